Context: an optimization exercise on an open-source flow, tuned for small area and a short achievable clock period. The choices shown serve that exercise and are no tape-out recipe.
Where RTL was checked, it was by simulation tests only, not by an equivalence proof against the original.
Runs are listed by start time; runs that overlapped did not see each other's results, and the first one shown may already differ from the original design.
The series may have gaps, and a smaller design here may also do less where the tests do not look.
The RTL of runs 13 and 15 to 18 was laid out without a check of its function.

### flow/run.sh
#!/bin/bash
# synth_recipe.tcl (not shown) runs the flow's synth.tcl, then flattens the netlist and writes it again
# the make line also repeats each setting of config.mk as NAME=value (left out here)
make -C /OpenROAD-flow-scripts/flow DESIGN_CONFIG=/design/flow/config.mk WORK_HOME=/design/flow/orfs CLKGATE_MAP_FILE= SYNTH_SCRIPT=/design/flow/synth_recipe.tcl finish
### flow/config.mk
export PLATFORM = sky130hd
export DESIGN_NAME = tmr_lif_neuron
export DESIGN_NICKNAME = tmr_lif_neuron
export VERILOG_FILES = /design/flow/design.v
export SDC_FILE = /design/flow/constraint.sdc
export NUM_CORES = 4
export LEC_CHECK = 0
export CAP_MARGIN = 20
export CORE_MARGIN = 2
export CORE_UTILIZATION = 40
export SLEW_MARGIN = 20
### flow/constraint.sdc
create_clock -name core_clock -period 13.0 [get_ports {clk}]
set_input_delay 2.6000 -clock core_clock [delete_from_list [all_inputs] [get_ports {clk}]]
set_output_delay 2.6000 -clock core_clock [all_outputs]
set_load 0.01 [all_outputs]
### flow/design.v
`timescale 1ns / 1ps
module fixed_point_q8_8 (
    input signed [15:0] a,  
    input signed [15:0] b,  
    input wire [1:0] op,    
    output reg signed [15:0] result
);
    wire signed [31:0] mul_temp;  
    reg signed [15:0] temp_result;
    always @(*) begin
        case (op)
            2'b00: temp_result = a + b;   
            2'b01: temp_result = a - b;   
            2'b10: temp_result = (a * b) >>> 8;  
            default: temp_result = 16'b0;
        endcase
        if (temp_result > 16'sh7FFF) 
            result = 16'sh7FFF;   
        else if (temp_result < 16'sh8000) 
            result = 16'sh8000;   
        else
            result = temp_result;
    end
endmodule
`timescale 1ns / 1ps
module lif_neuron_q8_8 (
    input signed [15:0] V_in,    
    input signed [15:0] I_in,    
    input signed [15:0] dt_tau,  
    input wire clk, rst,         
    output reg signed [15:0] V_out,  
    output reg spike               
);
    wire signed [15:0] delta_V, V_updated;
    localparam signed [15:0] threshold = 16'sh3200;  
    fixed_point_q8_8 adder (.a(I_in), .b(-V_in), .op(2'b01), .result(delta_V));  
    fixed_point_q8_8 multiplier (.a(delta_V), .b(dt_tau), .op(2'b10), .result(V_updated));  
    always @(posedge clk or posedge rst) begin
        if (rst) begin
            V_out <= 16'h0000;  
            spike <= 1'b0;
        end
        else begin
            V_out <= V_in + V_updated;  
            if (V_out >= threshold) begin
                spike <= 1;
                V_out <= 16'h0000;  
            end else
                spike <= 0;
        end
    end
endmodule
`timescale 1ns / 1ps
module tmr_lif_neuron (
    input signed [15:0] V_in1, V_in2, V_in3,   
    input signed [15:0] I_in1, I_in2, I_in3,   
    input signed [15:0] dt_tau,                
    input wire clk, rst,                       
    output reg signed [15:0] V_out,            
    output reg spike                           
);
    wire signed [15:0] V1, V2, V3;
    wire spike1, spike2, spike3;
    lif_neuron_q8_8 neuron1 (.V_in(V_in1), .I_in(I_in1), .dt_tau(dt_tau), .clk(clk), .rst(rst), .V_out(V1), .spike(spike1));
    lif_neuron_q8_8 neuron2 (.V_in(V_in2), .I_in(I_in2), .dt_tau(dt_tau), .clk(clk), .rst(rst), .V_out(V2), .spike(spike2));
    lif_neuron_q8_8 neuron3 (.V_in(V_in3), .I_in(I_in3), .dt_tau(dt_tau), .clk(clk), .rst(rst), .V_out(V3), .spike(spike3));
    always @(*) begin
        if ((V1 >= V2 && V1 <= V3) || (V1 <= V2 && V1 >= V3))
            V_out = V1;
        else if ((V2 >= V1 && V2 <= V3) || (V2 <= V1 && V2 >= V3))
            V_out = V2;
        else
            V_out = V3;
    end
    always @(*) begin
        spike = (spike1 & spike2) | (spike2 & spike3) | (spike1 & spike3);
    end
endmodule
==> results of run 1 <==
-- metrics by stage --
stage | utilization (%) | cells | instance area (µm²) | hold WS, ns
after floorplan | - | 2212 | 18700 | 0.556
after CTS | 45.4 | 2936 | 21000 | 0.609
final | 45.7 | 2939 | 21200 | 0.608
after global routing | 45.7 | 2938 | 21200 | 0.662
after detailed placement | 45.0 | 2929 | 20900 | 0.596
after global placement | 45.0 | 2928 | 20900 | 0.695
-- worst max-delay path, delay by kind of cell --
kind	cells	cell delay, ns
AOI/OAI and AO/OA	10	2.02
buffers and inverters	8	0.98
adders and majority gates	9	3.84
and+or+nand+nor	6	0.81
xor gates and xnor gates	12	2.45
-- area by class of cell --
| class | instances | area share [%] |
|---|---|---|
| multi-input cells | 1651 | 73.8 |
| repair buffers | 176 | 7.89 |
| inverters | 445 | 7.89 |
| flip-flops and latches | 51 | 6.03 |
| well taps | 607 | 3.59 |
| clock buffers | 5 | 0.591 |
| clock inverters | 2 | 0.177 |
| diodes | 2 | 0.0236 |
-- state kept, by name (all words and copies together) (netlist names) --
register / count
neuron3.spike: 1
neuron3.V_out: 16
neuron1.spike: 1
neuron2.spike: 1
neuron1.V_out: 16
neuron2.V_out: 16
-- cell families (layout without fill, tap and decap cells) --
group / after synthesis / after routing / share of synthesized area, %
DFF: 51 / 51 / 6.82
muxes: 1 / 1 / 0.0535
AOI/OAI and AO/OA: 251 / 251 / 8.33
and+or+nand+nor: 646 / 646 / 17.6
adders and majority gates: 563 / 563 / 47.3
xor gates and xnor gates: 190 / 190 / 9.64
other: 0 / 2 / 0
buffers and inverters: 510 / 628 / 10.3
-- cells in the mapped netlist, types with 3 or more instances --
master                     number  area, µm²
sky130_fd_sc_hd__a31oi_1        5       31.3
sky130_fd_sc_hd__nand3_1       16       80.1
sky130_fd_sc_hd__xnor3_1        8        180
sky130_fd_sc_hd__fa_1         240       4800
sky130_fd_sc_hd__nand2b_1      31        194
sky130_fd_sc_hd__or2_2          3       18.8
sky130_fd_sc_hd__xnor2_1      144       1260
sky130_fd_sc_hd__and2_1       190       1190
sky130_fd_sc_hd__xor2_1        35        307
sky130_fd_sc_hd__o21bai_1       7       52.6
sky130_fd_sc_hd__o311ai_0       3       26.3
sky130_fd_sc_hd__clkbuf_1      63        236
sky130_fd_sc_hd__dfrtp_1       51       1280
sky130_fd_sc_hd__nand2_1      195        732
sky130_fd_sc_hd__o21ai_0       48        240
sky130_fd_sc_hd__and3_1         7       43.8
sky130_fd_sc_hd__nor2_1        94        353
sky130_fd_sc_hd__inv_1        445       1670
sky130_fd_sc_hd__ha_1         322       4030
sky130_fd_sc_hd__nor3_1        17       85.1
sky130_fd_sc_hd__or3_1          8       50.1
sky130_fd_sc_hd__o31ai_1        3       22.5
sky130_fd_sc_hd__nor2b_1       67        419
sky130_fd_sc_hd__a211oi_1       7       52.6
sky130_fd_sc_hd__nand4_1       10       62.6
sky130_fd_sc_hd__o21a_1         9       67.6
sky130_fd_sc_hd__a21o_1        49        368
sky130_fd_sc_hd__o21ai_1        6       30.0
sky130_fd_sc_hd__a21oi_1       90        450
sky130_fd_sc_hd__a41oi_1        3       26.3
-- path summary, 6_finish.rpt --
check,to,cells after the start,slack [ns]
worst max-delay path,neuron3.V_out[15]$_DFF_PP0_,45,0.51
worst min-delay path,neuron3.V_out[1]$_DFF_PP0_,2,0.61
worst max register to register,neuron3.V_out[8]$_DFF_PP0_,4,11.41
worst min register to register,neuron3.V_out[1]$_DFF_PP0_,2,0.61
max in group asynchronous,neuron1.V_out[11]$_DFF_PP0_,2,9.71
min in group asynchronous,neuron3.spike$_DFF_PP0_,2,2.77
-- layer usage --
metal  up-vias  track usage (%)  part of all wire (%)  wire length [µm]
met4         0             4.94                   2.2              1110
met5         -                0                     0                 0
li1       7093                -                     -                 -
met1      7303             29.9                    44             22800
met2       400             37.2                    48             24800
met3        43             1.70                   5.5              2840
-- repair_timing --
| item | 4_1_cts | 5_1_grt |
|---|---|---|
| hold endpoints to repair | 0 | 0 |
| gates resized for setup | 0 | 24 |
| setup buffers | 0 | 1 |
| endpoints found under the setup margin | 0 | 8 |
==> flow_metrics.py, run 1 <==
metrics = {
    "status": {
        "result_of_the_run": "complete, no violations",
    },
    "routing": {
        "drtPass1Iterations": 5,
        "route.detailed.vias_per_inst": 5.05,
        "detail-route-antenna-nets": 0,
        "drt_drc_violations_left": 0,
        "route.detailed.wl_per_inst_um": 17.5,
        "via_count": 14800,
        "dr.first_iter.drc_count": 723,
        "totalWireLength_um": 51500,
    },
    "cells_and_area": {
        "drive_gt1_share_pct": 3.69,
        "fin_nets": 3006,
        "layout.cells.most_common": "sky130_fd_sc_hd__inv_1",
        "mostFrequentLayoutCells": "444 x sky130_fd_sc_hd__inv_1, 322 x sky130_fd_sc_hd__ha_1, 240 x sky130_fd_sc_hd__fa_1",
        "layout-area-overhead-vs-synth_pct": 13.2,
        "area_occupied_by_multi_input_gates_um2": 15600,
        "num-fill-cells": 4554,
        "sequential_cell_area_um2": 1280,
    },
    "hold_path": {
        "min_from": "neuron3.V_out[15]$_DFF_PP0_",
        "min_path_type": "reg2reg",
    },
    "place": {
        "dpl_worst_slack_ns": -0.245,
        "gpl.final_weighted_congestion": 0.936,
        "port_buffers": 130,
        "hpwl_um": 43400,
    },
    "clocking": {
        "tritoncts_num_sinks": 51,
        "tritoncts.num_buffers": 5,
        "cts_hold_buffers": 0,
        "cts.htree.levels": 2,
        "clock_path_buffers": 2,
        "path_clk_slew_ns": 0.06,
        "clock_insertion_delay_worst_skew_ns": 0.29,
        "tritoncts": "built",
        "root_buffer": "sky130_fd_sc_hd__clkbuf_16",
    },
    "die": {
        "die_w_um": 220,
        "placeableCoreArea_um2": 46400,
        "floorplan.die.height_um": 220,
        "dieArea_um2": 48500,
        "io_pins": 131,
        "rows": 79,
        "initial_utilization_pct": 40.4,
    },
    "synthesis": {
        "ys_warn_count": 3,
        "yosys_most_used_dff": "sky130_fd_sc_hd__dfrtp_1",
        "netlist-cell-type-count": 56,
        "synth_async_sr_flop_share_pct": 100,
        "count_of_state_elements_after_synthesis": 51,
        "post_synthesis_instance_area_um2": 18700,
        "number_of_enable_type_register_cells_in_the_synthesized_netlist": 0,
        "synthCells": 2212,
        "ys_seq_area_share_pct": 6.82,
        "synth_nets": 2888,
        "avgSynthCellArea_um2": 8.46,
    },
    "timing": {
        "rsz0062_at_grt": "true",
        "report.final.slew_viol_count": 0,
        "fmax_ghz": 0.0800,
        "hold_viol_final": 0,
        "final.setup_skew_ns": 0.00414,
        "setup_violations": 0,
        "tightestPinTransition_ns": 1.20,
        "fin_crit_sh_pct": 96.1,
        "postLayoutSetupSlackWorst_ns": 0.508,
        "totalNegativeSetupSlack_ns": 0,
        "relSlewSlack_pct": 19.7,
        "shortest_clock_period_the_worst_path_allows_after_layout_ns": 12.49,
    },
    "grt": {
        "antenna_found_initial": 1,
        "pin_count_of_the_biggest_net_entering_global_routing": 52,
        "grt_pass1_vias": 15300,
        "groute.usage.overall_pct": 21.7,
        "grt_first_pass_wirelength_um": 82300,
        "globalRoute.totalOverflow": 0,
    },
    "flow_run": {
        "drv.max_cap_violation_count": 0,
    },
    "critical_path": {
        "worst_setup_path_start_kind": "primary input",
        "cp_data_required_time_ns": 13.22,
        "crit_start": "V_in3[0]",
        "slowest_delay_ns": 0.54,
        "critPathMaxFanout": 5,
        "critical_path.slowest_cell": "sky130_fd_sc_hd__fa_1",
        "regToRegStartpoint": "neuron3.V_out[11]$_DFF_PP0_",
        "endpoint_kind": "register",
        "critPathKind": "in2reg",
        "critPathArrivalTime_ns": 12.71,
    },
}
Power of run 1 is not shown: default switching activity piles up to over one toggle a cycle in this logic, so the estimate is an artifact.
==> run 2, diff against run 1 <==
==> flow/design.v (replaced) <==
`timescale 1ns / 1ps
module fixed_point_q8_8 (
    input wire [15:0] V_in,
    input wire [15:0] I_in,
    input wire [15:0] dt_tau,
    input wire [7:0] one,
    input wire [7:0] two,
    input wire [7:0] neg,
    output wire [7:0] X
);
    wire [15:0] s = I_in + V_in;
    wire pp1 = (one[0] & s[0]) ^ neg[0];
    wire pp2 = ((one[0] & s[1]) | (two[0] & s[0])) ^ neg[0];
    wire pp3 = ((one[0] & s[2]) | (two[0] & s[1])) ^ neg[0];
    wire pp4 = ((one[0] & s[3]) | (two[0] & s[2])) ^ neg[0];
    wire pp5 = ((one[0] & s[4]) | (two[0] & s[3])) ^ neg[0];
    wire pp6 = ((one[0] & s[5]) | (two[0] & s[4])) ^ neg[0];
    wire pp7 = ((one[0] & s[6]) | (two[0] & s[5])) ^ neg[0];
    wire pp8 = ((one[0] & s[7]) | (two[0] & s[6])) ^ neg[0];
    wire pp9 = ((one[0] & s[8]) | (two[0] & s[7])) ^ neg[0];
    wire pp10 = ((one[0] & s[9]) | (two[0] & s[8])) ^ neg[0];
    wire pp11 = ((one[0] & s[10]) | (two[0] & s[9])) ^ neg[0];
    wire pp12 = ((one[0] & s[11]) | (two[0] & s[10])) ^ neg[0];
    wire pp13 = ((one[0] & s[12]) | (two[0] & s[11])) ^ neg[0];
    wire pp14 = ((one[0] & s[13]) | (two[0] & s[12])) ^ neg[0];
    wire pp15 = ((one[0] & s[14]) | (two[0] & s[13])) ^ neg[0];
    wire pp16 = ((one[0] & s[15]) | (two[0] & s[14])) ^ neg[0];
    wire pp17 = (one[1] & s[0]) ^ neg[1];
    wire pp18 = ((one[1] & s[1]) | (two[1] & s[0])) ^ neg[1];
    wire pp19 = ((one[1] & s[2]) | (two[1] & s[1])) ^ neg[1];
    wire pp20 = ((one[1] & s[3]) | (two[1] & s[2])) ^ neg[1];
    wire pp21 = ((one[1] & s[4]) | (two[1] & s[3])) ^ neg[1];
    wire pp22 = ((one[1] & s[5]) | (two[1] & s[4])) ^ neg[1];
    wire pp23 = ((one[1] & s[6]) | (two[1] & s[5])) ^ neg[1];
    wire pp24 = ((one[1] & s[7]) | (two[1] & s[6])) ^ neg[1];
    wire pp25 = ((one[1] & s[8]) | (two[1] & s[7])) ^ neg[1];
    wire pp26 = ((one[1] & s[9]) | (two[1] & s[8])) ^ neg[1];
    wire pp27 = ((one[1] & s[10]) | (two[1] & s[9])) ^ neg[1];
    wire pp28 = ((one[1] & s[11]) | (two[1] & s[10])) ^ neg[1];
    wire pp29 = ((one[1] & s[12]) | (two[1] & s[11])) ^ neg[1];
    wire pp30 = ((one[1] & s[13]) | (two[1] & s[12])) ^ neg[1];
    wire pp31 = (one[2] & s[0]) ^ neg[2];
    wire pp32 = ((one[2] & s[1]) | (two[2] & s[0])) ^ neg[2];
    wire pp33 = ((one[2] & s[2]) | (two[2] & s[1])) ^ neg[2];
    wire pp34 = ((one[2] & s[3]) | (two[2] & s[2])) ^ neg[2];
    wire pp35 = ((one[2] & s[4]) | (two[2] & s[3])) ^ neg[2];
    wire pp36 = ((one[2] & s[5]) | (two[2] & s[4])) ^ neg[2];
    wire pp37 = ((one[2] & s[6]) | (two[2] & s[5])) ^ neg[2];
    wire pp38 = ((one[2] & s[7]) | (two[2] & s[6])) ^ neg[2];
    wire pp39 = ((one[2] & s[8]) | (two[2] & s[7])) ^ neg[2];
    wire pp40 = ((one[2] & s[9]) | (two[2] & s[8])) ^ neg[2];
    wire pp41 = ((one[2] & s[10]) | (two[2] & s[9])) ^ neg[2];
    wire pp42 = ((one[2] & s[11]) | (two[2] & s[10])) ^ neg[2];
    wire pp43 = (one[3] & s[0]) ^ neg[3];
    wire pp44 = ((one[3] & s[1]) | (two[3] & s[0])) ^ neg[3];
    wire pp45 = ((one[3] & s[2]) | (two[3] & s[1])) ^ neg[3];
    wire pp46 = ((one[3] & s[3]) | (two[3] & s[2])) ^ neg[3];
    wire pp47 = ((one[3] & s[4]) | (two[3] & s[3])) ^ neg[3];
    wire pp48 = ((one[3] & s[5]) | (two[3] & s[4])) ^ neg[3];
    wire pp49 = ((one[3] & s[6]) | (two[3] & s[5])) ^ neg[3];
    wire pp50 = ((one[3] & s[7]) | (two[3] & s[6])) ^ neg[3];
    wire pp51 = ((one[3] & s[8]) | (two[3] & s[7])) ^ neg[3];
    wire pp52 = ((one[3] & s[9]) | (two[3] & s[8])) ^ neg[3];
    wire pp53 = (one[4] & s[0]) ^ neg[4];
    wire pp54 = ((one[4] & s[1]) | (two[4] & s[0])) ^ neg[4];
    wire pp55 = ((one[4] & s[2]) | (two[4] & s[1])) ^ neg[4];
    wire pp56 = ((one[4] & s[3]) | (two[4] & s[2])) ^ neg[4];
    wire pp57 = ((one[4] & s[4]) | (two[4] & s[3])) ^ neg[4];
    wire pp58 = ((one[4] & s[5]) | (two[4] & s[4])) ^ neg[4];
    wire pp59 = ((one[4] & s[6]) | (two[4] & s[5])) ^ neg[4];
    wire pp60 = ((one[4] & s[7]) | (two[4] & s[6])) ^ neg[4];
    wire pp61 = (one[5] & s[0]) ^ neg[5];
    wire pp62 = ((one[5] & s[1]) | (two[5] & s[0])) ^ neg[5];
    wire pp63 = ((one[5] & s[2]) | (two[5] & s[1])) ^ neg[5];
    wire pp64 = ((one[5] & s[3]) | (two[5] & s[2])) ^ neg[5];
    wire pp65 = ((one[5] & s[4]) | (two[5] & s[3])) ^ neg[5];
    wire pp66 = ((one[5] & s[5]) | (two[5] & s[4])) ^ neg[5];
    wire pp67 = (one[6] & s[0]) ^ neg[6];
    wire pp68 = ((one[6] & s[1]) | (two[6] & s[0])) ^ neg[6];
    wire pp69 = ((one[6] & s[2]) | (two[6] & s[1])) ^ neg[6];
    wire pp70 = ((one[6] & s[3]) | (two[6] & s[2])) ^ neg[6];
    wire pp71 = (one[7] & s[0]) ^ neg[7];
    wire pp72 = ((one[7] & s[1]) | (two[7] & s[0])) ^ neg[7];
    wire fs73 = neg[1] ^ pp17 ^ pp3;
    wire fc74 = (neg[1] & pp17) | (neg[1] & pp3) | (pp17 & pp3);
    wire fs75 = pp18 ^ pp4 ^ fc74;
    wire fc76 = (pp18 & pp4) | (pp18 & fc74) | (pp4 & fc74);
    wire fs77 = neg[2] ^ pp19 ^ pp31;
    wire fc78 = (neg[2] & pp19) | (neg[2] & pp31) | (pp19 & pp31);
    wire fs79 = pp5 ^ fs77 ^ fc76;
    wire fc80 = (pp5 & fs77) | (pp5 & fc76) | (fs77 & fc76);
    wire fs81 = pp20 ^ pp32 ^ pp6;
    wire fc82 = (pp20 & pp32) | (pp20 & pp6) | (pp32 & pp6);
    wire fs83 = fc78 ^ fs81 ^ fc80;
    wire fc84 = (fc78 & fs81) | (fc78 & fc80) | (fs81 & fc80);
    wire fs85 = neg[3] ^ pp21 ^ pp33;
    wire fc86 = (neg[3] & pp21) | (neg[3] & pp33) | (pp21 & pp33);
    wire fs87 = pp43 ^ pp7 ^ fc82;
    wire fc88 = (pp43 & pp7) | (pp43 & fc82) | (pp7 & fc82);
    wire fs89 = fs85 ^ fs87 ^ fc84;
    wire fc90 = (fs85 & fs87) | (fs85 & fc84) | (fs87 & fc84);
    wire fs91 = pp22 ^ pp34 ^ pp44;
    wire fc92 = (pp22 & pp34) | (pp22 & pp44) | (pp34 & pp44);
    wire fs93 = pp8 ^ fc86 ^ fs91;
    wire fc94 = (pp8 & fc86) | (pp8 & fs91) | (fc86 & fs91);
    wire fs95 = fc88 ^ fs93 ^ fc90;
    wire fc96 = (fc88 & fs93) | (fc88 & fc90) | (fs93 & fc90);
    wire fs97 = neg[4] ^ pp23 ^ pp35;
    wire fc98 = (neg[4] & pp23) | (neg[4] & pp35) | (pp23 & pp35);
    wire fs99 = pp45 ^ pp53 ^ pp9;
    wire fc100 = (pp45 & pp53) | (pp45 & pp9) | (pp53 & pp9);
    wire fs101 = fc92 ^ fs97 ^ fs99;
    wire fc102 = (fc92 & fs97) | (fc92 & fs99) | (fs97 & fs99);
    wire fs103 = fc94 ^ fs101 ^ fc96;
    wire fc104 = (fc94 & fs101) | (fc94 & fc96) | (fs101 & fc96);
    wire fs105 = pp10 ^ pp24 ^ pp36;
    wire fc106 = (pp10 & pp24) | (pp10 & pp36) | (pp24 & pp36);
    wire fs107 = pp46 ^ pp54 ^ fc100;
    wire fc108 = (pp46 & pp54) | (pp46 & fc100) | (pp54 & fc100);
    wire fs109 = fc98 ^ fs105 ^ fc102;
    wire fc110 = (fc98 & fs105) | (fc98 & fc102) | (fs105 & fc102);
    wire fs111 = fs107 ^ fs109 ^ fc104;
    wire fc112 = (fs107 & fs109) | (fs107 & fc104) | (fs109 & fc104);
    wire fs113 = neg[5] ^ pp11 ^ pp25;
    wire fc114 = (neg[5] & pp11) | (neg[5] & pp25) | (pp11 & pp25);
    wire fs115 = pp37 ^ pp47 ^ pp55;
    wire fc116 = (pp37 & pp47) | (pp37 & pp55) | (pp47 & pp55);
    wire fs117 = pp61 ^ fc106 ^ fs113;
    wire fc118 = (pp61 & fc106) | (pp61 & fs113) | (fc106 & fs113);
    wire fs119 = fs115 ^ fc108 ^ fs117;
    wire fc120 = (fs115 & fc108) | (fs115 & fs117) | (fc108 & fs117);
    wire fs121 = fc110 ^ fs119 ^ fc112;
    wire fc122 = (fc110 & fs119) | (fc110 & fc112) | (fs119 & fc112);
    wire fs123 = pp12 ^ pp26 ^ pp38;
    wire fc124 = (pp12 & pp26) | (pp12 & pp38) | (pp26 & pp38);
    wire fs125 = pp48 ^ pp56 ^ pp62;
    wire fc126 = (pp48 & pp56) | (pp48 & pp62) | (pp56 & pp62);
    wire fs127 = fc114 ^ fc116 ^ fs123;
    wire fc128 = (fc114 & fc116) | (fc114 & fs123) | (fc116 & fs123);
    wire fs129 = fs125 ^ fc118 ^ fs127;
    wire fc130 = (fs125 & fc118) | (fs125 & fs127) | (fc118 & fs127);
    wire fs131 = fc120 ^ fs129 ^ fc122;
    wire fc132 = (fc120 & fs129) | (fc120 & fc122) | (fs129 & fc122);
    wire fs133 = neg[6] ^ pp13 ^ pp27;
    wire fc134 = (neg[6] & pp13) | (neg[6] & pp27) | (pp13 & pp27);
    wire fs135 = pp39 ^ pp49 ^ pp57;
    wire fc136 = (pp39 & pp49) | (pp39 & pp57) | (pp49 & pp57);
    wire fs137 = pp63 ^ pp67 ^ fc124;
    wire fc138 = (pp63 & pp67) | (pp63 & fc124) | (pp67 & fc124);
    wire fs139 = fc126 ^ fs133 ^ fs135;
    wire fc140 = (fc126 & fs133) | (fc126 & fs135) | (fs133 & fs135);
    wire fs141 = fc128 ^ fs137 ^ fs139;
    wire fc142 = (fc128 & fs137) | (fc128 & fs139) | (fs137 & fs139);
    wire fs143 = fc130 ^ fs141 ^ fc132;
    wire fc144 = (fc130 & fs141) | (fc130 & fc132) | (fs141 & fc132);
    wire fs145 = pp14 ^ pp28 ^ pp40;
    wire fc146 = (pp14 & pp28) | (pp14 & pp40) | (pp28 & pp40);
    wire fs147 = pp50 ^ pp58 ^ pp64;
    wire fc148 = (pp50 & pp58) | (pp50 & pp64) | (pp58 & pp64);
    wire fs149 = pp68 ^ fc134 ^ fc136;
    wire fc150 = (pp68 & fc134) | (pp68 & fc136) | (fc134 & fc136);
    wire fs151 = fs145 ^ fs147 ^ fc138;
    wire fc152 = (fs145 & fs147) | (fs145 & fc138) | (fs147 & fc138);
    wire fs153 = fc140 ^ fs149 ^ fs151;
    wire fc154 = (fc140 & fs149) | (fc140 & fs151) | (fs149 & fs151);
    wire fs155 = fc142 ^ fs153 ^ fc144;
    wire fc156 = (fc142 & fs153) | (fc142 & fc144) | (fs153 & fc144);
    wire fs157 = neg[7] ^ pp15 ^ pp29;
    wire fc158 = (neg[7] & pp15) | (neg[7] & pp29) | (pp15 & pp29);
    wire fs159 = pp41 ^ pp51 ^ pp59;
    wire fc160 = (pp41 & pp51) | (pp41 & pp59) | (pp51 & pp59);
    wire fs161 = pp65 ^ pp69 ^ pp71;
    wire fc162 = (pp65 & pp69) | (pp65 & pp71) | (pp69 & pp71);
    wire fs163 = fc146 ^ fc148 ^ fs157;
    wire fc164 = (fc146 & fc148) | (fc146 & fs157) | (fc148 & fs157);
    wire fs165 = fs159 ^ fs161 ^ fc150;
    wire fc166 = (fs159 & fs161) | (fs159 & fc150) | (fs161 & fc150);
    wire fs167 = fs163 ^ fc152 ^ fs165;
    wire fc168 = (fs163 & fc152) | (fs163 & fs165) | (fc152 & fs165);
    wire fs169 = fc154 ^ fs167 ^ fc156;
    wire fc170 = (fc154 & fs167) | (fc154 & fc156) | (fs167 & fc156);
    wire fs171 = pp16 ^ pp30 ^ pp42;
    wire fs173 = pp52 ^ pp60 ^ pp66;
    wire fs175 = pp70 ^ pp72 ^ fc158;
    wire fs177 = fc160 ^ fc162 ^ fs171;
    wire fs179 = fs173 ^ fc164 ^ fs175;
    wire fs181 = fs177 ^ fc166 ^ fs179;
    wire fs183 = fc168 ^ fs181 ^ fc170;
    wire [15:0] ra = {fs183, fs169, fs155, fs143, fs131, fs121, fs111, fs103, fs95, fs89, fs83, fs79, fs75, fs73, pp2, neg[0]};
    wire [15:0] rb = {1'b0, 1'b0, 1'b0, 1'b0, 1'b0, 1'b0, 1'b0, 1'b0, 1'b0, 1'b0, 1'b0, 1'b0, 1'b0, 1'b0, 1'b0, pp1};
    wire [15:0] p = ra + rb;
    assign X = p[15:8];
endmodule
`timescale 1ns / 1ps
module lif_neuron_q8_8 (
    input  wire signed [15:0] a, b, c,
    output wire signed [15:0] m
);
    wire ab = a < b;
    wire bc = b < c;
    wire ac = a < c;
    assign m = (ab == ac) ? ((ab == bc) ? b : c) : a;
endmodule
`timescale 1ns / 1ps
module tmr_lif_neuron (
    input signed [15:0] V_in1, V_in2, V_in3,
    input signed [15:0] I_in1, I_in2, I_in3,
    input signed [15:0] dt_tau,
    input wire clk, rst,
    output wire signed [15:0] V_out,
    output wire spike
);
    wire [16:0] dx = {dt_tau, 1'b0};
    wire [7:0] one, two, neg;
    genvar g;
    generate for (g = 0; g < 8; g = g + 1) begin : enc
        assign one[g] = dx[2*g+1] ^ dx[2*g];
        assign two[g] = (dx[2*g+2] & ~dx[2*g+1] & ~dx[2*g]) | (~dx[2*g+2] & dx[2*g+1] & dx[2*g]);
        assign neg[g] = dx[2*g+2];
    end endgenerate
    reg [2:0] c;
    wire [7:0] x1_d;
    fixed_point_q8_8 l1 (.V_in(V_in1), .I_in(I_in1), .dt_tau(dt_tau), .one(one), .two(two), .neg(neg), .X(x1_d));
    reg [7:0] x1;
    reg [15:0] v1;
    wire [15:0] u1 = v1 + {{8{x1[7]}}, x1};
    wire signed [15:0] r1 = c[0] ? 16'h0000 : u1;
    wire [7:0] x2_d;
    fixed_point_q8_8 l2 (.V_in(V_in2), .I_in(I_in2), .dt_tau(dt_tau), .one(one), .two(two), .neg(neg), .X(x2_d));
    reg [7:0] x2;
    reg [15:0] v2;
    wire [15:0] u2 = v2 + {{8{x2[7]}}, x2};
    wire signed [15:0] r2 = c[1] ? 16'h0000 : u2;
    wire [7:0] x3_d;
    fixed_point_q8_8 l3 (.V_in(V_in3), .I_in(I_in3), .dt_tau(dt_tau), .one(one), .two(two), .neg(neg), .X(x3_d));
    reg [7:0] x3;
    reg [15:0] v3;
    wire [15:0] u3 = v3 + {{8{x3[7]}}, x3};
    wire signed [15:0] r3 = c[2] ? 16'h0000 : u3;
    lif_neuron_q8_8 vote (.a(r1), .b(r2), .c(r3), .m(V_out));
    assign spike = (c[0] & c[1]) | (c[1] & c[2]) | (c[0] & c[2]);
    always @(posedge clk or posedge rst) begin
        if (rst) begin
            c <= 3'b000;
            x1 <= 8'h00;
            v1 <= 16'h0000;
            x2 <= 8'h00;
            v2 <= 16'h0000;
            x3 <= 8'h00;
            v3 <= 16'h0000;
        end else begin
            c <= {r3 >= 16'sh3200, r2 >= 16'sh3200, r1 >= 16'sh3200};
            x1 <= x1_d;
            v1 <= V_in1;
            x2 <= x2_d;
            v2 <= V_in2;
            x3 <= x3_d;
            v3 <= V_in3;
        end
    end
endmodule
--- a/flow/config.mk
+++ b/flow/config.mk
@@ -5,6 +5,7 @@
 export SDC_FILE = /design/flow/constraint.sdc
 export NUM_CORES = 4
 export LEC_CHECK = 0
+export ABC_AREA = 1
 export CAP_MARGIN = 20
 export CORE_MARGIN = 2
 export CORE_UTILIZATION = 40
==> run 2 against run 1 <==
Still clean on timing, DRC and antenna. Synthesized cell count increased by 14%. Area after synthesis decreased by 7.8%. Core utilization decreased by 0.42 points. Clock skew increased by 0.0035 ns. Via count increased by 16%. First-iteration DRC count increased by 92%. Worst setup slack improved by 1.9 ns. Sequential share of layout area increased by 3.7 points. Critical path type unchanged. Largest cell class unchanged.
==> flow_metrics.py, run 2 <==
metrics = {
    "grt": {
        "globalRoute.totalOverflow": 0,
        "globalRouteMet3Util_pct": 2.80,
        "grt_first_pass_wirelength_um": 92900,
        "grt-busiest-layer": "met2",
        "antenna_found_initial": 2,
        "globalRouteMet1Util_pct": 36.9,
        "pin_count_of_the_biggest_net_entering_global_routing": 57,
        "groute.layer.met2.usage_pct": 45.4,
        "grt_pass1_vias": 16500,
        "groute.usage.overall_pct": 26.9,
    },
    "clocking": {
        "clock_path_buffers": 2,
        "cts_resized": 0,
        "tritoncts.num_buffers": 9,
        "path_clk_slew_ns": 0.07,
        "cts.htree.levels": 3,
        "tritoncts_num_sinks": 75,
        "tritoncts": "built",
        "post_cts_setup_inserts": 0,
        "clock_insertion_delay_worst_skew_ns": 0.37,
        "cts_hold_buffers": 0,
        "root_buffer": "sky130_fd_sc_hd__clkbuf_16",
    },
    "hold_path": {
        "hold_end": "c[0]$_DFF_PP0_",
        "worst_hold_path_cells": 4,
        "min_from": "v1[14]$_DFF_PP0_",
        "min_path_type": "reg2reg",
    },
    "critical_path": {
        "cpLargestDelayFamily": "adder cells",
        "cp_data_required_time_ns": 13.25,
        "slowest_delay_ns": 0.73,
        "worst_setup_path_start_kind": "primary input",
        "critPathKind": "in2reg",
        "regToRegSetupSlack_ns": 10.19,
        "crit_path_frequent_cell": "sky130_fd_sc_hd__nand2_1",
        "critical_path.reg2reg.endpoint": "c[2]$_DFF_PP0_",
        "critical_path.slowest_cell": "sky130_fd_sc_hd__clkdlybuf4s50_1",
        "cp.buffers_inverters": 10,
        "critPathArrivalTime_ns": 10.84,
        "regToRegStartpoint": "x3[7]$_DFF_PP0_",
        "critPathMaxFanout": 31,
        "endpoint_kind": "register",
        "ff2ff_path_depth": 8,
    },
    "synthesis": {
        "avgSynthCellArea_um2": 6.86,
        "yosysTopAreaCell": "sky130_fd_sc_hd__fa_1",
        "yosys.area.top_type_share_pct": 17.1,
        "synth_most_common_cell": "sky130_fd_sc_hd__nand2_1",
        "number_of_enable_type_register_cells_in_the_synthesized_netlist": 0,
        "synth_async_sr_flop_share_pct": 100,
        "netlist-cell-type-count": 57,
        "ys_seq_area_share_pct": 10.9,
        "synth_top_cells_by_count": "610 x sky130_fd_sc_hd__nand2_1, 395 x sky130_fd_sc_hd__inv_1, 202 x sky130_fd_sc_hd__xor2_1, 197 x sky130_fd_sc_hd__nand3_1, 158 x sky130_fd_sc_hd__o22ai_1",
        "post_synthesis_instance_area_um2": 17200,
        "yosys-top-cells-area": "sky130_fd_sc_hd__fa_1 17%, sky130_fd_sc_hd__nand2_1 13%, sky130_fd_sc_hd__dfrtp_1 11%, sky130_fd_sc_hd__xor2_1 10%, sky130_fd_sc_hd__ha_1 9.9%",
        "synthCells": 2512,
        "yosys_most_used_dff": "sky130_fd_sc_hd__dfrtp_1",
        "count_of_state_elements_after_synthesis": 75,
        "ys_warn_count": 1,
        "synth_nets": 2910,
    },
    "routing": {
        "drt_drc_violations_left": 0,
        "dr.first_iter.drc_count": 1387,
        "via_count": 17200,
        "route.detailed.wl_per_inst_um": 18.8,
        "route.detailed.vias_per_inst": 5.45,
        "detail-route-antenna-nets": 0,
        "totalWireLength_um": 59400,
        "drtPass1Iterations": 5,
    },
    "cells_and_area": {
        "fin_nets": 2997,
        "sequential_cell_area_um2": 1880,
        "area_occupied_by_multi_input_gates_um2": 13400,
        "num-fill-cells": 4447,
        "layout.cells.most_common": "sky130_fd_sc_hd__nand2_1",
        "final_cell_count_no_fill": 3151,
        "postLayoutCoreUtil_pct": 45.3,
        "layout-area-overhead-vs-synth_pct": 12.4,
        "largestRegisters": "v1 (16), v2 (16), v3 (16)",
        "mostFrequentLayoutCells": "610 x sky130_fd_sc_hd__nand2_1, 394 x sky130_fd_sc_hd__inv_1, 202 x sky130_fd_sc_hd__xor2_1",
        "drive_gt1_share_pct": 3.99,
    },
    "die": {
        "dieArea_um2": 44800,
        "initial_utilization_pct": 40.3,
        "floorplan.die.height_um": 212,
        "io_pins": 131,
        "rows": 76,
        "placeableCoreArea_um2": 42800,
        "die_w_um": 212,
    },
    "place": {
        "port_buffers": 130,
        "dp.cells": 3134,
        "gpl.final_weighted_congestion": 0.976,
        "hpwl_um": 49000,
    },
    "timing": {
        "timing.hold.ws_ns": 0.772,
        "shortest_clock_period_the_worst_path_allows_after_layout_ns": 10.59,
        "setup_violations": 0,
        "fmax_ghz": 0.0944,
        "tightestPinTransition_ns": 1.00,
        "fin_crit_sh_pct": 81.5,
        "totalNegativeSetupSlack_ns": 0,
        "final.setup_skew_ns": 0.00768,
        "relSlewSlack_pct": 32.3,
        "report.final.slew_viol_count": 0,
        "hold_viol_final": 0,
        "rsz0062_at_grt": "false",
    },
    "flow_run": {
        "drv.max_cap_violation_count": 0,
    },
    "status": {
        "result_of_the_run": "complete, no violations",
    },
}
## run 2: cell count changes after synthesis, sizes merged, moves of 157 or more
| cell | delta |
|---|---|
| nand2 | +428 |
| ha | -185 |
| nand3 | +184 |
| and2 | -182 |
| xor2 | +167 |
| o22ai | +157 |
## run 2: kinds of logic after synthesis
family | count (synthesis) | synth area share (%)
AO/OA/AOI/OAI | 385 | 13.2
AND/OR/NAND/NOR | 1053 | 26.5
flip-flops | 75 | 10.9
XOR/XNOR | 216 | 11.1
buffers and inverters | 499 | 11.3
adder cells (fa/ha/maj) | 284 | 27.0
## run 2: worst max-delay path by stage
stage                    from              end  slack (ns)  cells past startpoint
global placement    dt_tau[3]  x1[7]$_DFF_PP0_        2.14                     37
floorplan            V_in1[0]  x1[7]$_DFF_PP0_        3.41                     40
finish              dt_tau[3]  x1[7]$_DFF_PP0_        2.41                     37
global route        dt_tau[3]  x1[7]$_DFF_PP0_        1.97                     35
detailed placement  dt_tau[3]  x1[7]$_DFF_PP0_        2.06                     37
CTS                 dt_tau[3]  x1[7]$_DFF_PP0_        2.45                     37
## run 2: stage by stage
step,cell area [µm²],worst slack (ns)
6_report,19400,2.41
3_3_place_gp,19000,2.14
4_1_cts,19400,2.45
5_1_grt,19400,1.97
2_1_floorplan,17200,3.41
3_5_place_dp,19000,2.06
## run 2: tightest hold or removal path, delay by kind of cell, from the launching register on
| kind | cells | cell delay [ns] |
|---|---|---|
| AOI/OAI and AO/OA | 1 | 0.07 |
| adders and majority gates | 1 | 0.18 |
| DFF | 1 | 0.33 |
| and+or+nand+nor | 2 | 0.15 |
## run 2: layer usage
metal  part of all wire [%]  routed length (µm)
met5                      0                   0
met4                    2.0                1170
met3                    6.7                3980
met2                     48               28300
met1                     44               25900
## run 2: layout make-up
cell class / count / share of cell area, %
multi-input combinational: 1938 / 69.3
sequential: 75 / 9.69
inverter: 426 / 8.31
timing repair buffer: 149 / 7.45
tap: 546 / 3.53
clock buffer: 10 / 1.23
clock inverter: 6 / 0.484
antenna: 1 / 0.0129
Power of run 2 is not shown: the default activity estimate is doubtful for this run.
==> run 3, diff against run 2 <==
==> flow/design.v (replaced) <==
`timescale 1ns / 1ps
module fa (input wire a, b, c, output wire s, co);
    assign s = a ^ b ^ c;
    assign co = (a & b) | (a & c) | (b & c);
endmodule
module ha (input wire a, b, output wire s, co);
    assign s = a ^ b;
    assign co = a & b;
endmodule
module mj (input wire a, b, c, output wire y);
    assign y = (a & b) | (a & c) | (b & c);
endmodule
module c8net (
    input wire [7:0] g,
    input wire [7:0] p,
    output wire [7:0] c
);
    wire g_1 = g[1] | (p[1] & g[0]);
    wire p_1 = p[1] & p[0];
    wire g_2 = g[3] | (p[3] & g[2]);
    wire p_2 = p[3] & p[2];
    wire g_3 = g[5] | (p[5] & g[4]);
    wire p_3 = p[5] & p[4];
    wire g_4 = g[7] | (p[7] & g[6]);
    wire p_4 = p[7] & p[6];
    wire g_5 = g_2 | (p_2 & g_1);
    wire p_5 = p_2 & p_1;
    wire g_6 = g_4 | (p_4 & g_3);
    wire p_6 = p_4 & p_3;
    wire g_7 = g_6 | (p_6 & g_5);
    wire p_7 = p_6 & p_5;
    wire g_8 = g_3 | (p_3 & g_5);
    wire p_8 = p_3 & p_5;
    wire g_9 = g[2] | (p[2] & g_1);
    wire p_9 = p[2] & p_1;
    wire g_10 = g[4] | (p[4] & g_5);
    wire p_10 = p[4] & p_5;
    wire g_11 = g[6] | (p[6] & g_8);
    wire p_11 = p[6] & p_8;
    assign c = {g_7, g_11, g_8, g_10, g_5, g_9, g_1, g[0]};
endmodule
module add_s_c (
    input wire [15:0] g,
    input wire [15:0] p,
    output wire [15:0] c
);
    wire g_1 = g[1] | (p[1] & g[0]);
    wire p_1 = p[1] & p[0];
    wire g_2 = g[3] | (p[3] & g[2]);
    wire p_2 = p[3] & p[2];
    wire g_3 = g[5] | (p[5] & g[4]);
    wire p_3 = p[5] & p[4];
    wire g_4 = g[7] | (p[7] & g[6]);
    wire p_4 = p[7] & p[6];
    wire g_5 = g[9] | (p[9] & g[8]);
    wire p_5 = p[9] & p[8];
    wire g_6 = g[11] | (p[11] & g[10]);
    wire p_6 = p[11] & p[10];
    wire g_7 = g[13] | (p[13] & g[12]);
    wire p_7 = p[13] & p[12];
    wire g_8 = g[15] | (p[15] & g[14]);
    wire p_8 = p[15] & p[14];
    wire g_9 = g_2 | (p_2 & g_1);
    wire p_9 = p_2 & p_1;
    wire g_10 = g_4 | (p_4 & g_3);
    wire p_10 = p_4 & p_3;
    wire g_11 = g_6 | (p_6 & g_5);
    wire p_11 = p_6 & p_5;
    wire g_12 = g_8 | (p_8 & g_7);
    wire p_12 = p_8 & p_7;
    wire g_13 = g_10 | (p_10 & g_9);
    wire p_13 = p_10 & p_9;
    wire g_14 = g_12 | (p_12 & g_11);
    wire p_14 = p_12 & p_11;
    wire g_15 = g_14 | (p_14 & g_13);
    wire p_15 = p_14 & p_13;
    wire g_16 = g_11 | (p_11 & g_13);
    wire p_16 = p_11 & p_13;
    wire g_17 = g_3 | (p_3 & g_9);
    wire p_17 = p_3 & p_9;
    wire g_18 = g_5 | (p_5 & g_13);
    wire p_18 = p_5 & p_13;
    wire g_19 = g_7 | (p_7 & g_16);
    wire p_19 = p_7 & p_16;
    wire g_20 = g[2] | (p[2] & g_1);
    wire p_20 = p[2] & p_1;
    wire g_21 = g[4] | (p[4] & g_9);
    wire p_21 = p[4] & p_9;
    wire g_22 = g[6] | (p[6] & g_17);
    wire p_22 = p[6] & p_17;
    wire g_23 = g[8] | (p[8] & g_13);
    wire p_23 = p[8] & p_13;
    wire g_24 = g[10] | (p[10] & g_18);
    wire p_24 = p[10] & p_18;
    wire g_25 = g[12] | (p[12] & g_16);
    wire p_25 = p[12] & p_16;
    wire g_26 = g[14] | (p[14] & g_19);
    wire p_26 = p[14] & p_19;
    assign c = {g_15, g_26, g_19, g_25, g_16, g_24, g_18, g_23, g_13, g_22, g_17, g_21, g_9, g_20, g_1, g[0]};
endmodule
module add_s (
    input wire [15:0] a,
    input wire [15:0] b,
    output wire [15:0] s
);
    wire [15:0] p0 = a ^ b;
    wire [15:0] g0 = a & b;
    wire [15:0] cc;
    add_s_c cn (.g(g0), .p(p0), .c(cc));
    assign s = p0 ^ {cc[14:0], 1'b0};
endmodule
module add_p_c (
    input wire [7:0] g,
    input wire [7:0] p,
    output wire [7:0] c
);
    wire g_1 = g[1] | (p[1] & g[0]);
    wire p_1 = p[1] & p[0];
    wire g_2 = g[3] | (p[3] & g[2]);
    wire p_2 = p[3] & p[2];
    wire g_3 = g[5] | (p[5] & g[4]);
    wire p_3 = p[5] & p[4];
    wire g_4 = g[7] | (p[7] & g[6]);
    wire p_4 = p[7] & p[6];
    wire g_5 = g_2 | (p_2 & g_1);
    wire p_5 = p_2 & p_1;
    wire g_6 = g_4 | (p_4 & g_3);
    wire p_6 = p_4 & p_3;
    wire g_7 = g_6 | (p_6 & g_5);
    wire p_7 = p_6 & p_5;
    wire g_8 = g_3 | (p_3 & g_5);
    wire p_8 = p_3 & p_5;
    wire g_9 = g[2] | (p[2] & g_1);
    wire p_9 = p[2] & p_1;
    wire g_10 = g[4] | (p[4] & g_5);
    wire p_10 = p[4] & p_5;
    wire g_11 = g[6] | (p[6] & g_8);
    wire p_11 = p[6] & p_8;
    assign c = {g_7, g_11, g_8, g_10, g_5, g_9, g_1, g[0]};
endmodule
module add_p (
    input wire [7:0] a,
    input wire [7:0] b,
    output wire [7:0] s
);
    wire [7:0] p0 = a ^ b;
    wire [7:0] g0 = a & b;
    wire [7:0] cc;
    add_p_c cn (.g(g0), .p(p0), .c(cc));
    assign s = p0 ^ {cc[6:0], 1'b0};
endmodule
module add_u_c (
    input wire [15:0] g,
    input wire [15:0] p,
    output wire [15:0] c
);
    wire g_1 = g[1] | (p[1] & g[0]);
    wire p_1 = p[1] & p[0];
    wire g_2 = g[3] | (p[3] & g[2]);
    wire p_2 = p[3] & p[2];
    wire g_3 = g[5] | (p[5] & g[4]);
    wire p_3 = p[5] & p[4];
    wire g_4 = g[7] | (p[7] & g[6]);
    wire p_4 = p[7] & p[6];
    wire g_5 = g[9] | (p[9] & g[8]);
    wire p_5 = p[9] & p[8];
    wire g_6 = g[11] | (p[11] & g[10]);
    wire p_6 = p[11] & p[10];
    wire g_7 = g[13] | (p[13] & g[12]);
    wire p_7 = p[13] & p[12];
    wire g_8 = g[15] | (p[15] & g[14]);
    wire p_8 = p[15] & p[14];
    wire g_9 = g_2 | (p_2 & g_1);
    wire p_9 = p_2 & p_1;
    wire g_10 = g_4 | (p_4 & g_3);
    wire p_10 = p_4 & p_3;
    wire g_11 = g_6 | (p_6 & g_5);
    wire p_11 = p_6 & p_5;
    wire g_12 = g_8 | (p_8 & g_7);
    wire p_12 = p_8 & p_7;
    wire g_13 = g_10 | (p_10 & g_9);
    wire p_13 = p_10 & p_9;
    wire g_14 = g_12 | (p_12 & g_11);
    wire p_14 = p_12 & p_11;
    wire g_15 = g_14 | (p_14 & g_13);
    wire p_15 = p_14 & p_13;
    wire g_16 = g_11 | (p_11 & g_13);
    wire p_16 = p_11 & p_13;
    wire g_17 = g_3 | (p_3 & g_9);
    wire p_17 = p_3 & p_9;
    wire g_18 = g_5 | (p_5 & g_13);
    wire p_18 = p_5 & p_13;
    wire g_19 = g_7 | (p_7 & g_16);
    wire p_19 = p_7 & p_16;
    wire g_20 = g[2] | (p[2] & g_1);
    wire p_20 = p[2] & p_1;
    wire g_21 = g[4] | (p[4] & g_9);
    wire p_21 = p[4] & p_9;
    wire g_22 = g[6] | (p[6] & g_17);
    wire p_22 = p[6] & p_17;
    wire g_23 = g[8] | (p[8] & g_13);
    wire p_23 = p[8] & p_13;
    wire g_24 = g[10] | (p[10] & g_18);
    wire p_24 = p[10] & p_18;
    wire g_25 = g[12] | (p[12] & g_16);
    wire p_25 = p[12] & p_16;
    wire g_26 = g[14] | (p[14] & g_19);
    wire p_26 = p[14] & p_19;
    assign c = {g_15, g_26, g_19, g_25, g_16, g_24, g_18, g_23, g_13, g_22, g_17, g_21, g_9, g_20, g_1, g[0]};
endmodule
module add_u (
    input wire [15:0] a,
    input wire [15:0] b,
    output wire [15:0] s
);
    wire [15:0] p0 = a ^ b;
    wire [15:0] g0 = a & b;
    wire [15:0] cc;
    add_u_c cn (.g(g0), .p(p0), .c(cc));
    assign s = p0 ^ {cc[14:0], 1'b0};
endmodule
`timescale 1ns / 1ps
module lt16 (input wire [15:0] a, input wire [15:0] b, output wire y);
    wire [15:0] ua = {~a[15], a[14:0]}, ub = {~b[15], b[14:0]};
    wire [15:0] l [0:4];
    wire [15:0] e [0:4];
    assign l[0] = ~ua & ub;
    assign e[0] = ~(ua ^ ub);
    genvar k, i;
    generate for (k = 0; k < 4; k = k + 1) begin : lv
        for (i = 0; i < 16; i = i + 1) begin : bt
            if (i >= (1 << k)) begin : m
                assign l[k+1][i] = l[k][i] | (e[k][i] & l[k][i-(1<<k)]);
                assign e[k+1][i] = e[k][i] & e[k][i-(1<<k)];
            end else begin : p
                assign l[k+1][i] = l[k][i];
                assign e[k+1][i] = e[k][i];
            end
        end
    end endgenerate
    assign y = l[4][15];
endmodule
module lif_neuron_q8_8 (
    input  wire [15:0] a, b, c,
    output wire [15:0] m
);
    wire ab, bc, ac;
    lt16 c0 (.a(a), .b(b), .y(ab));
    lt16 c1 (.a(b), .b(c), .y(bc));
    lt16 c2 (.a(a), .b(c), .y(ac));
    assign m = (ab == ac) ? ((ab == bc) ? b : c) : a;
endmodule
`timescale 1ns / 1ps
module fixed_point_q8_8 (
    input wire [15:0] V_in,
    input wire [15:0] I_in,
    input wire [7:0] one,
    input wire [7:0] two,
    input wire [7:0] neg,
    output wire [7:0] X
);
    wire [15:0] s;
    add_s as (.a(I_in), .b(V_in), .s(s));
    wire pp1 = (one[0] & s[0]) ^ neg[0];
    wire pp2 = ((one[0] & s[1]) | (two[0] & s[0])) ^ neg[0];
    wire pp3 = ((one[0] & s[2]) | (two[0] & s[1])) ^ neg[0];
    wire pp4 = ((one[0] & s[3]) | (two[0] & s[2])) ^ neg[0];
    wire pp5 = ((one[0] & s[4]) | (two[0] & s[3])) ^ neg[0];
    wire pp6 = ((one[0] & s[5]) | (two[0] & s[4])) ^ neg[0];
    wire pp7 = ((one[0] & s[6]) | (two[0] & s[5])) ^ neg[0];
    wire pp8 = ((one[0] & s[7]) | (two[0] & s[6])) ^ neg[0];
    wire pp9 = ((one[0] & s[8]) | (two[0] & s[7])) ^ neg[0];
    wire pp10 = ((one[0] & s[9]) | (two[0] & s[8])) ^ neg[0];
    wire pp11 = ((one[0] & s[10]) | (two[0] & s[9])) ^ neg[0];
    wire pp12 = ((one[0] & s[11]) | (two[0] & s[10])) ^ neg[0];
    wire pp13 = ((one[0] & s[12]) | (two[0] & s[11])) ^ neg[0];
    wire pp14 = ((one[0] & s[13]) | (two[0] & s[12])) ^ neg[0];
    wire pp15 = ((one[0] & s[14]) | (two[0] & s[13])) ^ neg[0];
    wire pp16 = ((one[0] & s[15]) | (two[0] & s[14])) ^ neg[0];
    wire pp17 = (one[1] & s[0]) ^ neg[1];
    wire pp18 = ((one[1] & s[1]) | (two[1] & s[0])) ^ neg[1];
    wire pp19 = ((one[1] & s[2]) | (two[1] & s[1])) ^ neg[1];
    wire pp20 = ((one[1] & s[3]) | (two[1] & s[2])) ^ neg[1];
    wire pp21 = ((one[1] & s[4]) | (two[1] & s[3])) ^ neg[1];
    wire pp22 = ((one[1] & s[5]) | (two[1] & s[4])) ^ neg[1];
    wire pp23 = ((one[1] & s[6]) | (two[1] & s[5])) ^ neg[1];
    wire pp24 = ((one[1] & s[7]) | (two[1] & s[6])) ^ neg[1];
    wire pp25 = ((one[1] & s[8]) | (two[1] & s[7])) ^ neg[1];
    wire pp26 = ((one[1] & s[9]) | (two[1] & s[8])) ^ neg[1];
    wire pp27 = ((one[1] & s[10]) | (two[1] & s[9])) ^ neg[1];
    wire pp28 = ((one[1] & s[11]) | (two[1] & s[10])) ^ neg[1];
    wire pp29 = ((one[1] & s[12]) | (two[1] & s[11])) ^ neg[1];
    wire pp30 = ((one[1] & s[13]) | (two[1] & s[12])) ^ neg[1];
    wire pp31 = (one[2] & s[0]) ^ neg[2];
    wire pp32 = ((one[2] & s[1]) | (two[2] & s[0])) ^ neg[2];
    wire pp33 = ((one[2] & s[2]) | (two[2] & s[1])) ^ neg[2];
    wire pp34 = ((one[2] & s[3]) | (two[2] & s[2])) ^ neg[2];
    wire pp35 = ((one[2] & s[4]) | (two[2] & s[3])) ^ neg[2];
    wire pp36 = ((one[2] & s[5]) | (two[2] & s[4])) ^ neg[2];
    wire pp37 = ((one[2] & s[6]) | (two[2] & s[5])) ^ neg[2];
    wire pp38 = ((one[2] & s[7]) | (two[2] & s[6])) ^ neg[2];
    wire pp39 = ((one[2] & s[8]) | (two[2] & s[7])) ^ neg[2];
    wire pp40 = ((one[2] & s[9]) | (two[2] & s[8])) ^ neg[2];
    wire pp41 = ((one[2] & s[10]) | (two[2] & s[9])) ^ neg[2];
    wire pp42 = ((one[2] & s[11]) | (two[2] & s[10])) ^ neg[2];
    wire pp43 = (one[3] & s[0]) ^ neg[3];
    wire pp44 = ((one[3] & s[1]) | (two[3] & s[0])) ^ neg[3];
    wire pp45 = ((one[3] & s[2]) | (two[3] & s[1])) ^ neg[3];
    wire pp46 = ((one[3] & s[3]) | (two[3] & s[2])) ^ neg[3];
    wire pp47 = ((one[3] & s[4]) | (two[3] & s[3])) ^ neg[3];
    wire pp48 = ((one[3] & s[5]) | (two[3] & s[4])) ^ neg[3];
    wire pp49 = ((one[3] & s[6]) | (two[3] & s[5])) ^ neg[3];
    wire pp50 = ((one[3] & s[7]) | (two[3] & s[6])) ^ neg[3];
    wire pp51 = ((one[3] & s[8]) | (two[3] & s[7])) ^ neg[3];
    wire pp52 = ((one[3] & s[9]) | (two[3] & s[8])) ^ neg[3];
    wire pp53 = (one[4] & s[0]) ^ neg[4];
    wire pp54 = ((one[4] & s[1]) | (two[4] & s[0])) ^ neg[4];
    wire pp55 = ((one[4] & s[2]) | (two[4] & s[1])) ^ neg[4];
    wire pp56 = ((one[4] & s[3]) | (two[4] & s[2])) ^ neg[4];
    wire pp57 = ((one[4] & s[4]) | (two[4] & s[3])) ^ neg[4];
    wire pp58 = ((one[4] & s[5]) | (two[4] & s[4])) ^ neg[4];
    wire pp59 = ((one[4] & s[6]) | (two[4] & s[5])) ^ neg[4];
    wire pp60 = ((one[4] & s[7]) | (two[4] & s[6])) ^ neg[4];
    wire pp61 = (one[5] & s[0]) ^ neg[5];
    wire pp62 = ((one[5] & s[1]) | (two[5] & s[0])) ^ neg[5];
    wire pp63 = ((one[5] & s[2]) | (two[5] & s[1])) ^ neg[5];
    wire pp64 = ((one[5] & s[3]) | (two[5] & s[2])) ^ neg[5];
    wire pp65 = ((one[5] & s[4]) | (two[5] & s[3])) ^ neg[5];
    wire pp66 = ((one[5] & s[5]) | (two[5] & s[4])) ^ neg[5];
    wire pp67 = (one[6] & s[0]) ^ neg[6];
    wire pp68 = ((one[6] & s[1]) | (two[6] & s[0])) ^ neg[6];
    wire pp69 = ((one[6] & s[2]) | (two[6] & s[1])) ^ neg[6];
    wire pp70 = ((one[6] & s[3]) | (two[6] & s[2])) ^ neg[6];
    wire pp71 = (one[7] & s[0]) ^ neg[7];
    wire pp72 = ((one[7] & s[1]) | (two[7] & s[0])) ^ neg[7];
    wire [7:0] la = {hc90, fs87, hc80, fs77, hc74, pp3, pp2, neg[0]};
    wire [7:0] lb = {hs95, hs89, hs83, hs79, hs75, hs73, 1'b0, pp1};
    wire [7:0] lc;
    wire c8 = lc[7];
    c8net cn8 (.g(la & lb), .p(la ^ lb), .c(lc));
    wire hs73, hc74;
    ha uhs73 (.a(neg[1]), .b(pp17), .s(hs73), .co(hc74));
    wire hs75, hc76;
    ha uhs75 (.a(pp18), .b(pp4), .s(hs75), .co(hc76));
    wire fs77, fc78;
    fa ufs77 (.a(neg[2]), .b(pp19), .c(pp31), .s(fs77), .co(fc78));
    wire hs79, hc80;
    ha uhs79 (.a(pp5), .b(hc76), .s(hs79), .co(hc80));
    wire fs81, fc82;
    fa ufs81 (.a(pp20), .b(pp32), .c(pp6), .s(fs81), .co(fc82));
    wire hs83, hc84;
    ha uhs83 (.a(fc78), .b(fs81), .s(hs83), .co(hc84));
    wire fs85, fc86;
    fa ufs85 (.a(neg[3]), .b(pp21), .c(pp33), .s(fs85), .co(fc86));
    wire fs87, fc88;
    fa ufs87 (.a(pp43), .b(pp7), .c(fc82), .s(fs87), .co(fc88));
    wire hs89, hc90;
    ha uhs89 (.a(fs85), .b(hc84), .s(hs89), .co(hc90));
    wire fs91, fc92;
    fa ufs91 (.a(pp22), .b(pp34), .c(pp44), .s(fs91), .co(fc92));
    wire fs93, fc94;
    fa ufs93 (.a(pp8), .b(fc86), .c(fs91), .s(fs93), .co(fc94));
    wire hs95, hc96;
    ha uhs95 (.a(fc88), .b(fs93), .s(hs95), .co(hc96));
    wire fs97, fc98;
    fa ufs97 (.a(neg[4]), .b(pp23), .c(pp35), .s(fs97), .co(fc98));
    wire fs99, fc100;
    fa ufs99 (.a(pp45), .b(pp53), .c(pp9), .s(fs99), .co(fc100));
    wire fs101, fc102;
    fa ufs101 (.a(fc92), .b(fs97), .c(fs99), .s(fs101), .co(fc102));
    wire fs103, fc104;
    fa ufs103 (.a(fc94), .b(fs101), .c(hc96), .s(fs103), .co(fc104));
    wire fs105, fc106;
    fa ufs105 (.a(pp10), .b(pp24), .c(pp36), .s(fs105), .co(fc106));
    wire fs107, fc108;
    fa ufs107 (.a(pp46), .b(pp54), .c(fc100), .s(fs107), .co(fc108));
    wire fs109, fc110;
    fa ufs109 (.a(fc98), .b(fs105), .c(fc102), .s(fs109), .co(fc110));
    wire hs111, hc112;
    ha uhs111 (.a(fs107), .b(fs109), .s(hs111), .co(hc112));
    wire fs113, fc114;
    fa ufs113 (.a(neg[5]), .b(pp11), .c(pp25), .s(fs113), .co(fc114));
    wire fs115, fc116;
    fa ufs115 (.a(pp37), .b(pp47), .c(pp55), .s(fs115), .co(fc116));
    wire fs117, fc118;
    fa ufs117 (.a(pp61), .b(fc106), .c(fs113), .s(fs117), .co(fc118));
    wire fs119, fc120;
    fa ufs119 (.a(fs115), .b(fc108), .c(fs117), .s(fs119), .co(fc120));
    wire hs121, hc122;
    ha uhs121 (.a(fc110), .b(fs119), .s(hs121), .co(hc122));
    wire fs123, fc124;
    fa ufs123 (.a(pp12), .b(pp26), .c(pp38), .s(fs123), .co(fc124));
    wire fs125, fc126;
    fa ufs125 (.a(pp48), .b(pp56), .c(pp62), .s(fs125), .co(fc126));
    wire fs127, fc128;
    fa ufs127 (.a(fc114), .b(fc116), .c(fs123), .s(fs127), .co(fc128));
    wire fs129, fc130;
    fa ufs129 (.a(fs125), .b(fc118), .c(fs127), .s(fs129), .co(fc130));
    wire hs131, hc132;
    ha uhs131 (.a(fc120), .b(fs129), .s(hs131), .co(hc132));
    wire fs133, fc134;
    fa ufs133 (.a(neg[6]), .b(pp13), .c(pp27), .s(fs133), .co(fc134));
    wire fs135, fc136;
    fa ufs135 (.a(pp39), .b(pp49), .c(pp57), .s(fs135), .co(fc136));
    wire fs137, fc138;
    fa ufs137 (.a(pp63), .b(pp67), .c(fc124), .s(fs137), .co(fc138));
    wire fs139, fc140;
    fa ufs139 (.a(fc126), .b(fs133), .c(fs135), .s(fs139), .co(fc140));
    wire fs141, fc142;
    fa ufs141 (.a(fc128), .b(fs137), .c(fs139), .s(fs141), .co(fc142));
    wire hs143, hc144;
    ha uhs143 (.a(fc130), .b(fs141), .s(hs143), .co(hc144));
    wire fs145, fc146;
    fa ufs145 (.a(pp14), .b(pp28), .c(pp40), .s(fs145), .co(fc146));
    wire fs147, fc148;
    fa ufs147 (.a(pp50), .b(pp58), .c(pp64), .s(fs147), .co(fc148));
    wire fs149, fc150;
    fa ufs149 (.a(pp68), .b(fc134), .c(fc136), .s(fs149), .co(fc150));
    wire fs151, fc152;
    fa ufs151 (.a(fs145), .b(fs147), .c(fc138), .s(fs151), .co(fc152));
    wire fs153, fc154;
    fa ufs153 (.a(fc140), .b(fs149), .c(fs151), .s(fs153), .co(fc154));
    wire hs155, hc156;
    ha uhs155 (.a(fc142), .b(hc144), .s(hs155), .co(hc156));
    wire fs157, fc158;
    fa ufs157 (.a(neg[7]), .b(pp15), .c(pp29), .s(fs157), .co(fc158));
    wire fs159, fc160;
    fa ufs159 (.a(pp41), .b(pp51), .c(pp59), .s(fs159), .co(fc160));
    wire fs161, fc162;
    fa ufs161 (.a(pp65), .b(pp69), .c(pp71), .s(fs161), .co(fc162));
    wire fs163, fc164;
    fa ufs163 (.a(fc146), .b(fc148), .c(fs157), .s(fs163), .co(fc164));
    wire fs165, fc166;
    fa ufs165 (.a(fs159), .b(fs161), .c(fc150), .s(fs165), .co(fc166));
    wire fs167, fc168;
    fa ufs167 (.a(fs163), .b(fc152), .c(fs165), .s(fs167), .co(fc168));
    wire hs169, hc170;
    ha uhs169 (.a(fc154), .b(fs167), .s(hs169), .co(hc170));
    wire fs171 = pp16 ^ pp30 ^ pp42;
    wire fs173 = pp52 ^ pp60 ^ pp66;
    wire fs175 = pp70 ^ pp72 ^ fc158;
    wire fs177 = fc160 ^ fc162 ^ fs171;
    wire fs179 = fs173 ^ fc164 ^ fs175;
    wire fs181 = fs177 ^ fc166 ^ fs179;
    wire hs183 = fc168 ^ fs181;
    wire [7:0] ra = {hc170, hc156, fs153, hc132, hc122, hc112, fc104, fs103};
    wire [7:0] rb = {hs183, hs169, hs155, hs143, hs131, hs121, hs111, c8};
    wire [7:0] x;
    add_p ap (.a(ra), .b(rb), .s(x));
    assign X = x;
endmodule
module tmr_lif_neuron (
    input signed [15:0] V_in1, V_in2, V_in3,
    input signed [15:0] I_in1, I_in2, I_in3,
    input signed [15:0] dt_tau,
    input wire clk, rst,
    output wire signed [15:0] V_out,
    output wire spike
);
    wire [16:0] dx = {dt_tau, 1'b0};
    wire [7:0] one, two, neg;
    genvar g;
    generate for (g = 0; g < 8; g = g + 1) begin : enc
        assign one[g] = dx[2*g+1] ^ dx[2*g];
        assign two[g] = (dx[2*g+2] & ~dx[2*g+1] & ~dx[2*g]) | (~dx[2*g+2] & dx[2*g+1] & dx[2*g]);
        assign neg[g] = dx[2*g+2];
    end endgenerate
    reg [2:0] c;
    reg [7:0] x1;
    wire [7:0] x1_d;
    reg [15:0] v1;
    fixed_point_q8_8 l1 (.V_in(V_in1), .I_in(I_in1), .one(one), .two(two), .neg(neg), .X(x1_d));
    wire [15:0] u1;
    add_u au1 (.a(v1), .b({{8{x1[7]}}, x1}), .s(u1));
    wire signed [15:0] r1 = c[0] ? 16'h0000 : u1;
    reg [7:0] x2;
    wire [7:0] x2_d;
    reg [15:0] v2;
    fixed_point_q8_8 l2 (.V_in(V_in2), .I_in(I_in2), .one(one), .two(two), .neg(neg), .X(x2_d));
    wire [15:0] u2;
    add_u au2 (.a(v2), .b({{8{x2[7]}}, x2}), .s(u2));
    wire signed [15:0] r2 = c[1] ? 16'h0000 : u2;
    reg [7:0] x3;
    wire [7:0] x3_d;
    reg [15:0] v3;
    fixed_point_q8_8 l3 (.V_in(V_in3), .I_in(I_in3), .one(one), .two(two), .neg(neg), .X(x3_d));
    wire [15:0] u3;
    add_u au3 (.a(v3), .b({{8{x3[7]}}, x3}), .s(u3));
    wire signed [15:0] r3 = c[2] ? 16'h0000 : u3;
    lif_neuron_q8_8 vote (.a(r1), .b(r2), .c(r3), .m(V_out));
    assign spike = (c[0] & c[1]) | (c[1] & c[2]) | (c[0] & c[2]);
    always @(posedge clk or posedge rst) begin
        if (rst) begin
            c <= 3'b000;
            x1 <= 8'h0;
            v1 <= 16'h0;
            x2 <= 8'h0;
            v2 <= 16'h0;
            x3 <= 8'h0;
            v3 <= 16'h0;
        end else begin
            c <= {r3 >= 16'sh3200, r2 >= 16'sh3200, r1 >= 16'sh3200};
            x1 <= x1_d;
            v1 <= V_in1;
            x2 <= x2_d;
            v2 <= V_in2;
            x3 <= x3_d;
            v3 <= V_in3;
        end
    end
endmodule
--- a/flow/config.mk
+++ b/flow/config.mk
@@ -5,8 +5,10 @@
 export SDC_FILE = /design/flow/constraint.sdc
 export NUM_CORES = 4
 export LEC_CHECK = 0
-export ABC_AREA = 1
+export ABC_AREA = 0
+export ABC_CLOCK_PERIOD_IN_PS = 100000
 export CAP_MARGIN = 20
 export CORE_MARGIN = 2
 export CORE_UTILIZATION = 40
 export SLEW_MARGIN = 20
+export SYNTH_HIERARCHICAL = 1
==> run 3 against run 2 <==
Core utilization down 2.0 points. Worst setup slack better by 1.7 ns. Worst hold slack better by 0.035 ns. Global-route usage down 4.6 points. Flip-flop and latch count unchanged. Critical path type is now reg2out.
==> flow_metrics.py, run 3 <==
metrics = {
    "status": {
        "result_of_the_run": "complete, no violations",
    },
    "clocking": {
        "clock_insertion_delay_worst_skew_ns": 0.35,
        "tritoncts_num_sinks": 75,
        "post_cts_setup_inserts": 0,
        "tritoncts": "built",
        "clock_path_buffers": 2,
        "tritoncts.num_buffers": 9,
        "path_clk_slew_ns": 0.06,
        "root_buffer": "sky130_fd_sc_hd__clkbuf_16",
        "cts_hold_buffers": 0,
        "cts_resized": 0,
        "cts.htree.levels": 3,
    },
    "place": {
        "hpwl_um": 36600,
        "gpl.final_weighted_congestion": 0.926,
        "port_buffers": 130,
        "dpl_worst_slack_ns": 4.20,
    },
    "grt": {
        "groute.usage.overall_pct": 22.3,
        "grt_first_pass_wirelength_um": 77100,
        "globalRouteMet3Util_pct": 2.18,
        "globalRoute.totalOverflow": 0,
        "antenna_found_initial": 0,
        "grt_pass1_vias": 13500,
        "globalRouteMet1Util_pct": 29.0,
        "grt-busiest-layer": "met2",
        "pin_count_of_the_biggest_net_entering_global_routing": 76,
        "groute.layer.met2.usage_pct": 38.4,
    },
    "critical_path": {
        "critPathArrivalTime_ns": 6.28,
        "ff2ff_path_depth": 9,
        "critPathMaxFanout": 34,
        "endpoint_kind": "primary output",
        "critical_path.reg2reg.endpoint": "c[1]$_DFF_PP0_",
        "regToRegStartpoint": "v2[3]$_DFF_PP0_",
        "cp_data_required_time_ns": 10.40,
        "worst_setup_path_start_kind": "register",
        "setup.worst_path.end": "V_out[2]",
        "regToRegSetupSlack_ns": 10.01,
        "crit_start": "v2[3]$_DFF_PP0_",
        "critPathKind": "reg2out",
    },
    "die": {
        "die_w_um": 210,
        "placeableCoreArea_um2": 41900,
        "rows": 75,
        "floorplan.die.height_um": 210,
        "initial_utilization_pct": 40.5,
        "dieArea_um2": 44000,
        "io_pins": 131,
    },
    "cells_and_area": {
        "fin_nets": 2171,
        "total_inserted_antenna_cells": 0,
        "layout-area-overhead-vs-synth_pct": 6.86,
        "largestRegisters": "v1 (16), v2 (16), v3 (16)",
        "num-fill-cells": 4044,
        "mostFrequentLayoutCells": "222 x sky130_fd_sc_hd__ha_1, 219 x sky130_fd_sc_hd__xnor2_1, 183 x sky130_fd_sc_hd__a22oi_1",
        "drive_gt1_share_pct": 7.29,
        "layout.cells.most_common": "sky130_fd_sc_hd__ha_1",
    },
    "synthesis": {
        "synth_nets": 2222,
        "synthCells": 1775,
        "avgSynthCellArea_um2": 9.55,
        "post_synthesis_instance_area_um2": 16900,
        "ys_warn_count": 8,
    },
    "timing": {
        "fin_crit_sh_pct": 68.3,
        "rsz0062_at_grt": "false",
        "totalNegativeSetupSlack_ns": 0,
        "fmax_ghz": 0.113,
        "final.setup_skew_ns": 0.00687,
        "setup_violations": 0,
        "report.final.slew_viol_count": 0,
        "tightestPinTransition_ns": 1.11,
        "relSlewSlack_pct": 25.3,
        "hold_viol_final": 0,
        "postLayoutSetupSlackWorst_ns": 4.12,
        "shortest_clock_period_the_worst_path_allows_after_layout_ns": 8.88,
    },
    "routing": {
        "route.detailed.wl_per_inst_um": 21.5,
        "via_count": 13100,
        "drtPass1Iterations": 5,
        "dr.first_iter.drc_count": 938,
        "drt_drc_violations_left": 0,
        "detail-route-antenna-nets": 0,
        "route.detailed.vias_per_inst": 5.78,
        "totalWireLength_um": 48800,
    },
    "hold_path": {
        "min_path_type": "reg2reg",
    },
    "flow_run": {
        "drv.max_cap_violation_count": 0,
    },
}
## run 3: area by class of cell
type | instances | area [µm²] | share of cell area [%]
clock buffers | 9 | 225 | 1.24
clock inverters | 7 | 116 | 0.643
inverters | 55 | 208 | 1.15
multi-input cells | 1416 | 13500 | 74.3
flip-flops and latches | 75 | 1880 | 10.4
well taps | 539 | 674 | 3.72
repair buffers | 167 | 1550 | 8.55
## run 3: critical path: stages, from the launching register on
cell and delay [ns]:
sky130_fd_sc_hd__dfrtp_1 0.42, sky130_fd_sc_hd__ha_1 0.36, sky130_fd_sc_hd__a21o_1 0.20, sky130_fd_sc_hd__a22o_1 0.25
sky130_fd_sc_hd__a41o_1 0.31, sky130_fd_sc_hd__a21o_1 0.24, sky130_fd_sc_hd__a221o_1 0.33, sky130_fd_sc_hd__xor2_1 0.23
sky130_fd_sc_hd__nor2b_1 0.40, sky130_fd_sc_hd__inv_1 0.09, sky130_fd_sc_hd__ha_1 0.33, sky130_fd_sc_hd__nand4_1 0.18
sky130_fd_sc_hd__nor4_2 0.19, sky130_fd_sc_hd__a31oi_1 0.11, sky130_fd_sc_hd__o211ai_1 0.11, sky130_fd_sc_hd__buf_4 0.34
sky130_fd_sc_hd__or2_1 0.72, sky130_fd_sc_hd__o31ai_1 0.12, sky130_fd_sc_hd__nor3_1 0.39, sky130_fd_sc_hd__clkdlybuf4s50_1 0.62
## run 3: through the flow
step | cell area (µm²) | std cells | hold WS (ns) | util [%]
floorplan | 16900 | 1775 | 0.716 | -
global placement | 17800 | 2252 | 0.799 | 42.4
detailed placement | 17800 | 2252 | 0.800 | 42.4
CTS | 18100 | 2268 | 0.821 | 43.3
global route | 18100 | 2268 | 0.846 | 43.3
finish | 18100 | 2268 | 0.807 | 43.3
## run 3: worst min path at each step
stage | endpoint | startpoint | depth (start not counted)
3_5_place_dp | c[1]$_DFF_PP0_ | v2[15]$_DFF_PP0_ | 4
4_1_cts | c[1]$_DFF_PP0_ | v2[15]$_DFF_PP0_ | 4
3_3_place_gp | c[2]$_DFF_PP0_ | v3[15]$_DFF_PP0_ | 4
2_1_floorplan | c[0]$_DFF_PP0_ | v1[15]$_DFF_PP0_ | 4
6_report | c[2]$_DFF_PP0_ | v3[15]$_DFF_PP0_ | 4
5_1_grt | c[2]$_DFF_PP0_ | v3[15]$_DFF_PP0_ | 4
## run 3: routing by layer
metal  up-vias  wire length (µm)
met5         -                 0
met4         0              1510
met3        75              2660
met2       443             24100
met1      6496             20500
li1       6087                 -
Power of run 3 is left out: the tool's default activity adds up to more than one toggle a clock period on the data nets, which glitch-free logic cannot reach.
==> run 4, diff against run 3 <==
--- a/flow/config.mk
+++ b/flow/config.mk
@@ -6,9 +6,9 @@
 export NUM_CORES = 4
 export LEC_CHECK = 0
 export ABC_AREA = 0
-export ABC_CLOCK_PERIOD_IN_PS = 100000
 export CAP_MARGIN = 20
 export CORE_MARGIN = 2
 export CORE_UTILIZATION = 40
+export SETUP_SLACK_MARGIN = 5
 export SLEW_MARGIN = 20
 export SYNTH_HIERARCHICAL = 1
==> run 4 against run 3 <==
Flip-flop and latch count did not move. Non-clock buffer count rose by 44. Die area did not move. Critical endpoint is now x1[7]$_DFF_PP0_. Core utilization rose by 2.8 points. Final cell count rose by 1.9%. Cell area rose by 6.4%. Still clean on timing, DRC and antenna. Clock skew fell by 0.00072 ns.
==> flow_metrics.py, run 4 <==
metrics = {
    "status": {
        "result_of_the_run": "complete, no violations",
    },
    "timing": {
        "report.final.slew_viol_count": 0,
        "final.setup_skew_ns": 0.00616,
        "fin_crit_sh_pct": 60.5,
        "relSlewSlack_pct": 21.9,
        "totalNegativeSetupSlack_ns": 0,
        "fmax_ghz": 0.127,
        "setup_violations": 0,
        "rsz0062_at_grt": "true",
        "tightestPinTransition_ns": 1.16,
        "hold_viol_final": 0,
        "shortest_clock_period_the_worst_path_allows_after_layout_ns": 7.87,
    },
    "die": {
        "floorplan.die.height_um": 210,
        "dieArea_um2": 44000,
        "io_pins": 131,
        "die_w_um": 210,
        "rows": 75,
        "placeableCoreArea_um2": 41900,
        "initial_utilization_pct": 40.5,
    },
    "routing": {
        "route.detailed.wl_per_inst_um": 21.9,
        "dr.first_iter.drc_count": 1083,
        "drt_drc_violations_left": 0,
        "via_count": 13500,
        "totalWireLength_um": 50500,
        "detail-route-antenna-nets": 0,
        "route.detailed.vias_per_inst": 5.84,
        "drtPass1Iterations": 7,
    },
    "synthesis": {
        "post_synthesis_instance_area_um2": 16900,
        "ys_warn_count": 8,
        "synth_nets": 2222,
        "avgSynthCellArea_um2": 9.55,
        "synthCells": 1775,
    },
    "clocking": {
        "root_buffer": "sky130_fd_sc_hd__clkbuf_16",
        "tritoncts_num_sinks": 75,
        "tritoncts.num_buffers": 9,
        "clock_insertion_delay_worst_skew_ns": 0.35,
        "path_clk_slew_ns": 0.06,
        "cts_hold_buffers": 0,
        "cts.htree.levels": 3,
        "tritoncts": "built",
        "clock_path_buffers": 2,
    },
    "cells_and_area": {
        "fin_nets": 2215,
        "total_inserted_antenna_cells": 0,
        "drive_gt1_share_pct": 14.9,
        "layout.cells.most_common": "sky130_fd_sc_hd__xnor2_1",
        "mostFrequentLayoutCells": "215 x sky130_fd_sc_hd__xnor2_1, 204 x sky130_fd_sc_hd__ha_1, 175 x sky130_fd_sc_hd__a22oi_1",
        "largestRegisters": "v1 (16), v2 (16), v3 (16)",
        "layout-area-overhead-vs-synth_pct": 13.7,
    },
    "place": {
        "port_buffers": 130,
        "hpwl_um": 36600,
        "gpl.final_weighted_congestion": 0.926,
    },
    "critical_path": {
        "worst_setup_path_start_kind": "primary input",
        "cp_data_required_time_ns": 13.23,
        "critPathKind": "in2reg",
        "critPathMaxFanout": 4,
        "critPathArrivalTime_ns": 8.10,
        "endpoint_kind": "register",
    },
    "grt": {
        "groute.usage.overall_pct": 22.9,
        "pin_count_of_the_biggest_net_entering_global_routing": 76,
        "grt_pass1_vias": 13900,
        "antenna_found_initial": 0,
        "globalRoute.totalOverflow": 0,
        "grt_first_pass_wirelength_um": 79000,
    },
    "flow_run": {
        "drv.max_cap_violation_count": 0,
    },
    "hold_path": {
        "min_path_type": "reg2reg",
    },
}
run 4: per-stage QoR:
stage / std cells / instance area (µm²) / utilization [%] / hold slack (ns) / setup slack, ns
after global routing: 2312 / 19300 / 46.0 / 0.873 / 4.93
after CTS: 2296 / 18700 / 44.7 / 0.824 / 4.98
after floorplan: 1775 / 16900 / - / 0.716 / 5.10
after detailed placement: 2252 / 17800 / 42.4 / 0.800 / 4.20
final: 2312 / 19300 / 46.0 / 0.819 / 5.13
after global placement: 2252 / 17800 / 42.4 / 0.799 / 4.31
run 4: worst paths after layout:
| kind | startpoint | endpoint | slack (ns) | depth (start not counted) |
|---|---|---|---|---|
| max | I_in1[3] | x1[7]$_DFF_PP0_ | 5.13 | 19 |
| min | v1[15]$_DFF_PP0_ | c[0]$_DFF_PP0_ | 0.82 | 4 |
| max reg2reg | v1[1]$_DFF_PP0_ | c[0]$_DFF_PP0_ | 10.00 | 9 |
| min reg2reg | v1[15]$_DFF_PP0_ | c[0]$_DFF_PP0_ | 0.82 | 4 |
| max in group asynchronous | rst | v3[15]$_DFF_PP0_ | 9.70 | 3 |
| min in group asynchronous | rst | v1[9]$_DFF_PP0_ | 2.76 | 3 |
run 4: routing by layer:
layer | vias up | GRT usage, % | wire, µm
met2 | 497 | 39.5 | 24700
li1 | 6175 | - | -
met4 | 0 | 8.68 | 1710
met1 | 6739 | 29.3 | 21100
met3 | 98 | 2.84 | 2950
met5 | - | 0 | 0
run 4: critical path, cell delays in order:
cell and delay [ns]:
sky130_fd_sc_hd__clkdlybuf4s50_1 0.54, sky130_fd_sc_hd__ha_4 0.24, sky130_fd_sc_hd__a21o_1 0.18, sky130_fd_sc_hd__a22o_1 0.24
sky130_fd_sc_hd__a41o_1 0.26, sky130_fd_sc_hd__a21o_1 0.18, sky130_fd_sc_hd__a221o_1 0.37, sky130_fd_sc_hd__xor2_2 0.29
sky130_fd_sc_hd__a22oi_2 0.16, sky130_fd_sc_hd__xnor2_2 0.19, sky130_fd_sc_hd__fa_2 0.40, sky130_fd_sc_hd__fa_1 0.41
sky130_fd_sc_hd__fa_1 0.51, sky130_fd_sc_hd__fa_2 0.43, sky130_fd_sc_hd__ha_1 0.33, sky130_fd_sc_hd__ha_1 0.34
sky130_fd_sc_hd__a21oi_1 0.17, sky130_fd_sc_hd__o21ai_2 0.11, sky130_fd_sc_hd__xor2_1 0.15
run 4: timing repair:
| item | CTS | global route |
|---|---|---|
| setup buffers | 23 | 16 |
| gates resized for setup | 61 | 80 |
| endpoints found under the setup margin | 29 | 27 |
| cloned | 5 | 0 |
| pin swaps | 19 | 44 |
run 4: cell type report:
type / count / area (µm²)
Sequential cell: 75 / 1880
Clock inverter: 7 / 116
Fill cell: 3934 / 22600
Tap cell: 539 / 674
Clock buffer: 9 / 225
Inverter: 55 / 208
Timing Repair Buffer: 211 / 1990
Multi-Input combinational cell: 1416 / 14200
Power of run 4 is left out for the same reason.
==> run 5, diff against run 4 <==
--- a/flow/design.v
+++ b/flow/design.v
@@ -10,6 +10,9 @@
 module mj (input wire a, b, c, output wire y);
     assign y = (a & b) | (a & c) | (b & c);
 endmodule
+module bsel (input wire one, two, neg, a, b, output wire y);
+    assign y = ((one & a) | (two & b)) ^ neg;
+endmodule
 module c8net (
     input wire [7:0] g,
     input wire [7:0] p,
@@ -242,13 +245,24 @@
 endmodule
 module lif_neuron_q8_8 (
     input  wire [15:0] a, b, c,
+    input  wire ca, cb, cc,
     output wire [15:0] m
 );
-    wire ab, bc, ac;
-    lt16 c0 (.a(a), .b(b), .y(ab));
-    lt16 c1 (.a(b), .b(c), .y(bc));
-    lt16 c2 (.a(a), .b(c), .y(ac));
-    assign m = (ab == ac) ? ((ab == bc) ? b : c) : a;
+    wire [15:0] ra = ca ? 16'h0000 : a;
+    wire [15:0] rb = cb ? 16'h0000 : b;
+    wire [15:0] rc = cc ? 16'h0000 : c;
+    wire uab, ubc, uac;
+    lt16 c0 (.a(a), .b(b), .y(uab));
+    lt16 c1 (.a(b), .b(c), .y(ubc));
+    lt16 c2 (.a(a), .b(c), .y(uac));
+    wire pa = ~a[15] & (|a), pb = ~b[15] & (|b), pc = ~c[15] & (|c);
+    wire ab = (ca & cb) ? 1'b0 : ca ? pb : cb ? a[15] : uab;
+    wire bc = (cb & cc) ? 1'b0 : cb ? pc : cc ? b[15] : ubc;
+    wire ac = (ca & cc) ? 1'b0 : ca ? pc : cc ? a[15] : uac;
+    wire sa = ab ^ ac;
+    wire sb = ~sa & ~(ab ^ bc);
+    wire sc = ~sa & (ab ^ bc);
+    assign m = ({16{sa}} & ra) | ({16{sb}} & rb) | ({16{sc}} & rc);
 endmodule
 `timescale 1ns / 1ps
 module fixed_point_q8_8 (
@@ -487,25 +501,24 @@
     wire [15:0] u3;
     add_u au3 (.a(v3), .b({{8{x3[7]}}, x3}), .s(u3));
     wire signed [15:0] r3 = c[2] ? 16'h0000 : u3;
-    lif_neuron_q8_8 vote (.a(r1), .b(r2), .c(r3), .m(V_out));
-    assign spike = (c[0] & c[1]) | (c[1] & c[2]) | (c[0] & c[2]);
+    lif_neuron_q8_8 vote (.a(u1), .b(u2), .c(u3), .ca(c[0]), .cb(c[1]), .cc(c[2]), .m(V_out));
+    reg rs;
+    assign spike = ~rs & ((c[0] & c[1]) | (c[1] & c[2]) | (c[0] & c[2]));
     always @(posedge clk or posedge rst) begin
         if (rst) begin
-            c <= 3'b000;
-            x1 <= 8'h0;
-            v1 <= 16'h0;
-            x2 <= 8'h0;
-            v2 <= 16'h0;
-            x3 <= 8'h0;
-            v3 <= 16'h0;
+            c <= 3'b111;
+            rs <= 1'b1;
         end else begin
             c <= {r3 >= 16'sh3200, r2 >= 16'sh3200, r1 >= 16'sh3200};
-            x1 <= x1_d;
-            v1 <= V_in1;
-            x2 <= x2_d;
-            v2 <= V_in2;
-            x3 <= x3_d;
-            v3 <= V_in3;
+            rs <= 1'b0;
         end
     end
+    always @(posedge clk) begin
+        x1 <= x1_d;
+        v1 <= V_in1;
+        x2 <= x2_d;
+        v2 <= V_in2;
+        x3 <= x3_d;
+        v3 <= V_in3;
+    end
 endmodule
==> run 5 against run 4 <==
Maximum frequency down 1.2%. Flip-flop and latch count up 1. Still clean. Clock skew down 0.0017 ns. Highest routed layer unchanged.
==> flow_metrics.py, run 5 <==
metrics = {
    "status": {
        "result_of_the_run": "complete, no violations",
    },
    "grt": {
        "grt_first_pass_wirelength_um": 71300,
        "antenna_found_initial": 0,
        "pin_count_of_the_biggest_net_entering_global_routing": 51,
        "grt_pass1_vias": 12700,
        "globalRoute.totalOverflow": 0,
        "groute.usage.overall_pct": 21.9,
    },
    "synthesis": {
        "synth_nets": 2181,
        "ys_warn_count": 8,
        "avgSynthCellArea_um2": 9.32,
        "post_synthesis_instance_area_um2": 16200,
        "synthCells": 1734,
    },
    "clocking": {
        "tritoncts": "built",
        "cts.htree.levels": 3,
        "clock_insertion_delay_worst_skew_ns": 0.35,
        "clock_path_buffers": 2,
        "tritoncts_num_sinks": 76,
        "tritoncts.num_buffers": 9,
        "cts_hold_buffers": 0,
        "root_buffer": "sky130_fd_sc_hd__clkbuf_16",
        "path_clk_slew_ns": 0.07,
    },
    "cells_and_area": {
        "drive_gt1_share_pct": 11.8,
        "mostFrequentLayoutCells": "219 x sky130_fd_sc_hd__xnor2_1, 218 x sky130_fd_sc_hd__ha_1, 184 x sky130_fd_sc_hd__a22oi_1",
        "layout.cells.most_common": "sky130_fd_sc_hd__xnor2_1",
        "final_cell_area_um2": 18100,
        "largestRegisters": "v1 (16), v2 (16), v3 (16)",
        "total_inserted_antenna_cells": 0,
        "layout-area-overhead-vs-synth_pct": 11.9,
        "fin_nets": 2182,
    },
    "die": {
        "placeableCoreArea_um2": 39800,
        "dieArea_um2": 42000,
        "initial_utilization_pct": 40.6,
        "io_pins": 131,
        "floorplan.die.height_um": 205,
        "rows": 73,
        "die_w_um": 205,
    },
    "place": {
        "hpwl_um": 34800,
        "gpl.final_weighted_congestion": 0.887,
        "placed_cell_area_um2": 17000,
        "port_buffers": 130,
    },
    "timing": {
        "totalNegativeSetupSlack_ns": 0,
        "hold_viol_final": 0,
        "shortest_clock_period_the_worst_path_allows_after_layout_ns": 7.96,
        "tightestPinTransition_ns": 1.01,
        "report.final.slew_viol_count": 0,
        "fin_crit_sh_pct": 61.3,
        "setup_violations": 0,
        "relSlewSlack_pct": 32.6,
        "rsz0062_at_grt": "true",
        "final.setup_skew_ns": 0.00447,
        "fmax_ghz": 0.126,
    },
    "routing": {
        "route.detailed.wl_per_inst_um": 20.4,
        "drtPass1Iterations": 6,
        "totalWireLength_um": 46200,
        "via_count": 12900,
        "drt_drc_violations_left": 0,
        "route.detailed.vias_per_inst": 5.68,
        "detail-route-antenna-nets": 0,
        "dr.first_iter.drc_count": 1060,
    },
    "critical_path": {
        "slowest_delay_ns": 0.48,
        "critPathMaxFanout": 9,
        "cp.buffers_inverters": 1,
        "endpoint_kind": "register",
        "crit_path_frequent_cell": "sky130_fd_sc_hd__fa_1",
        "cpLargestDelayFamily": "adder cells",
        "critPathKind": "in2reg",
        "cp_data_required_time_ns": 13.24,
        "path_cells": "clkdlybuf4s50_1 -> ha_1 -> a21o_1 -> a31o_4 -> a21o_1 -> a31o_1 -> xor2_4 -> a22oi_1 -> xnor2_1 -> fa_1 -> fa_1 -> fa_1 -> fa_1 -> xor2_1 -> xnor2_1 -> xnor2_1 -> xnor3_1 -> ha_1 -> xor2_1",
        "critical_path.slowest_cell": "sky130_fd_sc_hd__fa_1",
        "worst_setup_path_start_kind": "primary input",
        "critPathArrivalTime_ns": 8.21,
    },
    "hold_path": {
        "min_path_type": "reg2reg",
    },
    "flow_run": {
        "drv.max_cap_violation_count": 0,
    },
}
==> run 5: cell type report <==
cell class | instances | area (µm²)
Inverter | 69 | 259
Sequential cell | 76 | 1550
Clock inverter | 5 | 52.6
Timing Repair Buffer | 203 | 1830
Fill cell | 3848 | 21800
Multi-Input combinational cell | 1376 | 13500
Tap cell | 525 | 657
Clock buffer | 11 | 233
==> run 5: stage by stage <==
stage / std cells / util (%) / hold slack, ns / worst slack, ns
after global routing: 2265 / 45.4 / 0.794 / 4.78
after floorplan: 1734 / - / 0.566 / 5.50
final: 2265 / 45.4 / 0.746 / 5.04
after CTS: 2232 / 44.1 / 0.743 / 5.00
after global placement: 2208 / 42.7 / 0.714 / 4.53
after detailed placement: 2208 / 42.7 / 0.715 / 4.38
==> run 5: final timing paths <==
| path | start | endpoint | slack, ns | cells after the start |
|---|---|---|---|---|
| max | V_in2[1] | x2[7]$_DFF_P_ | 5.04 | 19 |
| min | c[0]$_DFF_PP1_ | c[0]$_DFF_PP1_ | 0.75 | 1 |
| max reg2reg | v2[3]$_DFF_P_ | c[1]$_DFF_PP1_ | 10.13 | 10 |
| min reg2reg | c[0]$_DFF_PP1_ | c[0]$_DFF_PP1_ | 0.75 | 1 |
| max in group asynchronous | rst | c[2]$_DFF_PP1_ | 10.32 | 2 |
| min in group asynchronous | rst | c[0]$_DFF_PP1_ | 2.65 | 2 |
==> run 5: layer usage <==
layer	global-route usage (%)	share of wire, %
met4	8.17	3.3
met1	29.9	44
met5	0	0
met3	2.94	7.6
met2	35.1	45
==> run 5: repair_timing <==
action,4_1_cts,5_1_grt
endpoints found under the setup margin,19,27
resized for setup,44,35
setup buffers,8,33
pin swaps,9,13
==> run 5: worst register-to-register path: cells and delay by family, from the launching register on <==
family / cells / cell delay, ns
AOI/OAI and AO/OA: 5 / 1.35
adders and majority gates: 1 / 0.35
DFF: 1 / 0.34
and+or+nand+nor: 2 / 0.31
xor gates and xnor gates: 1 / 0.25
buffers and inverters: 1 / 0.16
Power of run 5 is left out for the same reason.
==> run 6, diff against run 5 <==
==> flow/config.mk (replaced) <==
export PLATFORM = sky130hd
export DESIGN_NAME = tmr_lif_neuron
export DESIGN_NICKNAME = tmr_lif_neuron
export VERILOG_FILES = /design/flow/design.v
export SDC_FILE = /design/flow/constraint.sdc
export NUM_CORES = 4
export LEC_CHECK = 0
export ABC_AREA = 1
export CAP_MARGIN = 20
export CORE_MARGIN = 2
export CORE_UTILIZATION = 40
export SETUP_SLACK_MARGIN = 5.0
export SLEW_MARGIN = 20
export SYNTH_HIERARCHICAL = 0
==> run 6 against run 5 <==
Cell area up 6.3%. Synthesized cell count up 15%. Non-clock buffer count up 11. Count of clock-buffer cells in the layout up 1. Worst hold slack better by 0.0027 ns. Largest cell class unchanged.
==> flow_metrics.py, run 6 <==
metrics = {
    "status": {
        "result_of_the_run": "complete, no violations",
    },
    "die": {
        "floorplan.die.height_um": 201,
        "rows": 72,
        "dieArea_um2": 40500,
        "die_w_um": 201,
        "placeableCoreArea_um2": 38600,
        "io_pins": 131,
        "initial_utilization_pct": 40.4,
    },
    "synthesis": {
        "number_of_enable_type_register_cells_in_the_synthesized_netlist": 0,
        "synth_top_cells_by_count": "336 x sky130_fd_sc_hd__inv_1, 285 x sky130_fd_sc_hd__nand2_1, 214 x sky130_fd_sc_hd__xor2_1, 192 x sky130_fd_sc_hd__ha_1, 176 x sky130_fd_sc_hd__o22ai_1",
        "avgSynthCellArea_um2": 7.82,
        "post_synthesis_instance_area_um2": 15600,
        "yosys.area.top_type_share_pct": 21.6,
        "ys_seq_area_share_pct": 9.93,
        "yosys-top-cells-area": "sky130_fd_sc_hd__fa_1 22%, sky130_fd_sc_hd__ha_1 15%, sky130_fd_sc_hd__xor2_1 12%, sky130_fd_sc_hd__dfxtp_1 9.3%, sky130_fd_sc_hd__inv_1 8.1%",
        "synth_most_common_cell": "sky130_fd_sc_hd__inv_1",
        "synth_async_sr_flop_share_pct": 5.26,
        "synthCells": 1991,
        "synth_nets": 2465,
        "yosysTopAreaCell": "sky130_fd_sc_hd__fa_1",
        "ys_warn_count": 2,
        "count_of_state_elements_after_synthesis": 76,
        "yosys_most_used_dff": "sky130_fd_sc_hd__dfxtp_1",
        "netlist-cell-type-count": 51,
    },
    "timing": {
        "shortest_clock_period_the_worst_path_allows_after_layout_ns": 8.74,
        "fin_crit_sh_pct": 67.2,
        "fmax_ghz": 0.114,
        "hold_viol_final": 0,
        "final.setup_skew_ns": 0.0140,
        "timing.hold.ws_ns": 0.749,
        "setup_violations": 0,
        "totalNegativeSetupSlack_ns": 0,
        "tightestPinTransition_ns": 0.907,
        "rsz0062_at_grt": "true",
        "relSlewSlack_pct": 39.4,
        "report.final.slew_viol_count": 0,
        "postLayoutSetupSlackWorst_ns": 4.26,
    },
    "grt": {
        "grt_pass1_vias": 14500,
        "globalRouteMet3Util_pct": 2.72,
        "groute.usage.overall_pct": 24.6,
        "groute.layer.met2.usage_pct": 43.0,
        "pin_count_of_the_biggest_net_entering_global_routing": 43,
        "antenna_found_initial": 0,
        "globalRouteMet1Util_pct": 31.8,
        "grt_first_pass_wirelength_um": 78200,
        "globalRoute.totalOverflow": 0,
        "grt-busiest-layer": "met2",
    },
    "routing": {
        "route.detailed.vias_per_inst": 5.35,
        "totalWireLength_um": 49800,
        "drt_drc_violations_left": 0,
        "route.detailed.wl_per_inst_um": 18.8,
        "via_count": 14200,
        "drtPass1Iterations": 6,
        "dr.first_iter.drc_count": 901,
        "detail-route-antenna-nets": 0,
    },
    "place": {
        "hpwl_um": 37500,
        "port_buffers": 130,
        "gpl.final_weighted_congestion": 0.878,
        "dpl_worst_slack_ns": 3.16,
        "dp.cells": 2568,
    },
    "clocking": {
        "clock_insertion_delay_worst_skew_ns": 0.37,
        "cts_hold_buffers": 0,
        "cts.htree.levels": 3,
        "path_clk_slew_ns": 0.07,
        "clock_path_buffers": 2,
        "tritoncts_num_sinks": 76,
        "tritoncts": "built",
        "root_buffer": "sky130_fd_sc_hd__clkbuf_16",
        "tritoncts.num_buffers": 9,
    },
    "cells_and_area": {
        "drive_gt1_share_pct": 16.2,
        "mostFrequentLayoutCells": "308 x sky130_fd_sc_hd__inv_1, 257 x sky130_fd_sc_hd__nand2_1, 203 x sky130_fd_sc_hd__xor2_1",
        "total_inserted_antenna_cells": 0,
        "layout.cells.most_common": "sky130_fd_sc_hd__inv_1",
        "area_occupied_by_multi_input_gates_um2": 13400,
        "layout-area-overhead-vs-synth_pct": 23.5,
        "fin_nets": 2601,
        "sequential_cell_area_um2": 1550,
        "final_cell_count_no_fill": 2650,
        "num-fill-cells": 3727,
        "largestRegisters": "v1 (16), v2 (16), v3 (16)",
    },
    "critical_path": {
        "regToRegSetupSlack_ns": 9.93,
        "critical_path.reg2reg.endpoint": "c[2]$_DFF_PP1_",
        "critPathArrivalTime_ns": 9.00,
        "slowest_delay_ns": 0.53,
        "crit_start": "V_in2[0]",
        "regToRegStartpoint": "v3[0]$_DFF_P_",
        "endpoint_kind": "register",
        "ff2ff_path_depth": 13,
        "cp_data_required_time_ns": 13.26,
        "crit_path_frequent_cell": "sky130_fd_sc_hd__nand2_2",
        "worst_setup_path_start_kind": "primary input",
        "critPathKind": "in2reg",
        "critPathMaxFanout": 3,
        "critical_path.slowest_cell": "sky130_fd_sc_hd__fa_1",
    },
    "hold_path": {
        "min_path_type": "reg2reg",
        "min_from": "v3[14]$_DFF_P_",
        "worst_hold_path_cells": 3,
        "hold_end": "c[2]$_DFF_PP1_",
    },
    "flow_run": {
        "drv.max_cap_violation_count": 0,
    },
}
-- run 6: critical path: cells and delay by family --
family          cells  cell delay, ns
compound gates      5            0.55
xor+xnor            3            0.50
fa+ha+maj           9            3.18
buf+inv             8            0.57
simple gates       20            1.60
-- run 6: layer usage --
metal,part of all wire (%),up-vias,wire [µm]
met1,43,6940,21300
met4,2.5,0,1230
li1,-,6704,-
met2,49,478,24500
met3,5.5,63,2760
met5,0,-,0
-- run 6: logic make-up after synthesis --
| family | share of synthesized area [%] |
|---|---|
| simple gates | 15.3 |
| buf+inv | 11.0 |
| fa+ha+maj | 37.0 |
| compound gates | 12.5 |
| xor+xnor | 14.2 |
| flops | 9.93 |
| other cells | 0.0241 |
-- run 6: timing repair --
item	CTS	global route
setup buffers	43	21
setup endpoints to repair	33	26
gates resized for setup	227	77
pin swaps	106	77
cloned	1	1
-- run 6: cell type report --
type	instances	area share [%]
well taps	518	3.37
clock inverters	4	0.365
repair buffers	214	10.1
multi-input cells	1483	69.9
flip-flops and latches	76	8.05
inverters	343	6.84
clock buffers	12	1.39
-- run 6: metrics by stage --
stage,area [µm²],util (%)
3_3_place_gp,17500,45.3
5_1_grt,19200,49.8
3_5_place_dp,17500,45.3
6_report,19200,49.8
4_1_cts,18600,48.4
2_1_floorplan,15800,-
-- run 6: worst max-delay path by stage --
stage	to	cells after the start	slack, ns
final	x2[7]$_DFF_P_	45	4.26
after floorplan	x2[7]$_DFF_P_	43	4.39
after global placement	x2[7]$_DFF_P_	38	3.33
after detailed placement	x2[7]$_DFF_P_	38	3.16
after CTS	x2[7]$_DFF_P_	41	4.32
after global routing	x2[7]$_DFF_P_	43	3.93
Power of run 6 is left out for the same reason.
==> run 7, diff against run 6 <==
==> flow/flow/run.sh (new file) <==
#!/bin/bash
set -euo pipefail
MARGIN=${MARGIN:-7}
bash standard.sh SETUP_SLACK_MARGIN=$MARGIN finish > make_finish.log 2>&1
==> flow/standard.sh (new file) <==
#!/bin/bash
# synth_recipe.tcl (not shown) runs the flow's synth.tcl, then flattens the netlist and writes it again
# the make line also repeats each setting of config.mk as NAME=value (left out here)
make -C /OpenROAD-flow-scripts/flow DESIGN_CONFIG=/design/flow/config.mk WORK_HOME=/design/flow/orfs CLKGATE_MAP_FILE= SYNTH_SCRIPT=/design/flow/synth_recipe.tcl "${@:-finish}"
==> flow/config.mk (replaced) <==
export PLATFORM = sky130hd
export DESIGN_NAME = tmr_lif_neuron
export DESIGN_NICKNAME = tmr_lif_neuron
export VERILOG_FILES = /design/flow/design.v
export SDC_FILE = /design/flow/constraint.sdc
export NUM_CORES = 4
export LEC_CHECK = 0
export ABC_AREA = 0
export CAP_MARGIN = 20
export CORE_MARGIN = 2
export CORE_UTILIZATION = 40
export SETUP_SLACK_MARGIN = 5
export SLEW_MARGIN = 20
export SYNTH_HIERARCHICAL = 1
removed: flow/run.sh
==> run 7 against run 6 <==
Maximum frequency grew 16%. Worst hold slack improved by 0.046 ns. Sequential share of layout area decreased by 0.93 points. Area after synthesis increased by 3.8%. Flip-flop and latch count stayed put. Non-clock buffer count is 141 higher. Critical path type is now reg2out. Largest cell class unchanged.
==> flow_metrics.py, run 7 <==
metrics = {
    "die": {
        "rows": 73,
        "die_w_um": 205,
        "io_pins": 131,
        "dieArea_um2": 42000,
        "placeableCoreArea_um2": 39800,
        "floorplan.die.height_um": 205,
        "initial_utilization_pct": 40.6,
    },
    "timing": {
        "timing.hold.ws_ns": 0.795,
        "rsz0062_at_grt": "true",
        "fin_crit_sh_pct": 57.9,
        "relSlewSlack_pct": 31.4,
        "fmax_ghz": 0.133,
        "shortest_clock_period_the_worst_path_allows_after_layout_ns": 7.53,
        "setup_violations": 0,
        "report.final.slew_viol_count": 0,
        "tightestPinTransition_ns": 1.03,
        "final.setup_skew_ns": 0.00807,
        "hold_viol_final": 0,
        "totalNegativeSetupSlack_ns": 0,
    },
    "cells_and_area": {
        "layout.cells.most_common": "sky130_fd_sc_hd__xnor2_1",
        "num-fill-cells": 3377,
        "layout-area-overhead-vs-synth_pct": 36.4,
        "final_cell_area_um2": 22000,
        "largestRegisters": "v1 (16), v2 (16), v3 (16)",
        "final_cell_count_no_fill": 2418,
        "fin_nets": 2334,
        "mostFrequentLayoutCells": "189 x sky130_fd_sc_hd__xnor2_1, 169 x sky130_fd_sc_hd__buf_4, 135 x sky130_fd_sc_hd__a22oi_1",
        "drive_gt1_share_pct": 39.4,
    },
    "grt": {
        "pin_count_of_the_biggest_net_entering_global_routing": 51,
        "antenna_found_initial": 1,
        "groute.usage.overall_pct": 24.3,
        "globalRoute.totalOverflow": 0,
        "grt_pass1_vias": 14100,
        "grt_first_pass_wirelength_um": 79500,
    },
    "critical_path": {
        "endpoint_kind": "primary output",
        "worst_setup_path_start_kind": "register",
        "critPathMaxFanout": 8,
        "regToRegSetupSlack_ns": 10.23,
        "cp_data_required_time_ns": 10.40,
        "critPathKind": "reg2out",
        "critPathArrivalTime_ns": 4.93,
    },
    "place": {
        "dp.cells": 2213,
        "port_buffers": 130,
        "placed_cell_area_um2": 17600,
        "gpl.final_weighted_congestion": 0.879,
        "hpwl_um": 35700,
    },
    "routing": {
        "detail-route-antenna-nets": 0,
        "drt_drc_violations_left": 0,
        "route.detailed.vias_per_inst": 5.72,
        "drtPass1Iterations": 5,
        "via_count": 13800,
        "route.detailed.wl_per_inst_um": 21.9,
        "dr.first_iter.drc_count": 968,
        "totalWireLength_um": 52900,
    },
    "clocking": {
        "cts.htree.levels": 3,
        "tritoncts": "built",
        "tritoncts.num_buffers": 9,
        "clock_insertion_delay_worst_skew_ns": 0.36,
        "cts_hold_buffers": 0,
        "path_clk_slew_ns": 0.07,
        "root_buffer": "sky130_fd_sc_hd__clkbuf_16",
        "tritoncts_num_sinks": 76,
        "clock_path_buffers": 2,
    },
    "synthesis": {
        "synthCells": 1734,
        "ys_warn_count": 8,
        "post_synthesis_instance_area_um2": 16200,
        "synth_nets": 2181,
        "avgSynthCellArea_um2": 9.32,
    },
    "hold_path": {
        "min_path_type": "reg2reg",
    },
    "status": {
        "result_of_the_run": "complete, no violations",
    },
    "flow_run": {
        "drv.max_cap_violation_count": 0,
    },
}
-- run 7: what timing repair did --
item	4_1_cts	5_1_grt
pin swaps	202	231
gates cloned	2	1
buffers inserted	131	54
setup endpoints to repair	40	40
resized for setup	473	218
-- run 7: final cells by class --
type                            count  area (µm²)  area share, %
Antenna cell                        1        2.50         0.0114
Tap cell                          525         657           2.98
Inverter                           69         259           1.18
Timing Repair Buffer              355        3140           14.2
Sequential cell                    76        1570           7.13
Clock buffer                       11         253           1.15
Multi-Input combinational cell   1376       16100           73.1
Clock inverter                      5        58.8          0.267
-- run 7: path summary, 6_finish.rpt --
path | from | endpoint | cells after the start
setup / recovery | v3[2]$_DFF_P_ | V_out[7] | 21
hold / removal | c[2]$_DFF_PP1_ | c[2]$_DFF_PP1_ | 1
setup reg to reg | v2[1]$_DFF_P_ | c[1]$_DFF_PP1_ | 10
hold reg to reg | c[2]$_DFF_PP1_ | c[2]$_DFF_PP1_ | 1
max in group asynchronous | rst | c[0]$_DFF_PP1_ | 2
min in group asynchronous | rst | c[1]$_DFF_PP1_ | 2
-- run 7: per-layer routing --
layer	track usage [%]	vias to the layer above	wire length, µm
li1	-	6324	-
met1	32.0	6913	22100
met2	41.2	515	26000
met3	2.96	91	3280
met4	8.35	0	1530
met5	0	-	0
-- run 7: critical path, cell delays in order, from the launching register on --
cell and delay, ns:
sky130_fd_sc_hd__dfxtp_2 0.34, sky130_fd_sc_hd__ha_4 0.25, sky130_fd_sc_hd__and3_4 0.16, sky130_fd_sc_hd__a22o_1 0.22
sky130_fd_sc_hd__a41o_1 0.30, sky130_fd_sc_hd__a31o_2 0.27, sky130_fd_sc_hd__a21o_1 0.20, sky130_fd_sc_hd__xor2_2 0.38
sky130_fd_sc_hd__ha_4 0.21, sky130_fd_sc_hd__nand4_4 0.10, sky130_fd_sc_hd__nor4_2 0.23, sky130_fd_sc_hd__a31oi_1 0.12
sky130_fd_sc_hd__o211ai_1 0.22, sky130_fd_sc_hd__buf_4 0.18, sky130_fd_sc_hd__mux2i_1 0.05, sky130_fd_sc_hd__nor2_1 0.19
sky130_fd_sc_hd__a31oi_4 0.07, sky130_fd_sc_hd__or3_4 0.42, sky130_fd_sc_hd__a21oi_4 0.16, sky130_fd_sc_hd__buf_6 0.16
sky130_fd_sc_hd__a221o_1 0.19, sky130_fd_sc_hd__buf_2 0.14
-- run 7: per-stage QoR --
step | worst slack, ns | util [%]
after floorplan | 5.92 | -
after global placement | 4.66 | 44.3
after detailed placement | 4.60 | 44.3
after CTS | 5.44 | 51.7
after global routing | 5.28 | 55.3
final | 5.47 | 55.3
Power of run 7 is left out for the same reason.
==> run 8, diff against run 7 <==
==> flow/run.sh (new file) <==
#!/bin/bash
# synth_recipe.tcl (not shown) runs the flow's synth.tcl, then flattens the netlist and writes it again
# the make line also repeats each setting of config.mk as NAME=value (left out here)
make -C /OpenROAD-flow-scripts/flow DESIGN_CONFIG=/design/flow/config.mk WORK_HOME=/design/flow/orfs CLKGATE_MAP_FILE= SYNTH_SCRIPT=/design/flow/synth_recipe.tcl finish
--- a/flow/config.mk
+++ b/flow/config.mk
@@ -8,7 +8,7 @@
 export ABC_AREA = 0
 export CAP_MARGIN = 20
 export CORE_MARGIN = 2
-export CORE_UTILIZATION = 40
+export CORE_UTILIZATION = 65
 export SETUP_SLACK_MARGIN = 5
 export SLEW_MARGIN = 20
 export SYNTH_HIERARCHICAL = 1
removed: flow/flow/run.sh
removed: flow/standard.sh
==> run 8 against run 7 <==
Still clean. Global-route usage rose by 9.6 points. Maximum frequency is 6.5% lower. Die area is 38% lower. Critical path type unchanged.
==> flow_metrics.py, run 8 <==
metrics = {
    "place": {
        "gpl.final_weighted_congestion": 0.892,
        "dpl_worst_slack_ns": 4.34,
        "placed_cell_area_um2": 16700,
        "hpwl_um": 32000,
        "port_buffers": 130,
    },
    "cells_and_area": {
        "drive_gt1_share_pct": 13.4,
        "layout.cells.most_common": "sky130_fd_sc_hd__xnor2_1",
        "mostFrequentLayoutCells": "219 x sky130_fd_sc_hd__xnor2_1, 215 x sky130_fd_sc_hd__ha_1, 181 x sky130_fd_sc_hd__a22oi_1",
        "total_inserted_antenna_cells": 0,
        "postLayoutCoreUtil_pct": 74.1,
        "fin_nets": 2190,
        "final_cell_area_um2": 18100,
        "layout-area-overhead-vs-synth_pct": 11.9,
        "largestRegisters": "v1 (16), v2 (16), v3 (16)",
    },
    "routing": {
        "drt_drc_violations_left": 0,
        "drtPass1Iterations": 7,
        "totalWireLength_um": 44700,
        "detail-route-antenna-nets": 0,
        "dr.first_iter.drc_count": 1391,
        "via_count": 13100,
        "route.detailed.wl_per_inst_um": 21.6,
        "route.detailed.vias_per_inst": 6.34,
    },
    "die": {
        "initial_utilization_pct": 66.2,
        "placeableCoreArea_um2": 24400,
        "dieArea_um2": 26100,
        "io_pins": 131,
        "rows": 57,
        "floorplan.die.height_um": 162,
        "die_w_um": 162,
    },
    "critical_path": {
        "critPathKind": "reg2out",
        "setup.worst_path.end": "V_out[6]",
        "ff2ff_path_depth": 9,
        "endpoint_kind": "primary output",
        "critical_path.reg2reg.endpoint": "c[1]$_DFF_PP1_",
        "critical_path.slowest_cell": "sky130_fd_sc_hd__clkdlybuf4s50_1",
        "critPathMaxFanout": 16,
        "cp_data_required_time_ns": 10.40,
        "critPathArrivalTime_ns": 5.45,
        "slowest_delay_ns": 0.55,
        "regToRegSetupSlack_ns": 10.12,
        "worst_setup_path_start_kind": "register",
        "regToRegStartpoint": "v2[3]$_DFF_P_",
        "path_cells": "ha_1 -> a21o_1 -> a22o_1 -> a41o_1 -> a21o_1 -> a221o_1 -> xor2_4 -> inv_1 -> ha_1 -> nand4_1 -> nor4_2 -> a31oi_1 -> o211ai_1 -> mux2i_1 -> nor2_1 -> a31oi_2 -> or3_4 -> a21oi_4 -> buf_12 -> a221o_1 -> clkdlybuf4s50_1",
        "crit_start": "v1[1]$_DFF_P_",
    },
    "clocking": {
        "tritoncts.num_buffers": 9,
        "tritoncts": "built",
        "cts.htree.levels": 3,
        "cts_hold_buffers": 0,
        "clock_insertion_delay_worst_skew_ns": 0.35,
        "path_clk_slew_ns": 0.07,
        "tritoncts_num_sinks": 76,
        "clock_path_buffers": 2,
        "root_buffer": "sky130_fd_sc_hd__clkbuf_16",
    },
    "grt": {
        "groute.usage.overall_pct": 34.0,
        "globalRoute.totalOverflow": 0,
        "grt_first_pass_wirelength_um": 69900,
        "pin_count_of_the_biggest_net_entering_global_routing": 51,
        "grt_pass1_vias": 13000,
        "antenna_found_initial": 0,
    },
    "status": {
        "result_of_the_run": "complete, no violations",
    },
    "timing": {
        "setup_violations": 0,
        "final.setup_skew_ns": 0.00853,
        "fmax_ghz": 0.124,
        "hold_viol_final": 0,
        "relSlewSlack_pct": 22.7,
        "rsz0062_at_grt": "true",
        "fin_crit_sh_pct": 61.9,
        "shortest_clock_period_the_worst_path_allows_after_layout_ns": 8.05,
        "report.final.slew_viol_count": 0,
        "totalNegativeSetupSlack_ns": 0,
        "tightestPinTransition_ns": 1.16,
        "postLayoutSetupSlackWorst_ns": 4.95,
    },
    "flow_run": {
        "drv.max_cap_violation_count": 0,
    },
    "hold_path": {
        "min_path_type": "reg2reg",
    },
    "synthesis": {
        "synth_nets": 2181,
        "synthCells": 1734,
        "avgSynthCellArea_um2": 9.32,
        "post_synthesis_instance_area_um2": 16200,
        "ys_warn_count": 8,
    },
}
## run 8: changes by cell type in the layout (fill, tap and decap cells not counted), sizes merged, moves of 6 or more
| cell | change |
|---|---|
| dlygate4sd2 | -21 |
| clkbuf | -13 |
| clkdlybuf4s50 | +72 |
| clkdlybuf4s15 | -6 |
| buf | -178 |
## run 8: per-layer routing
| layer | GRT usage, % | wire length (µm) | up-vias |
|---|---|---|---|
| li1 | - | - | 6031 |
| met1 | 46.6 | 19000 | 6390 |
| met2 | 55.9 | 20900 | 623 |
| met3 | 4.67 | 3680 | 100 |
| met4 | 10.5 | 1130 | 0 |
| met5 | 0 | 0 | - |
## run 8: layout make-up
class / instances / area [µm²]
tap: 324 / 405
inverter: 69 / 259
clock buffer: 10 / 239
clock inverter: 6 / 71.3
multi-input combinational: 1377 / 13600
timing repair buffer: 210 / 1940
fill: 1811 / 6310
sequential: 76 / 1550
## run 8: worst max-delay path, delay by kind of cell, from the launching register on
| kind | cells | cell delay, ns |
|---|---|---|
| AO/OA/AOI/OAI | 10 | 2.05 |
| AND/OR/NAND/NOR | 4 | 0.87 |
| buffers and inverters | 3 | 0.78 |
| adder cells (fa/ha/maj) | 2 | 0.64 |
| flip-flops | 1 | 0.32 |
| XOR/XNOR | 1 | 0.26 |
| multiplexers | 1 | 0.16 |
## run 8: how the worst min path moves through the flow
stage          slack (ns)            from  cells after the start        endpoint
6_report             0.77  c[2]$_DFF_PP1_                      1  c[2]$_DFF_PP1_
5_1_grt              0.79  c[2]$_DFF_PP1_                      1  c[2]$_DFF_PP1_
4_1_cts              0.75  c[0]$_DFF_PP1_                      1  c[0]$_DFF_PP1_
3_5_place_dp         0.73  c[0]$_DFF_PP1_                      1  c[0]$_DFF_PP1_
3_3_place_gp         0.73  c[0]$_DFF_PP1_                      1  c[0]$_DFF_PP1_
2_1_floorplan        0.57  c[0]$_DFF_PP1_                      1  c[0]$_DFF_PP1_
## run 8: stage by stage
step,hold WS (ns),std cells
after global routing,0.794,2072
after CTS,0.754,2033
final,0.767,2072
after detailed placement,0.728,2005
after global placement,0.729,2005
after floorplan,0.566,1734
## run 8: what timing repair did
item / 4_1_cts / 5_1_grt
pin swaps: 8 / 25
buffers inserted: 12 / 38
gates cloned: 0 / 1
gates resized for setup: 49 / 61
setup endpoints to repair: 24 / 26
Power of run 8 is left out for the same reason.
==> run 9, diff against run 8 <==
--- a/flow/design.v
+++ b/flow/design.v
@@ -63,43 +63,55 @@
     wire p_7 = p[13] & p[12];
     wire g_8 = g[15] | (p[15] & g[14]);
     wire p_8 = p[15] & p[14];
-    wire g_9 = g_2 | (p_2 & g_1);
-    wire p_9 = p_2 & p_1;
-    wire g_10 = g_4 | (p_4 & g_3);
-    wire p_10 = p_4 & p_3;
-    wire g_11 = g_6 | (p_6 & g_5);
-    wire p_11 = p_6 & p_5;
-    wire g_12 = g_8 | (p_8 & g_7);
-    wire p_12 = p_8 & p_7;
-    wire g_13 = g_10 | (p_10 & g_9);
-    wire p_13 = p_10 & p_9;
-    wire g_14 = g_12 | (p_12 & g_11);
-    wire p_14 = p_12 & p_11;
-    wire g_15 = g_14 | (p_14 & g_13);
-    wire p_15 = p_14 & p_13;
-    wire g_16 = g_11 | (p_11 & g_13);
-    wire p_16 = p_11 & p_13;
-    wire g_17 = g_3 | (p_3 & g_9);
-    wire p_17 = p_3 & p_9;
-    wire g_18 = g_5 | (p_5 & g_13);
-    wire p_18 = p_5 & p_13;
-    wire g_19 = g_7 | (p_7 & g_16);
-    wire p_19 = p_7 & p_16;
-    wire g_20 = g[2] | (p[2] & g_1);
-    wire p_20 = p[2] & p_1;
-    wire g_21 = g[4] | (p[4] & g_9);
-    wire p_21 = p[4] & p_9;
-    wire g_22 = g[6] | (p[6] & g_17);
-    wire p_22 = p[6] & p_17;
-    wire g_23 = g[8] | (p[8] & g_13);
-    wire p_23 = p[8] & p_13;
-    wire g_24 = g[10] | (p[10] & g_18);
-    wire p_24 = p[10] & p_18;
-    wire g_25 = g[12] | (p[12] & g_16);
-    wire p_25 = p[12] & p_16;
-    wire g_26 = g[14] | (p[14] & g_19);
-    wire p_26 = p[14] & p_19;
-    assign c = {g_15, g_26, g_19, g_25, g_16, g_24, g_18, g_23, g_13, g_22, g_17, g_21, g_9, g_20, g_1, g[0]};
+    wire g_9 = g[2] | (p[2] & g_1);
+    wire p_9 = p[2] & p_1;
+    wire g_10 = g_2 | (p_2 & g_1);
+    wire p_10 = p_2 & p_1;
+    wire g_11 = g[6] | (p[6] & g_3);
+    wire p_11 = p[6] & p_3;
+    wire g_12 = g_4 | (p_4 & g_3);
+    wire p_12 = p_4 & p_3;
+    wire g_13 = g[10] | (p[10] & g_5);
+    wire p_13 = p[10] & p_5;
+    wire g_14 = g_6 | (p_6 & g_5);
+    wire p_14 = p_6 & p_5;
+    wire g_15 = g[14] | (p[14] & g_7);
+    wire p_15 = p[14] & p_7;
+    wire g_16 = g_8 | (p_8 & g_7);
+    wire p_16 = p_8 & p_7;
+    wire g_17 = g[4] | (p[4] & g_10);
+    wire p_17 = p[4] & p_10;
+    wire g_18 = g_3 | (p_3 & g_10);
+    wire p_18 = p_3 & p_10;
+    wire g_19 = g_11 | (p_11 & g_10);
+    wire p_19 = p_11 & p_10;
+    wire g_20 = g_12 | (p_12 & g_10);
+    wire p_20 = p_12 & p_10;
+    wire g_21 = g[12] | (p[12] & g_14);
+    wire p_21 = p[12] & p_14;
+    wire g_22 = g_7 | (p_7 & g_14);
+    wire p_22 = p_7 & p_14;
+    wire g_23 = g_15 | (p_15 & g_14);
+    wire p_23 = p_15 & p_14;
+    wire g_24 = g_16 | (p_16 & g_14);
+    wire p_24 = p_16 & p_14;
+    wire g_25 = g[8] | (p[8] & g_20);
+    wire p_25 = p[8] & p_20;
+    wire g_26 = g_5 | (p_5 & g_20);
+    wire p_26 = p_5 & p_20;
+    wire g_27 = g_13 | (p_13 & g_20);
+    wire p_27 = p_13 & p_20;
+    wire g_28 = g_14 | (p_14 & g_20);
+    wire p_28 = p_14 & p_20;
+    wire g_29 = g_21 | (p_21 & g_20);
+    wire p_29 = p_21 & p_20;
+    wire g_30 = g_22 | (p_22 & g_20);
+    wire p_30 = p_22 & p_20;
+    wire g_31 = g_23 | (p_23 & g_20);
+    wire p_31 = p_23 & p_20;
+    wire g_32 = g_24 | (p_24 & g_20);
+    wire p_32 = p_24 & p_20;
+    assign c = {g_32, g_31, g_30, g_29, g_28, g_27, g_26, g_25, g_20, g_19, g_18, g_17, g_10, g_9, g_1, g[0]};
 endmodule
 module add_s (
     input wire [15:0] a,
@@ -450,12 +462,18 @@
     fa ufs167 (.a(fs163), .b(fc152), .c(fs165), .s(fs167), .co(fc168));
     wire hs169, hc170;
     ha uhs169 (.a(fc154), .b(fs167), .s(hs169), .co(hc170));
-    wire fs171 = pp16 ^ pp30 ^ pp42;
-    wire fs173 = pp52 ^ pp60 ^ pp66;
-    wire fs175 = pp70 ^ pp72 ^ fc158;
-    wire fs177 = fc160 ^ fc162 ^ fs171;
-    wire fs179 = fs173 ^ fc164 ^ fs175;
-    wire fs181 = fs177 ^ fc166 ^ fs179;
+    wire fs171;
+    fa ufs171 (.a(pp16), .b(pp30), .c(pp42), .s(fs171), .co());
+    wire fs173;
+    fa ufs173 (.a(pp52), .b(pp60), .c(pp66), .s(fs173), .co());
+    wire fs175;
+    fa ufs175 (.a(pp70), .b(pp72), .c(fc158), .s(fs175), .co());
+    wire fs177;
+    fa ufs177 (.a(fc160), .b(fc162), .c(fs171), .s(fs177), .co());
+    wire fs179;
+    fa ufs179 (.a(fs173), .b(fc164), .c(fs175), .s(fs179), .co());
+    wire fs181;
+    fa ufs181 (.a(fs177), .b(fc166), .c(fs179), .s(fs181), .co());
     wire hs183 = fc168 ^ fs181;
     wire [7:0] ra = {hc170, hc156, fs153, hc132, hc122, hc112, fc104, fs103};
     wire [7:0] rb = {hs183, hs169, hs155, hs143, hs131, hs121, hs111, c8};
--- a/flow/config.mk
+++ b/flow/config.mk
@@ -8,7 +8,7 @@
 export ABC_AREA = 0
 export CAP_MARGIN = 20
 export CORE_MARGIN = 2
-export CORE_UTILIZATION = 65
-export SETUP_SLACK_MARGIN = 5
+export CORE_UTILIZATION = 40
+export SETUP_SLACK_MARGIN = 5.0
 export SLEW_MARGIN = 20
 export SYNTH_HIERARCHICAL = 1
==> run 9 against run 8 <==
Die area is 62% higher. Via count is 4.4% lower. Critical path depth is 3 lower. Sequential share of layout area hardly changed. Wire length is 2.7% higher. Worst setup slack better by 0.095 ns. First-iteration DRC count is 24% lower. Critical endpoint is now V_out[15]. Highest routed layer unchanged.
==> flow_metrics.py, run 9 <==
metrics = {
    "status": {
        "result_of_the_run": "complete, no violations",
    },
    "critical_path": {
        "endpoint_kind": "primary output",
        "setup.worst_path.end": "V_out[15]",
        "worst_setup_path_start_kind": "register",
        "critPathMaxFanout": 16,
        "crit_start": "v2[1]$_DFF_P_",
        "critPathKind": "reg2out",
        "regToRegStartpoint": "v3[3]$_DFF_P_",
        "cp_data_required_time_ns": 10.40,
        "critPathArrivalTime_ns": 5.35,
        "regToRegSetupSlack_ns": 10.07,
        "ff2ff_path_depth": 11,
        "critical_path.reg2reg.endpoint": "c[2]$_DFF_PP1_",
    },
    "timing": {
        "rsz0062_at_grt": "true",
        "totalNegativeSetupSlack_ns": 0,
        "relSlewSlack_pct": 23.5,
        "report.final.slew_viol_count": 0,
        "hold_viol_final": 0,
        "tightestPinTransition_ns": 1.14,
        "fin_crit_sh_pct": 61.2,
        "fmax_ghz": 0.126,
        "final.setup_skew_ns": 0.0100,
        "setup_violations": 0,
        "shortest_clock_period_the_worst_path_allows_after_layout_ns": 7.95,
    },
    "die": {
        "die_w_um": 206,
        "dieArea_um2": 42400,
        "rows": 73,
        "placeableCoreArea_um2": 40000,
        "io_pins": 131,
        "initial_utilization_pct": 40.7,
        "floorplan.die.height_um": 206,
    },
    "clocking": {
        "cts.htree.levels": 3,
        "clock_path_buffers": 2,
        "path_clk_slew_ns": 0.07,
        "tritoncts_num_sinks": 76,
        "root_buffer": "sky130_fd_sc_hd__clkbuf_16",
        "tritoncts.num_buffers": 9,
        "cts_hold_buffers": 0,
        "tritoncts": "built",
        "clock_insertion_delay_worst_skew_ns": 0.37,
    },
    "routing": {
        "drt_drc_violations_left": 0,
        "totalWireLength_um": 45900,
        "route.detailed.vias_per_inst": 5.67,
        "detail-route-antenna-nets": 0,
        "route.detailed.wl_per_inst_um": 20.7,
        "drtPass1Iterations": 6,
        "dr.first_iter.drc_count": 1053,
        "via_count": 12600,
    },
    "cells_and_area": {
        "layout-area-overhead-vs-synth_pct": 10.5,
        "largestRegisters": "v1 (16), v2 (16), v3 (16)",
        "drive_gt1_share_pct": 13.6,
        "final_cell_area_um2": 18000,
        "total_inserted_antenna_cells": 0,
        "layout.cells.most_common": "sky130_fd_sc_hd__ha_1",
        "fin_nets": 2151,
        "mostFrequentLayoutCells": "216 x sky130_fd_sc_hd__ha_1, 211 x sky130_fd_sc_hd__xnor2_1, 158 x sky130_fd_sc_hd__a22oi_1",
    },
    "grt": {
        "antenna_found_initial": 0,
        "grt_pass1_vias": 12800,
        "groute.usage.overall_pct": 21.8,
        "grt_first_pass_wirelength_um": 71600,
        "pin_count_of_the_biggest_net_entering_global_routing": 51,
        "globalRoute.totalOverflow": 0,
    },
    "synthesis": {
        "ys_warn_count": 8,
        "synth_nets": 2166,
        "avgSynthCellArea_um2": 9.58,
        "post_synthesis_instance_area_um2": 16300,
        "synthCells": 1701,
    },
    "place": {
        "hpwl_um": 34200,
        "placed_cell_area_um2": 16900,
        "port_buffers": 130,
        "gpl.final_weighted_congestion": 0.869,
    },
    "flow_run": {
        "drv.max_cap_violation_count": 0,
    },
    "hold_path": {
        "min_path_type": "reg2reg",
    },
}
run 9: cell type report:
| type | count | area (µm²) |
|---|---|---|
| repair buffers | 190 | 1740 |
| multi-input cells | 1346 | 13500 |
| well taps | 525 | 657 |
| inverters | 63 | 236 |
| clock inverters | 6 | 65.1 |
| clock buffers | 10 | 229 |
| fillers | 3793 | 22000 |
| flip-flops and latches | 76 | 1550 |
run 9: worst min path at each step:
stage	endpoint	slack (ns)	depth (start not counted)	from
after CTS	c[0]$_DFF_PP1_	0.75	1	c[0]$_DFF_PP1_
final	c[0]$_DFF_PP1_	0.75	1	c[0]$_DFF_PP1_
after global routing	c[0]$_DFF_PP1_	0.78	1	c[0]$_DFF_PP1_
after floorplan	c[0]$_DFF_PP1_	0.57	1	c[0]$_DFF_PP1_
after detailed placement	c[0]$_DFF_PP1_	0.72	1	c[0]$_DFF_PP1_
after global placement	c[0]$_DFF_PP1_	0.72	1	c[0]$_DFF_PP1_
run 9: worst max-delay path, stage by stage, from the launching register on:
cell and delay (ns):
sky130_fd_sc_hd__dfxtp_1 0.35, sky130_fd_sc_hd__ha_1 0.33, sky130_fd_sc_hd__a21o_1 0.22, sky130_fd_sc_hd__a22o_1 0.22
sky130_fd_sc_hd__a41o_4 0.32, sky130_fd_sc_hd__a31o_2 0.26, sky130_fd_sc_hd__xor2_1 0.51, sky130_fd_sc_hd__inv_1 0.11
sky130_fd_sc_hd__ha_1 0.31, sky130_fd_sc_hd__nand4_2 0.11, sky130_fd_sc_hd__nor4_2 0.29, sky130_fd_sc_hd__a31oi_1 0.12
sky130_fd_sc_hd__o211ai_1 0.23, sky130_fd_sc_hd__mux2i_1 0.17, sky130_fd_sc_hd__or3_4 0.42, sky130_fd_sc_hd__a21oi_4 0.15
sky130_fd_sc_hd__buf_12 0.15, sky130_fd_sc_hd__a221o_2 0.16, sky130_fd_sc_hd__clkdlybuf4s50_1 0.52
run 9: stage by stage:
| stage | hold slack, ns | utilization (%) | setup slack, ns | instances |
|---|---|---|---|---|
| floorplan | 0.566 | - | 5.50 | 1701 |
| global placement | 0.721 | 42.3 | 4.52 | 2171 |
| detailed placement | 0.720 | 42.3 | 4.42 | 2171 |
| CTS | 0.753 | 44.0 | 5.00 | 2198 |
| global route | 0.784 | 45.0 | 4.81 | 2216 |
| finish | 0.749 | 45.0 | 5.05 | 2216 |
run 9: repair_timing:
action / in CTS / in global routing
pin swaps: 9 / 13
resized for setup: 50 / 39
setup buffers: 11 / 18
endpoints found under the setup margin: 26 / 28
run 9: metal layers:
layer | wire [µm] | global-route usage [%] | part of all wire (%)
met2 | 22500 | 37.7 | 49
met4 | 1020 | 6.66 | 2.2
met1 | 19900 | 28.4 | 43
met5 | 0 | 0 | 0
met3 | 2510 | 2.50 | 5.5
Power of run 9 is left out for the same reason.
==> run 10, diff against run 9 <==
==> flow/flow/run.sh (new file) <==
#!/bin/bash
set -euo pipefail
bash standard.sh "BUFFER_PORTS_ARGS=-buffer_cell sky130_fd_sc_hd__buf_1" SETUP_SLACK_MARGIN=6 finish > make_finish.log 2>&1
==> flow/standard.sh (new file) <==
#!/bin/bash
# synth_recipe.tcl (not shown) runs the flow's synth.tcl, then flattens the netlist and writes it again
# the make line also repeats each setting of config.mk as NAME=value (left out here)
make -C /OpenROAD-flow-scripts/flow DESIGN_CONFIG=/design/flow/config.mk WORK_HOME=/design/flow/orfs CLKGATE_MAP_FILE= SYNTH_SCRIPT=/design/flow/synth_recipe.tcl "${@:-finish}"
removed: flow/run.sh
==> run 10 against run 9 <==
Cell area increased by 8.4%. Largest cell class unchanged. Core utilization grew 3.8 points. Highest routed layer unchanged. Area after synthesis unchanged. Maximum frequency grew 5.8%. Non-clock buffer count increased by 77. Register-to-register slack improved by 0.11 ns. Flip-flop and latch count unchanged. First-iteration DRC count shrank 17%. Critical endpoint is now V_out[6]. Worst setup slack improved by 0.43 ns. Via count up 3.7%. Count of clock-buffer cells in the layout is 1 lower. Worst hold slack improved by 0.018 ns.
==> flow_metrics.py, run 10 <==
metrics = {
    "timing": {
        "postLayoutSetupSlackWorst_ns": 5.48,
        "relSlewSlack_pct": 21.7,
        "shortest_clock_period_the_worst_path_allows_after_layout_ns": 7.52,
        "rsz0062_at_grt": "true",
        "report.final.slew_viol_count": 0,
        "setup_violations": 0,
        "final.setup_skew_ns": 0.0102,
        "tightestPinTransition_ns": 1.17,
        "totalNegativeSetupSlack_ns": 0,
        "fmax_ghz": 0.133,
        "fin_crit_sh_pct": 57.8,
        "hold_viol_final": 0,
    },
    "hold_path": {
        "min_path_type": "reg2reg",
        "worst_hold_path_cells": 1,
        "min_from": "c[0]$_DFF_PP1_",
        "hold_end": "c[0]$_DFF_PP1_",
    },
    "cells_and_area": {
        "total_inserted_antenna_cells": 0,
        "largestRegisters": "v1 (16), v2 (16), v3 (16)",
        "layout-area-overhead-vs-synth_pct": 19.8,
        "postLayoutCoreUtil_pct": 48.8,
        "drive_gt1_share_pct": 28.2,
        "fin_nets": 2229,
        "num-fill-cells": 3605,
        "mostFrequentLayoutCells": "202 x sky130_fd_sc_hd__xnor2_1, 152 x sky130_fd_sc_hd__ha_1, 142 x sky130_fd_sc_hd__a22oi_1",
        "layout.cells.most_common": "sky130_fd_sc_hd__xnor2_1",
    },
    "critical_path": {
        "ff2ff_path_depth": 10,
        "worst_setup_path_start_kind": "register",
        "regToRegSetupSlack_ns": 10.18,
        "critical_path.reg2reg.endpoint": "c[2]$_DFF_PP1_",
        "endpoint_kind": "primary output",
        "critPathMaxFanout": 8,
        "critPathArrivalTime_ns": 4.92,
        "critPathKind": "reg2out",
        "cp_data_required_time_ns": 10.40,
        "regToRegStartpoint": "v3[3]$_DFF_P_",
    },
    "synthesis": {
        "synth_nets": 2166,
        "ys_warn_count": 8,
        "synthCells": 1701,
        "avgSynthCellArea_um2": 9.58,
        "post_synthesis_instance_area_um2": 16300,
    },
    "grt": {
        "groute.usage.overall_pct": 23.0,
        "globalRoute.totalOverflow": 0,
        "grt_first_pass_wirelength_um": 75300,
        "antenna_found_initial": 0,
        "pin_count_of_the_biggest_net_entering_global_routing": 52,
        "grt_pass1_vias": 13600,
    },
    "die": {
        "io_pins": 131,
        "die_w_um": 206,
        "floorplan.die.height_um": 206,
        "initial_utilization_pct": 40.7,
        "dieArea_um2": 42400,
        "placeableCoreArea_um2": 40000,
        "rows": 73,
    },
    "routing": {
        "totalWireLength_um": 48100,
        "route.detailed.vias_per_inst": 5.68,
        "detail-route-antenna-nets": 0,
        "drt_drc_violations_left": 0,
        "route.detailed.wl_per_inst_um": 21.0,
        "via_count": 13000,
        "drtPass1Iterations": 6,
        "dr.first_iter.drc_count": 870,
    },
    "place": {
        "port_buffers": 130,
        "dpl_worst_slack_ns": 4.89,
        "hpwl_um": 34100,
        "gpl.final_weighted_congestion": 0.875,
    },
    "clocking": {
        "clock_insertion_delay_worst_skew_ns": 0.36,
        "cts_hold_buffers": 0,
        "root_buffer": "sky130_fd_sc_hd__clkbuf_16",
        "clock_path_buffers": 2,
        "tritoncts_num_sinks": 76,
        "path_clk_slew_ns": 0.06,
        "tritoncts": "built",
        "tritoncts.num_buffers": 9,
        "cts.htree.levels": 3,
    },
    "status": {
        "result_of_the_run": "complete, no violations",
    },
    "flow_run": {
        "drv.max_cap_violation_count": 0,
    },
}
[run 10: through the flow]
step / area [µm²] / cells / hold WS [ns]
floorplan: 17000 / 1701 / 0.566
global placement: 16800 / 2170 / 0.721
detailed placement: 16900 / 2170 / 0.716
CTS: 19000 / 2269 / 0.752
global route: 19500 / 2293 / 0.767
finish: 19500 / 2293 / 0.767
[run 10: metal layers]
metal	track usage, %	part of all wire [%]	vias to the layer above
li1	-	-	5968
met1	29.7	43	6485
met4	7.78	3.0	0
met3	3.47	6.2	88
met5	0	0	-
met2	39.2	48	484
[run 10: worst max-delay path, cell delays in order, from the launching register on]
cell	delay [ns]
sky130_fd_sc_hd__dfxtp_2	0.33
sky130_fd_sc_hd__ha_4	0.25
sky130_fd_sc_hd__a21o_1	0.17
sky130_fd_sc_hd__a22o_1	0.24
sky130_fd_sc_hd__a41o_1	0.23
sky130_fd_sc_hd__a31o_2	0.27
sky130_fd_sc_hd__a21o_1	0.18
sky130_fd_sc_hd__xor2_2	0.26
sky130_fd_sc_hd__inv_1	0.14
sky130_fd_sc_hd__ha_4	0.31
sky130_fd_sc_hd__nand4_4	0.10
sky130_fd_sc_hd__nor4_2	0.21
sky130_fd_sc_hd__a31oi_1	0.12
sky130_fd_sc_hd__o211ai_1	0.27
sky130_fd_sc_hd__mux2i_1	0.14
sky130_fd_sc_hd__nor2_1	0.14
sky130_fd_sc_hd__a31oi_2	0.08
sky130_fd_sc_hd__or3_4	0.43
sky130_fd_sc_hd__a21oi_4	0.21
sky130_fd_sc_hd__buf_12	0.16
sky130_fd_sc_hd__a221o_1	0.19
sky130_fd_sc_hd__buf_2	0.15
[run 10: worst max path at each step]
| stage | cells past startpoint | from | end |
|---|---|---|---|
| 2_1_floorplan | 22 | I_in1[1] | x1[7]$_DFF_P_ |
| 3_3_place_gp | 19 | V_in1[1] | x1[6]$_DFF_P_ |
| 3_5_place_dp | 19 | V_in1[1] | x1[7]$_DFF_P_ |
| 4_1_cts | 21 | x1[1]$_DFF_P_ | V_out[0] |
| 5_1_grt | 21 | v1[3]$_DFF_P_ | V_out[6] |
| 6_report | 21 | x1[3]$_DFF_P_ | V_out[6] |
[run 10: what timing repair did]
item,4_1_cts,5_1_grt
resized for setup,206,61
pin swaps,116,57
setup endpoints to repair,36,32
setup buffers,81,23
gates cloned,3,1
[run 10: layout make-up]
class	count	area (µm²)	area share, %
tap	525	657	3.36
timing repair buffer	267	1910	9.78
inverter	63	236	1.21
clock buffer	9	225	1.15
multi-input combinational	1347	14800	76.0
sequential	76	1560	7.99
clock inverter	6	90.1	0.461
Power of run 10 is left out for the same reason.
==> run 11, diff against run 10 <==
==> flow/flow/run.sh (replaced) <==
#!/bin/bash
set -euo pipefail
bash standard.sh "BUFFER_PORTS_ARGS=-buffer_cell sky130_fd_sc_hd__buf_1" SETUP_SLACK_MARGIN=7 finish > make_finish.log 2>&1
==> run 11 against run 10 <==
Register-to-register slack gained 0.03 ns. Maximum frequency is 0.40% higher. Final cell count up 1.6%. Cell area increased by 3.4%. Worst setup slack improved by 0.030 ns. Via count rose by 2.0%. Highest routed layer is now met5. Still clean. Sequential share of layout area shrank 0.26 points. Count of clock-buffer cells in the layout grew 1. Flip-flop and latch count is the same. First-iteration DRC count up 28%.
==> flow_metrics.py, run 11 <==
metrics = {
    "status": {
        "result_of_the_run": "complete, no violations",
    },
    "timing": {
        "rsz0062_at_grt": "true",
        "setup_violations": 0,
        "shortest_clock_period_the_worst_path_allows_after_layout_ns": 7.49,
        "report.final.slew_viol_count": 0,
        "relSlewSlack_pct": 25.0,
        "final.setup_skew_ns": 0.00965,
        "totalNegativeSetupSlack_ns": 0,
        "timing.hold.ws_ns": 0.774,
        "hold_viol_final": 0,
        "fin_crit_sh_pct": 57.6,
        "fmax_ghz": 0.134,
        "tightestPinTransition_ns": 1.12,
    },
    "cells_and_area": {
        "layout-area-overhead-vs-synth_pct": 24.0,
        "final_cell_area_um2": 20200,
        "num-fill-cells": 3526,
        "layout.cells.most_common": "sky130_fd_sc_hd__xnor2_1",
        "fin_nets": 2263,
        "drive_gt1_share_pct": 31.2,
        "largestRegisters": "v1 (16), v2 (16), v3 (16)",
        "mostFrequentLayoutCells": "197 x sky130_fd_sc_hd__xnor2_1, 144 x sky130_fd_sc_hd__a22oi_1, 140 x sky130_fd_sc_hd__ha_1",
    },
    "synthesis": {
        "avgSynthCellArea_um2": 9.58,
        "synth_nets": 2166,
        "synthCells": 1701,
        "ys_warn_count": 8,
        "post_synthesis_instance_area_um2": 16300,
    },
    "clocking": {
        "tritoncts": "built",
        "cts.htree.levels": 3,
        "root_buffer": "sky130_fd_sc_hd__clkbuf_16",
        "tritoncts.num_buffers": 9,
        "cts_hold_buffers": 0,
        "clock_insertion_delay_worst_skew_ns": 0.36,
        "tritoncts_num_sinks": 76,
        "clock_path_buffers": 2,
        "path_clk_slew_ns": 0.07,
    },
    "routing": {
        "drt_drc_violations_left": 0,
        "totalWireLength_um": 49700,
        "via_count": 13300,
        "dr.first_iter.drc_count": 1111,
        "route.detailed.wl_per_inst_um": 21.4,
        "route.detailed.vias_per_inst": 5.70,
        "drtPass1Iterations": 5,
        "detail-route-antenna-nets": 0,
    },
    "die": {
        "die_w_um": 206,
        "floorplan.die.height_um": 206,
        "rows": 73,
        "io_pins": 131,
        "placeableCoreArea_um2": 40000,
        "dieArea_um2": 42400,
        "initial_utilization_pct": 40.7,
    },
    "critical_path": {
        "critPathKind": "reg2out",
        "slowest_delay_ns": 0.42,
        "critPathMaxFanout": 16,
        "cpLargestDelayFamily": "compound AO/OA/AOI/OAI gates",
        "path_cells": "ha_1 -> a211oi_2 -> o21bai_1 -> a41o_1 -> a21o_1 -> a221o_1 -> xor2_4 -> ha_4 -> buf_4 -> a211oi_2 -> o211ai_1 -> buf_4 -> mux2i_1 -> nor2_1 -> a31oi_2 -> or3_4 -> a21oi_4 -> buf_12 -> a221o_2 -> buf_2",
        "worst_setup_path_start_kind": "register",
        "endpoint_kind": "primary output",
        "critical_path.slowest_cell": "sky130_fd_sc_hd__a221o_2",
        "critPathArrivalTime_ns": 4.89,
        "cp_data_required_time_ns": 10.40,
        "cp.buffers_inverters": 4,
    },
    "grt": {
        "grt_first_pass_wirelength_um": 77900,
        "pin_count_of_the_biggest_net_entering_global_routing": 51,
        "groute.usage.overall_pct": 23.6,
        "globalRoute.totalOverflow": 0,
        "antenna_found_initial": 1,
        "grt_pass1_vias": 14000,
    },
    "place": {
        "placed_cell_area_um2": 17000,
        "port_buffers": 130,
        "hpwl_um": 34900,
        "gpl.final_weighted_congestion": 0.861,
    },
    "hold_path": {
        "min_path_type": "reg2reg",
    },
    "flow_run": {
        "drv.max_cap_violation_count": 0,
    },
}
-- run 11: path summary, 6_finish.rpt --
kind                       cells after the start  slack (ns)             end           start
hold / removal                                 1        0.77  c[0]$_DFF_PP1_  c[0]$_DFF_PP1_
setup / recovery                              20        5.51        V_out[2]   v3[5]$_DFF_P_
min in group asynchronous                      2        2.28    rs$_DFF_PP1_             rst
max in group asynchronous                      2       10.69  c[0]$_DFF_PP1_             rst
setup reg to reg                              10       10.21  c[2]$_DFF_PP1_   v3[5]$_DFF_P_
hold reg to reg                                1        0.77  c[0]$_DFF_PP1_  c[0]$_DFF_PP1_
-- run 11: area by class of cell --
class,count,area [µm²],share of cell area (%)
tap,525,657,3.25
clock buffer,10,229,1.13
inverter,63,236,1.17
sequential,76,1560,7.73
timing repair buffer,302,2230,11.0
clock inverter,6,136,0.675
antenna,1,2.50,0.0124
multi-input combinational,1346,15100,75.0
-- run 11: layer usage --
layer	up-vias	global-route usage [%]	wire, µm
met5	-	0	13
met4	2	7.68	1430
met3	98	3.74	3070
met2	490	40.6	24300
met1	6650	30.2	21000
li1	6041	-	-
-- run 11: metrics by stage --
step / cells / util (%) / setup WS (ns)
finish: 2329 / 50.5 / 5.51
global route: 2328 / 50.5 / 5.30
floorplan: 1701 / - / 5.76
detailed placement: 2169 / 42.5 / 4.77
CTS: 2285 / 48.7 / 5.63
global placement: 2169 / 42.5 / 4.84
-- run 11: repair_timing --
item	in CTS	in global routing
endpoints found under the hold margin	0	0
pin swaps	114	71
endpoints found under the setup margin	40	40
buffers inserted	100	42
cloned	0	1
resized for setup	222	68
Power of run 11 is left out for the same reason.
==> run 12, diff against run 11 <==
==> flow/flow/run.sh (replaced) <==
#!/bin/bash
set -euo pipefail
bash standard.sh "BUFFER_PORTS_ARGS=-buffer_cell sky130_fd_sc_hd__buf_1" finish > make_finish.log 2>&1
==> run 12 against run 11 <==
Maximum frequency shrank 4.6%. Sequential share of layout area is 1.5 points higher. Still clean on timing, DRC and antenna. Synthesized cell count unchanged. Clock skew down 0.0027 ns. Non-clock buffer count shrank 136.
==> flow_metrics.py, run 12 <==
metrics = {
    "status": {
        "result_of_the_run": "complete, no violations",
    },
    "clocking": {
        "tritoncts": "built",
        "cts.htree.levels": 3,
        "cts_hold_buffers": 0,
        "clock_path_buffers": 2,
        "tritoncts.num_buffers": 9,
        "clock_insertion_delay_worst_skew_ns": 0.39,
        "root_buffer": "sky130_fd_sc_hd__clkbuf_16",
        "tritoncts_num_sinks": 76,
        "path_clk_slew_ns": 0.07,
    },
    "timing": {
        "tightestPinTransition_ns": 1.19,
        "timing.hold.ws_ns": 0.744,
        "fin_crit_sh_pct": 60.4,
        "hold_viol_final": 0,
        "final.setup_skew_ns": 0.00695,
        "postLayoutSetupSlackWorst_ns": 5.15,
        "totalNegativeSetupSlack_ns": 0,
        "rsz0062_at_grt": "false",
        "setup_violations": 0,
        "relSlewSlack_pct": 20.5,
        "report.final.slew_viol_count": 0,
        "fmax_ghz": 0.127,
        "shortest_clock_period_the_worst_path_allows_after_layout_ns": 7.85,
    },
    "critical_path": {
        "slowest_delay_ns": 0.42,
        "regToRegStartpoint": "v2[3]$_DFF_P_",
        "cp_data_required_time_ns": 10.40,
        "regToRegSetupSlack_ns": 10.13,
        "stages_on_the_worst_setup_path": 20,
        "worst_setup_path_start_kind": "register",
        "critPathMaxFanout": 16,
        "critPathKind": "reg2out",
        "ff2ff_path_depth": 9,
        "setup.worst_path.end": "V_out[0]",
        "endpoint_kind": "primary output",
        "cpLargestDelayFamily": "compound AO/OA/AOI/OAI gates",
        "path_cells": "ha_1 -> a21o_1 -> a22o_1 -> a41o_1 -> a21o_1 -> a221o_1 -> xor2_4 -> ha_1 -> nand4_1 -> nor4_2 -> a31oi_1 -> o211ai_1 -> mux2i_1 -> nor2_1 -> a31oi_1 -> or3_4 -> a21oi_4 -> buf_12 -> a221o_2 -> buf_1",
        "critPathArrivalTime_ns": 5.25,
        "crit_start": "v2[3]$_DFF_P_",
        "cp.buffers_inverters": 2,
        "critical_path.slowest_cell": "sky130_fd_sc_hd__a221o_2",
        "critical_path.reg2reg.endpoint": "c[1]$_DFF_PP1_",
    },
    "die": {
        "placeableCoreArea_um2": 40000,
        "initial_utilization_pct": 40.7,
        "die_w_um": 206,
        "dieArea_um2": 42400,
        "rows": 73,
        "io_pins": 131,
        "floorplan.die.height_um": 206,
    },
    "synthesis": {
        "post_synthesis_instance_area_um2": 16300,
        "synth_nets": 2166,
        "synthCells": 1701,
        "avgSynthCellArea_um2": 9.58,
        "ys_warn_count": 8,
    },
    "place": {
        "hpwl_um": 33900,
        "gpl.final_weighted_congestion": 0.876,
        "dpl_worst_slack_ns": 4.78,
        "port_buffers": 130,
    },
    "cells_and_area": {
        "mostFrequentLayoutCells": "221 x sky130_fd_sc_hd__ha_1, 213 x sky130_fd_sc_hd__xnor2_1, 160 x sky130_fd_sc_hd__a22oi_1",
        "fin_nets": 2127,
        "layout-area-overhead-vs-synth_pct": 2.99,
        "total_inserted_antenna_cells": 0,
        "layout.cells.most_common": "sky130_fd_sc_hd__ha_1",
        "drive_gt1_share_pct": 10.6,
        "num-fill-cells": 3917,
        "largestRegisters": "v1 (16), v2 (16), v3 (16)",
    },
    "grt": {
        "groute.layer.met2.usage_pct": 35.6,
        "globalRouteMet3Util_pct": 3.04,
        "antenna_found_initial": 0,
        "grt_pass1_vias": 12500,
        "grt_first_pass_wirelength_um": 70000,
        "groute.usage.overall_pct": 21.4,
        "globalRouteMet1Util_pct": 28.3,
        "grt-busiest-layer": "met2",
        "globalRoute.totalOverflow": 0,
        "pin_count_of_the_biggest_net_entering_global_routing": 51,
    },
    "flow_run": {
        "drv.max_cap_violation_count": 0,
    },
    "routing": {
        "totalWireLength_um": 45100,
        "via_count": 12500,
        "drt_drc_violations_left": 0,
        "detail-route-antenna-nets": 0,
        "dr.first_iter.drc_count": 955,
        "route.detailed.wl_per_inst_um": 20.6,
        "drtPass1Iterations": 6,
        "route.detailed.vias_per_inst": 5.68,
    },
    "hold_path": {
        "min_path_type": "reg2reg",
        "worst_hold_path_cells": 1,
    },
}
[run 12: metrics by stage]
stage	area (µm²)	std cells	util, %
after global routing	16800	2192	41.9
final	16800	2192	41.9
after CTS	16500	2187	41.3
after floorplan	16300	1701	-
after detailed placement	16100	2169	40.3
after global placement	16100	2169	40.3
[run 12: layout make-up]
type,instances,area (µm²),area share [%]
Inverter,63,236,1.41
Clock inverter,7,90.1,0.537
Clock buffer,9,225,1.34
Sequential cell,76,1550,9.22
Multi-Input combinational cell,1346,13200,78.8
Tap cell,525,657,3.91
Timing Repair Buffer,166,796,4.74
[run 12: worst min-delay path by stage]
stage	to	from	slack (ns)
after floorplan	c[0]$_DFF_PP1_	c[0]$_DFF_PP1_	0.57
after detailed placement	c[0]$_DFF_PP1_	c[0]$_DFF_PP1_	0.72
final	c[0]$_DFF_PP1_	c[0]$_DFF_PP1_	0.74
after global routing	c[0]$_DFF_PP1_	c[0]$_DFF_PP1_	0.78
after CTS	c[0]$_DFF_PP1_	c[0]$_DFF_PP1_	0.73
after global placement	c[0]$_DFF_PP1_	c[0]$_DFF_PP1_	0.73
[run 12: routing by layer]
layer | wire, µm | vias up
met2 | 21500 | 388
met5 | 0 | -
met4 | 1130 | 0
met1 | 20000 | 6202
met3 | 2470 | 66
li1 | - | 5798
[run 12: what timing repair did]
action,4_1_cts,5_1_grt
resized for setup,5,28
endpoints found under the hold margin,0,0
gates cloned,0,0
pin swaps,2,6
setup endpoints to repair,16,22
setup buffers,2,5
Power of run 12 is left out for the same reason.
==> run 13, diff against run 12 <==
--- a/flow/design.v
+++ b/flow/design.v
@@ -47,71 +47,105 @@
     input wire [15:0] p,
     output wire [15:0] c
 );
-    wire g_1 = g[1] | (p[1] & g[0]);
-    wire p_1 = p[1] & p[0];
-    wire g_2 = g[3] | (p[3] & g[2]);
-    wire p_2 = p[3] & p[2];
-    wire g_3 = g[5] | (p[5] & g[4]);
-    wire p_3 = p[5] & p[4];
-    wire g_4 = g[7] | (p[7] & g[6]);
-    wire p_4 = p[7] & p[6];
-    wire g_5 = g[9] | (p[9] & g[8]);
-    wire p_5 = p[9] & p[8];
-    wire g_6 = g[11] | (p[11] & g[10]);
-    wire p_6 = p[11] & p[10];
-    wire g_7 = g[13] | (p[13] & g[12]);
-    wire p_7 = p[13] & p[12];
-    wire g_8 = g[15] | (p[15] & g[14]);
-    wire p_8 = p[15] & p[14];
-    wire g_9 = g[2] | (p[2] & g_1);
-    wire p_9 = p[2] & p_1;
-    wire g_10 = g_2 | (p_2 & g_1);
-    wire p_10 = p_2 & p_1;
-    wire g_11 = g[6] | (p[6] & g_3);
-    wire p_11 = p[6] & p_3;
-    wire g_12 = g_4 | (p_4 & g_3);
-    wire p_12 = p_4 & p_3;
-    wire g_13 = g[10] | (p[10] & g_5);
-    wire p_13 = p[10] & p_5;
-    wire g_14 = g_6 | (p_6 & g_5);
-    wire p_14 = p_6 & p_5;
-    wire g_15 = g[14] | (p[14] & g_7);
-    wire p_15 = p[14] & p_7;
-    wire g_16 = g_8 | (p_8 & g_7);
-    wire p_16 = p_8 & p_7;
-    wire g_17 = g[4] | (p[4] & g_10);
-    wire p_17 = p[4] & p_10;
-    wire g_18 = g_3 | (p_3 & g_10);
-    wire p_18 = p_3 & p_10;
-    wire g_19 = g_11 | (p_11 & g_10);
-    wire p_19 = p_11 & p_10;
-    wire g_20 = g_12 | (p_12 & g_10);
-    wire p_20 = p_12 & p_10;
-    wire g_21 = g[12] | (p[12] & g_14);
-    wire p_21 = p[12] & p_14;
-    wire g_22 = g_7 | (p_7 & g_14);
-    wire p_22 = p_7 & p_14;
-    wire g_23 = g_15 | (p_15 & g_14);
-    wire p_23 = p_15 & p_14;
-    wire g_24 = g_16 | (p_16 & g_14);
-    wire p_24 = p_16 & p_14;
-    wire g_25 = g[8] | (p[8] & g_20);
-    wire p_25 = p[8] & p_20;
-    wire g_26 = g_5 | (p_5 & g_20);
-    wire p_26 = p_5 & p_20;
-    wire g_27 = g_13 | (p_13 & g_20);
-    wire p_27 = p_13 & p_20;
-    wire g_28 = g_14 | (p_14 & g_20);
-    wire p_28 = p_14 & p_20;
-    wire g_29 = g_21 | (p_21 & g_20);
-    wire p_29 = p_21 & p_20;
-    wire g_30 = g_22 | (p_22 & g_20);
-    wire p_30 = p_22 & p_20;
-    wire g_31 = g_23 | (p_23 & g_20);
-    wire p_31 = p_23 & p_20;
-    wire g_32 = g_24 | (p_24 & g_20);
-    wire p_32 = p_24 & p_20;
-    assign c = {g_32, g_31, g_30, g_29, g_28, g_27, g_26, g_25, g_20, g_19, g_18, g_17, g_10, g_9, g_1, g[0]};
+    wire g_1 = g[15] | (p[15] & g[14]);
+    wire p_1 = p[15] & p[14];
+    wire g_2 = g[14] | (p[14] & g[13]);
+    wire p_2 = p[14] & p[13];
+    wire g_3 = g[13] | (p[13] & g[12]);
+    wire p_3 = p[13] & p[12];
+    wire g_4 = g[12] | (p[12] & g[11]);
+    wire p_4 = p[12] & p[11];
+    wire g_5 = g[11] | (p[11] & g[10]);
+    wire p_5 = p[11] & p[10];
+    wire g_6 = g[10] | (p[10] & g[9]);
+    wire p_6 = p[10] & p[9];
+    wire g_7 = g[9] | (p[9] & g[8]);
+    wire p_7 = p[9] & p[8];
+    wire g_8 = g[8] | (p[8] & g[7]);
+    wire p_8 = p[8] & p[7];
+    wire g_9 = g[7] | (p[7] & g[6]);
+    wire p_9 = p[7] & p[6];
+    wire g_10 = g[6] | (p[6] & g[5]);
+    wire p_10 = p[6] & p[5];
+    wire g_11 = g[5] | (p[5] & g[4]);
+    wire p_11 = p[5] & p[4];
+    wire g_12 = g[4] | (p[4] & g[3]);
+    wire p_12 = p[4] & p[3];
+    wire g_13 = g[3] | (p[3] & g[2]);
+    wire p_13 = p[3] & p[2];
+    wire g_14 = g[2] | (p[2] & g[1]);
+    wire p_14 = p[2] & p[1];
+    wire g_15 = g[1] | (p[1] & g[0]);
+    wire p_15 = p[1] & p[0];
+    wire g_16 = g_1 | (p_1 & g_3);
+    wire p_16 = p_1 & p_3;
+    wire g_17 = g_2 | (p_2 & g_4);
+    wire p_17 = p_2 & p_4;
+    wire g_18 = g_3 | (p_3 & g_5);
+    wire p_18 = p_3 & p_5;
+    wire g_19 = g_4 | (p_4 & g_6);
+    wire p_19 = p_4 & p_6;
+    wire g_20 = g_5 | (p_5 & g_7);
+    wire p_20 = p_5 & p_7;
+    wire g_21 = g_6 | (p_6 & g_8);
+    wire p_21 = p_6 & p_8;
+    wire g_22 = g_7 | (p_7 & g_9);
+    wire p_22 = p_7 & p_9;
+    wire g_23 = g_8 | (p_8 & g_10);
+    wire p_23 = p_8 & p_10;
+    wire g_24 = g_9 | (p_9 & g_11);
+    wire p_24 = p_9 & p_11;
+    wire g_25 = g_10 | (p_10 & g_12);
+    wire p_25 = p_10 & p_12;
+    wire g_26 = g_11 | (p_11 & g_13);
+    wire p_26 = p_11 & p_13;
+    wire g_27 = g_12 | (p_12 & g_14);
+    wire p_27 = p_12 & p_14;
+    wire g_28 = g_13 | (p_13 & g_15);
+    wire p_28 = p_13 & p_15;
+    wire g_29 = g_14 | (p_14 & g[0]);
+    wire p_29 = p_14 & p[0];
+    wire g_30 = g_16 | (p_16 & g_20);
+    wire p_30 = p_16 & p_20;
+    wire g_31 = g_17 | (p_17 & g_21);
+    wire p_31 = p_17 & p_21;
+    wire g_32 = g_18 | (p_18 & g_22);
+    wire p_32 = p_18 & p_22;
+    wire g_33 = g_19 | (p_19 & g_23);
+    wire p_33 = p_19 & p_23;
+    wire g_34 = g_20 | (p_20 & g_24);
+    wire p_34 = p_20 & p_24;
+    wire g_35 = g_21 | (p_21 & g_25);
+    wire p_35 = p_21 & p_25;
+    wire g_36 = g_22 | (p_22 & g_26);
+    wire p_36 = p_22 & p_26;
+    wire g_37 = g_23 | (p_23 & g_27);
+    wire p_37 = p_23 & p_27;
+    wire g_38 = g_24 | (p_24 & g_28);
+    wire p_38 = p_24 & p_28;
+    wire g_39 = g_25 | (p_25 & g_29);
+    wire p_39 = p_25 & p_29;
+    wire g_40 = g_26 | (p_26 & g_15);
+    wire p_40 = p_26 & p_15;
+    wire g_41 = g_27 | (p_27 & g[0]);
+    wire p_41 = p_27 & p[0];
+    wire g_42 = g_30 | (p_30 & g_38);
+    wire p_42 = p_30 & p_38;
+    wire g_43 = g_31 | (p_31 & g_39);
+    wire p_43 = p_31 & p_39;
+    wire g_44 = g_32 | (p_32 & g_40);
+    wire p_44 = p_32 & p_40;
+    wire g_45 = g_33 | (p_33 & g_41);
+    wire p_45 = p_33 & p_41;
+    wire g_46 = g_34 | (p_34 & g_28);
+    wire p_46 = p_34 & p_28;
+    wire g_47 = g_35 | (p_35 & g_29);
+    wire p_47 = p_35 & p_29;
+    wire g_48 = g_36 | (p_36 & g_15);
+    wire p_48 = p_36 & p_15;
+    wire g_49 = g_37 | (p_37 & g[0]);
+    wire p_49 = p_37 & p[0];
+    assign c = {g_42, g_43, g_44, g_45, g_46, g_47, g_48, g_49, g_38, g_39, g_40, g_41, g_28, g_29, g_15, g[0]};
 endmodule
 module add_s (
     input wire [15:0] a,
@@ -185,43 +219,55 @@
     wire p_7 = p[13] & p[12];
     wire g_8 = g[15] | (p[15] & g[14]);
     wire p_8 = p[15] & p[14];
-    wire g_9 = g_2 | (p_2 & g_1);
-    wire p_9 = p_2 & p_1;
-    wire g_10 = g_4 | (p_4 & g_3);
-    wire p_10 = p_4 & p_3;
-    wire g_11 = g_6 | (p_6 & g_5);
-    wire p_11 = p_6 & p_5;
-    wire g_12 = g_8 | (p_8 & g_7);
-    wire p_12 = p_8 & p_7;
-    wire g_13 = g_10 | (p_10 & g_9);
-    wire p_13 = p_10 & p_9;
-    wire g_14 = g_12 | (p_12 & g_11);
-    wire p_14 = p_12 & p_11;
-    wire g_15 = g_14 | (p_14 & g_13);
-    wire p_15 = p_14 & p_13;
-    wire g_16 = g_11 | (p_11 & g_13);
-    wire p_16 = p_11 & p_13;
-    wire g_17 = g_3 | (p_3 & g_9);
-    wire p_17 = p_3 & p_9;
-    wire g_18 = g_5 | (p_5 & g_13);
-    wire p_18 = p_5 & p_13;
-    wire g_19 = g_7 | (p_7 & g_16);
-    wire p_19 = p_7 & p_16;
-    wire g_20 = g[2] | (p[2] & g_1);
-    wire p_20 = p[2] & p_1;
-    wire g_21 = g[4] | (p[4] & g_9);
-    wire p_21 = p[4] & p_9;
-    wire g_22 = g[6] | (p[6] & g_17);
-    wire p_22 = p[6] & p_17;
-    wire g_23 = g[8] | (p[8] & g_13);
-    wire p_23 = p[8] & p_13;
-    wire g_24 = g[10] | (p[10] & g_18);
-    wire p_24 = p[10] & p_18;
-    wire g_25 = g[12] | (p[12] & g_16);
-    wire p_25 = p[12] & p_16;
-    wire g_26 = g[14] | (p[14] & g_19);
-    wire p_26 = p[14] & p_19;
-    assign c = {g_15, g_26, g_19, g_25, g_16, g_24, g_18, g_23, g_13, g_22, g_17, g_21, g_9, g_20, g_1, g[0]};
+    wire g_9 = g[2] | (p[2] & g_1);
+    wire p_9 = p[2] & p_1;
+    wire g_10 = g_2 | (p_2 & g_1);
+    wire p_10 = p_2 & p_1;
+    wire g_11 = g[6] | (p[6] & g_3);
+    wire p_11 = p[6] & p_3;
+    wire g_12 = g_4 | (p_4 & g_3);
+    wire p_12 = p_4 & p_3;
+    wire g_13 = g[10] | (p[10] & g_5);
+    wire p_13 = p[10] & p_5;
+    wire g_14 = g_6 | (p_6 & g_5);
+    wire p_14 = p_6 & p_5;
+    wire g_15 = g[14] | (p[14] & g_7);
+    wire p_15 = p[14] & p_7;
+    wire g_16 = g_8 | (p_8 & g_7);
+    wire p_16 = p_8 & p_7;
+    wire g_17 = g[4] | (p[4] & g_10);
+    wire p_17 = p[4] & p_10;
+    wire g_18 = g_3 | (p_3 & g_10);
+    wire p_18 = p_3 & p_10;
+    wire g_19 = g_11 | (p_11 & g_10);
+    wire p_19 = p_11 & p_10;
+    wire g_20 = g_12 | (p_12 & g_10);
+    wire p_20 = p_12 & p_10;
+    wire g_21 = g[12] | (p[12] & g_14);
+    wire p_21 = p[12] & p_14;
+    wire g_22 = g_7 | (p_7 & g_14);
+    wire p_22 = p_7 & p_14;
+    wire g_23 = g_15 | (p_15 & g_14);
+    wire p_23 = p_15 & p_14;
+    wire g_24 = g_16 | (p_16 & g_14);
+    wire p_24 = p_16 & p_14;
+    wire g_25 = g[8] | (p[8] & g_20);
+    wire p_25 = p[8] & p_20;
+    wire g_26 = g_5 | (p_5 & g_20);
+    wire p_26 = p_5 & p_20;
+    wire g_27 = g_13 | (p_13 & g_20);
+    wire p_27 = p_13 & p_20;
+    wire g_28 = g_14 | (p_14 & g_20);
+    wire p_28 = p_14 & p_20;
+    wire g_29 = g_21 | (p_21 & g_20);
+    wire p_29 = p_21 & p_20;
+    wire g_30 = g_22 | (p_22 & g_20);
+    wire p_30 = p_22 & p_20;
+    wire g_31 = g_23 | (p_23 & g_20);
+    wire p_31 = p_23 & p_20;
+    wire g_32 = g_24 | (p_24 & g_20);
+    wire p_32 = p_24 & p_20;
+    assign c = {g_32, g_31, g_30, g_29, g_28, g_27, g_26, g_25, g_20, g_19, g_18, g_17, g_10, g_9, g_1, g[0]};
 endmodule
 module add_u (
     input wire [15:0] a,
==> run 13 against run 12 <==
Flip-flop and latch count unchanged. Cell area increased by 1.4%. Synthesized cell count up 4.1%. Global-route usage up 0.15 points. Worst setup slack improved by 0.10 ns. Largest cell class unchanged.
==> flow_metrics.py, run 13 <==
metrics = {
    "status": {
        "result_of_the_run": "complete, no violations",
    },
    "clocking": {
        "tritoncts": "built",
        "path_clk_slew_ns": 0.06,
        "tritoncts_num_sinks": 76,
        "clock_insertion_delay_worst_skew_ns": 0.38,
        "cts.htree.levels": 3,
        "root_buffer": "sky130_fd_sc_hd__clkbuf_16",
        "tritoncts.num_buffers": 9,
        "clock_path_buffers": 2,
    },
    "cells_and_area": {
        "fin_nets": 2203,
        "layout.cells.most_common": "sky130_fd_sc_hd__ha_1",
        "largestRegisters": "v1 (16), v2 (16), v3 (16)",
        "drive_gt1_share_pct": 10.3,
        "layout-area-overhead-vs-synth_pct": 2.66,
        "mostFrequentLayoutCells": "222 x sky130_fd_sc_hd__ha_1, 213 x sky130_fd_sc_hd__xnor2_1, 160 x sky130_fd_sc_hd__a22oi_1",
        "total_inserted_antenna_cells": 0,
    },
    "place": {
        "port_buffers": 130,
        "gpl.final_weighted_congestion": 0.852,
        "hpwl_um": 35700,
    },
    "timing": {
        "tightestPinTransition_ns": 1.14,
        "shortest_clock_period_the_worst_path_allows_after_layout_ns": 7.75,
        "hold_viol_final": 0,
        "fin_crit_sh_pct": 59.6,
        "report.final.slew_viol_count": 0,
        "final.setup_skew_ns": 0.0122,
        "fmax_ghz": 0.129,
        "setup_violations": 0,
        "relSlewSlack_pct": 23.7,
        "totalNegativeSetupSlack_ns": 0,
        "rsz0062_at_grt": "false",
    },
    "grt": {
        "grt_pass1_vias": 13300,
        "grt_first_pass_wirelength_um": 73800,
        "globalRoute.totalOverflow": 0,
        "antenna_found_initial": 0,
        "pin_count_of_the_biggest_net_entering_global_routing": 51,
        "groute.usage.overall_pct": 21.6,
    },
    "hold_path": {
        "min_from": "c[0]$_DFF_PP1_",
        "min_path_type": "reg2reg",
        "hold_end": "c[0]$_DFF_PP1_",
        "worst_hold_path_cells": 1,
    },
    "routing": {
        "detail-route-antenna-nets": 0,
        "drtPass1Iterations": 5,
        "dr.first_iter.drc_count": 790,
        "route.detailed.wl_per_inst_um": 20.4,
        "totalWireLength_um": 46500,
        "wl_met3_um": 2230,
        "top_signal_layer_used": "met4",
        "met2WireLength_um": 22800,
        "via_count": 12900,
        "route.detailed.vias_per_inst": 5.67,
        "route.layer.met1.wl_um": 20100,
        "drt_drc_violations_left": 0,
    },
    "synthesis": {
        "synthCells": 1770,
        "post_synthesis_instance_area_um2": 16600,
        "ys_warn_count": 8,
        "synth_nets": 2235,
        "avgSynthCellArea_um2": 9.36,
    },
    "critical_path": {
        "cpLargestDelayFamily": "compound AO/OA/AOI/OAI gates",
        "cp.buffers_inverters": 4,
        "worst_setup_path_start_kind": "register",
        "critPathKind": "reg2out",
        "endpoint_kind": "primary output",
        "critical_path.slowest_cell": "sky130_fd_sc_hd__a221o_2",
        "critical_path.reg2reg.endpoint": "c[2]$_DFF_PP1_",
        "critPathArrivalTime_ns": 5.15,
        "ff2ff_path_depth": 9,
        "regToRegStartpoint": "v3[1]$_DFF_P_",
        "slowest_delay_ns": 0.37,
        "cp_data_required_time_ns": 10.40,
        "regToRegSetupSlack_ns": 10.29,
        "path_cells": "ha_1 -> a21o_1 -> a22o_1 -> a41o_4 -> a21oi_4 -> inv_2 -> a21o_1 -> xor2_1 -> inv_1 -> ha_1 -> nand4_2 -> nor4_2 -> a31oi_1 -> o211ai_1 -> mux2i_1 -> nor2_1 -> a31oi_1 -> a31oi_1 -> o22ai_4 -> buf_12 -> a221o_2 -> buf_1",
        "critPathMaxFanout": 16,
        "crit_path_frequent_cell": "sky130_fd_sc_hd__a31oi_1",
    },
    "die": {
        "io_pins": 131,
        "die_w_um": 208,
        "initial_utilization_pct": 40.6,
        "dieArea_um2": 43100,
        "floorplan.die.height_um": 208,
        "rows": 74,
        "placeableCoreArea_um2": 40800,
    },
    "flow_run": {
        "drv.max_cap_violation_count": 0,
    },
}
[run 13: metrics by stage]
step / utilization [%] / cells / hold slack (ns) / setup WS, ns / area, µm²
floorplan: - / 1770 / 0.566 / 5.71 / 16600
global placement: 40.2 / 2244 / 0.709 / 4.73 / 16400
detailed placement: 40.3 / 2245 / 0.711 / 4.61 / 16400
CTS: 41.2 / 2262 / 0.719 / 5.02 / 16800
global route: 41.7 / 2275 / 0.754 / 4.97 / 17000
finish: 41.7 / 2275 / 0.716 / 5.25 / 17000
[run 13: worst reg2reg max path: stages (launching register included)]
cell and delay, ns:
sky130_fd_sc_hd__dfxtp_1 0.35, sky130_fd_sc_hd__ha_1 0.34, sky130_fd_sc_hd__a21o_1 0.23, sky130_fd_sc_hd__a22o_1 0.24, sky130_fd_sc_hd__a41o_4 0.31, sky130_fd_sc_hd__nand2_1 0.11, sky130_fd_sc_hd__a21oi_1 0.08, sky130_fd_sc_hd__xor2_1 0.50
sky130_fd_sc_hd__nor4_1 0.11, sky130_fd_sc_hd__nor4_1 0.33
[run 13: timing repair]
| action | in CTS | in global routing |
|---|---|---|
| cloned | 0 | 0 |
| resized for setup | 7 | 15 |
| endpoints found under the setup margin | 16 | 26 |
| buffers inserted | 1 | 13 |
| hold endpoints to repair | 0 | 0 |
| pin swaps | 1 | 7 |
| hold buffers | 0 | 0 |
[run 13: cell type report]
cell class / count / area, µm²
inverters: 78 / 293
multi-input cells: 1400 / 13400
well taps: 532 / 666
clock buffers: 11 / 233
flip-flops and latches: 76 / 1550
clock inverters: 5 / 61.3
repair buffers: 173 / 845
fillers: 4003 / 23800
[run 13: how the worst max path moves through the flow]
stage,startpoint,endpoint,slack [ns],cells after the start
after CTS,I_in2[2],x2[7]$_DFF_P_,5.02,20
final,v1[1]$_DFF_P_,V_out[0],5.25,22
after global routing,v1[1]$_DFF_P_,V_out[5],4.97,22
after detailed placement,I_in2[2],x2[7]$_DFF_P_,4.61,20
after floorplan,I_in1[1],x1[7]$_DFF_P_,5.71,22
after global placement,I_in2[2],x2[7]$_DFF_P_,4.73,20
[run 13: per-layer routing]
metal | global-route usage, % | up-vias
met5 | 0 | -
met2 | 37.4 | 412
met4 | 7.54 | 0
met1 | 27.8 | 6385
met3 | 2.33 | 76
li1 | - | 6019
Power of run 13 is left out for the same reason.
==> run 14, diff against run 13 <==
==> flow/design.v: back to that of run 9 <==
--- a/flow/config.mk
+++ b/flow/config.mk
@@ -8,7 +8,7 @@
 export ABC_AREA = 0
 export CAP_MARGIN = 20
 export CORE_MARGIN = 2
-export CORE_UTILIZATION = 40
+export CORE_UTILIZATION = 50
 export SETUP_SLACK_MARGIN = 5.0
 export SLEW_MARGIN = 20
 export SYNTH_HIERARCHICAL = 1
==> run 14 against run 13 <==
Still clean. Final cell count fell by 7.3%. Worst setup slack got worse by 0.069 ns. Worst hold slack improved by 0.014 ns. Via count fell by 4.4%. Critical path depth fell by 2. Cell area fell by 2.4%. First-iteration DRC count rose by 7.2%. Area after synthesis fell by 1.7%. Critical path type is now in2reg.
==> flow_metrics.py, run 14 <==
metrics = {
    "die": {
        "dieArea_um2": 34000,
        "io_pins": 131,
        "placeableCoreArea_um2": 32300,
        "rows": 66,
        "floorplan.die.height_um": 185,
        "die_w_um": 185,
        "initial_utilization_pct": 50.5,
    },
    "clocking": {
        "root_buffer": "sky130_fd_sc_hd__clkbuf_16",
        "tritoncts.num_buffers": 9,
        "cts.htree.levels": 3,
        "clock_insertion_delay_worst_skew_ns": 0.35,
        "clock_path_buffers": 2,
        "cts_hold_buffers": 0,
        "tritoncts_num_sinks": 76,
        "tritoncts": "built",
        "path_clk_slew_ns": 0.05,
    },
    "critical_path": {
        "cp_data_required_time_ns": 13.23,
        "worst_setup_path_start_kind": "primary input",
        "critPathMaxFanout": 7,
        "critPathArrivalTime_ns": 8.05,
        "endpoint_kind": "register",
        "critPathKind": "in2reg",
    },
    "cells_and_area": {
        "drive_gt1_share_pct": 9.66,
        "total_inserted_antenna_cells": 0,
        "fin_nets": 2127,
        "largestRegisters": "v1 (16), v2 (16), v3 (16)",
        "layout.cells.most_common": "sky130_fd_sc_hd__ha_1",
        "layout-area-overhead-vs-synth_pct": 1.88,
        "mostFrequentLayoutCells": "222 x sky130_fd_sc_hd__ha_1, 213 x sky130_fd_sc_hd__xnor2_1, 160 x sky130_fd_sc_hd__a22oi_1",
        "num-fill-cells": 2970,
    },
    "synthesis": {
        "ys_warn_count": 8,
        "synth_nets": 2166,
        "synthCells": 1701,
        "avgSynthCellArea_um2": 9.58,
        "post_synthesis_instance_area_um2": 16300,
    },
    "timing": {
        "fmax_ghz": 0.128,
        "hold_viol_final": 0,
        "totalNegativeSetupSlack_ns": 0,
        "rsz0062_at_grt": "false",
        "final.setup_skew_ns": 0.00582,
        "shortest_clock_period_the_worst_path_allows_after_layout_ns": 7.82,
        "report.final.slew_viol_count": 0,
        "setup_violations": 0,
        "fin_crit_sh_pct": 60.2,
        "relSlewSlack_pct": 23.1,
        "tightestPinTransition_ns": 1.15,
    },
    "routing": {
        "drt_drc_violations_left": 0,
        "via_count": 12300,
        "totalWireLength_um": 43000,
        "detail-route-antenna-nets": 0,
        "drtPass1Iterations": 6,
        "route.detailed.vias_per_inst": 5.84,
        "dr.first_iter.drc_count": 847,
        "route.detailed.wl_per_inst_um": 20.4,
    },
    "hold_path": {
        "min_path_type": "reg2reg",
    },
    "status": {
        "result_of_the_run": "complete, no violations",
    },
    "place": {
        "hpwl_um": 32200,
        "port_buffers": 130,
        "gpl.final_weighted_congestion": 0.922,
    },
    "grt": {
        "pin_count_of_the_biggest_net_entering_global_routing": 53,
        "groute.usage.overall_pct": 25.6,
        "globalRoute.totalOverflow": 0,
        "grt_pass1_vias": 12200,
        "grt_first_pass_wirelength_um": 67500,
        "antenna_found_initial": 0,
    },
    "flow_run": {
        "drv.max_cap_violation_count": 0,
    },
}
[run 14: metrics by stage]
stage | hold slack (ns) | utilization [%] | std cells | instance area [µm²] | setup slack (ns)
3_5_place_dp | 0.719 | 49.7 | 2090 | 16100 | 4.74
5_1_grt | 0.763 | 51.4 | 2109 | 16600 | 4.99
4_1_cts | 0.727 | 50.8 | 2106 | 16400 | 5.03
3_3_place_gp | 0.722 | 49.7 | 2090 | 16100 | 4.78
2_1_floorplan | 0.566 | - | 1701 | 16300 | 5.50
6_report | 0.731 | 51.4 | 2109 | 16600 | 5.18
[run 14: final timing paths]
check | startpoint | cells after the start | slack [ns] | to
min in group asynchronous | rst | 2 | 2.30 | c[1]$_DFF_PP1_
worst min register to register | c[0]$_DFF_PP1_ | 1 | 0.73 | c[0]$_DFF_PP1_
worst max-delay path | I_in3[3] | 20 | 5.18 | x3[7]$_DFF_P_
worst max register to register | v3[3]$_DFF_P_ | 9 | 10.10 | c[2]$_DFF_PP1_
max in group asynchronous | rst | 2 | 10.68 | rs$_DFF_PP1_
worst min-delay path | c[0]$_DFF_PP1_ | 1 | 0.73 | c[0]$_DFF_PP1_
[run 14: layout make-up]
type,count,area (µm²),share of cell area [%]
sequential,76,1550,9.32
inverter,63,236,1.42
tap,442,553,3.33
multi-input combinational,1346,13200,79.3
clock buffer,12,236,1.42
clock inverter,4,73.8,0.445
timing repair buffer,166,792,4.77
[run 14: critical path, stage by stage]
cell                       delay, ns
sky130_fd_sc_hd__buf_1          0.08
sky130_fd_sc_hd__ha_1           0.35
sky130_fd_sc_hd__and3_1         0.18
sky130_fd_sc_hd__a22o_1         0.26
sky130_fd_sc_hd__a41o_4         0.31
sky130_fd_sc_hd__nand2_1        0.10
sky130_fd_sc_hd__nand2b_1       0.07
sky130_fd_sc_hd__xor2_1         0.80
sky130_fd_sc_hd__a22oi_1        0.21
sky130_fd_sc_hd__xnor2_1        0.27
sky130_fd_sc_hd__fa_1           0.47
sky130_fd_sc_hd__fa_1           0.54
sky130_fd_sc_hd__fa_1           0.43
sky130_fd_sc_hd__ha_1           0.20
sky130_fd_sc_hd__ha_1           0.27
sky130_fd_sc_hd__ha_1           0.34
sky130_fd_sc_hd__a21o_1         0.20
sky130_fd_sc_hd__a21oi_1        0.14
sky130_fd_sc_hd__o21ai_1        0.09
sky130_fd_sc_hd__xor2_1         0.14
[run 14: repair_timing]
item                       in CTS  in global routing
pin swaps                       0                  3
setup endpoints to repair      16                 24
buffers inserted                0                  3
gates resized for setup         3                 19
[run 14: per-layer routing]
layer	part of all wire (%)	vias to the layer above	global-route usage, %	routed length, µm
li1	-	5791	-	-
met1	45	6075	34.7	19300
met2	47	401	42.5	20200
met4	2.7	0	9.06	1170
met3	5.6	57	2.43	2400
met5	0	-	0	0
Power of run 14 is left out for the same reason.
==> run 15, diff against run 14 <==
--- a/flow/design.v
+++ b/flow/design.v
@@ -164,75 +164,44 @@
     add_p_c cn (.g(g0), .p(p0), .c(cc));
     assign s = p0 ^ {cc[6:0], 1'b0};
 endmodule
-module add_u_c (
-    input wire [15:0] g,
-    input wire [15:0] p,
-    output wire [15:0] c
-);
-    wire g_1 = g[1] | (p[1] & g[0]);
-    wire p_1 = p[1] & p[0];
-    wire g_2 = g[3] | (p[3] & g[2]);
-    wire p_2 = p[3] & p[2];
-    wire g_3 = g[5] | (p[5] & g[4]);
-    wire p_3 = p[5] & p[4];
-    wire g_4 = g[7] | (p[7] & g[6]);
-    wire p_4 = p[7] & p[6];
-    wire g_5 = g[9] | (p[9] & g[8]);
-    wire p_5 = p[9] & p[8];
-    wire g_6 = g[11] | (p[11] & g[10]);
-    wire p_6 = p[11] & p[10];
-    wire g_7 = g[13] | (p[13] & g[12]);
-    wire p_7 = p[13] & p[12];
-    wire g_8 = g[15] | (p[15] & g[14]);
-    wire p_8 = p[15] & p[14];
-    wire g_9 = g_2 | (p_2 & g_1);
-    wire p_9 = p_2 & p_1;
-    wire g_10 = g_4 | (p_4 & g_3);
-    wire p_10 = p_4 & p_3;
-    wire g_11 = g_6 | (p_6 & g_5);
-    wire p_11 = p_6 & p_5;
-    wire g_12 = g_8 | (p_8 & g_7);
-    wire p_12 = p_8 & p_7;
-    wire g_13 = g_10 | (p_10 & g_9);
-    wire p_13 = p_10 & p_9;
-    wire g_14 = g_12 | (p_12 & g_11);
-    wire p_14 = p_12 & p_11;
-    wire g_15 = g_14 | (p_14 & g_13);
-    wire p_15 = p_14 & p_13;
-    wire g_16 = g_11 | (p_11 & g_13);
-    wire p_16 = p_11 & p_13;
-    wire g_17 = g_3 | (p_3 & g_9);
-    wire p_17 = p_3 & p_9;
-    wire g_18 = g_5 | (p_5 & g_13);
-    wire p_18 = p_5 & p_13;
-    wire g_19 = g_7 | (p_7 & g_16);
-    wire p_19 = p_7 & p_16;
-    wire g_20 = g[2] | (p[2] & g_1);
-    wire p_20 = p[2] & p_1;
-    wire g_21 = g[4] | (p[4] & g_9);
-    wire p_21 = p[4] & p_9;
-    wire g_22 = g[6] | (p[6] & g_17);
-    wire p_22 = p[6] & p_17;
-    wire g_23 = g[8] | (p[8] & g_13);
-    wire p_23 = p[8] & p_13;
-    wire g_24 = g[10] | (p[10] & g_18);
-    wire p_24 = p[10] & p_18;
-    wire g_25 = g[12] | (p[12] & g_16);
-    wire p_25 = p[12] & p_16;
-    wire g_26 = g[14] | (p[14] & g_19);
-    wire p_26 = p[14] & p_19;
-    assign c = {g_15, g_26, g_19, g_25, g_16, g_24, g_18, g_23, g_13, g_22, g_17, g_21, g_9, g_20, g_1, g[0]};
-endmodule
 module add_u (
     input wire [15:0] a,
     input wire [15:0] b,
     output wire [15:0] s
 );
-    wire [15:0] p0 = a ^ b;
-    wire [15:0] g0 = a & b;
-    wire [15:0] cc;
-    add_u_c cn (.g(g0), .p(p0), .c(cc));
-    assign s = p0 ^ {cc[14:0], 1'b0};
+    wire [16:0] c;
+    assign c[0] = 1'b0;
+    ha h0 (.a(a[0]), .b(b[0]), .s(s[0]), .co(c[1]));
+    fa f1 (.a(a[1]), .b(b[1]), .c(c[1]), .s(s[1]), .co(c[2]));
+    fa f2 (.a(a[2]), .b(b[2]), .c(c[2]), .s(s[2]), .co(c[3]));
+    fa f3 (.a(a[3]), .b(b[3]), .c(c[3]), .s(s[3]), .co(c[4]));
+    fa f4 (.a(a[4]), .b(b[4]), .c(c[4]), .s(s[4]), .co(c[5]));
+    fa f5 (.a(a[5]), .b(b[5]), .c(c[5]), .s(s[5]), .co(c[6]));
+    fa f6 (.a(a[6]), .b(b[6]), .c(c[6]), .s(s[6]), .co(c[7]));
+    fa f7 (.a(a[7]), .b(b[7]), .c(c[7]), .s(s[7]), .co(c[8]));
+    wire [8:0] z8, o8;
+    wire [7:0] sz8, so8;
+    assign z8[0] = 1'b0;
+    assign o8[0] = 1'b1;
+    ha hz8 (.a(a[8]), .b(b[8]), .s(sz8[0]), .co(z8[1]));
+    assign so8[0] = ~(a[8] ^ b[8]);
+    assign o8[1] = a[8] | b[8];
+    fa fz9 (.a(a[9]), .b(b[9]), .c(z8[1]), .s(sz8[1]), .co(z8[2]));
+    fa fo9 (.a(a[9]), .b(b[9]), .c(o8[1]), .s(so8[1]), .co(o8[2]));
+    fa fz10 (.a(a[10]), .b(b[10]), .c(z8[2]), .s(sz8[2]), .co(z8[3]));
+    fa fo10 (.a(a[10]), .b(b[10]), .c(o8[2]), .s(so8[2]), .co(o8[3]));
+    fa fz11 (.a(a[11]), .b(b[11]), .c(z8[3]), .s(sz8[3]), .co(z8[4]));
+    fa fo11 (.a(a[11]), .b(b[11]), .c(o8[3]), .s(so8[3]), .co(o8[4]));
+    fa fz12 (.a(a[12]), .b(b[12]), .c(z8[4]), .s(sz8[4]), .co(z8[5]));
+    fa fo12 (.a(a[12]), .b(b[12]), .c(o8[4]), .s(so8[4]), .co(o8[5]));
+    fa fz13 (.a(a[13]), .b(b[13]), .c(z8[5]), .s(sz8[5]), .co(z8[6]));
+    fa fo13 (.a(a[13]), .b(b[13]), .c(o8[5]), .s(so8[5]), .co(o8[6]));
+    fa fz14 (.a(a[14]), .b(b[14]), .c(z8[6]), .s(sz8[6]), .co(z8[7]));
+    fa fo14 (.a(a[14]), .b(b[14]), .c(o8[6]), .s(so8[6]), .co(o8[7]));
+    fa fz15 (.a(a[15]), .b(b[15]), .c(z8[7]), .s(sz8[7]), .co(z8[8]));
+    fa fo15 (.a(a[15]), .b(b[15]), .c(o8[7]), .s(so8[7]), .co(o8[8]));
+    assign s[15:8] = c[8] ? so8 : sz8;
+    assign c[16] = c[8] ? o8[8] : z8[8];
 endmodule
 `timescale 1ns / 1ps
 module lt16 (input wire [15:0] a, input wire [15:0] b, output wire y);
==> run 15 against run 14 <==
Cell area is 5.4% higher. Wire length is 2.2% higher. Critical path depth is 4 higher. Critical endpoint is now V_out[3]. Core utilization is 3.9 points higher. Largest cell class unchanged. Final cell count is 3.3% lower. Critical path type is now reg2out.
==> flow_metrics.py, run 15 <==
metrics = {
    "grt": {
        "groute.usage.overall_pct": 26.4,
        "antenna_found_initial": 2,
        "pin_count_of_the_biggest_net_entering_global_routing": 51,
        "globalRoute.totalOverflow": 0,
        "grt_first_pass_wirelength_um": 68100,
        "grt_pass1_vias": 12000,
    },
    "critical_path": {
        "worst_setup_path_start_kind": "register",
        "critPathKind": "reg2out",
        "critPathArrivalTime_ns": 6.20,
        "endpoint_kind": "primary output",
        "ff2ff_path_depth": 13,
        "critPathMaxFanout": 8,
        "crit_start": "x3[0]$_DFF_P_",
        "cp_data_required_time_ns": 10.40,
        "regToRegSetupSlack_ns": 8.97,
        "regToRegStartpoint": "v2[0]$_DFF_P_",
        "critical_path.reg2reg.endpoint": "c[1]$_DFF_PP1_",
    },
    "clocking": {
        "cts.htree.levels": 3,
        "root_buffer": "sky130_fd_sc_hd__clkbuf_16",
        "tritoncts": "built",
        "tritoncts.num_buffers": 9,
        "cts_hold_buffers": 0,
        "clock_path_buffers": 2,
        "clock_insertion_delay_worst_skew_ns": 0.35,
        "path_clk_slew_ns": 0.06,
        "tritoncts_num_sinks": 76,
    },
    "cells_and_area": {
        "drive_gt1_share_pct": 20.1,
        "layout-area-overhead-vs-synth_pct": 8.86,
        "largestRegisters": "v1 (16), v2 (16), v3 (16)",
        "mostFrequentLayoutCells": "213 x sky130_fd_sc_hd__xnor2_1, 165 x sky130_fd_sc_hd__ha_1, 159 x sky130_fd_sc_hd__a22oi_1",
        "num-fill-cells": 2803,
        "fin_nets": 2118,
        "layout.cells.most_common": "sky130_fd_sc_hd__xnor2_1",
    },
    "synthesis": {
        "post_synthesis_instance_area_um2": 16100,
        "synth_nets": 2067,
        "synthCells": 1578,
        "ys_warn_count": 8,
        "avgSynthCellArea_um2": 10.2,
    },
    "routing": {
        "route.detailed.wl_per_inst_um": 21.5,
        "drt_drc_violations_left": 0,
        "dr.first_iter.drc_count": 780,
        "drtPass1Iterations": 5,
        "via_count": 12000,
        "route.detailed.vias_per_inst": 5.88,
        "totalWireLength_um": 43900,
        "detail-route-antenna-nets": 0,
    },
    "flow_run": {
        "drv.max_cap_violation_count": 0,
    },
    "timing": {
        "tightestPinTransition_ns": 1.17,
        "hold_viol_final": 0,
        "fmax_ghz": 0.114,
        "relSlewSlack_pct": 22.0,
        "timing.hold.ws_ns": 0.780,
        "fin_crit_sh_pct": 67.7,
        "rsz0062_at_grt": "true",
        "totalNegativeSetupSlack_ns": 0,
        "report.final.slew_viol_count": 0,
        "shortest_clock_period_the_worst_path_allows_after_layout_ns": 8.80,
        "final.setup_skew_ns": 0.00553,
        "setup_violations": 0,
    },
    "place": {
        "gpl.final_weighted_congestion": 0.904,
        "hpwl_um": 32000,
        "port_buffers": 130,
    },
    "die": {
        "dieArea_um2": 33600,
        "floorplan.die.height_um": 183,
        "initial_utilization_pct": 50.8,
        "rows": 65,
        "die_w_um": 183,
        "io_pins": 131,
        "placeableCoreArea_um2": 31600,
    },
    "hold_path": {
        "min_path_type": "reg2reg",
        "min_from": "c[2]$_DFF_PP1_",
        "worst_hold_path_cells": 1,
        "hold_end": "c[2]$_DFF_PP1_",
    },
    "status": {
        "result_of_the_run": "complete, no violations",
    },
}
==> run 15: area by class of cell <==
class | count | area (µm²) | area share [%]
Tap cell | 402 | 503 | 2.87
Clock buffer | 11 | 253 | 1.44
Multi-Input combinational cell | 1259 | 13600 | 77.7
Inverter | 72 | 270 | 1.54
Sequential cell | 76 | 1560 | 8.92
Clock inverter | 5 | 82.6 | 0.472
Antenna cell | 4 | 10.0 | 0.0572
Timing Repair Buffer | 211 | 1230 | 7.02
==> run 15: metal layers <==
metal  vias to the layer above  global-route usage, %  part of all wire, %
met3                        46                   4.07                  6.1
met2                       440                   43.7                   48
li1                       5523                      -                    -
met4                         0                   7.46                  2.0
met5                         -                      0                    0
met1                      5990                   35.9                   44
==> run 15: per-stage QoR <==
stage | cell area [µm²] | cells | utilization [%] | setup WS (ns)
6_report | 17500 | 2040 | 55.3 | 4.20
5_1_grt | 17500 | 2036 | 55.3 | 4.02
4_1_cts | 17200 | 2026 | 54.4 | 4.20
3_5_place_dp | 16300 | 1971 | 51.7 | 4.14
3_3_place_gp | 16300 | 1971 | 51.7 | 4.24
2_1_floorplan | 16300 | 1578 | - | 4.84
==> run 15: worst max-delay path, cell delays in order (launching register included) <==
cell and delay (ns):
sky130_fd_sc_hd__dfxtp_1 0.32, sky130_fd_sc_hd__ha_4 0.16, sky130_fd_sc_hd__fa_2 0.33, sky130_fd_sc_hd__fa_2 0.35, sky130_fd_sc_hd__fa_2 0.34, sky130_fd_sc_hd__fa_2 0.35, sky130_fd_sc_hd__fa_2 0.35, sky130_fd_sc_hd__fa_2 0.35
sky130_fd_sc_hd__fa_2 0.38, sky130_fd_sc_hd__buf_12 0.15, sky130_fd_sc_hd__mux2_4 0.35, sky130_fd_sc_hd__ha_4 0.29, sky130_fd_sc_hd__nand4_1 0.19, sky130_fd_sc_hd__nor4_4 0.18, sky130_fd_sc_hd__a31oi_1 0.11, sky130_fd_sc_hd__o211ai_1 0.20
sky130_fd_sc_hd__mux2i_1 0.13, sky130_fd_sc_hd__nor2_1 0.14, sky130_fd_sc_hd__a31oi_2 0.09, sky130_fd_sc_hd__a31oi_4 0.24, sky130_fd_sc_hd__o22ai_4 0.09, sky130_fd_sc_hd__buf_6 0.14, sky130_fd_sc_hd__buf_12 0.12, sky130_fd_sc_hd__a221o_2 0.36
sky130_fd_sc_hd__buf_6 0.12
==> run 15: worst max-delay path by stage <==
stage	endpoint	slack [ns]	depth (start not counted)
2_1_floorplan	V_out[10]	4.84	23
3_3_place_gp	V_out[8]	4.24	21
3_5_place_dp	V_out[8]	4.14	21
4_1_cts	V_out[2]	4.20	24
5_1_grt	V_out[15]	4.02	24
6_report	V_out[3]	4.20	24
==> run 15: what timing repair did <==
item,CTS,global route
pin swaps,9,9
setup endpoints to repair,16,28
gates cloned,1,0
buffers inserted,38,10
gates resized for setup,48,41
Power of run 15 is left out for the same reason.
==> run 16, diff against run 15 <==
--- a/flow/design.v
+++ b/flow/design.v
@@ -42,87 +42,62 @@
     wire p_11 = p[6] & p_8;
     assign c = {g_7, g_11, g_8, g_10, g_5, g_9, g_1, g[0]};
 endmodule
-module add_s_c (
-    input wire [15:0] g,
-    input wire [15:0] p,
-    output wire [15:0] c
-);
-    wire g_1 = g[1] | (p[1] & g[0]);
-    wire p_1 = p[1] & p[0];
-    wire g_2 = g[3] | (p[3] & g[2]);
-    wire p_2 = p[3] & p[2];
-    wire g_3 = g[5] | (p[5] & g[4]);
-    wire p_3 = p[5] & p[4];
-    wire g_4 = g[7] | (p[7] & g[6]);
-    wire p_4 = p[7] & p[6];
-    wire g_5 = g[9] | (p[9] & g[8]);
-    wire p_5 = p[9] & p[8];
-    wire g_6 = g[11] | (p[11] & g[10]);
-    wire p_6 = p[11] & p[10];
-    wire g_7 = g[13] | (p[13] & g[12]);
-    wire p_7 = p[13] & p[12];
-    wire g_8 = g[15] | (p[15] & g[14]);
-    wire p_8 = p[15] & p[14];
-    wire g_9 = g[2] | (p[2] & g_1);
-    wire p_9 = p[2] & p_1;
-    wire g_10 = g_2 | (p_2 & g_1);
-    wire p_10 = p_2 & p_1;
-    wire g_11 = g[6] | (p[6] & g_3);
-    wire p_11 = p[6] & p_3;
-    wire g_12 = g_4 | (p_4 & g_3);
-    wire p_12 = p_4 & p_3;
-    wire g_13 = g[10] | (p[10] & g_5);
-    wire p_13 = p[10] & p_5;
-    wire g_14 = g_6 | (p_6 & g_5);
-    wire p_14 = p_6 & p_5;
-    wire g_15 = g[14] | (p[14] & g_7);
-    wire p_15 = p[14] & p_7;
-    wire g_16 = g_8 | (p_8 & g_7);
-    wire p_16 = p_8 & p_7;
-    wire g_17 = g[4] | (p[4] & g_10);
-    wire p_17 = p[4] & p_10;
-    wire g_18 = g_3 | (p_3 & g_10);
-    wire p_18 = p_3 & p_10;
-    wire g_19 = g_11 | (p_11 & g_10);
-    wire p_19 = p_11 & p_10;
-    wire g_20 = g_12 | (p_12 & g_10);
-    wire p_20 = p_12 & p_10;
-    wire g_21 = g[12] | (p[12] & g_14);
-    wire p_21 = p[12] & p_14;
-    wire g_22 = g_7 | (p_7 & g_14);
-    wire p_22 = p_7 & p_14;
-    wire g_23 = g_15 | (p_15 & g_14);
-    wire p_23 = p_15 & p_14;
-    wire g_24 = g_16 | (p_16 & g_14);
-    wire p_24 = p_16 & p_14;
-    wire g_25 = g[8] | (p[8] & g_20);
-    wire p_25 = p[8] & p_20;
-    wire g_26 = g_5 | (p_5 & g_20);
-    wire p_26 = p_5 & p_20;
-    wire g_27 = g_13 | (p_13 & g_20);
-    wire p_27 = p_13 & p_20;
-    wire g_28 = g_14 | (p_14 & g_20);
-    wire p_28 = p_14 & p_20;
-    wire g_29 = g_21 | (p_21 & g_20);
-    wire p_29 = p_21 & p_20;
-    wire g_30 = g_22 | (p_22 & g_20);
-    wire p_30 = p_22 & p_20;
-    wire g_31 = g_23 | (p_23 & g_20);
-    wire p_31 = p_23 & p_20;
-    wire g_32 = g_24 | (p_24 & g_20);
-    wire p_32 = p_24 & p_20;
-    assign c = {g_32, g_31, g_30, g_29, g_28, g_27, g_26, g_25, g_20, g_19, g_18, g_17, g_10, g_9, g_1, g[0]};
-endmodule
 module add_s (
     input wire [15:0] a,
     input wire [15:0] b,
     output wire [15:0] s
 );
-    wire [15:0] p0 = a ^ b;
-    wire [15:0] g0 = a & b;
-    wire [15:0] cc;
-    add_s_c cn (.g(g0), .p(p0), .c(cc));
-    assign s = p0 ^ {cc[14:0], 1'b0};
+    wire [16:0] c;
+    assign c[0] = 1'b0;
+    ha h0 (.a(a[0]), .b(b[0]), .s(s[0]), .co(c[1]));
+    fa f1 (.a(a[1]), .b(b[1]), .c(c[1]), .s(s[1]), .co(c[2]));
+    fa f2 (.a(a[2]), .b(b[2]), .c(c[2]), .s(s[2]), .co(c[3]));
+    fa f3 (.a(a[3]), .b(b[3]), .c(c[3]), .s(s[3]), .co(c[4]));
+    wire [4:0] z4, o4;
+    wire [3:0] sz4, so4;
+    assign z4[0] = 1'b0;
+    assign o4[0] = 1'b1;
+    ha hz4 (.a(a[4]), .b(b[4]), .s(sz4[0]), .co(z4[1]));
+    assign so4[0] = ~(a[4] ^ b[4]);
+    assign o4[1] = a[4] | b[4];
+    fa fz5 (.a(a[5]), .b(b[5]), .c(z4[1]), .s(sz4[1]), .co(z4[2]));
+    fa fo5 (.a(a[5]), .b(b[5]), .c(o4[1]), .s(so4[1]), .co(o4[2]));
+    fa fz6 (.a(a[6]), .b(b[6]), .c(z4[2]), .s(sz4[2]), .co(z4[3]));
+    fa fo6 (.a(a[6]), .b(b[6]), .c(o4[2]), .s(so4[2]), .co(o4[3]));
+    fa fz7 (.a(a[7]), .b(b[7]), .c(z4[3]), .s(sz4[3]), .co(z4[4]));
+    fa fo7 (.a(a[7]), .b(b[7]), .c(o4[3]), .s(so4[3]), .co(o4[4]));
+    assign s[7:4] = c[4] ? so4 : sz4;
+    assign c[8] = c[4] ? o4[4] : z4[4];
+    wire [4:0] z8, o8;
+    wire [3:0] sz8, so8;
+    assign z8[0] = 1'b0;
+    assign o8[0] = 1'b1;
+    ha hz8 (.a(a[8]), .b(b[8]), .s(sz8[0]), .co(z8[1]));
+    assign so8[0] = ~(a[8] ^ b[8]);
+    assign o8[1] = a[8] | b[8];
+    fa fz9 (.a(a[9]), .b(b[9]), .c(z8[1]), .s(sz8[1]), .co(z8[2]));
+    fa fo9 (.a(a[9]), .b(b[9]), .c(o8[1]), .s(so8[1]), .co(o8[2]));
+    fa fz10 (.a(a[10]), .b(b[10]), .c(z8[2]), .s(sz8[2]), .co(z8[3]));
+    fa fo10 (.a(a[10]), .b(b[10]), .c(o8[2]), .s(so8[2]), .co(o8[3]));
+    fa fz11 (.a(a[11]), .b(b[11]), .c(z8[3]), .s(sz8[3]), .co(z8[4]));
+    fa fo11 (.a(a[11]), .b(b[11]), .c(o8[3]), .s(so8[3]), .co(o8[4]));
+    assign s[11:8] = c[8] ? so8 : sz8;
+    assign c[12] = c[8] ? o8[4] : z8[4];
+    wire [4:0] z12, o12;
+    wire [3:0] sz12, so12;
+    assign z12[0] = 1'b0;
+    assign o12[0] = 1'b1;
+    ha hz12 (.a(a[12]), .b(b[12]), .s(sz12[0]), .co(z12[1]));
+    assign so12[0] = ~(a[12] ^ b[12]);
+    assign o12[1] = a[12] | b[12];
+    fa fz13 (.a(a[13]), .b(b[13]), .c(z12[1]), .s(sz12[1]), .co(z12[2]));
+    fa fo13 (.a(a[13]), .b(b[13]), .c(o12[1]), .s(so12[1]), .co(o12[2]));
+    fa fz14 (.a(a[14]), .b(b[14]), .c(z12[2]), .s(sz12[2]), .co(z12[3]));
+    fa fo14 (.a(a[14]), .b(b[14]), .c(o12[2]), .s(so12[2]), .co(o12[3]));
+    fa fz15 (.a(a[15]), .b(b[15]), .c(z12[3]), .s(sz12[3]), .co(z12[4]));
+    fa fo15 (.a(a[15]), .b(b[15]), .c(o12[3]), .s(so12[3]), .co(o12[4]));
+    assign s[15:12] = c[12] ? so12 : sz12;
+    assign c[16] = c[12] ? o12[4] : z12[4];
 endmodule
 module add_p_c (
     input wire [7:0] g,
@@ -164,44 +139,75 @@
     add_p_c cn (.g(g0), .p(p0), .c(cc));
     assign s = p0 ^ {cc[6:0], 1'b0};
 endmodule
+module add_u_c (
+    input wire [15:0] g,
+    input wire [15:0] p,
+    output wire [15:0] c
+);
+    wire g_1 = g[1] | (p[1] & g[0]);
+    wire p_1 = p[1] & p[0];
+    wire g_2 = g[3] | (p[3] & g[2]);
+    wire p_2 = p[3] & p[2];
+    wire g_3 = g[5] | (p[5] & g[4]);
+    wire p_3 = p[5] & p[4];
+    wire g_4 = g[7] | (p[7] & g[6]);
+    wire p_4 = p[7] & p[6];
+    wire g_5 = g[9] | (p[9] & g[8]);
+    wire p_5 = p[9] & p[8];
+    wire g_6 = g[11] | (p[11] & g[10]);
+    wire p_6 = p[11] & p[10];
+    wire g_7 = g[13] | (p[13] & g[12]);
+    wire p_7 = p[13] & p[12];
+    wire g_8 = g[15] | (p[15] & g[14]);
+    wire p_8 = p[15] & p[14];
+    wire g_9 = g_2 | (p_2 & g_1);
+    wire p_9 = p_2 & p_1;
+    wire g_10 = g_4 | (p_4 & g_3);
+    wire p_10 = p_4 & p_3;
+    wire g_11 = g_6 | (p_6 & g_5);
+    wire p_11 = p_6 & p_5;
+    wire g_12 = g_8 | (p_8 & g_7);
+    wire p_12 = p_8 & p_7;
+    wire g_13 = g_10 | (p_10 & g_9);
+    wire p_13 = p_10 & p_9;
+    wire g_14 = g_12 | (p_12 & g_11);
+    wire p_14 = p_12 & p_11;
+    wire g_15 = g_14 | (p_14 & g_13);
+    wire p_15 = p_14 & p_13;
+    wire g_16 = g_11 | (p_11 & g_13);
+    wire p_16 = p_11 & p_13;
+    wire g_17 = g_3 | (p_3 & g_9);
+    wire p_17 = p_3 & p_9;
+    wire g_18 = g_5 | (p_5 & g_13);
+    wire p_18 = p_5 & p_13;
+    wire g_19 = g_7 | (p_7 & g_16);
+    wire p_19 = p_7 & p_16;
+    wire g_20 = g[2] | (p[2] & g_1);
+    wire p_20 = p[2] & p_1;
+    wire g_21 = g[4] | (p[4] & g_9);
+    wire p_21 = p[4] & p_9;
+    wire g_22 = g[6] | (p[6] & g_17);
+    wire p_22 = p[6] & p_17;
+    wire g_23 = g[8] | (p[8] & g_13);
+    wire p_23 = p[8] & p_13;
+    wire g_24 = g[10] | (p[10] & g_18);
+    wire p_24 = p[10] & p_18;
+    wire g_25 = g[12] | (p[12] & g_16);
+    wire p_25 = p[12] & p_16;
+    wire g_26 = g[14] | (p[14] & g_19);
+    wire p_26 = p[14] & p_19;
+    assign c = {g_15, g_26, g_19, g_25, g_16, g_24, g_18, g_23, g_13, g_22, g_17, g_21, g_9, g_20, g_1, g[0]};
+endmodule
 module add_u (
     input wire [15:0] a,
     input wire [15:0] b,
     output wire [15:0] s
 );
-    wire [16:0] c;
-    assign c[0] = 1'b0;
-    ha h0 (.a(a[0]), .b(b[0]), .s(s[0]), .co(c[1]));
-    fa f1 (.a(a[1]), .b(b[1]), .c(c[1]), .s(s[1]), .co(c[2]));
-    fa f2 (.a(a[2]), .b(b[2]), .c(c[2]), .s(s[2]), .co(c[3]));
-    fa f3 (.a(a[3]), .b(b[3]), .c(c[3]), .s(s[3]), .co(c[4]));
-    fa f4 (.a(a[4]), .b(b[4]), .c(c[4]), .s(s[4]), .co(c[5]));
-    fa f5 (.a(a[5]), .b(b[5]), .c(c[5]), .s(s[5]), .co(c[6]));
-    fa f6 (.a(a[6]), .b(b[6]), .c(c[6]), .s(s[6]), .co(c[7]));
-    fa f7 (.a(a[7]), .b(b[7]), .c(c[7]), .s(s[7]), .co(c[8]));
-    wire [8:0] z8, o8;
-    wire [7:0] sz8, so8;
-    assign z8[0] = 1'b0;
-    assign o8[0] = 1'b1;
-    ha hz8 (.a(a[8]), .b(b[8]), .s(sz8[0]), .co(z8[1]));
-    assign so8[0] = ~(a[8] ^ b[8]);
-    assign o8[1] = a[8] | b[8];
-    fa fz9 (.a(a[9]), .b(b[9]), .c(z8[1]), .s(sz8[1]), .co(z8[2]));
-    fa fo9 (.a(a[9]), .b(b[9]), .c(o8[1]), .s(so8[1]), .co(o8[2]));
-    fa fz10 (.a(a[10]), .b(b[10]), .c(z8[2]), .s(sz8[2]), .co(z8[3]));
-    fa fo10 (.a(a[10]), .b(b[10]), .c(o8[2]), .s(so8[2]), .co(o8[3]));
-    fa fz11 (.a(a[11]), .b(b[11]), .c(z8[3]), .s(sz8[3]), .co(z8[4]));
-    fa fo11 (.a(a[11]), .b(b[11]), .c(o8[3]), .s(so8[3]), .co(o8[4]));
-    fa fz12 (.a(a[12]), .b(b[12]), .c(z8[4]), .s(sz8[4]), .co(z8[5]));
-    fa fo12 (.a(a[12]), .b(b[12]), .c(o8[4]), .s(so8[4]), .co(o8[5]));
-    fa fz13 (.a(a[13]), .b(b[13]), .c(z8[5]), .s(sz8[5]), .co(z8[6]));
-    fa fo13 (.a(a[13]), .b(b[13]), .c(o8[5]), .s(so8[5]), .co(o8[6]));
-    fa fz14 (.a(a[14]), .b(b[14]), .c(z8[6]), .s(sz8[6]), .co(z8[7]));
-    fa fo14 (.a(a[14]), .b(b[14]), .c(o8[6]), .s(so8[6]), .co(o8[7]));
-    fa fz15 (.a(a[15]), .b(b[15]), .c(z8[7]), .s(sz8[7]), .co(z8[8]));
-    fa fo15 (.a(a[15]), .b(b[15]), .c(o8[7]), .s(so8[7]), .co(o8[8]));
-    assign s[15:8] = c[8] ? so8 : sz8;
-    assign c[16] = c[8] ? o8[8] : z8[8];
+    wire [15:0] p0 = a ^ b;
+    wire [15:0] g0 = a & b;
+    wire [15:0] cc;
+    add_u_c cn (.g(g0), .p(p0), .c(cc));
+    assign s = p0 ^ {cc[14:0], 1'b0};
 endmodule
 `timescale 1ns / 1ps
 module lt16 (input wire [15:0] a, input wire [15:0] b, output wire y);
==> run 16 against run 15 <==
Cell area grew 0.49%. Critical endpoint is now x3[7]$_DFF_P_. Global-route usage decreased by 0.69 points. Worst hold slack lost 0.021 ns. Maximum frequency up 12%. Register-to-register slack improved by 0.90 ns. Critical path depth fell by 5. Via count increased by 0.21%. Non-clock buffer count down 29. Flip-flop and latch count unchanged.
==> flow_metrics.py, run 16 <==
metrics = {
    "status": {
        "result_of_the_run": "complete, no violations",
    },
    "critical_path": {
        "worst_setup_path_start_kind": "primary input",
        "endpoint_kind": "register",
        "critPathArrivalTime_ns": 8.09,
        "critPathKind": "in2reg",
        "critical_path.slowest_cell": "sky130_fd_sc_hd__fa_2",
        "cp_data_required_time_ns": 13.22,
        "critPathMaxFanout": 5,
        "crit_path_frequent_cell": "sky130_fd_sc_hd__fa_2",
        "path_cells": "buf_1 -> ha_1 -> fa_2 -> fa_2 -> fa_2 -> mux2i_4 -> mux2i_4 -> mux2i_4 -> a22oi_2 -> xnor2_2 -> fa_2 -> fa_1 -> fa_1 -> ha_2 -> ha_4 -> and3_1 -> a22oi_2 -> o21ai_2 -> xor2_1",
        "slowest_delay_ns": 0.56,
    },
    "routing": {
        "dr.first_iter.drc_count": 798,
        "route.detailed.vias_per_inst": 5.77,
        "drtPass1Iterations": 5,
        "via_count": 12000,
        "detail-route-antenna-nets": 0,
        "route.detailed.wl_per_inst_um": 20.9,
        "totalWireLength_um": 43600,
        "drt_drc_violations_left": 0,
    },
    "hold_path": {
        "min_path_type": "reg2reg",
    },
    "cells_and_area": {
        "largestRegisters": "v1 (16), v2 (16), v3 (16)",
        "mostFrequentLayoutCells": "210 x sky130_fd_sc_hd__xnor2_1, 178 x sky130_fd_sc_hd__ha_1, 164 x sky130_fd_sc_hd__fa_1",
        "fin_nets": 2137,
        "final_cell_area_um2": 17600,
        "layout-area-overhead-vs-synth_pct": 6.68,
        "layout.cells.most_common": "sky130_fd_sc_hd__xnor2_1",
        "drive_gt1_share_pct": 15.9,
    },
    "clocking": {
        "clock_insertion_delay_worst_skew_ns": 0.34,
        "root_buffer": "sky130_fd_sc_hd__clkbuf_16",
        "tritoncts": "built",
        "path_clk_slew_ns": 0.06,
        "tritoncts_num_sinks": 76,
        "cts.htree.levels": 3,
        "tritoncts.num_buffers": 9,
        "clock_path_buffers": 2,
        "cts_hold_buffers": 0,
    },
    "timing": {
        "totalNegativeSetupSlack_ns": 0,
        "report.final.slew_viol_count": 0,
        "setup_violations": 0,
        "tightestPinTransition_ns": 1.06,
        "final.setup_skew_ns": 0.00745,
        "rsz0062_at_grt": "true",
        "hold_viol_final": 0,
        "fmax_ghz": 0.127,
        "relSlewSlack_pct": 28.9,
        "shortest_clock_period_the_worst_path_allows_after_layout_ns": 7.87,
        "fin_crit_sh_pct": 60.6,
    },
    "die": {
        "die_w_um": 186,
        "io_pins": 131,
        "initial_utilization_pct": 50.7,
        "placeableCoreArea_um2": 32500,
        "dieArea_um2": 34400,
        "rows": 66,
        "floorplan.die.height_um": 186,
    },
    "synthesis": {
        "synth_nets": 2115,
        "synthCells": 1614,
        "avgSynthCellArea_um2": 10.2,
        "ys_warn_count": 8,
        "post_synthesis_instance_area_um2": 16500,
    },
    "grt": {
        "groute.usage.overall_pct": 25.7,
        "grt_pass1_vias": 12200,
        "pin_count_of_the_biggest_net_entering_global_routing": 53,
        "antenna_found_initial": 1,
        "grt_first_pass_wirelength_um": 67900,
        "globalRoute.totalOverflow": 0,
    },
    "place": {
        "gpl.final_weighted_congestion": 0.912,
        "placed_cell_area_um2": 16700,
        "port_buffers": 130,
        "hpwl_um": 32800,
    },
    "flow_run": {
        "drv.max_cap_violation_count": 0,
    },
}
## run 16: per-stage QoR
stage | util (%) | std cells | hold WS [ns] | worst slack (ns)
6_report | 54.1 | 2085 | 0.759 | 5.13
5_1_grt | 54.0 | 2083 | 0.777 | 4.94
4_1_cts | 52.7 | 2060 | 0.739 | 5.00
3_5_place_dp | 51.4 | 2041 | 0.731 | 4.51
3_3_place_gp | 51.4 | 2041 | 0.736 | 4.60
2_1_floorplan | - | 1614 | 0.566 | 5.00
## run 16: worst max-delay path: cells and delay by family
kind                       cells  cell delay (ns)
muxes                          3             1.07
adders and majority gates      9             3.35
buffers and inverters          1             0.09
xor gates and xnor gates       2             0.32
AOI/OAI and AO/OA              3             0.48
and+or+nand+nor                1             0.18
## run 16: final timing paths
kind | startpoint | to | slack (ns) | cells past startpoint
min in group asynchronous | rst | c[0]$_DFF_PP1_ | 2.30 | 2
hold reg to reg | c[0]$_DFF_PP1_ | c[0]$_DFF_PP1_ | 0.76 | 1
max in group asynchronous | rst | c[1]$_DFF_PP1_ | 10.68 | 2
setup reg to reg | v3[3]$_DFF_P_ | c[2]$_DFF_PP1_ | 9.87 | 9
hold / removal | c[0]$_DFF_PP1_ | c[0]$_DFF_PP1_ | 0.76 | 1
setup / recovery | V_in3[0] | x3[7]$_DFF_P_ | 5.13 | 19
## run 16: final cells by class
| cell class | instances | area, µm² |
|---|---|---|
| clock buffer | 9 | 225 |
| antenna | 2 | 5.00 |
| multi-input combinational | 1277 | 13900 |
| clock inverter | 7 | 123 |
| sequential | 76 | 1550 |
| inverter | 90 | 338 |
| tap | 442 | 553 |
| timing repair buffer | 182 | 916 |
| fill | 2974 | 14900 |
## run 16: layer usage
layer | routed length, µm | share of wire (%) | up-vias | global-route usage [%]
met2 | 21100 | 49 | 403 | 43.4
li1 | - | - | 5602 | -
met3 | 2490 | 5.7 | 54 | 2.66
met4 | 836 | 1.9 | 0 | 6.52
met1 | 19100 | 44 | 5965 | 35.2
met5 | 0 | 0 | - | 0
## run 16: repair_timing
action / 4_1_cts / 5_1_grt
resized for setup: 8 / 46
buffers inserted: 3 / 23
pin swaps: 1 / 22
setup endpoints to repair: 24 / 25
gates cloned: 0 / 0
Power of run 16 is left out for the same reason.
==> run 17, diff against run 16 <==
--- a/flow/design.v
+++ b/flow/design.v
@@ -42,62 +42,87 @@
     wire p_11 = p[6] & p_8;
     assign c = {g_7, g_11, g_8, g_10, g_5, g_9, g_1, g[0]};
 endmodule
+module add_s_c (
+    input wire [15:0] g,
+    input wire [15:0] p,
+    output wire [15:0] c
+);
+    wire g_1 = g[1] | (p[1] & g[0]);
+    wire p_1 = p[1] & p[0];
+    wire g_2 = g[3] | (p[3] & g[2]);
+    wire p_2 = p[3] & p[2];
+    wire g_3 = g[5] | (p[5] & g[4]);
+    wire p_3 = p[5] & p[4];
+    wire g_4 = g[7] | (p[7] & g[6]);
+    wire p_4 = p[7] & p[6];
+    wire g_5 = g[9] | (p[9] & g[8]);
+    wire p_5 = p[9] & p[8];
+    wire g_6 = g[11] | (p[11] & g[10]);
+    wire p_6 = p[11] & p[10];
+    wire g_7 = g[13] | (p[13] & g[12]);
+    wire p_7 = p[13] & p[12];
+    wire g_8 = g[15] | (p[15] & g[14]);
+    wire p_8 = p[15] & p[14];
+    wire g_9 = g[2] | (p[2] & g_1);
+    wire p_9 = p[2] & p_1;
+    wire g_10 = g_2 | (p_2 & g_1);
+    wire p_10 = p_2 & p_1;
+    wire g_11 = g[6] | (p[6] & g_3);
+    wire p_11 = p[6] & p_3;
+    wire g_12 = g_4 | (p_4 & g_3);
+    wire p_12 = p_4 & p_3;
+    wire g_13 = g[10] | (p[10] & g_5);
+    wire p_13 = p[10] & p_5;
+    wire g_14 = g_6 | (p_6 & g_5);
+    wire p_14 = p_6 & p_5;
+    wire g_15 = g[14] | (p[14] & g_7);
+    wire p_15 = p[14] & p_7;
+    wire g_16 = g_8 | (p_8 & g_7);
+    wire p_16 = p_8 & p_7;
+    wire g_17 = g[4] | (p[4] & g_10);
+    wire p_17 = p[4] & p_10;
+    wire g_18 = g_3 | (p_3 & g_10);
+    wire p_18 = p_3 & p_10;
+    wire g_19 = g_11 | (p_11 & g_10);
+    wire p_19 = p_11 & p_10;
+    wire g_20 = g_12 | (p_12 & g_10);
+    wire p_20 = p_12 & p_10;
+    wire g_21 = g[12] | (p[12] & g_14);
+    wire p_21 = p[12] & p_14;
+    wire g_22 = g_7 | (p_7 & g_14);
+    wire p_22 = p_7 & p_14;
+    wire g_23 = g_15 | (p_15 & g_14);
+    wire p_23 = p_15 & p_14;
+    wire g_24 = g_16 | (p_16 & g_14);
+    wire p_24 = p_16 & p_14;
+    wire g_25 = g[8] | (p[8] & g_20);
+    wire p_25 = p[8] & p_20;
+    wire g_26 = g_5 | (p_5 & g_20);
+    wire p_26 = p_5 & p_20;
+    wire g_27 = g_13 | (p_13 & g_20);
+    wire p_27 = p_13 & p_20;
+    wire g_28 = g_14 | (p_14 & g_20);
+    wire p_28 = p_14 & p_20;
+    wire g_29 = g_21 | (p_21 & g_20);
+    wire p_29 = p_21 & p_20;
+    wire g_30 = g_22 | (p_22 & g_20);
+    wire p_30 = p_22 & p_20;
+    wire g_31 = g_23 | (p_23 & g_20);
+    wire p_31 = p_23 & p_20;
+    wire g_32 = g_24 | (p_24 & g_20);
+    wire p_32 = p_24 & p_20;
+    assign c = {g_32, g_31, g_30, g_29, g_28, g_27, g_26, g_25, g_20, g_19, g_18, g_17, g_10, g_9, g_1, g[0]};
+endmodule
 module add_s (
     input wire [15:0] a,
     input wire [15:0] b,
     output wire [15:0] s
 );
-    wire [16:0] c;
-    assign c[0] = 1'b0;
-    ha h0 (.a(a[0]), .b(b[0]), .s(s[0]), .co(c[1]));
-    fa f1 (.a(a[1]), .b(b[1]), .c(c[1]), .s(s[1]), .co(c[2]));
-    fa f2 (.a(a[2]), .b(b[2]), .c(c[2]), .s(s[2]), .co(c[3]));
-    fa f3 (.a(a[3]), .b(b[3]), .c(c[3]), .s(s[3]), .co(c[4]));
-    wire [4:0] z4, o4;
-    wire [3:0] sz4, so4;
-    assign z4[0] = 1'b0;
-    assign o4[0] = 1'b1;
-    ha hz4 (.a(a[4]), .b(b[4]), .s(sz4[0]), .co(z4[1]));
-    assign so4[0] = ~(a[4] ^ b[4]);
-    assign o4[1] = a[4] | b[4];
-    fa fz5 (.a(a[5]), .b(b[5]), .c(z4[1]), .s(sz4[1]), .co(z4[2]));
-    fa fo5 (.a(a[5]), .b(b[5]), .c(o4[1]), .s(so4[1]), .co(o4[2]));
-    fa fz6 (.a(a[6]), .b(b[6]), .c(z4[2]), .s(sz4[2]), .co(z4[3]));
-    fa fo6 (.a(a[6]), .b(b[6]), .c(o4[2]), .s(so4[2]), .co(o4[3]));
-    fa fz7 (.a(a[7]), .b(b[7]), .c(z4[3]), .s(sz4[3]), .co(z4[4]));
-    fa fo7 (.a(a[7]), .b(b[7]), .c(o4[3]), .s(so4[3]), .co(o4[4]));
-    assign s[7:4] = c[4] ? so4 : sz4;
-    assign c[8] = c[4] ? o4[4] : z4[4];
-    wire [4:0] z8, o8;
-    wire [3:0] sz8, so8;
-    assign z8[0] = 1'b0;
-    assign o8[0] = 1'b1;
-    ha hz8 (.a(a[8]), .b(b[8]), .s(sz8[0]), .co(z8[1]));
-    assign so8[0] = ~(a[8] ^ b[8]);
-    assign o8[1] = a[8] | b[8];
-    fa fz9 (.a(a[9]), .b(b[9]), .c(z8[1]), .s(sz8[1]), .co(z8[2]));
-    fa fo9 (.a(a[9]), .b(b[9]), .c(o8[1]), .s(so8[1]), .co(o8[2]));
-    fa fz10 (.a(a[10]), .b(b[10]), .c(z8[2]), .s(sz8[2]), .co(z8[3]));
-    fa fo10 (.a(a[10]), .b(b[10]), .c(o8[2]), .s(so8[2]), .co(o8[3]));
-    fa fz11 (.a(a[11]), .b(b[11]), .c(z8[3]), .s(sz8[3]), .co(z8[4]));
-    fa fo11 (.a(a[11]), .b(b[11]), .c(o8[3]), .s(so8[3]), .co(o8[4]));
-    assign s[11:8] = c[8] ? so8 : sz8;
-    assign c[12] = c[8] ? o8[4] : z8[4];
-    wire [4:0] z12, o12;
-    wire [3:0] sz12, so12;
-    assign z12[0] = 1'b0;
-    assign o12[0] = 1'b1;
-    ha hz12 (.a(a[12]), .b(b[12]), .s(sz12[0]), .co(z12[1]));
-    assign so12[0] = ~(a[12] ^ b[12]);
-    assign o12[1] = a[12] | b[12];
-    fa fz13 (.a(a[13]), .b(b[13]), .c(z12[1]), .s(sz12[1]), .co(z12[2]));
-    fa fo13 (.a(a[13]), .b(b[13]), .c(o12[1]), .s(so12[1]), .co(o12[2]));
-    fa fz14 (.a(a[14]), .b(b[14]), .c(z12[2]), .s(sz12[2]), .co(z12[3]));
-    fa fo14 (.a(a[14]), .b(b[14]), .c(o12[2]), .s(so12[2]), .co(o12[3]));
-    fa fz15 (.a(a[15]), .b(b[15]), .c(z12[3]), .s(sz12[3]), .co(z12[4]));
-    fa fo15 (.a(a[15]), .b(b[15]), .c(o12[3]), .s(so12[3]), .co(o12[4]));
-    assign s[15:12] = c[12] ? so12 : sz12;
-    assign c[16] = c[12] ? o12[4] : z12[4];
+    wire [15:0] p0 = a ^ b;
+    wire [15:0] g0 = a & b;
+    wire [15:0] cc;
+    add_s_c cn (.g(g0), .p(p0), .c(cc));
+    assign s = p0 ^ {cc[14:0], 1'b0};
 endmodule
 module add_p_c (
     input wire [7:0] g,
@@ -139,75 +164,43 @@
     add_p_c cn (.g(g0), .p(p0), .c(cc));
     assign s = p0 ^ {cc[6:0], 1'b0};
 endmodule
-module add_u_c (
-    input wire [15:0] g,
-    input wire [15:0] p,
-    output wire [15:0] c
-);
-    wire g_1 = g[1] | (p[1] & g[0]);
-    wire p_1 = p[1] & p[0];
-    wire g_2 = g[3] | (p[3] & g[2]);
-    wire p_2 = p[3] & p[2];
-    wire g_3 = g[5] | (p[5] & g[4]);
-    wire p_3 = p[5] & p[4];
-    wire g_4 = g[7] | (p[7] & g[6]);
-    wire p_4 = p[7] & p[6];
-    wire g_5 = g[9] | (p[9] & g[8]);
-    wire p_5 = p[9] & p[8];
-    wire g_6 = g[11] | (p[11] & g[10]);
-    wire p_6 = p[11] & p[10];
-    wire g_7 = g[13] | (p[13] & g[12]);
-    wire p_7 = p[13] & p[12];
-    wire g_8 = g[15] | (p[15] & g[14]);
-    wire p_8 = p[15] & p[14];
-    wire g_9 = g_2 | (p_2 & g_1);
-    wire p_9 = p_2 & p_1;
-    wire g_10 = g_4 | (p_4 & g_3);
-    wire p_10 = p_4 & p_3;
-    wire g_11 = g_6 | (p_6 & g_5);
-    wire p_11 = p_6 & p_5;
-    wire g_12 = g_8 | (p_8 & g_7);
-    wire p_12 = p_8 & p_7;
-    wire g_13 = g_10 | (p_10 & g_9);
-    wire p_13 = p_10 & p_9;
-    wire g_14 = g_12 | (p_12 & g_11);
-    wire p_14 = p_12 & p_11;
-    wire g_15 = g_14 | (p_14 & g_13);
-    wire p_15 = p_14 & p_13;
-    wire g_16 = g_11 | (p_11 & g_13);
-    wire p_16 = p_11 & p_13;
-    wire g_17 = g_3 | (p_3 & g_9);
-    wire p_17 = p_3 & p_9;
-    wire g_18 = g_5 | (p_5 & g_13);
-    wire p_18 = p_5 & p_13;
-    wire g_19 = g_7 | (p_7 & g_16);
-    wire p_19 = p_7 & p_16;
-    wire g_20 = g[2] | (p[2] & g_1);
-    wire p_20 = p[2] & p_1;
-    wire g_21 = g[4] | (p[4] & g_9);
-    wire p_21 = p[4] & p_9;
-    wire g_22 = g[6] | (p[6] & g_17);
-    wire p_22 = p[6] & p_17;
-    wire g_23 = g[8] | (p[8] & g_13);
-    wire p_23 = p[8] & p_13;
-    wire g_24 = g[10] | (p[10] & g_18);
-    wire p_24 = p[10] & p_18;
-    wire g_25 = g[12] | (p[12] & g_16);
-    wire p_25 = p[12] & p_16;
-    wire g_26 = g[14] | (p[14] & g_19);
-    wire p_26 = p[14] & p_19;
-    assign c = {g_15, g_26, g_19, g_25, g_16, g_24, g_18, g_23, g_13, g_22, g_17, g_21, g_9, g_20, g_1, g[0]};
+module uhi (input wire [7:0] x, input wire [15:0] v, output wire [15:0] u);
+    wire kk;
+    lt8 cmp (.a(x), .b({~v[7], v[6:0]}), .y(kk));
+    wire [7:0] hi = v[15:8];
+    wire [7:0] inc, dec;
+    incdec id (.a(hi), .inc(inc), .dec(dec));
+    wire up = v[7] & kk, dn = ~v[7] & ~kk;
+    assign u[7:0] = x;
+    assign u[15:8] = ({8{up}} & inc) | ({8{dn}} & dec) | ({8{~(up | dn)}} & hi);
 endmodule
-module add_u (
-    input wire [15:0] a,
-    input wire [15:0] b,
-    output wire [15:0] s
-);
-    wire [15:0] p0 = a ^ b;
-    wire [15:0] g0 = a & b;
-    wire [15:0] cc;
-    add_u_c cn (.g(g0), .p(p0), .c(cc));
-    assign s = p0 ^ {cc[14:0], 1'b0};
+module lt8 (input wire [7:0] a, input wire [7:0] b, output wire y);
+    wire [7:0] l [0:3];
+    wire [7:0] e [0:3];
+    assign l[0] = ~a & b;
+    assign e[0] = ~(a ^ b);
+    genvar k, i;
+    generate for (k = 0; k < 3; k = k + 1) begin : lv
+        for (i = 0; i < 8; i = i + 1) begin : bt
+            if (i >= (1 << k)) begin : m
+                assign l[k+1][i] = l[k][i] | (e[k][i] & l[k][i-(1<<k)]);
+                assign e[k+1][i] = e[k][i] & e[k][i-(1<<k)];
+            end else begin : p
+                assign l[k+1][i] = l[k][i];
+                assign e[k+1][i] = e[k][i];
+            end
+        end
+    end endgenerate
+    assign y = l[3][7];
+endmodule
+module incdec (input wire [7:0] a, output wire [7:0] inc, output wire [7:0] dec);
+    genvar i;
+    assign inc[0] = ~a[0];
+    assign dec[0] = ~a[0];
+    generate for (i = 1; i < 8; i = i + 1) begin : c
+        assign inc[i] = a[i] ^ (&a[i-1:0]);
+        assign dec[i] = a[i] ^ ~(|a[i-1:0]);
+    end endgenerate
 endmodule
 `timescale 1ns / 1ps
 module lt16 (input wire [15:0] a, input wire [15:0] b, output wire y);
@@ -364,94 +357,110 @@
     wire hs95, hc96;
     ha uhs95 (.a(fc88), .b(fs93), .s(hs95), .co(hc96));
     wire fs97, fc98;
-    fa ufs97 (.a(neg[4]), .b(pp23), .c(pp35), .s(fs97), .co(fc98));
+    fa ufs97 (.a(V_in[0]), .b(neg[4]), .c(pp23), .s(fs97), .co(fc98));
     wire fs99, fc100;
-    fa ufs99 (.a(pp45), .b(pp53), .c(pp9), .s(fs99), .co(fc100));
+    fa ufs99 (.a(pp35), .b(pp45), .c(pp53), .s(fs99), .co(fc100));
     wire fs101, fc102;
-    fa ufs101 (.a(fc92), .b(fs97), .c(fs99), .s(fs101), .co(fc102));
+    fa ufs101 (.a(pp9), .b(fc92), .c(fs97), .s(fs101), .co(fc102));
     wire fs103, fc104;
-    fa ufs103 (.a(fc94), .b(fs101), .c(hc96), .s(fs103), .co(fc104));
-    wire fs105, fc106;
-    fa ufs105 (.a(pp10), .b(pp24), .c(pp36), .s(fs105), .co(fc106));
+    fa ufs103 (.a(fs99), .b(fc94), .c(fs101), .s(fs103), .co(fc104));
+    wire hs105, hc106;
+    ha uhs105 (.a(hc96), .b(fs103), .s(hs105), .co(hc106));
     wire fs107, fc108;
-    fa ufs107 (.a(pp46), .b(pp54), .c(fc100), .s(fs107), .co(fc108));
+    fa ufs107 (.a(V_in[1]), .b(pp10), .c(pp24), .s(fs107), .co(fc108));
     wire fs109, fc110;
-    fa ufs109 (.a(fc98), .b(fs105), .c(fc102), .s(fs109), .co(fc110));
-    wire hs111, hc112;
-    ha uhs111 (.a(fs107), .b(fs109), .s(hs111), .co(hc112));
+    fa ufs109 (.a(pp36), .b(pp46), .c(pp54), .s(fs109), .co(fc110));
+    wire fs111, fc112;
+    fa ufs111 (.a(fc100), .b(fc98), .c(fs107), .s(fs111), .co(fc112));
     wire fs113, fc114;
-    fa ufs113 (.a(neg[5]), .b(pp11), .c(pp25), .s(fs113), .co(fc114));
-    wire fs115, fc116;
-    fa ufs115 (.a(pp37), .b(pp47), .c(pp55), .s(fs115), .co(fc116));
+    fa ufs113 (.a(fs109), .b(fc102), .c(fs111), .s(fs113), .co(fc114));
+    wire hs115, hc116;
+    ha uhs115 (.a(fc104), .b(fs113), .s(hs115), .co(hc116));
     wire fs117, fc118;
-    fa ufs117 (.a(pp61), .b(fc106), .c(fs113), .s(fs117), .co(fc118));
+    fa ufs117 (.a(V_in[2]), .b(neg[5]), .c(pp11), .s(fs117), .co(fc118));
     wire fs119, fc120;
-    fa ufs119 (.a(fs115), .b(fc108), .c(fs117), .s(fs119), .co(fc120));
-    wire hs121, hc122;
-    ha uhs121 (.a(fc110), .b(fs119), .s(hs121), .co(hc122));
+    fa ufs119 (.a(pp25), .b(pp37), .c(pp47), .s(fs119), .co(fc120));
+    wire fs121, fc122;
+    fa ufs121 (.a(pp55), .b(pp61), .c(fc108), .s(fs121), .co(fc122));
     wire fs123, fc124;
-    fa ufs123 (.a(pp12), .b(pp26), .c(pp38), .s(fs123), .co(fc124));
+    fa ufs123 (.a(fc110), .b(fs117), .c(fs119), .s(fs123), .co(fc124));
     wire fs125, fc126;
-    fa ufs125 (.a(pp48), .b(pp56), .c(pp62), .s(fs125), .co(fc126));
-    wire fs127, fc128;
-    fa ufs127 (.a(fc114), .b(fc116), .c(fs123), .s(fs127), .co(fc128));
+    fa ufs125 (.a(fc112), .b(fs121), .c(fs123), .s(fs125), .co(fc126));
+    wire hs127, hc128;
+    ha uhs127 (.a(fc114), .b(fs125), .s(hs127), .co(hc128));
     wire fs129, fc130;
-    fa ufs129 (.a(fs125), .b(fc118), .c(fs127), .s(fs129), .co(fc130));
-    wire hs131, hc132;
-    ha uhs131 (.a(fc120), .b(fs129), .s(hs131), .co(hc132));
+    fa ufs129 (.a(V_in[3]), .b(pp12), .c(pp26), .s(fs129), .co(fc130));
+    wire fs131, fc132;
+    fa ufs131 (.a(pp38), .b(pp48), .c(pp56), .s(fs131), .co(fc132));
     wire fs133, fc134;
-    fa ufs133 (.a(neg[6]), .b(pp13), .c(pp27), .s(fs133), .co(fc134));
+    fa ufs133 (.a(pp62), .b(fc118), .c(fc120), .s(fs133), .co(fc134));
     wire fs135, fc136;
-    fa ufs135 (.a(pp39), .b(pp49), .c(pp57), .s(fs135), .co(fc136));
+    fa ufs135 (.a(fs129), .b(fs131), .c(fc122), .s(fs135), .co(fc136));
     wire fs137, fc138;
-    fa ufs137 (.a(pp63), .b(pp67), .c(fc124), .s(fs137), .co(fc138));
-    wire fs139, fc140;
-    fa ufs139 (.a(fc126), .b(fs133), .c(fs135), .s(fs139), .co(fc140));
+    fa ufs137 (.a(fc124), .b(fs133), .c(fs135), .s(fs137), .co(fc138));
+    wire hs139, hc140;
+    ha uhs139 (.a(fc126), .b(hc128), .s(hs139), .co(hc140));
     wire fs141, fc142;
-    fa ufs141 (.a(fc128), .b(fs137), .c(fs139), .s(fs141), .co(fc142));
-    wire hs143, hc144;
-    ha uhs143 (.a(fc130), .b(fs141), .s(hs143), .co(hc144));
+    fa ufs141 (.a(V_in[4]), .b(neg[6]), .c(pp13), .s(fs141), .co(fc142));
+    wire fs143, fc144;
+    fa ufs143 (.a(pp27), .b(pp39), .c(pp49), .s(fs143), .co(fc144));
     wire fs145, fc146;
-    fa ufs145 (.a(pp14), .b(pp28), .c(pp40), .s(fs145), .co(fc146));
+    fa ufs145 (.a(pp57), .b(pp63), .c(pp67), .s(fs145), .co(fc146));
     wire fs147, fc148;
-    fa ufs147 (.a(pp50), .b(pp58), .c(pp64), .s(fs147), .co(fc148));
+    fa ufs147 (.a(fc130), .b(fc132), .c(fs141), .s(fs147), .co(fc148));
     wire fs149, fc150;
-    fa ufs149 (.a(pp68), .b(fc134), .c(fc136), .s(fs149), .co(fc150));
+    fa ufs149 (.a(fs143), .b(fs145), .c(fc134), .s(fs149), .co(fc150));
     wire fs151, fc152;
-    fa ufs151 (.a(fs145), .b(fs147), .c(fc138), .s(fs151), .co(fc152));
-    wire fs153, fc154;
-    fa ufs153 (.a(fc140), .b(fs149), .c(fs151), .s(fs153), .co(fc154));
-    wire hs155, hc156;
-    ha uhs155 (.a(fc142), .b(hc144), .s(hs155), .co(hc156));
+    fa ufs151 (.a(fs147), .b(fc136), .c(fs149), .s(fs151), .co(fc152));
+    wire hs153, hc154;
+    ha uhs153 (.a(fc138), .b(fs151), .s(hs153), .co(hc154));
+    wire fs155, fc156;
+    fa ufs155 (.a(V_in[5]), .b(pp14), .c(pp28), .s(fs155), .co(fc156));
     wire fs157, fc158;
-    fa ufs157 (.a(neg[7]), .b(pp15), .c(pp29), .s(fs157), .co(fc158));
+    fa ufs157 (.a(pp40), .b(pp50), .c(pp58), .s(fs157), .co(fc158));
     wire fs159, fc160;
-    fa ufs159 (.a(pp41), .b(pp51), .c(pp59), .s(fs159), .co(fc160));
+    fa ufs159 (.a(pp64), .b(pp68), .c(fc142), .s(fs159), .co(fc160));
     wire fs161, fc162;
-    fa ufs161 (.a(pp65), .b(pp69), .c(pp71), .s(fs161), .co(fc162));
+    fa ufs161 (.a(fc144), .b(fc146), .c(fs155), .s(fs161), .co(fc162));
     wire fs163, fc164;
-    fa ufs163 (.a(fc146), .b(fc148), .c(fs157), .s(fs163), .co(fc164));
+    fa ufs163 (.a(fs157), .b(fc148), .c(fs159), .s(fs163), .co(fc164));
     wire fs165, fc166;
-    fa ufs165 (.a(fs159), .b(fs161), .c(fc150), .s(fs165), .co(fc166));
-    wire fs167, fc168;
-    fa ufs167 (.a(fs163), .b(fc152), .c(fs165), .s(fs167), .co(fc168));
-    wire hs169, hc170;
-    ha uhs169 (.a(fc154), .b(fs167), .s(hs169), .co(hc170));
-    wire fs171;
-    fa ufs171 (.a(pp16), .b(pp30), .c(pp42), .s(fs171), .co());
-    wire fs173;
-    fa ufs173 (.a(pp52), .b(pp60), .c(pp66), .s(fs173), .co());
-    wire fs175;
-    fa ufs175 (.a(pp70), .b(pp72), .c(fc158), .s(fs175), .co());
-    wire fs177;
-    fa ufs177 (.a(fc160), .b(fc162), .c(fs171), .s(fs177), .co());
-    wire fs179;
-    fa ufs179 (.a(fs173), .b(fc164), .c(fs175), .s(fs179), .co());
-    wire fs181;
-    fa ufs181 (.a(fs177), .b(fc166), .c(fs179), .s(fs181), .co());
-    wire hs183 = fc168 ^ fs181;
-    wire [7:0] ra = {hc170, hc156, fs153, hc132, hc122, hc112, fc104, fs103};
-    wire [7:0] rb = {hs183, hs169, hs155, hs143, hs131, hs121, hs111, c8};
+    fa ufs165 (.a(fs161), .b(fc150), .c(fs163), .s(fs165), .co(fc166));
+    wire hs167, hc168;
+    ha uhs167 (.a(fc152), .b(fs165), .s(hs167), .co(hc168));
+    wire fs169, fc170;
+    fa ufs169 (.a(V_in[6]), .b(neg[7]), .c(pp15), .s(fs169), .co(fc170));
+    wire fs171, fc172;
+    fa ufs171 (.a(pp29), .b(pp41), .c(pp51), .s(fs171), .co(fc172));
+    wire fs173, fc174;
+    fa ufs173 (.a(pp59), .b(pp65), .c(pp69), .s(fs173), .co(fc174));
+    wire fs175, fc176;
+    fa ufs175 (.a(pp71), .b(fc156), .c(fc158), .s(fs175), .co(fc176));
+    wire fs177, fc178;
+    fa ufs177 (.a(fs169), .b(fs171), .c(fs173), .s(fs177), .co(fc178));
+    wire fs179, fc180;
+    fa ufs179 (.a(fc160), .b(fc162), .c(fs175), .s(fs179), .co(fc180));
+    wire fs181, fc182;
+    fa ufs181 (.a(fs177), .b(fc164), .c(fs179), .s(fs181), .co(fc182));
+    wire hs183, hc184;
+    ha uhs183 (.a(fc166), .b(fs181), .s(hs183), .co(hc184));
+    wire fs185;
+    fa ufs185 (.a(V_in[7]), .b(pp16), .c(pp30), .s(fs185), .co());
+    wire fs187;
+    fa ufs187 (.a(pp42), .b(pp52), .c(pp60), .s(fs187), .co());
+    wire fs189;
+    fa ufs189 (.a(pp66), .b(pp70), .c(pp72), .s(fs189), .co());
+    wire fs191;
+    fa ufs191 (.a(fc170), .b(fc172), .c(fc174), .s(fs191), .co());
+    wire fs193;
+    fa ufs193 (.a(fs185), .b(fs187), .c(fs189), .s(fs193), .co());
+    wire fs195;
+    fa ufs195 (.a(fc176), .b(fc178), .c(fs191), .s(fs195), .co());
+    wire fs197;
+    fa ufs197 (.a(fs193), .b(fc180), .c(fs195), .s(fs197), .co());
+    wire hs199 = fc182 ^ fs197;
+    wire [7:0] ra = {hc184, hc168, hc154, hc140, fs137, hc116, hc106, hs105};
+    wire [7:0] rb = {hs199, hs183, hs167, hs153, hs139, hs127, hs115, c8};
     wire [7:0] x;
     add_p ap (.a(ra), .b(rb), .s(x));
     assign X = x;
@@ -478,21 +487,21 @@
     reg [15:0] v1;
     fixed_point_q8_8 l1 (.V_in(V_in1), .I_in(I_in1), .one(one), .two(two), .neg(neg), .X(x1_d));
     wire [15:0] u1;
-    add_u au1 (.a(v1), .b({{8{x1[7]}}, x1}), .s(u1));
+    uhi uh1 (.x(x1), .v(v1), .u(u1));
     wire signed [15:0] r1 = c[0] ? 16'h0000 : u1;
     reg [7:0] x2;
     wire [7:0] x2_d;
     reg [15:0] v2;
     fixed_point_q8_8 l2 (.V_in(V_in2), .I_in(I_in2), .one(one), .two(two), .neg(neg), .X(x2_d));
     wire [15:0] u2;
-    add_u au2 (.a(v2), .b({{8{x2[7]}}, x2}), .s(u2));
+    uhi uh2 (.x(x2), .v(v2), .u(u2));
     wire signed [15:0] r2 = c[1] ? 16'h0000 : u2;
     reg [7:0] x3;
     wire [7:0] x3_d;
     reg [15:0] v3;
     fixed_point_q8_8 l3 (.V_in(V_in3), .I_in(I_in3), .one(one), .two(two), .neg(neg), .X(x3_d));
     wire [15:0] u3;
-    add_u au3 (.a(v3), .b({{8{x3[7]}}, x3}), .s(u3));
+    uhi uh3 (.x(x3), .v(v3), .u(u3));
     wire signed [15:0] r3 = c[2] ? 16'h0000 : u3;
     lif_neuron_q8_8 vote (.a(u1), .b(u2), .c(u3), .ca(c[0]), .cb(c[1]), .cc(c[2]), .m(V_out));
     reg rs;
==> flow/flow/run.sh (replaced) <==
#!/bin/bash
set -euo pipefail
bash standard.sh "BUFFER_PORTS_ARGS=-buffer_cell sky130_fd_sc_hd__buf_1" SETUP_SLACK_MARGIN=5 finish > make_finish.log 2>&1
==> run 17 against run 16 <==
Wire length rose by 4.8%. Non-clock buffer count rose by 23. Still clean on timing, DRC and antenna. Largest cell class unchanged. Count of clock-buffer cells in the layout rose by 1. Cell area fell by 0.40%. Synthesized cell count rose by 8.4%. First-iteration DRC count rose by 24%. Critical path depth rose by 1. Highest routed layer unchanged. Clock skew rose by 0.0037 ns. Via count rose by 6.9%.
==> flow_metrics.py, run 17 <==
metrics = {
    "die": {
        "rows": 66,
        "io_pins": 131,
        "floorplan.die.height_um": 187,
        "initial_utilization_pct": 51.0,
        "dieArea_um2": 34800,
        "placeableCoreArea_um2": 32700,
        "die_w_um": 187,
    },
    "critical_path": {
        "critical_path.slowest_cell": "sky130_fd_sc_hd__fa_1",
        "cp_data_required_time_ns": 13.23,
        "critPathArrivalTime_ns": 8.03,
        "slowest_delay_ns": 0.52,
        "crit_path_frequent_cell": "sky130_fd_sc_hd__fa_1",
        "worst_setup_path_start_kind": "primary input",
        "path_cells": "buf_1 -> ha_1 -> and3_1 -> a22o_1 -> a41o_4 -> nand2_1 -> nand2b_1 -> xor2_4 -> a22oi_2 -> xnor2_1 -> fa_1 -> fa_1 -> fa_1 -> fa_1 -> ha_1 -> ha_1 -> and3_1 -> a22oi_2 -> o21ai_1 -> xor2_1",
        "regToRegSetupSlack_ns": 10.09,
        "critPathKind": "in2reg",
        "endpoint_kind": "register",
        "critPathMaxFanout": 7,
    },
    "flow_run": {
        "drv.max_cap_violation_count": 0,
    },
    "clocking": {
        "clock_insertion_delay_worst_skew_ns": 0.35,
        "cts_hold_buffers": 0,
        "tritoncts.num_buffers": 9,
        "path_clk_slew_ns": 0.06,
        "cts.htree.levels": 3,
        "tritoncts_num_sinks": 76,
        "root_buffer": "sky130_fd_sc_hd__clkbuf_16",
        "tritoncts": "built",
        "clock_path_buffers": 2,
    },
    "cells_and_area": {
        "fin_nets": 2247,
        "sequential_cell_area_um2": 1560,
        "postLayoutCoreUtil_pct": 53.6,
        "largestRegisters": "v1 (16), v2 (16), v3 (16)",
        "num-fill-cells": 3037,
        "final_cell_area_um2": 17500,
        "layout.cells.most_common": "sky130_fd_sc_hd__xnor2_1",
        "layout-area-overhead-vs-synth_pct": 5.13,
        "mostFrequentLayoutCells": "225 x sky130_fd_sc_hd__xnor2_1, 216 x sky130_fd_sc_hd__ha_1, 160 x sky130_fd_sc_hd__a22oi_1",
        "area_occupied_by_multi_input_gates_um2": 13500,
        "drive_gt1_share_pct": 13.9,
    },
    "timing": {
        "hold_viol_final": 0,
        "postLayoutSetupSlackWorst_ns": 5.20,
        "relSlewSlack_pct": 30.5,
        "report.final.slew_viol_count": 0,
        "shortest_clock_period_the_worst_path_allows_after_layout_ns": 7.80,
        "fmax_ghz": 0.128,
        "fin_crit_sh_pct": 60.0,
        "setup_violations": 0,
        "rsz0062_at_grt": "true",
        "totalNegativeSetupSlack_ns": 0,
        "final.setup_skew_ns": 0.0111,
        "tightestPinTransition_ns": 1.04,
    },
    "routing": {
        "route.detailed.vias_per_inst": 5.83,
        "totalWireLength_um": 45700,
        "drt_drc_violations_left": 0,
        "dr.first_iter.drc_count": 989,
        "route.detailed.wl_per_inst_um": 20.7,
        "via_count": 12900,
        "drtPass1Iterations": 7,
        "detail-route-antenna-nets": 0,
    },
    "place": {
        "hpwl_um": 33800,
        "gpl.final_weighted_congestion": 0.906,
        "placed_cell_area_um2": 16500,
        "dpl_worst_slack_ns": 4.43,
        "port_buffers": 130,
    },
    "hold_path": {
        "min_path_type": "reg2reg",
    },
    "grt": {
        "pin_count_of_the_biggest_net_entering_global_routing": 46,
        "groute.usage.overall_pct": 26.3,
        "globalRoute.totalOverflow": 0,
        "grt_pass1_vias": 13200,
        "antenna_found_initial": 1,
        "grt_first_pass_wirelength_um": 72700,
    },
    "synthesis": {
        "ys_warn_count": 9,
        "post_synthesis_instance_area_um2": 16700,
        "synth_nets": 2235,
        "synthCells": 1749,
        "avgSynthCellArea_um2": 9.53,
    },
    "status": {
        "result_of_the_run": "complete, no violations",
    },
}
-- run 17: area by class of cell --
cell class	count	area share (%)
antenna	1	0.0143
clock buffer	10	1.36
clock inverter	4	0.293
inverter	141	3.02
multi-input combinational	1328	77.0
sequential	76	8.91
tap	442	3.16
timing repair buffer	205	6.21
-- run 17: repair_timing --
action / CTS / global route
endpoints found under the hold margin: 0 / 0
endpoints found under the setup margin: 25 / 26
pin swaps: 2 / 19
resized for setup: 10 / 57
setup buffers: 4 / 37
cloned: 0 / 1
-- run 17: worst max-delay path, delay by kind of cell --
family	cells	cell delay, ns
adders and majority gates	7	2.84
xor gates and xnor gates	3	0.70
buffers and inverters	1	0.13
AOI/OAI and AO/OA	5	1.08
and+or+nand+nor	4	0.66
-- run 17: worst paths after layout --
kind / from / to / cells after the start
max: I_in2[4] / x2[7]$_DFF_P_ / 20
min: c[0]$_DFF_PP1_ / c[0]$_DFF_PP1_ / 1
max reg2reg: x3[7]$_DFF_P_ / c[2]$_DFF_PP1_ / 12
min reg2reg: c[0]$_DFF_PP1_ / c[0]$_DFF_PP1_ / 1
max in group asynchronous: rst / c[1]$_DFF_PP1_ / 2
min in group asynchronous: rst / c[2]$_DFF_PP1_ / 2
-- run 17: metrics by stage --
step | hold slack [ns] | cells
after detailed placement | 0.718 | 2149
after global placement | 0.724 | 2149
after floorplan | 0.566 | 1749
after global routing | 0.790 | 2206
final | 0.737 | 2207
after CTS | 0.727 | 2167
-- run 17: layer usage --
metal,GRT usage [%],vias up,part of all wire (%),wire length (µm)
met5,0,-,0,0
met4,7.63,0,2.1,971
met3,5.13,67,7.5,3440
met2,43.7,461,47,21600
met1,34.8,6340,43,19700
li1,-,5991,-,-
Power of run 17 is not shown: the default activity estimate is doubtful for this run.
==> run 18, diff against run 17 <==
==> flow/flow/run.sh (replaced) <==
#!/bin/bash
set -euo pipefail
bash standard.sh "BUFFER_PORTS_ARGS=-buffer_cell sky130_fd_sc_hd__buf_1" SETUP_SLACK_MARGIN=6 finish > make_finish.log 2>&1
==> run 18 against run 17 <==
Clock skew down 0.0029 ns. Wire length up 11%. Via count up 6.8%. Global-route usage up 2.1 points. Core utilization up 9.7 points. Critical endpoint is now V_out[6]. Maximum frequency up 2.7%. Highest routed layer unchanged. Die area unchanged.
==> flow_metrics.py, run 18 <==
metrics = {
    "cells_and_area": {
        "mostFrequentLayoutCells": "210 x sky130_fd_sc_hd__xnor2_1, 182 x sky130_fd_sc_hd__buf_4, 145 x sky130_fd_sc_hd__ha_1",
        "layout.cells.most_common": "sky130_fd_sc_hd__xnor2_1",
        "largestRegisters": "v1 (16), v2 (16), v3 (16)",
        "fin_nets": 2380,
        "layout-area-overhead-vs-synth_pct": 24.1,
        "drive_gt1_share_pct": 34.2,
    },
    "synthesis": {
        "synth_nets": 2235,
        "post_synthesis_instance_area_um2": 16700,
        "ys_warn_count": 9,
        "avgSynthCellArea_um2": 9.53,
        "synthCells": 1749,
    },
    "place": {
        "gpl.final_weighted_congestion": 0.856,
        "port_buffers": 130,
        "hpwl_um": 34100,
    },
    "critical_path": {
        "worst_setup_path_start_kind": "register",
        "endpoint_kind": "primary output",
        "critPathMaxFanout": 8,
        "critPathKind": "reg2out",
        "cp_data_required_time_ns": 10.40,
        "critPathArrivalTime_ns": 5.00,
    },
    "grt": {
        "grt_first_pass_wirelength_um": 78300,
        "pin_count_of_the_biggest_net_entering_global_routing": 51,
        "antenna_found_initial": 1,
        "groute.usage.overall_pct": 28.4,
        "globalRoute.totalOverflow": 0,
        "grt_pass1_vias": 13800,
    },
    "timing": {
        "report.final.slew_viol_count": 0,
        "shortest_clock_period_the_worst_path_allows_after_layout_ns": 7.60,
        "tightestPinTransition_ns": 0.979,
        "totalNegativeSetupSlack_ns": 0,
        "rsz0062_at_grt": "true",
        "relSlewSlack_pct": 34.5,
        "hold_viol_final": 0,
        "setup_violations": 0,
        "fmax_ghz": 0.132,
        "final.setup_skew_ns": 0.00817,
        "fin_crit_sh_pct": 58.4,
    },
    "routing": {
        "via_count": 13700,
        "totalWireLength_um": 50500,
        "drtPass1Iterations": 8,
        "drt_drc_violations_left": 0,
        "route.detailed.wl_per_inst_um": 21.6,
        "detail-route-antenna-nets": 0,
        "dr.first_iter.drc_count": 1183,
        "route.detailed.vias_per_inst": 5.86,
    },
    "die": {
        "die_w_um": 187,
        "rows": 66,
        "initial_utilization_pct": 51.0,
        "io_pins": 131,
        "placeableCoreArea_um2": 32700,
        "floorplan.die.height_um": 187,
        "dieArea_um2": 34800,
    },
    "flow_run": {
        "drv.max_cap_violation_count": 0,
    },
    "status": {
        "result_of_the_run": "complete, no violations",
    },
    "clocking": {
        "tritoncts_num_sinks": 76,
        "tritoncts": "built",
        "clock_path_buffers": 2,
        "path_clk_slew_ns": 0.07,
        "root_buffer": "sky130_fd_sc_hd__clkbuf_16",
        "tritoncts.num_buffers": 9,
        "cts.htree.levels": 3,
        "clock_insertion_delay_worst_skew_ns": 0.35,
    },
    "hold_path": {
        "min_path_type": "reg2reg",
    },
}
[run 18: layout make-up]
type	instances	area, µm²
antenna	1	2.50
clock buffer	13	270
inverter	141	539
fill	2652	12000
clock inverter	3	43.8
timing repair buffer	338	2480
multi-input combinational	1328	15200
sequential	76	1610
tap	442	553
[run 18: final timing paths]
path	from	to	slack, ns	cells past startpoint
worst max-delay path	v1[7]$_DFF_P_	V_out[6]	5.40	24
worst min-delay path	c[0]$_DFF_PP1_	c[0]$_DFF_PP1_	0.79	1
worst max register to register	x2[7]$_DFF_P_	c[1]$_DFF_PP1_	10.11	12
worst min register to register	c[0]$_DFF_PP1_	c[0]$_DFF_PP1_	0.79	1
max in group asynchronous	rst	c[2]$_DFF_PP1_	10.64	2
min in group asynchronous	rst	c[0]$_DFF_PP1_	2.33	2
[run 18: worst max-delay path, cell delays in order, from the launching register on]
cell and delay, ns:
sky130_fd_sc_hd__dfxtp_4 0.36, sky130_fd_sc_hd__inv_4 0.04, sky130_fd_sc_hd__ha_4 0.24, sky130_fd_sc_hd__nand4_1 0.14, sky130_fd_sc_hd__nor2_1 0.07, sky130_fd_sc_hd__or3_4 0.42
sky130_fd_sc_hd__ha_4 0.20, sky130_fd_sc_hd__buf_6 0.12, sky130_fd_sc_hd__a222oi_1 0.35, sky130_fd_sc_hd__inv_1 0.21, sky130_fd_sc_hd__inv_2 0.11, sky130_fd_sc_hd__ha_4 0.14
sky130_fd_sc_hd__nand4_4 0.11, sky130_fd_sc_hd__nor4_2 0.28, sky130_fd_sc_hd__a31oi_1 0.12, sky130_fd_sc_hd__o211ai_1 0.19, sky130_fd_sc_hd__buf_4 0.19, sky130_fd_sc_hd__mux2i_1 0.06
sky130_fd_sc_hd__nor2_1 0.12, sky130_fd_sc_hd__a31oi_2 0.06, sky130_fd_sc_hd__or3_4 0.43, sky130_fd_sc_hd__a21oi_4 0.22, sky130_fd_sc_hd__buf_12 0.15, sky130_fd_sc_hd__a221o_1 0.18
sky130_fd_sc_hd__buf_2 0.14
[run 18: timing repair]
item,4_1_cts,5_1_grt
setup buffers,143,38
pin swaps,130,133
hold buffers,0,0
endpoints found under the hold margin,0,0
endpoints found under the setup margin,40,33
resized for setup,269,125
gates cloned,1,0
[run 18: through the flow]
stage,hold WS (ns),cells,setup WS (ns),area (µm²),utilization [%]
after detailed placement,0.739,2143,4.45,17000,52.1
after floorplan,0.566,1749,5.60,17200,-
after global routing,0.823,2342,5.19,20700,63.3
after global placement,0.737,2143,4.43,17000,52.1
final,0.787,2342,5.40,20700,63.3
after CTS,0.746,2303,5.57,19800,60.7
[run 18: metal layers]
layer	share of wire (%)	track usage (%)	vias up
met5	0	0	-
met4	2.1	7.42	0
met1	44	40.0	6813
met3	7.1	4.16	72
li1	-	-	6255
met2	46	45.7	587
Power of run 18 is not shown: the default activity estimate is doubtful for this run.
==> run 19, diff against run 18 <==
==> flow/design.v: back to that of run 9 <==
==> flow/flow/run.sh (replaced) <==
#!/bin/bash
set -euo pipefail
bash standard.sh "BUFFER_PORTS_ARGS=-buffer_cell sky130_fd_sc_hd__buf_1" finish > make_finish.log 2>&1
--- a/flow/config.mk
+++ b/flow/config.mk
@@ -8,7 +8,8 @@
 export ABC_AREA = 0
 export CAP_MARGIN = 20
 export CORE_MARGIN = 2
-export CORE_UTILIZATION = 50
+export CORE_UTILIZATION = 40
+export GPL_TIMING_DRIVEN = 1
 export SETUP_SLACK_MARGIN = 5.0
 export SLEW_MARGIN = 20
 export SYNTH_HIERARCHICAL = 1
==> run 19 against run 18 <==
Critical path depth fell by 4. Register-to-register slack improved by 0.02 ns. Critical endpoint is now V_out[0]. Area after synthesis fell by 2.2%. Cell area fell by 19%. Core utilization fell by 21 points. First-iteration DRC count fell by 19%. Critical path type unchanged. Die area rose by 22%. Global-route usage fell by 7.0 points. Worst hold slack got worse by 0.043 ns. Worst setup slack got worse by 0.26 ns. Still clean on timing, DRC and antenna. Wire length fell by 11%.
==> flow_metrics.py, run 19 <==
metrics = {
    "critical_path": {
        "worst_setup_path_start_kind": "register",
        "cp_data_required_time_ns": 10.40,
        "critical_path.slowest_cell": "sky130_fd_sc_hd__a221o_2",
        "slowest_delay_ns": 0.42,
        "path_cells": "ha_1 -> a21o_1 -> a22o_1 -> a41o_1 -> a21o_1 -> a221o_1 -> xor2_4 -> ha_1 -> nand4_1 -> nor4_2 -> a31oi_1 -> o211ai_1 -> mux2i_1 -> nor2_1 -> a31oi_1 -> or3_4 -> a21oi_4 -> buf_12 -> a221o_2 -> buf_1",
        "crit_start": "v2[3]$_DFF_P_",
        "critPathMaxFanout": 16,
        "critPathKind": "reg2out",
        "endpoint_kind": "primary output",
        "regToRegStartpoint": "v2[3]$_DFF_P_",
        "cp.buffers_inverters": 2,
        "critPathArrivalTime_ns": 5.25,
        "cpLargestDelayFamily": "compound AO/OA/AOI/OAI gates",
    },
    "grt": {
        "grt_first_pass_wirelength_um": 70000,
        "globalRoute.totalOverflow": 0,
        "grt_pass1_vias": 12500,
        "antenna_found_initial": 0,
        "pin_count_of_the_biggest_net_entering_global_routing": 51,
        "groute.usage.overall_pct": 21.4,
    },
    "synthesis": {
        "avgSynthCellArea_um2": 9.58,
        "synthCells": 1701,
        "synth_nets": 2166,
        "post_synthesis_instance_area_um2": 16300,
        "ys_warn_count": 8,
    },
    "die": {
        "rows": 73,
        "dieArea_um2": 42400,
        "io_pins": 131,
        "initial_utilization_pct": 40.7,
        "floorplan.die.height_um": 206,
        "die_w_um": 206,
        "placeableCoreArea_um2": 40000,
    },
    "timing": {
        "report.final.slew_viol_count": 0,
        "postLayoutSetupSlackWorst_ns": 5.15,
        "totalNegativeSetupSlack_ns": 0,
        "hold_viol_final": 0,
        "rsz0062_at_grt": "false",
        "tightestPinTransition_ns": 1.19,
        "fmax_ghz": 0.127,
        "relSlewSlack_pct": 20.5,
        "final.setup_skew_ns": 0.00695,
        "shortest_clock_period_the_worst_path_allows_after_layout_ns": 7.85,
        "setup_violations": 0,
        "fin_crit_sh_pct": 60.4,
    },
    "routing": {
        "totalWireLength_um": 45100,
        "dr.first_iter.drc_count": 955,
        "drtPass1Iterations": 6,
        "route.detailed.wl_per_inst_um": 20.6,
        "via_count": 12500,
        "detail-route-antenna-nets": 0,
        "route.detailed.vias_per_inst": 5.68,
        "drt_drc_violations_left": 0,
    },
    "clocking": {
        "path_clk_slew_ns": 0.07,
        "tritoncts": "built",
        "clock_path_buffers": 2,
        "tritoncts_num_sinks": 76,
        "clock_insertion_delay_worst_skew_ns": 0.39,
        "tritoncts.num_buffers": 9,
        "cts.htree.levels": 3,
        "cts_hold_buffers": 0,
        "root_buffer": "sky130_fd_sc_hd__clkbuf_16",
    },
    "place": {
        "dpl_worst_slack_ns": 4.78,
        "hpwl_um": 33900,
        "gpl.final_weighted_congestion": 0.876,
        "port_buffers": 130,
    },
    "cells_and_area": {
        "largestRegisters": "v1 (16), v2 (16), v3 (16)",
        "total_inserted_antenna_cells": 0,
        "drive_gt1_share_pct": 10.6,
        "mostFrequentLayoutCells": "221 x sky130_fd_sc_hd__ha_1, 213 x sky130_fd_sc_hd__xnor2_1, 160 x sky130_fd_sc_hd__a22oi_1",
        "layout-area-overhead-vs-synth_pct": 2.99,
        "fin_nets": 2127,
        "layout.cells.most_common": "sky130_fd_sc_hd__ha_1",
    },
    "hold_path": {
        "min_path_type": "reg2reg",
        "min_from": "c[0]$_DFF_PP1_",
    },
    "flow_run": {
        "drv.max_cap_violation_count": 0,
    },
    "status": {
        "result_of_the_run": "complete, no violations",
    },
}
-- run 19: changes by cell type in the layout (fill, tap and decap cells not counted), sizes merged, moves of 8 or more --
cell	previous run	this run
a21oi	55	46
xor2	88	121
a21o	48	78
clkbuf	26	18
fa	150	129
buf	324	157
xnor2	225	213
inv	141	69
a222oi	24	0
-- run 19: worst register-to-register path, cell delays in order, from the launching register on --
cell and delay [ns]:
sky130_fd_sc_hd__dfxtp_1 0.35, sky130_fd_sc_hd__ha_1 0.35, sky130_fd_sc_hd__a21o_1 0.19, sky130_fd_sc_hd__a22o_1 0.23, sky130_fd_sc_hd__a41o_1 0.33, sky130_fd_sc_hd__a21o_1 0.25
sky130_fd_sc_hd__a221o_1 0.40, sky130_fd_sc_hd__xor2_4 0.28, sky130_fd_sc_hd__nor4_1 0.10, sky130_fd_sc_hd__nor4_1 0.29
-- run 19: repair_timing --
action                                  in CTS  in global routing
cloned                                       0                  0
gates resized for setup                      5                 28
setup buffers                                2                  5
endpoints found under the setup margin      16                 22
pin swaps                                    2                  6
-- run 19: per-stage QoR --
step | hold slack (ns) | utilization, % | std cells | cell area (µm²)
global placement | 0.727 | 40.3 | 2169 | 16100
floorplan | 0.566 | - | 1701 | 16300
CTS | 0.733 | 41.3 | 2187 | 16500
detailed placement | 0.725 | 40.3 | 2169 | 16100
finish | 0.744 | 41.9 | 2192 | 16800
global route | 0.780 | 41.9 | 2192 | 16800
-- run 19: final cells by class --
cell class	instances	area, µm²
Clock buffer	9	225
Clock inverter	7	90.1
Fill cell	3917	23200
Inverter	63	236
Multi-Input combinational cell	1346	13200
Sequential cell	76	1550
Tap cell	525	657
Timing Repair Buffer	166	796
-- run 19: path summary, 6_finish.rpt --
path | slack [ns] | depth (start not counted) | endpoint
max | 5.15 | 20 | V_out[0]
min | 0.74 | 1 | c[0]$_DFF_PP1_
max reg2reg | 10.13 | 9 | c[1]$_DFF_PP1_
min reg2reg | 0.74 | 1 | c[0]$_DFF_PP1_
max in group asynchronous | 10.72 | 2 | c[0]$_DFF_PP1_
min in group asynchronous | 2.26 | 2 | c[2]$_DFF_PP1_
-- run 19: routing by layer --
metal	global-route usage (%)	share of wire [%]	vias up	wire length (µm)
met3	3.04	5.5	66	2470
met5	0	0	-	0
li1	-	-	5798	-
met2	35.6	48	388	21500
met4	7.73	2.5	0	1130
met1	28.3	44	6202	20000
Power of run 19 is left out: the tool's default activity adds up to more than one toggle a clock period on the data nets, which glitch-free logic cannot reach.
==> run 20, diff against run 19 <==
--- a/flow/config.mk
+++ b/flow/config.mk
@@ -9,7 +9,7 @@
 export CAP_MARGIN = 20
 export CORE_MARGIN = 2
 export CORE_UTILIZATION = 40
-export GPL_TIMING_DRIVEN = 1
+export PLACE_DENSITY = 0.8
 export SETUP_SLACK_MARGIN = 5.0
 export SLEW_MARGIN = 20
 export SYNTH_HIERARCHICAL = 1
==> run 20 against run 19 <==
Die area stayed put. Count of clock-buffer cells in the layout unchanged. Cell area down 0.60%. Worst hold slack lost 0.018 ns. Worst setup slack gained 0.065 ns. Sequential share of layout area about the same. Flip-flop and latch count is the same. Register-to-register slack lost 0.08 ns. First-iteration DRC count up 5.2%. Critical path type unchanged. Critical endpoint is now V_out[2]. Highest routed layer unchanged.
==> flow_metrics.py, run 20 <==
metrics = {
    "die": {
        "initial_utilization_pct": 40.7,
        "floorplan.die.height_um": 206,
        "rows": 73,
        "io_pins": 131,
        "die_w_um": 206,
        "dieArea_um2": 42400,
        "placeableCoreArea_um2": 40000,
    },
    "routing": {
        "detail-route-antenna-nets": 0,
        "totalWireLength_um": 43800,
        "route.detailed.vias_per_inst": 5.82,
        "route.detailed.wl_per_inst_um": 20.0,
        "dr.first_iter.drc_count": 1005,
        "drt_drc_violations_left": 0,
        "via_count": 12700,
        "drtPass1Iterations": 6,
    },
    "timing": {
        "relSlewSlack_pct": 20.4,
        "hold_viol_final": 0,
        "fin_crit_sh_pct": 59.9,
        "final.setup_skew_ns": 0.00772,
        "rsz0062_at_grt": "true",
        "shortest_clock_period_the_worst_path_allows_after_layout_ns": 7.79,
        "tightestPinTransition_ns": 1.19,
        "totalNegativeSetupSlack_ns": 0,
        "fmax_ghz": 0.128,
        "setup_violations": 0,
        "report.final.slew_viol_count": 0,
    },
    "grt": {
        "grt_first_pass_wirelength_um": 68700,
        "antenna_found_initial": 0,
        "globalRoute.totalOverflow": 0,
        "grt_pass1_vias": 13000,
        "groute.usage.overall_pct": 20.7,
        "pin_count_of_the_biggest_net_entering_global_routing": 51,
    },
    "place": {
        "placed_cell_area_um2": 16100,
        "port_buffers": 130,
        "hpwl_um": 33600,
        "gpl.final_weighted_congestion": 0.912,
    },
    "critical_path": {
        "endpoint_kind": "primary output",
        "critical_path.slowest_cell": "sky130_fd_sc_hd__ha_1",
        "cp_data_required_time_ns": 10.40,
        "slowest_delay_ns": 0.36,
        "critPathMaxFanout": 16,
        "worst_setup_path_start_kind": "register",
        "critPathKind": "reg2out",
        "regToRegStartpoint": "v3[3]$_DFF_P_",
        "cpLargestDelayFamily": "compound AO/OA/AOI/OAI gates",
        "critPathArrivalTime_ns": 5.19,
        "path_cells": "ha_1 -> a21o_1 -> a22o_1 -> a41o_1 -> a21o_1 -> a221o_1 -> xor2_2 -> ha_1 -> nand2_1 -> nor2_1 -> a211oi_1 -> o211ai_1 -> buf_4 -> nor3_1 -> nor3_1 -> a21oi_1 -> a211oi_1 -> buf_4 -> and2_1 -> a221o_2 -> buf_1",
        "cp.buffers_inverters": 3,
        "crit_start": "v3[3]$_DFF_P_",
    },
    "cells_and_area": {
        "final_cell_area_um2": 16700,
        "layout-area-overhead-vs-synth_pct": 2.37,
        "largestRegisters": "v1 (16), v2 (16), v3 (16)",
        "mostFrequentLayoutCells": "222 x sky130_fd_sc_hd__ha_1, 213 x sky130_fd_sc_hd__xnor2_1, 160 x sky130_fd_sc_hd__a22oi_1",
        "total_inserted_antenna_cells": 0,
        "layout.cells.most_common": "sky130_fd_sc_hd__ha_1",
        "num-fill-cells": 3780,
        "drive_gt1_share_pct": 9.60,
        "fin_nets": 2126,
        "postLayoutCoreUtil_pct": 41.7,
    },
    "clocking": {
        "root_buffer": "sky130_fd_sc_hd__clkbuf_16",
        "tritoncts": "built",
        "cts_hold_buffers": 0,
        "clock_path_buffers": 2,
        "path_clk_slew_ns": 0.07,
        "tritoncts.num_buffers": 9,
        "cts.htree.levels": 3,
        "clock_insertion_delay_worst_skew_ns": 0.36,
        "tritoncts_num_sinks": 76,
    },
    "hold_path": {
        "min_path_type": "reg2reg",
        "min_from": "c[0]$_DFF_PP1_",
    },
    "status": {
        "result_of_the_run": "complete, no violations",
    },
    "synthesis": {
        "synthCells": 1701,
        "post_synthesis_instance_area_um2": 16300,
        "avgSynthCellArea_um2": 9.58,
        "ys_warn_count": 8,
        "synth_nets": 2166,
    },
    "flow_run": {
        "drv.max_cap_violation_count": 0,
    },
}
==> run 20: repair_timing <==
| item | in CTS | in global routing |
|---|---|---|
| pin swaps | 1 | 3 |
| resized for setup | 5 | 13 |
| setup endpoints to repair | 16 | 22 |
| gates cloned | 0 | 0 |
| setup buffers | 1 | 4 |
==> run 20: through the flow <==
stage | instances | worst slack (ns) | hold WS [ns]
CTS | 2186 | 5.03 | 0.725
finish | 2191 | 5.21 | 0.727
floorplan | 1701 | 5.50 | 0.566
global route | 2191 | 4.98 | 0.751
detailed placement | 2169 | 4.79 | 0.716
global placement | 2169 | 4.91 | 0.711
==> run 20: layer usage <==
layer  GRT usage [%]  wire [µm]  vias up  part of all wire [%]
li1                -          -     5778                     -
met1            24.1      16700     6240                    38
met2            35.8      21400      603                    49
met3            3.71       3440      127                   7.9
met4            11.6       2300        0                   5.3
met5               0          0        -                     0
==> run 20: worst paths after layout <==
| check | end | slack [ns] | cells past startpoint |
|---|---|---|---|
| min in group asynchronous | c[2]$_DFF_PP1_ | 2.29 | 2 |
| worst max register to register | c[2]$_DFF_PP1_ | 10.05 | 9 |
| max in group asynchronous | c[0]$_DFF_PP1_ | 10.69 | 2 |
| worst min-delay path | c[0]$_DFF_PP1_ | 0.73 | 1 |
| worst min register to register | c[0]$_DFF_PP1_ | 0.73 | 1 |
| worst max-delay path | V_out[2] | 5.21 | 21 |
==> run 20: final cells by class <==
type	count	area (µm²)	area share, %
Tap cell	525	657	3.94
Clock inverter	7	98.8	0.593
Clock buffer	9	225	1.35
Multi-Input combinational cell	1346	13100	78.7
Timing Repair Buffer	165	787	4.72
Inverter	63	236	1.42
Sequential cell	76	1550	9.27
Power of run 20 is left out for the same reason.
==> run 21, diff against run 20 <==
==> flow/flow/run.sh (replaced) <==
#!/bin/bash
set -euo pipefail
bash standard.sh "BUFFER_PORTS_ARGS=-buffer_cell sky130_fd_sc_hd__buf_1" SETUP_SLACK_MARGIN=5.5 finish > make_finish.log 2>&1
==> run 21 against run 20 <==
First-iteration DRC count rose by 32%. Cell area rose by 6.7%. Highest routed layer unchanged. Via count rose by 3.4%. Critical path type unchanged. Clock skew rose by 0.0014 ns. Worst setup slack improved by 0.20 ns. Final cell count rose by 1.9%. Area after synthesis did not move. Still clean on timing, DRC and antenna. Largest cell class unchanged. Core utilization rose by 2.8 points. Global-route usage rose by 0.38 points. Count of clock-buffer cells in the layout did not move.
==> flow_metrics.py, run 21 <==
metrics = {
    "grt": {
        "antenna_found_initial": 0,
        "groute.usage.overall_pct": 21.1,
        "grt_pass1_vias": 13200,
        "globalRoute.totalOverflow": 0,
        "grt_first_pass_wirelength_um": 70100,
        "pin_count_of_the_biggest_net_entering_global_routing": 51,
    },
    "timing": {
        "timing.hold.ws_ns": 0.743,
        "rsz0062_at_grt": "true",
        "tightestPinTransition_ns": 1.10,
        "hold_viol_final": 0,
        "shortest_clock_period_the_worst_path_allows_after_layout_ns": 7.59,
        "fmax_ghz": 0.132,
        "relSlewSlack_pct": 26.7,
        "setup_violations": 0,
        "totalNegativeSetupSlack_ns": 0,
        "final.setup_skew_ns": 0.00911,
        "fin_crit_sh_pct": 58.4,
        "report.final.slew_viol_count": 0,
    },
    "die": {
        "die_w_um": 206,
        "floorplan.die.height_um": 206,
        "placeableCoreArea_um2": 40000,
        "io_pins": 131,
        "initial_utilization_pct": 40.7,
        "dieArea_um2": 42400,
        "rows": 73,
    },
    "clocking": {
        "cts_hold_buffers": 0,
        "tritoncts_num_sinks": 76,
        "tritoncts": "built",
        "cts.htree.levels": 3,
        "root_buffer": "sky130_fd_sc_hd__clkbuf_16",
        "clock_path_buffers": 2,
        "clock_insertion_delay_worst_skew_ns": 0.36,
        "tritoncts.num_buffers": 9,
        "path_clk_slew_ns": 0.07,
    },
    "routing": {
        "route.detailed.wl_per_inst_um": 20.9,
        "via_count": 13200,
        "dr.first_iter.drc_count": 1327,
        "drt_drc_violations_left": 0,
        "totalWireLength_um": 46700,
        "detail-route-antenna-nets": 0,
        "drtPass1Iterations": 7,
        "route.detailed.vias_per_inst": 5.90,
    },
    "cells_and_area": {
        "postLayoutCoreUtil_pct": 44.5,
        "mostFrequentLayoutCells": "213 x sky130_fd_sc_hd__xnor2_1, 197 x sky130_fd_sc_hd__ha_1, 158 x sky130_fd_sc_hd__a22oi_1",
        "layout-area-overhead-vs-synth_pct": 9.25,
        "drive_gt1_share_pct": 17.5,
        "total_inserted_antenna_cells": 0,
        "fin_nets": 2167,
        "largestRegisters": "v1 (16), v2 (16), v3 (16)",
        "layout.cells.most_common": "sky130_fd_sc_hd__xnor2_1",
    },
    "synthesis": {
        "ys_warn_count": 8,
        "avgSynthCellArea_um2": 9.58,
        "synth_nets": 2166,
        "post_synthesis_instance_area_um2": 16300,
        "synthCells": 1701,
    },
    "hold_path": {
        "hold_end": "c[0]$_DFF_PP1_",
        "min_path_type": "reg2reg",
        "worst_hold_path_cells": 1,
        "min_from": "c[0]$_DFF_PP1_",
    },
    "place": {
        "gpl.final_weighted_congestion": 0.912,
        "port_buffers": 130,
        "hpwl_um": 33600,
    },
    "critical_path": {
        "worst_setup_path_start_kind": "register",
        "critPathMaxFanout": 8,
        "critPathArrivalTime_ns": 4.99,
        "ff2ff_path_depth": 11,
        "endpoint_kind": "primary output",
        "critical_path.reg2reg.endpoint": "c[1]$_DFF_PP1_",
        "cp_data_required_time_ns": 10.40,
        "regToRegSetupSlack_ns": 10.12,
        "critPathKind": "reg2out",
        "regToRegStartpoint": "v2[1]$_DFF_P_",
    },
    "status": {
        "result_of_the_run": "complete, no violations",
    },
    "flow_run": {
        "drv.max_cap_violation_count": 0,
    },
}
-- run 21: through the flow --
stage | instance area, µm² | setup WS, ns | std cells
floorplan | 16300 | 5.50 | 1701
global placement | 16100 | 4.91 | 2169
global route | 17800 | 5.17 | 2232
detailed placement | 16100 | 4.79 | 2169
CTS | 17000 | 5.50 | 2200
finish | 17800 | 5.41 | 2232
-- run 21: how the worst max path moves through the flow --
stage | to | cells after the start | slack [ns] | start
floorplan | x1[7]$_DFF_P_ | 22 | 5.50 | I_in1[3]
global placement | x3[7]$_DFF_P_ | 20 | 4.91 | I_in3[1]
detailed placement | x3[7]$_DFF_P_ | 20 | 4.79 | I_in3[1]
CTS | V_out[6] | 20 | 5.50 | v2[1]$_DFF_P_
global route | V_out[6] | 21 | 5.17 | x1[3]$_DFF_P_
finish | V_out[6] | 20 | 5.41 | v3[3]$_DFF_P_
-- run 21: per-layer routing --
layer,part of all wire [%],global-route usage (%),up-vias
li1,-,-,5847
met1,36,24.5,6403
met2,49,36.8,744
met3,9.4,3.74,185
met4,5.8,11.3,0
met5,0,0,-
-- run 21: what timing repair did --
action	in CTS	in global routing
endpoints found under the setup margin	28	29
gates resized for setup	55	99
cloned	0	2
endpoints found under the hold margin	0	0
setup buffers	15	29
pin swaps	16	57
-- run 21: critical path: stages, from the launching register on --
cell and delay, ns:
sky130_fd_sc_hd__dfxtp_2 0.40, sky130_fd_sc_hd__ha_4 0.23, sky130_fd_sc_hd__a21o_1 0.18, sky130_fd_sc_hd__a22o_1 0.24
sky130_fd_sc_hd__a41o_1 0.22, sky130_fd_sc_hd__a21o_1 0.20, sky130_fd_sc_hd__a221o_1 0.39, sky130_fd_sc_hd__xor2_4 0.20
sky130_fd_sc_hd__ha_4 0.29, sky130_fd_sc_hd__nand4_1 0.13, sky130_fd_sc_hd__nor4_2 0.30, sky130_fd_sc_hd__a31oi_1 0.12
sky130_fd_sc_hd__o211ai_1 0.23, sky130_fd_sc_hd__mux2i_1 0.13, sky130_fd_sc_hd__nor2_1 0.15, sky130_fd_sc_hd__a31oi_2 0.07
sky130_fd_sc_hd__or3_4 0.37, sky130_fd_sc_hd__a21oi_4 0.24, sky130_fd_sc_hd__buf_12 0.16, sky130_fd_sc_hd__a221o_1 0.21
sky130_fd_sc_hd__buf_2 0.15
-- run 21: cell type report --
type / count / area [µm²]
inverter: 63 / 236
fill: 3598 / 22200
clock buffer: 9 / 225
clock inverter: 7 / 98.8
timing repair buffer: 205 / 1150
multi-input combinational: 1347 / 13900
tap: 525 / 657
sequential: 76 / 1560
Power of run 21 is left out for the same reason.
==> run 22, diff against run 21 <==
--- a/flow/design.v
+++ b/flow/design.v
@@ -127,9 +127,11 @@
 module add_p_c (
     input wire [7:0] g,
     input wire [7:0] p,
+    input wire ci,
     output wire [7:0] c
 );
-    wire g_1 = g[1] | (p[1] & g[0]);
+    wire gc0 = g[0] | (p[0] & ci);
+    wire g_1 = g[1] | (p[1] & gc0);
     wire p_1 = p[1] & p[0];
     wire g_2 = g[3] | (p[3] & g[2]);
     wire p_2 = p[3] & p[2];
@@ -151,18 +153,19 @@
     wire p_10 = p[4] & p_5;
     wire g_11 = g[6] | (p[6] & g_8);
     wire p_11 = p[6] & p_8;
-    assign c = {g_7, g_11, g_8, g_10, g_5, g_9, g_1, g[0]};
+    assign c = {g_7, g_11, g_8, g_10, g_5, g_9, g_1, gc0};
 endmodule
 module add_p (
     input wire [7:0] a,
     input wire [7:0] b,
+    input wire ci,
     output wire [7:0] s
 );
     wire [7:0] p0 = a ^ b;
     wire [7:0] g0 = a & b;
     wire [7:0] cc;
-    add_p_c cn (.g(g0), .p(p0), .c(cc));
-    assign s = p0 ^ {cc[6:0], 1'b0};
+    add_p_c cn (.g(g0), .p(p0), .ci(ci), .c(cc));
+    assign s = p0 ^ {cc[6:0], ci};
 endmodule
 module add_u_c (
     input wire [15:0] g,
@@ -359,126 +362,126 @@
     wire pp70 = ((one[6] & s[3]) | (two[6] & s[2])) ^ neg[6];
     wire pp71 = (one[7] & s[0]) ^ neg[7];
     wire pp72 = ((one[7] & s[1]) | (two[7] & s[0])) ^ neg[7];
-    wire [7:0] la = {hc90, fs87, hc80, fs77, hc74, pp3, pp2, neg[0]};
-    wire [7:0] lb = {hs95, hs89, hs83, hs79, hs75, hs73, 1'b0, pp1};
+    wire [7:0] la = {fc166, fc164, fc162, hc160, hc158, pp3, pp2, neg[0]};
+    wire [7:0] lb = {fs167, fs165, fs163, fs161, hs159, hs157, 1'b0, pp1};
     wire [7:0] lc;
     wire c8 = lc[7];
     c8net cn8 (.g(la & lb), .p(la ^ lb), .c(lc));
     wire hs73, hc74;
-    ha uhs73 (.a(neg[1]), .b(pp17), .s(hs73), .co(hc74));
+    ha uhs73 (.a(neg[5]), .b(pp11), .s(hs73), .co(hc74));
     wire hs75, hc76;
-    ha uhs75 (.a(pp18), .b(pp4), .s(hs75), .co(hc76));
+    ha uhs75 (.a(pp12), .b(pp26), .s(hs75), .co(hc76));
     wire fs77, fc78;
-    fa ufs77 (.a(neg[2]), .b(pp19), .c(pp31), .s(fs77), .co(fc78));
+    fa ufs77 (.a(neg[6]), .b(pp13), .c(pp27), .s(fs77), .co(fc78));
     wire hs79, hc80;
-    ha uhs79 (.a(pp5), .b(hc76), .s(hs79), .co(hc80));
+    ha uhs79 (.a(pp39), .b(pp49), .s(hs79), .co(hc80));
     wire fs81, fc82;
-    fa ufs81 (.a(pp20), .b(pp32), .c(pp6), .s(fs81), .co(fc82));
+    fa ufs81 (.a(pp14), .b(pp28), .c(pp40), .s(fs81), .co(fc82));
     wire hs83, hc84;
-    ha uhs83 (.a(fc78), .b(fs81), .s(hs83), .co(hc84));
+    ha uhs83 (.a(pp50), .b(pp58), .s(hs83), .co(hc84));
     wire fs85, fc86;
-    fa ufs85 (.a(neg[3]), .b(pp21), .c(pp33), .s(fs85), .co(fc86));
+    fa ufs85 (.a(neg[7]), .b(pp15), .c(pp29), .s(fs85), .co(fc86));
     wire fs87, fc88;
-    fa ufs87 (.a(pp43), .b(pp7), .c(fc82), .s(fs87), .co(fc88));
+    fa ufs87 (.a(pp41), .b(pp51), .c(pp59), .s(fs87), .co(fc88));
     wire hs89, hc90;
-    ha uhs89 (.a(fs85), .b(hc84), .s(hs89), .co(hc90));
-    wire fs91, fc92;
-    fa ufs91 (.a(pp22), .b(pp34), .c(pp44), .s(fs91), .co(fc92));
-    wire fs93, fc94;
-    fa ufs93 (.a(pp8), .b(fc86), .c(fs91), .s(fs93), .co(fc94));
-    wire hs95, hc96;
-    ha uhs95 (.a(fc88), .b(fs93), .s(hs95), .co(hc96));
-    wire fs97, fc98;
-    fa ufs97 (.a(neg[4]), .b(pp23), .c(pp35), .s(fs97), .co(fc98));
-    wire fs99, fc100;
-    fa ufs99 (.a(pp45), .b(pp53), .c(pp9), .s(fs99), .co(fc100));
+    ha uhs89 (.a(pp65), .b(pp69), .s(hs89), .co(hc90));
+    wire fs91;
+    fa ufs91 (.a(pp16), .b(pp30), .c(pp42), .s(fs91), .co());
+    wire fs93;
+    fa ufs93 (.a(pp52), .b(pp60), .c(pp66), .s(fs93), .co());
+    wire hs95 = pp70 ^ pp72;
+    wire hs97, hc98;
+    ha uhs97 (.a(neg[3]), .b(pp21), .s(hs97), .co(hc98));
+    wire hs99, hc100;
+    ha uhs99 (.a(pp22), .b(pp34), .s(hs99), .co(hc100));
     wire fs101, fc102;
-    fa ufs101 (.a(fc92), .b(fs97), .c(fs99), .s(fs101), .co(fc102));
-    wire fs103, fc104;
-    fa ufs103 (.a(fc94), .b(fs101), .c(hc96), .s(fs103), .co(fc104));
+    fa ufs101 (.a(neg[4]), .b(pp23), .c(pp35), .s(fs101), .co(fc102));
+    wire hs103, hc104;
+    ha uhs103 (.a(pp45), .b(pp53), .s(hs103), .co(hc104));
     wire fs105, fc106;
     fa ufs105 (.a(pp10), .b(pp24), .c(pp36), .s(fs105), .co(fc106));
-    wire fs107, fc108;
-    fa ufs107 (.a(pp46), .b(pp54), .c(fc100), .s(fs107), .co(fc108));
+    wire hs107, hc108;
+    ha uhs107 (.a(pp46), .b(pp54), .s(hs107), .co(hc108));
     wire fs109, fc110;
-    fa ufs109 (.a(fc98), .b(fs105), .c(fc102), .s(fs109), .co(fc110));
-    wire hs111, hc112;
-    ha uhs111 (.a(fs107), .b(fs109), .s(hs111), .co(hc112));
+    fa ufs109 (.a(pp25), .b(pp37), .c(pp47), .s(fs109), .co(fc110));
+    wire fs111, fc112;
+    fa ufs111 (.a(pp55), .b(pp61), .c(hs73), .s(fs111), .co(fc112));
     wire fs113, fc114;
-    fa ufs113 (.a(neg[5]), .b(pp11), .c(pp25), .s(fs113), .co(fc114));
+    fa ufs113 (.a(pp38), .b(pp48), .c(pp56), .s(fs113), .co(fc114));
     wire fs115, fc116;
-    fa ufs115 (.a(pp37), .b(pp47), .c(pp55), .s(fs115), .co(fc116));
+    fa ufs115 (.a(pp62), .b(hc74), .c(hs75), .s(fs115), .co(fc116));
     wire fs117, fc118;
-    fa ufs117 (.a(pp61), .b(fc106), .c(fs113), .s(fs117), .co(fc118));
+    fa ufs117 (.a(pp57), .b(pp63), .c(pp67), .s(fs117), .co(fc118));
     wire fs119, fc120;
-    fa ufs119 (.a(fs115), .b(fc108), .c(fs117), .s(fs119), .co(fc120));
-    wire hs121, hc122;
-    ha uhs121 (.a(fc110), .b(fs119), .s(hs121), .co(hc122));
+    fa ufs119 (.a(hc76), .b(hs79), .c(fs77), .s(fs119), .co(fc120));
+    wire fs121, fc122;
+    fa ufs121 (.a(pp64), .b(pp68), .c(hc80), .s(fs121), .co(fc122));
     wire fs123, fc124;
-    fa ufs123 (.a(pp12), .b(pp26), .c(pp38), .s(fs123), .co(fc124));
+    fa ufs123 (.a(hs83), .b(fc78), .c(fs81), .s(fs123), .co(fc124));
     wire fs125, fc126;
-    fa ufs125 (.a(pp48), .b(pp56), .c(pp62), .s(fs125), .co(fc126));
+    fa ufs125 (.a(pp71), .b(hc84), .c(hs89), .s(fs125), .co(fc126));
     wire fs127, fc128;
-    fa ufs127 (.a(fc114), .b(fc116), .c(fs123), .s(fs127), .co(fc128));
-    wire fs129, fc130;
-    fa ufs129 (.a(fs125), .b(fc118), .c(fs127), .s(fs129), .co(fc130));
-    wire hs131, hc132;
-    ha uhs131 (.a(fc120), .b(fs129), .s(hs131), .co(hc132));
-    wire fs133, fc134;
-    fa ufs133 (.a(neg[6]), .b(pp13), .c(pp27), .s(fs133), .co(fc134));
-    wire fs135, fc136;
-    fa ufs135 (.a(pp39), .b(pp49), .c(pp57), .s(fs135), .co(fc136));
+    fa ufs127 (.a(fc82), .b(fs85), .c(fs87), .s(fs127), .co(fc128));
+    wire fs129;
+    fa ufs129 (.a(hc90), .b(hs95), .c(fc86), .s(fs129), .co());
+    wire fs131;
+    fa ufs131 (.a(fc88), .b(fs91), .c(fs93), .s(fs131), .co());
+    wire hs133, hc134;
+    ha uhs133 (.a(neg[2]), .b(pp19), .s(hs133), .co(hc134));
+    wire hs135, hc136;
+    ha uhs135 (.a(pp20), .b(pp32), .s(hs135), .co(hc136));
     wire fs137, fc138;
-    fa ufs137 (.a(pp63), .b(pp67), .c(fc124), .s(fs137), .co(fc138));
+    fa ufs137 (.a(pp33), .b(pp43), .c(pp7), .s(fs137), .co(fc138));
     wire fs139, fc140;
-    fa ufs139 (.a(fc126), .b(fs133), .c(fs135), .s(fs139), .co(fc140));
+    fa ufs139 (.a(pp44), .b(pp8), .c(hc98), .s(fs139), .co(fc140));
     wire fs141, fc142;
-    fa ufs141 (.a(fc128), .b(fs137), .c(fs139), .s(fs141), .co(fc142));
-    wire hs143, hc144;
-    ha uhs143 (.a(fc130), .b(fs141), .s(hs143), .co(hc144));
+    fa ufs141 (.a(pp9), .b(hc100), .c(hs103), .s(fs141), .co(fc142));
+    wire fs143, fc144;
+    fa ufs143 (.a(hc104), .b(hs107), .c(fc102), .s(fs143), .co(fc144));
     wire fs145, fc146;
-    fa ufs145 (.a(pp14), .b(pp28), .c(pp40), .s(fs145), .co(fc146));
+    fa ufs145 (.a(hc108), .b(fc106), .c(fs109), .s(fs145), .co(fc146));
     wire fs147, fc148;
-    fa ufs147 (.a(pp50), .b(pp58), .c(pp64), .s(fs147), .co(fc148));
+    fa ufs147 (.a(fc110), .b(fs113), .c(fc112), .s(fs147), .co(fc148));
     wire fs149, fc150;
-    fa ufs149 (.a(pp68), .b(fc134), .c(fc136), .s(fs149), .co(fc150));
+    fa ufs149 (.a(fc114), .b(fs117), .c(fc116), .s(fs149), .co(fc150));
     wire fs151, fc152;
-    fa ufs151 (.a(fs145), .b(fs147), .c(fc138), .s(fs151), .co(fc152));
+    fa ufs151 (.a(fc118), .b(fs121), .c(fc120), .s(fs151), .co(fc152));
     wire fs153, fc154;
-    fa ufs153 (.a(fc140), .b(fs149), .c(fs151), .s(fs153), .co(fc154));
-    wire hs155, hc156;
-    ha uhs155 (.a(fc142), .b(hc144), .s(hs155), .co(hc156));
-    wire fs157, fc158;
-    fa ufs157 (.a(neg[7]), .b(pp15), .c(pp29), .s(fs157), .co(fc158));
-    wire fs159, fc160;
-    fa ufs159 (.a(pp41), .b(pp51), .c(pp59), .s(fs159), .co(fc160));
+    fa ufs153 (.a(fc122), .b(fs125), .c(fc124), .s(fs153), .co(fc154));
+    wire fs155;
+    fa ufs155 (.a(fc126), .b(fc128), .c(fs129), .s(fs155), .co());
+    wire hs157, hc158;
+    ha uhs157 (.a(neg[1]), .b(pp17), .s(hs157), .co(hc158));
+    wire hs159, hc160;
+    ha uhs159 (.a(pp18), .b(pp4), .s(hs159), .co(hc160));
     wire fs161, fc162;
-    fa ufs161 (.a(pp65), .b(pp69), .c(pp71), .s(fs161), .co(fc162));
+    fa ufs161 (.a(pp31), .b(pp5), .c(hs133), .s(fs161), .co(fc162));
     wire fs163, fc164;
-    fa ufs163 (.a(fc146), .b(fc148), .c(fs157), .s(fs163), .co(fc164));
+    fa ufs163 (.a(pp6), .b(hc134), .c(hs135), .s(fs163), .co(fc164));
     wire fs165, fc166;
-    fa ufs165 (.a(fs159), .b(fs161), .c(fc150), .s(fs165), .co(fc166));
+    fa ufs165 (.a(hc136), .b(hs97), .c(fs137), .s(fs165), .co(fc166));
     wire fs167, fc168;
-    fa ufs167 (.a(fs163), .b(fc152), .c(fs165), .s(fs167), .co(fc168));
-    wire hs169, hc170;
-    ha uhs169 (.a(fc154), .b(fs167), .s(hs169), .co(hc170));
-    wire fs171;
-    fa ufs171 (.a(pp16), .b(pp30), .c(pp42), .s(fs171), .co());
-    wire fs173;
-    fa ufs173 (.a(pp52), .b(pp60), .c(pp66), .s(fs173), .co());
-    wire fs175;
-    fa ufs175 (.a(pp70), .b(pp72), .c(fc158), .s(fs175), .co());
-    wire fs177;
-    fa ufs177 (.a(fc160), .b(fc162), .c(fs171), .s(fs177), .co());
-    wire fs179;
-    fa ufs179 (.a(fs173), .b(fc164), .c(fs175), .s(fs179), .co());
-    wire fs181;
-    fa ufs181 (.a(fs177), .b(fc166), .c(fs179), .s(fs181), .co());
-    wire hs183 = fc168 ^ fs181;
-    wire [7:0] ra = {hc170, hc156, fs153, hc132, hc122, hc112, fc104, fs103};
-    wire [7:0] rb = {hs183, hs169, hs155, hs143, hs131, hs121, hs111, c8};
+    fa ufs167 (.a(hs99), .b(fc138), .c(fs139), .s(fs167), .co(fc168));
+    wire fs169, fc170;
+    fa ufs169 (.a(fs101), .b(fc140), .c(fs141), .s(fs169), .co(fc170));
+    wire fs171, fc172;
+    fa ufs171 (.a(fs105), .b(fc142), .c(fs143), .s(fs171), .co(fc172));
+    wire fs173, fc174;
+    fa ufs173 (.a(fs111), .b(fc144), .c(fs145), .s(fs173), .co(fc174));
+    wire fs175, fc176;
+    fa ufs175 (.a(fs115), .b(fc146), .c(fs147), .s(fs175), .co(fc176));
+    wire fs177, fc178;
+    fa ufs177 (.a(fs119), .b(fc148), .c(fs149), .s(fs177), .co(fc178));
+    wire fs179, fc180;
+    fa ufs179 (.a(fs123), .b(fc150), .c(fs151), .s(fs179), .co(fc180));
+    wire fs181, fc182;
+    fa ufs181 (.a(fs127), .b(fc152), .c(fs153), .s(fs181), .co(fc182));
+    wire fs183;
+    fa ufs183 (.a(fs131), .b(fc154), .c(fs155), .s(fs183), .co());
+    wire [7:0] ra = {fc182, fc180, fc178, fc176, fc174, fc172, fc170, fc168};
+    wire [7:0] rb = {fs183, fs181, fs179, fs177, fs175, fs173, fs171, fs169};
     wire [7:0] x;
-    add_p ap (.a(ra), .b(rb), .s(x));
+    add_p ap (.a(ra), .b(rb), .ci(c8), .s(x));
     assign X = x;
 endmodule
 module tmr_lif_neuron (
==> flow/flow/run.sh (replaced) <==
#!/bin/bash
set -euo pipefail
bash standard.sh "BUFFER_PORTS_ARGS=-buffer_cell sky130_fd_sc_hd__buf_1" finish > make_finish.log 2>&1
==> run 22 against run 21 <==
Register-to-register slack is essentially flat. Cell area decreased by 6.8%. Still clean on timing, DRC and antenna. Worst hold slack worse by 0.019 ns. Via count decreased by 2.6%. Count of clock-buffer cells in the layout rose by 1. Sequential share of layout area increased by 0.54 points. Global-route usage rose by 0.46 points. Core utilization shrank 2.7 points. Die area shrank 1.1%. Worst setup slack worse by 0.25 ns. Clock skew is 0.0071 ns higher. Final cell count decreased by 2.2%.
==> flow_metrics.py, run 22 <==
metrics = {
    "status": {
        "result_of_the_run": "complete, no violations",
    },
    "clocking": {
        "tritoncts_num_sinks": 76,
        "tritoncts.num_buffers": 9,
        "tritoncts": "built",
        "clock_path_buffers": 2,
        "path_clk_slew_ns": 0.06,
        "cts_hold_buffers": 0,
        "root_buffer": "sky130_fd_sc_hd__clkbuf_16",
        "clock_insertion_delay_worst_skew_ns": 0.37,
        "cts.htree.levels": 3,
    },
    "critical_path": {
        "regToRegSetupSlack_ns": 10.11,
        "critPathKind": "in2reg",
        "cp_data_required_time_ns": 13.24,
        "critPathMaxFanout": 9,
        "worst_setup_path_start_kind": "primary input",
        "endpoint_kind": "register",
        "critPathArrivalTime_ns": 8.08,
    },
    "timing": {
        "report.final.slew_viol_count": 0,
        "fmax_ghz": 0.128,
        "shortest_clock_period_the_worst_path_allows_after_layout_ns": 7.84,
        "totalNegativeSetupSlack_ns": 0,
        "fin_crit_sh_pct": 60.3,
        "rsz0062_at_grt": "true",
        "tightestPinTransition_ns": 1.25,
        "postLayoutSetupSlackWorst_ns": 5.16,
        "relSlewSlack_pct": 16.2,
        "setup_violations": 0,
        "final.setup_skew_ns": 0.0162,
        "hold_viol_final": 0,
    },
    "routing": {
        "drt_drc_violations_left": 0,
        "totalWireLength_um": 44700,
        "route.layer.met1.wl_um": 16800,
        "detail-route-antenna-nets": 0,
        "dr.first_iter.drc_count": 1345,
        "route.detailed.vias_per_inst": 5.88,
        "met2WireLength_um": 22100,
        "drtPass1Iterations": 6,
        "top_signal_layer_used": "met4",
        "wl_met3_um": 3580,
        "via_count": 12800,
        "route.detailed.wl_per_inst_um": 20.5,
    },
    "flow_run": {
        "drv.max_cap_violation_count": 0,
    },
    "cells_and_area": {
        "largestRegisters": "v1 (16), v2 (16), v3 (16)",
        "final_cell_area_um2": 16600,
        "layout-area-overhead-vs-synth_pct": 2.99,
        "total_inserted_antenna_cells": 0,
        "mostFrequentLayoutCells": "225 x sky130_fd_sc_hd__ha_1, 210 x sky130_fd_sc_hd__xnor2_1, 187 x sky130_fd_sc_hd__a22oi_1",
        "fin_nets": 2119,
        "postLayoutCoreUtil_pct": 41.7,
        "layout.cells.most_common": "sky130_fd_sc_hd__ha_1",
        "drive_gt1_share_pct": 8.50,
    },
    "die": {
        "rows": 73,
        "die_w_um": 205,
        "dieArea_um2": 41900,
        "io_pins": 131,
        "floorplan.die.height_um": 205,
        "initial_utilization_pct": 40.5,
        "placeableCoreArea_um2": 39700,
    },
    "place": {
        "port_buffers": 130,
        "hpwl_um": 34300,
        "gpl.final_weighted_congestion": 0.922,
        "placed_cell_area_um2": 16100,
        "dpl_worst_slack_ns": 4.91,
    },
    "grt": {
        "grt_first_pass_wirelength_um": 70900,
        "antenna_found_initial": 1,
        "groute.usage.overall_pct": 21.5,
        "pin_count_of_the_biggest_net_entering_global_routing": 50,
        "grt_pass1_vias": 13500,
        "globalRoute.totalOverflow": 0,
    },
    "synthesis": {
        "post_synthesis_instance_area_um2": 16100,
        "synth_nets": 2157,
        "ys_warn_count": 8,
        "synthCells": 1692,
        "avgSynthCellArea_um2": 9.52,
    },
    "hold_path": {
        "min_path_type": "reg2reg",
    },
}
[run 22: layer usage]
layer,GRT usage (%),up-vias
met4,11.9,0
met3,3.90,166
met5,0,-
li1,-,5791
met2,37.4,603
met1,25.0,6281
[run 22: repair_timing]
action	in CTS	in global routing
setup buffers	1	2
pin swaps	1	2
hold endpoints to repair	0	0
endpoints found under the setup margin	16	16
gates resized for setup	9	5
[run 22: worst max-delay path: stages]
cell and delay [ns]:
sky130_fd_sc_hd__buf_1 0.12, sky130_fd_sc_hd__ha_1 0.37, sky130_fd_sc_hd__and3_1 0.19, sky130_fd_sc_hd__a22o_1 0.26, sky130_fd_sc_hd__or2_1 0.25, sky130_fd_sc_hd__a21o_1 0.21
sky130_fd_sc_hd__a21o_1 0.19, sky130_fd_sc_hd__xor2_1 0.70, sky130_fd_sc_hd__a22oi_1 0.23, sky130_fd_sc_hd__xnor2_1 0.21, sky130_fd_sc_hd__fa_1 0.54, sky130_fd_sc_hd__fa_1 0.54
sky130_fd_sc_hd__fa_1 0.42, sky130_fd_sc_hd__ha_1 0.33, sky130_fd_sc_hd__a21oi_1 0.20, sky130_fd_sc_hd__o31ai_2 0.12, sky130_fd_sc_hd__a31o_1 0.25, sky130_fd_sc_hd__a21o_2 0.22
sky130_fd_sc_hd__xor2_1 0.14
[run 22: final timing paths]
check,start,endpoint,cells past startpoint
worst min-delay path,c[0]$_DFF_PP1_,c[0]$_DFF_PP1_,1
worst max-delay path,V_in1[3],x1[7]$_DFF_P_,19
min in group asynchronous,rst,c[1]$_DFF_PP1_,2
max in group asynchronous,rst,c[0]$_DFF_PP1_,2
worst min register to register,c[0]$_DFF_PP1_,c[0]$_DFF_PP1_,1
worst max register to register,v3[3]$_DFF_P_,c[2]$_DFF_PP1_,9
[run 22: stage by stage]
step / cells / hold slack [ns]
floorplan: 1692 / 0.566
global placement: 2163 / 0.697
detailed placement: 2163 / 0.712
CTS: 2180 / 0.722
global route: 2184 / 0.751
finish: 2184 / 0.724
[run 22: final cells by class]
type                            instances  area [µm²]
Tap cell                              525         657
Clock inverter                          6        70.1
Clock buffer                           10         239
Inverter                               66         248
Fill cell                            3747       23100
Timing Repair Buffer                  164         805
Sequential cell                        76        1550
Multi-Input combinational cell       1337       13000
Power of run 22 is left out for the same reason.
==> run 23, diff against run 22 <==
--- a/flow/config.mk
+++ b/flow/config.mk
@@ -9,6 +9,8 @@
 export CAP_MARGIN = 20
 export CORE_MARGIN = 2
 export CORE_UTILIZATION = 40
+export CTS_BUF_LIST = sky130_fd_sc_hd__clkbuf_8
+export CTS_CLUSTER_SIZE = 40
 export PLACE_DENSITY = 0.8
 export SETUP_SLACK_MARGIN = 5.0
 export SLEW_MARGIN = 20
==> run 23 against run 22 <==
Clock skew rose by 0.0044 ns. Still clean. Maximum frequency rose by 0.90%. First-iteration DRC count fell by 5.7%. Worst setup slack improved by 0.070 ns. Via count barely moved. Cell area fell by 0.23%. Highest routed layer unchanged. Core utilization fell by 0.098 points.
==> flow_metrics.py, run 23 <==
metrics = {
    "timing": {
        "fmax_ghz": 0.129,
        "shortest_clock_period_the_worst_path_allows_after_layout_ns": 7.77,
        "relSlewSlack_pct": 19.7,
        "rsz0062_at_grt": "false",
        "timing.hold.ws_ns": 0.739,
        "final.setup_skew_ns": 0.0206,
        "report.final.slew_viol_count": 0,
        "fin_crit_sh_pct": 59.7,
        "totalNegativeSetupSlack_ns": 0,
        "setup_violations": 0,
        "tightestPinTransition_ns": 1.20,
        "postLayoutSetupSlackWorst_ns": 5.23,
        "hold_viol_final": 0,
    },
    "critical_path": {
        "slowest_delay_ns": 0.66,
        "critPathMaxFanout": 9,
        "cpLargestDelayFamily": "adder cells",
        "setup.worst_path.end": "x1[7]$_DFF_P_",
        "ff2ff_path_depth": 9,
        "crit_start": "V_in1[3]",
        "endpoint_kind": "register",
        "critical_path.slowest_cell": "sky130_fd_sc_hd__xor2_1",
        "critPathArrivalTime_ns": 8.04,
        "critPathKind": "in2reg",
        "path_cells": "buf_1 -> ha_1 -> and3_1 -> a22o_1 -> or2_1 -> a21o_1 -> a21o_1 -> xor2_1 -> a22oi_1 -> xnor2_1 -> fa_1 -> fa_1 -> fa_1 -> ha_1 -> a21oi_1 -> o31ai_2 -> a31o_1 -> a21o_2 -> xor2_1",
        "cp_data_required_time_ns": 13.27,
        "regToRegSetupSlack_ns": 10.12,
        "worst_setup_path_start_kind": "primary input",
        "stages_on_the_worst_setup_path": 19,
        "cp.buffers_inverters": 1,
        "regToRegStartpoint": "v3[3]$_DFF_P_",
        "crit_path_frequent_cell": "sky130_fd_sc_hd__fa_1",
        "critical_path.reg2reg.endpoint": "c[2]$_DFF_PP1_",
    },
    "routing": {
        "via_count": 12800,
        "totalWireLength_um": 44800,
        "route.detailed.wl_per_inst_um": 20.5,
        "drt_drc_violations_left": 0,
        "route.detailed.vias_per_inst": 5.87,
        "drtPass1Iterations": 7,
        "detail-route-antenna-nets": 0,
        "dr.first_iter.drc_count": 1268,
    },
    "grt": {
        "globalRoute.totalOverflow": 0,
        "grt_pass1_vias": 13600,
        "globalRouteMet1Util_pct": 24.9,
        "grt-busiest-layer": "met2",
        "groute.usage.overall_pct": 21.6,
        "globalRouteMet3Util_pct": 3.88,
        "grt_first_pass_wirelength_um": 71200,
        "pin_count_of_the_biggest_net_entering_global_routing": 50,
        "groute.layer.met2.usage_pct": 37.4,
        "antenna_found_initial": 1,
    },
    "cells_and_area": {
        "largestRegisters": "v1 (16), v2 (16), v3 (16)",
        "total_inserted_antenna_cells": 0,
        "layout.cells.most_common": "sky130_fd_sc_hd__ha_1",
        "fin_nets": 2121,
        "drive_gt1_share_pct": 8.73,
        "mostFrequentLayoutCells": "225 x sky130_fd_sc_hd__ha_1, 210 x sky130_fd_sc_hd__xnor2_1, 187 x sky130_fd_sc_hd__a22oi_1",
        "layout-area-overhead-vs-synth_pct": 2.75,
        "postLayoutCoreUtil_pct": 41.7,
    },
    "synthesis": {
        "avgSynthCellArea_um2": 9.52,
        "synth_nets": 2157,
        "synthCells": 1692,
        "post_synthesis_instance_area_um2": 16100,
        "ys_warn_count": 8,
    },
    "clocking": {
        "clock_insertion_delay_worst_skew_ns": 0.40,
        "root_buffer": "sky130_fd_sc_hd__clkbuf_8",
        "tritoncts": "built",
        "clock_path_buffers": 2,
        "tritoncts.num_buffers": 9,
        "cts.htree.levels": 3,
        "tritoncts_num_sinks": 76,
        "path_clk_slew_ns": 0.09,
        "cts_hold_buffers": 0,
    },
    "die": {
        "initial_utilization_pct": 40.5,
        "die_w_um": 205,
        "floorplan.die.height_um": 205,
        "io_pins": 131,
        "placeableCoreArea_um2": 39700,
        "rows": 73,
        "dieArea_um2": 41900,
    },
    "place": {
        "dpl_worst_slack_ns": 4.91,
        "gpl.final_weighted_congestion": 0.922,
        "hpwl_um": 34300,
        "port_buffers": 130,
    },
    "status": {
        "result_of_the_run": "complete, no violations",
    },
    "hold_path": {
        "worst_hold_path_cells": 1,
        "min_path_type": "reg2reg",
    },
    "flow_run": {
        "drv.max_cap_violation_count": 0,
    },
}
## run 23: area by class of cell
cell class / instances / area (µm²)
multi-input combinational: 1337 / 13100
inverter: 66 / 248
fill: 3754 / 23200
sequential: 76 / 1550
timing repair buffer: 166 / 820
clock buffer: 10 / 138
tap: 525 / 657
clock inverter: 6 / 70.1
## run 23: worst min path at each step
stage,from,to,slack [ns]
floorplan,c[0]$_DFF_PP1_,c[0]$_DFF_PP1_,0.57
global placement,c[0]$_DFF_PP1_,c[0]$_DFF_PP1_,0.70
detailed placement,c[0]$_DFF_PP1_,c[0]$_DFF_PP1_,0.71
CTS,c[0]$_DFF_PP1_,c[0]$_DFF_PP1_,0.73
global route,c[0]$_DFF_PP1_,c[0]$_DFF_PP1_,0.76
finish,c[0]$_DFF_PP1_,c[0]$_DFF_PP1_,0.74
## run 23: timing repair
| action | 4_1_cts | 5_1_grt |
|---|---|---|
| pin swaps | 1 | 4 |
| gates resized for setup | 9 | 10 |
| setup endpoints to repair | 16 | 16 |
| setup buffers | 1 | 4 |
## run 23: stage by stage
step / std cells / cell area, µm²
after floorplan: 1692 / 16100
after global placement: 2163 / 16100
after detailed placement: 2163 / 16100
after CTS: 2180 / 16400
after global routing: 2186 / 16500
final: 2186 / 16500
## run 23: metal layers
layer | routed length [µm] | share of wire, %
met5 | 0 | 0
met4 | 2420 | 5.4
met3 | 3740 | 8.4
met2 | 22000 | 49
met1 | 16700 | 37
Power of run 23 is left out for the same reason.
==> run 24, diff against run 23 <==
--- a/flow/config.mk
+++ b/flow/config.mk
@@ -8,9 +8,8 @@
 export ABC_AREA = 0
 export CAP_MARGIN = 20
 export CORE_MARGIN = 2
-export CORE_UTILIZATION = 40
+export CORE_UTILIZATION = 50
 export CTS_BUF_LIST = sky130_fd_sc_hd__clkbuf_8
-export CTS_CLUSTER_SIZE = 40
 export PLACE_DENSITY = 0.8
 export SETUP_SLACK_MARGIN = 5.0
 export SLEW_MARGIN = 20
==> run 24 against run 23 <==
Global-route usage up 4.0 points. First-iteration DRC count down 9.7%. Synthesized cell count unchanged. Flip-flop and latch count unchanged. Worst setup slack worse by 0.074 ns. Area after synthesis unchanged. Via count down 0.15%. Final cell count down 5.5%. Worst hold slack better by 0.018 ns. Core utilization up 10 points. Register-to-register slack better by 0.04 ns. Critical path type is now reg2out. Highest routed layer unchanged.
==> flow_metrics.py, run 24 <==
metrics = {
    "clocking": {
        "tritoncts.num_buffers": 9,
        "tritoncts": "built",
        "tritoncts_num_sinks": 76,
        "clock_insertion_delay_worst_skew_ns": 0.39,
        "clock_path_buffers": 2,
        "root_buffer": "sky130_fd_sc_hd__clkbuf_8",
        "cts.htree.levels": 3,
        "path_clk_slew_ns": 0.09,
    },
    "place": {
        "port_buffers": 130,
        "gpl.final_weighted_congestion": 0.950,
        "hpwl_um": 32400,
    },
    "critical_path": {
        "critPathArrivalTime_ns": 5.24,
        "cp.buffers_inverters": 2,
        "slowest_delay_ns": 0.41,
        "cp_data_required_time_ns": 10.40,
        "path_cells": "ha_1 -> a21o_1 -> a22o_1 -> a41o_1 -> a21o_1 -> a221o_1 -> xor2_2 -> ha_1 -> nand4_1 -> nor4_2 -> a31oi_1 -> o211ai_1 -> mux2i_1 -> nor2_1 -> a31oi_1 -> or3_4 -> a21oi_4 -> buf_12 -> a221o_2 -> clkbuf_2",
        "endpoint_kind": "primary output",
        "critPathMaxFanout": 16,
        "critPathKind": "reg2out",
        "cpLargestDelayFamily": "compound AO/OA/AOI/OAI gates",
        "critical_path.slowest_cell": "sky130_fd_sc_hd__a221o_2",
        "worst_setup_path_start_kind": "register",
    },
    "routing": {
        "detail-route-antenna-nets": 0,
        "dr.first_iter.drc_count": 1145,
        "route.detailed.vias_per_inst": 6.21,
        "drt_drc_violations_left": 0,
        "route.detailed.wl_per_inst_um": 20.9,
        "totalWireLength_um": 43100,
        "via_count": 12800,
        "drtPass1Iterations": 6,
    },
    "die": {
        "placeableCoreArea_um2": 31600,
        "io_pins": 131,
        "initial_utilization_pct": 50.9,
        "rows": 65,
        "floorplan.die.height_um": 183,
        "dieArea_um2": 33700,
        "die_w_um": 183,
    },
    "grt": {
        "grt_pass1_vias": 13200,
        "pin_count_of_the_biggest_net_entering_global_routing": 51,
        "globalRoute.totalOverflow": 0,
        "antenna_found_initial": 0,
        "groute.usage.overall_pct": 25.6,
        "grt_first_pass_wirelength_um": 68500,
    },
    "timing": {
        "report.final.slew_viol_count": 0,
        "relSlewSlack_pct": 25.0,
        "final.setup_skew_ns": 0.0179,
        "shortest_clock_period_the_worst_path_allows_after_layout_ns": 7.84,
        "tightestPinTransition_ns": 1.12,
        "totalNegativeSetupSlack_ns": 0,
        "fin_crit_sh_pct": 60.3,
        "setup_violations": 0,
        "hold_viol_final": 0,
        "rsz0062_at_grt": "false",
        "fmax_ghz": 0.128,
    },
    "cells_and_area": {
        "largestRegisters": "v1 (16), v2 (16), v3 (16)",
        "num-fill-cells": 2770,
        "fin_nets": 2123,
        "total_inserted_antenna_cells": 0,
        "mostFrequentLayoutCells": "223 x sky130_fd_sc_hd__ha_1, 210 x sky130_fd_sc_hd__xnor2_1, 187 x sky130_fd_sc_hd__a22oi_1",
        "layout-area-overhead-vs-synth_pct": 2.15,
        "layout.cells.most_common": "sky130_fd_sc_hd__ha_1",
        "drive_gt1_share_pct": 9.74,
    },
    "synthesis": {
        "post_synthesis_instance_area_um2": 16100,
        "synthCells": 1692,
        "synth_nets": 2157,
        "ys_warn_count": 8,
        "avgSynthCellArea_um2": 9.52,
    },
    "status": {
        "result_of_the_run": "complete, no violations",
    },
    "flow_run": {
        "drv.max_cap_violation_count": 0,
    },
    "hold_path": {
        "min_path_type": "reg2reg",
    },
}
[run 24: layout make-up]
class	count	area, µm²	share of cell area (%)
inverters	66	248	1.51
repair buffers	168	815	4.95
well taps	402	503	3.06
flip-flops and latches	76	1550	9.40
clock buffers	10	138	0.837
multi-input cells	1337	13100	79.7
clock inverters	6	93.8	0.570
[run 24: stage by stage]
stage          area (µm²)  cells  setup WS (ns)  util [%]  hold WS [ns]
2_1_floorplan       16100   1692           5.47         -         0.566
3_3_place_gp        15900   2040           5.02      50.3         0.710
3_5_place_dp        15900   2040           4.87      50.3         0.708
4_1_cts             16200   2057           5.02      51.2         0.722
5_1_grt             16500   2065           4.98      52.0         0.778
6_report            16500   2065           5.16      52.0         0.757
[run 24: path summary, 6_finish.rpt]
kind,slack (ns),startpoint,to,cells past startpoint
setup / recovery,5.16,v2[1]$_DFF_P_,V_out[2],20
min in group asynchronous,2.27,rst,c[1]$_DFF_PP1_,2
hold / removal,0.76,c[0]$_DFF_PP1_,c[0]$_DFF_PP1_,1
max in group asynchronous,10.71,rst,c[0]$_DFF_PP1_,2
hold reg to reg,0.76,c[0]$_DFF_PP1_,c[0]$_DFF_PP1_,1
setup reg to reg,10.16,v2[1]$_DFF_P_,c[1]$_DFF_PP1_,9
[run 24: worst register-to-register path, cell delays in order (launching register included)]
cell and delay [ns]:
sky130_fd_sc_hd__dfxtp_1 0.36, sky130_fd_sc_hd__ha_1 0.33, sky130_fd_sc_hd__a21o_1 0.22, sky130_fd_sc_hd__a22o_1 0.21, sky130_fd_sc_hd__a41o_1 0.30, sky130_fd_sc_hd__a21o_1 0.24, sky130_fd_sc_hd__a221o_1 0.36, sky130_fd_sc_hd__xor2_2 0.36
sky130_fd_sc_hd__nor4_1 0.11, sky130_fd_sc_hd__nor4_1 0.26
[run 24: timing repair]
item	4_1_cts	5_1_grt
resized for setup	4	28
setup endpoints to repair	16	17
cloned	0	1
pin swaps	1	9
buffers inserted	1	7
hold buffers	0	0
[run 24: routing by layer]
metal  routed length, µm  part of all wire [%]  vias up  track usage [%]
li1                    -                     -     5777                -
met1               16600                    38     6202             31.1
met2               21000                    49      688             44.5
met3                3670                   8.5      152             3.90
met4                1830                   4.2        0             12.2
met5                   0                     0        -                0
Power of run 24 is left out for the same reason.
==> run 25, diff against run 24 <==
--- a/flow/config.mk
+++ b/flow/config.mk
@@ -8,7 +8,7 @@
 export ABC_AREA = 0
 export CAP_MARGIN = 20
 export CORE_MARGIN = 2
-export CORE_UTILIZATION = 50
+export CORE_UTILIZATION = 40
 export CTS_BUF_LIST = sky130_fd_sc_hd__clkbuf_8
 export PLACE_DENSITY = 0.8
 export SETUP_SLACK_MARGIN = 5.0
==> run 25 against run 24 <==
Flip-flop and latch count unchanged. Non-clock buffer count decreased by 2. Worst hold slack got worse by 0.018 ns. Core utilization decreased by 10 points. Count of clock-buffer cells in the layout unchanged. First-iteration DRC count increased by 11%. Final cell count increased by 5.9%. Synthesized cell count unchanged. Area after synthesis unchanged. Via count increased by 0.15%.
==> flow_metrics.py, run 25 <==
metrics = {
    "status": {
        "result_of_the_run": "complete, no violations",
    },
    "cells_and_area": {
        "drive_gt1_share_pct": 8.73,
        "largestRegisters": "v1 (16), v2 (16), v3 (16)",
        "mostFrequentLayoutCells": "225 x sky130_fd_sc_hd__ha_1, 210 x sky130_fd_sc_hd__xnor2_1, 187 x sky130_fd_sc_hd__a22oi_1",
        "num-fill-cells": 3754,
        "fin_nets": 2121,
        "total_inserted_antenna_cells": 0,
        "final_cell_area_um2": 16500,
        "layout-area-overhead-vs-synth_pct": 2.75,
        "layout.cells.most_common": "sky130_fd_sc_hd__ha_1",
    },
    "die": {
        "initial_utilization_pct": 40.5,
        "io_pins": 131,
        "dieArea_um2": 41900,
        "die_w_um": 205,
        "placeableCoreArea_um2": 39700,
        "floorplan.die.height_um": 205,
        "rows": 73,
    },
    "timing": {
        "tightestPinTransition_ns": 1.20,
        "totalNegativeSetupSlack_ns": 0,
        "final.setup_skew_ns": 0.0206,
        "fin_crit_sh_pct": 59.7,
        "rsz0062_at_grt": "false",
        "report.final.slew_viol_count": 0,
        "fmax_ghz": 0.129,
        "setup_violations": 0,
        "hold_viol_final": 0,
        "relSlewSlack_pct": 19.7,
        "shortest_clock_period_the_worst_path_allows_after_layout_ns": 7.77,
    },
    "critical_path": {
        "ff2ff_path_depth": 9,
        "cp_data_required_time_ns": 13.27,
        "worst_setup_path_start_kind": "primary input",
        "endpoint_kind": "register",
        "critPathArrivalTime_ns": 8.04,
        "critPathMaxFanout": 9,
        "critPathKind": "in2reg",
    },
    "routing": {
        "drtPass1Iterations": 7,
        "detail-route-antenna-nets": 0,
        "route.detailed.vias_per_inst": 5.87,
        "dr.first_iter.drc_count": 1268,
        "route.detailed.wl_per_inst_um": 20.5,
        "drt_drc_violations_left": 0,
        "totalWireLength_um": 44800,
        "via_count": 12800,
    },
    "clocking": {
        "clock_path_buffers": 2,
        "clock_insertion_delay_worst_skew_ns": 0.40,
        "root_buffer": "sky130_fd_sc_hd__clkbuf_8",
        "cts.htree.levels": 3,
        "tritoncts": "built",
        "path_clk_slew_ns": 0.09,
        "tritoncts.num_buffers": 9,
        "tritoncts_num_sinks": 76,
        "cts_hold_buffers": 0,
    },
    "hold_path": {
        "min_path_type": "reg2reg",
        "worst_hold_path_cells": 1,
    },
    "flow_run": {
        "drv.max_cap_violation_count": 0,
    },
    "grt": {
        "grt_first_pass_wirelength_um": 71200,
        "grt_pass1_vias": 13600,
        "groute.usage.overall_pct": 21.6,
        "globalRoute.totalOverflow": 0,
        "pin_count_of_the_biggest_net_entering_global_routing": 50,
        "antenna_found_initial": 1,
    },
    "synthesis": {
        "avgSynthCellArea_um2": 9.52,
        "ys_warn_count": 8,
        "synthCells": 1692,
        "synth_nets": 2157,
        "post_synthesis_instance_area_um2": 16100,
    },
    "place": {
        "placed_cell_area_um2": 16100,
        "hpwl_um": 34300,
        "gpl.final_weighted_congestion": 0.922,
        "port_buffers": 130,
    },
}
==> run 25: final cells by class <==
class                   instances  area [µm²]  area share (%)
clock buffers                  10         138           0.832
clock inverters                 6        70.1           0.423
inverters                      66         248            1.50
multi-input cells            1337       13100            79.0
flip-flops and latches         76        1550            9.35
well taps                     525         657            3.97
repair buffers                166         820            4.95
==> run 25: metrics by stage <==
| step | cells | hold slack [ns] | util, % | setup WS [ns] |
|---|---|---|---|---|
| floorplan | 1692 | 0.566 | - | 5.47 |
| global placement | 2163 | 0.697 | 40.4 | 5.01 |
| detailed placement | 2163 | 0.712 | 40.5 | 4.91 |
| CTS | 2180 | 0.725 | 41.2 | 5.01 |
| global route | 2186 | 0.762 | 41.7 | 4.99 |
| finish | 2186 | 0.739 | 41.7 | 5.23 |
==> run 25: critical path: stages <==
cell                      delay, ns
sky130_fd_sc_hd__buf_1         0.12
sky130_fd_sc_hd__ha_1          0.36
sky130_fd_sc_hd__and3_1        0.19
sky130_fd_sc_hd__a22o_1        0.25
sky130_fd_sc_hd__or2_1         0.25
sky130_fd_sc_hd__a21o_1        0.21
sky130_fd_sc_hd__a21o_1        0.19
sky130_fd_sc_hd__xor2_1        0.66
sky130_fd_sc_hd__a22oi_1       0.23
sky130_fd_sc_hd__xnor2_1       0.21
sky130_fd_sc_hd__fa_1          0.54
sky130_fd_sc_hd__fa_1          0.54
sky130_fd_sc_hd__fa_1          0.42
sky130_fd_sc_hd__ha_1          0.33
sky130_fd_sc_hd__a21oi_1       0.20
sky130_fd_sc_hd__o31ai_2       0.12
sky130_fd_sc_hd__a31o_1        0.25
sky130_fd_sc_hd__a21o_2        0.22
sky130_fd_sc_hd__xor2_1        0.13
==> run 25: final timing paths <==
check	from	to	slack, ns
hold reg to reg	c[0]$_DFF_PP1_	c[0]$_DFF_PP1_	0.74
setup reg to reg	v3[3]$_DFF_P_	c[2]$_DFF_PP1_	10.12
hold / removal	c[0]$_DFF_PP1_	c[0]$_DFF_PP1_	0.74
setup / recovery	V_in1[3]	x1[7]$_DFF_P_	5.23
min in group asynchronous	rst	c[1]$_DFF_PP1_	2.26
max in group asynchronous	rst	c[0]$_DFF_PP1_	10.72
==> run 25: what timing repair did <==
action                     in CTS  in global routing
gates resized for setup         9                 10
pin swaps                       1                  4
setup endpoints to repair      16                 16
buffers inserted                1                  4
==> run 25: metal layers <==
layer	vias to the layer above	part of all wire, %	global-route usage (%)
met3	172	8.4	3.88
met2	596	49	37.4
li1	5791	-	-
met1	6279	37	24.9
met5	-	0	0
met4	0	5.4	12.4
Power of run 25 is left out for the same reason.
==> run 26, diff against run 25 <==
--- a/flow/config.mk
+++ b/flow/config.mk
@@ -5,7 +5,7 @@
 export SDC_FILE = /design/flow/constraint.sdc
 export NUM_CORES = 4
 export LEC_CHECK = 0
-export ABC_AREA = 0
+export ABC_AREA = 1
 export CAP_MARGIN = 20
 export CORE_MARGIN = 2
 export CORE_UTILIZATION = 40
@@ -13,4 +13,4 @@
 export PLACE_DENSITY = 0.8
 export SETUP_SLACK_MARGIN = 5.0
 export SLEW_MARGIN = 20
-export SYNTH_HIERARCHICAL = 1
+export SYNTH_HIERARCHICAL = 0
==> run 26 against run 25 <==
Still clean on timing, DRC and antenna. Clock skew fell by 0.011 ns. Final cell count is 28% higher. Global-route usage rose by 3.7 points. Flip-flop and latch count unchanged. Worst hold slack worse by 0.016 ns. Non-clock buffer count up 19. Maximum frequency fell by 11%. Cell area up 8.9%. Area after synthesis down 0.82%. Via count rose by 22%. Count of clock-buffer cells in the layout decreased by 1. Core utilization up 3.9 points. Critical path type unchanged.
==> flow_metrics.py, run 26 <==
metrics = {
    "status": {
        "result_of_the_run": "complete, no violations",
    },
    "synthesis": {
        "synth_top_cells_by_count": "373 x sky130_fd_sc_hd__inv_1, 360 x sky130_fd_sc_hd__nand2_1, 204 x sky130_fd_sc_hd__xor2_1, 195 x sky130_fd_sc_hd__ha_1, 167 x sky130_fd_sc_hd__nand3_1",
        "synth_nets": 2611,
        "synthCells": 2143,
        "yosysTopAreaCell": "sky130_fd_sc_hd__fa_1",
        "yosys.area.top_type_share_pct": 19.9,
        "yosys-top-cells-area": "sky130_fd_sc_hd__fa_1 20%, sky130_fd_sc_hd__ha_1 15%, sky130_fd_sc_hd__xor2_1 11%, sky130_fd_sc_hd__dfxtp_1 9.0%, sky130_fd_sc_hd__inv_1 8.8%",
        "number_of_enable_type_register_cells_in_the_synthesized_netlist": 0,
        "yosys_most_used_dff": "sky130_fd_sc_hd__dfxtp_1",
        "netlist-cell-type-count": 47,
        "ys_warn_count": 2,
        "avgSynthCellArea_um2": 7.45,
        "synth_async_sr_flop_share_pct": 5.26,
        "count_of_state_elements_after_synthesis": 76,
        "post_synthesis_instance_area_um2": 16000,
        "synth_most_common_cell": "sky130_fd_sc_hd__inv_1",
        "ys_seq_area_share_pct": 9.68,
    },
    "flow_run": {
        "drv.max_cap_violation_count": 0,
    },
    "timing": {
        "shortest_clock_period_the_worst_path_allows_after_layout_ns": 8.70,
        "setup_violations": 0,
        "fmax_ghz": 0.115,
        "tightestPinTransition_ns": 0.732,
        "totalNegativeSetupSlack_ns": 0,
        "hold_viol_final": 0,
        "final.setup_skew_ns": 0.00987,
        "report.final.slew_viol_count": 0,
        "rsz0062_at_grt": "true",
        "postLayoutSetupSlackWorst_ns": 4.30,
        "fin_crit_sh_pct": 66.9,
        "relSlewSlack_pct": 51.2,
    },
    "die": {
        "initial_utilization_pct": 40.4,
        "dieArea_um2": 41500,
        "floorplan.die.height_um": 204,
        "io_pins": 131,
        "die_w_um": 204,
        "rows": 73,
        "placeableCoreArea_um2": 39500,
    },
    "grt": {
        "globalRoute.totalOverflow": 0,
        "antenna_found_initial": 5,
        "groute.usage.overall_pct": 25.2,
        "grt_pass1_vias": 15700,
        "grt_first_pass_wirelength_um": 82200,
        "pin_count_of_the_biggest_net_entering_global_routing": 38,
    },
    "routing": {
        "totalWireLength_um": 52700,
        "route.detailed.wl_per_inst_um": 18.9,
        "route.detailed.vias_per_inst": 5.60,
        "drtPass1Iterations": 7,
        "via_count": 15600,
        "dr.first_iter.drc_count": 1537,
        "drt_drc_violations_left": 0,
        "detail-route-antenna-nets": 0,
    },
    "clocking": {
        "clock_insertion_delay_worst_skew_ns": 0.42,
        "root_buffer": "sky130_fd_sc_hd__clkbuf_8",
        "path_clk_slew_ns": 0.09,
        "tritoncts.num_buffers": 9,
        "cts.htree.levels": 3,
        "tritoncts": "built",
        "tritoncts_num_sinks": 76,
        "clock_path_buffers": 2,
        "cts_hold_buffers": 0,
    },
    "critical_path": {
        "critPathArrivalTime_ns": 9.02,
        "endpoint_kind": "register",
        "cp_data_required_time_ns": 13.32,
        "crit_path_frequent_cell": "sky130_fd_sc_hd__nand2_1",
        "critPathMaxFanout": 3,
        "critical_path.slowest_cell": "sky130_fd_sc_hd__fa_1",
        "critPathKind": "in2reg",
        "worst_setup_path_start_kind": "primary input",
        "regToRegSetupSlack_ns": 9.71,
        "slowest_delay_ns": 0.54,
    },
    "place": {
        "port_buffers": 130,
        "dp.cells": 2740,
        "hpwl_um": 41100,
        "dpl_worst_slack_ns": 3.46,
        "gpl.final_weighted_congestion": 0.925,
    },
    "cells_and_area": {
        "layout.cells.most_common": "sky130_fd_sc_hd__inv_1",
        "drive_gt1_share_pct": 8.92,
        "largestRegisters": "v1 (16), v2 (16), v3 (16)",
        "layout-area-overhead-vs-synth_pct": 12.8,
        "mostFrequentLayoutCells": "362 x sky130_fd_sc_hd__inv_1, 356 x sky130_fd_sc_hd__nand2_1, 200 x sky130_fd_sc_hd__xor2_1",
        "fin_nets": 2728,
        "final_cell_count_no_fill": 2791,
    },
    "hold_path": {
        "min_path_type": "reg2reg",
    },
}
## run 26: cell types whose count changed in the layout (fill, tap and decap cells not counted), moves of 55 or more
cell / delta
sky130_fd_sc_hd__inv_1: +299
sky130_fd_sc_hd__nand2_1: +298
sky130_fd_sc_hd__a22oi_1: -186
sky130_fd_sc_hd__xnor2_1: -184
sky130_fd_sc_hd__o22ai_1: +156
sky130_fd_sc_hd__nand3_1: +149
sky130_fd_sc_hd__xor2_1: +98
sky130_fd_sc_hd__nor2_1: +72
sky130_fd_sc_hd__a21o_1: -55
## run 26: area by class of cell
class | count | area (µm²)
Fill cell | 3730 | 21500
Multi-Input combinational cell | 1600 | 13200
Clock buffer | 9 | 124
Sequential cell | 76 | 1550
Tap cell | 525 | 657
Inverter | 388 | 1480
Clock inverter | 6 | 114
Timing Repair Buffer | 185 | 931
Antenna cell | 2 | 5.00
## run 26: worst max-delay path: cells and delay by family
kind | cells | cell delay (ns)
buffers and inverters | 10 | 0.51
and+or+nand+nor | 20 | 1.47
xor gates and xnor gates | 1 | 0.17
adders and majority gates | 10 | 3.48
AOI/OAI and AO/OA | 5 | 0.80
## run 26: per-stage QoR
step / hold WS (ns) / util (%) / instance area (µm²)
floorplan: 0.609 / - / 16100
global placement: 0.696 / 43.0 / 17000
detailed placement: 0.717 / 43.0 / 17000
CTS: 0.729 / 44.6 / 17600
global route: 0.806 / 45.5 / 18000
finish: 0.724 / 45.5 / 18000
## run 26: cell families after synthesis
logic type,synth area share (%)
xor gates and xnor gates,13.1
AOI/OAI and AO/OA,12.1
adders and majority gates,35.2
and+or+nand+nor,18.5
buffers and inverters,11.4
DFF,9.68
other,0.0235
## run 26: what timing repair did
item	in CTS	in global routing
cloned	0	3
pin swaps	20	39
setup buffers	21	10
gates resized for setup	54	60
endpoints found under the hold margin	0	0
endpoints found under the setup margin	22	20
## run 26: path summary, 6_finish.rpt
path                                startpoint              to  cells past startpoint
worst max-delay path                  I_in2[0]   x2[7]$_DFF_P_                     46
min in group asynchronous                  rst  c[0]$_DFF_PP1_                      2
worst max register to register   v3[0]$_DFF_P_  c[2]$_DFF_PP1_                     13
worst min register to register  v3[14]$_DFF_P_  c[2]$_DFF_PP1_                      3
worst min-delay path            v3[14]$_DFF_P_  c[2]$_DFF_PP1_                      3
max in group asynchronous                  rst  c[2]$_DFF_PP1_                      2
## run 26: metal layers
metal | up-vias | wire (µm) | share of wire, % | GRT usage [%]
li1 | 7191 | - | - | -
met5 | - | 26 | 0.049 | 0
met2 | 917 | 24100 | 46 | 41.3
met3 | 222 | 5110 | 9.7 | 4.54
met1 | 7290 | 20000 | 38 | 30.5
met4 | 4 | 3530 | 6.7 | 16.5
Power of run 26 is left out for the same reason.
==> run 27, diff against run 26 <==
--- a/flow/config.mk
+++ b/flow/config.mk
@@ -5,7 +5,7 @@
 export SDC_FILE = /design/flow/constraint.sdc
 export NUM_CORES = 4
 export LEC_CHECK = 0
-export ABC_AREA = 1
+export ABC_AREA = 0
 export CAP_MARGIN = 20
 export CORE_MARGIN = 2
 export CORE_UTILIZATION = 40
@@ -13,4 +13,5 @@
 export PLACE_DENSITY = 0.8
 export SETUP_SLACK_MARGIN = 5.0
 export SLEW_MARGIN = 20
-export SYNTH_HIERARCHICAL = 0
+export SYNTH_HIERARCHICAL = 1
+export TNS_END_PERCENT = 20
==> run 27 against run 26 <==
Still clean. Synthesized cell count is 21% lower. Area after synthesis grew 0.83%. Sequential share of layout area is 0.75 points higher. Global-route usage fell by 3.7 points. Maximum frequency grew 12%.
==> flow_metrics.py, run 27 <==
metrics = {
    "grt": {
        "grt_pass1_vias": 13600,
        "globalRoute.totalOverflow": 0,
        "pin_count_of_the_biggest_net_entering_global_routing": 50,
        "grt_first_pass_wirelength_um": 71200,
        "groute.usage.overall_pct": 21.6,
        "antenna_found_initial": 1,
    },
    "routing": {
        "drt_drc_violations_left": 0,
        "via_count": 12800,
        "drtPass1Iterations": 7,
        "dr.first_iter.drc_count": 1268,
        "detail-route-antenna-nets": 0,
        "route.detailed.wl_per_inst_um": 20.5,
        "totalWireLength_um": 44800,
        "route.detailed.vias_per_inst": 5.87,
    },
    "timing": {
        "relSlewSlack_pct": 19.7,
        "final.setup_skew_ns": 0.0206,
        "fin_crit_sh_pct": 59.7,
        "fmax_ghz": 0.129,
        "timing.hold.ws_ns": 0.739,
        "postLayoutSetupSlackWorst_ns": 5.23,
        "report.final.slew_viol_count": 0,
        "rsz0062_at_grt": "false",
        "setup_violations": 0,
        "totalNegativeSetupSlack_ns": 0,
        "hold_viol_final": 0,
        "shortest_clock_period_the_worst_path_allows_after_layout_ns": 7.77,
        "tightestPinTransition_ns": 1.20,
    },
    "clocking": {
        "clock_insertion_delay_worst_skew_ns": 0.40,
        "tritoncts.num_buffers": 9,
        "cts_hold_buffers": 0,
        "clock_path_buffers": 2,
        "tritoncts": "built",
        "cts.htree.levels": 3,
        "path_clk_slew_ns": 0.09,
        "tritoncts_num_sinks": 76,
        "root_buffer": "sky130_fd_sc_hd__clkbuf_8",
    },
    "flow_run": {
        "drv.max_cap_violation_count": 0,
    },
    "place": {
        "dpl_worst_slack_ns": 4.91,
        "gpl.final_weighted_congestion": 0.922,
        "hpwl_um": 34300,
        "port_buffers": 130,
    },
    "synthesis": {
        "avgSynthCellArea_um2": 9.52,
        "synth_nets": 2157,
        "post_synthesis_instance_area_um2": 16100,
        "ys_warn_count": 8,
        "synthCells": 1692,
    },
    "hold_path": {
        "min_path_type": "reg2reg",
        "min_from": "c[0]$_DFF_PP1_",
    },
    "cells_and_area": {
        "fin_nets": 2121,
        "total_inserted_antenna_cells": 0,
        "largestRegisters": "v1 (16), v2 (16), v3 (16)",
        "drive_gt1_share_pct": 8.73,
        "layout.cells.most_common": "sky130_fd_sc_hd__ha_1",
        "mostFrequentLayoutCells": "225 x sky130_fd_sc_hd__ha_1, 210 x sky130_fd_sc_hd__xnor2_1, 187 x sky130_fd_sc_hd__a22oi_1",
        "layout-area-overhead-vs-synth_pct": 2.75,
    },
    "critical_path": {
        "crit_start": "V_in1[3]",
        "critPathArrivalTime_ns": 8.04,
        "worst_setup_path_start_kind": "primary input",
        "regToRegSetupSlack_ns": 10.12,
        "cp_data_required_time_ns": 13.27,
        "critPathKind": "in2reg",
        "critPathMaxFanout": 9,
        "endpoint_kind": "register",
        "regToRegStartpoint": "v3[3]$_DFF_P_",
    },
    "die": {
        "rows": 73,
        "die_w_um": 205,
        "dieArea_um2": 41900,
        "initial_utilization_pct": 40.5,
        "floorplan.die.height_um": 205,
        "io_pins": 131,
        "placeableCoreArea_um2": 39700,
    },
    "status": {
        "result_of_the_run": "complete, no violations",
    },
}
run 27: metal layers:
layer	wire length [µm]	global-route usage, %	vias to the layer above	part of all wire (%)
met1	16700	24.9	6279	37
met5	0	0	-	0
met4	2420	12.4	0	5.4
li1	-	-	5791	-
met2	22000	37.4	596	49
met3	3740	3.88	172	8.4
run 27: worst paths after layout:
path / end / cells past startpoint
max: x1[7]$_DFF_P_ / 19
min: c[0]$_DFF_PP1_ / 1
max reg2reg: c[2]$_DFF_PP1_ / 9
min reg2reg: c[0]$_DFF_PP1_ / 1
max in group asynchronous: c[0]$_DFF_PP1_ / 2
min in group asynchronous: c[1]$_DFF_PP1_ / 2
run 27: timing repair:
action,CTS,global route
endpoints found under the setup margin,16,16
setup buffers,1,4
pin swaps,1,4
resized for setup,9,10
run 27: layout make-up:
class / count / area (µm²)
Tap cell: 525 / 657
Clock inverter: 6 / 70.1
Fill cell: 3754 / 23200
Inverter: 66 / 248
Clock buffer: 10 / 138
Sequential cell: 76 / 1550
Timing Repair Buffer: 166 / 820
Multi-Input combinational cell: 1337 / 13100
run 27: critical path, stage by stage:
cell and delay, ns:
sky130_fd_sc_hd__buf_1 0.12, sky130_fd_sc_hd__ha_1 0.36, sky130_fd_sc_hd__and3_1 0.19, sky130_fd_sc_hd__a22o_1 0.25, sky130_fd_sc_hd__or2_1 0.25, sky130_fd_sc_hd__a21o_1 0.21
sky130_fd_sc_hd__a21o_1 0.19, sky130_fd_sc_hd__xor2_1 0.66, sky130_fd_sc_hd__a22oi_1 0.23, sky130_fd_sc_hd__xnor2_1 0.21, sky130_fd_sc_hd__fa_1 0.54, sky130_fd_sc_hd__fa_1 0.54
sky130_fd_sc_hd__fa_1 0.42, sky130_fd_sc_hd__ha_1 0.33, sky130_fd_sc_hd__a21oi_1 0.20, sky130_fd_sc_hd__o31ai_2 0.12, sky130_fd_sc_hd__a31o_1 0.25, sky130_fd_sc_hd__a21o_2 0.22
sky130_fd_sc_hd__xor2_1 0.13
run 27: metrics by stage:
step / utilization (%) / instances / cell area, µm²
final: 41.7 / 2186 / 16500
after global routing: 41.7 / 2186 / 16500
after CTS: 41.2 / 2180 / 16400
after detailed placement: 40.5 / 2163 / 16100
after global placement: 40.4 / 2163 / 16100
after floorplan: - / 1692 / 16100
Power of run 27 is left out for the same reason.

[separate check: timing with driven ports]
The flow's constraints put no driver on any port. The routed layouts listed below were extracted and timed again, unchanged, in two steps.
Step 1, drivers: a clkbuf_16 drives clk and a buf_2 each remaining input, both assumed.
Step 2 also shifts input and output timing later by t, the mid clock arrival at the registers, as if the neighbouring blocks saw the same clock.
Slacks: ideal / step 1 / step 2; pairs: ideal / step 1.
run | t (ns) | setup slack, ns | slew at the worst register clock pin (ns) | worst data-port slew with drivers (ns) | cell pins on the clock port's net
run 1 | 0.327 | 0.508 / 0.504 / 0.177 | 0.06 / 0.06 | 0.11 | 1
run 2 | 0.407 | 2.408 / 2.430 / 2.023 | 0.07 / 0.07 | 0.09 | 1
run 3 | 0.395 | 4.117 / 4.070 / 4.140 | 0.06 / 0.06 | 0.06 | 1
run 4 | 0.391 | 5.131 / 5.152 / 4.761 | 0.06 / 0.06 | 0.06 | 1
run 5 | 0.407 | 5.036 / 5.067 / 4.660 | 0.07 / 0.07 | 0.05 | 1
run 6 | 0.411 | 4.264 / 4.275 / 3.864 | 0.07 / 0.07 | 0.05 | 1
run 7 | 0.399 | 5.473 / 5.428 / 5.557 | 0.07 / 0.07 | 0.08 | 1
run 8 | 0.386 | 4.951 / 4.907 / 4.781 | 0.07 / 0.07 | 0.05 | 1
run 9 | 0.399 | 5.045 / 5.005 / 4.762 | 0.07 / 0.07 | 0.05 | 1
run 10 | 0.403 | 5.480 / 5.429 / 5.473 | 0.07 / 0.07 | 0.06 | 1
run 11 | 0.403 | 5.510 / 5.461 / 5.436 | 0.07 / 0.07 | 0.05 | 1
run 12 | 0.424 | 5.147 / 5.102 / 4.884 | 0.08 / 0.08 | 0.06 | 1
run 13 | 0.414 | 5.247 / 5.203 / 4.870 | 0.07 / 0.07 | 0.05 | 1
run 14 | 0.390 | 5.177 / 5.199 / 4.814 | 0.06 / 0.06 | 0.07 | 1
run 15 | 0.390 | 4.202 / 4.158 / 4.547 | 0.06 / 0.06 | 0.09 | 1
run 16 | 0.384 | 5.128 / 5.129 / 4.758 | 0.06 / 0.06 | 0.08 | 1
run 17 | 0.390 | 5.199 / 5.166 / 4.809 | 0.07 / 0.07 | 0.09 | 1
run 18 | 0.398 | 5.404 / 5.352 / 5.248 | 0.07 / 0.07 | 0.10 | 1
run 19 | 0.424 | 5.147 / 5.102 / 4.884 | 0.08 / 0.08 | 0.06 | 1
run 20 | 0.404 | 5.212 / 5.168 / 4.852 | 0.07 / 0.07 | 0.05 | 1
run 21 | 0.401 | 5.410 / 5.367 / 5.189 | 0.07 / 0.07 | 0.05 | 1
run 22 | 0.409 | 5.163 / 5.137 / 4.787 | 0.08 / 0.08 | 0.07 | 1
run 23 | 0.428 | 5.233 / 5.190 / 4.830 | 0.11 / 0.11 | 0.07 | 1
run 24 | 0.413 | 5.159 / 5.121 / 4.851 | 0.10 / 0.10 | 0.04 | 1
run 25 | 0.428 | 5.233 / 5.190 / 4.830 | 0.11 / 0.11 | 0.07 | 1
run 26 | 0.451 | 4.301 / 4.303 / 3.853 | 0.10 / 0.10 | 0.09 | 1
run 27 | 0.428 | 5.233 / 5.190 / 4.830 | 0.11 / 0.11 | 0.07 | 1
After both steps every run listed still meets setup and hold. The setup slack of run 26, which loses most, moves by +0.002 ns with the drivers and by -0.448 ns with both steps.
